Context: an optimization exercise on an open-source flow, tuned for small area, a short achievable clock period and few clock cycles. The choices shown serve that exercise and are no tape-out recipe.
At most, simulation tests tie the RTL to the original design; equivalence was not proved.
Runs are listed by start time; runs that overlapped did not see each other's results, and the first one shown may already differ from the original design.
Some runs may be left out. An edit can pass the tests and still lose a function that they never use.
Function not checked in runs 11 to 16, 28, 29 and 39: the RTL went through the layout flow alone.
The clock cells of runs 18, 19, 30 and 37 come from the design's own scripts or RTL, not from TritonCTS.
The flow treats the clock pin as an ideal source. Dropping or thinning the clock tree relies on that and would not hold on a real chip.

==> design/flow/design.v <==
module GND (output G);
  assign G = 1'b0;
endmodule
module VCC (output P);
  assign P = 1'b1;
endmodule
module BUF (output O, input I);
  assign O = I;
endmodule
module INV (output O, input I);
  assign O = ~I;
endmodule
module AND2 (output O, input I0, input I1);
  assign O = I0 & I1;
endmodule
module AND2B1 (output O, input I0, input I1);
  assign O = ~I0 & I1;
endmodule
module AND3 (output O, input I0, input I1, input I2);
  assign O = I0 & I1 & I2;
endmodule
module AND3B1 (output O, input I0, input I1, input I2);
  assign O = ~I0 & I1 & I2;
endmodule
module AND3B2 (output O, input I0, input I1, input I2);
  assign O = ~I0 & ~I1 & I2;
endmodule
module AND4 (output O, input I0, input I1, input I2, input I3);
  assign O = I0 & I1 & I2 & I3;
endmodule
module AND4B1 (output O, input I0, input I1, input I2, input I3);
  assign O = ~I0 & I1 & I2 & I3;
endmodule
module AND4B2 (output O, input I0, input I1, input I2, input I3);
  assign O = ~I0 & ~I1 & I2 & I3;
endmodule
module AND4B3 (output O, input I0, input I1, input I2, input I3);
  assign O = ~I0 & ~I1 & ~I2 & I3;
endmodule
module OR2 (output O, input I0, input I1);
  assign O = I0 | I1;
endmodule
module OR2B1 (output O, input I0, input I1);
  assign O = ~I0 | I1;
endmodule
module OR3 (output O, input I0, input I1, input I2);
  assign O = I0 | I1 | I2;
endmodule
module OR4 (output O, input I0, input I1, input I2, input I3);
  assign O = I0 | I1 | I2 | I3;
endmodule
module NOR4 (output O, input I0, input I1, input I2, input I3);
  assign O = ~(I0 | I1 | I2 | I3);
endmodule
module XOR2 (output O, input I0, input I1);
  assign O = I0 ^ I1;
endmodule
module FDC (output reg Q, input C, input CLR, input D);
  always @(posedge C or posedge CLR)
    if (CLR) Q <= 1'b0;
    else     Q <= D;
endmodule
module FDCE (output reg Q, input C, input CE, input CLR, input D);
  always @(posedge C or posedge CLR)
    if (CLR)     Q <= 1'b0;
    else if (CE) Q <= D;
endmodule
module mux_3_1 ( Q, A, B, C, sel );
output  Q;
input  A, B, C;
input [1:0]  sel;
AND3B1  I2 ( .O(net10), .I2(B), .I1(sel[0]), .I0(sel[1]));
AND3B1  I1 ( .O(net11), .I2(C), .I1(sel[1]), .I0(sel[0]));
AND3B2  I3 ( .O(net12), .I2(A), .I1(sel[1]), .I0(sel[0]));
AND3  I0 ( .O(net13), .I2(sel[1]), .I1(sel[0]), .I0(C));
OR4  I4 ( .O(Q), .I3(net12), .I2(net10), .I1(net11), .I0(net13));
endmodule
module decoder_3_8 ( Q, En, F );
input  En;
output [0:7]  Q;
input [2:0]  F;
AND4B3  I4 ( .I0(F[2]), .I1(F[1]), .I2(F[0]), .I3(En), .O(Q[0]));
AND4B1  I1 ( .I0(F[0]), .I1(F[2]), .I2(F[1]), .I3(En), .O(Q[6]));
AND4B1  I2 ( .I0(F[1]), .I1(F[2]), .I2(F[0]), .I3(En), .O(Q[5]));
AND4B1  I7 ( .I0(F[2]), .I1(F[1]), .I2(F[0]), .I3(En), .O(Q[3]));
AND4  I0 ( .I0(F[2]), .I1(F[1]), .I2(F[0]), .I3(En), .O(Q[7]));
AND4B2  I3 ( .I0(F[1]), .I1(F[0]), .I2(F[2]), .I3(En), .O(Q[4]));
AND4B2  I5 ( .I0(F[2]), .I1(F[1]), .I2(F[0]), .I3(En), .O(Q[1]));
AND4B2  I6 ( .I0(F[2]), .I1(F[0]), .I2(F[1]), .I3(En), .O(Q[2]));
endmodule
module MU0_control ( Acc_En, Halted, IR_En, M, PC_En, Rd, Wr, X_sel,
     Y_sel, addr_sel, fetch, Clk, F, N, Reset, Z );
output  Acc_En, Halted, IR_En, PC_En, Rd, Wr, X_sel, Y_sel, addr_sel,
     fetch;
input  Clk, N, Reset, Z;
output [1:0]  M;
input [3:0]  F;
decoder_3_8 I2 ( .Q({lda, sta, add, sub, jmp, jge, jne, stp}), .En(addr_sel),
     .F(F[2:0]));
BUF  I10 ( .I(F[2]), .O(Y_sel));
BUF  I8 ( .I(stp), .O(Halted));
FDC  I0 ( .C(Clk), .CLR(Reset), .Q(addr_sel), .D(net110));
AND2  I12 ( .I0(net120), .I1(addr_sel), .O(M[0]));
AND2  I9 ( .I0(net103), .I1(addr_sel), .O(Acc_En));
AND2  I4 ( .I0(sta), .I1(addr_sel), .O(Wr));
INV  I3 ( .I(addr_sel), .O(X_sel));
INV  I11 ( .I(addr_sel), .O(IR_En));
INV  I5 ( .I(addr_sel), .O(fetch));
AND2B1  I15 ( .I0(Z), .I1(jne), .O(net123));
AND2B1  I17 ( .I0(N), .I1(jge), .O(net126));
OR4  I16 ( .I0(net123), .I1(net126), .I2(jmp), .I3(fetch), .O(PC_En));
OR2B1  I14 ( .I0(addr_sel), .I1(sub), .O(M[1]));
OR2B1  I1 ( .I0(addr_sel), .I1(stp), .O(net110));
OR2B1  I6 ( .I0(addr_sel), .I1(net103), .O(Rd));
OR2  I13 ( .I0(sub), .I1(add), .O(net120));
OR3  I7 ( .I0(add), .I1(sub), .I2(lda), .O(net103));
endmodule
module fulladder ( cout, s, a, b, cin );
output  cout, s;
input  a, b, cin;
XOR2  I5 ( .O(net5), .I1(b), .I0(a));
XOR2  I3 ( .O(s), .I1(cin), .I0(net5));
AND2  I7 ( .O(net4), .I1(cin), .I0(net5));
AND2  I6 ( .O(net6), .I1(b), .I0(a));
OR2  I8 ( .O(cout), .I1(net6), .I0(net4));
endmodule
module adder_4bit ( cout, s, a, b, cin );
output  cout;
input  cin;
output [3:0]  s;
input [3:0]  a;
input [3:0]  b;
fulladder I3 ( net2, s[1], a[1], b[1], net1);
fulladder I2 ( net1, s[0], a[0], b[0], cin);
fulladder I1 ( cout, s[3], a[3], b[3], net3);
fulladder I0 ( net3, s[2], a[2], b[2], net2);
endmodule
module adder_16bit ( cout, s, a, b, cin );
output  cout;
input  cin;
output [15:0]  s;
input [15:0]  b;
input [15:0]  a;
adder_4bit I3 ( cout, s[15:12], a[15:12], b[15:12], net3);
adder_4bit I2 ( net3, s[11:8], a[11:8], b[11:8], net2);
adder_4bit I1 ( net2, s[7:4], a[7:4], b[7:4], net1);
adder_4bit I0 ( net1, s[3:0], a[3:0], b[3:0], cin);
endmodule
module MU0_ALU ( Q, M, X, Y );
output [15:0]  Q;
input [15:0]  X;
input [15:0]  Y;
input [1:0]  M;
wire  [0:15]  net18;
wire  [0:15]  net9;
wire  [0:15]  net6;
wire  [0:15]  net15;
AND2B1  I3[15:0] ( .O(net9[0:15]), .I0(Y[15:0]), .I1(net12));
adder_16bit I8 ( net2, Q[15:0], net18[0:15], net6[0:15], M[1]);
OR2  I4[15:0] ( .O(net6[0:15]), .I0(net15[0:15]), .I1(net9[0:15]));
OR2  I5 ( .I0(M[1]), .I1(M[0]), .O(net3));
AND2  I1[15:0] ( .O(net18[0:15]), .I0(net3), .I1(X[15:0]));
AND2  I2[15:0] ( .O(net15[0:15]), .I0(net1), .I1(Y[15:0]));
AND2  I7 ( .I0(M[1]), .I1(M[0]), .O(net12));
INV  I6 ( .I(M[1]), .O(net1));
endmodule
module MU0_conditions ( N, Z, Acc );
output  N, Z;
input [15:0]  Acc;
OR4  I0 ( .I0(Acc[15]), .I1(Acc[14]), .I2(Acc[13]), .I3(Acc[12]),
     .O(net26));
OR4  I1 ( .I0(Acc[11]), .I1(Acc[10]), .I2(Acc[9]), .I3(Acc[8]),
     .O(net21));
OR4  I2 ( .I0(Acc[7]), .I1(Acc[6]), .I2(Acc[5]), .I3(Acc[4]),
     .O(net16));
OR4  I3 ( .I0(Acc[3]), .I1(Acc[2]), .I2(Acc[1]), .I3(Acc[0]),
     .O(net11));
BUF  I5 ( .I(Acc[15]), .O(N));
NOR4  I4 ( .I0(net26), .I1(net21), .I2(net16), .I3(net11), .O(Z));
endmodule
module mux_2to1_16bit ( output reg [15:0] q,
			input [15:0] a,
			input [15:0] b,
			input sel);
	always @ (*)			 
		begin
		if (sel) q[15:0]=a[15:0];  
		else  q[15:0]=b[15:0];  
		end
endmodule
module mux_2to1_12bit ( output reg [11:0] q,
			input [11:0] a,
			input [11:0] b,
			input sel );
		always @ (*)			 
				begin
				if (sel) q[11:0]=a[11:0];	 
				else  q[11:0]=b[11:0];		 
		end
endmodule
module MU0_datapath ( Acc, Addr, Dout, F, N, PC, Z, Acc_En, Clk, Din,
     IR_En, M, PC_En, Reset, X_sel, Y_sel, addr_sel );
output  N, Z;
input  Acc_En, Clk, IR_En, PC_En, Reset, X_sel, Y_sel, addr_sel;
output [15:0]  Dout;
output [3:0]  F;
output [11:0]  Addr;
output [15:0]  Acc;
output [15:0]  PC;
input [15:0]  Din;
input [1:0]  M;
wire  [15:0]  Y;
wire  [15:0]  ALU;
wire  [15:0]  IR;
BUF  I8[3:0] ( .O(F[3:0]), .I(IR[15:12]));
MU0_ALU I0 ( ALU[15:0], M[1:0], Dout[15:0], Y[15:0]);
MU0_conditions I7 ( N, Z, Acc[15:0]);
mux_2to1_16bit I13 ( Dout[15:0], PC[15:0], Acc[15:0], X_sel);
mux_2to1_16bit I12 ( Y[15:0], IR[15:0], Din[15:0], Y_sel);
GND  I11[3:0] ( .G(PC[15:12]));
mux_2to1_12bit I14 ( Addr[11:0], IR[11:0], PC[11:0], addr_sel);
FDCE  I16[15:0] ( .Q(Acc[15:0]), .C(Clk), .CE(Acc_En), .CLR(Reset),
     .D(ALU[15:0]));
FDCE  I15[11:0] ( .Q(PC[11:0]), .C(Clk), .CE(PC_En), .CLR(Reset),
     .D(ALU[11:0]));
FDCE  I17[15:0] ( .Q(IR[15:0]), .C(Clk), .CE(IR_En), .CLR(Reset),
     .D(Din[15:0]));
endmodule
module MU0 ( Addr, Dout, Halted, Rd, Wr, cc, fetch, regC, Clk, Din,
     Reset, srcC );
output  Halted, Rd, Wr, fetch;
input  Clk, Reset;
output [11:0]  Addr;
output [1:0]  cc;
output [15:0]  Dout;
output [15:0]  regC;
input [15:0]  Din;
input [1:0]  srcC;
wire  [15:0]  flags;
wire  [0:15]  net028;
wire  [0:1]  net34;
wire  [0:3]  net35;
wire  [0:15]  net027;
mux_3_1 I9[15:0] ( regC[15:0], net028[0:15], net027[0:15], flags[15:0],
     srcC[1:0]);
MU0_control Control1 ( net26, Halted, net25, net34[0:1], net24, Rd, Wr,
     net28, net27, net29, fetch, Clk, net35[0:3], cc[1], Reset, cc[0]);
MU0_datapath DataPath1 ( net028[0:15], Addr[11:0], Dout[15:0],
     net35[0:3], cc[1], net027[0:15], cc[0], net26, Clk, Din[15:0],
     net25, net34[0:1], net24, Reset, net28, net27, net29);
GND  I6[15:2] ( .G(flags[15:2]));
BUF  I8 ( .O(flags[0]), .I(cc[0]));
BUF  I7 ( .O(flags[1]), .I(cc[1]));
endmodule
==> design/flow/run.sh <==
#!/bin/bash
# synth_recipe.tcl (not shown) runs the flow's synth.tcl, then flattens the netlist and writes it again
# the make line also repeats each setting of config.mk as NAME=value (left out here)
make -C /OpenROAD-flow-scripts/flow DESIGN_CONFIG=/design/flow/config.mk WORK_HOME=/design/flow/orfs CLKGATE_MAP_FILE= SYNTH_SCRIPT=/design/flow/synth_recipe.tcl finish
==> design/flow/config.mk <==
export PLATFORM = sky130hd
export DESIGN_NAME = MU0
export DESIGN_NICKNAME = MU0
export VERILOG_FILES = /design/flow/design.v
export SDC_FILE = /design/flow/constraint.sdc
export NUM_CORES = 4
export LEC_CHECK = 0
export CAP_MARGIN = 20
export CORE_MARGIN = 2
export CORE_UTILIZATION = 40
export SLEW_MARGIN = 20
==> design/flow/constraint.sdc <==
create_clock -name core_clock -period 10.0 [get_ports {Clk}]
set_input_delay 2.0000 -clock core_clock [delete_from_list [all_inputs] [get_ports {Clk}]]
set_output_delay 2.0000 -clock core_clock [all_outputs]
set_load 0.01 [all_outputs]
==> impl_metrics.json, run 1 <==
{
  "drtIter0Drc": 144,
  "place_congestion": 0.836,
  "syn_inst": 396,
  "ff2ff_setup_slack_ps": 1850,
  "hold_viol": 0,
  "min_from": "DataPath1.I17[6].Q",
  "worst_r2r_startpoint": "Control1.I0.Q",
  "core_area_sq_um": 7810,
  "drive_gt1_share_pct": 6.41,
  "die_y_um": 94.1,
  "cp.required_ps": 10170,
  "hold_path_class": "flop to flop",
  "status": "timing/DRC/antenna clean",
  "synth_edf_count": 0,
  "seq_area_frac_synth_pct": 34.7,
  "ys_types": 33,
  "max_cap_violations": 0,
  "drv_slew": 0,
  "syn-cell-area_sq_um": 3250,
  "htree_num_levels": 2,
  "drt_first_pass_iters": 4,
  "worstMarginPinSlew_ps": 845,
  "ios": 70,
  "synth_top_area_cell": "dfrtp_1",
  "nNetsFinal": 455,
  "cts_tree": "done",
  "antenna_left": 0,
  "synthFlopType": "dfrtp_1",
  "synthArstFlopShare_pct": 100,
  "die_w_um": 94.1,
  "crit_start": "Din[0]",
  "vias": 2605,
  "clockRootBuffer": "clkbuf_8",
  "rsz0062_at_grt": "false",
  "clockBufferDepth": 2,
  "fin_skew_ps": 6.09,
  "grt_start_max_net_pins": 52,
  "yosysWarnings": 44,
  "synth.avg_cell_area_sq_um": 8.20,
  "clock.fmax_mhz": 108,
  "layout_min_cycle_time_ps": 9290,
  "tns_ps": 0,
  "wl_per_cell_um": 15.3,
  "cts_made_buffers": 5,
  "dieArea_sq_um": 8850,
  "cts_resized": 0,
  "grt_pass1_vias": 2501,
  "synth_area_leaders": "dfrtp_1 35%, nand2_1 12%, fa_1 9.3%, buf_4 7.9%, nor2_1 4.6%",
  "io_buffers": 69,
  "numClockSinks": 45,
  "clock_latency_ps": 290,
  "slew_headroom_pct": 43.7,
  "arrival_ps": 9460,
  "cp-end-kind": "flop",
  "start_util_pct": 41.6,
  "grt_remaining_overflow": 0,
  "antenna_found_initial": 0,
  "period_share_pct": 92.9,
  "antennaDiodeCount": 0,
  "syn_nets": 431,
  "cts_setup_buffers": 0,
  "path_clk_slew_ps": 90,
  "viasPerCell": 4.98,
  "ys_ff_latch": 45,
  "detailed_place_hpwl_um": 5850,
  "drc": 0,
  "area_delta_synth_final_pct": 17.7,
  "finalSetupViolCount": 0,
  "grt_usage_pct": 18.9,
  "grt_first_pass_wirelength_um": 12900,
  "hold_buffers": 0,
  "worstSetupPathType": "primary input to flop",
  "synth_top_area_share_pct": 34.7,
  "finalWirelength_um": 8010,
  "setup.worst_path.start_class": "primary input",
  "rows": 32,
  "cp_max_fo": 2
}
[cell usage in the layout (no fill, tap or decap), drive strengths merged, types with 7 or more instances in the layout]
cell,instances
nor2,40
o21ai,29
clkbuf,7
dfrtp,45
fa,15
and2,9
nand2,102
mux2i,13
clkdlybuf4s50,69
inv,18
xnor2,14
a21oi,29
[state kept, by name (all words and copies together), names as in the netlist]
signal,count
DataPath1.I17.Q,16
Control1.I0.Q,1
DataPath1.I16.Q,16
DataPath1.I15.Q,12
[path summary, 6_finish.rpt]
kind,endpoint,depth (start not counted)
max,DataPath1.I16[15].Q,23
min,DataPath1.I17[6].Q,2
max reg2reg,DataPath1.I16[15].Q,22
min reg2reg,DataPath1.I17[6].Q,2
max in group asynchronous,Control1.I0.Q,3
min in group asynchronous,DataPath1.I16[12].Q,3
[cells by family (layout without fill, tap and decap cells)]
group	count (synthesis)	count (layout)	synth area share [%]
and+or+nand+nor	162	162	20.6
buffers and inverters	75	100	13.3
AOI/OAI and AO/OA	70	70	13.4
DFF	45	45	34.7
adders and majority gates	15	15	9.25
muxes	15	15	4.70
xor gates and xnor gates	14	14	4.01
[Yosys cell counts, types with 2 or more instances]
| master | instances |
|---|---|
| buf_6 | 2 |
| fa_1 | 15 |
| a21oi_1 | 21 |
| inv_1 | 17 |
| o21ai_0 | 29 |
| o211ai_1 | 6 |
| dfrtp_1 | 45 |
| buf_4 | 34 |
| nor4_1 | 4 |
| mux2_2 | 2 |
| mux2i_1 | 13 |
| buf_2 | 7 |
| clkbuf_1 | 14 |
| nor2_1 | 40 |
| a21oi_2 | 8 |
| nand2_1 | 102 |
| and2_1 | 9 |
| xnor2_1 | 13 |
[worst max-delay path, stage by stage]
cell	delay, ps
clkdlybuf4s50_1	450
inv_1	50
xnor2_1	110
o21ai_0	160
nand2_1	90
fa_1	410
fa_1	400
fa_1	420
fa_1	400
fa_1	420
fa_1	420
fa_1	410
fa_1	410
fa_1	390
fa_1	400
fa_1	390
fa_1	410
fa_1	400
fa_1	390
fa_1	420
xnor2_2	210
mux2i_1	200
a21oi_1	80
[through the flow]
stage                     instance area [sq um]  cells  util, %  setup slack [ps]  hold slack [ps]
final                                      3820    523     48.9               715              513
after global placement                     3740    515     47.9               565              480
after detailed placement                   3740    515     47.9               422              492
after floorplan                            3250    396        -              1330              468
after global routing                       3820    523     48.9               490              539
after CTS                                  3820    523     48.9               739              514
[layout make-up]
| cell class | instances | area, sq um |
|---|---|---|
| fillers | 783 | 3990 |
| multi-input cells | 276 | 1690 |
| clock inverters | 1 | 7.51 |
| repair buffers | 74 | 728 |
| well taps | 102 | 128 |
| inverters | 18 | 67.6 |
| clock buffers | 7 | 76.3 |
| flip-flops and latches | 45 | 1130 |
[layer usage]
layer,track usage [%],up-vias,share of wire [%]
li1,-,1288,-
met1,29.8,1217,50
met2,26.3,92,43
met3,2.97,8,5.3
met4,5.92,0,1.7
met5,0,-,0
Testbench counts, summed over its fixed seeds: cycles 70,912.
Power of run 1 is not shown: the default activity estimate is doubtful for this run.
==> inputs of run 2 (changes only) <==
==> design/flow/design.v (replaced) <==
module MU0 ( Addr, Dout, Halted, Rd, Wr, cc, fetch, regC, Clk, Din,
     Reset, srcC );
output  Halted, Rd, Wr, fetch;
input  Clk, Reset;
output [11:0]  Addr;
output [1:0]  cc;
output [15:0]  Dout;
output [15:0]  regC;
input [15:0]  Din;
input [1:0]  srcC;
reg  [15:0] acc;
reg  [11:0] pc;      
reg  [11:0] sa;      
reg  [1:0]  op;      
reg         st;      
reg         hlt;     
wire        N = acc[15];
wire        Z = ~|acc;
wire [11:0] pc_inc = pc + 12'd1;
wire        fc   = ~st & ~hlt;                   
wire [2:0]  f    = Din[14:12];
wire        stp  = &f;
wire        take = f[2] & ~f[0] & (~f[1] | ~Z) |    
               f[2] & ~f[1] & f[0] & ~N;            
wire        is_sta = ~op[1] & op[0];
wire [15:0] alu = (acc & {16{op[1]}}) + (Din ^ {16{op[0]}}) + {15'd0, op[0]};
always @(posedge Clk or posedge Reset)
  if (Reset) begin
    acc <= 16'd0;
    pc  <= 12'd0;
    st  <= 1'b0;
    hlt <= 1'b0;
  end else begin
    st  <= fc & ~f[2];
    hlt <= hlt | fc & stp;
    if (st & ~is_sta) acc <= alu;
    if (fc & ~stp) pc <= take ? Din[11:0] : pc_inc;
  end
always @(posedge Clk) begin
  sa <= Din[11:0];
  op <= Din[13:12];
end
assign Addr   = st ? sa : pc;
assign Dout   = acc;
assign Rd     = ~Reset & ~hlt & ~(st & is_sta);
assign fetch  = ~Reset & fc;
assign Wr     = st & is_sta;
assign Halted = hlt | ~Reset & fc & stp;
assign cc     = {N, Z};
assign regC   = srcC[1] ? {14'd0, N, Z} :
                srcC[0] ? {4'd0, pc_inc} : acc;
endmodule
==> impl_metrics.json, run 2 <==
{
  "core_area_sq_um": 7730,
  "fin_skew_ps": 10.2,
  "grt_first_pass_wirelength_um": 14300,
  "place_congestion": 0.878,
  "rows": 32,
  "ys_ff_latch": 44,
  "hold_viol": 0,
  "drt_first_pass_iters": 4,
  "clockRootBuffer": "clkbuf_8",
  "arrival_ps": 4010,
  "synth_area_leaders": "dfrtp_1 24%, dfxtp_1 8.8%, o21ai_0 6.1%, ha_1 5.9%, nand2_1 5.3%",
  "largest_register_ffs": 16,
  "period_share_pct": 60.1,
  "layout_min_cycle_time_ps": 6010,
  "worstSetupPathType": "primary input to primary output",
  "cp_max_fo": 23,
  "io_buffers": 69,
  "antenna_found_initial": 0,
  "drive_gt1_share_pct": 6.14,
  "cts_tree": "done",
  "setup.worst_path.start_class": "primary input",
  "numClockSinks": 44,
  "syn-cell-area_sq_um": 3180,
  "grt_pass1_vias": 2838,
  "whs_ps": 535,
  "reg_top3": "acc (16), pc (12), sa (12)",
  "clock.fmax_mhz": 166,
  "cp.required_ps": 8000,
  "synthFlopType": "dfrtp_1",
  "vias": 2946,
  "grt_start_max_net_pins": 31,
  "dpl_cell_area_sq_um": 3880,
  "cts_setup_buffers": 0,
  "hold_buffers": 0,
  "hold_path_class": "flop to flop",
  "cts_resized": 0,
  "start_util_pct": 41.2,
  "final_area_sq_um": 4000,
  "synth_top_area_cell": "dfrtp_1",
  "antennaDiodeCount": 0,
  "path_clk_slew_ps": 90,
  "dieArea_sq_um": 8680,
  "ys_types": 55,
  "layout_common_cells": "69 x clkdlybuf4s50_1, 45 x nand2_1, 39 x o21ai_0",
  "slew_headroom_pct": 29.5,
  "yosysWarnings": 1,
  "syn_nets": 421,
  "ios": 70,
  "synth.most_common_cell": "nand2_1",
  "final_cell_count_no_fill": 542,
  "die_y_um": 93.2,
  "synth_top_area_share_pct": 23.6,
  "grt_remaining_overflow": 0,
  "viasPerCell": 5.44,
  "dp_cells": 534,
  "detailed_place_hpwl_um": 6480,
  "clockBufferDepth": 2,
  "area_delta_synth_final_pct": 25.6,
  "synth.avg_cell_area_sq_um": 8.26,
  "htree_num_levels": 2,
  "die_w_um": 93.2,
  "status": "timing/DRC/antenna clean",
  "nNetsFinal": 475,
  "tns_ps": 0,
  "synth_edf_count": 0,
  "synthArstFlopShare_pct": 68.2,
  "worstMarginPinSlew_ps": 1060,
  "clock_latency_ps": 310,
  "n_fill_cell": 750,
  "drv_slew": 0,
  "regMostFlops": "acc",
  "antenna_left": 0,
  "finalSetupViolCount": 0,
  "synth_commonest_cells": "45 x nand2_1, 39 x o21ai_0, 30 x dfrtp_1",
  "max_cap_violations": 0,
  "seq_area_frac_synth_pct": 32.4,
  "rsz0062_at_grt": "false",
  "grt_usage_pct": 20.9,
  "drtIter0Drc": 108,
  "cp-end-kind": "primary output",
  "cts_made_buffers": 5,
  "wl_per_cell_um": 16.2,
  "final_common_cell": "clkdlybuf4s50_1",
  "syn_inst": 385,
  "finalWirelength_um": 8760,
  "drc": 0
}
-- run 2: cell families after synthesis --
| group | synth area share (%) |
|---|---|
| and+or+nand+nor | 20.9 |
| AOI/OAI and AO/OA | 22.6 |
| DFF | 32.4 |
| buffers and inverters | 5.58 |
| xor gates and xnor gates | 9.63 |
| adders and majority gates | 6.53 |
| muxes | 2.40 |
-- run 2: layout make-up --
class	instances	area [sq um]	share of cell area (%)
inverters	14	52.6	1.31
repair buffers	70	698	17.5
well taps	102	128	3.19
flip-flops and latches	44	1030	25.8
clock buffers	5	68.8	1.72
multi-input cells	304	1970	49.4
clock inverters	3	46.3	1.16
-- run 2: path summary, 6_finish.rpt --
check                      startpoint      end  slack [ps]  depth (start not counted)
setup / recovery              srcC[0]  regC[8]        3990                          4
hold / removal                 pc[11]   pc[11]         540                          1
setup reg to reg                op[0]  acc[14]        6680                          9
hold reg to reg                pc[11]   pc[11]         540                          1
max in group asynchronous       Reset    pc[6]        7530                          3
min in group asynchronous       Reset      hlt        2170                          3
-- run 2: metal layers --
layer	up-vias	GRT usage [%]	wire, um
met5	-	0	0
met4	0	4.17	78
met3	6	4.51	453
met2	71	34.1	4120
met1	1403	28.7	4110
li1	1466	-	-
-- run 2: stage by stage --
step,setup WS (ps),utilization (%)
global placement,4000,50.2
global route,3820,51.7
CTS,4010,51.7
finish,3990,51.7
floorplan,5110,-
detailed placement,4010,50.2
-- run 2: critical path, cell delays in order --
cell and delay [ps]:
clkdlybuf4s50_1 1000, nor2_1 80, a211oi_1 320, clkdlybuf4s50_1 600
Testbench counts for the RTL of run 2, summed over its fixed seeds: cycles 63,547.
Power of run 2 is not shown: the default activity estimate is doubtful for this run.
==> inputs of run 3 (changes only) <==
--- a/design/flow/config.mk
+++ b/design/flow/config.mk
@@ -6,6 +6,8 @@
 export NUM_CORES = 4
 export LEC_CHECK = 0
+export ABC_AREA = 1
 export CAP_MARGIN = 20
 export CORE_MARGIN = 2
-export CORE_UTILIZATION = 40
+export CORE_UTILIZATION = 60
+export SETUP_SLACK_MARGIN = 5
 export SLEW_MARGIN = 20
==> impl_metrics.json, run 3 <==
{
  "status": "timing/DRC/antenna clean",
  "syn-cell-area_sq_um": 3550,
  "hold_path_class": "flop to flop",
  "worst_r2r_startpoint": "st",
  "clockRootBuffer": "clkbuf_8",
  "nNetsFinal": 598,
  "grt_usage_pct": 32.2,
  "finalWirelength_um": 9930,
  "io_buffers": 69,
  "dieArea_sq_um": 6550,
  "hold_viol": 0,
  "clockBufferDepth": 2,
  "synth_commonest_cells": "131 x nand2_1, 76 x inv_1, 33 x nand3_1",
  "cp_max_fo": 15,
  "clock_latency_ps": 300,
  "detailed_place_hpwl_um": 7660,
  "regArea_sq_um": 1030,
  "drt_first_pass_iters": 5,
  "synth.avg_cell_area_sq_um": 7.09,
  "cp_slowest_cell": "dlygate4sd2_1",
  "rows": 28,
  "numClockSinks": 44,
  "drtIter0Drc": 216,
  "final_common_cell": "nand2_1",
  "drive_gt1_share_pct": 14.2,
  "htree_num_levels": 2,
  "min_to": "pc[11]",
  "largest_register_ffs": 16,
  "antennaDiodeCount": 0,
  "setup.worst_path.start_class": "primary input",
  "synth_top_area_share_pct": 21.1,
  "cpPeakStageDelay_ps": 300,
  "cts_tree": "done",
  "regMostFlops": "acc",
  "max_cap_violations": 0,
  "slew_headroom_pct": 37.9,
  "cp.depth": 5,
  "critPathTopFamily": "buffers and inverters",
  "layout_min_cycle_time_ps": 5000,
  "fin_skew_ps": 13.7,
  "seq_area_frac_synth_pct": 29.0,
  "crit_buf_inv": 3,
  "antenna_found_initial": 0,
  "rsz0062_at_grt": "false",
  "period_share_pct": 50.0,
  "vias": 3492,
  "syn_nets": 537,
  "ios": 70,
  "cp.required_ps": 8000,
  "layout_common_cells": "130 x nand2_1, 74 x inv_1, 45 x clkdlybuf4s50_1",
  "synthFlopType": "dfrtp_1",
  "worstSetupPathType": "primary input to primary output",
  "synth_top_area_cell": "dfrtp_1",
  "grt_remaining_overflow": 0,
  "worstMarginPinSlew_ps": 932,
  "start_util_pct": 61.1,
  "synth.most_common_cell": "nand2_1",
  "hold_depth": 2,
  "grt_first_pass_wirelength_um": 16100,
  "drc": 0,
  "synthArstFlopShare_pct": 68.2,
  "synth_edf_count": 0,
  "finalSetupViolCount": 0,
  "cts_made_buffers": 5,
  "r2r_end": "acc[0]",
  "grt_start_max_net_pins": 26,
  "reg_top3": "acc (16), pc (12), sa (12)",
  "n_fill_cell": 498,
  "syn_inst": 501,
  "min_from": "pc[11]",
  "die_y_um": 80.9,
  "core_area_sq_um": 5820,
  "viasPerCell": 5.47,
  "area_delta_synth_final_pct": 22.0,
  "path_clk_slew_ps": 80,
  "grt_pass1_vias": 3432,
  "worstPathCellList": "dlygate4sd2_1, nor2_4, inv_4, o22ai_1, clkdlybuf4s15_1",
  "ff2ff_setup_slack_ps": 7600,
  "cp-end-kind": "primary output",
  "wl_per_cell_um": 15.6,
  "multi_input_area_sq_um": 2070,
  "drv_slew": 0,
  "ys_ff_latch": 44,
  "rr_worst_depth": 5,
  "yosysWarnings": 1,
  "place_congestion": 0.921,
  "die_w_um": 80.9,
  "tns_ps": 0,
  "ys_types": 40,
  "synth_area_leaders": "dfrtp_1 21%, nand2_1 14%, inv_1 8.0%, dfxtp_1 7.9%, ha_1 5.3%",
  "arrival_ps": 3000,
  "antenna_left": 0,
  "clock.fmax_mhz": 200
}
run 3: cell types whose count changed after synthesis, moves of 11 or more:
| cell | previous run | this run |
|---|---|---|
| xnor2_1 | 19 | 5 |
| inv_1 | 14 | 76 |
| clkbuf_1 | 15 | 4 |
| a211oi_1 | 11 | 0 |
| nand3_1 | 14 | 33 |
| nand3_2 | 0 | 12 |
| and2_1 | 19 | 3 |
| nand2_1 | 45 | 131 |
| o21ai_0 | 39 | 21 |
| o22ai_1 | 2 | 14 |
| nand2_2 | 0 | 13 |
| inv_2 | 0 | 11 |
run 3: through the flow:
| stage | area (sq um) | util, % | setup slack (ps) | hold WS, ps | cells |
|---|---|---|---|---|---|
| 2_1_floorplan | 3550 | - | 5100 | 457 | 501 |
| 3_3_place_gp | 4210 | 72.3 | 4390 | 491 | 628 |
| 3_5_place_dp | 4210 | 72.3 | 4290 | 500 | 628 |
| 4_1_cts | 4350 | 74.8 | 4980 | 517 | 638 |
| 5_1_grt | 4330 | 74.5 | 4990 | 562 | 638 |
| 6_report | 4330 | 74.5 | 5000 | 540 | 638 |
run 3: cell type report:
class                   instances  area share, %
flip-flops and latches         44           23.8
clock inverters                 2          0.808
inverters                      87           7.59
repair buffers                 73           16.2
clock buffers                   6           1.67
multi-input cells             351           47.7
well taps                      75           2.17
run 3: cells by family after synthesis:
kind of cell / Yosys count / synth area share (%)
AOI/OAI and AO/OA: 66 / 11.4
xor gates and xnor gates: 26 / 6.41
adders and majority gates: 16 / 5.85
DFF: 44 / 29.0
buffers and inverters: 106 / 13.3
and+or+nand+nor: 243 / 34.0
run 3: what timing repair did:
| action | 4_1_cts | 5_1_grt |
|---|---|---|
| cloned | 1 | 0 |
| hold buffers | 0 | 0 |
| resized for setup | 43 | 21 |
| setup buffers | 1 | 0 |
| pin swaps | 1 | 0 |
| endpoints found under the setup margin | 19 | 12 |
run 3: how the worst max path moves through the flow:
stage               to  startpoint
2_1_floorplan       Rd       Reset
3_3_place_gp    Halted     Din[13]
3_5_place_dp    Halted     Din[13]
4_1_cts        regC[0]     srcC[1]
5_1_grt         Halted     Din[14]
6_report       regC[2]     srcC[0]
run 3: metal layers:
metal,vias up,share of wire (%),global-route usage [%]
li1,1717,-,-
met1,1638,42,38.9
met2,106,51,56.8
met3,31,4.9,5.11
met4,0,2.9,13.4
met5,-,0,0
run 3: worst reg2reg max path, delay by kind of cell, from the launching register on:
family / cells / cell delay [ps]
compound gates: 3 / 1010
flops: 1 / 770
buf+inv: 2 / 490
Power of run 3 is not shown: the default activity estimate is doubtful for this run.
==> inputs of run 4 (changes only) <==
--- a/design/flow/config.mk
+++ b/design/flow/config.mk
@@ -6,8 +6,7 @@
 export NUM_CORES = 4
 export LEC_CHECK = 0
-export ABC_AREA = 1
 export CAP_MARGIN = 20
 export CORE_MARGIN = 2
-export CORE_UTILIZATION = 60
+export CORE_UTILIZATION = 40
 export SETUP_SLACK_MARGIN = 5
 export SLEW_MARGIN = 20
==> impl_metrics.json, run 4 <==
{
  "status": "timing/DRC/antenna clean",
  "cp.required_ps": 8000,
  "drv_slew": 0,
  "detailed_place_hpwl_um": 6480,
  "io_buffers": 69,
  "reg_top3": "acc (16), pc (12), sa (12)",
  "wl_per_cell_um": 16.2,
  "synth.avg_cell_area_sq_um": 8.26,
  "drtIter0Drc": 113,
  "antenna_left": 0,
  "synthFlopType": "dfrtp_1",
  "dpl_cell_area_sq_um": 3880,
  "drt_first_pass_iters": 4,
  "finalWirelength_um": 8780,
  "syn-cell-area_sq_um": 3180,
  "rsz0062_at_grt": "false",
  "synth_top_area_cell": "dfrtp_1",
  "layout_min_cycle_time_ps": 4940,
  "start_util_pct": 41.2,
  "regMostFlops": "acc",
  "die_y_um": 93.2,
  "finalSetupViolCount": 0,
  "hold_viol": 0,
  "max_cap_violations": 0,
  "viasPerCell": 5.40,
  "path_clk_slew_ps": 90,
  "dp_slack_ps": 4010,
  "ios": 70,
  "yosysWarnings": 1,
  "setup.worst_path.start_class": "primary input",
  "antennaDiodeCount": 0,
  "grt_pass1_vias": 2834,
  "grt_remaining_overflow": 0,
  "cts_made_buffers": 5,
  "final_area_sq_um": 4010,
  "n_fill_cell": 757,
  "vias": 2930,
  "largest_register_ffs": 16,
  "clock_latency_ps": 300,
  "syn_inst": 385,
  "die_w_um": 93.2,
  "htree_num_levels": 2,
  "critPathTopFamily": "buffers and inverters",
  "cp_max_fo": 4,
  "slew_headroom_pct": 31.3,
  "worstMarginPinSlew_ps": 1030,
  "ys_types": 55,
  "setup_ws_ps": 5060,
  "worstSetupPathType": "primary input to primary output",
  "multi_input_area_sq_um": 1990,
  "place_congestion": 0.878,
  "numClockSinks": 44,
  "rows": 32,
  "clock.fmax_mhz": 203,
  "cpPeakStageDelay_ps": 460,
  "grt_start_max_net_pins": 31,
  "ys_ff_latch": 44,
  "grt_usage_pct": 20.9,
  "whs_ps": 535,
  "cts_tree": "done",
  "drive_gt1_share_pct": 8.16,
  "synth.most_common_cell": "nand2_1",
  "synth_edf_count": 0,
  "seq_area_frac_synth_pct": 32.4,
  "synth_area_leaders": "dfrtp_1 24%, dfxtp_1 8.8%, o21ai_0 6.1%, ha_1 5.9%, nand2_1 5.3%",
  "fin_skew_ps": 9.55,
  "cp_slowest_cell": "clkdlybuf4s50_1",
  "synth_top_area_share_pct": 23.6,
  "cp-end-kind": "primary output",
  "nNetsFinal": 476,
  "worstPathCellList": "clkdlybuf4s50_1, nor3_1, clkdlybuf4s15_1",
  "crit_buf_inv": 2,
  "synth_commonest_cells": "45 x nand2_1, 39 x o21ai_0, 30 x dfrtp_1",
  "layout_common_cells": "45 x nand2_1, 45 x clkdlybuf4s50_1, 39 x o21ai_0",
  "grt_first_pass_wirelength_um": 14400,
  "arrival_ps": 2940,
  "regArea_sq_um": 1030,
  "synthArstFlopShare_pct": 68.2,
  "area_delta_synth_final_pct": 25.9,
  "drc": 0,
  "tns_ps": 0,
  "dieArea_sq_um": 8680,
  "period_share_pct": 49.4,
  "core_area_sq_um": 7730,
  "clockRootBuffer": "clkbuf_8",
  "antenna_found_initial": 0,
  "clockBufferDepth": 2,
  "hold_path_class": "flop to flop",
  "syn_nets": 421
}
[run 4: worst paths after layout]
| check | from | to | slack, ps | cells past startpoint |
|---|---|---|---|---|
| worst min register to register | pc[11] | pc[11] | 540 | 1 |
| worst max-delay path | Reset | Rd | 5060 | 3 |
| max in group asynchronous | Reset | pc[11] | 7530 | 3 |
| min in group asynchronous | Reset | hlt | 2170 | 3 |
| worst max register to register | op[0] | acc[14] | 6700 | 9 |
| worst min-delay path | pc[11] | pc[11] | 540 | 1 |
[run 4: cell type report]
class                           count  share of cell area, %
Inverter                           14                   1.31
Clock buffer                        5                   1.72
Multi-Input combinational cell    304                   49.7
Timing Repair Buffer               71                   17.2
Sequential cell                    44                   25.7
Clock inverter                      3                   1.16
Tap cell                          102                   3.19
[run 4: routing by layer]
layer	share of wire [%]	track usage, %	wire, um	vias up
met5	0	0	0	-
li1	-	-	-	1473
met1	48	28.7	4200	1392
met3	4.6	4.59	406	6
met4	0.89	4.17	78	0
met2	47	34.1	4100	59
[run 4: cells by family (layout without fill, tap and decap cells)]
family	Yosys count	after routing	share of synthesized area [%]
buf+inv	37	93	5.58
fa+ha+maj	16	16	6.53
flops	44	44	32.4
simple gates	136	136	20.9
compound gates	110	110	22.6
xor+xnor	35	35	9.63
mux	7	7	2.40
[run 4: what timing repair did]
| item | in CTS | in global routing |
|---|---|---|
| pin swaps | 1 | 1 |
| hold endpoints to repair | 0 | 0 |
| setup buffers | 1 | 0 |
| resized for setup | 41 | 8 |
| hold buffers | 0 | 0 |
| setup endpoints to repair | 19 | 5 |
[run 4: metrics by stage]
stage	utilization [%]	instances
CTS	51.8	543
global route	51.8	543
global placement	50.2	534
floorplan	-	385
finish	51.8	543
detailed placement	50.2	534
Power of run 4 is not shown: the default activity estimate is doubtful for this run.
==> inputs of run 5 (changes only) <==
==> design/flow/flow/run.sh (new file) <==
#!/bin/bash
set -euo pipefail
bash standard.sh "SETUP_SLACK_MARGIN=6" "BUFFER_PORTS_ARGS=-buffer_cell sky130_fd_sc_hd__buf_1" finish > standard.log 2>&1
==> design/flow/standard.sh (new file) <==
#!/bin/bash
# synth_recipe.tcl (not shown) runs the flow's synth.tcl, then flattens the netlist and writes it again
# the make line also repeats each setting of config.mk as NAME=value (left out here)
make -C /OpenROAD-flow-scripts/flow DESIGN_CONFIG=/design/flow/config.mk WORK_HOME=/design/flow/orfs CLKGATE_MAP_FILE= SYNTH_SCRIPT=/design/flow/synth_recipe.tcl "${@:-finish}"
--- a/design/flow/config.mk
+++ b/design/flow/config.mk
@@ -9,4 +9,3 @@
 export CORE_MARGIN = 2
 export CORE_UTILIZATION = 40
-export SETUP_SLACK_MARGIN = 5
 export SLEW_MARGIN = 20
removed: design/flow/run.sh
==> impl_metrics.json, run 5 <==
{
  "status": "timing/DRC/antenna clean",
  "cp_max_fo": 6,
  "cts_made_buffers": 5,
  "grt_remaining_overflow": 0,
  "r2r_end": "acc[10]",
  "dp_cells": 535,
  "grt_pass1_vias": 2881,
  "met1Wirelength_um": 4190,
  "area_delta_synth_final_pct": 26.0,
  "syn-cell-area_sq_um": 3180,
  "synth.avg_cell_area_sq_um": 8.26,
  "synth_top_area_cell": "dfrtp_1",
  "max_cap_violations": 0,
  "wl_met3_um": 360,
  "regMostFlops": "acc",
  "antennaDiodeCount": 0,
  "highest_layer": "met4",
  "clockBufferDepth": 2,
  "numClockSinks": 44,
  "rows": 32,
  "largest_register_ffs": 16,
  "hold_viol": 0,
  "synth_commonest_cells": "45 x nand2_1, 39 x o21ai_0, 30 x dfrtp_1",
  "worst_r2r_startpoint": "op[1]",
  "core_area_sq_um": 7730,
  "n_fill_cell": 738,
  "drive_gt1_share_pct": 21.5,
  "grt_first_pass_wirelength_um": 14500,
  "cts_tree": "done",
  "min_to": "pc[11]",
  "drt_first_pass_iters": 4,
  "met2WireLength_um": 4430,
  "final_area_sq_um": 4010,
  "drv_slew": 0,
  "hold_path_class": "flop to flop",
  "clock.fmax_mhz": 214,
  "die_y_um": 93.2,
  "arrival_ps": 2670,
  "multi_input_area_sq_um": 2140,
  "setup.worst_path.start_class": "primary input",
  "synth.most_common_cell": "nand2_1",
  "final_common_cell": "nand2_1",
  "syn_inst": 385,
  "io_buffers": 69,
  "cp-end-kind": "primary output",
  "finalSetupViolCount": 0,
  "clock_latency_ps": 300,
  "syn_nets": 421,
  "grt_start_max_net_pins": 31,
  "antenna_found_initial": 0,
  "viasPerCell": 5.42,
  "synth_edf_count": 0,
  "slew_headroom_pct": 42.3,
  "die_w_um": 93.2,
  "drc": 0,
  "worstMarginPinSlew_ps": 863,
  "clockRootBuffer": "clkbuf_8",
  "seq_area_frac_synth_pct": 32.4,
  "grt_usage_pct": 21.0,
  "ios": 70,
  "tns_ps": 0,
  "start_util_pct": 41.2,
  "dpl_cell_area_sq_um": 3570,
  "crit_start": "srcC[0]",
  "place_congestion": 0.888,
  "antenna_left": 0,
  "rsz0062_at_grt": "true",
  "nNetsFinal": 487,
  "hold_depth": 1,
  "fin_skew_ps": 3.97,
  "ys_types": 55,
  "finalWirelength_um": 9100,
  "path_clk_slew_ps": 80,
  "min_from": "pc[11]",
  "htree_num_levels": 2,
  "ys_ff_latch": 44,
  "final_cell_count_no_fill": 554,
  "worstSetupPathType": "primary input to primary output",
  "cp.required_ps": 8000,
  "synth_top_area_share_pct": 23.6,
  "reg_top3": "acc (16), pc (12), sa (12)",
  "ff2ff_setup_slack_ps": 7210,
  "layout_common_cells": "44 x nand2_1, 39 x buf_1, 35 x o21ai_0",
  "period_share_pct": 46.7,
  "rr_worst_depth": 11,
  "synthArstFlopShare_pct": 68.2,
  "vias": 3004,
  "synth_area_leaders": "dfrtp_1 24%, dfxtp_1 8.8%, o21ai_0 6.1%, ha_1 5.9%, nand2_1 5.3%",
  "drtIter0Drc": 163,
  "dieArea_sq_um": 8680,
  "wl_per_cell_um": 16.4,
  "detailed_place_hpwl_um": 6270,
  "layout_min_cycle_time_ps": 4670,
  "regArea_sq_um": 1030,
  "yosysWarnings": 1,
  "synthFlopType": "dfrtp_1"
}
## run 5: cell counts after synthesis
No cell type changed its count.
## run 5: area by class of cell
type	instances	area share (%)
flip-flops and latches	44	25.8
clock buffers	6	1.81
multi-input cells	304	53.4
clock inverters	2	0.874
inverters	14	1.31
well taps	102	3.18
repair buffers	82	13.6
## run 5: layer usage
| metal | vias to the layer above | global-route usage, % |
|---|---|---|
| met5 | - | 0 |
| met4 | 0 | 6.62 |
| met3 | 10 | 2.26 |
| met2 | 69 | 35.3 |
| met1 | 1443 | 28.5 |
| li1 | 1482 | - |
## run 5: logic make-up after synthesis
group / share of synthesized area, %
AOI/OAI and AO/OA: 22.6
xor gates and xnor gates: 9.63
adders and majority gates: 6.53
buffers and inverters: 5.58
DFF: 32.4
muxes: 2.40
and+or+nand+nor: 20.9
## run 5: worst max path at each step
| stage | to | slack, ps | depth (start not counted) |
|---|---|---|---|
| floorplan | regC[10] | 5440 | 3 |
| CTS | regC[15] | 5320 | 5 |
| global placement | regC[15] | 4680 | 4 |
| global route | regC[15] | 5310 | 5 |
| detailed placement | regC[15] | 4640 | 4 |
| finish | regC[15] | 5330 | 5 |
## run 5: through the flow
step	hold slack, ps	util (%)	setup slack, ps
3_5_place_dp	518	46.3	4640
4_1_cts	537	50.7	5320
5_1_grt	567	51.9	5310
3_3_place_gp	513	46.3	4680
6_report	533	51.9	5330
2_1_floorplan	489	-	5440
## run 5: critical path: stages
cell    delay, ps
buf_12        120
buf_16        140
nor2_4        140
and2_1        140
buf_2         120
## run 5: timing repair
action | 4_1_cts | 5_1_grt
cloned | 2 | 1
hold buffers | 0 | 0
resized for setup | 61 | 14
pin swaps | 4 | 9
setup endpoints to repair | 23 | 25
setup buffers | 4 | 4
Power of run 5 is not shown: the default activity estimate is doubtful for this run.
==> inputs of run 6 (changes only) <==
==> design/flow/flow/run.sh (replaced) <==
#!/bin/bash
set -euo pipefail
bash standard.sh "SETUP_SLACK_MARGIN=5" "BUFFER_PORTS_ARGS=-buffer_cell sky130_fd_sc_hd__buf_1" finish > standard.log 2>&1
==> impl_metrics.json, run 6 <==
{
  "synth_commonest_cells": "45 x nand2_1, 39 x o21ai_0, 30 x dfrtp_1",
  "ys_ff_latch": 44,
  "viasPerCell": 5.43,
  "synth.avg_cell_area_sq_um": 8.26,
  "regMostFlops": "acc",
  "drt_first_pass_iters": 4,
  "clockRootBuffer": "clkbuf_8",
  "cp_slowest_cell": "buf_1",
  "grt_usage_pct": 20.7,
  "hold_depth": 1,
  "worstPathCellList": "buf_1, nand3_1, o31ai_1, buf_1",
  "cts_tree": "done",
  "largest_register_ffs": 16,
  "antenna_found_initial": 0,
  "drtIter0Drc": 138,
  "synth_fa_ha_area_share_pct": 6.53,
  "start_util_pct": 41.2,
  "io_buffers": 69,
  "yosysWarnings": 1,
  "antenna_left": 0,
  "period_share_pct": 48.7,
  "grt_pass1_vias": 2862,
  "clock_latency_ps": 310,
  "grt_first_pass_wirelength_um": 14000,
  "synth.area.mux_share_pct": 2.40,
  "synth_area_leaders": "dfrtp_1 24%, dfxtp_1 8.8%, o21ai_0 6.1%, ha_1 5.9%, nand2_1 5.3%",
  "place_congestion": 0.845,
  "core_area_sq_um": 7730,
  "numClockSinks": 44,
  "synth_compound_area_share_pct": 22.6,
  "die_y_um": 93.2,
  "vias": 2941,
  "syn_inst": 385,
  "layout_min_cycle_time_ps": 4870,
  "detailed_place_hpwl_um": 6310,
  "synth.most_common_cell": "nand2_1",
  "htree_num_levels": 2,
  "layout_common_cells": "67 x buf_1, 45 x nand2_1, 39 x o21ai_0",
  "drive_gt1_share_pct": 6.59,
  "synth-simple-area-share_pct": 20.9,
  "drv_slew": 0,
  "clock.fmax_mhz": 205,
  "fin_skew_ps": 6.95,
  "cp.required_ps": 8000,
  "final_common_cell": "buf_1",
  "rr_worst_depth": 9,
  "syn-cell-area_sq_um": 3180,
  "cp-end-kind": "primary output",
  "clockBufferDepth": 2,
  "hold_viol": 0,
  "wl_per_cell_um": 15.8,
  "cpPeakStageDelay_ps": 260,
  "worstSetupPathType": "primary input to primary output",
  "rows": 32,
  "cts_made_buffers": 5,
  "area_delta_synth_final_pct": 12.4,
  "finalWirelength_um": 8560,
  "nNetsFinal": 475,
  "cp_max_fo": 5,
  "max_cap_violations": 0,
  "worstMarginPinSlew_ps": 990,
  "hold_path_class": "flop to flop",
  "synthArstFlopShare_pct": 68.2,
  "setup.worst_path.start_class": "primary input",
  "antennaDiodeCount": 0,
  "cts_setup_buffers": 0,
  "synth_edf_count": 0,
  "status": "timing/DRC/antenna clean",
  "dieArea_sq_um": 8680,
  "syn_nets": 421,
  "synthFlopType": "dfrtp_1",
  "grt_remaining_overflow": 0,
  "die_w_um": 93.2,
  "drc": 0,
  "synth_top_family_by_area": "compound AO/OA/AOI/OAI gates",
  "whs_ps": 540,
  "ios": 70,
  "synth_top_area_share_pct": 23.6,
  "seq_area_frac_synth_pct": 32.4,
  "rsz0062_at_grt": "false",
  "tns_ps": 0,
  "arrival_ps": 2870,
  "finalSetupViolCount": 0,
  "synth_top_area_cell": "dfrtp_1",
  "slew_headroom_pct": 33.9,
  "ys_types": 55,
  "synth_xor_area_share_pct": 9.63,
  "path_clk_slew_ps": 90,
  "cp_common_cell": "buf_1",
  "reg_top3": "acc (16), pc (12), sa (12)",
  "grt_start_max_net_pins": 31
}
==> run 6: cell counts after synthesis <==
No cell type changed its count.
==> run 6: metrics by stage <==
step	cells	cell area, sq um	util (%)	setup WS, ps
after floorplan	385	3180	-	5110
after global placement	534	3450	44.7	4730
after detailed placement	534	3450	44.7	4690
after CTS	542	3570	46.3	5090
after global routing	542	3580	46.3	5060
final	542	3580	46.3	5130
==> run 6: kinds of logic (layout without fill, tap and decap cells) <==
family	count (synthesis)	after routing
adder cells (fa/ha/maj)	16	16
multiplexers	7	7
XOR/XNOR	35	35
buffers and inverters	37	92
AND/OR/NAND/NOR	136	136
AO/OA/AOI/OAI	110	110
flip-flops	44	44
==> run 6: final timing paths <==
path                         start      end  slack (ps)
min reg2reg                    hlt       st         540
min in group asynchronous    Reset      hlt        1800
max in group asynchronous    Reset   acc[7]        7890
max reg2reg                  op[0]  acc[14]        6700
max                        Din[14]   Halted        5130
min                            hlt       st         540
==> run 6: area by class of cell <==
class | instances | area (sq um)
clock inverter | 2 | 38.8
clock buffer | 6 | 82.6
sequential | 44 | 1030
multi-input combinational | 304 | 1970
tap | 102 | 128
fill | 814 | 4150
timing repair buffer | 70 | 272
inverter | 14 | 52.6
==> run 6: timing repair <==
item	CTS	global route
endpoints found under the setup margin	16	4
gates cloned	0	0
resized for setup	5	1
hold buffers	0	0
==> run 6: layer usage <==
layer	vias up	GRT usage [%]	routed length (um)
met3	10	4.27	502
met5	-	0	0
li1	1460	-	-
met4	0	5.88	114
met2	77	32.5	3890
met1	1394	28.8	4050
==> run 6: worst max-delay path, delay by kind of cell <==
family / cells / cell delay [ps]
buf+inv: 2 / 440
compound gates: 1 / 220
simple gates: 1 / 200
Power of run 6 is not shown: the default activity estimate is doubtful for this run.
==> inputs of run 7 (changes only) <==
--- a/design/flow/design.v
+++ b/design/flow/design.v
@@ -1,2 +1,74 @@
+module add16 (output [15:0] s, input [15:0] a, input [15:0] b, input cin);
+wire [15:0] p0 = a ^ b;
+wire g0_0 = a[0] & b[0] | p0[0] & cin;
+wire g0_1 = a[1] & b[1];
+wire g0_2 = a[2] & b[2];
+wire g0_3 = a[3] & b[3];
+wire g0_4 = a[4] & b[4];
+wire g0_5 = a[5] & b[5];
+wire g0_6 = a[6] & b[6];
+wire g0_7 = a[7] & b[7];
+wire g0_8 = a[8] & b[8];
+wire g0_9 = a[9] & b[9];
+wire g0_10 = a[10] & b[10];
+wire g0_11 = a[11] & b[11];
+wire g0_12 = a[12] & b[12];
+wire g0_13 = a[13] & b[13];
+wire g0_14 = a[14] & b[14];
+wire g0_15 = a[15] & b[15];
+wire g_1_0 = g0_1 | p0[1] & g0_0;
+wire g_3_2 = g0_3 | p0[3] & g0_2;
+wire p_3_2 = p0[3] & p0[2];
+wire g_5_4 = g0_5 | p0[5] & g0_4;
+wire p_5_4 = p0[5] & p0[4];
+wire g_7_6 = g0_7 | p0[7] & g0_6;
+wire p_7_6 = p0[7] & p0[6];
+wire g_9_8 = g0_9 | p0[9] & g0_8;
+wire p_9_8 = p0[9] & p0[8];
+wire g_11_10 = g0_11 | p0[11] & g0_10;
+wire p_11_10 = p0[11] & p0[10];
+wire g_13_12 = g0_13 | p0[13] & g0_12;
+wire p_13_12 = p0[13] & p0[12];
+wire g_15_14 = g0_15 | p0[15] & g0_14;
+wire p_15_14 = p0[15] & p0[14];
+wire g_3_0 = g_3_2 | p_3_2 & g_1_0;
+wire g_7_4 = g_7_6 | p_7_6 & g_5_4;
+wire p_7_4 = p_7_6 & p_5_4;
+wire g_11_8 = g_11_10 | p_11_10 & g_9_8;
+wire p_11_8 = p_11_10 & p_9_8;
+wire g_15_12 = g_15_14 | p_15_14 & g_13_12;
+wire p_15_12 = p_15_14 & p_13_12;
+wire g_7_0 = g_7_4 | p_7_4 & g_3_0;
+wire g_15_8 = g_15_12 | p_15_12 & g_11_8;
+wire p_15_8 = p_15_12 & p_11_8;
+wire g_15_0 = g_15_8 | p_15_8 & g_7_0;
+wire g_11_0 = g_11_8 | p_11_8 & g_7_0;
+wire g_5_0 = g_5_4 | p_5_4 & g_3_0;
+wire g_9_0 = g_9_8 | p_9_8 & g_7_0;
+wire g_13_0 = g_13_12 | p_13_12 & g_11_0;
+wire g_2_0 = g0_2 | p0[2] & g_1_0;
+wire g_4_0 = g0_4 | p0[4] & g_3_0;
+wire g_6_0 = g0_6 | p0[6] & g_5_0;
+wire g_8_0 = g0_8 | p0[8] & g_7_0;
+wire g_10_0 = g0_10 | p0[10] & g_9_0;
+wire g_12_0 = g0_12 | p0[12] & g_11_0;
+wire g_14_0 = g0_14 | p0[14] & g_13_0;
+assign s[0] = p0[0] ^ cin;
+assign s[1] = p0[1] ^ g0_0;
+assign s[2] = p0[2] ^ g_1_0;
+assign s[3] = p0[3] ^ g_2_0;
+assign s[4] = p0[4] ^ g_3_0;
+assign s[5] = p0[5] ^ g_4_0;
+assign s[6] = p0[6] ^ g_5_0;
+assign s[7] = p0[7] ^ g_6_0;
+assign s[8] = p0[8] ^ g_7_0;
+assign s[9] = p0[9] ^ g_8_0;
+assign s[10] = p0[10] ^ g_9_0;
+assign s[11] = p0[11] ^ g_10_0;
+assign s[12] = p0[12] ^ g_11_0;
+assign s[13] = p0[13] ^ g_12_0;
+assign s[14] = p0[14] ^ g_13_0;
+assign s[15] = p0[15] ^ g_14_0;
+endmodule
 module MU0 ( Addr, Dout, Halted, Rd, Wr, cc, fetch, regC, Clk, Din,
      Reset, srcC );
@@ -17,5 +89,4 @@
 wire        N = acc[15];
 wire        Z = ~|acc;
-wire [11:0] pc_inc = pc + 12'd1;
 wire        fc   = ~st & ~hlt;                   
 wire [2:0]  f    = Din[14:12];
@@ -24,5 +95,9 @@
                f[2] & ~f[1] & f[0] & ~N;            
 wire        is_sta = ~op[1] & op[0];
-wire [15:0] alu = (acc & {16{op[1]}}) + (Din ^ {16{op[0]}}) + {15'd0, op[0]};
+wire [11:0] pc_n = pc + {11'd0, fc};
+wire        en = st & ~is_sta;
+wire [15:0] alu;
+add16 u_add (.s(alu), .a(acc & {16{op[1] | ~en}}),
+             .b((Din ^ {16{op[0]}}) & {16{en}}), .cin(op[0] & en));
 always @(posedge Clk or posedge Reset)
   if (Reset) begin
@@ -34,6 +109,6 @@
     st  <= fc & ~f[2];
     hlt <= hlt | fc & stp;
-    if (st & ~is_sta) acc <= alu;
-    if (fc & ~stp) pc <= take ? Din[11:0] : pc_inc;
+    acc <= alu;
+    pc  <= fc & take ? Din[11:0] : pc_n;
   end
 always @(posedge Clk) begin
@@ -49,4 +124,4 @@
 assign cc     = {N, Z};
 assign regC   = srcC[1] ? {14'd0, N, Z} :
-                srcC[0] ? {4'd0, pc_inc} : acc;
+                srcC[0] ? {4'd0, pc_n} : acc;
 endmodule
==> impl_metrics.json, run 7 <==
{
  "status": "timing/DRC/antenna clean",
  "grt_pass1_vias": 2235,
  "drc": 0,
  "rows": 30,
  "reg_top3": "acc (16), pc (12), sa (12)",
  "area_delta_synth_final_pct": 15.5,
  "setup.worst_path.start_class": "primary input",
  "cp_slowest_cell": "a211oi_1",
  "synth_top_area_share_pct": 26.6,
  "synth_area_leaders": "dfrtp_1 27%, dfxtp_1 9.9%, xnor2_1 7.1%, fa_1 6.4%, ha_1 6.2%",
  "hold_buffers": 0,
  "cts_tree": "done",
  "ys_ff_latch": 44,
  "regMostFlops": "acc",
  "largest_register_ffs": 16,
  "worstPathCellList": "clkbuf_4, nor2_1, a211oi_1, buf_1",
  "max_cap_violations": 0,
  "grt_start_max_net_pins": 31,
  "io_buffers": 69,
  "layout_min_cycle_time_ps": 4910,
  "dp_slack_ps": 4650,
  "grt_usage_pct": 19.2,
  "arrival_ps": 2910,
  "fin_skew_ps": 10.6,
  "clockBufferDepth": 2,
  "htree_num_levels": 2,
  "tns_ps": 0,
  "nNetsFinal": 401,
  "syn_nets": 337,
  "rsz0062_at_grt": "false",
  "synth_top_area_cell": "dfrtp_1",
  "place_congestion": 0.868,
  "min_from": "hlt",
  "cpPeakStageDelay_ps": 360,
  "drtIter0Drc": 93,
  "cts_setup_buffers": 0,
  "layout_common_cells": "67 x buf_1, 33 x inv_1, 30 x dfrtp_1",
  "die_y_um": 87.9,
  "crit_start": "srcC[0]",
  "period_share_pct": 49.1,
  "die_w_um": 87.9,
  "drv_slew": 0,
  "ys_types": 37,
  "vias": 2151,
  "synth.avg_cell_area_sq_um": 9.58,
  "grt_remaining_overflow": 0,
  "cp-end-kind": "primary output",
  "worstSetupPathType": "primary input to primary output",
  "core_area_sq_um": 6790,
  "ios": 70,
  "syn_inst": 294,
  "synthArstFlopShare_pct": 68.2,
  "cp.required_ps": 8000,
  "synth_commonest_cells": "33 x inv_1, 30 x dfrtp_1, 25 x nor2_1",
  "yosysWarnings": 1,
  "hold_viol": 0,
  "clock.fmax_mhz": 204,
  "worst_r2r_startpoint": "st",
  "antennaDiodeCount": 0,
  "clock_latency_ps": 310,
  "cts_resized": 4,
  "cts_made_buffers": 5,
  "antenna_found_initial": 0,
  "finalWirelength_um": 6630,
  "final_common_cell": "buf_1",
  "finalSetupViolCount": 0,
  "wl_per_cell_um": 14.6,
  "drt_first_pass_iters": 4,
  "detailed_place_hpwl_um": 5140,
  "start_util_pct": 41.5,
  "n_fill_cell": 665,
  "antenna_left": 0,
  "numClockSinks": 44,
  "clockRootBuffer": "clkbuf_8",
  "slew_headroom_pct": 35.7,
  "seq_area_frac_synth_pct": 36.6,
  "syn-cell-area_sq_um": 2820,
  "viasPerCell": 4.73,
  "hold_path_class": "flop to flop",
  "synth.most_common_cell": "inv_1",
  "dieArea_sq_um": 7730,
  "setup_ws_ps": 5090,
  "synthFlopType": "dfrtp_1",
  "synth_edf_count": 0,
  "grt_first_pass_wirelength_um": 11400,
  "cp_max_fo": 23,
  "drive_gt1_share_pct": 7.80,
  "path_clk_slew_ps": 90,
  "worstMarginPinSlew_ps": 964
}
run 7: changes by cell type in the layout (fill, tap and decap cells not counted), moves of 9 or more:
cell,change
a21oi_1,-17
nand3_1,-9
nand2_1,-28
inv_1,+19
mux2i_1,+11
o21ai_0,-28
run 7: kinds of logic (layout without fill, tap and decap cells):
family / Yosys count / in the layout / share of synthesized area, %
AND/OR/NAND/NOR: 90 / 90 / 16.4
buffers and inverters: 46 / 111 / 6.88
flip-flops: 44 / 44 / 36.6
XOR/XNOR: 33 / 33 / 10.3
AO/OA/AOI/OAI: 32 / 32 / 7.42
multiplexers: 26 / 26 / 9.81
adder cells (fa/ha/maj): 23 / 23 / 12.6
run 7: worst paths after layout:
check	end	slack [ps]	cells after the start
worst min-delay path	st	540	1
worst max register to register	acc[15]	5620	13
max in group asynchronous	acc[1]	7900	3
worst min register to register	st	540	1
worst max-delay path	regC[4]	5090	4
min in group asynchronous	pc[4]	1780	3
run 7: layout make-up:
class                           instances  area, sq um  area share [%]
Sequential cell                        44         1030            31.7
Timing Repair Buffer                   70          272            8.34
Multi-Input combinational cell        204         1590            48.9
Clock buffer                            5         68.8            2.11
Clock inverter                          3         46.3            1.42
Tap cell                               96          120            3.69
Inverter                               33          124            3.81
run 7: stage by stage:
step                instances  utilization (%)  hold WS, ps  instance area (sq um)
global route              455             47.9          583                   3250
detailed placement        447             46.1          529                   3130
CTS                       455             47.8          544                   3250
finish                    455             47.9          536                   3250
floorplan                 294                -          480                   2820
global placement          447             46.1          531                   3130
run 7: worst max-delay path: cells and delay by family:
family / cells / cell delay (ps)
AOI/OAI and AO/OA: 1 / 360
buffers and inverters: 2 / 460
and+or+nand+nor: 1 / 80
run 7: metal layers:
| metal | vias up | share of wire, % | GRT usage [%] |
|---|---|---|---|
| met4 | 0 | 1.4 | 4.76 |
| met1 | 1000 | 48 | 27.6 |
| li1 | 1102 | - | - |
| met2 | 41 | 48 | 30.3 |
| met3 | 8 | 2.8 | 3.02 |
| met5 | - | 0 | 0 |
Testbench counts for the RTL of run 7, summed over its fixed seeds: cycles 63,547.
Power of run 7 is not shown: the default activity estimate is doubtful for this run.
==> inputs of run 8 (changes only) <==
--- a/design/flow/config.mk
+++ b/design/flow/config.mk
@@ -8,4 +8,4 @@
 export CAP_MARGIN = 20
 export CORE_MARGIN = 2
-export CORE_UTILIZATION = 40
+export CORE_UTILIZATION = 70
 export SLEW_MARGIN = 20
==> impl_metrics.json, run 8 <==
{
  "status": "timing/DRC/antenna clean",
  "cpPeakStageDelay_ps": 290,
  "detailed_place_hpwl_um": 4750,
  "grt_usage_pct": 30.6,
  "fin_skew_ps": 6.84,
  "worstMarginPinSlew_ps": 998,
  "rows": 23,
  "hold_buffers": 0,
  "tns_ps": 0,
  "cp_max_fo": 23,
  "cts_resized": 4,
  "largest_register_ffs": 16,
  "dpl_cell_area_sq_um": 3080,
  "hold_viol": 0,
  "cts_made_buffers": 5,
  "n_fill_cell": 283,
  "path_clk_slew_ps": 80,
  "viasPerCell": 5.55,
  "drtIter0Drc": 185,
  "slew_headroom_pct": 33.4,
  "antenna_left": 0,
  "seq_area_frac_synth_pct": 36.6,
  "syn-cell-area_sq_um": 2820,
  "start_util_pct": 71.5,
  "hold_path_class": "flop to flop",
  "numClockSinks": 44,
  "crit_buf_inv": 2,
  "drt_first_pass_iters": 4,
  "synthFlopType": "dfrtp_1",
  "critPathTopFamily": "buffers and inverters",
  "final_area_sq_um": 3200,
  "die_y_um": 67.4,
  "yosysWarnings": 1,
  "area_delta_synth_final_pct": 13.7,
  "clockRootBuffer": "clkbuf_8",
  "syn_inst": 294,
  "clock.fmax_mhz": 207,
  "grt_pass1_vias": 2125,
  "wl_per_cell_um": 15.4,
  "final_common_cell": "buf_1",
  "grt_start_max_net_pins": 31,
  "max_cap_violations": 0,
  "dieArea_sq_um": 4550,
  "cts_tree": "done",
  "synth.most_common_cell": "inv_1",
  "synth.avg_cell_area_sq_um": 9.58,
  "finalSetupViolCount": 0,
  "drv_slew": 0,
  "htree_num_levels": 2,
  "ys_types": 37,
  "drive_gt1_share_pct": 7.80,
  "nNetsFinal": 401,
  "cp_slowest_cell": "a211oi_1",
  "ys_ff_latch": 44,
  "reg_top3": "acc (16), pc (12), sa (12)",
  "clock_latency_ps": 300,
  "io_buffers": 69,
  "die_w_um": 67.4,
  "cp-end-kind": "primary output",
  "synthArstFlopShare_pct": 68.2,
  "clockBufferDepth": 2,
  "arrival_ps": 2820,
  "synth_top_area_share_pct": 26.6,
  "syn_nets": 337,
  "antenna_found_initial": 0,
  "layout_min_cycle_time_ps": 4820,
  "synth_commonest_cells": "33 x inv_1, 30 x dfrtp_1, 25 x nor2_1",
  "rsz0062_at_grt": "false",
  "cts_setup_buffers": 0,
  "setup.worst_path.start_class": "primary input",
  "vias": 2269,
  "synth_area_leaders": "dfrtp_1 27%, dfxtp_1 9.9%, xnor2_1 7.1%, fa_1 6.4%, ha_1 6.2%",
  "finalWirelength_um": 6310,
  "period_share_pct": 48.2,
  "worstPathCellList": "clkbuf_4, nor2_1, a211oi_1, buf_1",
  "regMostFlops": "acc",
  "worstSetupPathType": "primary input to primary output",
  "cp.required_ps": 8000,
  "antennaDiodeCount": 0,
  "layout_common_cells": "67 x buf_1, 33 x inv_1, 30 x dfrtp_1",
  "synth_edf_count": 0,
  "finish.utilization_pct": 81.2,
  "grt_remaining_overflow": 0,
  "synth_top_area_cell": "dfrtp_1",
  "core_area_sq_um": 3940,
  "ios": 70,
  "grt_first_pass_wirelength_um": 10300,
  "place_congestion": 0.880,
  "drc": 0
}
-- run 8: cell counts after synthesis --
Identical to the previous run, type by type.
-- run 8: per-stage QoR --
step | hold slack [ps] | cells | worst slack, ps
2_1_floorplan | 480 | 294 | 5090
3_3_place_gp | 521 | 401 | 4730
3_5_place_dp | 552 | 401 | 4710
4_1_cts | 568 | 409 | 5050
5_1_grt | 611 | 409 | 5030
6_report | 569 | 409 | 5180
-- run 8: metal layers --
layer | global-route usage [%] | wire, um | up-vias
met5 | 0 | 0 | -
met4 | 11.2 | 129 | 0
met3 | 4.83 | 361 | 12
met2 | 47.2 | 3010 | 69
met1 | 43.7 | 2800 | 1086
li1 | - | - | 1102
-- run 8: path summary, 6_finish.rpt --
path                              start      end  slack [ps]  cells after the start
worst max-delay path            srcC[0]  regC[3]        5180                      4
worst min-delay path                hlt       st         570                      1
worst max register to register       st  acc[15]        5600                     13
worst min register to register      hlt       st         570                      1
max in group asynchronous         Reset   acc[3]        7890                      3
min in group asynchronous         Reset      hlt        1810                      3
-- run 8: final cells by class --
| class | count | area [sq um] | area share, % |
|---|---|---|---|
| inverters | 33 | 124 | 3.87 |
| flip-flops and latches | 44 | 1030 | 32.2 |
| repair buffers | 70 | 272 | 8.48 |
| multi-input cells | 204 | 1590 | 49.7 |
| clock buffers | 6 | 82.6 | 2.58 |
| clock inverters | 2 | 38.8 | 1.21 |
| well taps | 50 | 62.6 | 1.95 |
-- run 8: logic make-up after synthesis --
| kind of cell | count (synthesis) | share of synthesized area, % |
|---|---|---|
| simple gates | 90 | 16.4 |
| buf+inv | 46 | 6.88 |
| flops | 44 | 36.6 |
| xor+xnor | 33 | 10.3 |
| compound gates | 32 | 7.42 |
| mux | 26 | 9.81 |
| fa+ha+maj | 23 | 12.6 |
Power of run 8 is not shown: the default activity estimate is doubtful for this run.
==> inputs of run 9 (changes only) <==
==> design/flow/flow/run.sh (replaced) <==
#!/bin/bash
set -euo pipefail
bash standard.sh "SETUP_SLACK_MARGIN=5.5" "BUFFER_PORTS_ARGS=-buffer_cell sky130_fd_sc_hd__buf_1" finish > standard.log 2>&1
==> impl_metrics.json, run 9 <==
{
  "io_buffers": 69,
  "rsz0062_at_grt": "true",
  "slew_headroom_pct": 29.6,
  "synthFlopType": "dfrtp_1",
  "drv_slew": 0,
  "numClockSinks": 44,
  "rows": 23,
  "period_share_pct": 48.0,
  "dp_cells": 402,
  "syn_inst": 294,
  "hold_depth": 1,
  "antenna_left": 0,
  "antennaDiodeCount": 0,
  "dp_slack_ps": 4750,
  "nNetsFinal": 434,
  "grt_first_pass_wirelength_um": 13200,
  "cts_tree": "done",
  "regMostFlops": "acc",
  "hold_buffers": 0,
  "cts_made_buffers": 5,
  "setup.worst_path.start_class": "primary input",
  "fin_skew_ps": 6.20,
  "arrival_ps": 2800,
  "clock.fmax_mhz": 208,
  "htree_num_levels": 2,
  "finalSetupViolCount": 0,
  "rr_worst_depth": 13,
  "detailed_place_hpwl_um": 4830,
  "path_clk_slew_ps": 90,
  "drive_gt1_share_pct": 27.3,
  "whs_ps": 658,
  "clock_latency_ps": 310,
  "worstMarginPinSlew_ps": 1050,
  "synth.most_common_cell": "inv_1",
  "die_y_um": 67.4,
  "syn-cell-area_sq_um": 2820,
  "dieArea_sq_um": 4550,
  "grt_usage_pct": 40.5,
  "max_cap_violations": 0,
  "cpPeakStageDelay_ps": 260,
  "cp_slowest_cell": "mux2i_1",
  "vias": 3021,
  "cp_max_fo": 6,
  "synth_top_area_share_pct": 26.6,
  "viasPerCell": 6.83,
  "grt_remaining_overflow": 0,
  "setup_ws_ps": 5200,
  "place_congestion": 0.869,
  "clockBufferDepth": 2,
  "cp.required_ps": 8000,
  "synth.avg_cell_area_sq_um": 9.58,
  "status": "timing/DRC/antenna clean",
  "cp-end-kind": "primary output",
  "ys_ff_latch": 44,
  "synth_commonest_cells": "33 x inv_1, 30 x dfrtp_1, 25 x nor2_1",
  "seq_area_frac_synth_pct": 36.6,
  "antenna_found_initial": 0,
  "synth_top_area_cell": "dfrtp_1",
  "reg_top3": "acc (16), pc (12), sa (12)",
  "grt_start_max_net_pins": 31,
  "core_area_sq_um": 3940,
  "area_delta_synth_final_pct": 32.4,
  "cp.depth": 5,
  "drt_first_pass_iters": 6,
  "crit_start": "srcC[0]",
  "hold_viol": 0,
  "final_cell_count_no_fill": 442,
  "hold_path_class": "flop to flop",
  "synth_area_leaders": "dfrtp_1 27%, dfxtp_1 9.9%, xnor2_1 7.1%, fa_1 6.4%, ha_1 6.2%",
  "critPathTopFamily": "buffers and inverters",
  "yosysWarnings": 1,
  "drc": 0,
  "synthArstFlopShare_pct": 68.2,
  "finalWirelength_um": 10700,
  "worst_r2r_startpoint": "op[0]",
  "final_common_cell": "buf_1",
  "die_w_um": 67.4,
  "layout_common_cells": "46 x buf_1, 33 x inv_1, 29 x dfrtp_1",
  "grt_pass1_vias": 2583,
  "syn_nets": 337,
  "largest_register_ffs": 16,
  "ios": 70,
  "ys_types": 37,
  "start_util_pct": 71.5,
  "drtIter0Drc": 412,
  "worstSetupPathType": "primary input to primary output",
  "layout_min_cycle_time_ps": 4800,
  "crit_buf_inv": 3,
  "tns_ps": 0,
  "worstPathCellList": "buf_12, buf_16, mux2i_1, o21ai_1, buf_2",
  "synth_edf_count": 0,
  "clockRootBuffer": "clkbuf_8",
  "min_from": "hlt",
  "wl_per_cell_um": 24.3
}
==> run 9: cell counts after synthesis <==
Identical to the previous run, type by type.
==> run 9: stage by stage <==
| step | area, sq um | utilization, % |
|---|---|---|
| after floorplan | 2940 | - |
| after global placement | 3150 | 79.9 |
| after detailed placement | 3150 | 79.9 |
| after CTS | 3550 | 90.1 |
| after global routing | 3730 | 94.6 |
| final | 3730 | 94.6 |
==> run 9: timing repair <==
action | in CTS | in global routing
endpoints found under the setup margin | 20 | 24
setup buffers | 21 | 8
cloned | 3 | 0
gates resized for setup | 46 | 32
pin swaps | 12 | 11
==> run 9: cell type report <==
cell class	instances	area [sq um]
inverter	33	124
tap	50	62.6
timing repair buffer	103	703
multi-input combinational	204	1720
sequential	44	1030
clock buffer	7	76.3
fill	114	213
clock inverter	1	5.00
==> run 9: path summary, 6_finish.rpt <==
check                      endpoint  slack [ps]
setup reg to reg            acc[15]        5700
hold / removal                   st         660
min in group asynchronous        st        1900
max in group asynchronous        st        7770
setup / recovery            regC[0]        5200
hold reg to reg                  st         660
==> run 9: logic make-up (layout without fill, tap and decap cells) <==
kind of cell | after synthesis | count (layout) | synth area share [%]
AO/OA/AOI/OAI | 32 | 32 | 7.42
XOR/XNOR | 33 | 33 | 10.3
adder cells (fa/ha/maj) | 23 | 23 | 12.6
buffers and inverters | 46 | 144 | 6.88
flip-flops | 44 | 44 | 36.6
multiplexers | 26 | 26 | 9.81
AND/OR/NAND/NOR | 90 | 90 | 16.4
==> run 9: metal layers <==
layer	share of wire (%)	global-route usage, %
met5	0	0
met4	8.8	21.9
met3	12	10.5
met2	47	63.7
met1	33	50.8
Power of run 9 is not shown: the default activity estimate is doubtful for this run.
==> inputs of run 10 (changes only) <==
==> design/flow/flow/run.sh (replaced) <==
#!/bin/bash
set -euo pipefail
bash standard.sh "SETUP_SLACK_MARGIN=5" "BUFFER_PORTS_ARGS=-buffer_cell sky130_fd_sc_hd__buf_1" finish > standard.log 2>&1
--- a/design/flow/config.mk
+++ b/design/flow/config.mk
@@ -9,3 +9,5 @@
 export CORE_MARGIN = 2
 export CORE_UTILIZATION = 70
+export CTS_CLUSTER_DIAMETER = 200
+export CTS_CLUSTER_SIZE = 50
 export SLEW_MARGIN = 20
==> impl_metrics.json, run 10 <==
{
  "status": "timing/DRC/antenna clean",
  "io_buffers": 69,
  "viasPerCell": 5.55,
  "area_delta_synth_final_pct": 13.7,
  "largest_register_ffs": 16,
  "rows": 23,
  "clock_latency_ps": 300,
  "grt_pass1_vias": 2125,
  "nNetsFinal": 401,
  "cp_slowest_cell": "a211oi_1",
  "cts_setup_buffers": 0,
  "antenna_found_initial": 0,
  "place_congestion": 0.880,
  "die_y_um": 67.4,
  "synth_top_area_cell": "dfrtp_1",
  "r2r_end": "acc[15]",
  "synth_top_area_share_pct": 26.6,
  "numClockSinks": 44,
  "drtIter0Drc": 185,
  "die_w_um": 67.4,
  "cp_max_fo": 23,
  "clockBufferDepth": 2,
  "n_fill_cell": 283,
  "cpPeakStageDelay_ps": 290,
  "cp-end-kind": "primary output",
  "worstPathCellList": "clkbuf_4, nor2_1, a211oi_1, buf_1",
  "rr_worst_depth": 13,
  "core_area_sq_um": 3940,
  "min_from": "hlt",
  "finalWirelength_um": 6310,
  "hold_path_class": "flop to flop",
  "grt_remaining_overflow": 0,
  "regMostFlops": "acc",
  "finalSetupViolCount": 0,
  "min_to": "st",
  "seq_area_frac_synth_pct": 36.6,
  "period_share_pct": 48.2,
  "max_cap_violations": 0,
  "path_clk_slew_ps": 80,
  "drv_slew": 0,
  "start_util_pct": 71.5,
  "synth_area_leaders": "dfrtp_1 27%, dfxtp_1 9.9%, xnor2_1 7.1%, fa_1 6.4%, ha_1 6.2%",
  "finish.utilization_pct": 81.2,
  "hold_buffers": 0,
  "ys_ff_latch": 44,
  "worstMarginPinSlew_ps": 998,
  "vias": 2269,
  "worst_r2r_startpoint": "st",
  "hold_depth": 1,
  "worstSetupPathType": "primary input to primary output",
  "ys_types": 37,
  "htree_num_levels": 2,
  "cts_tree": "done",
  "cts_made_buffers": 5,
  "synthFlopType": "dfrtp_1",
  "drt_first_pass_iters": 4,
  "clock.fmax_mhz": 207,
  "antennaDiodeCount": 0,
  "dp_cells": 401,
  "detailed_place_hpwl_um": 4750,
  "syn_nets": 337,
  "final_cell_count_no_fill": 409,
  "yosysWarnings": 1,
  "final_common_cell": "buf_1",
  "hold_viol": 0,
  "grt_first_pass_wirelength_um": 10300,
  "setup.worst_path.start_class": "primary input",
  "antenna_left": 0,
  "syn_inst": 294,
  "cp.required_ps": 8000,
  "fin_skew_ps": 6.84,
  "synth.avg_cell_area_sq_um": 9.58,
  "layout_min_cycle_time_ps": 4820,
  "synth_commonest_cells": "33 x inv_1, 30 x dfrtp_1, 25 x nor2_1",
  "clockRootBuffer": "clkbuf_8",
  "synth_edf_count": 0,
  "slew_headroom_pct": 33.4,
  "layout_common_cells": "67 x buf_1, 33 x inv_1, 30 x dfrtp_1",
  "syn-cell-area_sq_um": 2820,
  "drc": 0,
  "reg_top3": "acc (16), pc (12), sa (12)",
  "arrival_ps": 2820,
  "dieArea_sq_um": 4550,
  "grt_start_max_net_pins": 31,
  "synth.most_common_cell": "inv_1",
  "drive_gt1_share_pct": 7.80,
  "wl_per_cell_um": 15.4,
  "tns_ps": 0,
  "rsz0062_at_grt": "false",
  "grt_usage_pct": 30.6,
  "ios": 70,
  "ff2ff_setup_slack_ps": 5600,
  "synthArstFlopShare_pct": 68.2
}
[run 10: cell families (layout without fill, tap and decap cells)]
logic type / after synthesis / after routing / synth area share [%]
muxes: 26 / 26 / 9.81
buffers and inverters: 46 / 111 / 6.88
xor gates and xnor gates: 33 / 33 / 10.3
adders and majority gates: 23 / 23 / 12.6
DFF: 44 / 44 / 36.6
and+or+nand+nor: 90 / 90 / 16.4
AOI/OAI and AO/OA: 32 / 32 / 7.42
[run 10: worst max path at each step]
stage                        from       end  slack [ps]  cells after the start
after floorplan           srcC[0]  regC[10]        5090                      4
after global placement    srcC[0]   regC[4]        4730                      4
after detailed placement  srcC[0]   regC[3]        4710                      4
after CTS                 srcC[1]  regC[15]        5050                      4
after global routing           st  regC[10]        5030                      8
final                     srcC[0]   regC[3]        5180                      4
[run 10: routing by layer]
metal  part of all wire (%)  vias to the layer above  global-route usage [%]
met5                      0                        -                       0
met4                    2.0                        0                    11.2
met3                    5.7                       12                    4.83
met2                     48                       69                    47.2
met1                     44                     1086                    43.7
li1                       -                     1102                       -
[run 10: stage by stage]
| stage | area (sq um) | setup slack, ps | hold WS [ps] |
|---|---|---|---|
| final | 3200 | 5180 | 569 |
| after global routing | 3200 | 5030 | 611 |
| after CTS | 3200 | 5050 | 568 |
| after detailed placement | 3080 | 4710 | 552 |
| after global placement | 3080 | 4730 | 521 |
| after floorplan | 2820 | 5090 | 480 |
[run 10: critical path, delay by kind of cell]
| kind | cells | cell delay, ps |
|---|---|---|
| AND/OR/NAND/NOR | 1 | 80 |
| buffers and inverters | 2 | 450 |
| AO/OA/AOI/OAI | 1 | 290 |
[run 10: cell type report]
| class | instances | area (sq um) | share of cell area, % |
|---|---|---|---|
| clock buffers | 6 | 82.6 | 2.58 |
| repair buffers | 70 | 272 | 8.48 |
| multi-input cells | 204 | 1590 | 49.7 |
| flip-flops and latches | 44 | 1030 | 32.2 |
| inverters | 33 | 124 | 3.87 |
| clock inverters | 2 | 38.8 | 1.21 |
| well taps | 50 | 62.6 | 1.95 |
[run 10: repair_timing]
action	in CTS	in global routing
pin swaps	0	0
endpoints found under the hold margin	0	0
resized for setup	4	2
setup endpoints to repair	16	5
cloned	0	0
Power of run 10 is not shown: the default activity estimate is doubtful for this run.
==> inputs of run 11 (changes only) <==
--- a/design/flow/design.v
+++ b/design/flow/design.v
@@ -97,10 +97,11 @@
 wire [11:0] pc_n = pc + {11'd0, fc};
 wire        en = st & ~is_sta;
+wire        ka = ~Reset & (op[1] | ~en);    
+wire        kb = ~Reset & en;               
 wire [15:0] alu;
-add16 u_add (.s(alu), .a(acc & {16{op[1] | ~en}}),
-             .b((Din ^ {16{op[0]}}) & {16{en}}), .cin(op[0] & en));
+add16 u_add (.s(alu), .a(acc & {16{ka}}),
+             .b((Din ^ {16{op[0]}}) & {16{kb}}), .cin(op[0] & kb));
 always @(posedge Clk or posedge Reset)
   if (Reset) begin
-    acc <= 16'd0;
     pc  <= 12'd0;
     st  <= 1'b0;
@@ -109,8 +110,8 @@
     st  <= fc & ~f[2];
     hlt <= hlt | fc & stp;
-    acc <= alu;
     pc  <= fc & take ? Din[11:0] : pc_n;
   end
 always @(posedge Clk) begin
+  acc <= alu;
   sa <= Din[11:0];
   op <= Din[13:12];
--- a/design/flow/config.mk
+++ b/design/flow/config.mk
@@ -9,5 +9,3 @@
 export CORE_MARGIN = 2
 export CORE_UTILIZATION = 70
-export CTS_CLUSTER_DIAMETER = 200
-export CTS_CLUSTER_SIZE = 50
 export SLEW_MARGIN = 20
==> impl_metrics.json, run 11 <==
{
  "status": "timing/DRC/antenna clean",
  "wl_per_cell_um": 15.6,
  "clock_latency_ps": 300,
  "ios": 70,
  "grt_pass1_vias": 2188,
  "syn_nets": 334,
  "antennaDiodeCount": 0,
  "synth_xor_area_share_pct": 10.9,
  "rsz0062_at_grt": "false",
  "finalWirelength_um": 6280,
  "ys_types": 40,
  "hold_buffers": 0,
  "ff2ff_setup_slack_ps": 6010,
  "synth_top_area_share_pct": 22.0,
  "layout_min_cycle_time_ps": 4950,
  "place_congestion": 0.915,
  "vias": 2211,
  "synth-simple-area-share_pct": 17.0,
  "fin_skew_ps": 7.64,
  "die_w_um": 66.4,
  "synth.area.mux_share_pct": 9.78,
  "hold_path_class": "flop to flop",
  "grt_start_max_net_pins": 24,
  "path_clk_slew_ps": 90,
  "period_share_pct": 49.5,
  "final_common_cell": "buf_1",
  "cts_made_buffers": 5,
  "seq_area_frac_synth_pct": 34.9,
  "die_y_um": 66.4,
  "io_buffers": 69,
  "cp_max_fo": 23,
  "synth_compound_area_share_pct": 7.30,
  "n_fill_cell": 220,
  "synth_top_family_by_area": "simple AND/OR/NAND/NOR gates",
  "synth.most_common_cell": "inv_1",
  "clock.fmax_mhz": 202,
  "drtIter0Drc": 167,
  "layout_common_cells": "66 x buf_1, 30 x inv_1, 30 x dfxtp_1",
  "dieArea_sq_um": 4410,
  "synth_commonest_cells": "31 x inv_1, 30 x dfxtp_1, 26 x nor2_1",
  "synthArstFlopShare_pct": 31.8,
  "drc": 0,
  "setup.worst_path.start_class": "primary input",
  "numClockSinks": 44,
  "core_area_sq_um": 3690,
  "worstSetupPathType": "primary input to primary output",
  "finalSetupViolCount": 0,
  "synth_fa_ha_area_share_pct": 13.0,
  "tns_ps": 0,
  "antenna_found_initial": 0,
  "viasPerCell": 5.49,
  "clockRootBuffer": "clkbuf_8",
  "syn_inst": 291,
  "cp.required_ps": 8000,
  "arrival_ps": 2950,
  "grt_usage_pct": 31.8,
  "yosysWarnings": 1,
  "grt_remaining_overflow": 0,
  "antenna_left": 0,
  "largest_register_ffs": 16,
  "ys_ff_latch": 44,
  "synth_top_area_cell": "dfxtp_1",
  "nNetsFinal": 398,
  "worstMarginPinSlew_ps": 1030,
  "clockBufferDepth": 2,
  "cts_tree": "done",
  "rows": 22,
  "area_delta_synth_final_pct": 15.2,
  "synth_area_leaders": "dfxtp_1 22%, dfrtp_1 13%, xnor2_1 7.1%, fa_1 6.6%, ha_1 6.4%",
  "htree_num_levels": 2,
  "drive_gt1_share_pct": 9.30,
  "regArea_sq_um": 951,
  "synth.avg_cell_area_sq_um": 9.36,
  "drt_first_pass_iters": 4,
  "reg_top3": "acc (16), pc (12), sa (12)",
  "grt_first_pass_wirelength_um": 10300,
  "slew_headroom_pct": 31.0,
  "max_cap_violations": 0,
  "syn-cell-area_sq_um": 2730,
  "start_util_pct": 73.9,
  "drv_slew": 0,
  "synthFlopType": "dfxtp_1",
  "synth_edf_count": 0,
  "hold_viol": 0,
  "regMostFlops": "acc",
  "multi_input_area_sq_um": 1600,
  "detailed_place_hpwl_um": 4700,
  "cp-end-kind": "primary output"
}
-- run 11: cell types whose count changed in the layout (fill, tap and decap cells not counted), sizes merged, moves of 2 or more --
| cell | previous run | this run |
|---|---|---|
| and2 | 18 | 20 |
| and3 | 4 | 1 |
| dfrtp | 30 | 14 |
| dfxtp | 14 | 30 |
| inv | 33 | 30 |
| nand3 | 6 | 8 |
| o21ai | 11 | 8 |
| xor2 | 10 | 12 |
-- run 11: area by class of cell --
class | count | area share (%)
multi-input combinational | 202 | 51.0
tap | 48 | 1.91
timing repair buffer | 71 | 8.85
clock inverter | 2 | 1.91
clock buffer | 5 | 2.19
sequential | 44 | 30.3
inverter | 31 | 3.83
-- run 11: final timing paths --
check,start,to,depth (start not counted)
max in group asynchronous,Reset,pc[11],3
hold / removal,hlt,st,1
setup reg to reg,op[0],acc[15],14
setup / recovery,srcC[0],regC[4],4
min in group asynchronous,Reset,hlt,3
hold reg to reg,hlt,st,1
-- run 11: kinds of logic after synthesis --
kind of cell,after synthesis
simple gates,91
buf+inv,45
flops,44
xor+xnor,34
compound gates,29
mux,25
fa+ha+maj,23
-- run 11: metal layers --
metal / GRT usage, % / part of all wire, % / up-vias
met1: 42.5 / 44 / 1046
met4: 11.2 / 1.8 / 0
met5: 0 / 0 / -
met3: 4.94 / 5.6 / 12
met2: 52.3 / 49 / 70
li1: - / - / 1083
-- run 11: repair_timing --
action	in CTS	in global routing
setup endpoints to repair	24	8
setup buffers	2	0
gates resized for setup	7	5
-- run 11: worst max-delay path: stages --
cell and delay (ps):
buf_2 330, nor2_1 100, a211oi_1 320, buf_1 200
-- run 11: through the flow --
stage | hold slack [ps] | cells | utilization, % | setup WS (ps) | instance area, sq um
3_3_place_gp | 528 | 394 | 80.5 | 4600 | 2970
5_1_grt | 601 | 403 | 85.1 | 5020 | 3140
6_report | 553 | 403 | 85.1 | 5050 | 3140
4_1_cts | 553 | 403 | 84.7 | 5030 | 3120
2_1_floorplan | 480 | 291 | - | 5090 | 2730
3_5_place_dp | 541 | 394 | 80.5 | 4520 | 2970
Power of run 11 is not shown: the default activity estimate is doubtful for this run.
==> inputs of run 12 (changes only) <==
==> design/flow/flow/run.sh (replaced) <==
#!/bin/bash
# Standard ORFS layout in two parts. Between placement and clock tree
# synthesis, flow/size_io.tcl sizes the port buffers on the paths from the
# inputs straight to the outputs (srcC to regC, Reset and Din to the bus
# controls). Ports are buffered with buf_1 first; timing repair then aims
# at a 5 ns setup margin.
set -euo pipefail
K=("SETUP_SLACK_MARGIN=5" "BUFFER_PORTS_ARGS=-buffer_cell sky130_fd_sc_hd__buf_1" "CTS_ARGS=-sink_clustering_enable -repair_clock_nets -dont_use_dummy_load")
bash standard.sh "${K[@]}" place > standard_place.log 2>&1
openroad -no_init -exit flow/size_io.tcl > size_io.log 2>&1
bash standard.sh "${K[@]}" finish > standard_finish.log 2>&1
==> design/flow/flow/size_io.tcl (new file) <==
set ::sizes {regC* sky130_fd_sc_hd__buf_2 Halted sky130_fd_sc_hd__buf_2 Rd sky130_fd_sc_hd__buf_2 fetch sky130_fd_sc_hd__buf_2 srcC* sky130_fd_sc_hd__buf_4}
# Resize the port buffers of the input-to-output paths in the placed design,
# then legalise the placement again.
set p $::env(FLOW_HOME)/platforms/$::env(FLOW_PLATFORM)
set r orfs/results/$::env(FLOW_PLATFORM)/MU0/base
read_lef $p/lef/sky130_fd_sc_hd.tlef
read_lef $p/lef/sky130_fd_sc_hd_merged.lef
read_liberty $p/lib/sky130_fd_sc_hd__tt_025C_1v80.lib
read_db $r/3_place.odb
read_sdc $r/3_place.sdc
source $p/setRC.tcl
estimate_parasitics -placement
report_checks -path_delay max -group_path_count 5 -format end
# the buffer on a port: the cell its net drives (input) or is driven by (output)
proc size_port {pattern cell} {
  set block [ord::get_db_block]
  foreach bt [$block getBTerms] {
    set name [$bt getName]
    if {![string match $pattern $name]} continue
    set want [expr {[$bt getIoType] eq "OUTPUT" ? "OUTPUT" : "INPUT"}]
    foreach it [[$bt getNet] getITerms] {
      if {[$it getIoType] ne $want} continue
      set inst [[$it getInst] getName]
      puts "$name: $inst [[[$it getInst] getMaster] getName] -> $cell"
      replace_cell [get_cells $inst] $cell
    }
  }
}
foreach {port cell} $::sizes { size_port $port $cell }
estimate_parasitics -placement
report_checks -path_delay max -group_path_count 5 -format end
report_checks -path_delay max
detailed_placement
check_placement -verbose
write_db $r/3_place.odb
==> impl_metrics.json, run 12 <==
{
  "grt_usage_pct": 31.0,
  "final_area_sq_um": 3100,
  "syn_inst": 291,
  "drt_first_pass_iters": 4,
  "clockRootBuffer": "clkbuf_8",
  "syn_nets": 334,
  "clockBufferDepth": 2,
  "rr_worst_depth": 14,
  "final_common_cell": "buf_1",
  "worst_r2r_startpoint": "op[0]",
  "synth_top_area_share_pct": 22.0,
  "core_area_sq_um": 3690,
  "tns_ps": 0,
  "viasPerCell": 5.49,
  "min_from": "hlt",
  "wl_per_cell_um": 15.7,
  "regMostFlops": "acc",
  "htree_num_levels": 2,
  "ios": 70,
  "hold_viol": 0,
  "reg_top3": "acc (16), pc (12), sa (12)",
  "synth_edf_count": 0,
  "fin_skew_ps": 12.9,
  "die_y_um": 66.4,
  "antenna_found_initial": 0,
  "drtIter0Drc": 128,
  "yosysWarnings": 1,
  "worstMarginPinSlew_ps": 1040,
  "cts_tree": "done",
  "status": "timing/DRC/antenna clean",
  "worstSetupPathType": "primary input to flop",
  "synth_commonest_cells": "31 x inv_1, 30 x dfxtp_1, 26 x nor2_1",
  "largest_register_ffs": 16,
  "cp.required_ps": 10210,
  "crit_end": "acc[15]",
  "arrival_ps": 5000,
  "finish.utilization_pct": 84.1,
  "finalWirelength_um": 6280,
  "hold_path_class": "flop to flop",
  "seq_area_frac_synth_pct": 34.9,
  "area_delta_synth_final_pct": 13.8,
  "antenna_left": 0,
  "max_cap_violations": 0,
  "synth.most_common_cell": "inv_1",
  "numClockSinks": 44,
  "clock.fmax_mhz": 209,
  "layout_min_cycle_time_ps": 4790,
  "synth_area_leaders": "dfxtp_1 22%, dfrtp_1 13%, xnor2_1 7.1%, fa_1 6.6%, ha_1 6.4%",
  "rows": 22,
  "drc": 0,
  "synthArstFlopShare_pct": 31.8,
  "ys_types": 40,
  "grt_start_max_net_pins": 24,
  "grt_remaining_overflow": 0,
  "place_congestion": 0.915,
  "cp_max_fo": 8,
  "grt_first_pass_wirelength_um": 10100,
  "cts_made_buffers": 5,
  "io_buffers": 69,
  "rsz0062_at_grt": "false",
  "clock_latency_ps": 290,
  "synthFlopType": "dfxtp_1",
  "ff2ff_setup_slack_ps": 5960,
  "grt_pass1_vias": 2147,
  "path_clk_slew_ps": 80,
  "synth.avg_cell_area_sq_um": 9.36,
  "die_w_um": 66.4,
  "crit_start": "Reset",
  "dieArea_sq_um": 4410,
  "vias": 2196,
  "period_share_pct": 47.9,
  "hold_buffers": 0,
  "layout_common_cells": "47 x buf_1, 30 x inv_1, 30 x dfxtp_1",
  "synth_top_area_cell": "dfxtp_1",
  "finalSetupViolCount": 0,
  "nNetsFinal": 397,
  "antennaDiodeCount": 0,
  "drive_gt1_share_pct": 13.9,
  "dpl_cell_area_sq_um": 2970,
  "detailed_place_hpwl_um": 4700,
  "syn-cell-area_sq_um": 2730,
  "slew_headroom_pct": 30.5,
  "cp-end-kind": "flop",
  "start_util_pct": 73.9,
  "setup.worst_path.start_class": "primary input",
  "ys_ff_latch": 44,
  "drv_slew": 0,
  "r2r_end": "acc[15]",
  "whs_ps": 554
}
run 12: worst min path at each step:
stage          end  slack, ps  depth (start not counted)
3_3_place_gp    st        530                          1
3_5_place_dp    st        540                          1
2_1_floorplan   st        480                          1
4_1_cts         st        550                          1
5_1_grt         st        590                          1
6_report        st        550                          1
run 12: final cells by class:
class	instances	area (sq um)
multi-input cells	202	1600
flip-flops and latches	44	951
fillers	239	588
repair buffers	70	299
inverters	31	120
clock buffers	5	68.8
well taps	48	60.1
run 12: timing repair:
action,in CTS,in global routing
endpoints found under the setup margin,8,4
buffers inserted,1,0
resized for setup,2,4
run 12: metrics by stage:
stage / instances / setup WS (ps)
final: 400 / 5210
after detailed placement: 394 / 4520
after floorplan: 291 / 5090
after global routing: 400 / 5000
after global placement: 394 / 4600
after CTS: 400 / 5020
run 12: logic make-up (layout without fill, tap and decap cells):
logic type,count (synthesis),in the layout,share of synthesized area [%]
compound gates,29,29,7.30
xor+xnor,34,34,10.9
fa+ha+maj,23,23,13.0
buf+inv,45,106,7.07
flops,44,44,34.9
mux,25,25,9.78
simple gates,91,91,17.0
run 12: critical path, cell delays in order:
cell	delay [ps]
clkbuf_2	180
clkinvlp_4	160
and3_1	270
and2_1	200
fa_1	350
inv_1	70
fa_1	210
nor2b_1	60
o21ai_0	190
o21ai_0	200
a41oi_2	280
o21ai_1	120
fa_1	390
xnor2_1	190
xnor2_1	130
run 12: per-layer routing:
| metal | global-route usage (%) | up-vias | wire length, um |
|---|---|---|---|
| li1 | - | 1083 | - |
| met1 | 41.2 | 1036 | 2720 |
| met2 | 52.1 | 69 | 3150 |
| met3 | 3.75 | 8 | 345 |
| met4 | 10.2 | 0 | 68 |
| met5 | 0 | - | 0 |
Power of run 12 is not shown: the default activity estimate is doubtful for this run.
==> inputs of run 13 (changes only) <==
--- a/design/flow/flow/run.sh
+++ b/design/flow/flow/run.sh
@@ -6,5 +6,5 @@
 # at a 5 ns setup margin.
 set -euo pipefail
-K=("SETUP_SLACK_MARGIN=5" "BUFFER_PORTS_ARGS=-buffer_cell sky130_fd_sc_hd__buf_1" "CTS_ARGS=-sink_clustering_enable -repair_clock_nets -dont_use_dummy_load")
+K=("SETUP_SLACK_MARGIN=5.3" "BUFFER_PORTS_ARGS=-buffer_cell sky130_fd_sc_hd__buf_1" "CTS_ARGS=-sink_clustering_enable -repair_clock_nets -dont_use_dummy_load")
 bash standard.sh "${K[@]}" place > standard_place.log 2>&1
 openroad -no_init -exit flow/size_io.tcl > size_io.log 2>&1
==> impl_metrics.json, run 13 <==
{
  "crit_start": "srcC[0]",
  "ys_types": 40,
  "synth.most_common_cell": "inv_1",
  "final_common_cell": "buf_1",
  "place_congestion": 0.894,
  "detailed_place_hpwl_um": 4780,
  "syn_nets": 334,
  "worstSetupPathType": "primary input to primary output",
  "drtIter0Drc": 199,
  "setup.worst_path.start_class": "primary input",
  "die_w_um": 66.4,
  "drt_first_pass_iters": 4,
  "synth.avg_cell_area_sq_um": 9.36,
  "wl_per_cell_um": 15.9,
  "clockBufferDepth": 2,
  "area_delta_synth_final_pct": 16.8,
  "rows": 22,
  "hold_depth": 1,
  "drv_slew": 0,
  "layout_common_cells": "45 x buf_1, 30 x inv_1, 30 x dfxtp_1",
  "viasPerCell": 5.48,
  "cp.required_ps": 8000,
  "synth_commonest_cells": "31 x inv_1, 30 x dfxtp_1, 26 x nor2_1",
  "synth_area_leaders": "dfxtp_1 22%, dfrtp_1 13%, xnor2_1 7.1%, fa_1 6.6%, ha_1 6.4%",
  "rsz0062_at_grt": "true",
  "dp_slack_ps": 4560,
  "grt_first_pass_wirelength_um": 10600,
  "arrival_ps": 2670,
  "htree_num_levels": 2,
  "grt_start_max_net_pins": 24,
  "ios": 70,
  "seq_area_frac_synth_pct": 34.9,
  "clock.fmax_mhz": 214,
  "ys_ff_latch": 44,
  "cts_tree": "done",
  "syn-cell-area_sq_um": 2730,
  "finalWirelength_um": 6380,
  "core_area_sq_um": 3690,
  "tns_ps": 0,
  "slew_headroom_pct": 33.3,
  "start_util_pct": 73.9,
  "rr_worst_depth": 14,
  "cp_max_fo": 23,
  "synth_top_area_share_pct": 22.0,
  "status": "timing/DRC/antenna clean",
  "cpPeakStageDelay_ps": 250,
  "synthFlopType": "dfxtp_1",
  "cp_slowest_cell": "a211oi_2",
  "antenna_left": 0,
  "nNetsFinal": 397,
  "setup_ws_ps": 5330,
  "largest_register_ffs": 16,
  "drive_gt1_share_pct": 19.0,
  "min_from": "hlt",
  "clock_latency_ps": 300,
  "numClockSinks": 44,
  "antenna_found_initial": 0,
  "worstMarginPinSlew_ps": 999,
  "hold_viol": 0,
  "antennaDiodeCount": 0,
  "io_buffers": 69,
  "clockRootBuffer": "clkbuf_8",
  "vias": 2190,
  "drc": 0,
  "hold_path_class": "flop to flop",
  "crit_buf_inv": 2,
  "cp-end-kind": "primary output",
  "worstPathCellList": "buf_12, nor2_1, a211oi_2, buf_2",
  "synthArstFlopShare_pct": 31.8,
  "reg_top3": "acc (16), pc (12), sa (12)",
  "cp.depth": 4,
  "grt_pass1_vias": 2217,
  "yosysWarnings": 1,
  "die_y_um": 66.4,
  "period_share_pct": 46.7,
  "synth_top_area_cell": "dfxtp_1",
  "path_clk_slew_ps": 80,
  "worst_r2r_startpoint": "op[0]",
  "finalSetupViolCount": 0,
  "dieArea_sq_um": 4410,
  "hold_buffers": 0,
  "grt_usage_pct": 31.9,
  "critPathTopFamily": "buffers and inverters",
  "layout_min_cycle_time_ps": 4670,
  "synth_edf_count": 0,
  "max_cap_violations": 0,
  "grt_remaining_overflow": 0,
  "fin_skew_ps": 20.2,
  "cts_made_buffers": 5,
  "regMostFlops": "acc",
  "syn_inst": 291
}
-- run 13: cell counts after synthesis --
No cell type changed its count.
-- run 13: final cells by class --
cell class / count / area [sq um]
Fill cell: 215 / 507
Sequential cell: 44 / 952
Multi-Input combinational cell: 202 / 1670
Clock buffer: 5 / 68.8
Tap cell: 48 / 60.1
Timing Repair Buffer: 70 / 314
Inverter: 31 / 120
-- run 13: layer usage --
| layer | GRT usage [%] | wire length (um) | vias up |
|---|---|---|---|
| met5 | 0 | 0 | - |
| met3 | 4.09 | 313 | 13 |
| met4 | 10.2 | 124 | 0 |
| met1 | 42.1 | 2840 | 1032 |
| li1 | - | - | 1076 |
| met2 | 54.0 | 3110 | 69 |
-- run 13: path summary, 6_finish.rpt --
path                       slack, ps  endpoint
max in group asynchronous       7980        st
min in group asynchronous       1820     pc[6]
min                              530        st
max reg2reg                     6210   acc[15]
min reg2reg                      530        st
max                             5330   regC[3]
-- run 13: per-stage QoR --
step           hold slack, ps  std cells  utilization [%]  area (sq um)
5_1_grt                   596        400             86.3          3180
3_5_place_dp              527        394             82.0          3020
6_report                  526        400             86.3          3180
3_3_place_gp              525        394             82.0          3020
2_1_floorplan             480        291                -          2790
4_1_cts                   534        400             85.3          3150
-- run 13: cell families after synthesis --
group,after synthesis,share of synthesized area [%]
muxes,25,9.78
DFF,44,34.9
xor gates and xnor gates,34,10.9
and+or+nand+nor,91,17.0
adders and majority gates,23,13.0
buffers and inverters,45,7.07
AOI/OAI and AO/OA,29,7.30
-- run 13: repair_timing --
action,CTS,global route
resized for setup,5,11
buffers inserted,1,0
pin swaps,0,1
gates cloned,0,0
setup endpoints to repair,23,16
Power of run 13 is not shown: the default activity estimate is doubtful for this run.
==> inputs of run 14 (changes only) <==
--- a/design/flow/flow/run.sh
+++ b/design/flow/flow/run.sh
@@ -6,5 +6,5 @@
 # at a 5 ns setup margin.
 set -euo pipefail
-K=("SETUP_SLACK_MARGIN=5.3" "BUFFER_PORTS_ARGS=-buffer_cell sky130_fd_sc_hd__buf_1" "CTS_ARGS=-sink_clustering_enable -repair_clock_nets -dont_use_dummy_load")
+K=("SETUP_SLACK_MARGIN=5.6" "BUFFER_PORTS_ARGS=-buffer_cell sky130_fd_sc_hd__buf_1" "CTS_ARGS=-sink_clustering_enable -repair_clock_nets -dont_use_dummy_load")
 bash standard.sh "${K[@]}" place > standard_place.log 2>&1
 openroad -no_init -exit flow/size_io.tcl > size_io.log 2>&1
==> impl_metrics.json, run 14 <==
{
  "status": "stopped before the end",
  "lastStage": "5_1_grt",
  "run.stop_error": "[ERROR GRT-0232] Routing congestion too high. Check the congestion heatmap in the GUI.",
  "io_buffers": 69,
  "synth.avg_cell_area_sq_um": 9.36,
  "syn-cell-area_sq_um": 2730,
  "synthArstFlopShare_pct": 31.8,
  "yosysWarnings": 1,
  "grt_remaining_overflow": 232,
  "place_congestion": 0.821,
  "ios": 70,
  "synth_top_area_share_pct": 22.0,
  "synth_edf_count": 0,
  "synth_commonest_cells": "31 x inv_1, 30 x dfxtp_1, 26 x nor2_1",
  "crit_endpoint": "regC[13]",
  "ys_types": 40,
  "ys_ff_latch": 44,
  "grt_start_max_net_pins": 22,
  "synth.most_common_cell": "inv_1",
  "clockBufferDepth": 2,
  "detailed_place_hpwl_um": 4960,
  "clockRootBuffer": "clkbuf_8",
  "synth_area_leaders": "dfxtp_1 22%, dfrtp_1 13%, xnor2_1 7.1%, fa_1 6.6%, ha_1 6.4%",
  "grt_usage_pct": 89.1,
  "die_y_um": 66.4,
  "start_util_pct": 73.9,
  "seq_area_frac_synth_pct": 34.9,
  "cts_made_buffers": 5,
  "synthFlopType": "dfxtp_1",
  "rows": 22,
  "die_w_um": 66.4,
  "worst_endpoint_kind": "top-level output",
  "syn_nets": 334,
  "syn_inst": 291,
  "numClockSinks": 44,
  "synth_top_area_cell": "dfxtp_1",
  "htree_num_levels": 2
}
-- run 14: repair_timing --
item	CTS
gates resized for setup	38
buffers inserted	4
hold buffers	0
cloned	2
pin swaps	12
setup endpoints to repair	31
-- run 14: worst min path at each step --
stage	startpoint	to	slack, ps	depth (start not counted)
2_1_floorplan	hlt	st	480	1
3_3_place_gp	hlt	st	520	1
3_5_place_dp	hlt	st	550	1
4_1_cts	hlt	st	560	1
-- run 14: logic make-up after synthesis --
kind of cell | share of synthesized area (%)
compound gates | 7.30
xor+xnor | 10.9
fa+ha+maj | 13.0
buf+inv | 7.07
flops | 34.9
mux | 9.78
simple gates | 17.0
-- run 14: stage by stage --
stage | setup slack [ps] | area, sq um | cells
4_1_cts | 5390 | 3470 | 406
3_5_place_dp | 4770 | 3150 | 395
3_3_place_gp | 4800 | 3150 | 395
2_1_floorplan | 5380 | 2960 | 291
-- run 14: routing by layer --
metal  GRT overflow  global-route usage (%)
met5              0                    18.1
met4             82                     110
met3              1                    61.7
met1              1                    80.2
met2            148                     115
==> inputs of run 15 (changes only) <==
--- a/design/flow/flow/run.sh
+++ b/design/flow/flow/run.sh
@@ -6,5 +6,5 @@
 # at a 5 ns setup margin.
 set -euo pipefail
-K=("SETUP_SLACK_MARGIN=5.6" "BUFFER_PORTS_ARGS=-buffer_cell sky130_fd_sc_hd__buf_1" "CTS_ARGS=-sink_clustering_enable -repair_clock_nets -dont_use_dummy_load")
+K=("SETUP_SLACK_MARGIN=5.3" "BUFFER_PORTS_ARGS=-buffer_cell sky130_fd_sc_hd__buf_1" "CTS_ARGS=-sink_clustering_enable -repair_clock_nets -dont_use_dummy_load -sink_clustering_size 50 -sink_clustering_max_diameter 1000 -buf_list sky130_fd_sc_hd__clkbuf_8 -root_buf sky130_fd_sc_hd__clkbuf_8")
 bash standard.sh "${K[@]}" place > standard_place.log 2>&1
 openroad -no_init -exit flow/size_io.tcl > size_io.log 2>&1
==> impl_metrics.json, run 15 <==
{
  "final_cell_count_no_fill": 400,
  "cp.required_ps": 8000,
  "antenna_found_initial": 0,
  "synth_top_area_cell": "dfxtp_1",
  "cp_max_fo": 23,
  "setup.worst_path.start_class": "primary input",
  "grt_start_max_net_pins": 24,
  "worstSetupPathType": "primary input to primary output",
  "vias": 2190,
  "grt_pass1_vias": 2217,
  "synth_commonest_cells": "31 x inv_1, 30 x dfxtp_1, 26 x nor2_1",
  "cp-end-kind": "primary output",
  "use_met1_pct": 42.1,
  "htree_num_levels": 2,
  "die_w_um": 66.4,
  "seq_area_frac_synth_pct": 34.9,
  "ys_ff_latch": 44,
  "final_common_cell": "buf_1",
  "synth_edf_count": 0,
  "synth_top_area_share_pct": 22.0,
  "busiest_layer": "met2",
  "largest_register_ffs": 16,
  "reg_top3": "acc (16), pc (12), sa (12)",
  "slew_headroom_pct": 33.3,
  "worst_r2r_startpoint": "op[0]",
  "crit_end": "regC[3]",
  "die_y_um": 66.4,
  "ys_types": 40,
  "grt_remaining_overflow": 0,
  "synth.most_common_cell": "inv_1",
  "final_area_sq_um": 3180,
  "crit_start": "srcC[0]",
  "viasPerCell": 5.48,
  "drive_gt1_share_pct": 19.0,
  "start_util_pct": 73.9,
  "path_clk_slew_ps": 80,
  "regMostFlops": "acc",
  "r2r_end": "acc[15]",
  "place_congestion": 0.894,
  "rows": 22,
  "hold_viol": 0,
  "drc": 0,
  "gr-usage-met2_pct": 54.0,
  "status": "timing/DRC/antenna clean",
  "max_cap_violations": 0,
  "syn_inst": 291,
  "worstMarginPinSlew_ps": 999,
  "syn-cell-area_sq_um": 2730,
  "rr_worst_depth": 14,
  "wl_per_cell_um": 15.9,
  "clockRootBuffer": "clkbuf_8",
  "ios": 70,
  "clock_latency_ps": 300,
  "grt_first_pass_wirelength_um": 10600,
  "cts_tree": "done",
  "dp_cells": 394,
  "drtIter0Drc": 199,
  "min_from": "hlt",
  "drv_slew": 0,
  "tns_ps": 0,
  "fin_skew_ps": 20.2,
  "drt_first_pass_iters": 4,
  "rsz0062_at_grt": "true",
  "period_share_pct": 46.7,
  "synthFlopType": "dfxtp_1",
  "dieArea_sq_um": 4410,
  "cts_made_buffers": 5,
  "detailed_place_hpwl_um": 4780,
  "finalSetupViolCount": 0,
  "finalWirelength_um": 6380,
  "synth_area_leaders": "dfxtp_1 22%, dfrtp_1 13%, xnor2_1 7.1%, fa_1 6.6%, ha_1 6.4%",
  "layout_min_cycle_time_ps": 4670,
  "grt_usage_pct": 31.9,
  "nNetsFinal": 397,
  "ff2ff_setup_slack_ps": 6210,
  "core_area_sq_um": 3690,
  "n_fill_cell": 215,
  "layout_common_cells": "45 x buf_1, 30 x inv_1, 30 x dfxtp_1",
  "syn_nets": 334,
  "yosysWarnings": 1,
  "synth.avg_cell_area_sq_um": 9.36,
  "io_buffers": 69,
  "clockBufferDepth": 2,
  "hold_path_class": "flop to flop",
  "numClockSinks": 44,
  "area_delta_synth_final_pct": 16.8,
  "antennaDiodeCount": 0,
  "arrival_ps": 2670,
  "synthArstFlopShare_pct": 31.8,
  "dpl_cell_area_sq_um": 3020,
  "clock.fmax_mhz": 214,
  "met3_usage_pct": 4.09,
  "antenna_left": 0
}
run 15: cell families after synthesis:
kind of cell	after synthesis	share of synthesized area, %
compound gates	29	7.30
flops	44	34.9
simple gates	91	17.0
buf+inv	45	7.07
fa+ha+maj	23	13.0
xor+xnor	34	10.9
mux	25	9.78
run 15: what timing repair did:
item                                    in CTS  in global routing
resized for setup                            5                 11
pin swaps                                    0                  1
gates cloned                                 0                  0
hold buffers                                 0                  0
endpoints found under the setup margin      23                 16
buffers inserted                             1                  0
run 15: final cells by class:
type / instances / area [sq um] / area share, %
sequential: 44 / 952 / 29.9
inverter: 31 / 120 / 3.78
clock buffer: 5 / 68.8 / 2.16
tap: 48 / 60.1 / 1.89
timing repair buffer: 70 / 314 / 9.87
multi-input combinational: 202 / 1670 / 52.4
run 15: through the flow:
step	setup slack, ps	utilization [%]	hold WS, ps
floorplan	5300	-	480
global placement	4590	82.0	525
detailed placement	4560	82.0	527
CTS	5320	85.3	534
global route	5230	86.3	596
finish	5330	86.3	526
run 15: worst max-delay path, stage by stage:
cell      delay [ps]
buf_12           150
nor2_1            90
a211oi_2         250
buf_2            180
run 15: metal layers:
metal  vias to the layer above  routed length [um]
met5                         -                   0
met2                        69                3110
li1                       1076                   -
met3                        13                 313
met1                      1032                2840
met4                         0                 124
run 15: how the worst min path moves through the flow:
stage,to,slack (ps),depth (start not counted)
2_1_floorplan,st,480,1
3_3_place_gp,st,530,1
3_5_place_dp,st,530,1
4_1_cts,st,530,1
5_1_grt,st,600,1
6_report,st,530,1
Power of run 15 is not shown: the default activity estimate is doubtful for this run.
==> inputs of run 16 (changes only) <==
==> design/flow/flow/run.sh (replaced) <==
#!/bin/bash
# Standard ORFS layout in two parts. Between placement and clock tree
# synthesis, flow/size_io.tcl sizes the port buffers on the paths from the
# inputs straight to the outputs (srcC to regC, Reset and Din to the bus
# controls). Ports are buffered with buf_1 first; timing repair then aims
# at a 5 ns setup margin.
set -euo pipefail
K=("SETUP_SLACK_MARGIN=5.3" "BUFFER_PORTS_ARGS=-buffer_cell sky130_fd_sc_hd__buf_1" "CTS_ARGS=-sink_clustering_enable -repair_clock_nets -dont_use_dummy_load -buf_list sky130_fd_sc_hd__clkbuf_16 -root_buf sky130_fd_sc_hd__clkbuf_16")
bash standard.sh "${K[@]}" place > standard_place.log 2>&1
openroad -no_init -exit flow/size_io.tcl > size_io.log 2>&1
bash standard.sh "${K[@]}" finish > standard_finish.log 2>&1
==> impl_metrics.json, run 16 <==
{
  "reg_top3": "acc (16), pc (12), sa (12)",
  "min_from": "hlt",
  "drive_gt1_share_pct": 19.9,
  "drv_slew": 0,
  "htree_num_levels": 2,
  "rows": 22,
  "slew_headroom_pct": 29.5,
  "crit_start": "srcC[0]",
  "clock_latency_ps": 290,
  "start_util_pct": 73.9,
  "grt_usage_pct": 34.5,
  "grt_pass1_vias": 2285,
  "antenna_left": 0,
  "numClockSinks": 44,
  "ys_ff_latch": 44,
  "n_fill_cell": 191,
  "drt_first_pass_iters": 5,
  "ys_types": 40,
  "fin_skew_ps": 12.2,
  "syn-cell-area_sq_um": 2730,
  "die_y_um": 66.4,
  "vias": 2378,
  "dieArea_sq_um": 4410,
  "wl_per_cell_um": 18.0,
  "grt_remaining_overflow": 0,
  "arrival_ps": 2660,
  "worstSetupPathType": "primary input to primary output",
  "synth_area_leaders": "dfxtp_1 22%, dfrtp_1 13%, xnor2_1 7.1%, fa_1 6.6%, ha_1 6.4%",
  "setup.worst_path.start_class": "primary input",
  "core_area_sq_um": 3690,
  "largest_register_ffs": 16,
  "worstMarginPinSlew_ps": 1060,
  "ios": 70,
  "synth_commonest_cells": "31 x inv_1, 30 x dfxtp_1, 26 x nor2_1",
  "synth_top_area_cell": "dfxtp_1",
  "clockRootBuffer": "clkbuf_16",
  "hold_viol": 0,
  "nNetsFinal": 402,
  "grt_first_pass_wirelength_um": 11200,
  "period_share_pct": 46.6,
  "layout_common_cells": "44 x buf_1, 30 x inv_1, 30 x dfxtp_1",
  "synthArstFlopShare_pct": 31.8,
  "highest_layer": "met4",
  "drc": 0,
  "synth_top_area_share_pct": 22.0,
  "synth.most_common_cell": "inv_1",
  "cp-end-kind": "primary output",
  "clockBufferDepth": 2,
  "layout_min_cycle_time_ps": 4660,
  "hold_buffers": 0,
  "worst_r2r_startpoint": "op[0]",
  "synth.avg_cell_area_sq_um": 9.36,
  "hold_path_class": "flop to flop",
  "whs_ps": 516,
  "cts_tree": "done",
  "detailed_place_hpwl_um": 4780,
  "met2WireLength_um": 3580,
  "wl_met3_um": 573,
  "clock.fmax_mhz": 214,
  "antennaDiodeCount": 0,
  "cp_max_fo": 23,
  "syn_nets": 334,
  "cts_made_buffers": 5,
  "grt_start_max_net_pins": 24,
  "viasPerCell": 5.87,
  "status": "timing/DRC/antenna clean",
  "synthFlopType": "dfxtp_1",
  "synth_edf_count": 0,
  "seq_area_frac_synth_pct": 34.9,
  "drtIter0Drc": 211,
  "die_w_um": 66.4,
  "antenna_found_initial": 0,
  "syn_inst": 291,
  "finalSetupViolCount": 0,
  "rsz0062_at_grt": "true",
  "max_cap_violations": 0,
  "yosysWarnings": 1,
  "place_congestion": 0.894,
  "path_clk_slew_ps": 60,
  "io_buffers": 69,
  "finalWirelength_um": 7270,
  "final_common_cell": "buf_1",
  "area_delta_synth_final_pct": 19.8,
  "tns_ps": 0,
  "cp.required_ps": 8000,
  "regMostFlops": "acc",
  "met1Wirelength_um": 2810
}
## run 16: cell counts after synthesis
No cell type changed its count.
## run 16: per-stage QoR
step	setup slack (ps)	utilization, %	instances	area (sq um)
finish	5340	88.5	405	3270
global placement	4590	82.0	394	3020
floorplan	5300	-	291	2790
global route	5240	88.5	405	3270
detailed placement	4560	82.0	394	3020
CTS	5310	86.8	400	3200
## run 16: cell families (layout without fill, tap and decap cells)
| group | after synthesis | in the layout | synth area share, % |
|---|---|---|---|
| adder cells (fa/ha/maj) | 23 | 23 | 13.0 |
| multiplexers | 25 | 25 | 9.78 |
| flip-flops | 44 | 44 | 34.9 |
| AO/OA/AOI/OAI | 29 | 29 | 7.30 |
| buffers and inverters | 45 | 111 | 7.07 |
| XOR/XNOR | 34 | 34 | 10.9 |
| AND/OR/NAND/NOR | 91 | 91 | 17.0 |
## run 16: timing repair
action | in CTS | in global routing
gates cloned | 0 | 0
pin swaps | 0 | 3
buffers inserted | 1 | 5
resized for setup | 6 | 9
setup endpoints to repair | 26 | 20
## run 16: final timing paths
path	end	slack [ps]	cells after the start
hold reg to reg	st	520	1
min in group asynchronous	pc[6]	1840	3
max in group asynchronous	st	7960	3
hold / removal	st	520	1
setup reg to reg	acc[15]	6190	14
setup / recovery	regC[5]	5340	4
## run 16: area by class of cell
type / count / area [sq um] / area share [%]
flip-flops and latches: 44 / 952 / 29.2
repair buffers: 75 / 348 / 10.7
inverters: 31 / 120 / 3.68
well taps: 48 / 60.1 / 1.84
multi-input cells: 202 / 1660 / 50.8
clock buffers: 5 / 125 / 3.83
## run 16: routing by layer
metal	global-route usage [%]	vias up
met3	5.79	33
met1	43.4	1114
met4	14.5	0
met2	58.3	136
li1	-	1095
met5	0	-
## run 16: worst max-delay path, cell delays in order
cell	delay, ps
buf_8	170
nor2_1	80
a211oi_2	230
buf_2	170
Power of run 16 is not shown: the default activity estimate is doubtful for this run.
==> inputs of run 17 (changes only) <==
--- a/design/flow/design.v
+++ b/design/flow/design.v
@@ -87,4 +87,5 @@
 reg         st;      
 reg         hlt;     
+reg         rq;      
 wire        N = acc[15];
 wire        Z = ~|acc;
@@ -97,9 +98,15 @@
 wire [11:0] pc_n = pc + {11'd0, fc};
 wire        en = st & ~is_sta;
-wire        ka = ~Reset & (op[1] | ~en);    
-wire        kb = ~Reset & en;               
+wire        ka = ~rq & (op[1] | ~en);       
+wire        kb = en;                        
+wire        b1 = kb & ~op[0], b0 = kb & op[0];
+wire [15:0] bop;
+genvar i;
+generate for (i = 0; i < 16; i = i + 1) begin : bsel
+  assign bop[i] = Din[i] ? b1 : b0;
+end endgenerate
 wire [15:0] alu;
 add16 u_add (.s(alu), .a(acc & {16{ka}}),
-             .b((Din ^ {16{op[0]}}) & {16{kb}}), .cin(op[0] & kb));
+             .b(bop), .cin(op[0] & kb));
 always @(posedge Clk or posedge Reset)
   if (Reset) begin
@@ -112,4 +119,7 @@
     pc  <= fc & take ? Din[11:0] : pc_n;
   end
+always @(posedge Clk or posedge Reset)
+  if (Reset) rq <= 1'b1;
+  else       rq <= 1'b0;
 always @(posedge Clk) begin
   acc <= alu;
--- a/design/flow/flow/run.sh
+++ b/design/flow/flow/run.sh
@@ -6,5 +6,5 @@
 # at a 5 ns setup margin.
 set -euo pipefail
-K=("SETUP_SLACK_MARGIN=5.3" "BUFFER_PORTS_ARGS=-buffer_cell sky130_fd_sc_hd__buf_1" "CTS_ARGS=-sink_clustering_enable -repair_clock_nets -dont_use_dummy_load -buf_list sky130_fd_sc_hd__clkbuf_16 -root_buf sky130_fd_sc_hd__clkbuf_16")
+K=("SETUP_SLACK_MARGIN=5.3" "BUFFER_PORTS_ARGS=-buffer_cell sky130_fd_sc_hd__buf_1" "CTS_ARGS=-sink_clustering_enable -repair_clock_nets -dont_use_dummy_load")
 bash standard.sh "${K[@]}" place > standard_place.log 2>&1
 openroad -no_init -exit flow/size_io.tcl > size_io.log 2>&1
==> impl_metrics.json, run 17 <==
{
  "cts_setup_buffers": 0,
  "antenna_found_initial": 0,
  "drt_first_pass_iters": 4,
  "antennaDiodeCount": 0,
  "drtIter0Drc": 158,
  "synthFlopType": "dfxtp_1",
  "reg_top3": "acc (16), pc (12), sa (12)",
  "rsz0062_at_grt": "true",
  "layout_min_cycle_time_ps": 4620,
  "cts_made_buffers": 5,
  "crit_start": "srcC[1]",
  "worstPathCellList": "buf_4, nor2_4, and2_1, buf_2",
  "ys_types": 38,
  "status": "timing/DRC/antenna clean",
  "synth-simple-area-share_pct": 16.4,
  "cpPeakStageDelay_ps": 190,
  "nNetsFinal": 398,
  "slew_headroom_pct": 57.2,
  "cp_max_fo": 15,
  "worst_r2r_startpoint": "st",
  "grt_start_max_net_pins": 24,
  "dieArea_sq_um": 4310,
  "syn_inst": 292,
  "period_share_pct": 46.2,
  "wl_per_cell_um": 15.3,
  "cts_resized": 3,
  "cp-end-kind": "primary output",
  "drv_slew": 0,
  "ios": 70,
  "n_fill_cell": 240,
  "seq_area_frac_synth_pct": 36.7,
  "path_clk_slew_ps": 70,
  "synth_top_family_by_area": "simple AND/OR/NAND/NOR gates",
  "hold_viol": 0,
  "final_common_cell": "buf_1",
  "synth_area_leaders": "dfxtp_1 23%, dfrtp_1 13%, fa_1 6.8%, ha_1 6.6%, mux2_2 5.5%",
  "ff2ff_setup_slack_ps": 5880,
  "synth_compound_area_share_pct": 10.3,
  "setup.worst_path.start_class": "primary input",
  "worstMarginPinSlew_ps": 639,
  "arrival_ps": 2620,
  "tns_ps": 0,
  "syn-cell-area_sq_um": 2660,
  "htree_num_levels": 2,
  "clockBufferDepth": 2,
  "synth.area.mux_share_pct": 10.0,
  "antenna_left": 0,
  "grt_usage_pct": 30.8,
  "cp_slowest_cell": "buf_4",
  "r2r_end": "acc[14]",
  "yosysWarnings": 1,
  "core_area_sq_um": 3660,
  "synth_top_area_share_pct": 22.6,
  "synth_xor_area_share_pct": 5.92,
  "synth_edf_count": 0,
  "layout_common_cells": "45 x buf_1, 31 x inv_1, 30 x nand2_1, 30 x dfxtp_1, 20 x o21ai_0",
  "grt_first_pass_wirelength_um": 9960,
  "cts_tree": "done",
  "final_area_sq_um": 3100,
  "die_w_um": 65.7,
  "min_from": "hlt",
  "max_cap_violations": 0,
  "synth_top_area_cell": "dfxtp_1",
  "syn_nets": 335,
  "fin_skew_ps": 19.3,
  "io_buffers": 69,
  "rr_worst_depth": 13,
  "ys_ff_latch": 45,
  "cp.required_ps": 8000,
  "drc": 0,
  "clock.fmax_mhz": 217,
  "grt_remaining_overflow": 0,
  "die_y_um": 65.7,
  "clock_latency_ps": 310,
  "dpl_cell_area_sq_um": 2960,
  "start_util_pct": 72.7,
  "drive_gt1_share_pct": 17.6,
  "area_delta_synth_final_pct": 16.4,
  "synth_commonest_cells": "31 x inv_1, 30 x dfxtp_1, 30 x nand2_1",
  "vias": 2266,
  "min_to": "st",
  "rows": 22,
  "grt_pass1_vias": 2048,
  "synthArstFlopShare_pct": 33.3,
  "worstSetupPathType": "primary input to primary output",
  "clockRootBuffer": "clkbuf_8",
  "viasPerCell": 5.65,
  "hold_buffers": 0,
  "place_congestion": 0.870,
  "finalWirelength_um": 6120,
  "synth_fa_ha_area_share_pct": 13.4,
  "regMostFlops": "acc",
  "synth.most_common_cell": "inv_1",
  "hold_path_class": "flop to flop",
  "largest_register_ffs": 16,
  "numClockSinks": 45,
  "detailed_place_hpwl_um": 4750,
  "finalSetupViolCount": 0,
  "hold_depth": 1,
  "synth.avg_cell_area_sq_um": 9.11
}
## run 17: cell count changes after synthesis, sizes merged, moves of 5 or more
cell / delta
xnor2: -8
xor2: -8
and2: -5
nand2: +13
a21oi: +6
o21ai: +12
nor2: -7
## run 17: logic make-up (layout without fill, tap and decap cells)
logic type,Yosys count,after routing
and+or+nand+nor,89,89
AOI/OAI and AO/OA,46,46
DFF,45,45
buffers and inverters,45,106
muxes,25,25
adders and majority gates,23,23
xor gates and xnor gates,18,18
other,1,1
## run 17: per-stage QoR
stage	hold slack, ps	util (%)	instances	worst slack, ps
after detailed placement	547	81.0	396	4580
after global placement	524	81.0	396	4620
after floorplan	480	-	292	5370
after global routing	571	84.6	401	5280
final	550	84.6	401	5380
after CTS	555	83.9	401	5310
## run 17: layer usage
layer	part of all wire (%)	vias up	track usage [%]	routed length [um]
met2	50	71	48.5	3030
met4	2.2	0	10.7	135
li1	-	1095	-	-
met1	43	1084	41.4	2660
met3	4.9	16	7.36	298
met5	0	-	0	0
## run 17: layout make-up
| type | instances | area, sq um | share of cell area [%] |
|---|---|---|---|
| Multi-Input combinational cell | 202 | 1560 | 50.3 |
| Sequential cell | 45 | 978 | 31.6 |
| Timing Repair Buffer | 70 | 314 | 10.1 |
| Tap cell | 48 | 60.1 | 1.94 |
| Clock buffer | 5 | 68.8 | 2.22 |
| Inverter | 31 | 116 | 3.76 |
## run 17: critical path, delay by kind of cell
family,cells,cell delay [ps]
buffers and inverters,2,330
and+or+nand+nor,2,280
## run 17: how the worst max path moves through the flow
stage,endpoint,slack (ps),cells past startpoint
floorplan,regC[10],5370,3
global placement,regC[11],4620,4
detailed placement,regC[13],4580,4
CTS,Halted,5310,4
global route,regC[10],5280,8
finish,regC[14],5380,4
Testbench counts for the RTL of run 17, summed over its fixed seeds: cycles 63,547.
Power of run 17 is not shown: the default activity estimate is doubtful for this run.
==> inputs of run 18 (changes only) <==
==> design/flow/flow/run.sh (replaced) <==
#!/bin/bash
# Standard ORFS layout in three parts:
#  1. synthesis and placement; flow/size_io.tcl then sizes the port buffers
#     on the paths from the inputs straight to the outputs (srcC to regC,
#     Reset and Din to the bus controls);
#  2. clock tree synthesis; flow/clock_tree.tcl then replaces the tree with
#     one clock buffer that drives every flip-flop;
#  3. routing and the rest.
# Ports are buffered with buf_1; timing repair aims at a 5.3 ns setup margin.
set -euo pipefail
K=("SETUP_SLACK_MARGIN=5.3" "BUFFER_PORTS_ARGS=-buffer_cell sky130_fd_sc_hd__buf_1" "CTS_ARGS=-sink_clustering_enable -repair_clock_nets -dont_use_dummy_load")
bash standard.sh "${K[@]}" place > standard_place.log 2>&1
openroad -no_init -exit flow/size_io.tcl > size_io.log 2>&1
bash standard.sh "${K[@]}" cts > standard_cts.log 2>&1
FLOW_CLOCK_PORT=Clk CLOCK_BUF=${CLOCK_BUF:-sky130_fd_sc_hd__clkbuf_16} CLOCK_NBUF=${CLOCK_NBUF:-2} openroad -no_init -exit flow/clock_tree.tcl > clock_tree.log 2>&1
bash standard.sh "${K[@]}" finish > standard_finish.log 2>&1
==> design/flow/flow/clock_tree.tcl (new file) <==
# Replace the clock tree that CTS built with CLOCK_NBUF clock buffers
# (CLOCK_BUF), each driving one cluster of the flip-flops and placed at its
# centre, all driven by the clock port; then legalise.
set p $::env(FLOW_HOME)/platforms/$::env(FLOW_PLATFORM)
set r orfs/results/$::env(FLOW_PLATFORM)/MU0/base
read_lef $p/lef/sky130_fd_sc_hd.tlef
read_lef $p/lef/sky130_fd_sc_hd_merged.lef
read_liberty $p/lib/sky130_fd_sc_hd__tt_025C_1v80.lib
read_db $r/4_cts.odb
read_sdc $r/4_cts.sdc
source $p/setRC.tcl
set_propagated_clock [all_clocks]
estimate_parasitics -placement
report_clock_skew
report_checks -path_delay max -group_path_count 3 -format end

set db [ord::get_db]
set block [ord::get_db_block]
set clk [$block findNet $::env(FLOW_CLOCK_PORT)]
# the flip-flop clock pins, and the cells between them and the clock port
set sinks {}
set tree {}
proc walk {net} {
  foreach it [$net getITerms] {
    if {[$it isOutputSignal]} continue
    set inst [$it getInst]
    set m [[$inst getMaster] getName]
    if {[string match "*clkbuf*" $m] || [string match "*clkinv*" $m] || [string match "*bufinv*" $m]} {
      lappend ::tree $inst
      foreach o [$inst getITerms] {
        if {[$o isOutputSignal] && [$o getNet] ne "NULL"} { walk [$o getNet] }
      }
    } else {
      lappend ::sinks $it
    }
  }
}
walk $clk
puts "clock tree cells: [llength $tree], sinks: [llength $sinks]"
foreach it $sinks {
  if {![string match "*df*" [[[$it getInst] getMaster] getName]]} { error "unexpected clock sink [[$it getInst] getName]" }
}
set nets {}
foreach inst $tree {
  foreach o [$inst getITerms] {
    if {[$o isOutputSignal] && [$o getNet] ne "NULL"} { lappend nets [$o getNet] }
  }
}
foreach it $sinks { $it disconnect }
foreach inst $tree { odb::dbInst_destroy $inst }
foreach n $nets { odb::dbNet_destroy $n }

set master [$db findMaster $::env(CLOCK_BUF)]
set k $::env(CLOCK_NBUF)
# sink positions
set pts {}
foreach it $sinks {
  set b [[$it getInst] getBBox]
  lappend pts [list [expr {([$b xMin] + [$b xMax]) / 2.0}] [expr {([$b yMin] + [$b yMax]) / 2.0}]]
}
# k-means, started from sinks spread along x
set order [lsort -real -index 0 [lmap q $pts {set q}]]
set cent {}
for {set c 0} {$c < $k} {incr c} {
  lappend cent [lindex $order [expr {int(($c + 0.5) * [llength $order] / $k)}]]
}
for {set iter 0} {$iter < 50} {incr iter} {
  set asg {}
  foreach q $pts {
    set best 0; set bd 1e30
    for {set c 0} {$c < $k} {incr c} {
      set d [expr {abs([lindex $q 0] - [lindex $cent $c 0]) + abs([lindex $q 1] - [lindex $cent $c 1])}]
      if {$d < $bd} { set bd $d; set best $c }
    }
    lappend asg $best
  }
  set new {}
  for {set c 0} {$c < $k} {incr c} {
    set sx 0; set sy 0; set n 0
    foreach q $pts a $asg { if {$a == $c} { set sx [expr {$sx + [lindex $q 0]}]; set sy [expr {$sy + [lindex $q 1]}]; incr n } }
    if {$n == 0} { lappend new [lindex $cent $c] } else { lappend new [list [expr {$sx / $n}] [expr {$sy / $n}]] }
  }
  set cent $new
}
for {set c 0} {$c < $k} {incr c} {
  set buf [odb::dbInst_create $block $master clkbuf_root_$c]
  set net [odb::dbNet_create $block clknet_root_$c]
  $net setSigType CLOCK
  [$buf findITerm A] connect $clk
  [$buf findITerm X] connect $net
  set n 0
  foreach it $sinks a $asg { if {$a == $c} { $it connect $net; incr n } }
  puts "clock buffer $c: $n flip-flops at [lindex $cent $c]"
  $buf setLocation [expr {int([lindex $cent $c 0])}] [expr {int([lindex $cent $c 1])}]
  $buf setPlacementStatus PLACED
}
detailed_placement
check_placement -verbose
estimate_parasitics -placement
report_clock_skew
report_checks -path_delay max -group_path_count 3 -format end
report_check_types -max_slew -max_capacitance -violators
write_db $r/4_cts.odb
==> impl_metrics.json, run 18 <==
{
  "gr-usage-met2_pct": 49.6,
  "syn-cell-area_sq_um": 2660,
  "finish.utilization_pct": 84.3,
  "dieArea_sq_um": 4310,
  "setup.worst_path.start_class": "primary input",
  "drive_gt1_share_pct": 16.9,
  "cp.depth": 4,
  "antenna_found_initial": 0,
  "drv_slew": 0,
  "met3_usage_pct": 4.45,
  "cts_setup_buffers": 0,
  "max_cap_violations": 0,
  "ys_types": 38,
  "cp_max_fo": 23,
  "syn_nets": 335,
  "largest_register_ffs": 16,
  "reg_top3": "acc (16), pc (12), sa (12)",
  "cpPeakStageDelay_ps": 240,
  "io_buffers": 69,
  "r2r_end": "acc[14]",
  "drt_first_pass_iters": 4,
  "cp-end-kind": "primary output",
  "synth_top_area_cell": "dfxtp_1",
  "crit_buf_inv": 2,
  "core_area_sq_um": 3660,
  "cp.required_ps": 8000,
  "fin_skew_ps": 21.5,
  "worstMarginPinSlew_ps": 639,
  "arrival_ps": 2640,
  "vias": 2263,
  "path_clk_slew_ps": 100,
  "rows": 22,
  "final_cell_count_no_fill": 398,
  "seq_area_frac_synth_pct": 36.7,
  "synth_area_leaders": "dfxtp_1 23%, dfrtp_1 13%, fa_1 6.8%, ha_1 6.6%, mux2_2 5.5%",
  "layout_min_cycle_time_ps": 4640,
  "antennaDiodeCount": 0,
  "critPathTopFamily": "buffers and inverters",
  "yosysWarnings": 1,
  "finalWirelength_um": 6260,
  "ff2ff_setup_slack_ps": 5820,
  "busiest_layer": "met2",
  "place_congestion": 0.870,
  "synth.avg_cell_area_sq_um": 9.11,
  "grt_first_pass_wirelength_um": 10000,
  "ios": 70,
  "period_share_pct": 46.4,
  "regMostFlops": "acc",
  "antenna_left": 0,
  "regArea_sq_um": 978,
  "ys_ff_latch": 45,
  "whs_ps": 549,
  "grt_start_max_net_pins": 29,
  "finalSetupViolCount": 0,
  "synthFlopType": "dfxtp_1",
  "clock_latency_ps": 160,
  "final_common_cell": "buf_1",
  "hold_viol": 0,
  "area_delta_synth_final_pct": 16.0,
  "wl_per_cell_um": 15.7,
  "worst_r2r_startpoint": "st",
  "min_from": "hlt",
  "hold_buffers": 0,
  "dp_cells": 396,
  "viasPerCell": 5.69,
  "synth.most_common_cell": "inv_1",
  "grt_remaining_overflow": 0,
  "drc": 0,
  "synth_top_area_share_pct": 22.6,
  "synthArstFlopShare_pct": 33.3,
  "crit_end": "regC[4]",
  "clock.fmax_mhz": 216,
  "slew_headroom_pct": 57.2,
  "cp_slowest_cell": "a211oi_2",
  "syn_inst": 292,
  "detailed_place_hpwl_um": 4750,
  "drtIter0Drc": 166,
  "die_w_um": 65.7,
  "nNetsFinal": 395,
  "multi_input_area_sq_um": 1570,
  "layout_common_cells": "45 x buf_1, 31 x inv_1, 30 x nand2_1, 30 x dfxtp_1, 20 x o21ai_0",
  "use_met1_pct": 41.6,
  "status": "timing/DRC/antenna clean",
  "rr_worst_depth": 13,
  "synth_commonest_cells": "31 x inv_1, 30 x dfxtp_1, 30 x nand2_1",
  "die_y_um": 65.7,
  "worstSetupPathType": "primary input to primary output",
  "grt_pass1_vias": 2055,
  "worstPathCellList": "buf_12, nor2_1, a211oi_2, buf_2",
  "n_fill_cell": 241,
  "hold_path_class": "flop to flop",
  "rsz0062_at_grt": "false",
  "cts_resized": 3,
  "tns_ps": 0,
  "grt_usage_pct": 30.2,
  "synth_edf_count": 0,
  "start_util_pct": 72.7,
  "numClockSinks": 45,
  "crit_start": "srcC[0]"
}
run 18: cell types whose count changed in the layout (fill, tap and decap cells not counted), sizes merged:
cell    before  now
clkbuf       8    5
run 18: area by class of cell:
class	instances	area share [%]
sequential	45	31.7
timing repair buffer	70	10.2
multi-input combinational	202	50.8
tap	48	1.95
inverter	31	3.77
buffer	2	1.62
run 18: logic make-up after synthesis:
kind of cell	share of synthesized area [%]
AO/OA/AOI/OAI	10.3
other	0.141
flip-flops	36.7
adder cells (fa/ha/maj)	13.4
AND/OR/NAND/NOR	16.4
XOR/XNOR	5.92
multiplexers	10.0
buffers and inverters	7.15
run 18: worst reg2reg max path, delay by kind of cell, from the launching register on:
family,cells,cell delay (ps)
AOI/OAI and AO/OA,5,1360
DFF,1,620
adders and majority gates,3,1050
buffers and inverters,3,190
and+or+nand+nor,2,910
run 18: metal layers:
layer	vias up	share of wire (%)	routed length, um
li1	1091	-	-
met1	1087	42	2640
met2	69	50	3160
met3	16	5.3	331
met4	0	2.1	131
met5	-	0	0
run 18: worst min-delay path by stage:
stage / cells past startpoint / slack, ps / endpoint
after floorplan: 1 / 480 / st
after global placement: 1 / 520 / st
after detailed placement: 1 / 550 / st
after CTS: 1 / 560 / st
after global routing: 1 / 580 / st
final: 1 / 550 / st
run 18: per-stage QoR:
stage | worst slack [ps] | cell area, sq um
global route | 5330 | 3090
global placement | 4620 | 2960
floorplan | 5370 | 2720
detailed placement | 4580 | 2960
finish | 5360 | 3090
CTS | 5310 | 3070
Power of run 18 is not shown: the default activity estimate is doubtful for this run.
==> inputs of run 19 (changes only) <==
--- a/design/flow/flow/run.sh
+++ b/design/flow/flow/run.sh
@@ -13,4 +13,4 @@
 openroad -no_init -exit flow/size_io.tcl > size_io.log 2>&1
 bash standard.sh "${K[@]}" cts > standard_cts.log 2>&1
-FLOW_CLOCK_PORT=Clk CLOCK_BUF=${CLOCK_BUF:-sky130_fd_sc_hd__clkbuf_16} CLOCK_NBUF=${CLOCK_NBUF:-2} openroad -no_init -exit flow/clock_tree.tcl > clock_tree.log 2>&1
+FLOW_CLOCK_PORT=Clk CLOCK_BUF=${CLOCK_BUF:-sky130_fd_sc_hd__clkbuf_8} CLOCK_NBUF=${CLOCK_NBUF:-3} openroad -no_init -exit flow/clock_tree.tcl > clock_tree.log 2>&1
 bash standard.sh "${K[@]}" finish > standard_finish.log 2>&1
==> impl_metrics.json, run 19 <==
{
  "finalWirelength_um": 6250,
  "slew_headroom_pct": 56.5,
  "synth.most_common_cell": "inv_1",
  "cp-end-kind": "primary output",
  "dieArea_sq_um": 4310,
  "setup.worst_path.start_class": "primary input",
  "rsz0062_at_grt": "false",
  "worst_r2r_startpoint": "st",
  "reg_top3": "acc (16), pc (12), sa (12)",
  "wl_per_cell_um": 15.7,
  "finalSetupViolCount": 0,
  "hold_viol": 0,
  "synth_edf_count": 0,
  "synth_area_leaders": "dfxtp_1 23%, dfrtp_1 13%, fa_1 6.8%, ha_1 6.6%, mux2_2 5.5%",
  "rr_worst_depth": 13,
  "min_from": "hlt",
  "ys_ff_latch": 45,
  "syn_nets": 335,
  "layout_min_cycle_time_ps": 4650,
  "grt_pass1_vias": 2064,
  "met1Wirelength_um": 2560,
  "ys_types": 38,
  "synth.avg_cell_area_sq_um": 9.11,
  "ff2ff_setup_slack_ps": 5870,
  "ios": 70,
  "antenna_left": 0,
  "start_util_pct": 72.7,
  "synth_commonest_cells": "31 x inv_1, 30 x dfxtp_1, 30 x nand2_1",
  "drc": 0,
  "grt_start_max_net_pins": 24,
  "period_share_pct": 46.5,
  "regMostFlops": "acc",
  "vias": 2269,
  "yosysWarnings": 1,
  "wl_met3_um": 395,
  "synthArstFlopShare_pct": 33.3,
  "synthFlopType": "dfxtp_1",
  "hold_depth": 1,
  "nNetsFinal": 396,
  "worstSetupPathType": "primary input to primary output",
  "area_delta_synth_final_pct": 15.7,
  "die_y_um": 65.7,
  "seq_area_frac_synth_pct": 36.7,
  "die_w_um": 65.7,
  "cp_slowest_cell": "a211oi_2",
  "layout_common_cells": "45 x buf_1, 31 x inv_1, 30 x nand2_1, 30 x dfxtp_1, 20 x o21ai_0",
  "worstPathCellList": "buf_12, nor2_1, a211oi_2, buf_2",
  "highest_layer": "met4",
  "io_buffers": 69,
  "rows": 22,
  "grt_usage_pct": 31.0,
  "core_area_sq_um": 3660,
  "max_cap_violations": 0,
  "fin_skew_ps": 9.64,
  "largest_register_ffs": 16,
  "antenna_found_initial": 0,
  "met2WireLength_um": 3170,
  "worstMarginPinSlew_ps": 653,
  "synth_top_area_share_pct": 22.6,
  "clock_latency_ps": 160,
  "syn-cell-area_sq_um": 2660,
  "hold_buffers": 0,
  "tns_ps": 0,
  "detailed_place_hpwl_um": 4750,
  "synth_top_area_cell": "dfxtp_1",
  "cp.required_ps": 8000,
  "path_clk_slew_ps": 90,
  "viasPerCell": 5.69,
  "drv_slew": 0,
  "drive_gt1_share_pct": 17.1,
  "drt_first_pass_iters": 4,
  "drtIter0Drc": 172,
  "numClockSinks": 45,
  "syn_inst": 292,
  "crit_buf_inv": 2,
  "clock.fmax_mhz": 215,
  "arrival_ps": 2650,
  "min_to": "st",
  "cpPeakStageDelay_ps": 240,
  "status": "timing/DRC/antenna clean",
  "grt_remaining_overflow": 0,
  "hold_path_class": "flop to flop",
  "cts_setup_buffers": 0,
  "final_common_cell": "buf_1",
  "critPathTopFamily": "buffers and inverters",
  "cp_max_fo": 23,
  "place_congestion": 0.870,
  "grt_first_pass_wirelength_um": 10100,
  "r2r_end": "acc[14]",
  "antennaDiodeCount": 0
}
[run 19: cell counts after synthesis]
No cell type changed its count.
[run 19: cells by family after synthesis]
logic type,synth area share [%]
simple gates,16.4
compound gates,10.3
flops,36.7
buf+inv,7.15
mux,10.0
fa+ha+maj,13.4
xor+xnor,5.92
other cells,0.141
[run 19: worst max-delay path by stage]
stage | start | endpoint | cells past startpoint
2_1_floorplan | srcC[0] | regC[10] | 3
4_1_cts | Din[13] | Halted | 4
6_report | srcC[0] | regC[11] | 4
5_1_grt | srcC[0] | regC[11] | 4
3_5_place_dp | srcC[0] | regC[13] | 4
3_3_place_gp | srcC[0] | regC[11] | 4
[run 19: stage by stage]
step / cell area, sq um / cells / setup WS, ps / utilization, % / hold WS, ps
after floorplan: 2720 / 292 / 5370 / - / 480
after global placement: 2960 / 396 / 4620 / 81.0 / 524
after detailed placement: 2960 / 396 / 4580 / 81.0 / 547
after CTS: 3070 / 401 / 5310 / 83.9 / 555
after global routing: 3080 / 399 / 5320 / 84.1 / 574
final: 3080 / 399 / 5350 / 84.1 / 546
[run 19: layer usage]
metal | global-route usage, % | vias up
met1 | 41.7 | 1071
met5 | 0 | -
li1 | - | 1086
met4 | 9.38 | 0
met3 | 6.68 | 14
met2 | 50.1 | 98
[run 19: layout make-up]
type                            instances  area [sq um]
Fill cell                             240           583
Timing Repair Buffer                   70           314
Tap cell                               48          60.1
Multi-Input combinational cell        202          1570
Sequential cell                        45           978
Buffer                                  3          41.3
Inverter                               31           116
[run 19: what timing repair did]
item                       in CTS  in global routing
gates resized for setup         3                  9
setup endpoints to repair      14                 13
pin swaps                       0                  0
gates cloned                    0                  0
[run 19: worst register-to-register path: stages (launching register included)]
cell and delay (ps):
dfrtp_2 610, nor2b_2 620, a21oi_2 330, and2_1 270, fa_1 390, inv_1 80
fa_1 200, inv_1 50, a21o_1 150, a21oi_1 400, o31ai_4 170, a41oi_1 320
fa_1 460, inv_1 60
Power of run 19 is not shown: the default activity estimate is doubtful for this run.
==> inputs of run 20 (changes only) <==
==> design/flow/flow/run.sh (replaced) <==
#!/bin/bash
# Standard ORFS layout in parts:
#  1. the standard synthesis; flow/remap.sh then re-maps its combinational
#     logic for area (flip-flops unchanged);
#  2. floorplan and placement; flow/size_io.tcl then sizes the port buffers
#     on the paths from the inputs straight to the outputs (srcC to regC,
#     Reset and Din to the bus controls);
#  3. clock tree, routing and the rest.
# Ports are buffered with buf_1; timing repair aims at a 5.3 ns setup margin.
set -euo pipefail
K=("SETUP_SLACK_MARGIN=5.3" "BUFFER_PORTS_ARGS=-buffer_cell sky130_fd_sc_hd__buf_1" "CTS_ARGS=-sink_clustering_enable -repair_clock_nets -dont_use_dummy_load -buf_list sky130_fd_sc_hd__clkbuf_8")
R=orfs/results/$FLOW_PLATFORM/MU0/base
bash standard.sh "${K[@]}" synth > standard_synth.log 2>&1
cp $R/1_2_yosys.v standard_1_2_yosys.v
bash flow/remap.sh standard_1_2_yosys.v $R/1_2_yosys.v > remap.log 2>&1
rm -f $R/1_synth.odb $R/1_synth.sdc
bash standard.sh "${K[@]}" place > standard_place.log 2>&1
openroad -no_init -exit flow/size_io.tcl > size_io.log 2>&1
bash standard.sh "${K[@]}" finish > standard_finish.log 2>&1
==> design/flow/flow/cellmodels.py (new file) <==
#!/usr/bin/env python3
"""Write Verilog models of the combinational cells of a liberty file, from
their function attributes (for re-mapping a mapped netlist with ABC).
usage: cellmodels.py LIB > models.v"""
import re, sys
s = open(sys.argv[1]).read()
out = []
for m in re.finditer(r'\n\s*cell\s*\(\s*"?(\w+)"?\s*\)\s*\{', s):
    name = m.group(1)
    # the cell body: up to the next cell
    start = m.end()
    nxt = re.search(r'\n\s*cell\s*\(', s[start:])
    body = s[start:start + nxt.start()] if nxt else s[start:]
    if re.search(r'\b(ff|latch|statetable)\s*\(', body):
        continue
    pins = re.findall(r'\n\s*pin\s*\(\s*"?(\w+)"?\s*\)\s*\{(.*?)\n\s*\}', body, re.S)
    ins, outs = [], []
    for pn, pb in pins:
        d = re.search(r'direction\s*:\s*"?(\w+)"?', pb)
        if not d:
            continue
        if d.group(1) == 'input':
            ins.append(pn)
        elif d.group(1) == 'output':
            f = re.search(r'function\s*:\s*"([^"]*)"', pb)
            if not f:
                outs = None
                break
            outs.append((pn, f.group(1)))
    if not outs or not ins:
        continue
    ports = ins + [o for o, _ in outs]
    out.append("module %s (%s);" % (name, ", ".join(ports)))
    for i in ins:
        out.append("  input %s;" % i)
    for o, f in outs:
        e = f.replace('!', '~').replace('*', '&').replace('+', '|')
        out.append("  output %s;\n  assign %s = %s;" % (o, o, e))
    out.append("endmodule")
print("\n".join(out))
==> design/flow/flow/remap.abc (new file) <==
strash
dch -f
amap
topo
==> design/flow/flow/remap.sh (new file) <==
#!/bin/bash
# Re-map the combinational logic of the standard synthesis netlist with ABC
# for area. The flip-flops stay the cells and names the standard synthesis
# gave them: the combinational cells are read as their liberty functions
# and flattened into gates, while the flip-flops and tie cells stay black
# boxes, and ABC maps only the gates. The cells on the short paths from
# the inputs straight to the outputs (srcC to regC, Reset and Din to
# Halted, Rd and fetch) are kept as the standard synthesis mapped them.
# usage: flow/remap.sh NETLIST_IN NETLIST_OUT
set -euo pipefail
LIB=$FLOW_HOME/platforms/$FLOW_PLATFORM/lib/sky130_fd_sc_hd__tt_025C_1v80.lib
python3 flow/cellmodels.py $LIB > remap_models.v
cat > remap.ys <<EOY
read_verilog remap_models.v
read_liberty -lib -ignore_redef $LIB
read_verilog $1
hierarchy -top $FLOW_TOP
cd $FLOW_TOP
select -set fwd w:srcC w:Reset %u w:Din %u %co3
select -set bwd w:regC w:Halted %u w:Rd %u w:fetch %u %ci3
select -set keep @fwd @bwd %i t:sky130_fd_sc_hd__df* %d
setattr -set keep_hierarchy 1 @keep
cd
flatten
opt -purge
techmap
opt -fast -purge
abc -liberty $LIB -script flow/remap.abc -dont_use *probe* -dont_use *lpflow*
opt_clean -purge
blackbox sky130_fd_sc_hd__*
stat -liberty $LIB
write_verilog -noattr -nohex -nodec $2
EOY
yosys -l remap_yosys.log remap.ys > /dev/null
removed: design/flow/flow/clock_tree.tcl
==> impl_metrics.json, run 20 <==
{
  "htree_num_levels": 2,
  "antennaDiodeCount": 0,
  "setup.worst_path.start_class": "flop",
  "arrival_ps": 3140,
  "rows": 21,
  "hold_viol": 0,
  "regMostFlops": "acc",
  "period_share_pct": 51.4,
  "dieArea_sq_um": 3910,
  "largest_register_ffs": 16,
  "clock.fmax_mhz": 195,
  "die_y_um": 62.5,
  "cp-end-kind": "primary output",
  "numClockSinks": 45,
  "layout_min_cycle_time_ps": 5140,
  "ios": 70,
  "worstSetupPathType": "flop to primary output",
  "grt_start_max_net_pins": 24,
  "n_fill_cell": 79,
  "status": "timing/DRC/antenna clean",
  "drtIter0Drc": 1035,
  "antenna_left": 0,
  "rsz0062_at_grt": "true",
  "syn_nets": 348,
  "hold_buffers": 0,
  "vias": 3608,
  "synth.avg_cell_area_sq_um": 7.31,
  "path_clk_slew_ps": 90,
  "nNetsFinal": 450,
  "start_util_pct": 72.4,
  "syn_inst": 328,
  "finalWirelength_um": 12200,
  "grt_usage_pct": 42.5,
  "io_buffers": 69,
  "drive_gt1_share_pct": 22.0,
  "finalSetupViolCount": 0,
  "detailed_place_hpwl_um": 4630,
  "drt_first_pass_iters": 30,
  "clockBufferDepth": 2,
  "reg_top3": "acc (16), pc (12), sa (12)",
  "grt_pass1_vias": 2741,
  "cts_tree": "done",
  "fin_skew_ps": 19.6,
  "syn-cell-area_sq_um": 2400,
  "cts_made_buffers": 5,
  "yosysWarnings": 1,
  "drc": 0,
  "final_common_cell": "nor2_1",
  "cp.required_ps": 8000,
  "hold_path_class": "flop to flop",
  "drv_slew": 0,
  "tns_ps": 0,
  "grt_first_pass_wirelength_um": 13000,
  "max_cap_violations": 0,
  "place_congestion": 0.861,
  "worstMarginPinSlew_ps": 642,
  "cp_max_fo": 3,
  "antenna_found_initial": 0,
  "wl_per_cell_um": 25.8,
  "core_area_sq_um": 3310,
  "slew_headroom_pct": 56.9,
  "grt_remaining_overflow": 0,
  "clockRootBuffer": "clkbuf_8",
  "die_w_um": 62.5,
  "layout_common_cells": "79 x nor2_1, 50 x a21oi_1, 47 x buf_1",
  "viasPerCell": 7.61,
  "clock_latency_ps": 320,
  "area_delta_synth_final_pct": 32.5
}
[run 20: repair_timing]
action	4_1_cts	5_1_grt
setup endpoints to repair	20	18
resized for setup	20	33
buffers inserted	12	14
pin swaps	3	9
[run 20: routing by layer]
layer	vias up	GRT usage [%]	part of all wire (%)
met3	235	9.19	17
met4	0	21.9	14
li1	1329	-	-
met5	-	0	0
met1	1494	51.6	29
met2	550	70.8	40
[run 20: final timing paths]
check                      startpoint  endpoint  slack (ps)  cells after the start
setup / recovery                  hlt  regC[11]        4860                     23
hold / removal                 acc[0]    acc[0]         690                      2
setup reg to reg                   st   acc[15]        4890                     24
hold reg to reg                acc[0]    acc[0]         690                      2
max in group asynchronous       Reset        rq        7900                      2
min in group asynchronous       Reset    pc[10]        1750                      2
[run 20: layout make-up]
| class | count | area [sq um] | area share (%) |
|---|---|---|---|
| Tap cell | 46 | 57.6 | 1.81 |
| Sequential cell | 45 | 978 | 30.8 |
| Clock buffer | 5 | 68.8 | 2.17 |
| Multi-Input combinational cell | 255 | 1450 | 45.6 |
| Inverter | 26 | 109 | 3.43 |
| Timing Repair Buffer | 97 | 514 | 16.2 |
[run 20: worst max-delay path: stages, from the launching register on]
cell      delay [ps]
dfrtp_1          450
nor2_4           160
and3_4           230
nand2_4           60
inv_2             70
nand2_2           90
inv_2             90
nand2_2           70
inv_2             70
nand2_2           80
inv_2             80
nand2_2           70
inv_2             80
nand2_2           80
inv_4             80
nand2_4           60
inv_4             70
nand2_4           60
inv_4             70
nand2_4           70
nor2_4           110
a21oi_2           60
a211oi_2         350
buf_2            200
[run 20: per-stage QoR]
| step | hold WS (ps) | setup WS (ps) | cells | util [%] | area, sq um |
|---|---|---|---|---|---|
| 2_1_floorplan | 499 | 5340 | 328 | - | 2400 |
| 3_3_place_gp | 525 | 4650 | 443 | 82.2 | 2720 |
| 3_5_place_dp | 537 | 4540 | 443 | 82.2 | 2720 |
| 4_1_cts | 563 | 5290 | 460 | 89.6 | 2970 |
| 5_1_grt | 717 | 4880 | 474 | 95.9 | 3180 |
| 6_report | 694 | 4860 | 474 | 95.9 | 3180 |
Power of run 20 is not shown: the default activity estimate is doubtful for this run.
==> inputs of run 21 (changes only) <==
==> design/flow/flow/remap.abc (replaced) <==
strash
dch -f
map -a
topo
==> impl_metrics.json, run 21 <==
{
  "detailed_place_hpwl_um": 4900,
  "io_buffers": 69,
  "syn-cell-area_sq_um": 2520,
  "grt_start_max_net_pins": 24,
  "syn_inst": 380,
  "place_congestion": 0.883,
  "crit_endpoint": "regC[11]",
  "htree_num_levels": 2,
  "synth.avg_cell_area_sq_um": 6.62,
  "die_y_um": 64.0,
  "syn_nets": 400,
  "lastStage": "5_1_grt",
  "run.stop_error": "[ERROR GRT-0232] Routing congestion too high. Check the congestion heatmap in the GUI.",
  "status": "stopped before the end",
  "cts_made_buffers": 5,
  "clockBufferDepth": 2,
  "ios": 70,
  "start_util_pct": 74.2,
  "grt_remaining_overflow": 321,
  "worst_endpoint_kind": "top-level output",
  "die_w_um": 64.0,
  "yosysWarnings": 1,
  "clockRootBuffer": "clkbuf_8",
  "rows": 21,
  "grt_usage_pct": 93.7
}
[run 21: per-layer routing]
metal	global-route usage, %	GRT overflow
met5	4.17	0
met2	133	267
met4	99.5	51
met3	60.9	1
met1	85.4	2
[run 21: what timing repair did]
| action | in CTS |
|---|---|
| pin swaps | 9 |
| setup buffers | 18 |
| gates resized for setup | 35 |
| hold buffers | 0 |
| endpoints found under the setup margin | 13 |
[run 21: worst min-delay path by stage]
stage | start | end | depth (start not counted) | slack, ps
global placement | acc[0] | acc[0] | 2 | 550
CTS | acc[0] | acc[0] | 2 | 570
floorplan | hlt | st | 1 | 540
detailed placement | acc[0] | acc[0] | 2 | 560
[run 21: through the flow]
stage,instances,cell area (sq um),hold slack [ps],setup WS (ps)
2_1_floorplan,380,2540,540,5260
3_3_place_gp,495,2860,550,4740
3_5_place_dp,495,2860,556,4680
4_1_cts,518,3210,571,5010
==> inputs of run 22 (changes only) <==
--- a/design/flow/config.mk
+++ b/design/flow/config.mk
@@ -8,4 +8,4 @@
 export CAP_MARGIN = 20
 export CORE_MARGIN = 2
-export CORE_UTILIZATION = 70
+export CORE_UTILIZATION = 55
 export SLEW_MARGIN = 20
==> impl_metrics.json, run 22 <==
{
  "final_common_cell": "nand2_1",
  "hold_path_class": "flop to flop",
  "detailed_place_hpwl_um": 4900,
  "hold_buffers": 0,
  "io_buffers": 69,
  "regMostFlops": "acc",
  "syn-cell-area_sq_um": 2520,
  "largest_register_ffs": 16,
  "area_delta_synth_final_pct": 29.6,
  "die_y_um": 71.6,
  "hold_viol": 0,
  "arrival_ps": 2900,
  "drive_gt1_share_pct": 19.9,
  "dp_cells": 501,
  "critPathTopFamily": "simple AND/OR/NAND/NOR gates",
  "viasPerCell": 5.12,
  "clock_latency_ps": 290,
  "cp_common_cell": "nor2_4",
  "worstPathCellList": "clkinv_4, nand2_4, nor2_4, nand2_2, nor2_2, clkinv_2, nor2_4, inv_4, nor2_4, inv_4, nor2_4, inv_4, nor2_4, inv_4, nor2_4, inv_4, nor2_4, inv_4, nor2_4, nand2_2, xor2_2, a211oi_2, buf_2",
  "start_util_pct": 57.4,
  "yosysWarnings": 1,
  "cts_made_buffers": 5,
  "place_congestion": 0.910,
  "drtIter0Drc": 150,
  "status": "timing/DRC/antenna clean",
  "antenna_left": 0,
  "cpPeakStageDelay_ps": 500,
  "grt_start_max_net_pins": 24,
  "numClockSinks": 45,
  "worstMarginPinSlew_ps": 607,
  "antenna_found_initial": 0,
  "wl_per_cell_um": 13.7,
  "cp.required_ps": 8000,
  "syn_nets": 400,
  "vias": 2662,
  "layout_common_cells": "95 x nand2_1, 46 x nor2_1, 46 x buf_1",
  "syn_inst": 380,
  "final_cell_count_no_fill": 520,
  "drv_slew": 0,
  "tns_ps": 0,
  "antennaDiodeCount": 0,
  "finalWirelength_um": 7100,
  "drc": 0,
  "die_w_um": 71.6,
  "grt_first_pass_wirelength_um": 11000,
  "htree_num_levels": 2,
  "rows": 24,
  "max_cap_violations": 0,
  "path_clk_slew_ps": 80,
  "cp_max_fo": 3,
  "cp-end-kind": "primary output",
  "grt_pass1_vias": 2361,
  "slew_headroom_pct": 59.1,
  "dieArea_sq_um": 5130,
  "clockRootBuffer": "clkbuf_8",
  "crit_buf_inv": 9,
  "nNetsFinal": 490,
  "grt_remaining_overflow": 0,
  "synth.avg_cell_area_sq_um": 6.62,
  "clock.fmax_mhz": 204,
  "rsz0062_at_grt": "true",
  "cp_slowest_cell": "dfrtp_4",
  "layout_min_cycle_time_ps": 4900,
  "worstSetupPathType": "flop to primary output",
  "drt_first_pass_iters": 4,
  "finalSetupViolCount": 0,
  "final_area_sq_um": 3260,
  "ios": 70,
  "period_share_pct": 49.0,
  "setup.worst_path.start_class": "flop",
  "dpl_cell_area_sq_um": 2870,
  "clockBufferDepth": 2,
  "reg_top3": "acc (16), pc (12), sa (12)",
  "cts_tree": "done",
  "grt_usage_pct": 27.5,
  "fin_skew_ps": 10.1,
  "core_area_sq_um": 4380
}
## run 22: stage by stage
step / setup WS, ps / hold WS [ps] / util [%]
finish: 5100 / 593 / 74.4
global route: 4950 / 611 / 74.4
CTS: 4930 / 561 / 72.0
global placement: 4680 / 551 / 65.5
detailed placement: 4680 / 544 / 65.5
floorplan: 5260 / 540 / -
## run 22: worst paths after layout
| path | start | end | slack [ps] | cells after the start |
|---|---|---|---|---|
| setup reg to reg | st | acc[15] | 6110 | 21 |
| max in group asynchronous | Reset | rq | 7950 | 2 |
| setup / recovery | st | regC[11] | 5100 | 23 |
| hold reg to reg | acc[0] | acc[0] | 590 | 2 |
| min in group asynchronous | Reset | st | 1710 | 2 |
| hold / removal | acc[0] | acc[0] | 590 | 2 |
## run 22: timing repair
| action | in CTS | in global routing |
|---|---|---|
| setup endpoints to repair | 11 | 16 |
| gates resized for setup | 37 | 25 |
| buffers inserted | 9 | 5 |
| pin swaps | 9 | 15 |
## run 22: layout make-up
cell class | count | area, sq um
Tap cell | 52 | 65.1
Timing Repair Buffer | 85 | 424
Clock buffer | 5 | 68.8
Multi-Input combinational cell | 276 | 1490
Sequential cell | 45 | 981
Fill cell | 364 | 1120
Inverter | 57 | 236
## run 22: worst reg2reg max path: cells and delay by family (launching register included)
kind                      cells  cell delay, ps
and+or+nand+nor               7            1230
AOI/OAI and AO/OA             6            1050
DFF                           1             440
buffers and inverters         7             960
xor gates and xnor gates      1             150
## run 22: per-layer routing
metal  track usage, %  wire, um  part of all wire, %
met5                0         0                    0
met4             6.08        44                 0.62
met3             5.34       350                  4.9
met2             45.5      3460                   49
met1             37.7      3240                   46
Power of run 22 is not shown: the default activity estimate is doubtful for this run.
==> inputs of run 23 (changes only) <==
--- a/design/flow/design.v
+++ b/design/flow/design.v
@@ -83,5 +83,5 @@
 reg  [15:0] acc;
 reg  [11:0] pc;      
-reg  [11:0] sa;      
+reg  [11:0] ra;      
 reg  [1:0]  op;      
 reg         st;      
@@ -117,5 +117,5 @@
     st  <= fc & ~f[2];
     hlt <= hlt | fc & stp;
-    pc  <= fc & take ? Din[11:0] : pc_n;
+    pc  <= fc & (~f[2] | take) ? Din[11:0] : st ? ra : pc_n;
   end
 always @(posedge Clk or posedge Reset)
@@ -124,15 +124,15 @@
 always @(posedge Clk) begin
   acc <= alu;
-  sa <= Din[11:0];
+  ra <= pc_n;
   op <= Din[13:12];
 end
-assign Addr   = st ? sa : pc;
+assign Addr   = pc;
 assign Dout   = acc;
 assign Rd     = ~Reset & ~hlt & ~(st & is_sta);
 assign fetch  = ~Reset & fc;
 assign Wr     = st & is_sta;
-assign Halted = hlt | ~Reset & fc & stp;
+assign Halted = hlt;
 assign cc     = {N, Z};
 assign regC   = srcC[1] ? {14'd0, N, Z} :
-                srcC[0] ? {4'd0, pc_n} : acc;
+                srcC[0] ? {4'd0, pc} : acc;
 endmodule
--- a/design/flow/flow/run.sh
+++ b/design/flow/flow/run.sh
@@ -5,6 +5,7 @@
 #  2. floorplan and placement; flow/size_io.tcl then sizes the port buffers
 #     on the paths from the inputs straight to the outputs (srcC to regC,
-#     Reset and Din to the bus controls);
+#     Reset to Rd and fetch);
 #  3. clock tree, routing and the rest.
+# Each step's full output is in its own .log file here.
 # Ports are buffered with buf_1; timing repair aims at a 5.3 ns setup margin.
 set -euo pipefail
--- a/design/flow/flow/remap.sh
+++ b/design/flow/flow/remap.sh
@@ -1,10 +1,10 @@
 #!/bin/bash
 # Re-map the combinational logic of the standard synthesis netlist with ABC
-# for area. The flip-flops stay the cells and names the standard synthesis
-# gave them: the combinational cells are read as their liberty functions
-# and flattened into gates, while the flip-flops and tie cells stay black
-# boxes, and ABC maps only the gates. The cells on the short paths from
-# the inputs straight to the outputs (srcC to regC, Reset and Din to
-# Halted, Rd and fetch) are kept as the standard synthesis mapped them.
+# for area (flow/remap.abc). The flip-flops stay the cells and names the
+# standard synthesis gave them: the combinational cells are read as their
+# liberty functions and flattened into gates, while the flip-flops and tie
+# cells stay black boxes, and ABC maps only the gates. The cells on the
+# short paths from the inputs straight to the outputs (srcC to regC, Reset
+# to Rd and fetch) are kept as the standard synthesis mapped them.
 # usage: flow/remap.sh NETLIST_IN NETLIST_OUT
 set -euo pipefail
==> impl_metrics.json, run 23 <==
{
  "detailed_place_hpwl_um": 4750,
  "drt_first_pass_iters": 4,
  "antenna_found_initial": 0,
  "clockBufferDepth": 2,
  "grt_usage_pct": 26.7,
  "final_common_cell": "nand2_1",
  "hold_depth": 2,
  "max_cap_violations": 0,
  "finalWirelength_um": 6300,
  "worstMarginPinSlew_ps": 812,
  "setup.worst_path.start_class": "primary input",
  "drc": 0,
  "synth.avg_cell_area_sq_um": 6.89,
  "cts_made_buffers": 5,
  "nNetsFinal": 453,
  "die_y_um": 70.8,
  "cts_tree": "done",
  "multi_input_area_sq_um": 1310,
  "hold_path_class": "flop to flop",
  "cp.required_ps": 8000,
  "min_from": "ra[5]",
  "cp_slowest_cell": "mux2i_1",
  "worst_r2r_startpoint": "st",
  "rows": 24,
  "regArea_sq_um": 978,
  "cp.depth": 4,
  "cp-end-kind": "primary output",
  "io_buffers": 69,
  "tns_ps": 0,
  "dieArea_sq_um": 5010,
  "worstPathCellList": "buf_6, mux2i_1, o21ai_0, buf_2",
  "worstSetupPathType": "primary input to primary output",
  "period_share_pct": 46.2,
  "arrival_ps": 2620,
  "regMostFlops": "acc",
  "cpPeakStageDelay_ps": 200,
  "core_area_sq_um": 4320,
  "numClockSinks": 45,
  "slew_headroom_pct": 45.7,
  "syn-cell-area_sq_um": 2450,
  "antenna_left": 0,
  "die_w_um": 70.8,
  "syn_inst": 356,
  "area_delta_synth_final_pct": 18.2,
  "grt_first_pass_wirelength_um": 10700,
  "place_congestion": 0.853,
  "reg_top3": "acc (16), pc (12), ra (12)",
  "htree_num_levels": 2,
  "crit_start": "srcC[0]",
  "critPathTopFamily": "buffers and inverters",
  "clock.fmax_mhz": 216,
  "wl_per_cell_um": 13.0,
  "viasPerCell": 5.08,
  "path_clk_slew_ps": 80,
  "ios": 70,
  "largest_register_ffs": 16,
  "fin_skew_ps": 11.1,
  "grt_pass1_vias": 2241,
  "layout_min_cycle_time_ps": 4620,
  "status": "timing/DRC/antenna clean",
  "drv_slew": 0,
  "start_util_pct": 56.7,
  "antennaDiodeCount": 0,
  "clock_latency_ps": 290,
  "yosysWarnings": 1,
  "crit_buf_inv": 2,
  "clockRootBuffer": "clkbuf_8",
  "grt_remaining_overflow": 0,
  "syn_nets": 376,
  "grt_start_max_net_pins": 22,
  "n_fill_cell": 421,
  "rsz0062_at_grt": "true",
  "rr_worst_depth": 17,
  "layout_common_cells": "86 x nand2_1, 64 x nor2_1, 48 x buf_1",
  "cp_max_fo": 21,
  "drive_gt1_share_pct": 8.12,
  "vias": 2452,
  "hold_viol": 0,
  "finalSetupViolCount": 0,
  "drtIter0Drc": 207
}
==> run 23: worst register-to-register path: cells and delay by family (launching register included) <==
kind	cells	cell delay, ps
AO/OA/AOI/OAI	8	1630
XOR/XNOR	1	150
buffers and inverters	2	520
flip-flops	1	610
AND/OR/NAND/NOR	6	990
==> run 23: path summary, 6_finish.rpt <==
check,end,slack (ps)
min in group asynchronous,pc[1],1810
min,pc[5],470
max in group asynchronous,st,7700
max,regC[0],5380
min reg2reg,pc[5],470
max reg2reg,acc[15],6000
==> run 23: metal layers <==
| layer | GRT usage, % | routed length (um) | vias to the layer above |
|---|---|---|---|
| met5 | 0 | 0 | - |
| met4 | 5.24 | 57 | 0 |
| met3 | 4.27 | 339 | 6 |
| met2 | 43.3 | 2940 | 58 |
| met1 | 38.3 | 2970 | 1100 |
| li1 | - | - | 1288 |
==> run 23: layout make-up <==
| class | instances | share of cell area [%] |
|---|---|---|
| multi-input combinational | 265 | 45.1 |
| sequential | 45 | 33.8 |
| timing repair buffer | 71 | 10.7 |
| inverter | 45 | 5.83 |
| clock buffer | 5 | 2.37 |
| tap | 52 | 2.24 |
==> run 23: stage by stage <==
stage | cell area (sq um) | hold WS (ps) | std cells | utilization, % | worst slack [ps]
after floorplan | 2450 | 438 | 356 | - | 5620
after global placement | 2790 | 448 | 478 | 64.5 | 4790
after detailed placement | 2790 | 459 | 478 | 64.5 | 4740
after CTS | 2890 | 472 | 483 | 66.8 | 5300
after global routing | 2900 | 506 | 483 | 67.0 | 5290
final | 2900 | 472 | 483 | 67.0 | 5380
==> run 23: timing repair <==
item	4_1_cts	5_1_grt
hold buffers	0	0
gates resized for setup	0	5
setup buffers	0	0
setup endpoints to repair	0	12
Testbench counts for the RTL of run 23, summed over its fixed seeds: cycles 63,739.
Power of run 23 is not shown: the default activity estimate is doubtful for this run.
==> inputs of run 24 (changes only) <==
==> design/flow/flow/remap.abc (replaced) <==
strash
dch -f
amap
topo
==> impl_metrics.json, run 24 <==
{
  "dpl_cell_area_sq_um": 2650,
  "syn_nets": 335,
  "cts_made_buffers": 5,
  "use_met1_pct": 37.5,
  "setup.worst_path.start_class": "primary input",
  "max_cap_violations": 0,
  "regMostFlops": "acc",
  "grt_start_max_net_pins": 23,
  "cts_setup_buffers": 0,
  "worstSetupPathType": "primary input to primary output",
  "met3_usage_pct": 5.41,
  "cp-end-kind": "primary output",
  "dieArea_sq_um": 4770,
  "drive_gt1_share_pct": 9.77,
  "clock_latency_ps": 300,
  "busiest_layer": "met2",
  "cp_max_fo": 14,
  "layout_min_cycle_time_ps": 4660,
  "clockBufferDepth": 2,
  "vias": 2439,
  "htree_num_levels": 2,
  "nNetsFinal": 411,
  "antennaDiodeCount": 0,
  "syn-cell-area_sq_um": 2330,
  "gr-usage-met2_pct": 43.5,
  "grt_first_pass_wirelength_um": 10500,
  "rows": 23,
  "drc": 0,
  "slew_headroom_pct": 45.6,
  "cp.required_ps": 8000,
  "drv_slew": 0,
  "arrival_ps": 2660,
  "yosysWarnings": 1,
  "status": "timing/DRC/antenna clean",
  "grt_remaining_overflow": 0,
  "antenna_left": 0,
  "io_buffers": 69,
  "layout_common_cells": "71 x nor2_1, 48 x buf_1, 36 x a21oi_1",
  "largest_register_ffs": 16,
  "clock.fmax_mhz": 215,
  "die_y_um": 69.1,
  "grt_usage_pct": 27.0,
  "grt_pass1_vias": 2203,
  "hold_path_class": "flop to flop",
  "cts_tree": "done",
  "worstMarginPinSlew_ps": 813,
  "period_share_pct": 46.6,
  "viasPerCell": 5.56,
  "die_w_um": 69.1,
  "tns_ps": 0,
  "wl_per_cell_um": 14.2,
  "rsz0062_at_grt": "false",
  "clockRootBuffer": "clkbuf_8",
  "synth.avg_cell_area_sq_um": 7.39,
  "syn_inst": 315,
  "detailed_place_hpwl_um": 4510,
  "hold_viol": 0,
  "final_common_cell": "nor2_1",
  "antenna_found_initial": 0,
  "area_delta_synth_final_pct": 20.4,
  "finalSetupViolCount": 0,
  "path_clk_slew_ps": 80,
  "core_area_sq_um": 4030,
  "ios": 70,
  "n_fill_cell": 367,
  "place_congestion": 0.814,
  "start_util_pct": 57.8,
  "numClockSinks": 45,
  "fin_skew_ps": 8.40,
  "reg_top3": "acc (16), pc (12), ra (12)",
  "drt_first_pass_iters": 5,
  "final_area_sq_um": 2800,
  "drtIter0Drc": 207,
  "finalWirelength_um": 6220
}
==> run 24: metal layers <==
metal | share of wire (%) | routed length, um | up-vias
li1 | - | - | 1251
met1 | 46 | 2840 | 1076
met2 | 46 | 2830 | 102
met3 | 7.5 | 464 | 10
met4 | 1.3 | 79 | 0
met5 | 0 | 0 | -
==> run 24: final timing paths <==
check                      startpoint  endpoint  slack, ps  depth (start not counted)
setup / recovery              srcC[0]   regC[2]       5340                          5
hold / removal                  ra[4]     pc[4]        450                          2
setup reg to reg                   st   acc[15]       5800                         19
hold reg to reg                 ra[4]     pc[4]        450                          2
max in group asynchronous       Reset        st       7760                          2
min in group asynchronous       Reset     pc[4]       1780                          2
==> run 24: through the flow <==
stage               worst slack [ps]  hold WS [ps]  utilization (%)  std cells
finish                          5340           454             69.6        439
global route                    5310           488             69.6        439
CTS                             5320           454             68.9        439
detailed placement              4570           434             65.9        434
global placement                4600           423             65.9        434
floorplan                       5520           414                -        315
==> run 24: repair_timing <==
item / 4_1_cts / 5_1_grt
pin swaps: 0 / 0
hold buffers: 0 / 0
setup endpoints to repair: 16 / 7
gates resized for setup: 8 / 8
==> run 24: critical path: stages <==
cell      delay (ps)
buf_6            150
clkinv_4         120
o22ai_1          190
nor2_1            50
buf_2            130
==> run 24: cell type report <==
class	instances	area [sq um]	share of cell area, %
inverter	31	124	4.42
sequential	45	981	35.0
clock buffer	5	68.8	2.46
timing repair buffer	70	302	10.8
tap	50	62.6	2.23
multi-input combinational	238	1260	45.1
Power of run 24 is not shown: the default activity estimate is doubtful for this run.
==> inputs of run 25 (changes only) <==
--- a/design/flow/flow/remap.sh
+++ b/design/flow/flow/remap.sh
@@ -17,6 +17,6 @@
 hierarchy -top $FLOW_TOP
 cd $FLOW_TOP
-select -set fwd w:srcC w:Reset %u w:Din %u %co3
-select -set bwd w:regC w:Halted %u w:Rd %u w:fetch %u %ci3
+select -set fwd w:srcC w:Reset %u %co5
+select -set bwd w:regC w:Halted %u w:Rd %u w:fetch %u %ci5
 select -set keep @fwd @bwd %i t:sky130_fd_sc_hd__df* %d
 setattr -set keep_hierarchy 1 @keep
==> impl_metrics.json, run 25 <==
{
  "hold_depth": 2,
  "antenna_found_initial": 0,
  "cp-end-kind": "primary output",
  "drive_gt1_share_pct": 10.1,
  "viasPerCell": 5.52,
  "min_to": "pc[5]",
  "grt_pass1_vias": 2279,
  "cp.required_ps": 8000,
  "drv_slew": 0,
  "grt_remaining_overflow": 0,
  "dieArea_sq_um": 4950,
  "hold_viol": 0,
  "r2r_end": "acc[15]",
  "vias": 2527,
  "hold_buffers": 0,
  "rr_worst_depth": 20,
  "syn_inst": 332,
  "n_fill_cell": 388,
  "worst_r2r_startpoint": "st",
  "hold_path_class": "flop to flop",
  "arrival_ps": 2640,
  "critPathTopFamily": "simple AND/OR/NAND/NOR gates",
  "layout_min_cycle_time_ps": 4640,
  "met3_usage_pct": 3.46,
  "syn_nets": 352,
  "die_w_um": 70.4,
  "status": "timing/DRC/antenna clean",
  "cts_tree": "done",
  "cts_made_buffers": 5,
  "htree_num_levels": 2,
  "antennaDiodeCount": 0,
  "tns_ps": 0,
  "grt_first_pass_wirelength_um": 10800,
  "finish.utilization_pct": 68.9,
  "place_congestion": 0.845,
  "layout_common_cells": "63 x nor2_1, 49 x nand2_1, 48 x buf_1",
  "detailed_place_hpwl_um": 4870,
  "min_from": "ra[5]",
  "path_clk_slew_ps": 80,
  "final_common_cell": "nor2_1",
  "drtIter0Drc": 187,
  "antenna_left": 0,
  "worstPathCellList": "buf_4, nor2_2, and2_1, buf_2",
  "finalSetupViolCount": 0,
  "grt_start_max_net_pins": 28,
  "ff2ff_setup_slack_ps": 5830,
  "finalWirelength_um": 6670,
  "cp_slowest_cell": "nor2_2",
  "grt_usage_pct": 27.4,
  "clock_latency_ps": 290,
  "area_delta_synth_final_pct": 22.1,
  "period_share_pct": 46.4,
  "clockRootBuffer": "clkbuf_8",
  "cpPeakStageDelay_ps": 190,
  "core_area_sq_um": 4290,
  "yosysWarnings": 1,
  "gr-usage-met2_pct": 42.1,
  "syn-cell-area_sq_um": 2420,
  "largest_register_ffs": 16,
  "clock.fmax_mhz": 216,
  "io_buffers": 69,
  "regMostFlops": "acc",
  "reg_top3": "acc (16), pc (12), ra (12)",
  "ios": 70,
  "max_cap_violations": 0,
  "start_util_pct": 56.4,
  "numClockSinks": 45,
  "rows": 24,
  "synth.avg_cell_area_sq_um": 7.30,
  "nNetsFinal": 428,
  "fin_skew_ps": 9.41,
  "busiest_layer": "met2",
  "drc": 0,
  "setup.worst_path.start_class": "primary input",
  "drt_first_pass_iters": 5,
  "rsz0062_at_grt": "false",
  "worstSetupPathType": "primary input to primary output",
  "use_met1_pct": 40.5,
  "die_y_um": 70.4,
  "crit_buf_inv": 2,
  "wl_per_cell_um": 14.6,
  "worstMarginPinSlew_ps": 826,
  "slew_headroom_pct": 45.0,
  "clockBufferDepth": 2,
  "cp_max_fo": 15
}
==> run 25: cell count changes in the layout (fill, tap and decap cells not counted), sizes merged, moves of 5 or more <==
cell	change
clkinv	-12
nand2	+24
nor2	-7
a21oi	-28
mux2i	+10
a222oi	-9
o21ai	+26
and3	+5
==> run 25: repair_timing <==
item,4_1_cts,5_1_grt
gates resized for setup,7,12
buffers inserted,0,4
endpoints found under the setup margin,14,16
pin swaps,0,2
==> run 25: layout make-up <==
type / count / area [sq um] / area share (%)
well taps: 52 / 65.1 / 2.20
repair buffers: 73 / 328 / 11.1
inverters: 19 / 71.3 / 2.41
clock buffers: 5 / 68.8 / 2.33
multi-input cells: 264 / 1440 / 48.8
flip-flops and latches: 45 / 981 / 33.2
==> run 25: tightest hold or removal path: cells and delay by family, from the launching register on <==
kind            cells  cell delay [ps]
flops               1              310
simple gates        1               40
compound gates      1               50
==> run 25: metal layers <==
metal / routed length [um] / share of wire (%) / vias to the layer above
li1: - / - / 1291
met1: 3280 / 49 / 1128
met2: 2930 / 44 / 98
met3: 366 / 5.5 / 10
met4: 91 / 1.4 / 0
met5: 0 / 0 / -
==> run 25: through the flow <==
| stage | std cells | hold WS [ps] | cell area [sq um] | setup WS (ps) |
|---|---|---|---|---|
| floorplan | 332 | 410 | 2420 | 5340 |
| global placement | 449 | 412 | 2730 | 4480 |
| detailed placement | 449 | 423 | 2730 | 4210 |
| CTS | 454 | 443 | 2860 | 5330 |
| global route | 458 | 472 | 2960 | 5270 |
| finish | 458 | 440 | 2960 | 5360 |
==> run 25: how the worst max path moves through the flow <==
stage                 start       end  slack, ps  depth (start not counted)
floorplan           srcC[0]  regC[10]       5340                          4
global placement         st   acc[15]       4480                         18
detailed placement       st   acc[15]       4210                         18
CTS                 srcC[0]   regC[0]       5330                          4
global route         Din[1]   acc[15]       5270                         16
finish              srcC[1]  regC[12]       5360                          4
Power of run 25 is not shown: the default activity estimate is doubtful for this run.
==> inputs of run 26 (changes only) <==
--- a/design/flow/flow/run.sh
+++ b/design/flow/flow/run.sh
@@ -10,5 +10,5 @@
 # Ports are buffered with buf_1; timing repair aims at a 5.3 ns setup margin.
 set -euo pipefail
-K=("SETUP_SLACK_MARGIN=5.3" "BUFFER_PORTS_ARGS=-buffer_cell sky130_fd_sc_hd__buf_1" "CTS_ARGS=-sink_clustering_enable -repair_clock_nets -dont_use_dummy_load -buf_list sky130_fd_sc_hd__clkbuf_8")
+K=("SETUP_SLACK_MARGIN=5.0" "BUFFER_PORTS_ARGS=-buffer_cell sky130_fd_sc_hd__buf_1" "CTS_ARGS=-sink_clustering_enable -repair_clock_nets -dont_use_dummy_load -buf_list sky130_fd_sc_hd__clkbuf_8")
 R=orfs/results/$FLOW_PLATFORM/MU0/base
 bash standard.sh "${K[@]}" synth > standard_synth.log 2>&1
--- a/design/flow/flow/remap.sh
+++ b/design/flow/flow/remap.sh
@@ -17,6 +17,6 @@
 hierarchy -top $FLOW_TOP
 cd $FLOW_TOP
-select -set fwd w:srcC w:Reset %u %co5
-select -set bwd w:regC w:Halted %u w:Rd %u w:fetch %u %ci5
+select -set fwd w:srcC w:Reset %u w:Din %u %co3
+select -set bwd w:regC w:Halted %u w:Rd %u w:fetch %u %ci3
 select -set keep @fwd @bwd %i t:sky130_fd_sc_hd__df* %d
 setattr -set keep_hierarchy 1 @keep
==> impl_metrics.json, run 26 <==
{
  "yosysWarnings": 1,
  "syn_inst": 315,
  "hold_path_class": "flop to flop",
  "grt_start_max_net_pins": 23,
  "met3_usage_pct": 5.41,
  "wl_per_cell_um": 14.1,
  "grt_first_pass_wirelength_um": 10400,
  "use_met1_pct": 37.5,
  "layout_min_cycle_time_ps": 4870,
  "n_fill_cell": 374,
  "cp_max_fo": 14,
  "finalWirelength_um": 6190,
  "grt_usage_pct": 26.8,
  "setup.worst_path.start_class": "primary input",
  "drt_first_pass_iters": 5,
  "crit_buf_inv": 3,
  "regArea_sq_um": 981,
  "cp-end-kind": "primary output",
  "cts_tree": "done",
  "drv_slew": 0,
  "layout_common_cells": "72 x nor2_1, 48 x buf_1, 37 x a21oi_1",
  "worstPathCellList": "buf_4, clkinvlp_4, o22ai_1, nor2_1, buf_2",
  "period_share_pct": 48.7,
  "reg_top3": "acc (16), pc (12), ra (12)",
  "die_y_um": 69.1,
  "rsz0062_at_grt": "false",
  "area_delta_synth_final_pct": 18.8,
  "clock.fmax_mhz": 205,
  "status": "timing/DRC/antenna clean",
  "die_w_um": 69.1,
  "ios": 70,
  "cpPeakStageDelay_ps": 250,
  "hold_viol": 0,
  "final_common_cell": "nor2_1",
  "largest_register_ffs": 16,
  "cts_setup_buffers": 0,
  "worstMarginPinSlew_ps": 819,
  "multi_input_area_sq_um": 1230,
  "gr-usage-met2_pct": 43.1,
  "cp.required_ps": 8000,
  "nNetsFinal": 411,
  "vias": 2434,
  "clockBufferDepth": 2,
  "drc": 0,
  "drtIter0Drc": 191,
  "rows": 23,
  "max_cap_violations": 0,
  "detailed_place_hpwl_um": 4510,
  "dieArea_sq_um": 4770,
  "htree_num_levels": 2,
  "synth.avg_cell_area_sq_um": 7.39,
  "drive_gt1_share_pct": 8.23,
  "antennaDiodeCount": 0,
  "ff2ff_setup_slack_ps": 5430,
  "tns_ps": 0,
  "grt_remaining_overflow": 0,
  "numClockSinks": 45,
  "grt_pass1_vias": 2186,
  "clock_latency_ps": 290,
  "antenna_left": 0,
  "fin_skew_ps": 7.59,
  "critPathTopFamily": "buffers and inverters",
  "core_area_sq_um": 4030,
  "finalSetupViolCount": 0,
  "hold_buffers": 0,
  "arrival_ps": 2870,
  "clockRootBuffer": "clkbuf_8",
  "path_clk_slew_ps": 80,
  "worstSetupPathType": "primary input to primary output",
  "antenna_found_initial": 0,
  "syn_nets": 335,
  "viasPerCell": 5.54,
  "slew_headroom_pct": 45.2,
  "cts_made_buffers": 5,
  "place_congestion": 0.814,
  "syn-cell-area_sq_um": 2330,
  "cp_slowest_cell": "clkinvlp_4",
  "busiest_layer": "met2",
  "regMostFlops": "acc",
  "start_util_pct": 57.8,
  "io_buffers": 69
}
-- run 26: cell count changes in the layout (fill, tap and decap cells not counted), sizes merged, moves of 5 or more --
cell / previous run / this run
nand2: 49 / 25
nor2: 66 / 73
a222oi: 0 / 9
and3: 6 / 1
mux2i: 12 / 2
a21oi: 9 / 37
o21ai: 48 / 22
clkinv: 17 / 29
-- run 26: layer usage --
layer	vias up	wire length [um]
li1	1253	-
met1	1074	2920
met2	99	2800
met3	8	419
met4	0	49
met5	-	0
-- run 26: final timing paths --
kind / startpoint / endpoint / cells past startpoint
max: srcC[0] / regC[2] / 5
min: ra[4] / pc[4] / 2
max reg2reg: st / acc[15] / 19
min reg2reg: ra[4] / pc[4] / 2
max in group asynchronous: Reset / st / 2
min in group asynchronous: Reset / pc[4] / 2
-- run 26: cell type report --
| cell class | instances | share of cell area, % |
|---|---|---|
| Sequential cell | 45 | 35.5 |
| Timing Repair Buffer | 70 | 10.8 |
| Multi-Input combinational cell | 238 | 44.6 |
| Tap cell | 50 | 2.26 |
| Clock buffer | 5 | 2.49 |
| Inverter | 31 | 4.39 |
-- run 26: what timing repair did --
action,CTS,global route
endpoints found under the hold margin,0,0
gates cloned,0,0
gates resized for setup,2,5
endpoints found under the setup margin,3,6
-- run 26: worst register-to-register path, cell delays in order, from the launching register on --
cell       delay (ps)
dfrtp_4           570
clkinv_1          180
nor2_2            280
clkinv_2          290
o21bai_1          270
buf_4             270
nor2b_1           100
nor2_1            160
o21ai_1           150
a21oi_1           210
nor2_1            110
a2111oi_1         380
a21oi_1           120
a31oi_1           300
nor2_1            120
a41o_1            300
o31a_1            280
o22ai_1           210
nor2_1             80
a21oi_1           110
-- run 26: per-stage QoR --
stage / hold WS, ps / instance area, sq um / setup slack (ps) / utilization, % / cells
after floorplan: 414 / 2330 / 5520 / - / 315
after global placement: 423 / 2650 / 4600 / 65.9 / 434
after detailed placement: 434 / 2650 / 4570 / 65.9 / 434
after CTS: 454 / 2760 / 5070 / 68.4 / 439
after global routing: 488 / 2770 / 5000 / 68.7 / 439
final: 456 / 2770 / 5130 / 68.7 / 439
Power of run 26 is not shown: the default activity estimate is doubtful for this run.
==> inputs of run 27 (changes only) <==
--- a/design/flow/flow/run.sh
+++ b/design/flow/flow/run.sh
@@ -10,5 +10,5 @@
 # Ports are buffered with buf_1; timing repair aims at a 5.3 ns setup margin.
 set -euo pipefail
-K=("SETUP_SLACK_MARGIN=5.0" "BUFFER_PORTS_ARGS=-buffer_cell sky130_fd_sc_hd__buf_1" "CTS_ARGS=-sink_clustering_enable -repair_clock_nets -dont_use_dummy_load -buf_list sky130_fd_sc_hd__clkbuf_8")
+K=("SETUP_SLACK_MARGIN=5.6" "BUFFER_PORTS_ARGS=-buffer_cell sky130_fd_sc_hd__buf_1" "CTS_ARGS=-sink_clustering_enable -repair_clock_nets -dont_use_dummy_load -buf_list sky130_fd_sc_hd__clkbuf_8")
 R=orfs/results/$FLOW_PLATFORM/MU0/base
 bash standard.sh "${K[@]}" synth > standard_synth.log 2>&1
==> impl_metrics.json, run 27 <==
{
  "status": "timing/DRC/antenna clean",
  "place_congestion": 0.849,
  "worst_r2r_startpoint": "st",
  "grt_remaining_overflow": 0,
  "yosysWarnings": 1,
  "grt_usage_pct": 29.5,
  "max_cap_violations": 0,
  "hold_path_class": "flop to flop",
  "viasPerCell": 5.81,
  "cts_made_buffers": 5,
  "final_common_cell": "nor2_1",
  "setup.worst_path.start_class": "primary input",
  "rsz0062_at_grt": "true",
  "setup_ws_ps": 5430,
  "rr_worst_depth": 20,
  "vias": 2595,
  "numClockSinks": 45,
  "ios": 70,
  "drc": 0,
  "fin_skew_ps": 6.17,
  "r2r_end": "acc[15]",
  "clockBufferDepth": 2,
  "die_w_um": 69.1,
  "multi_input_area_sq_um": 1390,
  "cts_tree": "done",
  "finish.utilization_pct": 76.8,
  "antennaDiodeCount": 0,
  "worstPathCellList": "buf_16, clkinv_4, o22ai_2, nor2_1, buf_2",
  "arrival_ps": 2570,
  "period_share_pct": 45.7,
  "layout_common_cells": "71 x nor2_1, 47 x buf_1, 35 x a21oi_1",
  "dieArea_sq_um": 4770,
  "io_buffers": 69,
  "syn-cell-area_sq_um": 2330,
  "finalSetupViolCount": 0,
  "n_fill_cell": 299,
  "drv_slew": 0,
  "cpPeakStageDelay_ps": 130,
  "worstSetupPathType": "primary input to primary output",
  "area_delta_synth_final_pct": 32.9,
  "clock.fmax_mhz": 219,
  "hold_buffers": 0,
  "cp.required_ps": 8000,
  "path_clk_slew_ps": 80,
  "worstMarginPinSlew_ps": 932,
  "grt_start_max_net_pins": 23,
  "drtIter0Drc": 266,
  "nNetsFinal": 419,
  "ff2ff_setup_slack_ps": 5870,
  "cp_max_fo": 8,
  "regArea_sq_um": 978,
  "synth.avg_cell_area_sq_um": 7.39,
  "die_y_um": 69.1,
  "clockRootBuffer": "clkbuf_8",
  "cp-end-kind": "primary output",
  "cp_slowest_cell": "buf_16",
  "start_util_pct": 57.8,
  "antenna_found_initial": 0,
  "rows": 23,
  "syn_nets": 335,
  "grt_first_pass_wirelength_um": 11400,
  "tns_ps": 0,
  "drive_gt1_share_pct": 16.9,
  "dp_slack_ps": 4590,
  "detailed_place_hpwl_um": 4560,
  "slew_headroom_pct": 37.7,
  "grt_pass1_vias": 2417,
  "clock_latency_ps": 300,
  "htree_num_levels": 2,
  "antenna_left": 0,
  "hold_viol": 0,
  "drt_first_pass_iters": 5,
  "whs_ps": 453,
  "min_from": "ra[5]",
  "min_to": "pc[5]",
  "reg_top3": "acc (16), pc (12), ra (12)",
  "core_area_sq_um": 4030,
  "regMostFlops": "acc",
  "wl_per_cell_um": 15.7,
  "syn_inst": 315,
  "hold_depth": 2,
  "layout_min_cycle_time_ps": 4570,
  "largest_register_ffs": 16,
  "finalWirelength_um": 7030
}
## run 27: cell count changes in the layout (fill, tap and decap cells not counted), sizes merged
| cell | previous run | this run |
|---|---|---|
| buf | 70 | 76 |
| clkbuf | 5 | 6 |
| clkinv | 29 | 30 |
## run 27: worst max-delay path: cells and delay by family
kind	cells	cell delay [ps]
compound gates	1	130
simple gates	1	60
buf+inv	3	370
## run 27: final cells by class
| cell class | instances | area share, % |
|---|---|---|
| inverter | 31 | 4.28 |
| timing repair buffer | 77 | 14.8 |
| clock buffer | 5 | 2.22 |
| timing repair inverter | 1 | 0.283 |
| tap | 50 | 2.02 |
| multi-input combinational | 238 | 44.7 |
| sequential | 45 | 31.6 |
## run 27: worst max path at each step
stage	to	start	slack (ps)	cells after the start
finish	regC[8]	srcC[0]	5430	5
global route	regC[8]	srcC[0]	5390	5
CTS	regC[2]	srcC[0]	5470	5
detailed placement	regC[7]	srcC[0]	4590	5
global placement	regC[4]	srcC[0]	4690	5
floorplan	regC[1]	srcC[0]	5620	2
## run 27: per-layer routing
| metal | track usage [%] | share of wire, % | vias to the layer above |
|---|---|---|---|
| met4 | 8.28 | 1.4 | 0 |
| met3 | 5.99 | 6.7 | 12 |
| met5 | 0 | 0 | - |
| li1 | - | - | 1268 |
| met1 | 39.6 | 43 | 1202 |
| met2 | 48.1 | 49 | 113 |
## run 27: per-stage QoR
step / instances / cell area, sq um
5_1_grt: 447 / 3100
6_report: 447 / 3100
3_3_place_gp: 433 / 2650
3_5_place_dp: 433 / 2650
4_1_cts: 443 / 2940
2_1_floorplan: 315 / 2330
## run 27: timing repair
item	4_1_cts	5_1_grt
cloned	2	1
endpoints found under the setup margin	26	23
pin swaps	16	9
gates resized for setup	27	26
hold endpoints to repair	0	0
buffers inserted	3	3
Power of run 27 is not shown: the default activity estimate is doubtful for this run.
==> inputs of run 28 (changes only) <==
--- a/design/flow/design.v
+++ b/design/flow/design.v
@@ -87,5 +87,4 @@
 reg         st;      
 reg         hlt;     
-reg         rq;      
 wire        N = acc[15];
 wire        Z = ~|acc;
@@ -98,5 +97,5 @@
 wire [11:0] pc_n = pc + {11'd0, fc};
 wire        en = st & ~is_sta;
-wire        ka = ~rq & (op[1] | ~en);       
+wire        ka = ~Reset & (op[1] | ~en);    
 wire        kb = en;                        
 wire        b1 = kb & ~op[0], b0 = kb & op[0];
@@ -119,7 +118,4 @@
     pc  <= fc & (~f[2] | take) ? Din[11:0] : st ? ra : pc_n;
   end
-always @(posedge Clk or posedge Reset)
-  if (Reset) rq <= 1'b1;
-  else       rq <= 1'b0;
 always @(posedge Clk) begin
   acc <= alu;
--- a/design/flow/flow/run.sh
+++ b/design/flow/flow/run.sh
@@ -10,5 +10,5 @@
 # Ports are buffered with buf_1; timing repair aims at a 5.3 ns setup margin.
 set -euo pipefail
-K=("SETUP_SLACK_MARGIN=5.6" "BUFFER_PORTS_ARGS=-buffer_cell sky130_fd_sc_hd__buf_1" "CTS_ARGS=-sink_clustering_enable -repair_clock_nets -dont_use_dummy_load -buf_list sky130_fd_sc_hd__clkbuf_8")
+K=("SETUP_SLACK_MARGIN=5.4" "BUFFER_PORTS_ARGS=-buffer_cell sky130_fd_sc_hd__buf_1" "CTS_ARGS=-sink_clustering_enable -repair_clock_nets -dont_use_dummy_load -buf_list sky130_fd_sc_hd__clkbuf_8")
 R=orfs/results/$FLOW_PLATFORM/MU0/base
 bash standard.sh "${K[@]}" synth > standard_synth.log 2>&1
==> impl_metrics.json, run 28 <==
{
  "io_buffers": 69,
  "largest_register_ffs": 16,
  "syn-cell-area_sq_um": 2290,
  "drtIter0Drc": 225,
  "period_share_pct": 45.8,
  "drv_slew": 0,
  "start_util_pct": 57.2,
  "path_clk_slew_ps": 80,
  "detailed_place_hpwl_um": 4570,
  "cp_slowest_cell": "o41ai_4",
  "final_common_cell": "nor2_1",
  "cp-end-kind": "flop",
  "tns_ps": 0,
  "ios": 70,
  "grt_pass1_vias": 2137,
  "slew_headroom_pct": 46.5,
  "cpPeakStageDelay_ps": 470,
  "arrival_ps": 4800,
  "setup.worst_path.start_class": "primary input",
  "rows": 23,
  "n_fill_cell": 331,
  "layout_common_cells": "61 x nor2_1, 47 x buf_1, 30 x a21oi_1, 30 x dfxtp_1, 26 x nand2_1",
  "clock_latency_ps": 300,
  "syn_inst": 309,
  "drive_gt1_share_pct": 15.8,
  "worstSetupPathType": "primary input to flop",
  "reg_top3": "acc (16), pc (12), ra (12)",
  "hold_path_class": "flop to flop",
  "drc": 0,
  "min_to": "pc[5]",
  "yosysWarnings": 1,
  "antennaDiodeCount": 0,
  "antenna_left": 0,
  "syn_nets": 329,
  "die_w_um": 68.5,
  "finalWirelength_um": 6570,
  "clockBufferDepth": 2,
  "grt_usage_pct": 29.2,
  "grt_remaining_overflow": 0,
  "vias": 2549,
  "grt_start_max_net_pins": 23,
  "cts_made_buffers": 5,
  "rr_worst_depth": 20,
  "r2r_end": "acc[14]",
  "hold_viol": 0,
  "cp_max_fo": 4,
  "ff2ff_setup_slack_ps": 5750,
  "hold_buffers": 0,
  "layout_min_cycle_time_ps": 4580,
  "synth.avg_cell_area_sq_um": 7.41,
  "grt_first_pass_wirelength_um": 9900,
  "hold_depth": 2,
  "numClockSinks": 44,
  "core_area_sq_um": 4000,
  "finalSetupViolCount": 0,
  "cp_common_cell": "nor2_2",
  "viasPerCell": 5.77,
  "min_from": "ra[5]",
  "antenna_found_initial": 0,
  "wl_per_cell_um": 14.9,
  "area_delta_synth_final_pct": 30.0,
  "clockRootBuffer": "clkbuf_8",
  "place_congestion": 0.813,
  "fin_skew_ps": 14.2,
  "cp.required_ps": 10230,
  "status": "timing/DRC/antenna clean",
  "worstMarginPinSlew_ps": 799,
  "rsz0062_at_grt": "true",
  "drt_first_pass_iters": 8,
  "worstPathCellList": "buf_1, clkinv_1, nor2_2, o22ai_4, o21ai_2, a21oi_2, nor2_4, a31oi_4, inv_2, a21oi_2, nor2_2, nand2_2, o41ai_4, nor2_2, o31ai_4, buf_4, nor2_1, a21oi_1",
  "regMostFlops": "acc",
  "max_cap_violations": 0,
  "htree_num_levels": 2,
  "nNetsFinal": 414,
  "cts_tree": "done",
  "dieArea_sq_um": 4690,
  "clock.fmax_mhz": 219,
  "die_y_um": 68.5,
  "worst_r2r_startpoint": "st"
}
==> run 28: through the flow <==
stage	cells	setup WS, ps	utilization, %	hold slack (ps)	cell area [sq um]
global placement	427	4480	65.8	424	2630
floorplan	309	5420	-	414	2320
CTS	435	5380	70.1	444	2800
finish	442	5420	74.4	444	2980
global route	442	5310	74.4	469	2980
detailed placement	427	4440	65.8	427	2630
==> run 28: worst max path at each step <==
stage | start | endpoint | slack [ps] | cells past startpoint
5_1_grt | Din[0] | acc[15] | 5310 | 18
3_3_place_gp | srcC[0] | regC[10] | 4480 | 5
6_report | Din[0] | acc[14] | 5420 | 18
4_1_cts | Reset | acc[15] | 5380 | 18
3_5_place_dp | srcC[0] | regC[2] | 4440 | 5
2_1_floorplan | Reset | acc[15] | 5420 | 17
==> run 28: metal layers <==
layer | vias up | part of all wire, % | track usage (%)
li1 | 1258 | - | -
met1 | 1168 | 43 | 37.9
met2 | 116 | 49 | 46.5
met3 | 7 | 7.1 | 6.66
met4 | 0 | 0.96 | 12.8
met5 | - | 0 | 0
==> run 28: repair_timing <==
| action | in CTS | in global routing |
|---|---|---|
| endpoints found under the hold margin | 0 | 0 |
| resized for setup | 11 | 29 |
| pin swaps | 5 | 14 |
| buffers inserted | 3 | 7 |
| endpoints found under the setup margin | 22 | 21 |
==> run 28: layout make-up <==
class                   count  area (sq um)  share of cell area, %
clock buffers               5          68.8                   2.31
repair buffers             79           397                   13.3
flip-flops and latches     44           952                   32.0
inverters                  28           119                   3.99
multi-input cells         236          1380                   46.3
well taps                  50          62.6                   2.10
==> run 28: worst max-delay path, delay by kind of cell <==
| kind | cells | cell delay (ps) |
|---|---|---|
| AOI/OAI and AO/OA | 8 | 1420 |
| buffers and inverters | 4 | 570 |
| and+or+nand+nor | 6 | 810 |
Power of run 28 is not shown: the default activity estimate is doubtful for this run.
==> inputs of run 29 (changes only) <==
--- a/design/flow/flow/run.sh
+++ b/design/flow/flow/run.sh
@@ -10,5 +10,5 @@
 # Ports are buffered with buf_1; timing repair aims at a 5.3 ns setup margin.
 set -euo pipefail
-K=("SETUP_SLACK_MARGIN=5.4" "BUFFER_PORTS_ARGS=-buffer_cell sky130_fd_sc_hd__buf_1" "CTS_ARGS=-sink_clustering_enable -repair_clock_nets -dont_use_dummy_load -buf_list sky130_fd_sc_hd__clkbuf_8")
+K=("SETUP_SLACK_MARGIN=5.3" "BUFFER_PORTS_ARGS=-buffer_cell sky130_fd_sc_hd__buf_1" "CTS_ARGS=-sink_clustering_enable -repair_clock_nets -dont_use_dummy_load -buf_list sky130_fd_sc_hd__clkbuf_8")
 R=orfs/results/$FLOW_PLATFORM/MU0/base
 bash standard.sh "${K[@]}" synth > standard_synth.log 2>&1
==> impl_metrics.json, run 29 <==
{
  "cts_made_buffers": 5,
  "max_cap_violations": 0,
  "final_common_cell": "nor2_1",
  "finalSetupViolCount": 0,
  "cpPeakStageDelay_ps": 200,
  "worstMarginPinSlew_ps": 886,
  "met2WireLength_um": 3090,
  "worstPathCellList": "buf_6, mux2i_1, o21ai_0, buf_2",
  "viasPerCell": 5.74,
  "rsz0062_at_grt": "false",
  "grt_first_pass_wirelength_um": 9930,
  "yosysWarnings": 1,
  "hold_path_class": "flop to flop",
  "ios": 70,
  "cp_max_fo": 14,
  "antennaDiodeCount": 0,
  "worstSetupPathType": "primary input to primary output",
  "clockRootBuffer": "clkbuf_8",
  "finish.utilization_pct": 73.1,
  "hold_viol": 0,
  "slew_headroom_pct": 40.7,
  "setup.worst_path.start_class": "primary input",
  "cp.required_ps": 8000,
  "fin_skew_ps": 13.1,
  "drt_first_pass_iters": 5,
  "detailed_place_hpwl_um": 4490,
  "nNetsFinal": 416,
  "core_area_sq_um": 4000,
  "final_area_sq_um": 2920,
  "io_buffers": 69,
  "wl_met3_um": 484,
  "syn-cell-area_sq_um": 2290,
  "dieArea_sq_um": 4690,
  "crit_buf_inv": 2,
  "wl_per_cell_um": 14.9,
  "synth.avg_cell_area_sq_um": 7.41,
  "antenna_left": 0,
  "rows": 23,
  "drive_gt1_share_pct": 14.0,
  "period_share_pct": 46.6,
  "arrival_ps": 2660,
  "htree_num_levels": 2,
  "syn_inst": 309,
  "final_cell_count_no_fill": 444,
  "die_y_um": 68.5,
  "path_clk_slew_ps": 80,
  "start_util_pct": 57.2,
  "drc": 0,
  "finalWirelength_um": 6620,
  "grt_start_max_net_pins": 23,
  "highest_layer": "met4",
  "cp_slowest_cell": "mux2i_1",
  "grt_usage_pct": 29.1,
  "grt_pass1_vias": 2150,
  "critPathTopFamily": "buffers and inverters",
  "drv_slew": 0,
  "drtIter0Drc": 195,
  "dp_cells": 427,
  "layout_common_cells": "63 x nor2_1, 48 x buf_1, 32 x a21oi_1",
  "die_w_um": 68.5,
  "cts_tree": "done",
  "met1Wirelength_um": 2950,
  "place_congestion": 0.795,
  "antenna_found_initial": 0,
  "dpl_cell_area_sq_um": 2620,
  "clockBufferDepth": 2,
  "regMostFlops": "acc",
  "numClockSinks": 44,
  "clock.fmax_mhz": 215,
  "multi_input_area_sq_um": 1340,
  "tns_ps": 0,
  "reg_top3": "acc (16), pc (12), ra (12)",
  "grt_remaining_overflow": 0,
  "vias": 2548,
  "status": "timing/DRC/antenna clean",
  "regArea_sq_um": 952,
  "syn_nets": 329,
  "hold_buffers": 0,
  "largest_register_ffs": 16,
  "area_delta_synth_final_pct": 27.7,
  "clock_latency_ps": 300,
  "n_fill_cell": 334,
  "cp-end-kind": "primary output",
  "layout_min_cycle_time_ps": 4660
}
## run 29: cell type report
cell class                 instances  share of cell area, %
clock buffer                       5                   2.35
inverter                          28                   3.98
multi-input combinational        236                   45.8
sequential                        44                   32.6
tap                               50                   2.14
timing repair buffer              81                   13.1
## run 29: metrics by stage
step / setup slack, ps / hold WS (ps)
2_1_floorplan: 5310 / 414
3_3_place_gp: 4450 / 425
3_5_place_dp: 4400 / 430
4_1_cts: 5300 / 462
5_1_grt: 5190 / 472
6_report: 5340 / 460
## run 29: path summary, 6_finish.rpt
kind / cells past startpoint / start / slack, ps / end
setup / recovery: 4 / srcC[0] / 5340 / regC[0]
hold / removal: 2 / ra[3] / 460 / pc[3]
setup reg to reg: 19 / st / 5820 / acc[14]
hold reg to reg: 2 / ra[3] / 460 / pc[3]
max in group asynchronous: 2 / Reset / 7760 / st
min in group asynchronous: 2 / Reset / 1810 / pc[1]
## run 29: tightest hold or removal path: stages, from the launching register on
cell	delay [ps]
dfxtp_1	310
nand2_1	40
o21ai_0	70
## run 29: timing repair
item                       in CTS  in global routing
setup endpoints to repair      19                  7
setup buffers                   2                 10
gates resized for setup        11                 14
pin swaps                       1                  5
## run 29: routing by layer
layer / track usage, % / up-vias
li1: - / 1266
met4: 9.25 / 0
met1: 38.2 / 1172
met3: 7.79 / 10
met5: 0 / -
met2: 46.6 / 100
Power of run 29 is not shown: the default activity estimate is doubtful for this run.
==> inputs of run 30 (changes only) <==
--- a/design/flow/design.v
+++ b/design/flow/design.v
@@ -87,4 +87,5 @@
 reg         st;      
 reg         hlt;     
+reg         rq;      
 wire        N = acc[15];
 wire        Z = ~|acc;
@@ -97,5 +98,5 @@
 wire [11:0] pc_n = pc + {11'd0, fc};
 wire        en = st & ~is_sta;
-wire        ka = ~Reset & (op[1] | ~en);    
+wire        ka = ~rq & (op[1] | ~en);       
 wire        kb = en;                        
 wire        b1 = kb & ~op[0], b0 = kb & op[0];
@@ -118,4 +119,7 @@
     pc  <= fc & (~f[2] | take) ? Din[11:0] : st ? ra : pc_n;
   end
+always @(posedge Clk or posedge Reset)
+  if (Reset) rq <= 1'b1;
+  else       rq <= 1'b0;
 always @(posedge Clk) begin
   acc <= alu;
--- a/design/flow/flow/run.sh
+++ b/design/flow/flow/run.sh
@@ -6,5 +6,7 @@
 #     on the paths from the inputs straight to the outputs (srcC to regC,
 #     Reset to Rd and fetch);
-#  3. clock tree, routing and the rest.
+#  3. clock tree synthesis; flow/clock_tree.tcl then replaces the tree with
+#     three clock buffers, each driving a cluster of the flip-flops;
+#  4. routing and the rest.
 # Each step's full output is in its own .log file here.
 # Ports are buffered with buf_1; timing repair aims at a 5.3 ns setup margin.
@@ -18,3 +20,5 @@
 bash standard.sh "${K[@]}" place > standard_place.log 2>&1
 openroad -no_init -exit flow/size_io.tcl > size_io.log 2>&1
+bash standard.sh "${K[@]}" cts > standard_cts.log 2>&1
+FLOW_CLOCK_PORT=Clk CLOCK_BUF=sky130_fd_sc_hd__clkbuf_8 CLOCK_NBUF=3 openroad -no_init -exit flow/clock_tree.tcl > clock_tree.log 2>&1
 bash standard.sh "${K[@]}" finish > standard_finish.log 2>&1
==> design/flow/flow/clock_tree.tcl: back to that of run 18 <==
--- a/design/flow/flow/size_io.tcl
+++ b/design/flow/flow/size_io.tcl
@@ -1,3 +1,3 @@
-set ::sizes {regC* sky130_fd_sc_hd__buf_2 Halted sky130_fd_sc_hd__buf_2 Rd sky130_fd_sc_hd__buf_2 fetch sky130_fd_sc_hd__buf_2 srcC* sky130_fd_sc_hd__buf_4}
+set ::sizes {regC* sky130_fd_sc_hd__buf_2 srcC* sky130_fd_sc_hd__buf_4}
 # Resize the port buffers of the input-to-output paths in the placed design,
 # then legalise the placement again.
==> impl_metrics.json, run 30 <==
{
  "synth.avg_cell_area_sq_um": 7.39,
  "drt_first_pass_iters": 5,
  "rows": 23,
  "start_util_pct": 57.8,
  "cp.depth": 5,
  "crit_buf_inv": 3,
  "grt_first_pass_wirelength_um": 10400,
  "place_congestion": 0.814,
  "worst_r2r_startpoint": "st",
  "antennaDiodeCount": 0,
  "grt_start_max_net_pins": 23,
  "hold_buffers": 0,
  "syn-cell-area_sq_um": 2330,
  "dpl_cell_area_sq_um": 2650,
  "grt_usage_pct": 26.6,
  "regMostFlops": "acc",
  "cpPeakStageDelay_ps": 190,
  "fin_skew_ps": 47.6,
  "cp_slowest_cell": "o22ai_1",
  "cp_max_fo": 14,
  "area_delta_synth_final_pct": 19.3,
  "die_y_um": 69.1,
  "critPathTopFamily": "buffers and inverters",
  "grt_pass1_vias": 2190,
  "drv_slew": 0,
  "ff2ff_setup_slack_ps": 5690,
  "grt_remaining_overflow": 0,
  "dieArea_sq_um": 4770,
  "worstMarginPinSlew_ps": 858,
  "vias": 2419,
  "nNetsFinal": 409,
  "min_to": "pc[11]",
  "cp.required_ps": 8000,
  "die_w_um": 69.1,
  "worstSetupPathType": "primary input to primary output",
  "core_area_sq_um": 4030,
  "antenna_left": 0,
  "detailed_place_hpwl_um": 4510,
  "ios": 70,
  "numClockSinks": 45,
  "final_common_cell": "nor2_1",
  "arrival_ps": 2660,
  "yosysWarnings": 1,
  "max_cap_violations": 0,
  "final_area_sq_um": 2780,
  "period_share_pct": 46.6,
  "antenna_found_initial": 0,
  "clock.fmax_mhz": 214,
  "drc": 0,
  "reg_top3": "acc (16), pc (12), ra (12)",
  "io_buffers": 69,
  "hold_viol": 0,
  "setup.worst_path.start_class": "primary input",
  "drtIter0Drc": 163,
  "status": "timing/DRC/antenna clean",
  "viasPerCell": 5.54,
  "min_from": "ra[11]",
  "drive_gt1_share_pct": 9.04,
  "hold_depth": 2,
  "clock_latency_ps": 180,
  "r2r_end": "acc[15]",
  "cp-end-kind": "primary output",
  "slew_headroom_pct": 42.6,
  "syn_nets": 335,
  "finalWirelength_um": 6250,
  "finalSetupViolCount": 0,
  "layout_common_cells": "71 x nor2_1, 51 x buf_1, 35 x a21oi_1",
  "hold_path_class": "flop to flop",
  "worstPathCellList": "buf_6, clkinv_4, o22ai_1, nor2_1, buf_2",
  "largest_register_ffs": 16,
  "wl_per_cell_um": 14.3,
  "rr_worst_depth": 19,
  "layout_min_cycle_time_ps": 4660,
  "syn_inst": 315,
  "path_clk_slew_ps": 100,
  "tns_ps": 0,
  "rsz0062_at_grt": "true"
}
==> run 30: how the worst max path moves through the flow <==
stage	endpoint	from
finish	regC[2]	srcC[0]
global route	acc[15]	Din[2]
CTS	regC[12]	srcC[1]
detailed placement	regC[2]	srcC[0]
global placement	regC[2]	srcC[0]
floorplan	acc[15]	st
==> run 30: repair_timing <==
item                                    in CTS  in global routing
endpoints found under the hold margin        0                  0
endpoints found under the setup margin      16                  8
gates resized for setup                      8                  9
buffers inserted                             0                  0
pin swaps                                    0                  1
==> run 30: area by class of cell <==
class	count	area, sq um
Fill cell	364	1250
Buffer	3	41.3
Multi-Input combinational cell	238	1270
Tap cell	50	62.6
Sequential cell	45	981
Inverter	31	123
Timing Repair Buffer	70	298
==> run 30: metal layers <==
layer | global-route usage, % | share of wire [%] | wire length, um | vias up
met5 | 0 | 0 | 0 | -
li1 | - | - | - | 1245
met2 | 43.3 | 45 | 2830 | 91
met4 | 6.75 | 1.5 | 93 | 0
met1 | 37.5 | 46 | 2890 | 1073
met3 | 3.65 | 6.9 | 432 | 10
==> run 30: worst reg2reg max path: stages (launching register included) <==
cell       delay (ps)
dfrtp_4           590
clkinv_1          180
nor2_2            290
clkinv_2          290
o21bai_1          280
buf_4             280
nor2b_1           100
nor2_1            190
o21ai_2           130
a21oi_2           160
nor2_1            100
a2111oi_2         360
a21oi_2            90
a31oi_2           210
nor2_1            110
a41o_1            290
o31a_1            290
o22ai_2           160
nor2_1             70
a21oi_1           110
==> run 30: stage by stage <==
stage	utilization [%]	hold WS, ps	setup WS [ps]	cells
floorplan	-	414	5520	315
global route	68.9	468	5290	437
CTS	68.8	454	5320	439
global placement	65.9	423	4600	434
finish	68.9	454	5340	437
detailed placement	65.9	434	4570	434
Testbench counts for the RTL of run 30, summed over its fixed seeds: cycles 63,739.
Power of run 30 is not shown: the default activity estimate is doubtful for this run.
==> inputs of run 31 (changes only) <==
--- a/design/flow/flow/run.sh
+++ b/design/flow/flow/run.sh
@@ -6,7 +6,5 @@
 #     on the paths from the inputs straight to the outputs (srcC to regC,
 #     Reset to Rd and fetch);
-#  3. clock tree synthesis; flow/clock_tree.tcl then replaces the tree with
-#     three clock buffers, each driving a cluster of the flip-flops;
-#  4. routing and the rest.
+#  3. clock tree, routing and the rest.
 # Each step's full output is in its own .log file here.
 # Ports are buffered with buf_1; timing repair aims at a 5.3 ns setup margin.
@@ -20,5 +18,3 @@
 bash standard.sh "${K[@]}" place > standard_place.log 2>&1
 openroad -no_init -exit flow/size_io.tcl > size_io.log 2>&1
-bash standard.sh "${K[@]}" cts > standard_cts.log 2>&1
-FLOW_CLOCK_PORT=Clk CLOCK_BUF=sky130_fd_sc_hd__clkbuf_8 CLOCK_NBUF=3 openroad -no_init -exit flow/clock_tree.tcl > clock_tree.log 2>&1
 bash standard.sh "${K[@]}" finish > standard_finish.log 2>&1
--- a/design/flow/flow/size_io.tcl
+++ b/design/flow/flow/size_io.tcl
@@ -1,3 +1,3 @@
-set ::sizes {regC* sky130_fd_sc_hd__buf_2 srcC* sky130_fd_sc_hd__buf_4}
+set ::sizes {regC* sky130_fd_sc_hd__buf_2 Halted sky130_fd_sc_hd__buf_2 Rd sky130_fd_sc_hd__buf_2 fetch sky130_fd_sc_hd__buf_2 srcC* sky130_fd_sc_hd__buf_4}
 # Resize the port buffers of the input-to-output paths in the placed design,
 # then legalise the placement again.
--- a/design/flow/config.mk
+++ b/design/flow/config.mk
@@ -8,4 +8,4 @@
 export CAP_MARGIN = 20
 export CORE_MARGIN = 2
-export CORE_UTILIZATION = 55
+export CORE_UTILIZATION = 65
 export SLEW_MARGIN = 20
removed: design/flow/flow/clock_tree.tcl
==> impl_metrics.json, run 31 <==
{
  "status": "timing/DRC/antenna clean",
  "fin_skew_ps": 10.6,
  "clockBufferDepth": 2,
  "worstSetupPathType": "primary input to primary output",
  "dieArea_sq_um": 4080,
  "rsz0062_at_grt": "false",
  "cp.required_ps": 8000,
  "reg_top3": "acc (16), pc (12), ra (12)",
  "wl_per_cell_um": 14.6,
  "grt_pass1_vias": 2249,
  "vias": 2497,
  "place_congestion": 0.848,
  "clockRootBuffer": "clkbuf_8",
  "io_buffers": 69,
  "syn_inst": 315,
  "drtIter0Drc": 287,
  "antenna_found_initial": 0,
  "whs_ps": 454,
  "worstMarginPinSlew_ps": 814,
  "hold_path_class": "flop to flop",
  "slew_headroom_pct": 45.5,
  "tns_ps": 0,
  "area_delta_synth_final_pct": 20.5,
  "period_share_pct": 46.8,
  "numClockSinks": 45,
  "max_cap_violations": 0,
  "n_fill_cell": 238,
  "cts_tree": "done",
  "grt_usage_pct": 32.5,
  "largest_register_ffs": 16,
  "regArea_sq_um": 981,
  "die_y_um": 63.9,
  "grt_start_max_net_pins": 23,
  "final_cell_count_no_fill": 436,
  "regMostFlops": "acc",
  "finalSetupViolCount": 0,
  "rr_worst_depth": 19,
  "setup_ws_ps": 5320,
  "hold_depth": 2,
  "die_w_um": 63.9,
  "dp_slack_ps": 4540,
  "syn_nets": 335,
  "drc": 0,
  "htree_num_levels": 2,
  "drive_gt1_share_pct": 10.0,
  "hold_viol": 0,
  "antennaDiodeCount": 0,
  "viasPerCell": 5.73,
  "start_util_pct": 68.7,
  "yosysWarnings": 1,
  "cp-end-kind": "primary output",
  "path_clk_slew_ps": 70,
  "syn-cell-area_sq_um": 2330,
  "drt_first_pass_iters": 6,
  "setup.worst_path.start_class": "primary input",
  "rows": 21,
  "ios": 70,
  "core_area_sq_um": 3390,
  "antenna_left": 0,
  "grt_remaining_overflow": 0,
  "nNetsFinal": 412,
  "detailed_place_hpwl_um": 4440,
  "clock.fmax_mhz": 213,
  "cts_made_buffers": 5,
  "dp_cells": 430,
  "cp_max_fo": 14,
  "layout_common_cells": "72 x nor2_1, 48 x buf_1, 36 x a21oi_1",
  "clock_latency_ps": 300,
  "synth.avg_cell_area_sq_um": 7.39,
  "arrival_ps": 2680,
  "drv_slew": 0,
  "final_common_cell": "nor2_1",
  "multi_input_area_sq_um": 1270,
  "layout_min_cycle_time_ps": 4680,
  "finalWirelength_um": 6370,
  "grt_first_pass_wirelength_um": 10300,
  "hold_buffers": 0
}
==> run 31: area by class of cell <==
class	count	share of cell area [%]
multi-input combinational	238	45.1
sequential	45	35.0
timing repair buffer	71	11.0
inverter	31	4.37
clock buffer	5	2.45
tap	46	2.05
==> run 31: final timing paths <==
| check | slack, ps | end | startpoint |
|---|---|---|---|
| max in group asynchronous | 7730 | st | Reset |
| max reg2reg | 5830 | acc[15] | st |
| min | 450 | pc[5] | ra[5] |
| max | 5320 | regC[0] | srcC[0] |
| min in group asynchronous | 1800 | hlt | Reset |
| min reg2reg | 450 | pc[5] | ra[5] |
==> run 31: critical path: stages <==
cell and delay [ps]:
buf_6 140, mux2i_1 130, o21ai_0 230, buf_2 180
==> run 31: timing repair <==
| item | 4_1_cts | 5_1_grt |
|---|---|---|
| pin swaps | 0 | 1 |
| endpoints found under the setup margin | 17 | 4 |
| resized for setup | 9 | 6 |
| buffers inserted | 1 | 0 |
| gates cloned | 0 | 0 |
==> run 31: through the flow <==
| step | util, % | instance area, sq um |
|---|---|---|
| 6_report | 82.8 | 2810 |
| 5_1_grt | 82.8 | 2810 |
| 4_1_cts | 82.2 | 2790 |
| 3_5_place_dp | 78.1 | 2650 |
| 3_3_place_gp | 78.1 | 2650 |
| 2_1_floorplan | - | 2330 |
==> run 31: routing by layer <==
layer  wire length (um)  vias up  track usage [%]
li1                   -     1255                -
met1               2710     1101             40.3
met2               3020      128             57.3
met3                534       13             4.58
met4                 96        0             11.4
met5                  0        -                0
Power of run 31 is not shown: the default activity estimate is doubtful for this run.
==> inputs of run 32 (changes only) <==
--- a/design/flow/config.mk
+++ b/design/flow/config.mk
@@ -8,4 +8,4 @@
 export CAP_MARGIN = 20
 export CORE_MARGIN = 2
-export CORE_UTILIZATION = 65
+export CORE_UTILIZATION = 45
 export SLEW_MARGIN = 20
==> impl_metrics.json, run 32 <==
{
  "detailed_place_hpwl_um": 4950,
  "htree_num_levels": 2,
  "start_util_pct": 46.2,
  "max_cap_violations": 0,
  "hold_viol": 0,
  "grt_pass1_vias": 2194,
  "nNetsFinal": 411,
  "cts_setup_buffers": 0,
  "cp.required_ps": 8000,
  "cp_slowest_cell": "mux2i_1",
  "worstMarginPinSlew_ps": 865,
  "synth.avg_cell_area_sq_um": 7.39,
  "antenna_found_initial": 0,
  "cp-end-kind": "primary output",
  "drive_gt1_share_pct": 9.00,
  "io_buffers": 69,
  "clockRootBuffer": "clkbuf_8",
  "largest_register_ffs": 16,
  "drv_slew": 0,
  "wl_per_cell_um": 14.7,
  "rsz0062_at_grt": "true",
  "cp_max_fo": 14,
  "finalSetupViolCount": 0,
  "grt_usage_pct": 23.6,
  "fin_skew_ps": 3.79,
  "arrival_ps": 2630,
  "dpl_cell_area_sq_um": 2680,
  "ios": 70,
  "finish.utilization_pct": 56.1,
  "antennaDiodeCount": 0,
  "worstPathCellList": "buf_6, mux2i_1, o21ai_0, buf_2",
  "reg_top3": "acc (16), pc (12), ra (12)",
  "area_delta_synth_final_pct": 21.4,
  "drc": 0,
  "hold_path_class": "flop to flop",
  "drt_first_pass_iters": 6,
  "period_share_pct": 46.3,
  "n_fill_cell": 504,
  "critPathTopFamily": "buffers and inverters",
  "final_area_sq_um": 2830,
  "regMostFlops": "acc",
  "cts_made_buffers": 5,
  "multi_input_area_sq_um": 1260,
  "layout_common_cells": "72 x nor2_1, 48 x buf_1, 37 x a21oi_1",
  "syn_inst": 315,
  "worstSetupPathType": "primary input to primary output",
  "grt_start_max_net_pins": 23,
  "viasPerCell": 5.40,
  "clock_latency_ps": 290,
  "finalWirelength_um": 6750,
  "tns_ps": 0,
  "die_y_um": 75.9,
  "yosysWarnings": 1,
  "layout_min_cycle_time_ps": 4630,
  "die_w_um": 75.9,
  "cpPeakStageDelay_ps": 210,
  "setup.worst_path.start_class": "primary input",
  "dieArea_sq_um": 5770,
  "rows": 26,
  "final_common_cell": "nor2_1",
  "syn-cell-area_sq_um": 2330,
  "status": "timing/DRC/antenna clean",
  "crit_buf_inv": 2,
  "final_cell_count_no_fill": 459,
  "grt_first_pass_wirelength_um": 10800,
  "path_clk_slew_ps": 80,
  "numClockSinks": 45,
  "antenna_left": 0,
  "slew_headroom_pct": 42.2,
  "cts_tree": "done",
  "dp_cells": 454,
  "grt_remaining_overflow": 0,
  "vias": 2478,
  "core_area_sq_um": 5040,
  "regArea_sq_um": 981,
  "drtIter0Drc": 155,
  "place_congestion": 0.856,
  "syn_nets": 335,
  "clock.fmax_mhz": 216,
  "clockBufferDepth": 2
}
[run 32: layer usage]
| metal | global-route usage [%] | part of all wire (%) | vias to the layer above |
|---|---|---|---|
| met1 | 33.8 | 47 | 1144 |
| met2 | 37.4 | 46 | 79 |
| li1 | - | - | 1249 |
| met3 | 3.33 | 5.5 | 6 |
| met4 | 6.91 | 1.1 | 0 |
| met5 | 0 | 0 | - |
[run 32: worst reg2reg max path: stages, from the launching register on]
cell	delay, ps
dfrtp_4	580
clkinv_1	170
nor2_1	310
clkinv_2	300
o21bai_4	310
nor2b_1	120
o22ai_2	190
o21ai_1	140
a21oi_1	210
nor2_1	120
a2111oi_2	340
a21oi_1	130
a31oi_1	280
nor2_1	110
a41o_1	300
o31a_1	280
o22ai_1	190
nor2_1	70
a21oi_1	100
[run 32: area by class of cell]
cell class / instances / share of cell area, %
clock buffer: 5 / 2.43
inverter: 31 / 4.43
multi-input combinational: 238 / 44.7
sequential: 45 / 34.7
tap: 70 / 3.10
timing repair buffer: 70 / 10.7
[run 32: what timing repair did]
action,in CTS,in global routing
hold buffers,0,0
setup endpoints to repair,20,18
resized for setup,7,8
[run 32: per-stage QoR]
| step | setup WS, ps | hold slack, ps |
|---|---|---|
| after global placement | 4340 | 425 |
| after CTS | 5330 | 448 |
| final | 5370 | 445 |
| after floorplan | 5520 | 414 |
| after global routing | 5220 | 494 |
| after detailed placement | 4330 | 429 |
[run 32: worst paths after layout]
kind                         start      end  slack [ps]  cells past startpoint
min reg2reg                  ra[5]    pc[5]         440                      2
max reg2reg                     st  acc[15]        5660                     18
min                          ra[5]    pc[5]         440                      2
max in group asynchronous    Reset       st        7720                      2
min in group asynchronous    Reset    pc[1]        1800                      2
max                        srcC[0]  regC[0]        5370                      4
Power of run 32 is not shown: the default activity estimate is doubtful for this run.
==> inputs of run 33 (changes only) <==
--- a/design/flow/flow/remap.sh
+++ b/design/flow/flow/remap.sh
@@ -4,7 +4,7 @@
 # standard synthesis gave them: the combinational cells are read as their
 # liberty functions and flattened into gates, while the flip-flops and tie
-# cells stay black boxes, and ABC maps only the gates. The cells on the
-# short paths from the inputs straight to the outputs (srcC to regC, Reset
-# to Rd and fetch) are kept as the standard synthesis mapped them.
+# cells stay black boxes, and ABC maps only the gates. The multiplexers
+# that srcC selects regC with (mux2i and nor2 cells between srcC and regC)
+# are kept as the standard synthesis mapped them, for speed.
 # usage: flow/remap.sh NETLIST_IN NETLIST_OUT
 set -euo pipefail
@@ -17,7 +17,7 @@
 hierarchy -top $FLOW_TOP
 cd $FLOW_TOP
-select -set fwd w:srcC w:Reset %u w:Din %u %co3
-select -set bwd w:regC w:Halted %u w:Rd %u w:fetch %u %ci3
-select -set keep @fwd @bwd %i t:sky130_fd_sc_hd__df* %d
+select -set fwd w:srcC %co5
+select -set bwd w:regC %ci5
+select -set keep @fwd @bwd %i t:sky130_fd_sc_hd__mux2i* t:sky130_fd_sc_hd__nor2_* %u %i
 setattr -set keep_hierarchy 1 @keep
 cd
--- a/design/flow/config.mk
+++ b/design/flow/config.mk
@@ -8,4 +8,4 @@
 export CAP_MARGIN = 20
 export CORE_MARGIN = 2
-export CORE_UTILIZATION = 45
+export CORE_UTILIZATION = 55
 export SLEW_MARGIN = 20
==> impl_metrics.json, run 33 <==
{
  "status": "timing/DRC/antenna clean",
  "max_cap_violations": 0,
  "period_share_pct": 46.6,
  "io_buffers": 69,
  "nNetsFinal": 410,
  "wl_met3_um": 438,
  "drv_slew": 0,
  "finish.utilization_pct": 70.9,
  "yosysWarnings": 1,
  "die_y_um": 69.3,
  "regMostFlops": "acc",
  "crit_start": "srcC[0]",
  "ios": 70,
  "setup_ws_ps": 5340,
  "die_w_um": 69.3,
  "final_common_cell": "nor2_1",
  "n_fill_cell": 351,
  "htree_num_levels": 2,
  "dp_cells": 427,
  "finalWirelength_um": 6310,
  "clock_latency_ps": 300,
  "viasPerCell": 5.58,
  "drtIter0Drc": 183,
  "cpPeakStageDelay_ps": 220,
  "cp_slowest_cell": "mux2i_1",
  "layout_min_cycle_time_ps": 4660,
  "hold_buffers": 0,
  "drt_first_pass_iters": 5,
  "drc": 0,
  "grt_remaining_overflow": 0,
  "slew_headroom_pct": 44.4,
  "dp_slack_ps": 4630,
  "rsz0062_at_grt": "true",
  "antenna_left": 0,
  "ff2ff_setup_slack_ps": 5860,
  "clockRootBuffer": "clkbuf_8",
  "setup.worst_path.start_class": "primary input",
  "start_util_pct": 57.8,
  "cts_tree": "done",
  "dieArea_sq_um": 4800,
  "arrival_ps": 2660,
  "finalSetupViolCount": 0,
  "antenna_found_initial": 0,
  "cp.required_ps": 8000,
  "worst_r2r_startpoint": "st",
  "cp-end-kind": "primary output",
  "rows": 23,
  "numClockSinks": 45,
  "layout_common_cells": "82 x nor2_1, 47 x buf_1, 30 x dfxtp_1",
  "syn-cell-area_sq_um": 2340,
  "largest_register_ffs": 16,
  "met2WireLength_um": 3070,
  "highest_layer": "met4",
  "reg_top3": "acc (16), pc (12), ra (12)",
  "path_clk_slew_ps": 80,
  "hold_path_class": "flop to flop",
  "grt_start_max_net_pins": 18,
  "area_delta_synth_final_pct": 22.7,
  "place_congestion": 0.802,
  "min_from": "ra[1]",
  "final_cell_count_no_fill": 438,
  "grt_first_pass_wirelength_um": 10200,
  "worstMarginPinSlew_ps": 830,
  "drive_gt1_share_pct": 12.1,
  "grt_pass1_vias": 2244,
  "wl_per_cell_um": 14.4,
  "cp_max_fo": 13,
  "worstSetupPathType": "primary input to primary output",
  "antennaDiodeCount": 0,
  "core_area_sq_um": 4060,
  "detailed_place_hpwl_um": 4430,
  "synth.avg_cell_area_sq_um": 7.63,
  "clock.fmax_mhz": 215,
  "grt_usage_pct": 26.5,
  "fin_skew_ps": 12.6,
  "worstPathCellList": "buf_6, mux2i_1, o22ai_1, buf_2",
  "syn_nets": 327,
  "hold_viol": 0,
  "critPathTopFamily": "buffers and inverters",
  "tns_ps": 0,
  "syn_inst": 307,
  "met1Wirelength_um": 2710,
  "crit_buf_inv": 2,
  "cts_made_buffers": 5,
  "vias": 2442,
  "clockBufferDepth": 2
}
==> run 33: worst register-to-register path, cell delays in order (launching register included) <==
cell	delay [ps]
dfrtp_2	570
clkinv_1	200
nor2_1	370
clkinvlp_4	230
o21bai_1	190
buf_4	260
nor2b_1	110
nand2_1	80
o21ai_0	120
nor2_1	160
nand2_1	70
nand3_1	100
o21ai_2	90
o31ai_2	280
nand2_1	160
o41ai_4	410
nor2_1	80
nor2_1	150
nand2_1	90
nand2_1	100
o21ai_1	90
nand2_1	60
o21ai_0	70
==> run 33: what timing repair did <==
item                                    in CTS  in global routing
endpoints found under the setup margin       4                 11
buffers inserted                             0                  6
pin swaps                                    0                  7
resized for setup                            3                 15
==> run 33: routing by layer <==
layer,global-route usage (%),vias up
met2,45.0,101
met1,34.1,1092
li1,-,1238
met5,0,-
met4,8.06,0
met3,5.09,11
==> run 33: layout make-up <==
class | count | area (sq um) | share of cell area, %
Multi-Input combinational cell | 233 | 1310 | 45.4
Sequential cell | 45 | 978 | 34.0
Timing Repair Buffer | 76 | 348 | 12.1
Inverter | 29 | 113 | 3.92
Clock buffer | 5 | 68.8 | 2.39
Tap cell | 50 | 62.6 | 2.18
==> run 33: metrics by stage <==
step           hold slack (ps)  cell area, sq um
2_1_floorplan              436              2340
3_3_place_gp               447              2670
3_5_place_dp               450              2670
4_1_cts                    467              2790
5_1_grt                    487              2880
6_report                   469              2880
==> run 33: final timing paths <==
| kind | cells after the start | end |
|---|---|---|
| max | 4 | regC[1] |
| min | 2 | pc[1] |
| max reg2reg | 22 | acc[15] |
| min reg2reg | 2 | pc[1] |
| max in group asynchronous | 2 | st |
| min in group asynchronous | 2 | pc[1] |
Power of run 33 is not shown: the default activity estimate is doubtful for this run.
==> inputs of run 34 (changes only) <==
--- a/design/flow/flow/run.sh
+++ b/design/flow/flow/run.sh
@@ -10,5 +10,5 @@
 # Ports are buffered with buf_1; timing repair aims at a 5.3 ns setup margin.
 set -euo pipefail
-K=("SETUP_SLACK_MARGIN=5.3" "BUFFER_PORTS_ARGS=-buffer_cell sky130_fd_sc_hd__buf_1" "CTS_ARGS=-sink_clustering_enable -repair_clock_nets -dont_use_dummy_load -buf_list sky130_fd_sc_hd__clkbuf_8")
+K=("SETUP_SLACK_MARGIN=5.4" "BUFFER_PORTS_ARGS=-buffer_cell sky130_fd_sc_hd__buf_1" "CTS_ARGS=-sink_clustering_enable -repair_clock_nets -dont_use_dummy_load -buf_list sky130_fd_sc_hd__clkbuf_8")
 R=orfs/results/$FLOW_PLATFORM/MU0/base
 bash standard.sh "${K[@]}" synth > standard_synth.log 2>&1
--- a/design/flow/flow/remap.sh
+++ b/design/flow/flow/remap.sh
@@ -4,7 +4,7 @@
 # standard synthesis gave them: the combinational cells are read as their
 # liberty functions and flattened into gates, while the flip-flops and tie
-# cells stay black boxes, and ABC maps only the gates. The multiplexers
-# that srcC selects regC with (mux2i and nor2 cells between srcC and regC)
-# are kept as the standard synthesis mapped them, for speed.
+# cells stay black boxes, and ABC maps only the gates. The cells on the
+# short paths from the inputs straight to the outputs (srcC to regC, Reset
+# to Rd and fetch) are kept as the standard synthesis mapped them.
 # usage: flow/remap.sh NETLIST_IN NETLIST_OUT
 set -euo pipefail
@@ -17,7 +17,7 @@
 hierarchy -top $FLOW_TOP
 cd $FLOW_TOP
-select -set fwd w:srcC %co5
-select -set bwd w:regC %ci5
-select -set keep @fwd @bwd %i t:sky130_fd_sc_hd__mux2i* t:sky130_fd_sc_hd__nor2_* %u %i
+select -set fwd w:srcC w:Reset %u w:Din %u %co3
+select -set bwd w:regC w:Halted %u w:Rd %u w:fetch %u %ci3
+select -set keep @fwd @bwd %i t:sky130_fd_sc_hd__df* %d
 setattr -set keep_hierarchy 1 @keep
 cd
==> impl_metrics.json, run 34 <==
{
  "vias": 2459,
  "grt_start_max_net_pins": 23,
  "finalWirelength_um": 6290,
  "area_delta_synth_final_pct": 21.7,
  "clock.fmax_mhz": 216,
  "whs_ps": 460,
  "cts_tree": "done",
  "die_w_um": 69.1,
  "syn_nets": 335,
  "met3_usage_pct": 5.41,
  "cp.depth": 4,
  "rsz0062_at_grt": "true",
  "path_clk_slew_ps": 80,
  "io_buffers": 69,
  "cp-end-kind": "primary output",
  "multi_input_area_sq_um": 1290,
  "status": "timing/DRC/antenna clean",
  "viasPerCell": 5.60,
  "cp.required_ps": 8000,
  "antennaDiodeCount": 0,
  "regArea_sq_um": 981,
  "regMostFlops": "acc",
  "period_share_pct": 46.3,
  "synth.avg_cell_area_sq_um": 7.39,
  "drv_slew": 0,
  "ios": 70,
  "numClockSinks": 45,
  "n_fill_cell": 360,
  "drc": 0,
  "busiest_layer": "met2",
  "worstPathCellList": "buf_12, mux2i_1, o21ai_0, buf_2",
  "layout_common_cells": "71 x nor2_1, 48 x buf_1, 36 x a21oi_1",
  "grt_first_pass_wirelength_um": 10500,
  "grt_usage_pct": 27.2,
  "max_cap_violations": 0,
  "grt_pass1_vias": 2203,
  "layout_min_cycle_time_ps": 4630,
  "slew_headroom_pct": 44.3,
  "worst_r2r_startpoint": "st",
  "critPathTopFamily": "buffers and inverters",
  "tns_ps": 0,
  "gr-usage-met2_pct": 44.0,
  "reg_top3": "acc (16), pc (12), ra (12)",
  "use_met1_pct": 37.6,
  "cpPeakStageDelay_ps": 210,
  "finalSetupViolCount": 0,
  "start_util_pct": 57.8,
  "place_congestion": 0.814,
  "clock_latency_ps": 290,
  "wl_per_cell_um": 14.3,
  "rows": 23,
  "clockRootBuffer": "clkbuf_8",
  "clockBufferDepth": 2,
  "cts_made_buffers": 5,
  "crit_start": "srcC[0]",
  "htree_num_levels": 2,
  "syn-cell-area_sq_um": 2330,
  "nNetsFinal": 411,
  "fin_skew_ps": 6.45,
  "detailed_place_hpwl_um": 4510,
  "antenna_left": 0,
  "final_common_cell": "nor2_1",
  "largest_register_ffs": 16,
  "core_area_sq_um": 4030,
  "r2r_end": "acc[15]",
  "worstSetupPathType": "primary input to primary output",
  "drtIter0Drc": 181,
  "cp_slowest_cell": "o21ai_0",
  "syn_inst": 315,
  "rr_worst_depth": 19,
  "cp_max_fo": 14,
  "hold_path_class": "flop to flop",
  "setup.worst_path.start_class": "primary input",
  "die_y_um": 69.1,
  "grt_remaining_overflow": 0,
  "drive_gt1_share_pct": 10.5,
  "hold_viol": 0,
  "antenna_found_initial": 0,
  "arrival_ps": 2630,
  "dieArea_sq_um": 4770,
  "ff2ff_setup_slack_ps": 5800,
  "crit_end": "regC[0]",
  "worstMarginPinSlew_ps": 832,
  "crit_buf_inv": 2,
  "drt_first_pass_iters": 8,
  "yosysWarnings": 1
}
==> run 34: how the worst min path moves through the flow <==
| stage | cells past startpoint | from | to | slack [ps] |
|---|---|---|---|---|
| 4_1_cts | 2 | ra[4] | pc[4] | 450 |
| 6_report | 2 | ra[5] | pc[5] | 460 |
| 2_1_floorplan | 2 | ra[3] | pc[3] | 410 |
| 5_1_grt | 2 | ra[4] | pc[4] | 490 |
| 3_5_place_dp | 2 | ra[4] | pc[4] | 430 |
| 3_3_place_gp | 2 | ra[5] | pc[5] | 420 |
==> run 34: final cells by class <==
class                   instances  area share, %
clock buffers                   5           2.43
well taps                      50           2.21
repair buffers                 70           11.0
flip-flops and latches         45           34.6
multi-input cells             238           45.4
inverters                      31           4.37
==> run 34: per-layer routing <==
layer,wire (um),part of all wire (%),vias up
met5,0,0,-
met4,59,0.94,0
met3,439,7.0,8
met2,2900,46,100
met1,2890,46,1098
li1,-,-,1253
==> run 34: timing repair <==
action                     in CTS  in global routing
pin swaps                       0                  1
resized for setup              13                  9
buffers inserted                0                  0
hold buffers                    0                  0
setup endpoints to repair      24                 17
==> run 34: worst register-to-register path, stage by stage (launching register included) <==
cell	delay, ps
dfrtp_4	580
clkinv_1	190
nor2_2	310
inv_4	150
o21bai_1	220
buf_4	280
nor2b_1	110
nor2_1	200
o21ai_2	130
a21oi_2	160
nor2_1	100
a2111oi_2	310
a21oi_1	120
a31oi_2	270
nor2_1	110
a41o_1	290
o31a_1	290
o22ai_2	160
nor2_1	70
a21oi_1	100
==> run 34: through the flow <==
step,cell area (sq um),instances,setup slack (ps),utilization [%]
2_1_floorplan,2330,315,5520,-
3_3_place_gp,2650,434,4600,65.9
3_5_place_dp,2650,434,4570,65.9
4_1_cts,2790,439,5380,69.3
5_1_grt,2830,439,5350,70.3
6_report,2830,439,5370,70.3
Power of run 34 is not shown: the default activity estimate is doubtful for this run.
==> inputs of run 35 (changes only) <==
--- a/design/flow/flow/run.sh
+++ b/design/flow/flow/run.sh
@@ -10,5 +10,5 @@
 # Ports are buffered with buf_1; timing repair aims at a 5.3 ns setup margin.
 set -euo pipefail
-K=("SETUP_SLACK_MARGIN=5.4" "BUFFER_PORTS_ARGS=-buffer_cell sky130_fd_sc_hd__buf_1" "CTS_ARGS=-sink_clustering_enable -repair_clock_nets -dont_use_dummy_load -buf_list sky130_fd_sc_hd__clkbuf_8")
+K=("SETUP_SLACK_MARGIN=5.5" "BUFFER_PORTS_ARGS=-buffer_cell sky130_fd_sc_hd__buf_1" "CTS_ARGS=-sink_clustering_enable -repair_clock_nets -dont_use_dummy_load -buf_list sky130_fd_sc_hd__clkbuf_8")
 R=orfs/results/$FLOW_PLATFORM/MU0/base
 bash standard.sh "${K[@]}" synth > standard_synth.log 2>&1
--- a/design/flow/flow/remap.sh
+++ b/design/flow/flow/remap.sh
@@ -4,7 +4,7 @@
 # standard synthesis gave them: the combinational cells are read as their
 # liberty functions and flattened into gates, while the flip-flops and tie
-# cells stay black boxes, and ABC maps only the gates. The cells on the
-# short paths from the inputs straight to the outputs (srcC to regC, Reset
-# to Rd and fetch) are kept as the standard synthesis mapped them.
+# cells stay black boxes, and ABC maps only the gates. The multiplexers
+# that srcC selects regC with (mux2i and nor2 cells between srcC and regC)
+# are kept as the standard synthesis mapped them, for speed.
 # usage: flow/remap.sh NETLIST_IN NETLIST_OUT
 set -euo pipefail
@@ -17,7 +17,7 @@
 hierarchy -top $FLOW_TOP
 cd $FLOW_TOP
-select -set fwd w:srcC w:Reset %u w:Din %u %co3
-select -set bwd w:regC w:Halted %u w:Rd %u w:fetch %u %ci3
-select -set keep @fwd @bwd %i t:sky130_fd_sc_hd__df* %d
+select -set fwd w:srcC %co5
+select -set bwd w:regC %ci5
+select -set keep @fwd @bwd %i t:sky130_fd_sc_hd__mux2i* t:sky130_fd_sc_hd__nor2_* %u %i
 setattr -set keep_hierarchy 1 @keep
 cd
==> impl_metrics.json, run 35 <==
{
  "status": "timing/DRC/antenna clean",
  "grt_usage_pct": 27.7,
  "worst_r2r_startpoint": "st",
  "drive_gt1_share_pct": 13.7,
  "rows": 23,
  "wl_per_cell_um": 14.8,
  "largest_register_ffs": 16,
  "start_util_pct": 57.8,
  "worstPathCellList": "buf_16, mux2i_1, o22ai_1, buf_2",
  "detailed_place_hpwl_um": 4520,
  "tns_ps": 0,
  "finalSetupViolCount": 0,
  "setup.worst_path.start_class": "primary input",
  "dp_cells": 427,
  "htree_num_levels": 2,
  "drt_first_pass_iters": 5,
  "grt_start_max_net_pins": 19,
  "hold_buffers": 0,
  "slew_headroom_pct": 42.3,
  "antenna_left": 0,
  "finish.utilization_pct": 72.7,
  "nNetsFinal": 410,
  "cp-end-kind": "primary output",
  "syn_nets": 327,
  "regMostFlops": "acc",
  "antennaDiodeCount": 0,
  "core_area_sq_um": 4060,
  "max_cap_violations": 0,
  "ff2ff_setup_slack_ps": 5790,
  "cts_made_buffers": 5,
  "path_clk_slew_ps": 70,
  "drc": 0,
  "period_share_pct": 45.7,
  "hold_viol": 0,
  "worstSetupPathType": "primary input to primary output",
  "clock_latency_ps": 300,
  "grt_remaining_overflow": 0,
  "grt_first_pass_wirelength_um": 10700,
  "fin_skew_ps": 7.24,
  "min_from": "ra[9]",
  "viasPerCell": 5.55,
  "area_delta_synth_final_pct": 25.9,
  "cts_tree": "done",
  "finalWirelength_um": 6470,
  "arrival_ps": 2570,
  "final_cell_count_no_fill": 438,
  "vias": 2431,
  "synth.avg_cell_area_sq_um": 7.63,
  "worstMarginPinSlew_ps": 862,
  "cpPeakStageDelay_ps": 160,
  "rr_worst_depth": 23,
  "cp_max_fo": 7,
  "grt_pass1_vias": 2283,
  "cp.required_ps": 8000,
  "hold_depth": 2,
  "cp_slowest_cell": "o22ai_1",
  "clock.fmax_mhz": 219,
  "r2r_end": "acc[15]",
  "clockRootBuffer": "clkbuf_8",
  "yosysWarnings": 1,
  "dpl_cell_area_sq_um": 2680,
  "reg_top3": "acc (16), pc (12), ra (12)",
  "layout_common_cells": "78 x nor2_1, 47 x buf_1, 30 x dfxtp_1",
  "layout_min_cycle_time_ps": 4570,
  "clockBufferDepth": 2,
  "die_w_um": 69.3,
  "die_y_um": 69.3,
  "ios": 70,
  "syn-cell-area_sq_um": 2340,
  "hold_path_class": "flop to flop",
  "final_area_sq_um": 2950,
  "drtIter0Drc": 170,
  "syn_inst": 307,
  "rsz0062_at_grt": "true",
  "io_buffers": 69,
  "min_to": "pc[9]",
  "dieArea_sq_um": 4800,
  "final_common_cell": "nor2_1",
  "drv_slew": 0,
  "antenna_found_initial": 0,
  "place_congestion": 0.793,
  "numClockSinks": 45
}
run 35: critical path: cells and delay by family:
family          cells  cell delay [ps]
mux                 1              120
buf+inv             2              290
compound gates      1              160
run 35: metrics by stage:
stage	hold WS (ps)	worst slack (ps)
floorplan	436	5560
global placement	446	4710
detailed placement	451	4680
CTS	468	5430
global route	500	5330
finish	472	5430
run 35: area by class of cell:
class                           instances  area (sq um)
Inverter                               29           114
Multi-Input combinational cell        233          1330
Sequential cell                        45           978
Tap cell                               50          62.6
Clock buffer                            5          68.8
Timing Repair Buffer                   76           400
Fill cell                             335          1110
run 35: what timing repair did:
| item | 4_1_cts | 5_1_grt |
|---|---|---|
| setup buffers | 1 | 4 |
| gates resized for setup | 16 | 18 |
| pin swaps | 6 | 8 |
| setup endpoints to repair | 20 | 15 |
| cloned | 1 | 0 |
run 35: how the worst max path moves through the flow:
| stage | startpoint | endpoint | slack, ps | depth (start not counted) |
|---|---|---|---|---|
| 2_1_floorplan | Din[0] | acc[15] | 5560 | 19 |
| 3_3_place_gp | srcC[0] | regC[0] | 4710 | 4 |
| 3_5_place_dp | srcC[0] | regC[1] | 4680 | 4 |
| 4_1_cts | Din[0] | acc[15] | 5430 | 20 |
| 5_1_grt | Din[0] | acc[15] | 5330 | 20 |
| 6_report | srcC[0] | regC[0] | 5430 | 4 |
run 35: per-layer routing:
metal | vias up | global-route usage, % | wire [um]
li1 | 1234 | - | -
met1 | 1124 | 35.1 | 2870
met2 | 68 | 48.4 | 3210
met3 | 5 | 5.23 | 333
met4 | 0 | 7.41 | 59
met5 | - | 0 | 0
Power of run 35 is not shown: the default activity estimate is doubtful for this run.
==> inputs of run 36 (changes only) <==
--- a/design/flow/flow/run.sh
+++ b/design/flow/flow/run.sh
@@ -10,5 +10,5 @@
 # Ports are buffered with buf_1; timing repair aims at a 5.3 ns setup margin.
 set -euo pipefail
-K=("SETUP_SLACK_MARGIN=5.5" "BUFFER_PORTS_ARGS=-buffer_cell sky130_fd_sc_hd__buf_1" "CTS_ARGS=-sink_clustering_enable -repair_clock_nets -dont_use_dummy_load -buf_list sky130_fd_sc_hd__clkbuf_8")
+K=("SETUP_SLACK_MARGIN=5.3" "BUFFER_PORTS_ARGS=-buffer_cell sky130_fd_sc_hd__buf_1" "CTS_ARGS=-sink_clustering_enable -repair_clock_nets -dont_use_dummy_load -buf_list sky130_fd_sc_hd__clkbuf_8")
 R=orfs/results/$FLOW_PLATFORM/MU0/base
 bash standard.sh "${K[@]}" synth > standard_synth.log 2>&1
==> design/flow/flow/remap.abc (replaced) <==
strash
dch -f
amap -m
topo
--- a/design/flow/flow/remap.sh
+++ b/design/flow/flow/remap.sh
@@ -4,7 +4,7 @@
 # standard synthesis gave them: the combinational cells are read as their
 # liberty functions and flattened into gates, while the flip-flops and tie
-# cells stay black boxes, and ABC maps only the gates. The multiplexers
-# that srcC selects regC with (mux2i and nor2 cells between srcC and regC)
-# are kept as the standard synthesis mapped them, for speed.
+# cells stay black boxes, and ABC maps only the gates. The cells on the
+# short paths from the inputs straight to the outputs (srcC to regC, Reset
+# to Rd and fetch) are kept as the standard synthesis mapped them.
 # usage: flow/remap.sh NETLIST_IN NETLIST_OUT
 set -euo pipefail
@@ -17,7 +17,7 @@
 hierarchy -top $FLOW_TOP
 cd $FLOW_TOP
-select -set fwd w:srcC %co5
-select -set bwd w:regC %ci5
-select -set keep @fwd @bwd %i t:sky130_fd_sc_hd__mux2i* t:sky130_fd_sc_hd__nor2_* %u %i
+select -set fwd w:srcC w:Reset %u w:Din %u %co3
+select -set bwd w:regC w:Halted %u w:Rd %u w:fetch %u %ci3
+select -set keep @fwd @bwd %i t:sky130_fd_sc_hd__df* %d
 setattr -set keep_hierarchy 1 @keep
 cd
==> impl_metrics.json, run 36 <==
{
  "cp.required_ps": 8000,
  "multi_input_area_sq_um": 1280,
  "n_fill_cell": 381,
  "yosysWarnings": 1,
  "worstMarginPinSlew_ps": 739,
  "hold_path_class": "flop to flop",
  "htree_num_levels": 2,
  "drv_slew": 0,
  "syn_inst": 320,
  "finalSetupViolCount": 0,
  "grt_pass1_vias": 2186,
  "finalWirelength_um": 6150,
  "drc": 0,
  "regArea_sq_um": 981,
  "nNetsFinal": 418,
  "hold_viol": 0,
  "layout_common_cells": "66 x nor2_1, 48 x buf_1, 34 x a21oi_1",
  "path_clk_slew_ps": 90,
  "final_common_cell": "nor2_1",
  "grt_first_pass_wirelength_um": 10100,
  "syn-cell-area_sq_um": 2340,
  "drt_first_pass_iters": 4,
  "hold_depth": 2,
  "arrival_ps": 2640,
  "start_util_pct": 57.6,
  "fin_skew_ps": 21.3,
  "clock_latency_ps": 300,
  "dp_slack_ps": 4640,
  "grt_usage_pct": 26.1,
  "grt_start_max_net_pins": 28,
  "setup_ws_ps": 5360,
  "dieArea_sq_um": 4790,
  "synth.avg_cell_area_sq_um": 7.31,
  "numClockSinks": 45,
  "slew_headroom_pct": 50.8,
  "die_w_um": 69.2,
  "cp-end-kind": "primary output",
  "setup.worst_path.start_class": "primary input",
  "die_y_um": 69.2,
  "drtIter0Drc": 146,
  "vias": 2461,
  "tns_ps": 0,
  "rsz0062_at_grt": "true",
  "rr_worst_depth": 18,
  "clockRootBuffer": "clkbuf_8",
  "antenna_found_initial": 0,
  "antenna_left": 0,
  "io_buffers": 69,
  "viasPerCell": 5.52,
  "rows": 23,
  "clockBufferDepth": 2,
  "core_area_sq_um": 4060,
  "wl_per_cell_um": 13.8,
  "period_share_pct": 46.4,
  "largest_register_ffs": 16,
  "layout_min_cycle_time_ps": 4640,
  "worstSetupPathType": "primary input to primary output",
  "detailed_place_hpwl_um": 4690,
  "antennaDiodeCount": 0,
  "status": "timing/DRC/antenna clean",
  "regMostFlops": "acc",
  "area_delta_synth_final_pct": 20.5,
  "hold_buffers": 0,
  "drive_gt1_share_pct": 9.34,
  "max_cap_violations": 0,
  "cts_made_buffers": 5,
  "reg_top3": "acc (16), pc (12), ra (12)",
  "ios": 70,
  "cts_tree": "done",
  "cp_max_fo": 14,
  "ff2ff_setup_slack_ps": 5760,
  "grt_remaining_overflow": 0,
  "place_congestion": 0.833,
  "syn_nets": 340,
  "clock.fmax_mhz": 216
}
run 36: worst paths after layout:
path,from,end
worst min register to register,ra[11],pc[11]
worst max register to register,st,acc[15]
worst max-delay path,srcC[0],regC[5]
max in group asynchronous,Reset,st
min in group asynchronous,Reset,hlt
worst min-delay path,ra[11],pc[11]
run 36: worst max-delay path: stages:
cell	delay, ps
buf_6	150
clkinv_4	110
o22ai_1	180
nor2_1	60
buf_2	130
run 36: repair_timing:
| item | in CTS | in global routing |
|---|---|---|
| setup endpoints to repair | 18 | 18 |
| setup buffers | 3 | 0 |
| pin swaps | 1 | 1 |
| resized for setup | 4 | 8 |
| cloned | 0 | 0 |
run 36: layout make-up:
type                            instances  share of cell area [%]
Multi-Input combinational cell        247                    45.4
Sequential cell                        45                    34.8
Timing Repair Buffer                   72                    11.2
Inverter                               27                    3.91
Clock buffer                            5                    2.44
Tap cell                               50                    2.22
run 36: routing by layer:
metal,wire (um),track usage [%]
met2,2910,45.0
met5,0,0
met1,2760,34.4
met4,59,5.88
met3,415,4.51
run 36: per-stage QoR:
stage                     utilization, %  cell area [sq um]  cells  hold WS (ps)
after detailed placement            65.6               2660    438           427
after CTS                           68.9               2800    446           449
after global placement              65.6               2660    438           422
after global routing                69.5               2820    446           471
final                               69.5               2820    446           445
after floorplan                        -               2340    320           414
Power of run 36 is not shown: the default activity estimate is doubtful for this run.
==> inputs of run 37 (changes only) <==
--- a/design/flow/flow/run.sh
+++ b/design/flow/flow/run.sh
@@ -6,5 +6,7 @@
 #     on the paths from the inputs straight to the outputs (srcC to regC,
 #     Reset to Rd and fetch);
-#  3. clock tree, routing and the rest.
+#  3. clock tree synthesis; flow/clock_tree.tcl then replaces the tree with
+#     two clock buffers, each driving a cluster of the flip-flops;
+#  4. routing and the rest.
 # Each step's full output is in its own .log file here.
 # Ports are buffered with buf_1; timing repair aims at a 5.3 ns setup margin.
@@ -18,3 +20,5 @@
 bash standard.sh "${K[@]}" place > standard_place.log 2>&1
 openroad -no_init -exit flow/size_io.tcl > size_io.log 2>&1
+bash standard.sh "${K[@]}" cts > standard_cts.log 2>&1
+FLOW_CLOCK_PORT=Clk CLOCK_BUF=sky130_fd_sc_hd__clkbuf_16 CLOCK_NBUF=2 openroad -no_init -exit flow/clock_tree.tcl > clock_tree.log 2>&1
 bash standard.sh "${K[@]}" finish > standard_finish.log 2>&1
==> design/flow/flow/clock_tree.tcl: back to that of run 18 <==
==> design/flow/flow/remap.abc (replaced) <==
strash
dch -f
amap
topo
==> impl_metrics.json, run 37 <==
{
  "hold_path_class": "flop to flop",
  "worstMarginPinSlew_ps": 878,
  "drtIter0Drc": 209,
  "path_clk_slew_ps": 90,
  "cp_max_fo": 14,
  "ff2ff_setup_slack_ps": 5710,
  "vias": 2453,
  "arrival_ps": 2670,
  "place_congestion": 0.814,
  "regMostFlops": "acc",
  "hold_viol": 0,
  "rows": 23,
  "clock_latency_ps": 160,
  "max_cap_violations": 0,
  "syn-cell-area_sq_um": 2330,
  "start_util_pct": 57.8,
  "rr_worst_depth": 19,
  "n_fill_cell": 357,
  "grt_remaining_overflow": 0,
  "core_area_sq_um": 4030,
  "hold_depth": 2,
  "drt_first_pass_iters": 5,
  "layout_common_cells": "71 x nor2_1, 48 x buf_1, 35 x a21oi_1",
  "wl_per_cell_um": 14.5,
  "min_to": "pc[4]",
  "layout_min_cycle_time_ps": 4670,
  "drv_slew": 0,
  "fin_skew_ps": 8.75,
  "area_delta_synth_final_pct": 20.6,
  "grt_start_max_net_pins": 25,
  "nNetsFinal": 408,
  "grt_pass1_vias": 2152,
  "antenna_found_initial": 0,
  "whs_ps": 461,
  "cts_setup_buffers": 0,
  "drc": 0,
  "detailed_place_hpwl_um": 4510,
  "ios": 70,
  "r2r_end": "acc[15]",
  "clock.fmax_mhz": 214,
  "multi_input_area_sq_um": 1290,
  "worstSetupPathType": "primary input to primary output",
  "io_buffers": 69,
  "die_y_um": 69.1,
  "hold_buffers": 0,
  "numClockSinks": 45,
  "syn_inst": 315,
  "regArea_sq_um": 981,
  "final_common_cell": "nor2_1",
  "cp.required_ps": 8000,
  "antennaDiodeCount": 0,
  "cp-end-kind": "primary output",
  "die_w_um": 69.1,
  "tns_ps": 0,
  "finalSetupViolCount": 0,
  "rsz0062_at_grt": "true",
  "synth.avg_cell_area_sq_um": 7.39,
  "grt_usage_pct": 26.4,
  "antenna_left": 0,
  "grt_first_pass_wirelength_um": 10400,
  "slew_headroom_pct": 41.2,
  "largest_register_ffs": 16,
  "viasPerCell": 5.63,
  "status": "timing/DRC/antenna clean",
  "period_share_pct": 46.7,
  "finalWirelength_um": 6340,
  "syn_nets": 335,
  "finish.utilization_pct": 69.7,
  "min_from": "ra[4]",
  "reg_top3": "acc (16), pc (12), ra (12)",
  "dieArea_sq_um": 4770,
  "yosysWarnings": 1,
  "worst_r2r_startpoint": "st",
  "drive_gt1_share_pct": 9.84,
  "setup.worst_path.start_class": "primary input"
}
## run 37: cell count changes in the layout (fill, tap and decap cells not counted), moves of 2 or more
cell       delta
o22ai_1      -13
clkinv_1      +4
o21ai_0       -5
nand2_1       -5
nor2_1        +5
a22oi_1       -4
clkbuf_8      -5
clkbuf_16     +2
nor3_1        -2
a21oi_2       +2
a222oi_1      +9
buf_4         -2
## run 37: cell type report
cell class	count	share of cell area (%)
Multi-Input combinational cell	238	45.9
Sequential cell	45	34.9
Timing Repair Buffer	70	10.7
Inverter	31	4.37
Tap cell	50	2.23
Buffer	2	1.78
## run 37: how the worst max path moves through the flow
stage            start  endpoint  slack [ps]  depth (start not counted)
5_1_grt         Din[0]   acc[15]        5280                         16
3_5_place_dp   srcC[0]   regC[2]        4570                          5
4_1_cts        srcC[1]  regC[12]        5320                          4
2_1_floorplan       st   acc[15]        5520                         18
6_report       srcC[0]   regC[2]        5330                          5
3_3_place_gp   srcC[0]   regC[2]        4600                          5
## run 37: stage by stage
| stage | worst slack [ps] | instances | instance area (sq um) |
|---|---|---|---|
| after floorplan | 5520 | 315 | 2330 |
| after global placement | 4600 | 434 | 2650 |
| after detailed placement | 4570 | 434 | 2650 |
| after CTS | 5320 | 439 | 2770 |
| after global routing | 5280 | 436 | 2810 |
| final | 5330 | 436 | 2810 |
## run 37: timing repair
action                     in CTS  in global routing
resized for setup               8                 11
pin swaps                       0                  1
setup endpoints to repair      16                  8
## run 37: routing by layer
| metal | up-vias | routed length [um] | track usage [%] |
|---|---|---|---|
| li1 | 1245 | - | - |
| met1 | 1116 | 2910 | 37.8 |
| met2 | 88 | 2980 | 44.6 |
| met3 | 4 | 412 | 3.07 |
| met4 | 0 | 44 | 2.40 |
| met5 | - | 0 | 0 |
## run 37: critical path, cell delays in order
cell and delay, ps:
buf_6 160, clkinv_4 120, o22ai_1 190, nor2_1 50, buf_2 130
Power of run 37 is not shown: the default activity estimate is doubtful for this run.
==> inputs of run 38 (changes only) <==
--- a/design/flow/flow/run.sh
+++ b/design/flow/flow/run.sh
@@ -6,7 +6,5 @@
 #     on the paths from the inputs straight to the outputs (srcC to regC,
 #     Reset to Rd and fetch);
-#  3. clock tree synthesis; flow/clock_tree.tcl then replaces the tree with
-#     two clock buffers, each driving a cluster of the flip-flops;
-#  4. routing and the rest.
+#  3. clock tree, routing and the rest.
 # Each step's full output is in its own .log file here.
 # Ports are buffered with buf_1; timing repair aims at a 5.3 ns setup margin.
@@ -20,5 +18,3 @@
 bash standard.sh "${K[@]}" place > standard_place.log 2>&1
 openroad -no_init -exit flow/size_io.tcl > size_io.log 2>&1
-bash standard.sh "${K[@]}" cts > standard_cts.log 2>&1
-FLOW_CLOCK_PORT=Clk CLOCK_BUF=sky130_fd_sc_hd__clkbuf_16 CLOCK_NBUF=2 openroad -no_init -exit flow/clock_tree.tcl > clock_tree.log 2>&1
 bash standard.sh "${K[@]}" finish > standard_finish.log 2>&1
--- a/design/flow/flow/remap.sh
+++ b/design/flow/flow/remap.sh
@@ -17,5 +17,5 @@
 hierarchy -top $FLOW_TOP
 cd $FLOW_TOP
-select -set fwd w:srcC w:Reset %u w:Din %u %co3
+select -set fwd w:srcC w:Reset %u %co3
 select -set bwd w:regC w:Halted %u w:Rd %u w:fetch %u %ci3
 select -set keep @fwd @bwd %i t:sky130_fd_sc_hd__df* %d
--- a/design/flow/flow/size_io.tcl
+++ b/design/flow/flow/size_io.tcl
@@ -1,3 +1,3 @@
-set ::sizes {regC* sky130_fd_sc_hd__buf_2 Halted sky130_fd_sc_hd__buf_2 Rd sky130_fd_sc_hd__buf_2 fetch sky130_fd_sc_hd__buf_2 srcC* sky130_fd_sc_hd__buf_4}
+set ::sizes {regC* sky130_fd_sc_hd__buf_2 Rd sky130_fd_sc_hd__buf_2 fetch sky130_fd_sc_hd__buf_2 srcC* sky130_fd_sc_hd__buf_4}
 # Resize the port buffers of the input-to-output paths in the placed design,
 # then legalise the placement again.
removed: design/flow/flow/clock_tree.tcl
==> impl_metrics.json, run 38 <==
{
  "status": "timing/DRC/antenna clean",
  "crit_end": "regC[10]",
  "worstMarginPinSlew_ps": 885,
  "path_clk_slew_ps": 70,
  "regArea_sq_um": 978,
  "crit_buf_inv": 3,
  "detailed_place_hpwl_um": 4600,
  "cpPeakStageDelay_ps": 160,
  "final_common_cell": "nor2_1",
  "start_util_pct": 57.3,
  "grt_remaining_overflow": 0,
  "die_y_um": 68.8,
  "arrival_ps": 2650,
  "drt_first_pass_iters": 4,
  "htree_num_levels": 2,
  "ff2ff_setup_slack_ps": 5810,
  "die_w_um": 68.8,
  "cp.required_ps": 8000,
  "finish.utilization_pct": 69.7,
  "drtIter0Drc": 187,
  "yosysWarnings": 1,
  "clockRootBuffer": "clkbuf_8",
  "grt_start_max_net_pins": 20,
  "clockBufferDepth": 2,
  "numClockSinks": 45,
  "layout_common_cells": "59 x nor2_1, 49 x buf_1, 31 x nand2_1",
  "fin_skew_ps": 13.0,
  "largest_register_ffs": 16,
  "antenna_left": 0,
  "core_area_sq_um": 4030,
  "dieArea_sq_um": 4730,
  "drc": 0,
  "cts_tree": "done",
  "finalWirelength_um": 6250,
  "synth.avg_cell_area_sq_um": 7.52,
  "dp_slack_ps": 4420,
  "tns_ps": 0,
  "regMostFlops": "acc",
  "rsz0062_at_grt": "true",
  "ios": 70,
  "r2r_end": "acc[15]",
  "drv_slew": 0,
  "rr_worst_depth": 19,
  "reg_top3": "acc (16), pc (12), ra (12)",
  "worstSetupPathType": "primary input to primary output",
  "syn_nets": 327,
  "cp.depth": 5,
  "finalSetupViolCount": 0,
  "grt_first_pass_wirelength_um": 9560,
  "crit_start": "srcC[0]",
  "cp-end-kind": "primary output",
  "clock_latency_ps": 300,
  "hold_buffers": 0,
  "place_congestion": 0.817,
  "syn_inst": 307,
  "setup_ws_ps": 5350,
  "setup.worst_path.start_class": "primary input",
  "io_buffers": 69,
  "clock.fmax_mhz": 215,
  "cp_max_fo": 14,
  "worstPathCellList": "buf_8, clkinv_4, o22ai_1, nor2_1, buf_2",
  "rows": 23,
  "antennaDiodeCount": 0,
  "hold_viol": 0,
  "max_cap_violations": 0,
  "multi_input_area_sq_um": 1270,
  "syn-cell-area_sq_um": 2310,
  "antenna_found_initial": 0,
  "vias": 2406,
  "hold_path_class": "flop to flop",
  "critPathTopFamily": "buffers and inverters",
  "cp_slowest_cell": "o22ai_1",
  "nNetsFinal": 404,
  "worst_r2r_startpoint": "st",
  "grt_pass1_vias": 2056,
  "layout_min_cycle_time_ps": 4650,
  "n_fill_cell": 369,
  "slew_headroom_pct": 40.8,
  "cts_made_buffers": 5,
  "wl_per_cell_um": 14.5,
  "drive_gt1_share_pct": 10.2,
  "viasPerCell": 5.57,
  "grt_usage_pct": 27.4,
  "area_delta_synth_final_pct": 21.7,
  "period_share_pct": 46.5
}
run 38: worst reg2reg max path, delay by kind of cell (launching register included):
kind	cells	cell delay, ps
compound gates	10	1900
buf+inv	3	560
flops	1	610
simple gates	6	1020
run 38: through the flow:
stage                     hold WS (ps)  area, sq um  cells
after floorplan                    418         2310    307
after global placement             429         2630    426
after detailed placement           430         2630    426
after CTS                          454         2760    431
after global routing               462         2810    432
final                              459         2810    432
run 38: cell type report:
type	count	share of cell area (%)
clock buffers	5	2.45
flip-flops and latches	45	34.8
inverters	30	4.28
repair buffers	71	11.1
multi-input cells	231	45.1
well taps	50	2.23
run 38: how the worst min path moves through the flow:
stage | from | endpoint | slack, ps | cells after the start
after global routing | ra[1] | pc[1] | 460 | 2
after floorplan | ra[1] | pc[1] | 420 | 2
final | ra[1] | pc[1] | 460 | 2
after global placement | ra[1] | pc[1] | 430 | 2
after detailed placement | ra[1] | pc[1] | 430 | 2
after CTS | ra[1] | pc[1] | 450 | 2
run 38: layer usage:
metal / vias to the layer above / share of wire (%) / track usage, %
met2: 89 / 47 / 46.2
met4: 0 / 0.98 / 8.58
li1: 1247 / - / -
met3: 9 / 6.9 / 4.87
met1: 1061 / 45 / 35.5
met5: - / 0 / 0
run 38: repair_timing:
action                     CTS  global route
setup buffers                0             1
resized for setup            9            10
pin swaps                    0             1
setup endpoints to repair   16            10
Power of run 38 is not shown: the default activity estimate is doubtful for this run.
==> inputs of run 39 (changes only) <==
--- a/design/flow/design.v
+++ b/design/flow/design.v
@@ -132,7 +132,7 @@
 assign fetch  = ~Reset & fc;
 assign Wr     = st & is_sta;
-assign Halted = hlt;
+assign Halted = hlt | ~Reset & fc & stp;
 assign cc     = {N, Z};
 assign regC   = srcC[1] ? {14'd0, N, Z} :
-                srcC[0] ? {4'd0, pc} : acc;
+                srcC[0] ? {4'd0, pc_n} : acc;
 endmodule
--- a/design/flow/flow/remap.sh
+++ b/design/flow/flow/remap.sh
@@ -17,5 +17,5 @@
 hierarchy -top $FLOW_TOP
 cd $FLOW_TOP
-select -set fwd w:srcC w:Reset %u %co3
+select -set fwd w:srcC w:Reset %u w:Din %u %co3
 select -set bwd w:regC w:Halted %u w:Rd %u w:fetch %u %ci3
 select -set keep @fwd @bwd %i t:sky130_fd_sc_hd__df* %d
--- a/design/flow/flow/size_io.tcl
+++ b/design/flow/flow/size_io.tcl
@@ -1,3 +1,3 @@
-set ::sizes {regC* sky130_fd_sc_hd__buf_2 Rd sky130_fd_sc_hd__buf_2 fetch sky130_fd_sc_hd__buf_2 srcC* sky130_fd_sc_hd__buf_4}
+set ::sizes {regC* sky130_fd_sc_hd__buf_2 Halted sky130_fd_sc_hd__buf_2 Rd sky130_fd_sc_hd__buf_2 fetch sky130_fd_sc_hd__buf_2 srcC* sky130_fd_sc_hd__buf_4}
 # Resize the port buffers of the input-to-output paths in the placed design,
 # then legalise the placement again.
==> impl_metrics.json, run 39 <==
{
  "status": "timing/DRC/antenna clean",
  "nNetsFinal": 430,
  "rsz0062_at_grt": "true",
  "drv_slew": 0,
  "yosysWarnings": 1,
  "critPathTopFamily": "simple AND/OR/NAND/NOR gates",
  "fin_skew_ps": 12.9,
  "antenna_found_initial": 0,
  "syn_inst": 320,
  "final_common_cell": "nor2_1",
  "die_y_um": 69.4,
  "arrival_ps": 2650,
  "core_area_sq_um": 4060,
  "r2r_end": "acc[15]",
  "grt_start_max_net_pins": 17,
  "slew_headroom_pct": 50.1,
  "cp_max_fo": 15,
  "cts_tree": "done",
  "hold_viol": 0,
  "worstSetupPathType": "primary input to primary output",
  "io_buffers": 69,
  "antennaDiodeCount": 0,
  "viasPerCell": 5.63,
  "path_clk_slew_ps": 90,
  "rr_worst_depth": 21,
  "cts_made_buffers": 5,
  "regMostFlops": "acc",
  "layout_common_cells": "74 x nor2_1, 46 x buf_1, 30 x dfxtp_1",
  "hold_path_class": "flop to flop",
  "min_to": "pc[2]",
  "ios": 70,
  "cp_slowest_cell": "nor2_2",
  "drt_first_pass_iters": 8,
  "min_from": "ra[2]",
  "cp.required_ps": 8000,
  "syn_nets": 340,
  "drtIter0Drc": 238,
  "syn-cell-area_sq_um": 2350,
  "drc": 0,
  "area_delta_synth_final_pct": 26.6,
  "crit_buf_inv": 2,
  "setup.worst_path.start_class": "primary input",
  "detailed_place_hpwl_um": 4690,
  "vias": 2580,
  "clock.fmax_mhz": 215,
  "htree_num_levels": 2,
  "tns_ps": 0,
  "largest_register_ffs": 16,
  "place_congestion": 0.946,
  "hold_depth": 2,
  "whs_ps": 454,
  "finalWirelength_um": 6570,
  "cpPeakStageDelay_ps": 190,
  "layout_min_cycle_time_ps": 4650,
  "worstPathCellList": "buf_4, nor2_2, and2_1, buf_2",
  "grt_usage_pct": 26.9,
  "finalSetupViolCount": 0,
  "cp-end-kind": "primary output",
  "clockRootBuffer": "clkbuf_8",
  "dieArea_sq_um": 4820,
  "ff2ff_setup_slack_ps": 5680,
  "reg_top3": "acc (16), pc (12), ra (12)",
  "clock_latency_ps": 300,
  "max_cap_violations": 0,
  "rows": 23,
  "drive_gt1_share_pct": 15.4,
  "synth.avg_cell_area_sq_um": 7.36,
  "numClockSinks": 45,
  "worst_r2r_startpoint": "st",
  "worstMarginPinSlew_ps": 745,
  "period_share_pct": 46.5,
  "start_util_pct": 58.0,
  "grt_first_pass_wirelength_um": 10400,
  "wl_per_cell_um": 14.4,
  "finish.utilization_pct": 73.5,
  "die_w_um": 69.4,
  "clockBufferDepth": 2,
  "grt_pass1_vias": 2186,
  "antenna_left": 0,
  "grt_remaining_overflow": 0
}
-- run 39: cell type report --
type | instances | area, sq um
flip-flops and latches | 45 | 982
fillers | 344 | 1080
multi-input cells | 251 | 1360
well taps | 50 | 62.6
clock buffers | 5 | 68.8
repair buffers | 84 | 409
inverters | 23 | 95.1
-- run 39: worst max-delay path by stage --
| stage | from | end | slack (ps) | cells past startpoint |
|---|---|---|---|---|
| after floorplan | st | regC[11] | 5520 | 11 |
| after global placement | srcC[0] | regC[7] | 4670 | 5 |
| after detailed placement | srcC[0] | regC[5] | 4640 | 5 |
| after CTS | st | regC[11] | 5270 | 13 |
| after global routing | st | regC[11] | 5210 | 13 |
| final | srcC[1] | regC[15] | 5350 | 4 |
-- run 39: per-stage QoR --
| step | area (sq um) | worst slack [ps] | cells |
|---|---|---|---|
| finish | 2980 | 5350 | 458 |
| global placement | 2680 | 4670 | 439 |
| CTS | 2840 | 5270 | 447 |
| global route | 2980 | 5210 | 458 |
| floorplan | 2350 | 5520 | 320 |
| detailed placement | 2680 | 4640 | 439 |
-- run 39: what timing repair did --
item / in CTS / in global routing
setup endpoints to repair: 17 / 15
hold buffers: 0 / 0
buffers inserted: 3 / 11
pin swaps: 0 / 5
gates resized for setup: 16 / 16
-- run 39: layer usage --
layer	vias to the layer above	global-route usage (%)	share of wire, %
met5	-	0	0
met4	0	7.19	1.3
met3	10	4.80	7.3
met2	106	41.7	48
met1	1174	38.6	44
li1	1290	-	-
-- run 39: tightest hold or removal path, cell delays in order, from the launching register on --
cell,delay (ps)
dfxtp_1,320
a222oi_1,60
clkinv_1,50
Power of run 39 is not shown: the default activity estimate is doubtful for this run.
==> inputs of run 40 (changes only) <==
--- a/design/flow/design.v
+++ b/design/flow/design.v
@@ -132,7 +132,7 @@
 assign fetch  = ~Reset & fc;
 assign Wr     = st & is_sta;
-assign Halted = hlt | ~Reset & fc & stp;
+assign Halted = hlt;
 assign cc     = {N, Z};
 assign regC   = srcC[1] ? {14'd0, N, Z} :
-                srcC[0] ? {4'd0, pc_n} : acc;
+                srcC[0] ? {4'd0, pc} : acc;
 endmodule
--- a/design/flow/config.mk
+++ b/design/flow/config.mk
@@ -6,6 +6,6 @@
 export NUM_CORES = 4
 export LEC_CHECK = 0
-export CAP_MARGIN = 20
+export CAP_MARGIN = 0
 export CORE_MARGIN = 2
 export CORE_UTILIZATION = 55
-export SLEW_MARGIN = 20
+export SLEW_MARGIN = 0
==> impl_metrics.json, run 40 <==
{
  "layout_min_cycle_time_ps": 4660,
  "slew_headroom_pct": 45.6,
  "cp-end-kind": "primary output",
  "hold_path_class": "flop to flop",
  "reg_top3": "acc (16), pc (12), ra (12)",
  "rows": 23,
  "place_congestion": 0.814,
  "htree_num_levels": 2,
  "grt_pass1_vias": 2203,
  "worst_r2r_startpoint": "st",
  "finalSetupViolCount": 0,
  "worstMarginPinSlew_ps": 813,
  "io_buffers": 69,
  "start_util_pct": 57.8,
  "grt_first_pass_wirelength_um": 10500,
  "cp.required_ps": 8000,
  "grt_start_max_net_pins": 23,
  "largest_register_ffs": 16,
  "viasPerCell": 5.56,
  "cts_tree": "done",
  "final_common_cell": "nor2_1",
  "clock_latency_ps": 300,
  "cpPeakStageDelay_ps": 190,
  "critPathTopFamily": "buffers and inverters",
  "setup.worst_path.start_class": "primary input",
  "die_w_um": 69.1,
  "max_cap_violations": 0,
  "clock.fmax_mhz": 215,
  "ios": 70,
  "drv_slew": 0,
  "regMostFlops": "acc",
  "min_to": "pc[4]",
  "rsz0062_at_grt": "false",
  "antenna_left": 0,
  "yosysWarnings": 1,
  "antennaDiodeCount": 0,
  "core_area_sq_um": 4030,
  "numClockSinks": 45,
  "cts_setup_buffers": 0,
  "worstPathCellList": "buf_6, clkinv_4, o22ai_1, nor2_1, buf_2",
  "tns_ps": 0,
  "drtIter0Drc": 207,
  "area_delta_synth_final_pct": 20.4,
  "drt_first_pass_iters": 5,
  "n_fill_cell": 367,
  "r2r_end": "acc[15]",
  "die_y_um": 69.1,
  "syn_inst": 315,
  "grt_usage_pct": 27.0,
  "fin_skew_ps": 8.40,
  "grt_remaining_overflow": 0,
  "syn_nets": 335,
  "cp_max_fo": 14,
  "clockRootBuffer": "clkbuf_8",
  "crit_buf_inv": 3,
  "hold_viol": 0,
  "synth.avg_cell_area_sq_um": 7.39,
  "syn-cell-area_sq_um": 2330,
  "finalWirelength_um": 6220,
  "wl_per_cell_um": 14.2,
  "layout_common_cells": "71 x nor2_1, 48 x buf_1, 36 x a21oi_1",
  "status": "timing/DRC/antenna clean",
  "rr_worst_depth": 19,
  "drive_gt1_share_pct": 9.77,
  "drc": 0,
  "antenna_found_initial": 0,
  "worstSetupPathType": "primary input to primary output",
  "hold_depth": 2,
  "nNetsFinal": 411,
  "path_clk_slew_ps": 80,
  "detailed_place_hpwl_um": 4510,
  "cts_made_buffers": 5,
  "arrival_ps": 2660,
  "period_share_pct": 46.6,
  "min_from": "ra[4]",
  "ff2ff_setup_slack_ps": 5800,
  "cp_slowest_cell": "o22ai_1",
  "clockBufferDepth": 2,
  "dieArea_sq_um": 4770,
  "vias": 2439
}
run 40: changes by cell type in the layout (fill, tap and decap cells not counted), sizes merged, moves of 5 or more:
cell / previous run / this run
and3: 7 / 1
o21a: 1 / 6
nor2: 78 / 73
buf: 83 / 70
o21ai: 29 / 22
clkinv: 22 / 29
a21oi: 30 / 37
run 40: worst max path at each step:
| stage | from | endpoint | slack (ps) | depth (start not counted) |
|---|---|---|---|---|
| 3_5_place_dp | srcC[0] | regC[2] | 4570 | 5 |
| 5_1_grt | Din[0] | acc[15] | 5310 | 16 |
| 4_1_cts | srcC[1] | regC[12] | 5320 | 4 |
| 3_3_place_gp | srcC[0] | regC[2] | 4600 | 5 |
| 2_1_floorplan | st | acc[15] | 5520 | 18 |
| 6_report | srcC[0] | regC[2] | 5340 | 5 |
run 40: final cells by class:
class	instances	area (sq um)	share of cell area (%)
multi-input combinational	238	1260	45.1
inverter	31	124	4.42
sequential	45	981	35.0
timing repair buffer	70	302	10.8
tap	50	62.6	2.23
clock buffer	5	68.8	2.46
run 40: worst register-to-register path, stage by stage (launching register included):
cell and delay, ps:
dfrtp_4 570, clkinv_1 180, nor2_2 310, inv_4 150
o21bai_1 230, buf_4 280, nor2b_1 100, nor2_1 160
o21ai_1 160, a21oi_2 180, nor2_1 100, a2111oi_2 310
a21oi_1 120, a31oi_2 270, nor2_1 110, a41o_1 290
o31a_1 290, o22ai_2 160, nor2_1 70, a21oi_1 100
run 40: repair_timing:
item | in CTS | in global routing
endpoints found under the setup margin | 16 | 7
hold buffers | 0 | 0
hold endpoints to repair | 0 | 0
gates resized for setup | 8 | 8
run 40: metal layers:
layer / vias to the layer above / track usage [%] / part of all wire [%]
met5: - / 0 / 0
met4: 0 / 6.10 / 1.3
met3: 10 / 5.41 / 7.5
met2: 102 / 43.5 / 46
met1: 1076 / 37.5 / 46
li1: 1251 / - / -
run 40: stage by stage:
stage	instance area (sq um)	cells	worst slack, ps	hold slack [ps]	utilization [%]
final	2800	439	5340	454	69.6
after global routing	2800	439	5310	488	69.6
after CTS	2770	439	5320	454	68.9
after detailed placement	2650	434	4570	434	65.9
after global placement	2650	434	4600	423	65.9
after floorplan	2330	315	5520	414	-
Testbench counts for the RTL of run 40, summed over its fixed seeds: cycles 63,739.
Power of run 40 is not shown: the default activity estimate is doubtful for this run.
==> inputs of run 41 (changes only) <==
--- a/design/flow/config.mk
+++ b/design/flow/config.mk
@@ -6,6 +6,7 @@
 export NUM_CORES = 4
 export LEC_CHECK = 0
-export CAP_MARGIN = 0
+export CAP_MARGIN = 20
 export CORE_MARGIN = 2
 export CORE_UTILIZATION = 55
-export SLEW_MARGIN = 0
+export GPL_TIMING_DRIVEN = 0
+export SLEW_MARGIN = 20
==> impl_metrics.json, run 41 <==
{
  "antenna_left": 0,
  "wl_per_cell_um": 14.2,
  "rsz0062_at_grt": "true",
  "worstMarginPinSlew_ps": 822,
  "rows": 23,
  "finalSetupViolCount": 0,
  "die_y_um": 69.1,
  "clock_latency_ps": 290,
  "numClockSinks": 45,
  "syn_inst": 315,
  "hold_viol": 0,
  "worst_r2r_startpoint": "st",
  "antenna_found_initial": 0,
  "status": "timing/DRC/antenna clean",
  "grt_usage_pct": 27.1,
  "grt_first_pass_wirelength_um": 10500,
  "max_cap_violations": 0,
  "place_congestion": 0.809,
  "htree_num_levels": 2,
  "rr_worst_depth": 20,
  "drv_slew": 0,
  "final_common_cell": "nor2_1",
  "slew_headroom_pct": 45.0,
  "final_cell_count_no_fill": 442,
  "tns_ps": 0,
  "cp-end-kind": "primary output",
  "start_util_pct": 57.8,
  "cts_tree": "done",
  "area_delta_synth_final_pct": 21.6,
  "layout_common_cells": "73 x nor2_1, 48 x buf_1, 36 x a21oi_1",
  "setup.worst_path.start_class": "primary input",
  "io_buffers": 69,
  "hold_path_class": "flop to flop",
  "nNetsFinal": 414,
  "setup_ws_ps": 5350,
  "clock.fmax_mhz": 215,
  "path_clk_slew_ps": 80,
  "viasPerCell": 5.63,
  "clockRootBuffer": "clkbuf_8",
  "antennaDiodeCount": 0,
  "finalWirelength_um": 6290,
  "drc": 0,
  "dp_cells": 434,
  "core_area_sq_um": 4030,
  "grt_pass1_vias": 2203,
  "syn_nets": 335,
  "vias": 2490,
  "cp.required_ps": 8000,
  "die_w_um": 69.1,
  "drt_first_pass_iters": 5,
  "synth.avg_cell_area_sq_um": 7.39,
  "regMostFlops": "acc",
  "fin_skew_ps": 9.53,
  "cp_max_fo": 14,
  "arrival_ps": 2650,
  "layout_min_cycle_time_ps": 4650,
  "drtIter0Drc": 170,
  "drive_gt1_share_pct": 10.5,
  "grt_start_max_net_pins": 23,
  "crit_start": "srcC[0]",
  "period_share_pct": 46.5,
  "crit_end": "regC[2]",
  "yosysWarnings": 1,
  "detailed_place_hpwl_um": 4510,
  "r2r_end": "acc[15]",
  "clockBufferDepth": 2,
  "syn-cell-area_sq_um": 2330,
  "dieArea_sq_um": 4770,
  "ios": 70,
  "grt_remaining_overflow": 0,
  "whs_ps": 450,
  "worstSetupPathType": "primary input to primary output",
  "largest_register_ffs": 16,
  "reg_top3": "acc (16), pc (12), ra (12)",
  "dp_slack_ps": 4270,
  "ff2ff_setup_slack_ps": 5620,
  "cts_made_buffers": 5
}
-- run 41: changes by cell type in the layout (fill, tap and decap cells not counted), sizes merged --
cell and delta:
buf +3, clkinv +1, inv -1
-- run 41: worst min path at each step --
stage | cells past startpoint | start | endpoint
floorplan | 2 | ra[3] | pc[3]
global placement | 2 | ra[4] | pc[4]
detailed placement | 2 | ra[5] | pc[5]
CTS | 2 | ra[5] | pc[5]
global route | 2 | ra[5] | pc[5]
finish | 2 | ra[5] | pc[5]
-- run 41: worst max-delay path, stage by stage --
cell	delay, ps
buf_6	160
clkinv_4	130
o22ai_1	150
nor2_1	60
buf_2	150
-- run 41: metrics by stage --
stage	utilization [%]	area [sq um]
4_1_cts	69.6	2800
3_5_place_dp	65.9	2650
3_3_place_gp	65.8	2650
2_1_floorplan	-	2330
5_1_grt	70.3	2830
6_report	70.3	2830
-- run 41: routing by layer --
metal / GRT usage (%) / vias to the layer above / wire, um
li1: - / 1262 / -
met1: 37.2 / 1116 / 2830
met2: 43.3 / 103 / 2870
met3: 5.12 / 9 / 492
met4: 8.71 / 0 / 99
met5: 0 / - / 0
-- run 41: area by class of cell --
class	instances	area, sq um
sequential	45	981
inverter	31	123
timing repair buffer	72	317
multi-input combinational	238	1270
tap	50	62.6
buffer	1	5.00
fill	377	1200
clock buffer	5	68.8
-- run 41: what timing repair did --
| item | CTS | global route |
|---|---|---|
| hold buffers | 0 | 0 |
| pin swaps | 1 | 0 |
| gates resized for setup | 9 | 8 |
| setup buffers | 3 | 0 |
| endpoints found under the setup margin | 19 | 10 |
| cloned | 0 | 0 |
Power of run 41 is not shown: the default activity estimate is doubtful for this run.
==> inputs of run 42 (changes only) <==
--- a/design/flow/flow/run.sh
+++ b/design/flow/flow/run.sh
@@ -10,5 +10,5 @@
 # Ports are buffered with buf_1; timing repair aims at a 5.3 ns setup margin.
 set -euo pipefail
-K=("SETUP_SLACK_MARGIN=5.3" "BUFFER_PORTS_ARGS=-buffer_cell sky130_fd_sc_hd__buf_1" "CTS_ARGS=-sink_clustering_enable -repair_clock_nets -dont_use_dummy_load -buf_list sky130_fd_sc_hd__clkbuf_8")
+K=("SETUP_SLACK_MARGIN=5.25" "BUFFER_PORTS_ARGS=-buffer_cell sky130_fd_sc_hd__buf_1" "CTS_ARGS=-sink_clustering_enable -repair_clock_nets -dont_use_dummy_load -buf_list sky130_fd_sc_hd__clkbuf_8")
 R=orfs/results/$FLOW_PLATFORM/MU0/base
 bash standard.sh "${K[@]}" synth > standard_synth.log 2>&1
--- a/design/flow/config.mk
+++ b/design/flow/config.mk
@@ -9,4 +9,3 @@
 export CORE_MARGIN = 2
 export CORE_UTILIZATION = 55
-export GPL_TIMING_DRIVEN = 0
 export SLEW_MARGIN = 20
==> impl_metrics.json, run 42 <==
{
  "drt_first_pass_iters": 6,
  "final_common_cell": "nor2_1",
  "viasPerCell": 5.60,
  "vias": 2457,
  "grt_pass1_vias": 2190,
  "cts_resized": 5,
  "layout_common_cells": "72 x nor2_1, 48 x buf_1, 36 x a21oi_1",
  "worstSetupPathType": "primary input to primary output",
  "clockRootBuffer": "clkbuf_8",
  "hold_buffers": 0,
  "period_share_pct": 46.7,
  "dieArea_sq_um": 4770,
  "max_cap_violations": 0,
  "core_area_sq_um": 4030,
  "status": "timing/DRC/antenna clean",
  "syn-cell-area_sq_um": 2330,
  "grt_usage_pct": 26.9,
  "grt_remaining_overflow": 0,
  "hold_path_class": "flop to flop",
  "clock.fmax_mhz": 214,
  "area_delta_synth_final_pct": 20.0,
  "detailed_place_hpwl_um": 4510,
  "rows": 23,
  "cts_setup_buffers": 0,
  "numClockSinks": 45,
  "nNetsFinal": 411,
  "worstMarginPinSlew_ps": 898,
  "drive_gt1_share_pct": 9.25,
  "arrival_ps": 2670,
  "syn_nets": 335,
  "io_buffers": 69,
  "whs_ps": 455,
  "drtIter0Drc": 212,
  "cp.required_ps": 8000,
  "layout_min_cycle_time_ps": 4670,
  "die_y_um": 69.1,
  "wl_per_cell_um": 14.3,
  "cp-end-kind": "primary output",
  "fin_skew_ps": 8.40,
  "cts_tree": "done",
  "path_clk_slew_ps": 80,
  "clock_latency_ps": 290,
  "largest_register_ffs": 16,
  "syn_inst": 315,
  "synth.avg_cell_area_sq_um": 7.39,
  "place_congestion": 0.814,
  "ios": 70,
  "start_util_pct": 57.8,
  "slew_headroom_pct": 39.9,
  "finalWirelength_um": 6260,
  "htree_num_levels": 2,
  "grt_start_max_net_pins": 23,
  "antenna_left": 0,
  "drc": 0,
  "drv_slew": 0,
  "regMostFlops": "acc",
  "antenna_found_initial": 0,
  "reg_top3": "acc (16), pc (12), ra (12)",
  "cp_max_fo": 15,
  "yosysWarnings": 1,
  "finalSetupViolCount": 0,
  "setup.worst_path.start_class": "primary input",
  "tns_ps": 0,
  "rsz0062_at_grt": "false",
  "die_w_um": 69.1,
  "cts_made_buffers": 5,
  "hold_viol": 0,
  "antennaDiodeCount": 0,
  "grt_first_pass_wirelength_um": 10400,
  "clockBufferDepth": 2
}
[run 42: changes by cell type in the layout (fill, tap and decap cells not counted), sizes merged]
cell / change
buf: -3
clkinv: -1
inv: +1
[run 42: cell type report]
type	count	area, sq um
multi-input cells	238	1260
fillers	368	1230
flip-flops and latches	45	981
repair buffers	70	302
inverters	31	124
clock buffers	5	68.8
well taps	50	62.6
[run 42: per-layer routing]
metal	track usage, %	vias up	wire [um]	part of all wire, %
li1	-	1255	-	-
met1	37.5	1089	2830	45
met2	43.2	107	2870	46
met3	5.41	6	513	8.2
met4	6.10	0	44	0.70
met5	0	-	0	0
[run 42: worst paths after layout]
path | start | end | slack (ps) | cells after the start
setup / recovery | srcC[1] | regC[14] | 5330 | 4
hold / removal | ra[4] | pc[4] | 450 | 2
setup reg to reg | st | acc[15] | 5740 | 19
hold reg to reg | ra[4] | pc[4] | 450 | 2
max in group asynchronous | Reset | st | 7750 | 2
min in group asynchronous | Reset | pc[4] | 1780 | 2
[run 42: critical path, cell delays in order]
cell	delay [ps]
buf_4	170
nor2_1	220
and2_1	160
buf_2	120
[run 42: metrics by stage]
stage | setup slack [ps] | instances | util, % | cell area (sq um)
after global placement | 4600 | 434 | 65.9 | 2650
after floorplan | 5520 | 315 | - | 2330
after CTS | 5240 | 439 | 68.6 | 2760
after detailed placement | 4570 | 434 | 65.9 | 2650
after global routing | 5260 | 439 | 69.3 | 2790
final | 5330 | 439 | 69.3 | 2790
Power of run 42 is not shown: the default activity estimate is doubtful for this run.
==> inputs of run 43 (changes only) <==
--- a/design/flow/flow/run.sh
+++ b/design/flow/flow/run.sh
@@ -10,5 +10,5 @@
 # Ports are buffered with buf_1; timing repair aims at a 5.3 ns setup margin.
 set -euo pipefail
-K=("SETUP_SLACK_MARGIN=5.25" "BUFFER_PORTS_ARGS=-buffer_cell sky130_fd_sc_hd__buf_1" "CTS_ARGS=-sink_clustering_enable -repair_clock_nets -dont_use_dummy_load -buf_list sky130_fd_sc_hd__clkbuf_8")
+K=("SETUP_SLACK_MARGIN=5.35" "BUFFER_PORTS_ARGS=-buffer_cell sky130_fd_sc_hd__buf_1" "CTS_ARGS=-sink_clustering_enable -repair_clock_nets -dont_use_dummy_load -buf_list sky130_fd_sc_hd__clkbuf_8")
 R=orfs/results/$FLOW_PLATFORM/MU0/base
 bash standard.sh "${K[@]}" synth > standard_synth.log 2>&1
==> impl_metrics.json, run 43 <==
{
  "status": "timing/DRC/antenna clean",
  "multi_input_area_sq_um": 1280,
  "die_y_um": 69.1,
  "wl_per_cell_um": 14.3,
  "detailed_place_hpwl_um": 4510,
  "drv_slew": 0,
  "met2WireLength_um": 2890,
  "antennaDiodeCount": 0,
  "max_cap_violations": 0,
  "grt_first_pass_wirelength_um": 10500,
  "whs_ps": 459,
  "slew_headroom_pct": 44.8,
  "clock_latency_ps": 300,
  "start_util_pct": 57.8,
  "synth.avg_cell_area_sq_um": 7.39,
  "clockRootBuffer": "clkbuf_8",
  "largest_register_ffs": 16,
  "drc": 0,
  "layout_common_cells": "71 x nor2_1, 48 x buf_1, 36 x a21oi_1",
  "finalSetupViolCount": 0,
  "hold_buffers": 0,
  "syn_nets": 335,
  "reg_top3": "acc (16), pc (12), ra (12)",
  "cts_tree": "done",
  "n_fill_cell": 359,
  "wl_met3_um": 469,
  "cp_max_fo": 14,
  "clockBufferDepth": 2,
  "syn-cell-area_sq_um": 2330,
  "grt_start_max_net_pins": 23,
  "cts_made_buffers": 5,
  "yosysWarnings": 1,
  "fin_skew_ps": 8.21,
  "period_share_pct": 46.3,
  "hold_viol": 0,
  "grt_usage_pct": 27.0,
  "numClockSinks": 45,
  "worstSetupPathType": "primary input to primary output",
  "grt_remaining_overflow": 0,
  "place_congestion": 0.814,
  "highest_layer": "met4",
  "path_clk_slew_ps": 80,
  "core_area_sq_um": 4030,
  "drive_gt1_share_pct": 10.3,
  "grt_pass1_vias": 2196,
  "viasPerCell": 5.59,
  "clock.fmax_mhz": 216,
  "ios": 70,
  "drt_first_pass_iters": 6,
  "arrival_ps": 2630,
  "finalWirelength_um": 6280,
  "layout_min_cycle_time_ps": 4630,
  "final_common_cell": "nor2_1",
  "worstMarginPinSlew_ps": 825,
  "dieArea_sq_um": 4770,
  "tns_ps": 0,
  "cp.required_ps": 8000,
  "regArea_sq_um": 981,
  "setup.worst_path.start_class": "primary input",
  "syn_inst": 315,
  "antenna_left": 0,
  "hold_path_class": "flop to flop",
  "antenna_found_initial": 0,
  "regMostFlops": "acc",
  "rsz0062_at_grt": "false",
  "nNetsFinal": 411,
  "die_w_um": 69.1,
  "met1Wirelength_um": 2860,
  "cp-end-kind": "primary output",
  "area_delta_synth_final_pct": 21.5,
  "io_buffers": 69,
  "drtIter0Drc": 196,
  "vias": 2455,
  "htree_num_levels": 2,
  "rows": 23
}
-- run 43: worst max-delay path, cell delays in order --
cell and delay, ps:
buf_12 130, mux2i_1 110, o21ai_0 210, buf_2 180
-- run 43: layout make-up --
type / count / share of cell area (%)
multi-input cells: 238 / 45.2
flip-flops and latches: 45 / 34.7
repair buffers: 70 / 11.0
inverters: 31 / 4.47
clock buffers: 5 / 2.43
well taps: 50 / 2.21
-- run 43: per-layer routing --
layer | global-route usage (%) | vias up
li1 | - | 1249
met1 | 37.6 | 1095
met2 | 43.5 | 103
met3 | 5.41 | 8
met4 | 6.10 | 0
met5 | 0 | -
-- run 43: through the flow --
| step | area, sq um | setup slack, ps | util (%) | cells |
|---|---|---|---|---|
| finish | 2830 | 5370 | 70.2 | 439 |
| global route | 2830 | 5360 | 70.2 | 439 |
| CTS | 2780 | 5350 | 68.9 | 439 |
| detailed placement | 2650 | 4570 | 65.9 | 434 |
| global placement | 2650 | 4600 | 65.9 | 434 |
| floorplan | 2330 | 5520 | - | 315 |
-- run 43: final timing paths --
kind	start	end	slack, ps	cells after the start
max in group asynchronous	Reset	st	7760	2
min reg2reg	ra[4]	pc[4]	460	2
max	srcC[0]	regC[0]	5370	4
min in group asynchronous	Reset	pc[4]	1780	2
max reg2reg	st	acc[15]	5800	19
min	ra[4]	pc[4]	460	2
-- run 43: timing repair --
item                                    4_1_cts  5_1_grt
gates cloned                                  0        0
gates resized for setup                       9       13
pin swaps                                     0        0
endpoints found under the setup margin       21       19
setup buffers                                 0        0
Power of run 43 is not shown: the default activity estimate is doubtful for this run.
==> inputs of run 44 (changes only) <==
--- a/design/flow/flow/run.sh
+++ b/design/flow/flow/run.sh
@@ -10,5 +10,5 @@
 # Ports are buffered with buf_1; timing repair aims at a 5.3 ns setup margin.
 set -euo pipefail
-K=("SETUP_SLACK_MARGIN=5.35" "BUFFER_PORTS_ARGS=-buffer_cell sky130_fd_sc_hd__buf_1" "CTS_ARGS=-sink_clustering_enable -repair_clock_nets -dont_use_dummy_load -buf_list sky130_fd_sc_hd__clkbuf_8")
+K=("SETUP_SLACK_MARGIN=5.45" "BUFFER_PORTS_ARGS=-buffer_cell sky130_fd_sc_hd__buf_1" "CTS_ARGS=-sink_clustering_enable -repair_clock_nets -dont_use_dummy_load -buf_list sky130_fd_sc_hd__clkbuf_8")
 R=orfs/results/$FLOW_PLATFORM/MU0/base
 bash standard.sh "${K[@]}" synth > standard_synth.log 2>&1
--- a/design/flow/flow/remap.sh
+++ b/design/flow/flow/remap.sh
@@ -4,7 +4,7 @@
 # standard synthesis gave them: the combinational cells are read as their
 # liberty functions and flattened into gates, while the flip-flops and tie
-# cells stay black boxes, and ABC maps only the gates. The cells on the
-# short paths from the inputs straight to the outputs (srcC to regC, Reset
-# to Rd and fetch) are kept as the standard synthesis mapped them.
+# cells stay black boxes, and ABC maps only the gates. The multiplexers
+# that srcC selects regC with (mux2i and nor2 cells between srcC and regC)
+# are kept as the standard synthesis mapped them, for speed.
 # usage: flow/remap.sh NETLIST_IN NETLIST_OUT
 set -euo pipefail
@@ -17,7 +17,7 @@
 hierarchy -top $FLOW_TOP
 cd $FLOW_TOP
-select -set fwd w:srcC w:Reset %u w:Din %u %co3
-select -set bwd w:regC w:Halted %u w:Rd %u w:fetch %u %ci3
-select -set keep @fwd @bwd %i t:sky130_fd_sc_hd__df* %d
+select -set fwd w:srcC %co5
+select -set bwd w:regC %ci5
+select -set keep @fwd @bwd %i t:sky130_fd_sc_hd__mux2i* t:sky130_fd_sc_hd__nor2_* %u %i
 setattr -set keep_hierarchy 1 @keep
 cd
==> impl_metrics.json, run 44 <==
{
  "status": "timing/DRC/antenna clean",
  "grt_first_pass_wirelength_um": 10500,
  "worstSetupPathType": "primary input to primary output",
  "final_common_cell": "nor2_1",
  "grt_remaining_overflow": 0,
  "critPathTopFamily": "buffers and inverters",
  "dieArea_sq_um": 4800,
  "cts_made_buffers": 5,
  "place_congestion": 0.802,
  "nNetsFinal": 410,
  "syn_nets": 327,
  "clock.fmax_mhz": 220,
  "cp-end-kind": "primary output",
  "fin_skew_ps": 13.2,
  "cp_slowest_cell": "o22ai_1",
  "hold_path_class": "flop to flop",
  "drtIter0Drc": 159,
  "hold_viol": 0,
  "setup.worst_path.start_class": "primary input",
  "crit_buf_inv": 2,
  "hold_buffers": 0,
  "regArea_sq_um": 978,
  "synth.avg_cell_area_sq_um": 7.63,
  "max_cap_violations": 0,
  "finalSetupViolCount": 0,
  "rows": 23,
  "wl_per_cell_um": 14.6,
  "worstMarginPinSlew_ps": 817,
  "viasPerCell": 5.66,
  "finalWirelength_um": 6410,
  "drt_first_pass_iters": 6,
  "die_y_um": 69.3,
  "largest_register_ffs": 16,
  "ios": 70,
  "slew_headroom_pct": 45.3,
  "grt_start_max_net_pins": 18,
  "regMostFlops": "acc",
  "period_share_pct": 45.5,
  "layout_common_cells": "77 x nor2_1, 46 x buf_1, 30 x dfxtp_1",
  "die_w_um": 69.3,
  "clockRootBuffer": "clkbuf_8",
  "multi_input_area_sq_um": 1330,
  "layout_min_cycle_time_ps": 4550,
  "grt_pass1_vias": 2264,
  "area_delta_synth_final_pct": 25.7,
  "worstPathCellList": "buf_16, mux2i_1, o22ai_1, buf_2",
  "core_area_sq_um": 4060,
  "io_buffers": 69,
  "grt_usage_pct": 27.2,
  "cp.required_ps": 8000,
  "arrival_ps": 2550,
  "n_fill_cell": 341,
  "yosysWarnings": 1,
  "antenna_found_initial": 0,
  "antenna_left": 0,
  "cts_tree": "done",
  "clockBufferDepth": 2,
  "drv_slew": 0,
  "path_clk_slew_ps": 80,
  "tns_ps": 0,
  "cpPeakStageDelay_ps": 150,
  "htree_num_levels": 2,
  "final_area_sq_um": 2950,
  "antennaDiodeCount": 0,
  "drive_gt1_share_pct": 14.2,
  "start_util_pct": 57.8,
  "clock_latency_ps": 300,
  "detailed_place_hpwl_um": 4430,
  "rsz0062_at_grt": "true",
  "cp_max_fo": 7,
  "dpl_cell_area_sq_um": 2670,
  "syn-cell-area_sq_um": 2340,
  "syn_inst": 307,
  "numClockSinks": 45,
  "vias": 2478,
  "drc": 0,
  "reg_top3": "acc (16), pc (12), ra (12)"
}
## run 44: worst register-to-register path, stage by stage, from the launching register on
cell      delay (ps)
dfrtp_2          560
clkinv_1         200
nor2_1           370
inv_4            170
o21bai_1         200
buf_4            270
nor2b_1          110
nand2_1           80
o21ai_0          120
nor2_1           160
nand2_1           70
nand3_1          100
o21ai_2           80
o31ai_2          270
nand2_1          160
o41ai_4          410
nor2_1            70
nor2_1           140
nand2_1          100
nand2_2          100
o21ai_2           70
nand2_1           60
o21ai_1           50
## run 44: worst paths after layout
check,from,cells past startpoint,slack [ps],end
max,srcC[0],4,5450,regC[1]
min,ra[1],2,470,pc[1]
max reg2reg,st,22,5990,acc[15]
min reg2reg,ra[1],2,470,pc[1]
max in group asynchronous,Reset,2,7950,st
min in group asynchronous,Reset,2,1700,pc[0]
## run 44: stage by stage
stage | utilization (%) | cells | worst slack (ps) | hold WS (ps)
5_1_grt | 72.6 | 438 | 5400 | 488
6_report | 72.6 | 438 | 5450 | 468
3_3_place_gp | 65.9 | 427 | 4720 | 447
2_1_floorplan | - | 307 | 5470 | 436
3_5_place_dp | 65.9 | 427 | 4630 | 450
4_1_cts | 70.2 | 433 | 5430 | 467
## run 44: layer usage
| metal | GRT usage, % | wire [um] | vias up |
|---|---|---|---|
| met5 | 0 | 0 | - |
| met4 | 8.50 | 70 | 0 |
| met3 | 5.09 | 431 | 11 |
| met2 | 45.7 | 3120 | 94 |
| met1 | 35.4 | 2790 | 1138 |
| li1 | - | - | 1235 |
## run 44: cell type report
| class | count | area share, % |
|---|---|---|
| Multi-Input combinational cell | 233 | 45.1 |
| Sequential cell | 45 | 33.2 |
| Timing Repair Buffer | 76 | 13.3 |
| Inverter | 29 | 3.87 |
| Clock buffer | 5 | 2.34 |
| Tap cell | 50 | 2.12 |
## run 44: repair_timing
action,CTS,global route
setup buffers,0,5
pin swaps,3,11
gates resized for setup,14,23
cloned,1,0
setup endpoints to repair,19,11
Power of run 44 is not shown: the default activity estimate is doubtful for this run.

==> port drivers added, routing unchanged <==
The flow's constraints put no driver on any port. The routed layouts listed below were extracted and timed again, unchanged, in two steps. Step 1 (the two cells are an assumption about what drives the block):
set clk [get_ports {Clk}]
set_driving_cell -lib_cell sky130_fd_sc_hd__clkbuf_16 $clk
set_driving_cell -lib_cell sky130_fd_sc_hd__buf_2 [delete_from_list [all_inputs] $clk]
Step 2 times the ports against the registers' clock, not the clock port: input delays grow and output delays shrink by t, the midpoint of the rising clock arrivals with the driver on. Slacks: ideal / step 1 / step 2; pairs: ideal / step 1.
run | t (ns) | setup WS [ns] | slew at the worst register clock pin (ns)
run 1 | 0.321 | 0.715 / 0.723 / 0.402 | 0.09 / 0.09
run 2 | 0.330 | 3.985 / 3.956 / 3.956 | 0.10 / 0.10
run 3 | 0.329 | 4.997 / 4.972 / 4.972 | 0.09 / 0.09
run 4 | 0.329 | 5.062 / 5.038 / 5.038 | 0.10 / 0.10
run 5 | 0.324 | 5.327 / 5.282 / 5.282 | 0.09 / 0.09
run 6 | 0.336 | 5.128 / 5.106 / 5.106 | 0.09 / 0.09
run 7 | 0.329 | 5.086 / 5.061 / 5.061 | 0.10 / 0.10
run 8 | 0.326 | 5.176 / 5.148 / 5.148 | 0.09 / 0.09
run 9 | 0.336 | 5.201 / 5.136 / 5.103 | 0.09 / 0.09
run 10 | 0.326 | 5.176 / 5.148 / 5.148 | 0.09 / 0.09
run 11 | 0.323 | 5.049 / 5.002 / 4.979 | 0.09 / 0.09
run 12 | 0.314 | 5.215 / 5.189 / 4.897 | 0.08 / 0.08
run 13 | 0.319 | 5.334 / 5.267 / 5.126 | 0.09 / 0.09
run 15 | 0.319 | 5.334 / 5.267 / 5.126 | 0.09 / 0.09
run 16 | 0.314 | 5.336 / 5.281 / 5.146 | 0.06 / 0.06
run 17 | 0.324 | 5.383 / 5.310 / 5.233 | 0.09 / 0.09
run 18 | 0.204 | 5.360 / 5.281 / 5.281 | 0.10 / 0.10
run 19 | 0.201 | 5.346 / 5.268 / 5.268 | 0.10 / 0.10
run 20 | 0.334 | 4.862 / 4.838 / 4.561 | 0.10 / 0.10
run 22 | 0.314 | 5.096 / 5.067 / 5.253 | 0.08 / 0.08
run 23 | 0.312 | 5.377 / 5.336 / 5.313 | 0.08 / 0.08
run 24 | 0.317 | 5.343 / 5.303 / 5.266 | 0.08 / 0.08
run 25 | 0.316 | 5.362 / 5.316 / 5.286 | 0.08 / 0.08
run 26 | 0.317 | 5.129 / 5.100 / 4.990 | 0.08 / 0.08
run 27 | 0.327 | 5.426 / 5.266 / 5.266 | 0.08 / 0.08
run 28 | 0.325 | 5.424 / 5.328 / 5.107 | 0.09 / 0.09
run 29 | 0.322 | 5.343 / 5.303 / 5.112 | 0.08 / 0.08
run 30 | 0.202 | 5.337 / 5.296 / 5.296 | 0.12 / 0.12
run 31 | 0.321 | 5.315 / 5.283 / 5.276 | 0.08 / 0.08
run 32 | 0.316 | 5.370 / 5.329 / 5.089 | 0.08 / 0.08
run 33 | 0.320 | 5.340 / 5.298 / 5.201 | 0.08 / 0.08
run 34 | 0.316 | 5.366 / 5.306 / 5.285 | 0.08 / 0.08
run 35 | 0.325 | 5.432 / 5.274 / 5.221 | 0.08 / 0.08
run 36 | 0.318 | 5.364 / 5.323 / 5.185 | 0.09 / 0.09
run 37 | 0.198 | 5.333 / 5.292 / 5.292 | 0.09 / 0.09
run 38 | 0.315 | 5.354 / 5.293 / 5.269 | 0.08 / 0.08
run 39 | 0.319 | 5.347 / 5.311 / 5.308 | 0.09 / 0.09
run 40 | 0.317 | 5.343 / 5.303 / 5.266 | 0.08 / 0.08
run 41 | 0.318 | 5.347 / 5.309 / 5.247 | 0.08 / 0.08
run 42 | 0.315 | 5.325 / 5.302 / 5.219 | 0.08 / 0.08
run 43 | 0.319 | 5.367 / 5.306 / 5.283 | 0.08 / 0.08
run 44 | 0.319 | 5.447 / 5.273 / 5.273 | 0.08 / 0.08
After both steps every run listed still meets setup and hold. For run 12, which loses most, drivers alone change the setup slack by -0.026 ns; drivers and shift together by -0.318 ns.
